Source: an optimization exercise on an open RTL-to-GDS flow (aim: small area). Production flows keep margins and buffers that such runs may drop.
At most, simulation tests tie the RTL to the original design; equivalence was not proved.
Runs are listed by start time; runs that overlapped did not see each other's results, and the first one shown may already differ from the original design.
Not every run is shown, and edits may drop behaviour that the tests do not exercise.
For runs 1 and 5, only the layout was checked, not whether the RTL still works.
Power and IR drop assume default switching activity.

$ cat flow/run.sh
#!/bin/bash
# synth_recipe.tcl (not shown) runs the flow's synth.tcl, then flattens the netlist and writes it again
# the make line also repeats each setting of config.mk as NAME=value (left out here)
make -C /OpenROAD-flow-scripts/flow DESIGN_CONFIG=/design/flow/config.mk WORK_HOME=/design/flow/orfs CLKGATE_MAP_FILE= SYNTH_SCRIPT=/design/flow/synth_recipe.tcl finish
$ cat flow/config.mk
export PLATFORM = sky130hd
export DESIGN_NAME = SubRenderer
export DESIGN_NICKNAME = SubRenderer
export VERILOG_FILES = /design/flow/design.v
export SDC_FILE = /design/flow/constraint.sdc
export NUM_CORES = 4
export LEC_CHECK = 0
export ABC_AREA = 1
export CAP_MARGIN = 20
export CORE_MARGIN = 2
export CORE_UTILIZATION = 40
export SLEW_MARGIN = 20
$ cat flow/constraint.sdc
create_clock -name core_clock -period 25.0 [get_ports {clk}]
set_input_delay 5.0000 -clock core_clock [delete_from_list [all_inputs] [get_ports {clk}]]
set_output_delay 5.0000 -clock core_clock [all_outputs]
set_load 0.01 [all_outputs]
$ cat flow/design.v
`timescale 1ns / 1ps
module drawWaves(blank, hcount, vcount, waveX, waveY, wave, nextWave);
	input blank;
	input signed[10:0] hcount, vcount;
	input signed[11:0] waveX, waveY;
	output wave;
	output signed[11:0] nextWave;
assign wave = ~blank & ((((hcount-(waveX))*(hcount-(waveX)))+((vcount-waveY)*(vcount-waveY))) <= 1024) |
											(hcount>=0 & hcount <=640 & vcount>=0 & vcount<=36);
assign nextWave = waveX-64;	
endmodule
`timescale 1ns / 1ps
module drawBubble(blank, hcount, vcount, bub1X, bub1Y, bubble);
	input blank;
	input signed [10:0] hcount, vcount;
	input signed [11:0] bub1X, bub1Y;
	output bubble;
	assign bubble = ~blank & ((((hcount-bub1X)*(hcount-bub1X) + (vcount-bub1Y)*(vcount-bub1Y)) <= 49 &
										(((hcount-bub1X)*(hcount-bub1X) + (vcount-bub1Y)*(vcount-bub1Y)) >= 25)));
endmodule
`timescale 1ns / 1ps
module drawRock(blank, hcount, vcount, rockX, rockY, rock);
	input blank;
	input signed [10:0] hcount, vcount;
	input signed [11:0] rockX, rockY;
	output rock;
	assign rock = ~blank & ((hcount>=(rockX-25) & hcount<=rockX) &
										(vcount>=rockY & vcount <= (rockY+25)));
endmodule
`timescale 1ns / 1ps
module drawFish(blank, hcount, vcount, fishX, fishY, fish, fishEyes);
	input blank;
	input signed [11:0] fishX, fishY;
	input signed [10:0] hcount,vcount;
	output fish, fishEyes;
	assign fish = ~blank & 	((hcount>=(fishX-90) & hcount <=(fishX-30) &            
										vcount>=(fishY-30) & vcount<=(fishY+30)) |
									(hcount>=(fishX-30) & hcount <=(fishX-20) &
										vcount>=(fishY-20) & vcount<=(fishY+23)) |
									(hcount>=(fishX-20) & hcount <=(fishX-15) &
										vcount>=(fishY-10) & vcount<=(fishY+15)) |
									(hcount>=(fishX-15) & hcount <=(fishX-10) &
										vcount>=(fishY) & vcount<=(fishY+10))   |
								   (hcount>=(fishX-10) & hcount<=(fishX) &					 
									(vcount>(fishY-15) & vcount<(fishY+27))	&
										((vcount-(fishY-15))>=(-(hcount-fishX)))   &
										((vcount-(fishY+27))<=(hcount-fishX))))
										&
									~((((hcount>=(fishX-79) & hcount<=(fishX-71))|           
										  (hcount>=(fishX-64) & hcount<=(fishX-57))  |
										  (hcount>=(fishX-53) & hcount<=(fishX-49)))  &
										  (vcount<=(fishY+11) & vcount>=(fishY))) |
										  (((hcount>=(fishX-90) & hcount<=(fishX-80))|
										  (hcount>=(fishX-72) & hcount<=(fishX-65))  |
										  (hcount>=(fishX-57) & hcount<=(fishX-49)))  &
										  (vcount<=(fishY+16) & vcount>=(fishY+6))));			
	assign fishEyes = ~blank & (hcount>=(fishX-85) & hcount<=(fishX-75) &			 
											vcount>=(fishY-20) & vcount <=(fishY-12))	|										
										(hcount>=(fishX-72) & hcount<=(fishX-60) &
											vcount>=(fishY-23) & vcount <=(fishY-11));
endmodule
`timescale 1ns / 1ps
module drawOcto(blank, hcount, vcount, octoX, octoY, octopus, octoEyes);
	input blank;
	input signed[11:0] octoX, octoY;
	input signed [10:0] hcount,vcount;
	output octopus, octoEyes;
	assign octopus = ~blank &  (hcount>=(octoX-65) & hcount<=(octoX-20) &			 
											vcount>=(octoY-25) & vcount <=(octoY+20))|										
										(hcount>=(octoX-90) & hcount<=(octoX-65) &			 
											vcount>=(octoY+7) & vcount <=(octoY+20))|										
										(hcount>=(octoX-100) & hcount<=(octoX-80) &
											vcount>=(octoY+20) & vcount <=(octoY+30))|										
										(hcount>=(octoX-65) & hcount<=(octoX-55) &
											vcount>=(octoY+20) & vcount <=(octoY+45))|										
										(hcount>=(octoX-70) & hcount<=(octoX-60) &
											vcount>=(octoY+40) & vcount <=(octoY+55))|										
										(hcount>=(octoX-45) & hcount<=(octoX-35) &
											vcount>=(octoY+20) & vcount <=(octoY+45))|										
										(hcount>=(octoX-35) & hcount<=(octoX-25) &
											vcount>=(octoY+35) & vcount <=(octoY+60))|										
										(hcount>=(octoX-35) & hcount<=(octoX-20) &
											vcount>=(octoY+50) & vcount <=(octoY+60))|										
										(hcount>=(octoX-30) & hcount<=(octoX-5) &
											vcount>=(octoY+20) & vcount <=(octoY+30))|										
										(hcount>=(octoX-15) & hcount<=(octoX-5) &
											vcount>=(octoY+20) & vcount <=(octoY+45))|										
										(hcount>=(octoX-15) & hcount<=(octoX) &
											vcount>=(octoY+35) & vcount <=(octoY+45));	
	assign octoEyes = ~blank &   (hcount>=(octoX-57) & hcount<=(octoX-45) &			 
											vcount>=(octoY-20) & vcount <=(octoY-5))|										
										(hcount>=(octoX-40) & hcount<=(octoX-30) &
											vcount>=(octoY-17) & vcount <=(octoY-5));									
endmodule
`timescale 1ns / 1ps
module drawShark(blank, hcount, vcount, sharkX, sharkY, shark, sharkEyes);
input blank;
input signed[11:0] hcount, vcount;
input signed[11:0] sharkX, sharkY;
output shark, sharkEyes;
assign shark = ~blank & (((hcount>=(sharkX-55) & hcount<=(sharkX-20)) &
((3*(vcount-(sharkY+10))) <= hcount-(sharkX-40)) &
((vcount-(sharkY+10)) <= (-1*(hcount-(sharkX-25)))) &
(vcount>(sharkY-5) & vcount <(sharkY+10))) |
((hcount>(sharkX-35) & hcount<=(sharkX-25)) &
((vcount-(sharkY-5)) >= (-1*(hcount-(sharkX-35)))) &
(vcount>(sharkY-15) & vcount<=(sharkY-5))) |
(((vcount-(sharkY+5)) <= (-1*(hcount-(sharkX-10)))) &
(hcount>=(sharkX-20) & hcount<=(sharkX-5)) &
(vcount>(sharkY-5) & vcount<(sharkY+5))) |
((hcount>=(sharkX-5) & hcount<=(sharkX+2)) &
(vcount>=(sharkY-10) & vcount<=(sharkY+7))));
assign sharkEyes = ~blank & ((hcount>=(sharkX-50) & hcount<=(sharkX-46)) & (vcount>=(sharkY-3) & vcount<=(sharkY)));
endmodule
`timescale 1ns / 1ps
module SubRenderer(clk, rst, hcount, vcount, blank, startscreen, collision,
                   yPos, fish1X, fish1Y, fish2X, fish2Y, octo1X, octo1Y,
                   rock1X, rock1Y, shark1X, shark1Y,
                   bub1Y, bub2Y, bub3Y, bub4Y, bub5Y, waveX,
                   R, G, B);
	input clk;
	input rst;	 
	input [10:0] hcount, vcount;	 
	input blank;	 
	input startscreen, collision;	 
	input signed [11:0] yPos,
		fish1X, fish1Y,
		fish2X, fish2Y,
		octo1X, octo1Y,
		rock1X, rock1Y,
		shark1X, shark1Y,
		bub1Y, bub2Y, bub3Y, bub4Y, bub5Y,
		waveX;
	output reg [2:0] R, G;
	output reg [1:0] B;
	wire signed [11:0] xPos = 100;
	wire signed [11:0] waveY = 30;
	wire signed [11:0] bub1X = 500, bub2X = 400, bub3X = 300, bub4X = 200, bub5X = 100;
	wire submarine, water, bubble1, bubble2, bubble3, bubble4, bubble5;
	wire wave1,wave2,wave3,wave4,wave5,wave6,wave7,wave8,wave9,wave10,wave11,moon,
			fish1, fishEyes1,
			fish2, fishEyes2,
		  octopus1, octoEyes1,
		  rock1,
		  shark1, sharkEyes1;
	assign submarine = ~blank & 																						
				((hcount >= xPos & hcount <= xPos+30 & vcount >= yPos & vcount <= yPos+10) |		 
				(hcount >= xPos+5 & hcount <= xPos+15 & vcount >= yPos-4 & vcount <= yPos) |		 
				(hcount >= xPos+30 & hcount <= xPos+32 & vcount >= yPos+1 & vcount <= yPos+9)|	 
				(hcount >= xPos+30 & hcount <= xPos+32 & vcount >= yPos+1 & vcount <= yPos+9) |
				(hcount >= xPos+32 & hcount <= xPos+34 & vcount >= yPos+2 & vcount <= yPos+8) |
				(hcount >= xPos+34 & hcount <= xPos+36 & vcount >= yPos+3 & vcount <= yPos+7) |		
				(hcount >= xPos-5 & hcount <= xPos & vcount >= yPos+2 & vcount <= yPos+8)) ;		 
	wire signed [11:0]nextWave1, nextWave2, nextWave3, nextWave4, nextWave5, nextWave6, 
						nextWave7 ,nextWave8, nextWave9, nextWave10, nextWave11;
	drawWaves wv1(blank, hcount, vcount, waveX, waveY, wave1, nextWave1);
	drawWaves wv2(blank, hcount, vcount, nextWave1, waveY, wave2, nextWave2);
	drawWaves wv3(blank, hcount, vcount, nextWave2, waveY, wave3, nextWave3);
	drawWaves wv4(blank, hcount, vcount, nextWave3, waveY, wave4, nextWave4);
	drawWaves wv5(blank, hcount, vcount, nextWave4, waveY, wave5, nextWave5);
	drawWaves wv6(blank, hcount, vcount, nextWave5, waveY, wave6, nextWave6);
	drawWaves wv7(blank, hcount, vcount, nextWave6, waveY, wave7, nextWave7);
	drawWaves wv8(blank, hcount, vcount, nextWave7, waveY, wave8, nextWave8);
	drawWaves wv9(blank, hcount, vcount, nextWave8, waveY, wave9, nextWave9);
	drawWaves wv10(blank, hcount, vcount, nextWave9, waveY, wave10, nextWave10);
	drawWaves wv11(blank, hcount, vcount, nextWave10, waveY, wave11, nextWave11);
	assign water = ~blank & (hcount>=0 & hcount<=640 & vcount>=30 & vcount<=480);
	drawBubble bub1(blank, hcount, vcount, bub1X, bub1Y, bubble1);
	drawBubble bub2(blank, hcount, vcount, bub2X, bub2Y, bubble2);
	drawBubble bub3(blank, hcount, vcount, bub3X, bub3Y, bubble3);
	drawBubble bub4(blank, hcount, vcount, bub4X, bub4Y, bubble4);
	drawBubble bub5(blank, hcount, vcount, bub5X, bub5Y, bubble5);
	assign moon = ~blank & (((hcount-400)*(hcount-400) + (vcount-0)*(vcount-0)) <= 1224);
	drawRock rck1(blank, hcount, vcount, rock1X, rock1Y, rock1);
	drawFish fsh1(blank, hcount, vcount, fish1X, fish1Y, fish1, fishEyes1);
	drawFish fsh2(blank, hcount, vcount, fish2X, fish2Y, fish2, fishEyes2);
	drawOcto oct1(blank, hcount, vcount, octo1X, octo1Y, octopus1, octoEyes1);
	drawShark sk1(blank, hcount, vcount, shark1X, shark1Y, shark1, sharkEyes1);
	always @ (posedge clk) begin
	if (rst) begin
		R <= 0;
		G <= 0;
		B <= 0;
	end
	else if (submarine)	begin    
			if (collision) begin
				if (~startscreen) begin
					R <= 3'b111;
					G <= 3'b001;
					B <= 2'b00;	
				end
			end
			else 
				begin
					R <= 3'b111;
					G <= 3'b110;
					B <= 2'b01;
				end
		end
		else if (moon) begin
			R <= 3'b111;
			G <= 3'b111;
			B <= 2'b11;
		end	
		else if (fishEyes1 | fishEyes2 ) begin
			R <= 3'b111;
			G <= 3'b010;
			B <= 2'b00;		
		end
		else if (fish1 | fish2) begin
			R <= 3'b111;
			G <= 3'b010;
			B <= 2'b11;		
		end
		else if (octoEyes1)begin
			R <= 3'b111;
			G <= 3'b000;
			B <= 2'b01;
		end		
		else if (sharkEyes1) begin
				R <= 3'b100;
				G <= 3'b000;
				B <= 2'b01;
		end
		else if (shark1) begin
				R <= 3'b110;
				G <= 3'b110;
				B <= 2'b11;
		end
		else if (octopus1) begin
			R <= 3'b001;
			G <= 3'b111;
			B <= 2'b11;		
		end
		else if (bubble1 | bubble2 | bubble3 | bubble4 | bubble5)begin
			R <= 3'b001;
			G <= 3'b110;
			B <= 2'b11;
		end
		else if (wave1 | wave2 | wave3 | wave4 | wave5 | wave6 |
									wave7 | wave8 | wave9 | wave10 | wave11) begin
			R <= 3'b000;
			G <= 3'b000;
			B <= 2'b00;
		end	
		else if (rock1) begin
				R <= 3'b011;
				G <= 3'b110;
				B <= 2'b01;
		end	
		else if (water) begin
			R <= 3'b000;
			G <= 3'b000;
			B <= 2'b11;
		end
		else begin	 
			R <= 0;
			G <= 0;
			B <= 0;
		end
	end
endmodule
==> flow_metrics.py, run 1 <==
metrics = {
    "synthesis": {
        "synth.distinct_cells": 75,
        "synthTopCellsByArea": "fa_1, ha_1, inv_1",
        "yosysWarnings": 3,
        "ys_top_cells_by_count": "inv_1, fa_1, nand2_1, ha_1, nor2_1",
        "synth_top_area_cell": "fa_1",
        "synth_edf_count": 0,
        "synthArstFlopShare_pct": 0,
        "yosysTopAreaCellShare_pct": 38.6,
        "syn_area_um2": 219000,
        "synth_seq_area_share_pct": 0.0730,
        "yosysMostFrequentCell": "inv_1",
        "syn_area_per_cell_um2": 7.88,
        "synth-seq-cells": 8,
        "synthCells": 27800,
        "ys.flop_type": "dfxtp_1",
    },
    "global_routing": {
        "overflow": 0,
        "track_usage_pct": 25.2,
        "grt_antenna_before_repair": 69,
        "grt_pass1_wl_mm": 1090,
        "grt_pass1_vias": 187000,
        "grt_max_degree": 65,
    },
    "floorplan": {
        "rows": 271,
        "ios": 239,
        "die-area_um2": 554000,
        "die_h_um": 744,
        "initial_utilization_pct": 40.2,
        "coreArea_um2": 545000,
        "die_width_um": 744,
    },
    "timing": {
        "hold_ws_ns": 0.607,
        "fmax_mhz": 47.6,
        "finalSetupViolCount": 0,
        "relSlewSlack_pct": 22.8,
        "slew_violations": 0,
        "worstMarginPinSlew_ns": 1.15,
        "final.setup.tns_ns": 0,
        "fin_skew_ns": 0,
        "min_period_over_period_pct": 84.0,
        "period_needed_ns": 20.99,
        "finalHoldViolations": 0,
        "rsz0062_at_grt": "false",
    },
    "place": {
        "place_congestion": 0.949,
        "dpl_cell_area_um2": 232000,
        "post-dp-hpwl_mm": 582,
        "numPlacedInstances": 35200,
        "port_buffers": 238,
    },
    "drt": {
        "drtPass1Iterations": 8,
        "drt-total-wl_mm": 693,
        "drtIter0Drc": 13300,
        "vias": 182000,
        "via_per_inst": 5.17,
        "wire_per_inst_um": 19.7,
        "drtAntennaViolNets": 0,
        "drc": 0,
    },
    "hold_path": {
        "hold_path_class": "flip-flop to flip-flop",
        "hold_depth": 2,
    },
    "clock_network": {
        "cts_buffers": 3,
        "cts_hold_buffers": 0,
        "clock_latency_ns": 0.23,
        "cts_max_path_buffers": 2,
        "clkTransAtPathRegs_ns": 0.04,
        "ctsResizeCount": 0,
        "cts_tree": "built",
        "root_buffer": "clkbuf_16",
        "cts.sinks": 8,
        "post_cts_buffers": 0,
        "cts_max_level": 1,
    },
    "cells_and_area": {
        "fin_cells": 35200,
        "final_area_um2": 232000,
        "syn_to_final_growth_pct": 5.87,
        "n_fill_cell": 55600,
        "nNetsFinal": 35700,
        "drive_above_1_share_pct": 2.09,
    },
    "setup_path": {
        "cpPeakStageDelay_ns": 0.78,
        "startpoint_type": "primary input",
        "crit_type": "primary input to flip-flop",
        "cp.required_ns": 25.15,
        "worst_path_max_delay_cell": "nor2_1",
        "end_kind": "flip-flop",
        "critPathMaxFanout": 20,
        "cpMostUsedCell": "nand2_1",
        "arrival_ns": 21.14,
        "reg2reg_depth": 2,
    },
    "run_status": {
        "status": "finished clean",
    },
    "run": {
        "drv_cap": 0,
    },
}
## registers in the layout, summed over array words and instances (netlist names)
name / flops
B: 2
G: 3
R: 3
## critical path: cells and delay by family
family | cells | cell delay, ns
AOI/OAI and AO/OA | 6 | 1.40
adders and majority gates | 14 | 6.67
buffers and inverters | 13 | 1.52
and+or+nand+nor | 32 | 6.46
## worst paths after layout
check                  from  slack (ns)    to
setup / recovery  vcount[1]        4.01  G[1]
setup reg to reg       B[1]       24.12  B[1]
hold / removal         G[1]        0.61  G[1]
hold reg to reg        G[1]        0.61  G[1]
## cell usage in the layout, fill, tap and decap left out, types with 52 or more instances in the layout
cell and instances:
a211oi_1 61, a21o_1 116, a21oi_1 1661, a31oi_1 129
buf_4 302, clkdlybuf4s50_1 217, clkinv_1 55, fa_1 4233
ha_1 3339, inv_1 6788, nand2_1 3901, nand3_1 792
nand3b_1 52, nand4_1 292, nor2_1 2722, nor3_1 197
nor4_1 66, o211ai_1 86, o21a_1 61, o21ai_0 727
o21bai_1 96, or2_2 101, xnor2_1 324, xor2_1 1130
## metal layers
metal / part of all wire [%] / track usage (%) / vias to the layer above
met4: 4.4 / 8.92 / 30
met2: 46 / 41.3 / 5530
met3: 6.7 / 2.78 / 1084
li1: - / - / 85800
met1: 43 / 34.4 / 89500
met5: 0.030 / 0 / -
## area by class of cell
type,instances,area (µm²),area share [%]
Inverter,6897,25900,11.2
Sequential cell,8,160,0.0690
Multi-Input combinational cell,20500,192000,82.8
Antenna cell,29,72.6,0.0313
Clock buffer,3,75.1,0.0323
Timing Repair Buffer,541,4750,2.05
Tap cell,7234,9050,3.90
## metrics by stage
step | setup slack (ns) | utilization, %
6_report | 4.01 | 42.6
5_1_grt | 3.05 | 42.6
4_1_cts | 4.12 | 42.6
3_5_place_dp | 3.91 | 42.5
3_3_place_gp | 3.93 | 42.5
2_1_floorplan | 8.57 | -
## cell families (layout without fill, tap and decap cells)
kind of cell | count (synthesis) | count (layout) | share of synthesized area (%)
compound gates | 3213 | 3213 | 8.33
buf+inv | 7318 | 7441 | 12.5
flops | 8 | 8 | 0.0730
fa+ha+maj | 7573 | 7573 | 57.7
mux | 10 | 10 | 0.0502
other cells | 1 | 30 | 0.00171
xor+xnor | 1492 | 1492 | 6.00
simple gates | 8202 | 8202 | 15.3
Power of run 1 is left out: the tool's default activity adds up to more than one toggle a clock period on the data nets, which glitch-free logic cannot reach.
## Run 2: large edit since run 1, in outline
flow/design.v: 262 -> 6987 lines; modules unchanged: 0
  SubRenderer: edited, 147 -> 6986 lines, shown in part
  removed: drawWaves, drawBubble, drawRock, drawFish, drawOcto, drawShark
  code outside the modules changed too, not shown
==> module SubRenderer as of run 2, first 74 of 6986 lines <==
module SubRenderer(clk, rst, hcount, vcount, blank, startscreen, collision,
                   yPos, fish1X, fish1Y, fish2X, fish2Y, octo1X, octo1Y,
                   rock1X, rock1Y, shark1X, shark1Y,
                   bub1Y, bub2Y, bub3Y, bub4Y, bub5Y, waveX,
                   R, G, B);
	input clk;
	input rst;	 
	input [10:0] hcount, vcount;	 
	input blank;	 
	input startscreen, collision;	 
	input signed [11:0] yPos,
		fish1X, fish1Y,
		fish2X, fish2Y,
		octo1X, octo1Y,
		rock1X, rock1Y,
		shark1X, shark1Y,
		bub1Y, bub2Y, bub3Y, bub4Y, bub5Y,
		waveX;
	output reg [2:0] R, G;
	output reg [1:0] B;
	function [12:0] add13(input [12:0] a, input [12:0] b);
		integer i;
		reg c;
		begin
			c = 1'b0;
			for (i = 0; i < 13; i = i + 1) begin
				add13[i] = a[i] ^ b[i] ^ c;
				c = (a[i] & b[i]) | (a[i] & c) | (b[i] & c);
			end
		end
	endfunction
	function le6(input [5:0] a, input [5:0] b);
		integer i;
		reg r;
		begin
			r = 1'b1;
			for (i = 0; i < 6; i = i + 1)
				r = (a[i] == b[i]) ? r : b[i];
			le6 = r;
		end
	endfunction
	function ge(input [12:0] x, input integer k);
		integer i;
		reg [12:0] kk;
		reg r, xb, kb;
		begin
			kk = k;
			r = 1'b1;
			for (i = 0; i < 13; i = i + 1) begin
				xb = (i == 12) ? ~x[i] : x[i];
				kb = (i == 12) ? ~kk[i] : kk[i];
				r = kb ? (xb & r) : (xb | r);
			end
			ge = r;
		end
	endfunction
	function le(input [12:0] x, input integer k);
		integer i;
		reg [12:0] kk;
		reg r, xb, kb;
		begin
			kk = k;
			r = 1'b1;
			for (i = 0; i < 13; i = i + 1) begin
				xb = (i == 12) ? ~x[i] : x[i];
				kb = (i == 12) ? ~kk[i] : kk[i];
				r = kb ? (~xb | r) : (~xb & r);
			end
			le = r;
		end
	endfunction
	function win(input [12:0] x, input integer lo, input integer hi);
		win = ge(x, lo) & le(x, hi);
	endfunction
==> run 2 against run 1 <==
Net effect:
- core utilization grew 9.5 points
- largest cell class unchanged
- sequential cell count is the same
- clock-buffer cell count is the same
- worst hold slack lost 0.13 ns
- maximum frequency grew 50%
- first-iteration DRC count shrank 93%
- wire length shrank 94%
- critical path depth shrank 31
- sequential share of layout area grew 1.2 points
==> flow_metrics.py, run 2 <==
metrics = {
    "run_status": {
        "status": "finished clean",
    },
    "synthesis": {
        "syn_area_per_cell_um2": 6.16,
        "ys_top_cells_by_count": "nand2_1, inv_1, nand3_1, nor2_1, fa_1",
        "ys.flop_type": "dfxtp_1",
        "yosysMostFrequentCell": "nand2_1",
        "synthCells": 1584,
        "synth.distinct_cells": 53,
        "synthTopCellsByArea": "fa_1, nand2_1, inv_1",
        "yosysTopAreaCellShare_pct": 28.5,
        "yosysWarnings": 1,
        "synth-seq-cells": 8,
        "syn_area_um2": 9760,
        "synth_top_area_cell": "fa_1",
        "synth_edf_count": 0,
        "synthArstFlopShare_pct": 0,
        "synth_seq_area_share_pct": 1.64,
    },
    "cells_and_area": {
        "drive_above_1_share_pct": 2.27,
        "mostFrequentLayoutCells": "nand2_1, inv_1, clkdlybuf4s50_1",
        "diodes": 0,
        "n_fill_cell": 2521,
        "reg.largest.list": "G (3), R (3), B (2)",
        "syn_to_final_growth_pct": 28.7,
        "nNetsFinal": 2213,
        "final_common_cell": "nand2_1",
    },
    "setup_path": {
        "cpMostUsedCell": "fa_1",
        "end_kind": "flip-flop",
        "startpoint_type": "primary input",
        "worst_path_max_delay_cell": "clkdlybuf4s50_1",
        "crit_type": "primary input to flip-flop",
        "cpPeakStageDelay_ns": 0.82,
        "arrival_ns": 14.19,
        "cp.required_ns": 25.16,
        "critPathMaxFanout": 15,
        "reg2reg_depth": 2,
    },
    "global_routing": {
        "grt_use_met3_pct": 2.88,
        "use_met2_pct": 53.4,
        "grt_pass1_wl_mm": 60.8,
        "grtUsageMet1_pct": 39.6,
        "grt_max_degree": 17,
        "track_usage_pct": 29.8,
        "grt_antenna_before_repair": 0,
        "top_usage_layer": "met2",
        "grt_pass1_vias": 11500,
        "overflow": 0,
    },
    "clock_network": {
        "ctsResizeCount": 0,
        "cts_hold_buffers": 0,
        "cts_tree": "built",
        "cts_max_path_buffers": 2,
        "cts.sinks": 8,
        "cts_max_level": 1,
        "clock_latency_ns": 0.24,
        "root_buffer": "clkbuf_16",
        "post_cts_buffers": 0,
        "clkTransAtPathRegs_ns": 0.04,
        "cts_buffers": 3,
    },
    "floorplan": {
        "ios": 239,
        "die_width_um": 160,
        "die_h_um": 160,
        "rows": 57,
        "initial_utilization_pct": 40.5,
        "coreArea_um2": 24100,
        "die-area_um2": 25700,
    },
    "timing": {
        "min_period_over_period_pct": 56.2,
        "final.setup.tns_ns": 0,
        "period_needed_ns": 14.04,
        "finalSetupViolCount": 0,
        "finalHoldViolations": 0,
        "fmax_mhz": 71.2,
        "fin_skew_ns": 0,
        "rsz0062_at_grt": "false",
        "slew_violations": 0,
        "relSlewSlack_pct": 45.6,
        "worstMarginPinSlew_ns": 0.815,
    },
    "pwr": {
        "p_leak_nw": 5.73,
        "powerDensity_nw_per_um2": 29.1,
        "switching_share_pct": 56.4,
        "p_comb_share_pct": 88.8,
        "clock_power_share_pct": 7.6,
        "vdd_drop_max_v": 0.0000172,
        "finalPower_uw": 366,
        "internal_power_uw": 159,
        "p_sw_uw": 206,
        "p_seq_share_pct": 3.6,
    },
    "drt": {
        "drtAntennaViolNets": 0,
        "wire_per_inst_um": 18.1,
        "vias": 11700,
        "drtIter0Drc": 956,
        "drtPass1Iterations": 6,
        "drc": 0,
        "drt-total-wl_mm": 38.5,
        "via_per_inst": 5.48,
    },
    "hold_path": {
        "hold_depth": 2,
        "hold_path_class": "flip-flop to flip-flop",
    },
    "run": {
        "drv_cap": 0,
    },
    "place": {
        "port_buffers": 238,
        "post-dp-hpwl_mm": 31.6,
        "place_congestion": 0.954,
    },
}
[run 2: cell families (layout without fill, tap and decap cells)]
logic type,count (synthesis),after routing,synth area share [%]
AND/OR/NAND/NOR,843,843,37.7
flip-flops,8,8,1.64
AO/OA/AOI/OAI,252,252,15.6
buffers and inverters,307,531,12.2
XOR/XNOR,2,2,0.179
adder cells (fa/ha/maj),172,172,32.7
[run 2: power by group through the flow]
stage | Clock [mW] | Combinational [mW] | Sequential [mW]
after floorplan | 0 | 0.209 | 0.0132
after global placement | 0 | 0.320 | 0.0132
after detailed placement | 0 | 0.318 | 0.0132
after CTS | 0.0282 | 0.321 | 0.0130
after global routing | 0.0283 | 0.366 | 0.0130
final | 0.0279 | 0.325 | 0.0130
[run 2: layout make-up]
type,count,area (µm²),area share [%]
multi-input combinational,1269,8410,67.0
clock buffer,3,75.1,0.598
inverter,281,1050,8.40
tap,324,405,3.23
sequential,8,160,1.28
timing repair buffer,247,2450,19.5
[run 2: path summary, 6_finish.rpt]
check | from | endpoint | slack, ns
setup / recovery | hcount[0] | G[2] | 10.96
hold / removal | B[0] | B[0] | 0.47
setup reg to reg | G[0] | G[0] | 24.28
hold reg to reg | B[0] | B[0] | 0.47
[run 2: metrics by stage]
stage	util, %	instances	worst slack [ns]	hold WS, ns	instance area (µm²)
CTS	52.1	2132	11.00	0.471	12600
floorplan	-	1584	13.10	0.482	9760
global route	52.1	2132	10.38	0.511	12600
global placement	51.8	2129	10.97	0.464	12500
detailed placement	51.8	2129	10.79	0.465	12500
finish	52.1	2132	10.96	0.475	12600
[run 2: critical path, delay by kind of cell]
family	cells	cell delay [ns]
adder cells (fa/ha/maj)	13	4.86
AO/OA/AOI/OAI	5	1.09
buffers and inverters	6	1.90
AND/OR/NAND/NOR	10	1.33
[run 2: per-layer routing]
layer,wire length (µm),vias up,share of wire (%)
li1,-,5663,-
met1,16400,5450,43
met2,18800,524,49
met3,2680,44,7.0
met4,680,0,1.8
met5,0,-,0
==> run 3: changes to the inputs <==
==> flow/flow/run.sh (new file) <==
#!/bin/bash
# The standard layout (standard.sh), with the smallest buffer, buf_1, as the buffer
# that placement puts on every input and output port.
set -euo pipefail
export BUFFER_PORTS_ARGS="-buffer_cell sky130_fd_sc_hd__buf_1"
bash standard.sh > standard.log 2>&1
==> flow/standard.sh (new file) <==
#!/bin/bash
# synth_recipe.tcl (not shown) runs the flow's synth.tcl, then flattens the netlist and writes it again
# the make line also repeats each setting of config.mk as NAME=value (left out here)
make -C /OpenROAD-flow-scripts/flow DESIGN_CONFIG=/design/flow/config.mk WORK_HOME=/design/flow/orfs CLKGATE_MAP_FILE= SYNTH_SCRIPT=/design/flow/synth_recipe.tcl "${@:-finish}"
removed: flow/run.sh
==> run 3 against run 2 <==
Net effect:
- clock-buffer cell count stayed put
- cell area fell by 12%
- combinational power decreased by 7.4%
- non-clock buffer count grew 4
- sequential cell count unchanged
- total power down 6.5%
- critical path depth rose by 2
- synthesized cell count is the same
- core utilization decreased by 6.1 points
- synthesized area stayed put
- clock skew stayed put
- wire length decreased by 2.6%
- critical path type unchanged
- highest routed layer unchanged
==> flow_metrics.py, run 3 <==
metrics = {
    "run_status": {
        "status": "finished clean",
    },
    "timing": {
        "worstMarginPinSlew_ns": 0.842,
        "hold_ws_ns": 0.486,
        "finalHoldViolations": 0,
        "finalSetupViolCount": 0,
        "slew_violations": 0,
        "setup_slack_ns": 11.38,
        "min_period_over_period_pct": 54.5,
        "fin_skew_ns": 0,
        "fmax_mhz": 73.4,
        "final.setup.tns_ns": 0,
        "rsz0062_at_grt": "false",
        "period_needed_ns": 13.62,
        "relSlewSlack_pct": 43.9,
    },
    "clock_network": {
        "root_buffer": "clkbuf_16",
        "clock_latency_ns": 0.24,
        "cts.sinks": 8,
        "ctsResizeCount": 0,
        "cts_tree": "built",
        "post_cts_buffers": 0,
        "cts_buffers": 3,
        "cts_max_level": 1,
        "cts_max_path_buffers": 2,
        "cts_hold_buffers": 0,
        "clkTransAtPathRegs_ns": 0.04,
    },
    "setup_path": {
        "arrival_ns": 13.78,
        "end_kind": "flip-flop",
        "cpMostUsedCell": "fa_1",
        "critPathMaxFanout": 15,
        "cp.required_ns": 25.17,
        "startpoint_type": "primary input",
        "cpPeakStageDelay_ns": 0.50,
        "crit_type": "primary input to flip-flop",
        "worst_path_max_delay_cell": "inv_1",
    },
    "cells_and_area": {
        "drive_above_1_share_pct": 2.48,
        "final_common_cell": "nand2_1",
        "diodes": 0,
        "nNetsFinal": 2217,
        "syn_to_final_growth_pct": 13.7,
        "mostFrequentLayoutCells": "nand2_1, inv_1, buf_1",
        "reg.largest.list": "G (3), R (3), B (2)",
        "n_fill_cell": 2702,
    },
    "place": {
        "post-dp-hpwl_mm": 31.0,
        "place_congestion": 0.973,
        "port_buffers": 238,
        "place_ws_ns": 11.19,
    },
    "synthesis": {
        "yosysMostFrequentCell": "nand2_1",
        "ys_top_cells_by_count": "nand2_1, inv_1, nand3_1, nor2_1, fa_1",
        "synthArstFlopShare_pct": 0,
        "ys.flop_type": "dfxtp_1",
        "synth_seq_area_share_pct": 1.64,
        "syn_area_um2": 9760,
        "synth-seq-cells": 8,
        "synth_top_area_cell": "fa_1",
        "synthTopCellsByArea": "fa_1, nand2_1, inv_1",
        "synth_edf_count": 0,
        "synth.distinct_cells": 53,
        "syn_area_per_cell_um2": 6.16,
        "yosysTopAreaCellShare_pct": 28.5,
        "synthCells": 1584,
        "yosysWarnings": 1,
    },
    "global_routing": {
        "track_usage_pct": 29.1,
        "grtUsageMet1_pct": 38.0,
        "grt_pass1_wl_mm": 59.5,
        "overflow": 0,
        "grt_antenna_before_repair": 0,
        "grt_pass1_vias": 11400,
        "top_usage_layer": "met2",
        "grt_max_degree": 17,
        "use_met2_pct": 49.5,
        "grt_use_met3_pct": 3.19,
    },
    "floorplan": {
        "die_width_um": 160,
        "coreArea_um2": 24100,
        "die_h_um": 160,
        "initial_utilization_pct": 40.5,
        "ios": 239,
        "die-area_um2": 25700,
        "rows": 57,
    },
    "pwr": {
        "powerDensity_nw_per_um2": 30.8,
        "vdd_drop_max_v": 0.0000166,
        "p_leak_nw": 5.11,
    },
    "drt": {
        "drt-total-wl_mm": 37.5,
        "wire_per_inst_um": 17.6,
        "drtPass1Iterations": 6,
        "vias": 11700,
        "drtAntennaViolNets": 0,
        "drc": 0,
        "via_per_inst": 5.48,
        "drtIter0Drc": 969,
    },
    "hold_path": {
        "hold_path_class": "flip-flop to flip-flop",
    },
    "run": {
        "drv_cap": 0,
    },
}
==> run 3: cell types whose count changed in the layout (fill, tap and decap cells not counted) <==
cell / change
clkdlybuf4s50_1: -238
buf_1: +238
buf_4: +4
==> run 3: layout make-up <==
type	instances	area, µm²	share of cell area [%]
timing repair buffer	251	991	8.93
clock buffer	3	75.1	0.676
tap	324	405	3.65
sequential	8	160	1.44
multi-input combinational	1269	8410	75.8
inverter	281	1050	9.50
==> run 3: routing by layer <==
layer	vias to the layer above	part of all wire, %
li1	5663	-
met2	530	47
met3	76	7.8
met1	5443	41
met4	0	4.0
met5	-	0
==> run 3: worst max-delay path: cells and delay by family <==
kind | cells | cell delay (ns)
AOI/OAI and AO/OA | 5 | 1.04
adders and majority gates | 13 | 4.90
buffers and inverters | 6 | 1.51
and+or+nand+nor | 12 | 1.32
==> run 3: kinds of logic after synthesis <==
group,count (synthesis),share of synthesized area [%]
and+or+nand+nor,843,37.7
DFF,8,1.64
AOI/OAI and AO/OA,252,15.6
buffers and inverters,307,12.2
adders and majority gates,172,32.7
xor gates and xnor gates,2,0.179
==> run 3: power by group <==
group	internal, mW	total, mW	switching [mW]
Combinational	0.103	0.301	0.199
Sequential	0.0129	0.0130	0.0000861
Clock	0.0207	0.0278	0.00707
Total	0.136	0.342	0.206
==> run 3: per-stage QoR <==
step | instance area (µm²) | std cells | total power, mW | utilization (%)
finish | 11100 | 2136 | 0.342 | 46.1
global route | 11100 | 2136 | 0.384 | 46.1
CTS | 11100 | 2136 | 0.338 | 46.1
detailed placement | 11000 | 2133 | 0.308 | 45.7
global placement | 11000 | 2133 | 0.309 | 45.7
floorplan | 9760 | 1584 | 0.222 | -
==> run 3: final timing paths <==
| kind | start | slack (ns) | endpoint | cells past startpoint |
|---|---|---|---|---|
| min | B[0] | 0.49 | B[0] | 2 |
| max | hcount[0] | 11.38 | B[1] | 36 |
| min reg2reg | B[0] | 0.49 | B[0] | 2 |
| max reg2reg | R[1] | 24.27 | R[1] | 2 |
==> run 4: changes to the inputs <==
==> flow/flow/run.sh (replaced) <==
#!/bin/bash
# The standard layout (standard.sh) with two changes:
#  - synthesis maps the logic with flow/abc_deep.script (ABC's deepsyn, then area
#    mapping) in place of ORFS's abc_area.script; everything else in the synthesis
#    is synth_recipe.tcl unchanged;
#  - placement buffers every input and output port with buf_1, the smallest buffer.
# Each tool's output goes to the ORFS logs under orfs/logs; standard.sh's own output
# goes to standard.log.
set -euo pipefail
HERE=$(pwd)
export MY_ABC_SCRIPT="$HERE/flow/abc_deep.script"
export BUFFER_PORTS_ARGS="-buffer_cell sky130_fd_sc_hd__buf_1"
{
  cat <<'EOT'
proc abc {args} {
  set i [lsearch -exact $args -script]
  if {$i >= 0} {
    set args [lreplace $args [expr {$i + 1}] [expr {$i + 1}] $::env(MY_ABC_SCRIPT)]
  }
  yosys abc {*}$args
}
EOT
  cat synth_recipe.tcl
} > own_synth.tcl
sed "s#SYNTH_SCRIPT=[^ ]*#SYNTH_SCRIPT=$HERE/own_synth.tcl#" standard.sh > own_standard.sh
grep -q "SYNTH_SCRIPT=$HERE/own_synth.tcl" own_standard.sh
bash own_standard.sh > standard.log 2>&1
==> flow/flow/abc_deep.script (new file) <==
strash; &get -n; &deepsyn -T 60; &put; strash; dch -f; amap; topo
==> run 4 against run 3 <==
Net effect:
- global-route usage up 0.44 points
- maximum frequency shrank 11%
- setup slack worse by 1.8 ns
- combinational power shrank 11%
- synthesized area shrank 16%
- first-iteration DRC count fell by 28%
- worst hold slack better by 0.018 ns
- cell area is 13% lower
- cell count shrank 23%
- clock power shrank 4%
- clock-buffer cell count did not move
- register-to-register slack worse by 0.11 ns
- critical path type unchanged
==> flow_metrics.py, run 4 <==
metrics = {
    "place": {
        "dpl_cell_area_um2": 9570,
        "place_congestion": 0.994,
        "place_ws_ns": 9.49,
        "port_buffers": 238,
        "post-dp-hpwl_mm": 27.3,
    },
    "clock_network": {
        "cts_tree": "built",
        "cts_max_level": 1,
        "cts.sinks": 8,
        "cts_max_path_buffers": 2,
        "cts_buffers": 3,
        "post_cts_buffers": 0,
        "root_buffer": "clkbuf_16",
        "clock_latency_ns": 0.23,
        "ctsResizeCount": 0,
        "cts_hold_buffers": 0,
        "clkTransAtPathRegs_ns": 0.04,
    },
    "cells_and_area": {
        "final_area_um2": 9650,
        "syn_to_final_growth_pct": 17.8,
        "final_common_cell": "buf_1",
        "drive_above_1_share_pct": 1.75,
        "diodes": 0,
        "regArea_um2": 160,
        "reg.largest.list": "G (3), R (3), B (2)",
        "multi_input_area_um2": 7200,
        "mostFrequentLayoutCells": "buf_1, clkinv_1, nor2_1",
        "n_fill_cell": 2147,
        "nNetsFinal": 1780,
    },
    "run": {
        "drv_cap": 0,
    },
    "global_routing": {
        "use_met2_pct": 48.0,
        "grt_max_degree": 17,
        "grt_antenna_before_repair": 0,
        "top_usage_layer": "met2",
        "grt_pass1_vias": 9386,
        "grt_use_met3_pct": 4.41,
        "grt_pass1_wl_mm": 50.0,
        "grtUsageMet1_pct": 40.4,
        "overflow": 0,
        "track_usage_pct": 29.5,
    },
    "timing": {
        "fin_skew_ns": 0,
        "rsz0062_at_grt": "false",
        "final.setup.tns_ns": 0,
        "fmax_mhz": 65.0,
        "period_needed_ns": 15.38,
        "worstMarginPinSlew_ns": 0.788,
        "setup_slack_ns": 9.62,
        "slew_violations": 0,
        "min_period_over_period_pct": 61.5,
        "hold_ws_ns": 0.504,
        "finalHoldViolations": 0,
        "relSlewSlack_pct": 46.1,
        "finalSetupViolCount": 0,
    },
    "synthesis": {
        "yosysMostFrequentCell": "clkinv_1",
        "synthCells": 1117,
        "synth-seq-cells": 8,
        "yosysTopAreaCellShare_pct": 34.0,
        "synthArstFlopShare_pct": 0,
        "synthTopCellsByArea": "fa_1, clkinv_1, nor2_1",
        "ys_top_cells_by_count": "clkinv_1, nor2_1, fa_1, nand2_1, o21ai_0",
        "yosysWarnings": 1,
        "synth_seq_area_share_pct": 1.96,
        "synth.distinct_cells": 52,
        "ys.flop_type": "dfxtp_1",
        "synth_edf_count": 0,
        "synth_top_area_cell": "fa_1",
        "syn_area_um2": 8190,
        "syn_area_per_cell_um2": 7.33,
    },
    "run_status": {
        "status": "finished clean",
    },
    "setup_path": {
        "arrival_ns": 15.52,
        "cpMostUsedCell": "fa_1",
        "end_kind": "flip-flop",
        "critPathMaxFanout": 13,
        "startpoint_type": "primary input",
        "cp.required_ns": 25.13,
        "cpPeakStageDelay_ns": 0.70,
        "worst_path_max_delay_cell": "clkinv_1",
        "crit_type": "primary input to flip-flop",
    },
    "floorplan": {
        "coreArea_um2": 20200,
        "die_width_um": 147,
        "initial_utilization_pct": 40.6,
        "rows": 52,
        "die-area_um2": 21600,
        "ios": 239,
        "die_h_um": 147,
    },
    "pwr": {
        "p_seq_share_pct": 4.2,
        "p_leak_nw": 3.14,
        "finalPower_uw": 307,
        "vdd_drop_max_v": 0.0000147,
        "powerDensity_nw_per_um2": 31.8,
        "p_sw_uw": 175,
        "switching_share_pct": 57.0,
        "internal_power_uw": 132,
        "p_comb_share_pct": 87.0,
        "clock_power_share_pct": 8.7,
    },
    "drt": {
        "drtAntennaViolNets": 0,
        "via_per_inst": 5.90,
        "drtIter0Drc": 693,
        "drt-total-wl_mm": 32.4,
        "wire_per_inst_um": 19.7,
        "vias": 9704,
        "drtPass1Iterations": 5,
        "drc": 0,
    },
    "hold_path": {
        "hold_path_class": "flip-flop to flip-flop",
    },
}
[run 4: cell types whose count changed after synthesis, sizes merged, moves of 13 or more]
cell	change
o211ai	-13
clkbuf	-15
a21oi	-29
a221oi	+13
nand2	-318
or4	+20
o21ai	-14
clkinv	+222
inv	-275
nand4	-28
nand3	-145
[run 4: area by class of cell]
class	count	share of cell area [%]
tap	270	3.50
multi-input combinational	881	74.6
inverter	228	8.87
sequential	8	1.66
timing repair buffer	255	10.6
clock buffer	3	0.778
[run 4: final timing paths]
path	depth (start not counted)	slack [ns]	startpoint	to
setup / recovery	36	9.62	hcount[3]	B[1]
hold / removal	2	0.50	B[0]	B[0]
setup reg to reg	3	24.16	G[0]	G[0]
hold reg to reg	2	0.50	B[0]	B[0]
[run 4: critical path, delay by kind of cell]
kind / cells / cell delay (ns)
buffers and inverters: 6 / 1.71
adders and majority gates: 12 / 4.49
AOI/OAI and AO/OA: 8 / 1.90
and+or+nand+nor: 10 / 2.41
[run 4: kinds of logic (layout without fill, tap and decap cells)]
| family | count (synthesis) | in the layout | share of synthesized area (%) |
|---|---|---|---|
| adder cells (fa/ha/maj) | 172 | 172 | 39.0 |
| AND/OR/NAND/NOR | 418 | 418 | 23.9 |
| AO/OA/AOI/OAI | 291 | 291 | 24.7 |
| flip-flops | 8 | 8 | 1.96 |
| buffers and inverters | 228 | 486 | 10.4 |
[run 4: metal layers]
layer / vias up / part of all wire, %
li1: 4508 / -
met1: 4562 / 40
met2: 559 / 46
met3: 75 / 9.8
met4: 0 / 3.8
met5: - / 0
[run 4: through the flow]
stage / cells / utilization (%)
after floorplan: 1117 / -
after global placement: 1642 / 47.5
after detailed placement: 1642 / 47.5
after CTS: 1645 / 47.8
after global routing: 1645 / 47.8
final: 1645 / 47.8
[run 4: power groups by stage]
stage / sequential, mW / clock [mW] / combinational, mW
after global routing: 0.0130 / 0.0276 / 0.298
final: 0.0130 / 0.0268 / 0.267
after floorplan: 0.0132 / 0 / 0.180
after detailed placement: 0.0132 / 0 / 0.260
after CTS: 0.0130 / 0.0267 / 0.262
after global placement: 0.0132 / 0 / 0.261
==> run 5: changes to the inputs <==
==> flow/design.v (replaced) <==
`timescale 1ns / 1ps
module add12(a, b, s);
	input [11:0] a, b;
	output [11:0] s;
	function [11:0] f(input [11:0] a, input [11:0] b);
		integer i;
		reg c;
		begin
			c = 1'b0;
			for (i = 0; i < 12; i = i + 1) begin
				f[i] = a[i] ^ b[i] ^ c;
				c = (a[i] & b[i]) | (a[i] & c) | (b[i] & c);
			end
		end
	endfunction
	assign s = f(a, b);
endmodule
module add13(a, b, s);
	input [12:0] a, b;
	output [12:0] s;
	function [12:0] f(input [12:0] a, input [12:0] b);
		integer i;
		reg c;
		begin
			c = 1'b0;
			for (i = 0; i < 13; i = i + 1) begin
				f[i] = a[i] ^ b[i] ^ c;
				c = (a[i] & b[i]) | (a[i] & c) | (b[i] & c);
			end
		end
	endfunction
	assign s = f(a, b);
endmodule
module SubRenderer(clk, rst, hcount, vcount, blank, startscreen, collision,
                   yPos, fish1X, fish1Y, fish2X, fish2Y, octo1X, octo1Y,
                   rock1X, rock1Y, shark1X, shark1Y,
                   bub1Y, bub2Y, bub3Y, bub4Y, bub5Y, waveX,
                   R, G, B);
	input clk;
	input rst;	 
	input [10:0] hcount, vcount;	 
	input blank;	 
	input startscreen, collision;	 
	input signed [11:0] yPos,
		fish1X, fish1Y,
		fish2X, fish2Y,
		octo1X, octo1Y,
		rock1X, rock1Y,
		shark1X, shark1Y,
		bub1Y, bub2Y, bub3Y, bub4Y, bub5Y,
		waveX;
	output reg [2:0] R, G;
	output reg [1:0] B;
	wire nb = ~blank;
	wire [11:0] nhs = ~{hcount[10], hcount};
	wire [11:0] nvs = ~{vcount[10], vcount};
	wire [12:0] nhu = ~{2'b00, hcount};
	wire [12:0] nvu = ~{2'b00, vcount};
	wire submarine, moon, fish1, fishEyes1, fish2, fishEyes2, octopus1, octoEyes1,
		shark1, sharkEyes1, bubble, wave, rock1;
	wire [12:0] hu = {2'b00, hcount};
	wire [12:0] vu = {2'b00, vcount};
	wire [12:0] sn;
	add13 sa(nvu, {1'b0, yPos}, sn);
	wire [11:0] f1x, f1y, f2x, f2y, ox, oy, rx, ry, bn, wn, bY;
	wire [12:0] kx, ky;
	add12 af1x(nhs, fish1X, f1x);
	add12 af1y(nvs, fish1Y, f1y);
	add12 af2x(nhs, fish2X, f2x);
	add12 af2y(nvs, fish2Y, f2y);
	add12 aox(nhs, octo1X, ox);
	add12 aoy(nvs, octo1Y, oy);
	add13 akx(nhu, {shark1X[11], shark1X}, kx);
	add13 aky(nvu, {shark1Y[11], shark1Y}, ky);
	add12 arx(nhs, rock1X, rx);
	add12 ary(nvs, rock1Y, ry);
	add12 abn(nvs, bY, bn);	 
	add12 awn(nhs, waveX, wn);	 
	function geu(input [12:0] x, input integer k);
		integer i;
		reg r;
		begin
			r = 1'b1;
			for (i = 0; i < 13; i = i + 1) r = k[i] ? (x[i] & r) : (x[i] | r);
			geu = r;
		end
	endfunction
	function leu(input [12:0] x, input integer k);
		integer i;
		reg r;
		begin
			r = 1'b1;
			for (i = 0; i < 13; i = i + 1) r = k[i] ? (~x[i] | r) : (~x[i] & r);
			leu = r;
		end
	endfunction
	function lev6(input [5:0] a, input [5:0] b);
		integer i;
		reg r;
		begin
			r = 1'b1;
			for (i = 0; i < 6; i = i + 1) r = (a[i] == b[i]) ? r : b[i];
			lev6 = r;
		end
	endfunction
	function [5:0] moon_t(input [6:0] i);
		case (i)
		7'd0: moon_t = 6'd31;
		7'd1: moon_t = 6'd31;
		7'd2: moon_t = 6'd32;
		7'd3: moon_t = 6'd32;
		7'd4: moon_t = 6'd32;
		7'd5: moon_t = 6'd33;
		7'd6: moon_t = 6'd33;
		7'd7: moon_t = 6'd33;
		7'd8: moon_t = 6'd34;
		7'd9: moon_t = 6'd34;
		7'd10: moon_t = 6'd34;
		7'd11: moon_t = 6'd34;
		7'd12: moon_t = 6'd34;
		7'd13: moon_t = 6'd34;
		7'd14: moon_t = 6'd34;
		7'd15: moon_t = 6'd34;
		7'd16: moon_t = 6'd34;
		7'd17: moon_t = 6'd34;
		7'd18: moon_t = 6'd34;
		7'd19: moon_t = 6'd34;
		7'd20: moon_t = 6'd34;
		7'd21: moon_t = 6'd34;
		7'd22: moon_t = 6'd34;
		7'd23: moon_t = 6'd34;
		7'd24: moon_t = 6'd34;
		7'd25: moon_t = 6'd33;
		7'd26: moon_t = 6'd33;
		7'd27: moon_t = 6'd33;
		7'd28: moon_t = 6'd32;
		7'd29: moon_t = 6'd32;
		7'd30: moon_t = 6'd32;
		7'd31: moon_t = 6'd31;
		7'd32: moon_t = 6'd31;
		7'd33: moon_t = 6'd30;
		7'd34: moon_t = 6'd30;
		7'd35: moon_t = 6'd29;
		7'd36: moon_t = 6'd28;
		7'd37: moon_t = 6'd27;
		7'd38: moon_t = 6'd27;
		7'd39: moon_t = 6'd26;
		7'd40: moon_t = 6'd25;
		7'd41: moon_t = 6'd24;
		7'd42: moon_t = 6'd23;
		7'd43: moon_t = 6'd22;
		7'd44: moon_t = 6'd20;
		7'd45: moon_t = 6'd19;
		7'd46: moon_t = 6'd18;
		7'd47: moon_t = 6'd16;
		7'd48: moon_t = 6'd14;
		7'd49: moon_t = 6'd11;
		7'd50: moon_t = 6'd8;
		7'd51: moon_t = 6'd0;
		7'd52: moon_t = 6'd0;
		7'd53: moon_t = 6'd0;
		7'd54: moon_t = 6'd0;
		7'd55: moon_t = 6'd0;
		7'd56: moon_t = 6'd0;
		7'd57: moon_t = 6'd0;
		7'd58: moon_t = 6'd0;
		7'd59: moon_t = 6'd0;
		7'd60: moon_t = 6'd0;
		7'd61: moon_t = 6'd0;
		7'd62: moon_t = 6'd0;
		7'd63: moon_t = 6'd0;
		7'd64: moon_t = 6'd0;
		7'd65: moon_t = 6'd0;
		7'd66: moon_t = 6'd0;
		7'd67: moon_t = 6'd0;
		7'd68: moon_t = 6'd0;
		7'd69: moon_t = 6'd0;
		7'd70: moon_t = 6'd0;
		7'd71: moon_t = 6'd0;
		7'd72: moon_t = 6'd0;
		7'd73: moon_t = 6'd0;
		7'd74: moon_t = 6'd0;
		7'd75: moon_t = 6'd0;
		7'd76: moon_t = 6'd0;
		7'd77: moon_t = 6'd0;
		7'd78: moon_t = 6'd0;
		7'd79: moon_t = 6'd0;
		7'd80: moon_t = 6'd0;
		7'd81: moon_t = 6'd0;
		7'd82: moon_t = 6'd0;
		7'd83: moon_t = 6'd0;
		7'd84: moon_t = 6'd0;
		7'd85: moon_t = 6'd0;
		7'd86: moon_t = 6'd0;
		7'd87: moon_t = 6'd0;
		7'd88: moon_t = 6'd0;
		7'd89: moon_t = 6'd0;
		7'd90: moon_t = 6'd0;
		7'd91: moon_t = 6'd0;
		7'd92: moon_t = 6'd0;
		7'd93: moon_t = 6'd0;
		7'd94: moon_t = 6'd0;
		7'd95: moon_t = 6'd0;
		7'd96: moon_t = 6'd0;
		7'd97: moon_t = 6'd0;
		7'd98: moon_t = 6'd0;
		7'd99: moon_t = 6'd0;
		7'd100: moon_t = 6'd0;
		7'd101: moon_t = 6'd0;
		7'd102: moon_t = 6'd0;
		7'd103: moon_t = 6'd0;
		7'd104: moon_t = 6'd0;
		7'd105: moon_t = 6'd0;
		7'd106: moon_t = 6'd0;
		7'd107: moon_t = 6'd0;
		7'd108: moon_t = 6'd0;
		7'd109: moon_t = 6'd0;
		7'd110: moon_t = 6'd8;
		7'd111: moon_t = 6'd11;
		7'd112: moon_t = 6'd14;
		7'd113: moon_t = 6'd16;
		7'd114: moon_t = 6'd18;
		7'd115: moon_t = 6'd19;
		7'd116: moon_t = 6'd20;
		7'd117: moon_t = 6'd22;
		7'd118: moon_t = 6'd23;
		7'd119: moon_t = 6'd24;
		7'd120: moon_t = 6'd25;
		7'd121: moon_t = 6'd26;
		7'd122: moon_t = 6'd27;
		7'd123: moon_t = 6'd27;
		7'd124: moon_t = 6'd28;
		7'd125: moon_t = 6'd29;
		7'd126: moon_t = 6'd30;
		7'd127: moon_t = 6'd30;
		default: moon_t = 6'd0;
		endcase
	endfunction
	function [0:0] ring2(input [9:0] i);
		case (i)
		10'd0: ring2 = 1'd0;
		10'd1: ring2 = 1'd0;
		10'd2: ring2 = 1'd0;
		10'd3: ring2 = 1'd0;
		10'd4: ring2 = 1'd0;
		10'd5: ring2 = 1'd1;
		10'd6: ring2 = 1'd1;
		10'd7: ring2 = 1'd1;
		10'd8: ring2 = 1'd0;
		10'd9: ring2 = 1'd1;
		10'd10: ring2 = 1'd1;
		10'd11: ring2 = 1'd1;
		10'd12: ring2 = 1'd0;
		10'd13: ring2 = 1'd0;
		10'd14: ring2 = 1'd0;
		10'd15: ring2 = 1'd0;
		10'd16: ring2 = 1'd0;
		10'd17: ring2 = 1'd0;
		10'd18: ring2 = 1'd0;
		10'd19: ring2 = 1'd1;
		10'd20: ring2 = 1'd1;
		10'd21: ring2 = 1'd1;
		10'd22: ring2 = 1'd0;
		10'd23: ring2 = 1'd0;
		10'd24: ring2 = 1'd0;
		10'd25: ring2 = 1'd0;
		10'd26: ring2 = 1'd0;
		10'd27: ring2 = 1'd1;
		10'd28: ring2 = 1'd1;
		10'd29: ring2 = 1'd1;
		10'd30: ring2 = 1'd0;
		10'd31: ring2 = 1'd0;
		10'd32: ring2 = 1'd0;
		10'd33: ring2 = 1'd0;
		10'd34: ring2 = 1'd0;
		10'd35: ring2 = 1'd0;
		10'd36: ring2 = 1'd0;
		10'd37: ring2 = 1'd0;
		10'd38: ring2 = 1'd0;
		10'd39: ring2 = 1'd0;
		10'd40: ring2 = 1'd0;
		10'd41: ring2 = 1'd0;
		10'd42: ring2 = 1'd0;
		10'd43: ring2 = 1'd0;
		10'd44: ring2 = 1'd0;
		10'd45: ring2 = 1'd0;
		10'd46: ring2 = 1'd0;
		10'd47: ring2 = 1'd0;
		10'd48: ring2 = 1'd0;
		10'd49: ring2 = 1'd0;
		10'd50: ring2 = 1'd0;
		10'd51: ring2 = 1'd1;
		10'd52: ring2 = 1'd1;
		10'd53: ring2 = 1'd1;
		10'd54: ring2 = 1'd0;
		10'd55: ring2 = 1'd0;
		10'd56: ring2 = 1'd0;
		10'd57: ring2 = 1'd0;
		10'd58: ring2 = 1'd0;
		10'd59: ring2 = 1'd1;
		10'd60: ring2 = 1'd1;
		10'd61: ring2 = 1'd1;
		10'd62: ring2 = 1'd0;
		10'd63: ring2 = 1'd0;
		10'd64: ring2 = 1'd0;
		10'd65: ring2 = 1'd0;
		10'd66: ring2 = 1'd0;
		10'd67: ring2 = 1'd0;
		10'd68: ring2 = 1'd0;
		10'd69: ring2 = 1'd1;
		10'd70: ring2 = 1'd1;
		10'd71: ring2 = 1'd0;
		10'd72: ring2 = 1'd0;
		10'd73: ring2 = 1'd0;
		10'd74: ring2 = 1'd1;
		10'd75: ring2 = 1'd1;
		10'd76: ring2 = 1'd0;
		10'd77: ring2 = 1'd0;
		10'd78: ring2 = 1'd0;
		10'd79: ring2 = 1'd0;
		10'd80: ring2 = 1'd0;
		10'd81: ring2 = 1'd0;
		10'd82: ring2 = 1'd0;
		10'd83: ring2 = 1'd0;
		10'd84: ring2 = 1'd1;
		10'd85: ring2 = 1'd1;
		10'd86: ring2 = 1'd1;
		10'd87: ring2 = 1'd0;
		10'd88: ring2 = 1'd0;
		10'd89: ring2 = 1'd0;
		10'd90: ring2 = 1'd1;
		10'd91: ring2 = 1'd1;
		10'd92: ring2 = 1'd1;
		10'd93: ring2 = 1'd0;
		10'd94: ring2 = 1'd0;
		10'd95: ring2 = 1'd0;
		10'd96: ring2 = 1'd1;
		10'd97: ring2 = 1'd0;
		10'd98: ring2 = 1'd0;
		10'd99: ring2 = 1'd0;
		10'd100: ring2 = 1'd0;
		10'd101: ring2 = 1'd0;
		10'd102: ring2 = 1'd0;
		10'd103: ring2 = 1'd0;
		10'd104: ring2 = 1'd0;
		10'd105: ring2 = 1'd0;
		10'd106: ring2 = 1'd0;
		10'd107: ring2 = 1'd0;
		10'd108: ring2 = 1'd0;
		10'd109: ring2 = 1'd0;
		10'd110: ring2 = 1'd0;
		10'd111: ring2 = 1'd0;
		10'd112: ring2 = 1'd1;
		10'd113: ring2 = 1'd1;
		10'd114: ring2 = 1'd1;
		10'd115: ring2 = 1'd1;
		10'd116: ring2 = 1'd1;
		10'd117: ring2 = 1'd0;
		10'd118: ring2 = 1'd0;
		10'd119: ring2 = 1'd0;
		10'd120: ring2 = 1'd0;
		10'd121: ring2 = 1'd0;
		10'd122: ring2 = 1'd0;
		10'd123: ring2 = 1'd0;
		10'd124: ring2 = 1'd1;
		10'd125: ring2 = 1'd1;
		10'd126: ring2 = 1'd1;
		10'd127: ring2 = 1'd1;
		10'd128: ring2 = 1'd0;
		10'd129: ring2 = 1'd0;
		10'd130: ring2 = 1'd0;
		10'd131: ring2 = 1'd0;
		10'd132: ring2 = 1'd0;
		10'd133: ring2 = 1'd1;
		10'd134: ring2 = 1'd1;
		10'd135: ring2 = 1'd0;
		10'd136: ring2 = 1'd0;
		10'd137: ring2 = 1'd0;
		10'd138: ring2 = 1'd1;
		10'd139: ring2 = 1'd1;
		10'd140: ring2 = 1'd0;
		10'd141: ring2 = 1'd0;
		10'd142: ring2 = 1'd0;
		10'd143: ring2 = 1'd0;
		10'd144: ring2 = 1'd0;
		10'd145: ring2 = 1'd0;
		10'd146: ring2 = 1'd0;
		10'd147: ring2 = 1'd0;
		10'd148: ring2 = 1'd0;
		10'd149: ring2 = 1'd1;
		10'd150: ring2 = 1'd1;
		10'd151: ring2 = 1'd0;
		10'd152: ring2 = 1'd0;
		10'd153: ring2 = 1'd0;
		10'd154: ring2 = 1'd1;
		10'd155: ring2 = 1'd1;
		10'd156: ring2 = 1'd0;
		10'd157: ring2 = 1'd0;
		10'd158: ring2 = 1'd0;
		10'd159: ring2 = 1'd0;
		10'd160: ring2 = 1'd1;
		10'd161: ring2 = 1'd1;
		10'd162: ring2 = 1'd1;
		10'd163: ring2 = 1'd1;
		10'd164: ring2 = 1'd0;
		10'd165: ring2 = 1'd0;
		10'd166: ring2 = 1'd0;
		10'd167: ring2 = 1'd0;
		10'd168: ring2 = 1'd0;
		10'd169: ring2 = 1'd0;
		10'd170: ring2 = 1'd0;
		10'd171: ring2 = 1'd0;
		10'd172: ring2 = 1'd0;
		10'd173: ring2 = 1'd1;
		10'd174: ring2 = 1'd1;
		10'd175: ring2 = 1'd1;
		10'd176: ring2 = 1'd1;
		10'd177: ring2 = 1'd1;
		10'd178: ring2 = 1'd1;
		10'd179: ring2 = 1'd1;
		10'd180: ring2 = 1'd0;
		10'd181: ring2 = 1'd0;
		10'd182: ring2 = 1'd0;
		10'd183: ring2 = 1'd0;
		10'd184: ring2 = 1'd0;
		10'd185: ring2 = 1'd0;
		10'd186: ring2 = 1'd0;
		10'd187: ring2 = 1'd0;
		10'd188: ring2 = 1'd0;
		10'd189: ring2 = 1'd1;
		10'd190: ring2 = 1'd1;
		10'd191: ring2 = 1'd1;
		10'd192: ring2 = 1'd0;
		10'd193: ring2 = 1'd0;
		10'd194: ring2 = 1'd0;
		10'd195: ring2 = 1'd0;
		10'd196: ring2 = 1'd1;
		10'd197: ring2 = 1'd1;
		10'd198: ring2 = 1'd1;
		10'd199: ring2 = 1'd0;
		10'd200: ring2 = 1'd0;
		10'd201: ring2 = 1'd0;
		10'd202: ring2 = 1'd1;
		10'd203: ring2 = 1'd1;
		10'd204: ring2 = 1'd1;
		10'd205: ring2 = 1'd0;
		10'd206: ring2 = 1'd0;
		10'd207: ring2 = 1'd0;
		10'd208: ring2 = 1'd0;
		10'd209: ring2 = 1'd0;
		10'd210: ring2 = 1'd0;
		10'd211: ring2 = 1'd0;
		10'd212: ring2 = 1'd0;
		10'd213: ring2 = 1'd1;
		10'd214: ring2 = 1'd1;
		10'd215: ring2 = 1'd0;
		10'd216: ring2 = 1'd0;
		10'd217: ring2 = 1'd0;
		10'd218: ring2 = 1'd1;
		10'd219: ring2 = 1'd1;
		10'd220: ring2 = 1'd0;
		10'd221: ring2 = 1'd0;
		10'd222: ring2 = 1'd0;
		10'd223: ring2 = 1'd0;
		10'd224: ring2 = 1'd1;
		10'd225: ring2 = 1'd1;
		10'd226: ring2 = 1'd1;
		10'd227: ring2 = 1'd1;
		10'd228: ring2 = 1'd1;
		10'd229: ring2 = 1'd0;
		10'd230: ring2 = 1'd0;
		10'd231: ring2 = 1'd0;
		10'd232: ring2 = 1'd0;
		10'd233: ring2 = 1'd0;
		10'd234: ring2 = 1'd0;
		10'd235: ring2 = 1'd0;
		10'd236: ring2 = 1'd1;
		10'd237: ring2 = 1'd1;
		10'd238: ring2 = 1'd1;
		10'd239: ring2 = 1'd1;
		10'd240: ring2 = 1'd1;
		10'd241: ring2 = 1'd0;
		10'd242: ring2 = 1'd0;
		10'd243: ring2 = 1'd0;
		10'd244: ring2 = 1'd0;
		10'd245: ring2 = 1'd0;
		10'd246: ring2 = 1'd0;
		10'd247: ring2 = 1'd0;
		10'd248: ring2 = 1'd0;
		10'd249: ring2 = 1'd0;
		10'd250: ring2 = 1'd0;
		10'd251: ring2 = 1'd0;
		10'd252: ring2 = 1'd0;
		10'd253: ring2 = 1'd0;
		10'd254: ring2 = 1'd0;
		10'd255: ring2 = 1'd0;
		10'd256: ring2 = 1'd0;
		10'd257: ring2 = 1'd0;
		10'd258: ring2 = 1'd0;
		10'd259: ring2 = 1'd1;
		10'd260: ring2 = 1'd1;
		10'd261: ring2 = 1'd1;
		10'd262: ring2 = 1'd0;
		10'd263: ring2 = 1'd0;
		10'd264: ring2 = 1'd0;
		10'd265: ring2 = 1'd0;
		10'd266: ring2 = 1'd0;
		10'd267: ring2 = 1'd1;
		10'd268: ring2 = 1'd1;
		10'd269: ring2 = 1'd1;
		10'd270: ring2 = 1'd0;
		10'd271: ring2 = 1'd0;
		10'd272: ring2 = 1'd0;
		10'd273: ring2 = 1'd0;
		10'd274: ring2 = 1'd0;
		10'd275: ring2 = 1'd0;
		10'd276: ring2 = 1'd0;
		10'd277: ring2 = 1'd1;
		10'd278: ring2 = 1'd1;
		10'd279: ring2 = 1'd1;
		10'd280: ring2 = 1'd0;
		10'd281: ring2 = 1'd1;
		10'd282: ring2 = 1'd1;
		10'd283: ring2 = 1'd1;
		10'd284: ring2 = 1'd0;
		10'd285: ring2 = 1'd0;
		10'd286: ring2 = 1'd0;
		10'd287: ring2 = 1'd0;
		10'd288: ring2 = 1'd0;
		10'd289: ring2 = 1'd0;
		10'd290: ring2 = 1'd0;
		10'd291: ring2 = 1'd1;
		10'd292: ring2 = 1'd1;
		10'd293: ring2 = 1'd1;
		10'd294: ring2 = 1'd0;
		10'd295: ring2 = 1'd0;
		10'd296: ring2 = 1'd0;
		10'd297: ring2 = 1'd0;
		10'd298: ring2 = 1'd0;
		10'd299: ring2 = 1'd1;
		10'd300: ring2 = 1'd1;
		10'd301: ring2 = 1'd1;
		10'd302: ring2 = 1'd0;
		10'd303: ring2 = 1'd0;
		10'd304: ring2 = 1'd0;
		10'd305: ring2 = 1'd0;
		10'd306: ring2 = 1'd0;
		10'd307: ring2 = 1'd0;
		10'd308: ring2 = 1'd0;
		10'd309: ring2 = 1'd0;
		10'd310: ring2 = 1'd0;
		10'd311: ring2 = 1'd0;
		10'd312: ring2 = 1'd0;
		10'd313: ring2 = 1'd0;
		10'd314: ring2 = 1'd0;
		10'd315: ring2 = 1'd0;
		10'd316: ring2 = 1'd0;
		10'd317: ring2 = 1'd0;
		10'd318: ring2 = 1'd0;
		10'd319: ring2 = 1'd0;
		10'd320: ring2 = 1'd1;
		10'd321: ring2 = 1'd1;
		10'd322: ring2 = 1'd1;
		10'd323: ring2 = 1'd1;
		10'd324: ring2 = 1'd1;
		10'd325: ring2 = 1'd0;
		10'd326: ring2 = 1'd0;
		10'd327: ring2 = 1'd0;
		10'd328: ring2 = 1'd0;
		10'd329: ring2 = 1'd0;
		10'd330: ring2 = 1'd0;
		10'd331: ring2 = 1'd0;
		10'd332: ring2 = 1'd1;
		10'd333: ring2 = 1'd1;
		10'd334: ring2 = 1'd1;
		10'd335: ring2 = 1'd1;
		10'd336: ring2 = 1'd0;
		10'd337: ring2 = 1'd0;
		10'd338: ring2 = 1'd0;
		10'd339: ring2 = 1'd0;
		10'd340: ring2 = 1'd0;
		10'd341: ring2 = 1'd1;
		10'd342: ring2 = 1'd1;
		10'd343: ring2 = 1'd0;
		10'd344: ring2 = 1'd0;
		10'd345: ring2 = 1'd0;
		10'd346: ring2 = 1'd1;
		10'd347: ring2 = 1'd1;
		10'd348: ring2 = 1'd0;
		10'd349: ring2 = 1'd0;
		10'd350: ring2 = 1'd0;
		10'd351: ring2 = 1'd0;
		10'd352: ring2 = 1'd0;
		10'd353: ring2 = 1'd0;
		10'd354: ring2 = 1'd0;
		10'd355: ring2 = 1'd0;
		10'd356: ring2 = 1'd1;
		10'd357: ring2 = 1'd1;
		10'd358: ring2 = 1'd1;
		10'd359: ring2 = 1'd0;
		10'd360: ring2 = 1'd0;
		10'd361: ring2 = 1'd0;
		10'd362: ring2 = 1'd1;
		10'd363: ring2 = 1'd1;
		10'd364: ring2 = 1'd1;
		10'd365: ring2 = 1'd0;
		10'd366: ring2 = 1'd0;
		10'd367: ring2 = 1'd0;
		10'd368: ring2 = 1'd1;
		10'd369: ring2 = 1'd0;
		10'd370: ring2 = 1'd0;
		10'd371: ring2 = 1'd0;
		10'd372: ring2 = 1'd0;
		10'd373: ring2 = 1'd0;
		10'd374: ring2 = 1'd0;
		10'd375: ring2 = 1'd0;
		10'd376: ring2 = 1'd0;
		10'd377: ring2 = 1'd0;
		10'd378: ring2 = 1'd0;
		10'd379: ring2 = 1'd0;
		10'd380: ring2 = 1'd0;
		10'd381: ring2 = 1'd0;
		10'd382: ring2 = 1'd0;
		10'd383: ring2 = 1'd0;
		10'd384: ring2 = 1'd1;
		10'd385: ring2 = 1'd1;
		10'd386: ring2 = 1'd1;
		10'd387: ring2 = 1'd1;
		10'd388: ring2 = 1'd0;
		10'd389: ring2 = 1'd0;
		10'd390: ring2 = 1'd0;
		10'd391: ring2 = 1'd0;
		10'd392: ring2 = 1'd0;
		10'd393: ring2 = 1'd0;
		10'd394: ring2 = 1'd0;
		10'd395: ring2 = 1'd0;
		10'd396: ring2 = 1'd0;
		10'd397: ring2 = 1'd1;
		10'd398: ring2 = 1'd1;
		10'd399: ring2 = 1'd1;
		10'd400: ring2 = 1'd0;
		10'd401: ring2 = 1'd0;
		10'd402: ring2 = 1'd0;
		10'd403: ring2 = 1'd0;
		10'd404: ring2 = 1'd0;
		10'd405: ring2 = 1'd1;
		10'd406: ring2 = 1'd1;
		10'd407: ring2 = 1'd0;
		10'd408: ring2 = 1'd0;
		10'd409: ring2 = 1'd0;
		10'd410: ring2 = 1'd1;
		10'd411: ring2 = 1'd1;
		10'd412: ring2 = 1'd0;
		10'd413: ring2 = 1'd0;
		10'd414: ring2 = 1'd0;
		10'd415: ring2 = 1'd0;
		10'd416: ring2 = 1'd0;
		10'd417: ring2 = 1'd0;
		10'd418: ring2 = 1'd0;
		10'd419: ring2 = 1'd0;
		10'd420: ring2 = 1'd0;
		10'd421: ring2 = 1'd1;
		10'd422: ring2 = 1'd1;
		10'd423: ring2 = 1'd0;
		10'd424: ring2 = 1'd0;
		10'd425: ring2 = 1'd0;
		10'd426: ring2 = 1'd1;
		10'd427: ring2 = 1'd1;
		10'd428: ring2 = 1'd0;
		10'd429: ring2 = 1'd0;
		10'd430: ring2 = 1'd0;
		10'd431: ring2 = 1'd0;
		10'd432: ring2 = 1'd1;
		10'd433: ring2 = 1'd1;
		10'd434: ring2 = 1'd1;
		10'd435: ring2 = 1'd1;
		10'd436: ring2 = 1'd0;
		10'd437: ring2 = 1'd0;
		10'd438: ring2 = 1'd0;
		10'd439: ring2 = 1'd0;
		10'd440: ring2 = 1'd0;
		10'd441: ring2 = 1'd0;
		10'd442: ring2 = 1'd0;
		10'd443: ring2 = 1'd0;
		10'd444: ring2 = 1'd0;
		10'd445: ring2 = 1'd1;
		10'd446: ring2 = 1'd1;
		10'd447: ring2 = 1'd1;
		10'd448: ring2 = 1'd1;
		10'd449: ring2 = 1'd0;
		10'd450: ring2 = 1'd0;
		10'd451: ring2 = 1'd0;
		10'd452: ring2 = 1'd0;
		10'd453: ring2 = 1'd0;
		10'd454: ring2 = 1'd0;
		10'd455: ring2 = 1'd0;
		10'd456: ring2 = 1'd0;
		10'd457: ring2 = 1'd0;
		10'd458: ring2 = 1'd0;
		10'd459: ring2 = 1'd0;
		10'd460: ring2 = 1'd0;
		10'd461: ring2 = 1'd0;
		10'd462: ring2 = 1'd0;
		10'd463: ring2 = 1'd0;
		10'd464: ring2 = 1'd0;
		10'd465: ring2 = 1'd0;
		10'd466: ring2 = 1'd0;
		10'd467: ring2 = 1'd0;
		10'd468: ring2 = 1'd1;
		10'd469: ring2 = 1'd1;
		10'd470: ring2 = 1'd1;
		10'd471: ring2 = 1'd0;
		10'd472: ring2 = 1'd0;
		10'd473: ring2 = 1'd0;
		10'd474: ring2 = 1'd1;
		10'd475: ring2 = 1'd1;
		10'd476: ring2 = 1'd1;
		10'd477: ring2 = 1'd0;
		10'd478: ring2 = 1'd0;
		10'd479: ring2 = 1'd0;
		10'd480: ring2 = 1'd0;
		10'd481: ring2 = 1'd0;
		10'd482: ring2 = 1'd0;
		10'd483: ring2 = 1'd0;
		10'd484: ring2 = 1'd0;
		10'd485: ring2 = 1'd1;
		10'd486: ring2 = 1'd1;
		10'd487: ring2 = 1'd0;
		10'd488: ring2 = 1'd0;
		10'd489: ring2 = 1'd0;
		10'd490: ring2 = 1'd1;
		10'd491: ring2 = 1'd1;
		10'd492: ring2 = 1'd0;
		10'd493: ring2 = 1'd0;
		10'd494: ring2 = 1'd0;
		10'd495: ring2 = 1'd0;
		10'd496: ring2 = 1'd1;
		10'd497: ring2 = 1'd1;
		10'd498: ring2 = 1'd1;
		10'd499: ring2 = 1'd1;
		10'd500: ring2 = 1'd1;
		10'd501: ring2 = 1'd0;
		10'd502: ring2 = 1'd0;
		10'd503: ring2 = 1'd0;
		10'd504: ring2 = 1'd0;
		10'd505: ring2 = 1'd0;
		10'd506: ring2 = 1'd0;
		10'd507: ring2 = 1'd0;
		10'd508: ring2 = 1'd1;
		10'd509: ring2 = 1'd1;
		10'd510: ring2 = 1'd1;
		10'd511: ring2 = 1'd1;
		10'd512: ring2 = 1'd0;
		10'd513: ring2 = 1'd0;
		10'd514: ring2 = 1'd0;
		10'd515: ring2 = 1'd0;
		10'd516: ring2 = 1'd0;
		10'd517: ring2 = 1'd0;
		10'd518: ring2 = 1'd0;
		10'd519: ring2 = 1'd0;
		10'd520: ring2 = 1'd0;
		10'd521: ring2 = 1'd0;
		10'd522: ring2 = 1'd0;
		10'd523: ring2 = 1'd0;
		10'd524: ring2 = 1'd0;
		10'd525: ring2 = 1'd0;
		10'd526: ring2 = 1'd0;
		10'd527: ring2 = 1'd0;
		10'd528: ring2 = 1'd0;
		10'd529: ring2 = 1'd0;
		10'd530: ring2 = 1'd0;
		10'd531: ring2 = 1'd1;
		10'd532: ring2 = 1'd1;
		10'd533: ring2 = 1'd1;
		10'd534: ring2 = 1'd0;
		10'd535: ring2 = 1'd0;
		10'd536: ring2 = 1'd0;
		10'd537: ring2 = 1'd0;
		10'd538: ring2 = 1'd0;
		10'd539: ring2 = 1'd1;
		10'd540: ring2 = 1'd1;
		10'd541: ring2 = 1'd1;
		10'd542: ring2 = 1'd0;
		10'd543: ring2 = 1'd0;
		10'd544: ring2 = 1'd0;
		10'd545: ring2 = 1'd0;
		10'd546: ring2 = 1'd0;
		10'd547: ring2 = 1'd0;
		10'd548: ring2 = 1'd0;
		10'd549: ring2 = 1'd1;
		10'd550: ring2 = 1'd1;
		10'd551: ring2 = 1'd1;
		10'd552: ring2 = 1'd0;
		10'd553: ring2 = 1'd1;
		10'd554: ring2 = 1'd1;
		10'd555: ring2 = 1'd1;
		10'd556: ring2 = 1'd0;
		10'd557: ring2 = 1'd0;
		10'd558: ring2 = 1'd0;
		10'd559: ring2 = 1'd0;
		10'd560: ring2 = 1'd0;
		10'd561: ring2 = 1'd0;
		10'd562: ring2 = 1'd0;
		10'd563: ring2 = 1'd1;
		10'd564: ring2 = 1'd1;
		10'd565: ring2 = 1'd1;
		10'd566: ring2 = 1'd0;
		10'd567: ring2 = 1'd0;
		10'd568: ring2 = 1'd0;
		10'd569: ring2 = 1'd0;
		10'd570: ring2 = 1'd0;
		10'd571: ring2 = 1'd1;
		10'd572: ring2 = 1'd1;
		10'd573: ring2 = 1'd1;
		10'd574: ring2 = 1'd0;
		10'd575: ring2 = 1'd0;
		10'd576: ring2 = 1'd1;
		10'd577: ring2 = 1'd0;
		10'd578: ring2 = 1'd0;
		10'd579: ring2 = 1'd0;
		10'd580: ring2 = 1'd0;
		10'd581: ring2 = 1'd0;
		10'd582: ring2 = 1'd0;
		10'd583: ring2 = 1'd0;
		10'd584: ring2 = 1'd0;
		10'd585: ring2 = 1'd0;
		10'd586: ring2 = 1'd0;
		10'd587: ring2 = 1'd0;
		10'd588: ring2 = 1'd0;
		10'd589: ring2 = 1'd0;
		10'd590: ring2 = 1'd0;
		10'd591: ring2 = 1'd0;
		10'd592: ring2 = 1'd1;
		10'd593: ring2 = 1'd1;
		10'd594: ring2 = 1'd1;
		10'd595: ring2 = 1'd1;
		10'd596: ring2 = 1'd1;
		10'd597: ring2 = 1'd0;
		10'd598: ring2 = 1'd0;
		10'd599: ring2 = 1'd0;
		10'd600: ring2 = 1'd0;
		10'd601: ring2 = 1'd0;
		10'd602: ring2 = 1'd0;
		10'd603: ring2 = 1'd0;
		10'd604: ring2 = 1'd1;
		10'd605: ring2 = 1'd1;
		10'd606: ring2 = 1'd1;
		10'd607: ring2 = 1'd1;
		10'd608: ring2 = 1'd0;
		10'd609: ring2 = 1'd0;
		10'd610: ring2 = 1'd0;
		10'd611: ring2 = 1'd0;
		10'd612: ring2 = 1'd0;
		10'd613: ring2 = 1'd1;
		10'd614: ring2 = 1'd1;
		10'd615: ring2 = 1'd0;
		10'd616: ring2 = 1'd0;
		10'd617: ring2 = 1'd0;
		10'd618: ring2 = 1'd1;
		10'd619: ring2 = 1'd1;
		10'd620: ring2 = 1'd0;
		10'd621: ring2 = 1'd0;
		10'd622: ring2 = 1'd0;
		10'd623: ring2 = 1'd0;
		10'd624: ring2 = 1'd0;
		10'd625: ring2 = 1'd0;
		10'd626: ring2 = 1'd0;
		10'd627: ring2 = 1'd0;
		10'd628: ring2 = 1'd1;
		10'd629: ring2 = 1'd1;
		10'd630: ring2 = 1'd1;
		10'd631: ring2 = 1'd0;
		10'd632: ring2 = 1'd0;
		10'd633: ring2 = 1'd0;
		10'd634: ring2 = 1'd1;
		10'd635: ring2 = 1'd1;
		10'd636: ring2 = 1'd1;
		10'd637: ring2 = 1'd0;
		10'd638: ring2 = 1'd0;
		10'd639: ring2 = 1'd0;
		10'd640: ring2 = 1'd1;
		10'd641: ring2 = 1'd1;
		10'd642: ring2 = 1'd1;
		10'd643: ring2 = 1'd1;
		10'd644: ring2 = 1'd0;
		10'd645: ring2 = 1'd0;
		10'd646: ring2 = 1'd0;
		10'd647: ring2 = 1'd0;
		10'd648: ring2 = 1'd0;
		10'd649: ring2 = 1'd0;
		10'd650: ring2 = 1'd0;
		10'd651: ring2 = 1'd0;
		10'd652: ring2 = 1'd0;
		10'd653: ring2 = 1'd1;
		10'd654: ring2 = 1'd1;
		10'd655: ring2 = 1'd1;
		10'd656: ring2 = 1'd1;
		10'd657: ring2 = 1'd1;
		10'd658: ring2 = 1'd1;
		10'd659: ring2 = 1'd1;
		10'd660: ring2 = 1'd0;
		10'd661: ring2 = 1'd0;
		10'd662: ring2 = 1'd0;
		10'd663: ring2 = 1'd0;
		10'd664: ring2 = 1'd0;
		10'd665: ring2 = 1'd0;
		10'd666: ring2 = 1'd0;
		10'd667: ring2 = 1'd0;
		10'd668: ring2 = 1'd0;
		10'd669: ring2 = 1'd1;
		10'd670: ring2 = 1'd1;
		10'd671: ring2 = 1'd1;
		10'd672: ring2 = 1'd0;
		10'd673: ring2 = 1'd0;
		10'd674: ring2 = 1'd0;
		10'd675: ring2 = 1'd0;
		10'd676: ring2 = 1'd0;
		10'd677: ring2 = 1'd1;
		10'd678: ring2 = 1'd1;
		10'd679: ring2 = 1'd0;
		10'd680: ring2 = 1'd0;
		10'd681: ring2 = 1'd0;
		10'd682: ring2 = 1'd1;
		10'd683: ring2 = 1'd1;
		10'd684: ring2 = 1'd0;
		10'd685: ring2 = 1'd0;
		10'd686: ring2 = 1'd0;
		10'd687: ring2 = 1'd0;
		10'd688: ring2 = 1'd0;
		10'd689: ring2 = 1'd0;
		10'd690: ring2 = 1'd0;
		10'd691: ring2 = 1'd0;
		10'd692: ring2 = 1'd0;
		10'd693: ring2 = 1'd1;
		10'd694: ring2 = 1'd1;
		10'd695: ring2 = 1'd0;
		10'd696: ring2 = 1'd0;
		10'd697: ring2 = 1'd0;
		10'd698: ring2 = 1'd1;
		10'd699: ring2 = 1'd1;
		10'd700: ring2 = 1'd0;
		10'd701: ring2 = 1'd0;
		10'd702: ring2 = 1'd0;
		10'd703: ring2 = 1'd0;
		10'd704: ring2 = 1'd1;
		10'd705: ring2 = 1'd1;
		10'd706: ring2 = 1'd1;
		10'd707: ring2 = 1'd1;
		10'd708: ring2 = 1'd1;
		10'd709: ring2 = 1'd0;
		10'd710: ring2 = 1'd0;
		10'd711: ring2 = 1'd0;
		10'd712: ring2 = 1'd0;
		10'd713: ring2 = 1'd0;
		10'd714: ring2 = 1'd0;
		10'd715: ring2 = 1'd0;
		10'd716: ring2 = 1'd1;
		10'd717: ring2 = 1'd1;
		10'd718: ring2 = 1'd1;
		10'd719: ring2 = 1'd1;
		10'd720: ring2 = 1'd1;
		10'd721: ring2 = 1'd0;
		10'd722: ring2 = 1'd0;
		10'd723: ring2 = 1'd0;
		10'd724: ring2 = 1'd0;
		10'd725: ring2 = 1'd0;
		10'd726: ring2 = 1'd0;
		10'd727: ring2 = 1'd0;
		10'd728: ring2 = 1'd0;
		10'd729: ring2 = 1'd0;
		10'd730: ring2 = 1'd0;
		10'd731: ring2 = 1'd0;
		10'd732: ring2 = 1'd0;
		10'd733: ring2 = 1'd0;
		10'd734: ring2 = 1'd0;
		10'd735: ring2 = 1'd0;
		10'd736: ring2 = 1'd0;
		10'd737: ring2 = 1'd0;
		10'd738: ring2 = 1'd0;
		10'd739: ring2 = 1'd0;
		10'd740: ring2 = 1'd1;
		10'd741: ring2 = 1'd1;
		10'd742: ring2 = 1'd1;
		10'd743: ring2 = 1'd0;
		10'd744: ring2 = 1'd0;
		10'd745: ring2 = 1'd0;
		10'd746: ring2 = 1'd1;
		10'd747: ring2 = 1'd1;
		10'd748: ring2 = 1'd1;
		10'd749: ring2 = 1'd0;
		10'd750: ring2 = 1'd0;
		10'd751: ring2 = 1'd0;
		10'd752: ring2 = 1'd0;
		10'd753: ring2 = 1'd0;
		10'd754: ring2 = 1'd0;
		10'd755: ring2 = 1'd0;
		10'd756: ring2 = 1'd0;
		10'd757: ring2 = 1'd1;
		10'd758: ring2 = 1'd1;
		10'd759: ring2 = 1'd0;
		10'd760: ring2 = 1'd0;
		10'd761: ring2 = 1'd0;
		10'd762: ring2 = 1'd1;
		10'd763: ring2 = 1'd1;
		10'd764: ring2 = 1'd0;
		10'd765: ring2 = 1'd0;
		10'd766: ring2 = 1'd0;
		10'd767: ring2 = 1'd0;
		10'd768: ring2 = 1'd0;
		10'd769: ring2 = 1'd0;
		10'd770: ring2 = 1'd0;
		10'd771: ring2 = 1'd1;
		10'd772: ring2 = 1'd1;
		10'd773: ring2 = 1'd1;
		10'd774: ring2 = 1'd0;
		10'd775: ring2 = 1'd0;
		10'd776: ring2 = 1'd0;
		10'd777: ring2 = 1'd0;
		10'd778: ring2 = 1'd0;
		10'd779: ring2 = 1'd1;
		10'd780: ring2 = 1'd1;
		10'd781: ring2 = 1'd1;
		10'd782: ring2 = 1'd0;
		10'd783: ring2 = 1'd0;
		10'd784: ring2 = 1'd0;
		10'd785: ring2 = 1'd0;
		10'd786: ring2 = 1'd0;
		10'd787: ring2 = 1'd0;
		10'd788: ring2 = 1'd0;
		10'd789: ring2 = 1'd0;
		10'd790: ring2 = 1'd0;
		10'd791: ring2 = 1'd0;
		10'd792: ring2 = 1'd0;
		10'd793: ring2 = 1'd0;
		10'd794: ring2 = 1'd0;
		10'd795: ring2 = 1'd0;
		10'd796: ring2 = 1'd0;
		10'd797: ring2 = 1'd0;
		10'd798: ring2 = 1'd0;
		10'd799: ring2 = 1'd0;
		10'd800: ring2 = 1'd0;
		10'd801: ring2 = 1'd0;
		10'd802: ring2 = 1'd0;
		10'd803: ring2 = 1'd1;
		10'd804: ring2 = 1'd1;
		10'd805: ring2 = 1'd1;
		10'd806: ring2 = 1'd0;
		10'd807: ring2 = 1'd0;
		10'd808: ring2 = 1'd0;
		10'd809: ring2 = 1'd0;
		10'd810: ring2 = 1'd0;
		10'd811: ring2 = 1'd1;
		10'd812: ring2 = 1'd1;
		10'd813: ring2 = 1'd1;
		10'd814: ring2 = 1'd0;
		10'd815: ring2 = 1'd0;
		10'd816: ring2 = 1'd0;
		10'd817: ring2 = 1'd0;
		10'd818: ring2 = 1'd0;
		10'd819: ring2 = 1'd0;
		10'd820: ring2 = 1'd0;
		10'd821: ring2 = 1'd1;
		10'd822: ring2 = 1'd1;
		10'd823: ring2 = 1'd1;
		10'd824: ring2 = 1'd0;
		10'd825: ring2 = 1'd1;
		10'd826: ring2 = 1'd1;
		10'd827: ring2 = 1'd1;
		10'd828: ring2 = 1'd0;
		10'd829: ring2 = 1'd0;
		10'd830: ring2 = 1'd0;
		10'd831: ring2 = 1'd0;
		10'd832: ring2 = 1'd0;
		10'd833: ring2 = 1'd0;
		10'd834: ring2 = 1'd0;
		10'd835: ring2 = 1'd0;
		10'd836: ring2 = 1'd1;
		10'd837: ring2 = 1'd1;
		10'd838: ring2 = 1'd1;
		10'd839: ring2 = 1'd0;
		10'd840: ring2 = 1'd0;
		10'd841: ring2 = 1'd0;
		10'd842: ring2 = 1'd1;
		10'd843: ring2 = 1'd1;
		10'd844: ring2 = 1'd1;
		10'd845: ring2 = 1'd0;
		10'd846: ring2 = 1'd0;
		10'd847: ring2 = 1'd0;
		10'd848: ring2 = 1'd1;
		10'd849: ring2 = 1'd0;
		10'd850: ring2 = 1'd0;
		10'd851: ring2 = 1'd0;
		10'd852: ring2 = 1'd0;
		10'd853: ring2 = 1'd0;
		10'd854: ring2 = 1'd0;
		10'd855: ring2 = 1'd0;
		10'd856: ring2 = 1'd0;
		10'd857: ring2 = 1'd0;
		10'd858: ring2 = 1'd0;
		10'd859: ring2 = 1'd0;
		10'd860: ring2 = 1'd0;
		10'd861: ring2 = 1'd0;
		10'd862: ring2 = 1'd0;
		10'd863: ring2 = 1'd0;
		10'd864: ring2 = 1'd1;
		10'd865: ring2 = 1'd1;
		10'd866: ring2 = 1'd1;
		10'd867: ring2 = 1'd1;
		10'd868: ring2 = 1'd1;
		10'd869: ring2 = 1'd0;
		10'd870: ring2 = 1'd0;
		10'd871: ring2 = 1'd0;
		10'd872: ring2 = 1'd0;
		10'd873: ring2 = 1'd0;
		10'd874: ring2 = 1'd0;
		10'd875: ring2 = 1'd0;
		10'd876: ring2 = 1'd1;
		10'd877: ring2 = 1'd1;
		10'd878: ring2 = 1'd1;
		10'd879: ring2 = 1'd1;
		10'd880: ring2 = 1'd0;
		10'd881: ring2 = 1'd0;
		10'd882: ring2 = 1'd0;
		10'd883: ring2 = 1'd0;
		10'd884: ring2 = 1'd0;
		10'd885: ring2 = 1'd1;
		10'd886: ring2 = 1'd1;
		10'd887: ring2 = 1'd0;
		10'd888: ring2 = 1'd0;
		10'd889: ring2 = 1'd0;
		10'd890: ring2 = 1'd1;
		10'd891: ring2 = 1'd1;
		10'd892: ring2 = 1'd0;
		10'd893: ring2 = 1'd0;
		10'd894: ring2 = 1'd0;
		10'd895: ring2 = 1'd0;
		10'd896: ring2 = 1'd0;
		10'd897: ring2 = 1'd0;
		10'd898: ring2 = 1'd0;
		10'd899: ring2 = 1'd0;
		10'd900: ring2 = 1'd0;
		10'd901: ring2 = 1'd1;
		10'd902: ring2 = 1'd1;
		10'd903: ring2 = 1'd0;
		10'd904: ring2 = 1'd0;
		10'd905: ring2 = 1'd0;
		10'd906: ring2 = 1'd1;
		10'd907: ring2 = 1'd1;
		10'd908: ring2 = 1'd0;
		10'd909: ring2 = 1'd0;
		10'd910: ring2 = 1'd0;
		10'd911: ring2 = 1'd0;
		10'd912: ring2 = 1'd1;
		10'd913: ring2 = 1'd1;
		10'd914: ring2 = 1'd1;
		10'd915: ring2 = 1'd1;
		10'd916: ring2 = 1'd0;
		10'd917: ring2 = 1'd0;
		10'd918: ring2 = 1'd0;
		10'd919: ring2 = 1'd0;
		10'd920: ring2 = 1'd0;
		10'd921: ring2 = 1'd0;
		10'd922: ring2 = 1'd0;
		10'd923: ring2 = 1'd0;
		10'd924: ring2 = 1'd0;
		10'd925: ring2 = 1'd1;
		10'd926: ring2 = 1'd1;
		10'd927: ring2 = 1'd1;
		10'd928: ring2 = 1'd1;
		10'd929: ring2 = 1'd1;
		10'd930: ring2 = 1'd1;
		10'd931: ring2 = 1'd1;
		10'd932: ring2 = 1'd0;
		10'd933: ring2 = 1'd0;
		10'd934: ring2 = 1'd0;
		10'd935: ring2 = 1'd0;
		10'd936: ring2 = 1'd0;
		10'd937: ring2 = 1'd0;
		10'd938: ring2 = 1'd0;
		10'd939: ring2 = 1'd0;
		10'd940: ring2 = 1'd0;
		10'd941: ring2 = 1'd1;
		10'd942: ring2 = 1'd1;
		10'd943: ring2 = 1'd1;
		10'd944: ring2 = 1'd0;
		10'd945: ring2 = 1'd0;
		10'd946: ring2 = 1'd0;
		10'd947: ring2 = 1'd0;
		10'd948: ring2 = 1'd0;
		10'd949: ring2 = 1'd1;
		10'd950: ring2 = 1'd1;
		10'd951: ring2 = 1'd0;
		10'd952: ring2 = 1'd0;
		10'd953: ring2 = 1'd0;
		10'd954: ring2 = 1'd1;
		10'd955: ring2 = 1'd1;
		10'd956: ring2 = 1'd0;
		10'd957: ring2 = 1'd0;
		10'd958: ring2 = 1'd0;
		10'd959: ring2 = 1'd0;
		10'd960: ring2 = 1'd0;
		10'd961: ring2 = 1'd0;
		10'd962: ring2 = 1'd0;
		10'd963: ring2 = 1'd0;
		10'd964: ring2 = 1'd0;
		10'd965: ring2 = 1'd1;
		10'd966: ring2 = 1'd1;
		10'd967: ring2 = 1'd0;
		10'd968: ring2 = 1'd0;
		10'd969: ring2 = 1'd0;
		10'd970: ring2 = 1'd1;
		10'd971: ring2 = 1'd1;
		10'd972: ring2 = 1'd0;
		10'd973: ring2 = 1'd0;
		10'd974: ring2 = 1'd0;
		10'd975: ring2 = 1'd0;
		10'd976: ring2 = 1'd1;
		10'd977: ring2 = 1'd1;
		10'd978: ring2 = 1'd1;
		10'd979: ring2 = 1'd1;
		10'd980: ring2 = 1'd1;
		10'd981: ring2 = 1'd0;
		10'd982: ring2 = 1'd0;
		10'd983: ring2 = 1'd0;
		10'd984: ring2 = 1'd0;
		10'd985: ring2 = 1'd0;
		10'd986: ring2 = 1'd0;
		10'd987: ring2 = 1'd0;
		10'd988: ring2 = 1'd1;
		10'd989: ring2 = 1'd1;
		10'd990: ring2 = 1'd1;
		10'd991: ring2 = 1'd1;
		10'd992: ring2 = 1'd1;
		10'd993: ring2 = 1'd0;
		10'd994: ring2 = 1'd0;
		10'd995: ring2 = 1'd0;
		10'd996: ring2 = 1'd0;
		10'd997: ring2 = 1'd0;
		10'd998: ring2 = 1'd0;
		10'd999: ring2 = 1'd0;
		10'd1000: ring2 = 1'd0;
		10'd1001: ring2 = 1'd0;
		10'd1002: ring2 = 1'd0;
		10'd1003: ring2 = 1'd0;
		10'd1004: ring2 = 1'd0;
		10'd1005: ring2 = 1'd0;
		10'd1006: ring2 = 1'd0;
		10'd1007: ring2 = 1'd0;
		10'd1008: ring2 = 1'd0;
		10'd1009: ring2 = 1'd0;
		10'd1010: ring2 = 1'd0;
		10'd1011: ring2 = 1'd0;
		10'd1012: ring2 = 1'd1;
		10'd1013: ring2 = 1'd1;
		10'd1014: ring2 = 1'd1;
		10'd1015: ring2 = 1'd0;
		10'd1016: ring2 = 1'd0;
		10'd1017: ring2 = 1'd0;
		10'd1018: ring2 = 1'd1;
		10'd1019: ring2 = 1'd1;
		10'd1020: ring2 = 1'd1;
		10'd1021: ring2 = 1'd0;
		10'd1022: ring2 = 1'd0;
		10'd1023: ring2 = 1'd0;
		default: ring2 = 1'd0;
		endcase
	endfunction
	function [5:0] wave_t(input [5:0] i);
		case (i)
		6'd0: wave_t = 6'd32;
		6'd1: wave_t = 6'd31;
		6'd2: wave_t = 6'd31;
		6'd3: wave_t = 6'd31;
		6'd4: wave_t = 6'd31;
		6'd5: wave_t = 6'd31;
		6'd6: wave_t = 6'd31;
		6'd7: wave_t = 6'd31;
		6'd8: wave_t = 6'd30;
		6'd9: wave_t = 6'd30;
		6'd10: wave_t = 6'd30;
		6'd11: wave_t = 6'd30;
		6'd12: wave_t = 6'd29;
		6'd13: wave_t = 6'd29;
		6'd14: wave_t = 6'd28;
		6'd15: wave_t = 6'd28;
		6'd16: wave_t = 6'd27;
		6'd17: wave_t = 6'd27;
		6'd18: wave_t = 6'd26;
		6'd19: wave_t = 6'd25;
		6'd20: wave_t = 6'd24;
		6'd21: wave_t = 6'd24;
		6'd22: wave_t = 6'd23;
		6'd23: wave_t = 6'd22;
		6'd24: wave_t = 6'd21;
		6'd25: wave_t = 6'd19;
		6'd26: wave_t = 6'd18;
		6'd27: wave_t = 6'd17;
		6'd28: wave_t = 6'd15;
		6'd29: wave_t = 6'd13;
		6'd30: wave_t = 6'd11;
		6'd31: wave_t = 6'd7;
		6'd32: wave_t = 6'd0;
		6'd33: wave_t = 6'd7;
		6'd34: wave_t = 6'd11;
		6'd35: wave_t = 6'd13;
		6'd36: wave_t = 6'd15;
		6'd37: wave_t = 6'd17;
		6'd38: wave_t = 6'd18;
		6'd39: wave_t = 6'd19;
		6'd40: wave_t = 6'd21;
		6'd41: wave_t = 6'd22;
		6'd42: wave_t = 6'd23;
		6'd43: wave_t = 6'd24;
		6'd44: wave_t = 6'd24;
		6'd45: wave_t = 6'd25;
		6'd46: wave_t = 6'd26;
		6'd47: wave_t = 6'd27;
		6'd48: wave_t = 6'd27;
		6'd49: wave_t = 6'd28;
		6'd50: wave_t = 6'd28;
		6'd51: wave_t = 6'd29;
		6'd52: wave_t = 6'd29;
		6'd53: wave_t = 6'd30;
		6'd54: wave_t = 6'd30;
		6'd55: wave_t = 6'd30;
		6'd56: wave_t = 6'd30;
		6'd57: wave_t = 6'd31;
		6'd58: wave_t = 6'd31;
		6'd59: wave_t = 6'd31;
		6'd60: wave_t = 6'd31;
		6'd61: wave_t = 6'd31;
		6'd62: wave_t = 6'd31;
		6'd63: wave_t = 6'd31;
		default: wave_t = 6'd0;
		endcase
	endfunction
	function [5:0] wave_b(input [6:0] i);
		case (i)
		7'd0: wave_b = 6'd30;
		7'd1: wave_b = 6'd29;
		7'd2: wave_b = 6'd28;
		7'd3: wave_b = 6'd27;
		7'd4: wave_b = 6'd26;
		7'd5: wave_b = 6'd25;
		7'd6: wave_b = 6'd24;
		7'd7: wave_b = 6'd23;
		7'd8: wave_b = 6'd22;
		7'd9: wave_b = 6'd21;
		7'd10: wave_b = 6'd20;
		7'd11: wave_b = 6'd19;
		7'd12: wave_b = 6'd18;
		7'd13: wave_b = 6'd17;
		7'd14: wave_b = 6'd16;
		7'd15: wave_b = 6'd15;
		7'd16: wave_b = 6'd14;
		7'd17: wave_b = 6'd13;
		7'd18: wave_b = 6'd12;
		7'd19: wave_b = 6'd11;
		7'd20: wave_b = 6'd10;
		7'd21: wave_b = 6'd9;
		7'd22: wave_b = 6'd8;
		7'd23: wave_b = 6'd7;
		7'd24: wave_b = 6'd6;
		7'd25: wave_b = 6'd5;
		7'd26: wave_b = 6'd4;
		7'd27: wave_b = 6'd3;
		7'd28: wave_b = 6'd2;
		7'd29: wave_b = 6'd1;
		7'd30: wave_b = 6'd0;
		7'd31: wave_b = 6'd1;
		7'd32: wave_b = 6'd2;
		7'd33: wave_b = 6'd3;
		7'd34: wave_b = 6'd4;
		7'd35: wave_b = 6'd5;
		7'd36: wave_b = 6'd6;
		7'd37: wave_b = 6'd7;
		7'd38: wave_b = 6'd8;
		7'd39: wave_b = 6'd9;
		7'd40: wave_b = 6'd10;
		7'd41: wave_b = 6'd11;
		7'd42: wave_b = 6'd12;
		7'd43: wave_b = 6'd13;
		7'd44: wave_b = 6'd14;
		7'd45: wave_b = 6'd15;
		7'd46: wave_b = 6'd16;
		7'd47: wave_b = 6'd17;
		7'd48: wave_b = 6'd18;
		7'd49: wave_b = 6'd19;
		7'd50: wave_b = 6'd20;
		7'd51: wave_b = 6'd21;
		7'd52: wave_b = 6'd22;
		7'd53: wave_b = 6'd23;
		7'd54: wave_b = 6'd24;
		7'd55: wave_b = 6'd25;
		7'd56: wave_b = 6'd26;
		7'd57: wave_b = 6'd27;
		7'd58: wave_b = 6'd28;
		7'd59: wave_b = 6'd29;
		7'd60: wave_b = 6'd30;
		7'd61: wave_b = 6'd31;
		7'd62: wave_b = 6'd32;
		7'd63: wave_b = 6'd33;
		7'd64: wave_b = 6'd63;
		7'd65: wave_b = 6'd63;
		7'd66: wave_b = 6'd63;
		7'd67: wave_b = 6'd63;
		7'd68: wave_b = 6'd63;
		7'd69: wave_b = 6'd63;
		7'd70: wave_b = 6'd63;
		7'd71: wave_b = 6'd63;
		7'd72: wave_b = 6'd63;
		7'd73: wave_b = 6'd63;
		7'd74: wave_b = 6'd63;
		7'd75: wave_b = 6'd63;
		7'd76: wave_b = 6'd63;
		7'd77: wave_b = 6'd63;
		7'd78: wave_b = 6'd63;
		7'd79: wave_b = 6'd63;
		7'd80: wave_b = 6'd63;
		7'd81: wave_b = 6'd63;
		7'd82: wave_b = 6'd63;
		7'd83: wave_b = 6'd63;
		7'd84: wave_b = 6'd63;
		7'd85: wave_b = 6'd63;
		7'd86: wave_b = 6'd63;
		7'd87: wave_b = 6'd63;
		7'd88: wave_b = 6'd63;
		7'd89: wave_b = 6'd63;
		7'd90: wave_b = 6'd63;
		7'd91: wave_b = 6'd63;
		7'd92: wave_b = 6'd63;
		7'd93: wave_b = 6'd63;
		7'd94: wave_b = 6'd63;
		7'd95: wave_b = 6'd63;
		7'd96: wave_b = 6'd63;
		7'd97: wave_b = 6'd63;
		7'd98: wave_b = 6'd63;
		7'd99: wave_b = 6'd63;
		7'd100: wave_b = 6'd63;
		7'd101: wave_b = 6'd63;
		7'd102: wave_b = 6'd63;
		7'd103: wave_b = 6'd63;
		7'd104: wave_b = 6'd63;
		7'd105: wave_b = 6'd63;
		7'd106: wave_b = 6'd63;
		7'd107: wave_b = 6'd63;
		7'd108: wave_b = 6'd63;
		7'd109: wave_b = 6'd63;
		7'd110: wave_b = 6'd63;
		7'd111: wave_b = 6'd63;
		7'd112: wave_b = 6'd63;
		7'd113: wave_b = 6'd63;
		7'd114: wave_b = 6'd63;
		7'd115: wave_b = 6'd63;
		7'd116: wave_b = 6'd63;
		7'd117: wave_b = 6'd63;
		7'd118: wave_b = 6'd63;
		7'd119: wave_b = 6'd63;
		7'd120: wave_b = 6'd63;
		7'd121: wave_b = 6'd63;
		7'd122: wave_b = 6'd63;
		7'd123: wave_b = 6'd63;
		7'd124: wave_b = 6'd63;
		7'd125: wave_b = 6'd63;
		7'd126: wave_b = 6'd32;
		7'd127: wave_b = 6'd31;
		default: wave_b = 6'd0;
		endcase
	endfunction
	wire f1_inx = ((f1x[11:7] == 0) | (&f1x[11:7]));
	wire f1_iny = ((f1y[11:5] == 0) | (&f1y[11:5]));
	wire f1_b = f1_inx & f1_iny & (((geu({~f1x[7], f1x[6:0]}, 207) & leu({~f1x[7], f1x[6:0]}, 217)) & ((geu({~f1y[5], f1y[4:0]}, 26) & leu({~f1y[5], f1y[4:0]}, 61)) | (geu({~f1y[5], f1y[4:0]}, 1) & leu({~f1y[5], f1y[4:0]}, 14)))) |
			((geu({~f1x[7], f1x[6:0]}, 200) & leu({~f1x[7], f1x[6:0]}, 206)) & ((geu({~f1y[5], f1y[4:0]}, 32) & leu({~f1y[5], f1y[4:0]}, 61)) | (geu({~f1y[5], f1y[4:0]}, 1) & leu({~f1y[5], f1y[4:0]}, 19)))) |
			((geu({~f1x[7], f1x[6:0]}, 198) & leu({~f1x[7], f1x[6:0]}, 199)) & ((geu({~f1y[5], f1y[4:0]}, 32) & leu({~f1y[5], f1y[4:0]}, 61)) | (geu({~f1y[5], f1y[4:0]}, 1) & leu({~f1y[5], f1y[4:0]}, 14)))) |
			((geu({~f1x[7], f1x[6:0]}, 192) & leu({~f1x[7], f1x[6:0]}, 197)) & ((geu({~f1y[5], f1y[4:0]}, 26) & leu({~f1y[5], f1y[4:0]}, 61)) | (geu({~f1y[5], f1y[4:0]}, 1) & leu({~f1y[5], f1y[4:0]}, 14)))) |
			((geu({~f1x[7], f1x[6:0]}, 185) & leu({~f1x[7], f1x[6:0]}, 191)) & ((geu({~f1y[5], f1y[4:0]}, 32) & leu({~f1y[5], f1y[4:0]}, 61)) | (geu({~f1y[5], f1y[4:0]}, 1) & leu({~f1y[5], f1y[4:0]}, 19)))) |
			((geu({~f1x[7], f1x[6:0]}, 184) & leu({~f1x[7], f1x[6:0]}, 184)) & ((geu({~f1y[5], f1y[4:0]}, 32) & leu({~f1y[5], f1y[4:0]}, 61)) | (geu({~f1y[5], f1y[4:0]}, 1) & leu({~f1y[5], f1y[4:0]}, 14)))) |
			((geu({~f1x[7], f1x[6:0]}, 181) & leu({~f1x[7], f1x[6:0]}, 183)) & ((geu({~f1y[5], f1y[4:0]}, 26) & leu({~f1y[5], f1y[4:0]}, 61)) | (geu({~f1y[5], f1y[4:0]}, 1) & leu({~f1y[5], f1y[4:0]}, 14)))) |
			((geu({~f1x[7], f1x[6:0]}, 176) & leu({~f1x[7], f1x[6:0]}, 180)) & ((geu({~f1y[5], f1y[4:0]}, 32) & leu({~f1y[5], f1y[4:0]}, 61)) | (geu({~f1y[5], f1y[4:0]}, 1) & leu({~f1y[5], f1y[4:0]}, 14)))) |
			((geu({~f1x[7], f1x[6:0]}, 157) & leu({~f1x[7], f1x[6:0]}, 175)) & ((geu({~f1y[5], f1y[4:0]}, 1) & leu({~f1y[5], f1y[4:0]}, 61)))) |
			((geu({~f1x[7], f1x[6:0]}, 147) & leu({~f1x[7], f1x[6:0]}, 156)) & ((geu({~f1y[5], f1y[4:0]}, 8) & leu({~f1y[5], f1y[4:0]}, 51)))) |
			((geu({~f1x[7], f1x[6:0]}, 142) & leu({~f1x[7], f1x[6:0]}, 146)) & ((geu({~f1y[5], f1y[4:0]}, 16) & leu({~f1y[5], f1y[4:0]}, 41)))) |
			((geu({~f1x[7], f1x[6:0]}, 138) & leu({~f1x[7], f1x[6:0]}, 141)) & ((geu({~f1y[5], f1y[4:0]}, 21) & leu({~f1y[5], f1y[4:0]}, 31)))) |
			((geu({~f1x[7], f1x[6:0]}, 137) & leu({~f1x[7], f1x[6:0]}, 137)) & ((geu({~f1y[5], f1y[4:0]}, 14) & leu({~f1y[5], f1y[4:0]}, 36)))) |
			((geu({~f1x[7], f1x[6:0]}, 136) & leu({~f1x[7], f1x[6:0]}, 136)) & ((geu({~f1y[5], f1y[4:0]}, 13) & leu({~f1y[5], f1y[4:0]}, 37)))) |
			((geu({~f1x[7], f1x[6:0]}, 135) & leu({~f1x[7], f1x[6:0]}, 135)) & ((geu({~f1y[5], f1y[4:0]}, 12) & leu({~f1y[5], f1y[4:0]}, 38)))) |
			((geu({~f1x[7], f1x[6:0]}, 134) & leu({~f1x[7], f1x[6:0]}, 134)) & ((geu({~f1y[5], f1y[4:0]}, 11) & leu({~f1y[5], f1y[4:0]}, 39)))) |
			((geu({~f1x[7], f1x[6:0]}, 133) & leu({~f1x[7], f1x[6:0]}, 133)) & ((geu({~f1y[5], f1y[4:0]}, 10) & leu({~f1y[5], f1y[4:0]}, 40)))) |
			((geu({~f1x[7], f1x[6:0]}, 132) & leu({~f1x[7], f1x[6:0]}, 132)) & ((geu({~f1y[5], f1y[4:0]}, 9) & leu({~f1y[5], f1y[4:0]}, 41)))) |
			((geu({~f1x[7], f1x[6:0]}, 131) & leu({~f1x[7], f1x[6:0]}, 131)) & ((geu({~f1y[5], f1y[4:0]}, 8) & leu({~f1y[5], f1y[4:0]}, 42)))) |
			((geu({~f1x[7], f1x[6:0]}, 130) & leu({~f1x[7], f1x[6:0]}, 130)) & ((geu({~f1y[5], f1y[4:0]}, 7) & leu({~f1y[5], f1y[4:0]}, 43)))) |
			((geu({~f1x[7], f1x[6:0]}, 129) & leu({~f1x[7], f1x[6:0]}, 129)) & ((geu({~f1y[5], f1y[4:0]}, 6) & leu({~f1y[5], f1y[4:0]}, 44)))) |
			((geu({~f1x[7], f1x[6:0]}, 127) & leu({~f1x[7], f1x[6:0]}, 128)) & ((geu({~f1y[5], f1y[4:0]}, 5) & leu({~f1y[5], f1y[4:0]}, 45)))));
	wire f1_e1 = f1_inx & f1_iny & (((geu({~f1x[7], f1x[6:0]}, 202) & leu({~f1x[7], f1x[6:0]}, 212)) & ((geu({~f1y[5], f1y[4:0]}, 43) & leu({~f1y[5], f1y[4:0]}, 51)))));
	wire f1_e2 = f1_inx & f1_iny & (((geu({~f1x[7], f1x[6:0]}, 187) & leu({~f1x[7], f1x[6:0]}, 199)) & ((geu({~f1y[5], f1y[4:0]}, 42) & leu({~f1y[5], f1y[4:0]}, 54)))));
	assign fish1 = nb & f1_b;
	assign fishEyes1 = (nb & f1_e1) | f1_e2;
	wire f2_inx = ((f2x[11:7] == 0) | (&f2x[11:7]));
	wire f2_iny = ((f2y[11:5] == 0) | (&f2y[11:5]));
	wire f2_b = f2_inx & f2_iny & (((geu({~f2x[7], f2x[6:0]}, 207) & leu({~f2x[7], f2x[6:0]}, 217)) & ((geu({~f2y[5], f2y[4:0]}, 26) & leu({~f2y[5], f2y[4:0]}, 61)) | (geu({~f2y[5], f2y[4:0]}, 1) & leu({~f2y[5], f2y[4:0]}, 14)))) |
			((geu({~f2x[7], f2x[6:0]}, 200) & leu({~f2x[7], f2x[6:0]}, 206)) & ((geu({~f2y[5], f2y[4:0]}, 32) & leu({~f2y[5], f2y[4:0]}, 61)) | (geu({~f2y[5], f2y[4:0]}, 1) & leu({~f2y[5], f2y[4:0]}, 19)))) |
			((geu({~f2x[7], f2x[6:0]}, 198) & leu({~f2x[7], f2x[6:0]}, 199)) & ((geu({~f2y[5], f2y[4:0]}, 32) & leu({~f2y[5], f2y[4:0]}, 61)) | (geu({~f2y[5], f2y[4:0]}, 1) & leu({~f2y[5], f2y[4:0]}, 14)))) |
			((geu({~f2x[7], f2x[6:0]}, 192) & leu({~f2x[7], f2x[6:0]}, 197)) & ((geu({~f2y[5], f2y[4:0]}, 26) & leu({~f2y[5], f2y[4:0]}, 61)) | (geu({~f2y[5], f2y[4:0]}, 1) & leu({~f2y[5], f2y[4:0]}, 14)))) |
			((geu({~f2x[7], f2x[6:0]}, 185) & leu({~f2x[7], f2x[6:0]}, 191)) & ((geu({~f2y[5], f2y[4:0]}, 32) & leu({~f2y[5], f2y[4:0]}, 61)) | (geu({~f2y[5], f2y[4:0]}, 1) & leu({~f2y[5], f2y[4:0]}, 19)))) |
			((geu({~f2x[7], f2x[6:0]}, 184) & leu({~f2x[7], f2x[6:0]}, 184)) & ((geu({~f2y[5], f2y[4:0]}, 32) & leu({~f2y[5], f2y[4:0]}, 61)) | (geu({~f2y[5], f2y[4:0]}, 1) & leu({~f2y[5], f2y[4:0]}, 14)))) |
			((geu({~f2x[7], f2x[6:0]}, 181) & leu({~f2x[7], f2x[6:0]}, 183)) & ((geu({~f2y[5], f2y[4:0]}, 26) & leu({~f2y[5], f2y[4:0]}, 61)) | (geu({~f2y[5], f2y[4:0]}, 1) & leu({~f2y[5], f2y[4:0]}, 14)))) |
			((geu({~f2x[7], f2x[6:0]}, 176) & leu({~f2x[7], f2x[6:0]}, 180)) & ((geu({~f2y[5], f2y[4:0]}, 32) & leu({~f2y[5], f2y[4:0]}, 61)) | (geu({~f2y[5], f2y[4:0]}, 1) & leu({~f2y[5], f2y[4:0]}, 14)))) |
			((geu({~f2x[7], f2x[6:0]}, 157) & leu({~f2x[7], f2x[6:0]}, 175)) & ((geu({~f2y[5], f2y[4:0]}, 1) & leu({~f2y[5], f2y[4:0]}, 61)))) |
			((geu({~f2x[7], f2x[6:0]}, 147) & leu({~f2x[7], f2x[6:0]}, 156)) & ((geu({~f2y[5], f2y[4:0]}, 8) & leu({~f2y[5], f2y[4:0]}, 51)))) |
			((geu({~f2x[7], f2x[6:0]}, 142) & leu({~f2x[7], f2x[6:0]}, 146)) & ((geu({~f2y[5], f2y[4:0]}, 16) & leu({~f2y[5], f2y[4:0]}, 41)))) |
			((geu({~f2x[7], f2x[6:0]}, 138) & leu({~f2x[7], f2x[6:0]}, 141)) & ((geu({~f2y[5], f2y[4:0]}, 21) & leu({~f2y[5], f2y[4:0]}, 31)))) |
			((geu({~f2x[7], f2x[6:0]}, 137) & leu({~f2x[7], f2x[6:0]}, 137)) & ((geu({~f2y[5], f2y[4:0]}, 14) & leu({~f2y[5], f2y[4:0]}, 36)))) |
			((geu({~f2x[7], f2x[6:0]}, 136) & leu({~f2x[7], f2x[6:0]}, 136)) & ((geu({~f2y[5], f2y[4:0]}, 13) & leu({~f2y[5], f2y[4:0]}, 37)))) |
			((geu({~f2x[7], f2x[6:0]}, 135) & leu({~f2x[7], f2x[6:0]}, 135)) & ((geu({~f2y[5], f2y[4:0]}, 12) & leu({~f2y[5], f2y[4:0]}, 38)))) |
			((geu({~f2x[7], f2x[6:0]}, 134) & leu({~f2x[7], f2x[6:0]}, 134)) & ((geu({~f2y[5], f2y[4:0]}, 11) & leu({~f2y[5], f2y[4:0]}, 39)))) |
			((geu({~f2x[7], f2x[6:0]}, 133) & leu({~f2x[7], f2x[6:0]}, 133)) & ((geu({~f2y[5], f2y[4:0]}, 10) & leu({~f2y[5], f2y[4:0]}, 40)))) |
			((geu({~f2x[7], f2x[6:0]}, 132) & leu({~f2x[7], f2x[6:0]}, 132)) & ((geu({~f2y[5], f2y[4:0]}, 9) & leu({~f2y[5], f2y[4:0]}, 41)))) |
			((geu({~f2x[7], f2x[6:0]}, 131) & leu({~f2x[7], f2x[6:0]}, 131)) & ((geu({~f2y[5], f2y[4:0]}, 8) & leu({~f2y[5], f2y[4:0]}, 42)))) |
			((geu({~f2x[7], f2x[6:0]}, 130) & leu({~f2x[7], f2x[6:0]}, 130)) & ((geu({~f2y[5], f2y[4:0]}, 7) & leu({~f2y[5], f2y[4:0]}, 43)))) |
			((geu({~f2x[7], f2x[6:0]}, 129) & leu({~f2x[7], f2x[6:0]}, 129)) & ((geu({~f2y[5], f2y[4:0]}, 6) & leu({~f2y[5], f2y[4:0]}, 44)))) |
			((geu({~f2x[7], f2x[6:0]}, 127) & leu({~f2x[7], f2x[6:0]}, 128)) & ((geu({~f2y[5], f2y[4:0]}, 5) & leu({~f2y[5], f2y[4:0]}, 45)))));
	wire f2_e1 = f2_inx & f2_iny & (((geu({~f2x[7], f2x[6:0]}, 202) & leu({~f2x[7], f2x[6:0]}, 212)) & ((geu({~f2y[5], f2y[4:0]}, 43) & leu({~f2y[5], f2y[4:0]}, 51)))));
	wire f2_e2 = f2_inx & f2_iny & (((geu({~f2x[7], f2x[6:0]}, 187) & leu({~f2x[7], f2x[6:0]}, 199)) & ((geu({~f2y[5], f2y[4:0]}, 42) & leu({~f2y[5], f2y[4:0]}, 54)))));
	assign fish2 = nb & f2_b;
	assign fishEyes2 = (nb & f2_e1) | f2_e2;
	wire o_inx = ((ox[11:7] == 0) | (&ox[11:7]));
	wire o_iny = ((oy[11:6] == 0) | (&oy[11:6]));
	wire o_b = o_inx & o_iny & (((geu({~ox[7], ox[6:0]}, 147) & leu({~ox[7], ox[6:0]}, 192)) & ((geu({~oy[6], oy[5:0]}, 43) & leu({~oy[6], oy[5:0]}, 88)))));
	wire o_l = o_inx & o_iny & (((geu({~ox[7], ox[6:0]}, 218) & leu({~ox[7], ox[6:0]}, 227)) & ((geu({~oy[6], oy[5:0]}, 33) & leu({~oy[6], oy[5:0]}, 43)))) |
			((geu({~ox[7], ox[6:0]}, 207) & leu({~ox[7], ox[6:0]}, 217)) & ((geu({~oy[6], oy[5:0]}, 33) & leu({~oy[6], oy[5:0]}, 56)))) |
			((geu({~ox[7], ox[6:0]}, 198) & leu({~ox[7], ox[6:0]}, 206)) & ((geu({~oy[6], oy[5:0]}, 43) & leu({~oy[6], oy[5:0]}, 56)))) |
			((geu({~ox[7], ox[6:0]}, 193) & leu({~ox[7], ox[6:0]}, 197)) & ((geu({~oy[6], oy[5:0]}, 43) & leu({~oy[6], oy[5:0]}, 56)) | (geu({~oy[6], oy[5:0]}, 8) & leu({~oy[6], oy[5:0]}, 23)))) |
			((geu({~ox[7], ox[6:0]}, 192) & leu({~ox[7], ox[6:0]}, 192)) & ((geu({~oy[6], oy[5:0]}, 8) & leu({~oy[6], oy[5:0]}, 56)))) |
			((geu({~ox[7], ox[6:0]}, 187) & leu({~ox[7], ox[6:0]}, 191)) & ((geu({~oy[6], oy[5:0]}, 8) & leu({~oy[6], oy[5:0]}, 43)))) |
			((geu({~ox[7], ox[6:0]}, 182) & leu({~ox[7], ox[6:0]}, 186)) & ((geu({~oy[6], oy[5:0]}, 18) & leu({~oy[6], oy[5:0]}, 43)))) |
			((geu({~ox[7], ox[6:0]}, 163) & leu({~ox[7], ox[6:0]}, 172)) & ((geu({~oy[6], oy[5:0]}, 18) & leu({~oy[6], oy[5:0]}, 43)))) |
			((geu({~ox[7], ox[6:0]}, 162) & leu({~ox[7], ox[6:0]}, 162)) & ((geu({~oy[6], oy[5:0]}, 3) & leu({~oy[6], oy[5:0]}, 43)))) |
			((geu({~ox[7], ox[6:0]}, 158) & leu({~ox[7], ox[6:0]}, 161)) & ((geu({~oy[6], oy[5:0]}, 3) & leu({~oy[6], oy[5:0]}, 28)))) |
			((geu({~ox[7], ox[6:0]}, 152) & leu({~ox[7], ox[6:0]}, 157)) & ((geu({~oy[6], oy[5:0]}, 33) & leu({~oy[6], oy[5:0]}, 43)) | (geu({~oy[6], oy[5:0]}, 3) & leu({~oy[6], oy[5:0]}, 28)))) |
			((geu({~ox[7], ox[6:0]}, 147) & leu({~ox[7], ox[6:0]}, 151)) & ((geu({~oy[6], oy[5:0]}, 33) & leu({~oy[6], oy[5:0]}, 43)) | (geu({~oy[6], oy[5:0]}, 3) & leu({~oy[6], oy[5:0]}, 13)))) |
			((geu({~ox[7], ox[6:0]}, 143) & leu({~ox[7], ox[6:0]}, 146)) & ((geu({~oy[6], oy[5:0]}, 33) & leu({~oy[6], oy[5:0]}, 43)))) |
			((geu({~ox[7], ox[6:0]}, 132) & leu({~ox[7], ox[6:0]}, 142)) & ((geu({~oy[6], oy[5:0]}, 18) & leu({~oy[6], oy[5:0]}, 43)))) |
			((geu({~ox[7], ox[6:0]}, 127) & leu({~ox[7], ox[6:0]}, 131)) & ((geu({~oy[6], oy[5:0]}, 18) & leu({~oy[6], oy[5:0]}, 28)))));
	wire o_e1 = o_inx & o_iny & (((geu({~ox[7], ox[6:0]}, 172) & leu({~ox[7], ox[6:0]}, 184)) & ((geu({~oy[6], oy[5:0]}, 68) & leu({~oy[6], oy[5:0]}, 83)))));
	wire o_e2 = o_inx & o_iny & (((geu({~ox[7], ox[6:0]}, 157) & leu({~ox[7], ox[6:0]}, 167)) & ((geu({~oy[6], oy[5:0]}, 68) & leu({~oy[6], oy[5:0]}, 80)))));
	assign octopus1 = (nb & o_b) | o_l;
	assign octoEyes1 = (nb & o_e1) | o_e2;
	wire k_inx = ((kx[12:6] == 0) | (&kx[12:6]));
	wire k_iny = ((ky[12:4] == 0) | (&ky[12:4]));
	wire k_b = k_inx & k_iny & (((geu({~kx[6], kx[5:0]}, 116) & leu({~kx[6], kx[5:0]}, 118)) & ((geu({~ky[4], ky[3:0]}, 10) & leu({~ky[4], ky[3:0]}, 19)))) |
			((geu({~kx[6], kx[5:0]}, 113) & leu({~kx[6], kx[5:0]}, 115)) & ((geu({~ky[4], ky[3:0]}, 9) & leu({~ky[4], ky[3:0]}, 19)))) |
			((geu({~kx[6], kx[5:0]}, 110) & leu({~kx[6], kx[5:0]}, 112)) & ((geu({~ky[4], ky[3:0]}, 8) & leu({~ky[4], ky[3:0]}, 19)))) |
			((geu({~kx[6], kx[5:0]}, 107) & leu({~kx[6], kx[5:0]}, 109)) & ((geu({~ky[4], ky[3:0]}, 7) & leu({~ky[4], ky[3:0]}, 19)))) |
			((geu({~kx[6], kx[5:0]}, 98) & leu({~kx[6], kx[5:0]}, 106)) & ((geu({~ky[4], ky[3:0]}, 6) & leu({~ky[4], ky[3:0]}, 19)))) |
			((geu({~kx[6], kx[5:0]}, 97) & leu({~kx[6], kx[5:0]}, 97)) & ((geu({~ky[4], ky[3:0]}, 6) & leu({~ky[4], ky[3:0]}, 21)))) |
			((geu({~kx[6], kx[5:0]}, 96) & leu({~kx[6], kx[5:0]}, 96)) & ((geu({~ky[4], ky[3:0]}, 6) & leu({~ky[4], ky[3:0]}, 22)))) |
			((geu({~kx[6], kx[5:0]}, 95) & leu({~kx[6], kx[5:0]}, 95)) & ((geu({~ky[4], ky[3:0]}, 6) & leu({~ky[4], ky[3:0]}, 23)))) |
			((geu({~kx[6], kx[5:0]}, 94) & leu({~kx[6], kx[5:0]}, 94)) & ((geu({~ky[4], ky[3:0]}, 6) & leu({~ky[4], ky[3:0]}, 24)))) |
			((geu({~kx[6], kx[5:0]}, 93) & leu({~kx[6], kx[5:0]}, 93)) & ((geu({~ky[4], ky[3:0]}, 6) & leu({~ky[4], ky[3:0]}, 25)))) |
			((geu({~kx[6], kx[5:0]}, 92) & leu({~kx[6], kx[5:0]}, 92)) & ((geu({~ky[4], ky[3:0]}, 6) & leu({~ky[4], ky[3:0]}, 26)))) |
			((geu({~kx[6], kx[5:0]}, 91) & leu({~kx[6], kx[5:0]}, 91)) & ((geu({~ky[4], ky[3:0]}, 6) & leu({~ky[4], ky[3:0]}, 27)))) |
			((geu({~kx[6], kx[5:0]}, 90) & leu({~kx[6], kx[5:0]}, 90)) & ((geu({~ky[4], ky[3:0]}, 6) & leu({~ky[4], ky[3:0]}, 28)))) |
			((geu({~kx[6], kx[5:0]}, 88) & leu({~kx[6], kx[5:0]}, 89)) & ((geu({~ky[4], ky[3:0]}, 6) & leu({~ky[4], ky[3:0]}, 29)))) |
			((geu({~kx[6], kx[5:0]}, 87) & leu({~kx[6], kx[5:0]}, 87)) & ((geu({~ky[4], ky[3:0]}, 6) & leu({~ky[4], ky[3:0]}, 19)))) |
			((geu({~kx[6], kx[5:0]}, 86) & leu({~kx[6], kx[5:0]}, 86)) & ((geu({~ky[4], ky[3:0]}, 7) & leu({~ky[4], ky[3:0]}, 19)))) |
			((geu({~kx[6], kx[5:0]}, 85) & leu({~kx[6], kx[5:0]}, 85)) & ((geu({~ky[4], ky[3:0]}, 8) & leu({~ky[4], ky[3:0]}, 19)))) |
			((geu({~kx[6], kx[5:0]}, 84) & leu({~kx[6], kx[5:0]}, 84)) & ((geu({~ky[4], ky[3:0]}, 9) & leu({~ky[4], ky[3:0]}, 19)))) |
			((geu({~kx[6], kx[5:0]}, 83) & leu({~kx[6], kx[5:0]}, 83)) & ((geu({~ky[4], ky[3:0]}, 10) & leu({~ky[4], ky[3:0]}, 19)))) |
			((geu({~kx[6], kx[5:0]}, 72) & leu({~kx[6], kx[5:0]}, 82)) & ((geu({~ky[4], ky[3:0]}, 11) & leu({~ky[4], ky[3:0]}, 19)))) |
			((geu({~kx[6], kx[5:0]}, 71) & leu({~kx[6], kx[5:0]}, 71)) & ((geu({~ky[4], ky[3:0]}, 12) & leu({~ky[4], ky[3:0]}, 19)))) |
			((geu({~kx[6], kx[5:0]}, 70) & leu({~kx[6], kx[5:0]}, 70)) & ((geu({~ky[4], ky[3:0]}, 13) & leu({~ky[4], ky[3:0]}, 19)))) |
			((geu({~kx[6], kx[5:0]}, 69) & leu({~kx[6], kx[5:0]}, 69)) & ((geu({~ky[4], ky[3:0]}, 14) & leu({~ky[4], ky[3:0]}, 19)))) |
			((geu({~kx[6], kx[5:0]}, 61) & leu({~kx[6], kx[5:0]}, 68)) & ((geu({~ky[4], ky[3:0]}, 8) & leu({~ky[4], ky[3:0]}, 25)))));
	wire k_e = k_inx & k_iny & (((geu({~kx[6], kx[5:0]}, 109) & leu({~kx[6], kx[5:0]}, 113)) & ((geu({~ky[4], ky[3:0]}, 15) & leu({~ky[4], ky[3:0]}, 18)))));
	assign shark1 = nb & k_b;
	assign sharkEyes1 = nb & k_e;
	wire r_inx = ((rx[11:5] == 0) | (&rx[11:5]));
	wire r_iny = ((ry[11:5] == 0) | (&ry[11:5]));
	wire r_b = r_inx & r_iny & (((geu({~rx[5], rx[4:0]}, 31) & leu({~rx[5], rx[4:0]}, 56)) & ((geu({~ry[5], ry[4:0]}, 6) & leu({~ry[5], ry[4:0]}, 31)))));
	assign rock1 = nb & r_b;
	assign submarine = nb & ((sn[12:4] == 0) | (&sn[12:4])) & (((geu(hu, 100) & leu(hu, 130)) & (geu({~sn[4], sn[3:0]}, 5) & leu({~sn[4], sn[3:0]}, 15))) |
		((geu(hu, 130) & leu(hu, 132)) & (geu({~sn[4], sn[3:0]}, 6) & leu({~sn[4], sn[3:0]}, 14))) |
		((geu(hu, 132) & leu(hu, 134)) & (geu({~sn[4], sn[3:0]}, 7) & leu({~sn[4], sn[3:0]}, 13))) |
		((geu(hu, 134) & leu(hu, 136)) & (geu({~sn[4], sn[3:0]}, 8) & leu({~sn[4], sn[3:0]}, 12))) |
		((geu(hu, 95) & leu(hu, 100)) & (geu({~sn[4], sn[3:0]}, 7) & leu({~sn[4], sn[3:0]}, 13))) |
		((geu(hu, 105) & leu(hu, 115)) & (geu({~sn[4], sn[3:0]}, 15) & leu({~sn[4], sn[3:0]}, 19)) & (yPos[11:2] != 0)));
	assign moon = nb & geu(hu, 366) & leu(hu, 434) & (vcount[10:6] == 5'd0) &
		lev6(vcount[5:0], moon_t(hcount[6:0]));
	wire bc1 = geu(hu, 493) & leu(hu, 507);
	wire bc2 = geu(hu, 393) & leu(hu, 407);
	wire bc3 = geu(hu, 293) & leu(hu, 307);
	wire bc4 = geu(hu, 193) & leu(hu, 207);
	wire bc5 = geu(hu, 93) & leu(hu, 107);
	assign bY = ({12{bc1}} & bub1Y) | ({12{bc2}} & bub2Y) | ({12{bc3}} & bub3Y) |
	            ({12{bc4}} & bub4Y) | ({12{bc5}} & bub5Y);
	wire [1:0] bj = {bc3 | bc4, bc1 | bc3 | bc5};
	assign bubble = nb & (bc1 | bc2 | bc3 | bc4 | bc5) & ((bn[11:3] == 0) | (&bn[11:3])) & (leu({~bn[3], bn[2:0]}, 14)) &
		ring2({hcount[3:0], bj, ~bn[3:0]});
	wire wcirc = ((wn[11:10] == 0) | (&wn[11:10])) & (geu({~wn[10], wn[9:0]}, 991) & leu({~wn[10], wn[9:0]}, 1695)) & ((vcount[10:6] == 5'd0) | (&vcount[10:6])) &
		lev6(wave_b({vcount[10], vcount[5:0]}), wave_t(~wn[5:0]));
	assign wave = (nb & wcirc) | (leu(hu, 640) & leu(vu, 36));
	wire water = nb & leu(hu, 640) & geu(vu, 30) & leu(vu, 480);
	always @ (posedge clk) begin
	if (rst) begin
		R <= 0;
		G <= 0;
		B <= 0;
	end
	else if (submarine)	begin    
			if (collision) begin
				if (~startscreen) begin
					R <= 3'b111;
					G <= 3'b001;
					B <= 2'b00;
				end
			end
			else
				begin
					R <= 3'b111;
					G <= 3'b110;
					B <= 2'b01;
				end
		end
		else if (moon) begin
			R <= 3'b111;
			G <= 3'b111;
			B <= 2'b11;
		end
		else if (fishEyes1 | fishEyes2 ) begin
			R <= 3'b111;
			G <= 3'b010;
			B <= 2'b00;
		end
		else if (fish1 | fish2) begin
			R <= 3'b111;
			G <= 3'b010;
			B <= 2'b11;
		end
		else if (octoEyes1)begin
			R <= 3'b111;
			G <= 3'b000;
			B <= 2'b01;
		end
		else if (sharkEyes1) begin
				R <= 3'b100;
				G <= 3'b000;
				B <= 2'b01;
		end
		else if (shark1) begin
				R <= 3'b110;
				G <= 3'b110;
				B <= 2'b11;
		end
		else if (octopus1) begin
			R <= 3'b001;
			G <= 3'b111;
			B <= 2'b11;
		end
		else if (bubble)begin
			R <= 3'b001;
			G <= 3'b110;
			B <= 2'b11;
		end
		else if (wave) begin
			R <= 3'b000;
			G <= 3'b000;
			B <= 2'b00;
		end
		else if (rock1) begin
				R <= 3'b011;
				G <= 3'b110;
				B <= 2'b01;
		end
		else if (water) begin
			R <= 3'b000;
			G <= 3'b000;
			B <= 2'b11;
		end
		else begin	 
			R <= 0;
			G <= 0;
			B <= 0;
		end
	end
endmodule
--- a/flow/config.mk
+++ b/flow/config.mk
@@ -10,3 +10,5 @@
 export CORE_MARGIN = 2
 export CORE_UTILIZATION = 40
 export SLEW_MARGIN = 20
+export SYNTH_HIERARCHICAL = 1
+export SYNTH_MINIMUM_KEEP_SIZE = 0
==> run 5 against run 4 <==
Net effect:
- clock skew unchanged
- clock-buffer cell count unchanged
- worst hold slack got worse by 0.022 ns
- cell count decreased by 3.6%
==> flow_metrics.py, run 5 <==
metrics = {
    "cells_and_area": {
        "syn_to_final_growth_pct": 18.5,
        "reg.largest.list": "G (3), R (3), B (2)",
        "final_area_um2": 9290,
        "multi_input_area_um2": 7250,
        "final_common_cell": "buf_1",
        "n_fill_cell": 1990,
        "drive_above_1_share_pct": 1.44,
        "regArea_um2": 160,
        "nNetsFinal": 1720,
        "mostFrequentLayoutCells": "buf_1, nor2_1, fa_1",
    },
    "setup_path": {
        "cpPeakStageDelay_ns": 0.68,
        "cpMostUsedCell": "fa_1",
        "critPathMaxFanout": 13,
        "cp.required_ns": 25.14,
        "crit_type": "primary input to flip-flop",
        "startpoint_type": "primary input",
        "end_kind": "flip-flop",
        "arrival_ns": 13.95,
        "worst_path_max_delay_cell": "clkinv_1",
    },
    "global_routing": {
        "grt_pass1_vias": 8887,
        "grt_pass1_wl_mm": 48.4,
        "grt_antenna_before_repair": 0,
        "grt_max_degree": 18,
        "overflow": 0,
        "track_usage_pct": 30.7,
    },
    "synthesis": {
        "yosysTopAreaCellShare_pct": 34.0,
        "yosysWarnings": 9,
        "ys_top_cells_by_count": "nor2_1, fa_1, clkinv_1, nand2_1, a21oi_1",
        "synth_top_area_cell": "fa_1",
        "synth_top_family_by_area": "adder cells",
        "synth-seq-cells": 8,
        "synth-simple-area-share_pct": 26.8,
        "yosysMostFrequentCell": "nor2_1",
        "synthTopCellsByArea": "fa_1, nor2_1, clkinv_1",
        "ys.flop_type": "dfxtp_1",
        "syn_area_um2": 7840,
        "synth.distinct_cells": 54,
        "synth-compound-area-share_pct": 25.5,
        "synth_edf_count": 0,
        "syn_area_per_cell_um2": 7.42,
        "synth_fa_ha_area_share_pct": 39.6,
        "synthMuxAreaShare_pct": 0,
        "synthArstFlopShare_pct": 0,
        "synthXorXnorAreaFrac_pct": 0,
        "synth_seq_area_share_pct": 2.04,
        "synthCells": 1056,
    },
    "place": {
        "place_congestion": 0.960,
        "dpl_cell_area_um2": 9210,
        "post-dp-hpwl_mm": 26.3,
        "place_ws_ns": 11.10,
        "port_buffers": 238,
    },
    "run_status": {
        "status": "finished clean",
    },
    "pwr": {
        "powerDensity_nw_per_um2": 34.2,
        "clock_power_share_pct": 8.5,
        "finalPower_uw": 318,
        "p_sw_uw": 179,
        "p_seq_share_pct": 4.1,
        "vdd_drop_max_v": 0.0000194,
        "internal_power_uw": 138,
        "p_comb_share_pct": 87.4,
        "switching_share_pct": 56.4,
        "p_leak_nw": 3.26,
    },
    "clock_network": {
        "cts.sinks": 8,
        "post_cts_buffers": 0,
        "root_buffer": "clkbuf_16",
        "cts_hold_buffers": 0,
        "ctsResizeCount": 0,
        "cts_max_path_buffers": 2,
        "cts_buffers": 3,
        "clock_latency_ns": 0.23,
        "cts_tree": "built",
        "clkTransAtPathRegs_ns": 0.04,
        "cts_max_level": 1,
    },
    "drt": {
        "via_per_inst": 5.89,
        "top_layer": "met4",
        "wire_per_inst_um": 20.3,
        "met3_length_mm": 2.66,
        "wl_met1_mm": 13.2,
        "drc": 0,
        "wl_met2_mm": 14.6,
        "drt-total-wl_mm": 32.1,
        "drtPass1Iterations": 8,
        "drtAntennaViolNets": 0,
        "drtIter0Drc": 832,
        "vias": 9342,
    },
    "timing": {
        "fin_skew_ns": 0,
        "setup_slack_ns": 11.19,
        "period_needed_ns": 13.81,
        "finalHoldViolations": 0,
        "min_period_over_period_pct": 55.2,
        "finalSetupViolCount": 0,
        "rsz0062_at_grt": "false",
        "final.setup.tns_ns": 0,
        "worstMarginPinSlew_ns": 0.914,
        "slew_violations": 0,
        "fmax_mhz": 72.4,
        "relSlewSlack_pct": 38.7,
        "hold_ws_ns": 0.482,
    },
    "floorplan": {
        "die_width_um": 144,
        "rows": 51,
        "ios": 239,
        "initial_utilization_pct": 40.5,
        "die_h_um": 144,
        "coreArea_um2": 19300,
        "die-area_um2": 20700,
    },
    "run": {
        "drv_cap": 0,
    },
    "hold_path": {
        "hold_path_class": "flip-flop to flip-flop",
    },
}
[run 5: layer usage]
| layer | track usage (%) | vias up |
|---|---|---|
| li1 | - | 4379 |
| met2 | 50.5 | 546 |
| met5 | 0 | - |
| met4 | 14.8 | 0 |
| met1 | 39.9 | 4348 |
| met3 | 3.93 | 69 |
[run 5: cell type report]
cell class	count	share of cell area (%)
inverter	126	5.09
antenna	1	0.0269
sequential	8	1.72
multi-input combinational	931	78.1
clock buffer	3	0.808
timing repair buffer	251	10.7
tap	265	3.57
[run 5: power groups by stage]
stage / clock, mW / sequential (mW) / combinational [mW]
floorplan: 0 / 0.0132 / 0.192
global placement: 0 / 0.0132 / 0.273
detailed placement: 0 / 0.0132 / 0.271
CTS: 0.0273 / 0.0130 / 0.272
global route: 0.0283 / 0.0130 / 0.309
finish: 0.0271 / 0.0130 / 0.278
[run 5: modules after synthesis (local to each module, per instance)]
module / flip-flops and latches / cells inside
SubRenderer: 8 / 858
add13: 0 / 16
add12: 0 / 15
[run 5: cells by family after synthesis]
| group | Yosys count |
|---|---|
| simple gates | 463 |
| compound gates | 289 |
| fa+ha+maj | 168 |
| buf+inv | 126 |
| flops | 8 |
| other cells | 2 |
[run 5: critical path, delay by kind of cell]
kind / cells / cell delay (ns)
adders and majority gates: 11 / 4.13
and+or+nand+nor: 12 / 2.09
buffers and inverters: 4 / 1.38
AOI/OAI and AO/OA: 7 / 1.35
[run 5: final timing paths]
kind         startpoint    to  slack, ns  cells after the start
min                B[1]  B[1]       0.48                      2
max reg2reg        G[0]  G[0]      24.17                      3
max           hcount[2]  B[1]      11.19                     34
min reg2reg        B[1]  B[1]       0.48                      2
[run 5: metrics by stage]
step           util [%]  instances
6_report           48.0       1585
5_1_grt            48.0       1584
4_1_cts            48.0       1584
3_5_place_dp       47.6       1581
3_3_place_gp       47.6       1581
2_1_floorplan         -       1065
==> run 6: changes to the inputs <==
==> flow/design.v (replaced) <==
`timescale 1ns / 1ps
module add12(a, b, s);
	input [11:0] a, b;
	output [11:0] s;
	function [11:0] f(input [11:0] a, input [11:0] b);
		integer i;
		reg c;
		begin
			c = 1'b0;
			for (i = 0; i < 12; i = i + 1) begin
				f[i] = a[i] ^ b[i] ^ c;
				c = (a[i] & b[i]) | (a[i] & c) | (b[i] & c);
			end
		end
	endfunction
	assign s = f(a, b);
endmodule
module add13(a, b, s);
	input [12:0] a, b;
	output [12:0] s;
	function [12:0] f(input [12:0] a, input [12:0] b);
		integer i;
		reg c;
		begin
			c = 1'b0;
			for (i = 0; i < 13; i = i + 1) begin
				f[i] = a[i] ^ b[i] ^ c;
				c = (a[i] & b[i]) | (a[i] & c) | (b[i] & c);
			end
		end
	endfunction
	assign s = f(a, b);
endmodule
module SubRenderer(clk, rst, hcount, vcount, blank, startscreen, collision,
                   yPos, fish1X, fish1Y, fish2X, fish2Y, octo1X, octo1Y,
                   rock1X, rock1Y, shark1X, shark1Y,
                   bub1Y, bub2Y, bub3Y, bub4Y, bub5Y, waveX,
                   R, G, B);
	input clk;
	input rst;	 
	input [10:0] hcount, vcount;	 
	input blank;	 
	input startscreen, collision;	 
	input signed [11:0] yPos,
		fish1X, fish1Y,
		fish2X, fish2Y,
		octo1X, octo1Y,
		rock1X, rock1Y,
		shark1X, shark1Y,
		bub1Y, bub2Y, bub3Y, bub4Y, bub5Y,
		waveX;
	output reg [2:0] R, G;
	output reg [1:0] B;
	wire nb = ~blank;
	wire [11:0] nhs = ~{hcount[10], hcount};
	wire [11:0] nvs = ~{vcount[10], vcount};
	wire [12:0] nhu = ~{2'b00, hcount};
	wire [12:0] nvu = ~{2'b00, vcount};
	wire submarine, moon, fish1, fishEyes1, fish2, fishEyes2, octopus1, octoEyes1,
		shark1, sharkEyes1, bubble, wave, rock1;
	wire [12:0] hu = {2'b00, hcount};
	wire [12:0] vu = {2'b00, vcount};
	wire [12:0] sn;
	add13 sa(nvu, {1'b0, yPos}, sn);
	wire [11:0] f1x, f1y, f2x, f2y, ox, oy, rx, ry, bn, wn, bY;
	wire [12:0] kx, ky;
	add12 af1x(nhs, fish1X, f1x);
	add12 af1y(nvs, fish1Y, f1y);
	add12 af2x(nhs, fish2X, f2x);
	add12 af2y(nvs, fish2Y, f2y);
	add12 aox(nhs, octo1X, ox);
	add12 aoy(nvs, octo1Y, oy);
	add13 akx(nhu, {shark1X[11], shark1X}, kx);
	add13 aky(nvu, {shark1Y[11], shark1Y}, ky);
	add12 arx(nhs, rock1X, rx);
	add12 ary(nvs, rock1Y, ry);
	add12 abn(nvs, bY, bn);	 
	add12 awn(nhs, waveX, wn);	 
	function geu(input [12:0] x, input integer k);
		integer i;
		reg r;
		begin
			r = 1'b1;
			for (i = 0; i < 13; i = i + 1) r = k[i] ? (x[i] & r) : (x[i] | r);
			geu = r;
		end
	endfunction
	function leu(input [12:0] x, input integer k);
		integer i;
		reg r;
		begin
			r = 1'b1;
			for (i = 0; i < 13; i = i + 1) r = k[i] ? (~x[i] | r) : (~x[i] & r);
			leu = r;
		end
	endfunction
	function les6(input [5:0] a, input [5:0] b, input s);
		integer i;
		reg r;
		begin
			r = ~s;
			for (i = 0; i < 6; i = i + 1) r = (a[i] == b[i]) ? r : b[i];
			les6 = r;
		end
	endfunction
	function lev6(input [5:0] a, input [5:0] b);
		integer i;
		reg r;
		begin
			r = 1'b1;
			for (i = 0; i < 6; i = i + 1) r = (a[i] == b[i]) ? r : b[i];
			lev6 = r;
		end
	endfunction
	function [5:0] moon_w(input [5:0] i);
		case (i)
		6'd0: moon_w = 6'd34;
		6'd1: moon_w = 6'd34;
		6'd2: moon_w = 6'd34;
		6'd3: moon_w = 6'd34;
		6'd4: moon_w = 6'd34;
		6'd5: moon_w = 6'd34;
		6'd6: moon_w = 6'd34;
		6'd7: moon_w = 6'd34;
		6'd8: moon_w = 6'd34;
		6'd9: moon_w = 6'd33;
		6'd10: moon_w = 6'd33;
		6'd11: moon_w = 6'd33;
		6'd12: moon_w = 6'd32;
		6'd13: moon_w = 6'd32;
		6'd14: moon_w = 6'd32;
		6'd15: moon_w = 6'd31;
		6'd16: moon_w = 6'd31;
		6'd17: moon_w = 6'd30;
		6'd18: moon_w = 6'd30;
		6'd19: moon_w = 6'd29;
		6'd20: moon_w = 6'd28;
		6'd21: moon_w = 6'd27;
		6'd22: moon_w = 6'd27;
		6'd23: moon_w = 6'd26;
		6'd24: moon_w = 6'd25;
		6'd25: moon_w = 6'd24;
		6'd26: moon_w = 6'd23;
		6'd27: moon_w = 6'd22;
		6'd28: moon_w = 6'd20;
		6'd29: moon_w = 6'd19;
		6'd30: moon_w = 6'd18;
		6'd31: moon_w = 6'd16;
		6'd32: moon_w = 6'd14;
		6'd33: moon_w = 6'd11;
		6'd34: moon_w = 6'd8;
		6'd35: moon_w = 6'd0;
		6'd36: moon_w = 6'd0;
		6'd37: moon_w = 6'd0;
		6'd38: moon_w = 6'd0;
		6'd39: moon_w = 6'd0;
		6'd40: moon_w = 6'd0;
		6'd41: moon_w = 6'd0;
		6'd42: moon_w = 6'd0;
		6'd43: moon_w = 6'd0;
		6'd44: moon_w = 6'd0;
		6'd45: moon_w = 6'd0;
		6'd46: moon_w = 6'd0;
		6'd47: moon_w = 6'd0;
		6'd48: moon_w = 6'd0;
		6'd49: moon_w = 6'd0;
		6'd50: moon_w = 6'd0;
		6'd51: moon_w = 6'd0;
		6'd52: moon_w = 6'd0;
		6'd53: moon_w = 6'd0;
		6'd54: moon_w = 6'd0;
		6'd55: moon_w = 6'd0;
		6'd56: moon_w = 6'd0;
		6'd57: moon_w = 6'd0;
		6'd58: moon_w = 6'd0;
		6'd59: moon_w = 6'd0;
		6'd60: moon_w = 6'd0;
		6'd61: moon_w = 6'd0;
		6'd62: moon_w = 6'd0;
		6'd63: moon_w = 6'd0;
		default: moon_w = 6'd0;
		endcase
	endfunction
	function [0:0] ring(input [7:0] i);
		case (i)
		8'd0: ring = 1'd0;
		8'd1: ring = 1'd0;
		8'd2: ring = 1'd0;
		8'd3: ring = 1'd0;
		8'd4: ring = 1'd0;
		8'd5: ring = 1'd1;
		8'd6: ring = 1'd1;
		8'd7: ring = 1'd1;
		8'd8: ring = 1'd0;
		8'd9: ring = 1'd1;
		8'd10: ring = 1'd1;
		8'd11: ring = 1'd1;
		8'd12: ring = 1'd0;
		8'd13: ring = 1'd0;
		8'd14: ring = 1'd0;
		8'd15: ring = 1'd0;
		8'd16: ring = 1'd0;
		8'd17: ring = 1'd0;
		8'd18: ring = 1'd0;
		8'd19: ring = 1'd0;
		8'd20: ring = 1'd0;
		8'd21: ring = 1'd1;
		8'd22: ring = 1'd1;
		8'd23: ring = 1'd0;
		8'd24: ring = 1'd0;
		8'd25: ring = 1'd0;
		8'd26: ring = 1'd1;
		8'd27: ring = 1'd1;
		8'd28: ring = 1'd0;
		8'd29: ring = 1'd0;
		8'd30: ring = 1'd0;
		8'd31: ring = 1'd0;
		8'd32: ring = 1'd0;
		8'd33: ring = 1'd0;
		8'd34: ring = 1'd0;
		8'd35: ring = 1'd0;
		8'd36: ring = 1'd0;
		8'd37: ring = 1'd1;
		8'd38: ring = 1'd1;
		8'd39: ring = 1'd0;
		8'd40: ring = 1'd0;
		8'd41: ring = 1'd0;
		8'd42: ring = 1'd1;
		8'd43: ring = 1'd1;
		8'd44: ring = 1'd0;
		8'd45: ring = 1'd0;
		8'd46: ring = 1'd0;
		8'd47: ring = 1'd0;
		8'd48: ring = 1'd0;
		8'd49: ring = 1'd0;
		8'd50: ring = 1'd0;
		8'd51: ring = 1'd0;
		8'd52: ring = 1'd1;
		8'd53: ring = 1'd1;
		8'd54: ring = 1'd1;
		8'd55: ring = 1'd0;
		8'd56: ring = 1'd0;
		8'd57: ring = 1'd0;
		8'd58: ring = 1'd1;
		8'd59: ring = 1'd1;
		8'd60: ring = 1'd1;
		8'd61: ring = 1'd0;
		8'd62: ring = 1'd0;
		8'd63: ring = 1'd0;
		8'd64: ring = 1'd0;
		8'd65: ring = 1'd0;
		8'd66: ring = 1'd0;
		8'd67: ring = 1'd1;
		8'd68: ring = 1'd1;
		8'd69: ring = 1'd1;
		8'd70: ring = 1'd0;
		8'd71: ring = 1'd0;
		8'd72: ring = 1'd0;
		8'd73: ring = 1'd0;
		8'd74: ring = 1'd0;
		8'd75: ring = 1'd1;
		8'd76: ring = 1'd1;
		8'd77: ring = 1'd1;
		8'd78: ring = 1'd0;
		8'd79: ring = 1'd0;
		8'd80: ring = 1'd1;
		8'd81: ring = 1'd1;
		8'd82: ring = 1'd1;
		8'd83: ring = 1'd1;
		8'd84: ring = 1'd1;
		8'd85: ring = 1'd0;
		8'd86: ring = 1'd0;
		8'd87: ring = 1'd0;
		8'd88: ring = 1'd0;
		8'd89: ring = 1'd0;
		8'd90: ring = 1'd0;
		8'd91: ring = 1'd0;
		8'd92: ring = 1'd1;
		8'd93: ring = 1'd1;
		8'd94: ring = 1'd1;
		8'd95: ring = 1'd1;
		8'd96: ring = 1'd1;
		8'd97: ring = 1'd1;
		8'd98: ring = 1'd1;
		8'd99: ring = 1'd1;
		8'd100: ring = 1'd0;
		8'd101: ring = 1'd0;
		8'd102: ring = 1'd0;
		8'd103: ring = 1'd0;
		8'd104: ring = 1'd0;
		8'd105: ring = 1'd0;
		8'd106: ring = 1'd0;
		8'd107: ring = 1'd0;
		8'd108: ring = 1'd0;
		8'd109: ring = 1'd1;
		8'd110: ring = 1'd1;
		8'd111: ring = 1'd1;
		8'd112: ring = 1'd1;
		8'd113: ring = 1'd0;
		8'd114: ring = 1'd0;
		8'd115: ring = 1'd0;
		8'd116: ring = 1'd0;
		8'd117: ring = 1'd0;
		8'd118: ring = 1'd0;
		8'd119: ring = 1'd0;
		8'd120: ring = 1'd0;
		8'd121: ring = 1'd0;
		8'd122: ring = 1'd0;
		8'd123: ring = 1'd0;
		8'd124: ring = 1'd0;
		8'd125: ring = 1'd0;
		8'd126: ring = 1'd0;
		8'd127: ring = 1'd0;
		8'd128: ring = 1'd0;
		8'd129: ring = 1'd0;
		8'd130: ring = 1'd0;
		8'd131: ring = 1'd0;
		8'd132: ring = 1'd0;
		8'd133: ring = 1'd0;
		8'd134: ring = 1'd0;
		8'd135: ring = 1'd0;
		8'd136: ring = 1'd0;
		8'd137: ring = 1'd0;
		8'd138: ring = 1'd0;
		8'd139: ring = 1'd0;
		8'd140: ring = 1'd0;
		8'd141: ring = 1'd0;
		8'd142: ring = 1'd0;
		8'd143: ring = 1'd0;
		8'd144: ring = 1'd1;
		8'd145: ring = 1'd0;
		8'd146: ring = 1'd0;
		8'd147: ring = 1'd0;
		8'd148: ring = 1'd0;
		8'd149: ring = 1'd0;
		8'd150: ring = 1'd0;
		8'd151: ring = 1'd0;
		8'd152: ring = 1'd0;
		8'd153: ring = 1'd0;
		8'd154: ring = 1'd0;
		8'd155: ring = 1'd0;
		8'd156: ring = 1'd0;
		8'd157: ring = 1'd0;
		8'd158: ring = 1'd0;
		8'd159: ring = 1'd0;
		8'd160: ring = 1'd1;
		8'd161: ring = 1'd1;
		8'd162: ring = 1'd1;
		8'd163: ring = 1'd1;
		8'd164: ring = 1'd0;
		8'd165: ring = 1'd0;
		8'd166: ring = 1'd0;
		8'd167: ring = 1'd0;
		8'd168: ring = 1'd0;
		8'd169: ring = 1'd0;
		8'd170: ring = 1'd0;
		8'd171: ring = 1'd0;
		8'd172: ring = 1'd0;
		8'd173: ring = 1'd1;
		8'd174: ring = 1'd1;
		8'd175: ring = 1'd1;
		8'd176: ring = 1'd1;
		8'd177: ring = 1'd1;
		8'd178: ring = 1'd1;
		8'd179: ring = 1'd1;
		8'd180: ring = 1'd1;
		8'd181: ring = 1'd0;
		8'd182: ring = 1'd0;
		8'd183: ring = 1'd0;
		8'd184: ring = 1'd0;
		8'd185: ring = 1'd0;
		8'd186: ring = 1'd0;
		8'd187: ring = 1'd0;
		8'd188: ring = 1'd1;
		8'd189: ring = 1'd1;
		8'd190: ring = 1'd1;
		8'd191: ring = 1'd1;
		8'd192: ring = 1'd0;
		8'd193: ring = 1'd0;
		8'd194: ring = 1'd0;
		8'd195: ring = 1'd1;
		8'd196: ring = 1'd1;
		8'd197: ring = 1'd1;
		8'd198: ring = 1'd0;
		8'd199: ring = 1'd0;
		8'd200: ring = 1'd0;
		8'd201: ring = 1'd0;
		8'd202: ring = 1'd0;
		8'd203: ring = 1'd1;
		8'd204: ring = 1'd1;
		8'd205: ring = 1'd1;
		8'd206: ring = 1'd0;
		8'd207: ring = 1'd0;
		8'd208: ring = 1'd0;
		8'd209: ring = 1'd0;
		8'd210: ring = 1'd0;
		8'd211: ring = 1'd0;
		8'd212: ring = 1'd1;
		8'd213: ring = 1'd1;
		8'd214: ring = 1'd1;
		8'd215: ring = 1'd0;
		8'd216: ring = 1'd0;
		8'd217: ring = 1'd0;
		8'd218: ring = 1'd1;
		8'd219: ring = 1'd1;
		8'd220: ring = 1'd1;
		8'd221: ring = 1'd0;
		8'd222: ring = 1'd0;
		8'd223: ring = 1'd0;
		8'd224: ring = 1'd0;
		8'd225: ring = 1'd0;
		8'd226: ring = 1'd0;
		8'd227: ring = 1'd0;
		8'd228: ring = 1'd0;
		8'd229: ring = 1'd1;
		8'd230: ring = 1'd1;
		8'd231: ring = 1'd0;
		8'd232: ring = 1'd0;
		8'd233: ring = 1'd0;
		8'd234: ring = 1'd1;
		8'd235: ring = 1'd1;
		8'd236: ring = 1'd0;
		8'd237: ring = 1'd0;
		8'd238: ring = 1'd0;
		8'd239: ring = 1'd0;
		8'd240: ring = 1'd0;
		8'd241: ring = 1'd0;
		8'd242: ring = 1'd0;
		8'd243: ring = 1'd0;
		8'd244: ring = 1'd0;
		8'd245: ring = 1'd1;
		8'd246: ring = 1'd1;
		8'd247: ring = 1'd0;
		8'd248: ring = 1'd0;
		8'd249: ring = 1'd0;
		8'd250: ring = 1'd1;
		8'd251: ring = 1'd1;
		8'd252: ring = 1'd0;
		8'd253: ring = 1'd0;
		8'd254: ring = 1'd0;
		8'd255: ring = 1'd0;
		default: ring = 1'd0;
		endcase
	endfunction
	function [5:0] wave_w(input [6:0] i);
		case (i)
		7'd0: wave_w = 6'd11;
		7'd1: wave_w = 6'd13;
		7'd2: wave_w = 6'd15;
		7'd3: wave_w = 6'd17;
		7'd4: wave_w = 6'd18;
		7'd5: wave_w = 6'd19;
		7'd6: wave_w = 6'd21;
		7'd7: wave_w = 6'd22;
		7'd8: wave_w = 6'd23;
		7'd9: wave_w = 6'd24;
		7'd10: wave_w = 6'd24;
		7'd11: wave_w = 6'd25;
		7'd12: wave_w = 6'd26;
		7'd13: wave_w = 6'd27;
		7'd14: wave_w = 6'd27;
		7'd15: wave_w = 6'd28;
		7'd16: wave_w = 6'd28;
		7'd17: wave_w = 6'd29;
		7'd18: wave_w = 6'd29;
		7'd19: wave_w = 6'd30;
		7'd20: wave_w = 6'd30;
		7'd21: wave_w = 6'd30;
		7'd22: wave_w = 6'd30;
		7'd23: wave_w = 6'd31;
		7'd24: wave_w = 6'd31;
		7'd25: wave_w = 6'd31;
		7'd26: wave_w = 6'd31;
		7'd27: wave_w = 6'd31;
		7'd28: wave_w = 6'd31;
		7'd29: wave_w = 6'd31;
		7'd30: wave_w = 6'd32;
		7'd31: wave_w = 6'd31;
		7'd32: wave_w = 6'd31;
		7'd33: wave_w = 6'd31;
		7'd34: wave_w = 6'd31;
		7'd35: wave_w = 6'd31;
		7'd36: wave_w = 6'd31;
		7'd37: wave_w = 6'd31;
		7'd38: wave_w = 6'd30;
		7'd39: wave_w = 6'd30;
		7'd40: wave_w = 6'd30;
		7'd41: wave_w = 6'd30;
		7'd42: wave_w = 6'd29;
		7'd43: wave_w = 6'd29;
		7'd44: wave_w = 6'd28;
		7'd45: wave_w = 6'd28;
		7'd46: wave_w = 6'd27;
		7'd47: wave_w = 6'd27;
		7'd48: wave_w = 6'd26;
		7'd49: wave_w = 6'd25;
		7'd50: wave_w = 6'd24;
		7'd51: wave_w = 6'd24;
		7'd52: wave_w = 6'd23;
		7'd53: wave_w = 6'd22;
		7'd54: wave_w = 6'd21;
		7'd55: wave_w = 6'd19;
		7'd56: wave_w = 6'd18;
		7'd57: wave_w = 6'd17;
		7'd58: wave_w = 6'd15;
		7'd59: wave_w = 6'd13;
		7'd60: wave_w = 6'd11;
		7'd61: wave_w = 6'd7;
		7'd62: wave_w = 6'd0;
		7'd63: wave_w = 6'd0;
		7'd64: wave_w = 6'd0;
		7'd65: wave_w = 6'd0;
		7'd66: wave_w = 6'd0;
		7'd67: wave_w = 6'd0;
		7'd68: wave_w = 6'd0;
		7'd69: wave_w = 6'd0;
		7'd70: wave_w = 6'd0;
		7'd71: wave_w = 6'd0;
		7'd72: wave_w = 6'd0;
		7'd73: wave_w = 6'd0;
		7'd74: wave_w = 6'd0;
		7'd75: wave_w = 6'd0;
		7'd76: wave_w = 6'd0;
		7'd77: wave_w = 6'd0;
		7'd78: wave_w = 6'd0;
		7'd79: wave_w = 6'd0;
		7'd80: wave_w = 6'd0;
		7'd81: wave_w = 6'd0;
		7'd82: wave_w = 6'd0;
		7'd83: wave_w = 6'd0;
		7'd84: wave_w = 6'd0;
		7'd85: wave_w = 6'd0;
		7'd86: wave_w = 6'd0;
		7'd87: wave_w = 6'd0;
		7'd88: wave_w = 6'd0;
		7'd89: wave_w = 6'd0;
		7'd90: wave_w = 6'd0;
		7'd91: wave_w = 6'd0;
		7'd92: wave_w = 6'd0;
		7'd93: wave_w = 6'd0;
		7'd94: wave_w = 6'd0;
		7'd95: wave_w = 6'd0;
		7'd96: wave_w = 6'd0;
		7'd97: wave_w = 6'd0;
		7'd98: wave_w = 6'd0;
		7'd99: wave_w = 6'd0;
		7'd100: wave_w = 6'd0;
		7'd101: wave_w = 6'd0;
		7'd102: wave_w = 6'd0;
		7'd103: wave_w = 6'd0;
		7'd104: wave_w = 6'd0;
		7'd105: wave_w = 6'd0;
		7'd106: wave_w = 6'd0;
		7'd107: wave_w = 6'd0;
		7'd108: wave_w = 6'd0;
		7'd109: wave_w = 6'd0;
		7'd110: wave_w = 6'd0;
		7'd111: wave_w = 6'd0;
		7'd112: wave_w = 6'd0;
		7'd113: wave_w = 6'd0;
		7'd114: wave_w = 6'd0;
		7'd115: wave_w = 6'd0;
		7'd116: wave_w = 6'd0;
		7'd117: wave_w = 6'd0;
		7'd118: wave_w = 6'd0;
		7'd119: wave_w = 6'd0;
		7'd120: wave_w = 6'd0;
		7'd121: wave_w = 6'd0;
		7'd122: wave_w = 6'd0;
		7'd123: wave_w = 6'd0;
		7'd124: wave_w = 6'd0;
		7'd125: wave_w = 6'd0;
		7'd126: wave_w = 6'd0;
		7'd127: wave_w = 6'd7;
		default: wave_w = 6'd0;
		endcase
	endfunction
	wire f1_inx = ((f1x[11:7] == 0) | (&f1x[11:7]));
	wire f1_iny = ((f1y[11:5] == 0) | (&f1y[11:5]));
	wire f1_b = f1_inx & f1_iny & (((geu({~f1x[7], f1x[6:0]}, 207) & leu({~f1x[7], f1x[6:0]}, 217)) & ((geu({~f1y[5], f1y[4:0]}, 26) & leu({~f1y[5], f1y[4:0]}, 61)) | (geu({~f1y[5], f1y[4:0]}, 1) & leu({~f1y[5], f1y[4:0]}, 14)))) |
			((geu({~f1x[7], f1x[6:0]}, 200) & leu({~f1x[7], f1x[6:0]}, 206)) & ((geu({~f1y[5], f1y[4:0]}, 32) & leu({~f1y[5], f1y[4:0]}, 61)) | (geu({~f1y[5], f1y[4:0]}, 1) & leu({~f1y[5], f1y[4:0]}, 19)))) |
			((geu({~f1x[7], f1x[6:0]}, 198) & leu({~f1x[7], f1x[6:0]}, 199)) & ((geu({~f1y[5], f1y[4:0]}, 32) & leu({~f1y[5], f1y[4:0]}, 61)) | (geu({~f1y[5], f1y[4:0]}, 1) & leu({~f1y[5], f1y[4:0]}, 14)))) |
			((geu({~f1x[7], f1x[6:0]}, 192) & leu({~f1x[7], f1x[6:0]}, 197)) & ((geu({~f1y[5], f1y[4:0]}, 26) & leu({~f1y[5], f1y[4:0]}, 61)) | (geu({~f1y[5], f1y[4:0]}, 1) & leu({~f1y[5], f1y[4:0]}, 14)))) |
			((geu({~f1x[7], f1x[6:0]}, 185) & leu({~f1x[7], f1x[6:0]}, 191)) & ((geu({~f1y[5], f1y[4:0]}, 32) & leu({~f1y[5], f1y[4:0]}, 61)) | (geu({~f1y[5], f1y[4:0]}, 1) & leu({~f1y[5], f1y[4:0]}, 19)))) |
			((geu({~f1x[7], f1x[6:0]}, 184) & leu({~f1x[7], f1x[6:0]}, 184)) & ((geu({~f1y[5], f1y[4:0]}, 32) & leu({~f1y[5], f1y[4:0]}, 61)) | (geu({~f1y[5], f1y[4:0]}, 1) & leu({~f1y[5], f1y[4:0]}, 14)))) |
			((geu({~f1x[7], f1x[6:0]}, 181) & leu({~f1x[7], f1x[6:0]}, 183)) & ((geu({~f1y[5], f1y[4:0]}, 26) & leu({~f1y[5], f1y[4:0]}, 61)) | (geu({~f1y[5], f1y[4:0]}, 1) & leu({~f1y[5], f1y[4:0]}, 14)))) |
			((geu({~f1x[7], f1x[6:0]}, 176) & leu({~f1x[7], f1x[6:0]}, 180)) & ((geu({~f1y[5], f1y[4:0]}, 32) & leu({~f1y[5], f1y[4:0]}, 61)) | (geu({~f1y[5], f1y[4:0]}, 1) & leu({~f1y[5], f1y[4:0]}, 14)))) |
			((geu({~f1x[7], f1x[6:0]}, 157) & leu({~f1x[7], f1x[6:0]}, 175)) & ((geu({~f1y[5], f1y[4:0]}, 1) & leu({~f1y[5], f1y[4:0]}, 61)))) |
			((geu({~f1x[7], f1x[6:0]}, 147) & leu({~f1x[7], f1x[6:0]}, 156)) & ((geu({~f1y[5], f1y[4:0]}, 8) & leu({~f1y[5], f1y[4:0]}, 51)))) |
			((geu({~f1x[7], f1x[6:0]}, 142) & leu({~f1x[7], f1x[6:0]}, 146)) & ((geu({~f1y[5], f1y[4:0]}, 16) & leu({~f1y[5], f1y[4:0]}, 41)))) |
			((geu({~f1x[7], f1x[6:0]}, 138) & leu({~f1x[7], f1x[6:0]}, 141)) & ((geu({~f1y[5], f1y[4:0]}, 21) & leu({~f1y[5], f1y[4:0]}, 31)))) |
			((geu({~f1x[7], f1x[6:0]}, 137) & leu({~f1x[7], f1x[6:0]}, 137)) & ((geu({~f1y[5], f1y[4:0]}, 14) & leu({~f1y[5], f1y[4:0]}, 36)))) |
			((geu({~f1x[7], f1x[6:0]}, 136) & leu({~f1x[7], f1x[6:0]}, 136)) & ((geu({~f1y[5], f1y[4:0]}, 13) & leu({~f1y[5], f1y[4:0]}, 37)))) |
			((geu({~f1x[7], f1x[6:0]}, 135) & leu({~f1x[7], f1x[6:0]}, 135)) & ((geu({~f1y[5], f1y[4:0]}, 12) & leu({~f1y[5], f1y[4:0]}, 38)))) |
			((geu({~f1x[7], f1x[6:0]}, 134) & leu({~f1x[7], f1x[6:0]}, 134)) & ((geu({~f1y[5], f1y[4:0]}, 11) & leu({~f1y[5], f1y[4:0]}, 39)))) |
			((geu({~f1x[7], f1x[6:0]}, 133) & leu({~f1x[7], f1x[6:0]}, 133)) & ((geu({~f1y[5], f1y[4:0]}, 10) & leu({~f1y[5], f1y[4:0]}, 40)))) |
			((geu({~f1x[7], f1x[6:0]}, 132) & leu({~f1x[7], f1x[6:0]}, 132)) & ((geu({~f1y[5], f1y[4:0]}, 9) & leu({~f1y[5], f1y[4:0]}, 41)))) |
			((geu({~f1x[7], f1x[6:0]}, 131) & leu({~f1x[7], f1x[6:0]}, 131)) & ((geu({~f1y[5], f1y[4:0]}, 8) & leu({~f1y[5], f1y[4:0]}, 42)))) |
			((geu({~f1x[7], f1x[6:0]}, 130) & leu({~f1x[7], f1x[6:0]}, 130)) & ((geu({~f1y[5], f1y[4:0]}, 7) & leu({~f1y[5], f1y[4:0]}, 43)))) |
			((geu({~f1x[7], f1x[6:0]}, 129) & leu({~f1x[7], f1x[6:0]}, 129)) & ((geu({~f1y[5], f1y[4:0]}, 6) & leu({~f1y[5], f1y[4:0]}, 44)))) |
			((geu({~f1x[7], f1x[6:0]}, 127) & leu({~f1x[7], f1x[6:0]}, 128)) & ((geu({~f1y[5], f1y[4:0]}, 5) & leu({~f1y[5], f1y[4:0]}, 45)))));
	wire f1_e1 = f1_inx & f1_iny & (((geu({~f1x[7], f1x[6:0]}, 202) & leu({~f1x[7], f1x[6:0]}, 212)) & ((geu({~f1y[5], f1y[4:0]}, 43) & leu({~f1y[5], f1y[4:0]}, 51)))));
	wire f1_e2 = f1_inx & f1_iny & (((geu({~f1x[7], f1x[6:0]}, 187) & leu({~f1x[7], f1x[6:0]}, 199)) & ((geu({~f1y[5], f1y[4:0]}, 42) & leu({~f1y[5], f1y[4:0]}, 54)))));
	assign fish1 = nb & f1_b;
	assign fishEyes1 = (nb & f1_e1) | f1_e2;
	wire f2_inx = ((f2x[11:7] == 0) | (&f2x[11:7]));
	wire f2_iny = ((f2y[11:5] == 0) | (&f2y[11:5]));
	wire f2_b = f2_inx & f2_iny & (((geu({~f2x[7], f2x[6:0]}, 207) & leu({~f2x[7], f2x[6:0]}, 217)) & ((geu({~f2y[5], f2y[4:0]}, 26) & leu({~f2y[5], f2y[4:0]}, 61)) | (geu({~f2y[5], f2y[4:0]}, 1) & leu({~f2y[5], f2y[4:0]}, 14)))) |
			((geu({~f2x[7], f2x[6:0]}, 200) & leu({~f2x[7], f2x[6:0]}, 206)) & ((geu({~f2y[5], f2y[4:0]}, 32) & leu({~f2y[5], f2y[4:0]}, 61)) | (geu({~f2y[5], f2y[4:0]}, 1) & leu({~f2y[5], f2y[4:0]}, 19)))) |
			((geu({~f2x[7], f2x[6:0]}, 198) & leu({~f2x[7], f2x[6:0]}, 199)) & ((geu({~f2y[5], f2y[4:0]}, 32) & leu({~f2y[5], f2y[4:0]}, 61)) | (geu({~f2y[5], f2y[4:0]}, 1) & leu({~f2y[5], f2y[4:0]}, 14)))) |
			((geu({~f2x[7], f2x[6:0]}, 192) & leu({~f2x[7], f2x[6:0]}, 197)) & ((geu({~f2y[5], f2y[4:0]}, 26) & leu({~f2y[5], f2y[4:0]}, 61)) | (geu({~f2y[5], f2y[4:0]}, 1) & leu({~f2y[5], f2y[4:0]}, 14)))) |
			((geu({~f2x[7], f2x[6:0]}, 185) & leu({~f2x[7], f2x[6:0]}, 191)) & ((geu({~f2y[5], f2y[4:0]}, 32) & leu({~f2y[5], f2y[4:0]}, 61)) | (geu({~f2y[5], f2y[4:0]}, 1) & leu({~f2y[5], f2y[4:0]}, 19)))) |
			((geu({~f2x[7], f2x[6:0]}, 184) & leu({~f2x[7], f2x[6:0]}, 184)) & ((geu({~f2y[5], f2y[4:0]}, 32) & leu({~f2y[5], f2y[4:0]}, 61)) | (geu({~f2y[5], f2y[4:0]}, 1) & leu({~f2y[5], f2y[4:0]}, 14)))) |
			((geu({~f2x[7], f2x[6:0]}, 181) & leu({~f2x[7], f2x[6:0]}, 183)) & ((geu({~f2y[5], f2y[4:0]}, 26) & leu({~f2y[5], f2y[4:0]}, 61)) | (geu({~f2y[5], f2y[4:0]}, 1) & leu({~f2y[5], f2y[4:0]}, 14)))) |
			((geu({~f2x[7], f2x[6:0]}, 176) & leu({~f2x[7], f2x[6:0]}, 180)) & ((geu({~f2y[5], f2y[4:0]}, 32) & leu({~f2y[5], f2y[4:0]}, 61)) | (geu({~f2y[5], f2y[4:0]}, 1) & leu({~f2y[5], f2y[4:0]}, 14)))) |
			((geu({~f2x[7], f2x[6:0]}, 157) & leu({~f2x[7], f2x[6:0]}, 175)) & ((geu({~f2y[5], f2y[4:0]}, 1) & leu({~f2y[5], f2y[4:0]}, 61)))) |
			((geu({~f2x[7], f2x[6:0]}, 147) & leu({~f2x[7], f2x[6:0]}, 156)) & ((geu({~f2y[5], f2y[4:0]}, 8) & leu({~f2y[5], f2y[4:0]}, 51)))) |
			((geu({~f2x[7], f2x[6:0]}, 142) & leu({~f2x[7], f2x[6:0]}, 146)) & ((geu({~f2y[5], f2y[4:0]}, 16) & leu({~f2y[5], f2y[4:0]}, 41)))) |
			((geu({~f2x[7], f2x[6:0]}, 138) & leu({~f2x[7], f2x[6:0]}, 141)) & ((geu({~f2y[5], f2y[4:0]}, 21) & leu({~f2y[5], f2y[4:0]}, 31)))) |
			((geu({~f2x[7], f2x[6:0]}, 137) & leu({~f2x[7], f2x[6:0]}, 137)) & ((geu({~f2y[5], f2y[4:0]}, 14) & leu({~f2y[5], f2y[4:0]}, 36)))) |
			((geu({~f2x[7], f2x[6:0]}, 136) & leu({~f2x[7], f2x[6:0]}, 136)) & ((geu({~f2y[5], f2y[4:0]}, 13) & leu({~f2y[5], f2y[4:0]}, 37)))) |
			((geu({~f2x[7], f2x[6:0]}, 135) & leu({~f2x[7], f2x[6:0]}, 135)) & ((geu({~f2y[5], f2y[4:0]}, 12) & leu({~f2y[5], f2y[4:0]}, 38)))) |
			((geu({~f2x[7], f2x[6:0]}, 134) & leu({~f2x[7], f2x[6:0]}, 134)) & ((geu({~f2y[5], f2y[4:0]}, 11) & leu({~f2y[5], f2y[4:0]}, 39)))) |
			((geu({~f2x[7], f2x[6:0]}, 133) & leu({~f2x[7], f2x[6:0]}, 133)) & ((geu({~f2y[5], f2y[4:0]}, 10) & leu({~f2y[5], f2y[4:0]}, 40)))) |
			((geu({~f2x[7], f2x[6:0]}, 132) & leu({~f2x[7], f2x[6:0]}, 132)) & ((geu({~f2y[5], f2y[4:0]}, 9) & leu({~f2y[5], f2y[4:0]}, 41)))) |
			((geu({~f2x[7], f2x[6:0]}, 131) & leu({~f2x[7], f2x[6:0]}, 131)) & ((geu({~f2y[5], f2y[4:0]}, 8) & leu({~f2y[5], f2y[4:0]}, 42)))) |
			((geu({~f2x[7], f2x[6:0]}, 130) & leu({~f2x[7], f2x[6:0]}, 130)) & ((geu({~f2y[5], f2y[4:0]}, 7) & leu({~f2y[5], f2y[4:0]}, 43)))) |
			((geu({~f2x[7], f2x[6:0]}, 129) & leu({~f2x[7], f2x[6:0]}, 129)) & ((geu({~f2y[5], f2y[4:0]}, 6) & leu({~f2y[5], f2y[4:0]}, 44)))) |
			((geu({~f2x[7], f2x[6:0]}, 127) & leu({~f2x[7], f2x[6:0]}, 128)) & ((geu({~f2y[5], f2y[4:0]}, 5) & leu({~f2y[5], f2y[4:0]}, 45)))));
	wire f2_e1 = f2_inx & f2_iny & (((geu({~f2x[7], f2x[6:0]}, 202) & leu({~f2x[7], f2x[6:0]}, 212)) & ((geu({~f2y[5], f2y[4:0]}, 43) & leu({~f2y[5], f2y[4:0]}, 51)))));
	wire f2_e2 = f2_inx & f2_iny & (((geu({~f2x[7], f2x[6:0]}, 187) & leu({~f2x[7], f2x[6:0]}, 199)) & ((geu({~f2y[5], f2y[4:0]}, 42) & leu({~f2y[5], f2y[4:0]}, 54)))));
	assign fish2 = nb & f2_b;
	assign fishEyes2 = (nb & f2_e1) | f2_e2;
	wire o_inx = ((ox[11:7] == 0) | (&ox[11:7]));
	wire o_iny = ((oy[11:6] == 0) | (&oy[11:6]));
	wire o_b = o_inx & o_iny & (((geu({~ox[7], ox[6:0]}, 147) & leu({~ox[7], ox[6:0]}, 192)) & ((geu({~oy[6], oy[5:0]}, 43) & leu({~oy[6], oy[5:0]}, 88)))));
	wire o_l = o_inx & o_iny & (((geu({~ox[7], ox[6:0]}, 218) & leu({~ox[7], ox[6:0]}, 227)) & ((geu({~oy[6], oy[5:0]}, 33) & leu({~oy[6], oy[5:0]}, 43)))) |
			((geu({~ox[7], ox[6:0]}, 207) & leu({~ox[7], ox[6:0]}, 217)) & ((geu({~oy[6], oy[5:0]}, 33) & leu({~oy[6], oy[5:0]}, 56)))) |
			((geu({~ox[7], ox[6:0]}, 198) & leu({~ox[7], ox[6:0]}, 206)) & ((geu({~oy[6], oy[5:0]}, 43) & leu({~oy[6], oy[5:0]}, 56)))) |
			((geu({~ox[7], ox[6:0]}, 193) & leu({~ox[7], ox[6:0]}, 197)) & ((geu({~oy[6], oy[5:0]}, 43) & leu({~oy[6], oy[5:0]}, 56)) | (geu({~oy[6], oy[5:0]}, 8) & leu({~oy[6], oy[5:0]}, 23)))) |
			((geu({~ox[7], ox[6:0]}, 192) & leu({~ox[7], ox[6:0]}, 192)) & ((geu({~oy[6], oy[5:0]}, 8) & leu({~oy[6], oy[5:0]}, 56)))) |
			((geu({~ox[7], ox[6:0]}, 187) & leu({~ox[7], ox[6:0]}, 191)) & ((geu({~oy[6], oy[5:0]}, 8) & leu({~oy[6], oy[5:0]}, 43)))) |
			((geu({~ox[7], ox[6:0]}, 182) & leu({~ox[7], ox[6:0]}, 186)) & ((geu({~oy[6], oy[5:0]}, 18) & leu({~oy[6], oy[5:0]}, 43)))) |
			((geu({~ox[7], ox[6:0]}, 163) & leu({~ox[7], ox[6:0]}, 172)) & ((geu({~oy[6], oy[5:0]}, 18) & leu({~oy[6], oy[5:0]}, 43)))) |
			((geu({~ox[7], ox[6:0]}, 162) & leu({~ox[7], ox[6:0]}, 162)) & ((geu({~oy[6], oy[5:0]}, 3) & leu({~oy[6], oy[5:0]}, 43)))) |
			((geu({~ox[7], ox[6:0]}, 158) & leu({~ox[7], ox[6:0]}, 161)) & ((geu({~oy[6], oy[5:0]}, 3) & leu({~oy[6], oy[5:0]}, 28)))) |
			((geu({~ox[7], ox[6:0]}, 152) & leu({~ox[7], ox[6:0]}, 157)) & ((geu({~oy[6], oy[5:0]}, 33) & leu({~oy[6], oy[5:0]}, 43)) | (geu({~oy[6], oy[5:0]}, 3) & leu({~oy[6], oy[5:0]}, 28)))) |
			((geu({~ox[7], ox[6:0]}, 147) & leu({~ox[7], ox[6:0]}, 151)) & ((geu({~oy[6], oy[5:0]}, 33) & leu({~oy[6], oy[5:0]}, 43)) | (geu({~oy[6], oy[5:0]}, 3) & leu({~oy[6], oy[5:0]}, 13)))) |
			((geu({~ox[7], ox[6:0]}, 143) & leu({~ox[7], ox[6:0]}, 146)) & ((geu({~oy[6], oy[5:0]}, 33) & leu({~oy[6], oy[5:0]}, 43)))) |
			((geu({~ox[7], ox[6:0]}, 132) & leu({~ox[7], ox[6:0]}, 142)) & ((geu({~oy[6], oy[5:0]}, 18) & leu({~oy[6], oy[5:0]}, 43)))) |
			((geu({~ox[7], ox[6:0]}, 127) & leu({~ox[7], ox[6:0]}, 131)) & ((geu({~oy[6], oy[5:0]}, 18) & leu({~oy[6], oy[5:0]}, 28)))));
	wire o_e1 = o_inx & o_iny & (((geu({~ox[7], ox[6:0]}, 172) & leu({~ox[7], ox[6:0]}, 184)) & ((geu({~oy[6], oy[5:0]}, 68) & leu({~oy[6], oy[5:0]}, 83)))));
	wire o_e2 = o_inx & o_iny & (((geu({~ox[7], ox[6:0]}, 157) & leu({~ox[7], ox[6:0]}, 167)) & ((geu({~oy[6], oy[5:0]}, 68) & leu({~oy[6], oy[5:0]}, 80)))));
	assign octopus1 = (nb & o_b) | o_l;
	assign octoEyes1 = (nb & o_e1) | o_e2;
	wire k_inx = ((kx[12:6] == 0) | (&kx[12:6]));
	wire k_iny = ((ky[12:4] == 0) | (&ky[12:4]));
	wire k_b = k_inx & k_iny & (((geu({~kx[6], kx[5:0]}, 116) & leu({~kx[6], kx[5:0]}, 118)) & ((geu({~ky[4], ky[3:0]}, 10) & leu({~ky[4], ky[3:0]}, 19)))) |
			((geu({~kx[6], kx[5:0]}, 113) & leu({~kx[6], kx[5:0]}, 115)) & ((geu({~ky[4], ky[3:0]}, 9) & leu({~ky[4], ky[3:0]}, 19)))) |
			((geu({~kx[6], kx[5:0]}, 110) & leu({~kx[6], kx[5:0]}, 112)) & ((geu({~ky[4], ky[3:0]}, 8) & leu({~ky[4], ky[3:0]}, 19)))) |
			((geu({~kx[6], kx[5:0]}, 107) & leu({~kx[6], kx[5:0]}, 109)) & ((geu({~ky[4], ky[3:0]}, 7) & leu({~ky[4], ky[3:0]}, 19)))) |
			((geu({~kx[6], kx[5:0]}, 98) & leu({~kx[6], kx[5:0]}, 106)) & ((geu({~ky[4], ky[3:0]}, 6) & leu({~ky[4], ky[3:0]}, 19)))) |
			((geu({~kx[6], kx[5:0]}, 97) & leu({~kx[6], kx[5:0]}, 97)) & ((geu({~ky[4], ky[3:0]}, 6) & leu({~ky[4], ky[3:0]}, 21)))) |
			((geu({~kx[6], kx[5:0]}, 96) & leu({~kx[6], kx[5:0]}, 96)) & ((geu({~ky[4], ky[3:0]}, 6) & leu({~ky[4], ky[3:0]}, 22)))) |
			((geu({~kx[6], kx[5:0]}, 95) & leu({~kx[6], kx[5:0]}, 95)) & ((geu({~ky[4], ky[3:0]}, 6) & leu({~ky[4], ky[3:0]}, 23)))) |
			((geu({~kx[6], kx[5:0]}, 94) & leu({~kx[6], kx[5:0]}, 94)) & ((geu({~ky[4], ky[3:0]}, 6) & leu({~ky[4], ky[3:0]}, 24)))) |
			((geu({~kx[6], kx[5:0]}, 93) & leu({~kx[6], kx[5:0]}, 93)) & ((geu({~ky[4], ky[3:0]}, 6) & leu({~ky[4], ky[3:0]}, 25)))) |
			((geu({~kx[6], kx[5:0]}, 92) & leu({~kx[6], kx[5:0]}, 92)) & ((geu({~ky[4], ky[3:0]}, 6) & leu({~ky[4], ky[3:0]}, 26)))) |
			((geu({~kx[6], kx[5:0]}, 91) & leu({~kx[6], kx[5:0]}, 91)) & ((geu({~ky[4], ky[3:0]}, 6) & leu({~ky[4], ky[3:0]}, 27)))) |
			((geu({~kx[6], kx[5:0]}, 90) & leu({~kx[6], kx[5:0]}, 90)) & ((geu({~ky[4], ky[3:0]}, 6) & leu({~ky[4], ky[3:0]}, 28)))) |
			((geu({~kx[6], kx[5:0]}, 88) & leu({~kx[6], kx[5:0]}, 89)) & ((geu({~ky[4], ky[3:0]}, 6) & leu({~ky[4], ky[3:0]}, 29)))) |
			((geu({~kx[6], kx[5:0]}, 87) & leu({~kx[6], kx[5:0]}, 87)) & ((geu({~ky[4], ky[3:0]}, 6) & leu({~ky[4], ky[3:0]}, 19)))) |
			((geu({~kx[6], kx[5:0]}, 86) & leu({~kx[6], kx[5:0]}, 86)) & ((geu({~ky[4], ky[3:0]}, 7) & leu({~ky[4], ky[3:0]}, 19)))) |
			((geu({~kx[6], kx[5:0]}, 85) & leu({~kx[6], kx[5:0]}, 85)) & ((geu({~ky[4], ky[3:0]}, 8) & leu({~ky[4], ky[3:0]}, 19)))) |
			((geu({~kx[6], kx[5:0]}, 84) & leu({~kx[6], kx[5:0]}, 84)) & ((geu({~ky[4], ky[3:0]}, 9) & leu({~ky[4], ky[3:0]}, 19)))) |
			((geu({~kx[6], kx[5:0]}, 83) & leu({~kx[6], kx[5:0]}, 83)) & ((geu({~ky[4], ky[3:0]}, 10) & leu({~ky[4], ky[3:0]}, 19)))) |
			((geu({~kx[6], kx[5:0]}, 72) & leu({~kx[6], kx[5:0]}, 82)) & ((geu({~ky[4], ky[3:0]}, 11) & leu({~ky[4], ky[3:0]}, 19)))) |
			((geu({~kx[6], kx[5:0]}, 71) & leu({~kx[6], kx[5:0]}, 71)) & ((geu({~ky[4], ky[3:0]}, 12) & leu({~ky[4], ky[3:0]}, 19)))) |
			((geu({~kx[6], kx[5:0]}, 70) & leu({~kx[6], kx[5:0]}, 70)) & ((geu({~ky[4], ky[3:0]}, 13) & leu({~ky[4], ky[3:0]}, 19)))) |
			((geu({~kx[6], kx[5:0]}, 69) & leu({~kx[6], kx[5:0]}, 69)) & ((geu({~ky[4], ky[3:0]}, 14) & leu({~ky[4], ky[3:0]}, 19)))) |
			((geu({~kx[6], kx[5:0]}, 61) & leu({~kx[6], kx[5:0]}, 68)) & ((geu({~ky[4], ky[3:0]}, 8) & leu({~ky[4], ky[3:0]}, 25)))));
	wire k_e = k_inx & k_iny & (((geu({~kx[6], kx[5:0]}, 109) & leu({~kx[6], kx[5:0]}, 113)) & ((geu({~ky[4], ky[3:0]}, 15) & leu({~ky[4], ky[3:0]}, 18)))));
	assign shark1 = nb & k_b;
	assign sharkEyes1 = nb & k_e;
	wire r_inx = ((rx[11:5] == 0) | (&rx[11:5]));
	wire r_iny = ((ry[11:5] == 0) | (&ry[11:5]));
	wire r_b = r_inx & r_iny & (((geu({~rx[5], rx[4:0]}, 31) & leu({~rx[5], rx[4:0]}, 56)) & ((geu({~ry[5], ry[4:0]}, 6) & leu({~ry[5], ry[4:0]}, 31)))));
	assign rock1 = nb & r_b;
	assign submarine = nb & ((sn[12:4] == 0) | (&sn[12:4])) & (((geu(hu, 100) & leu(hu, 130)) & (geu({~sn[4], sn[3:0]}, 5) & leu({~sn[4], sn[3:0]}, 15))) |
		((geu(hu, 130) & leu(hu, 132)) & (geu({~sn[4], sn[3:0]}, 6) & leu({~sn[4], sn[3:0]}, 14))) |
		((geu(hu, 132) & leu(hu, 134)) & (geu({~sn[4], sn[3:0]}, 7) & leu({~sn[4], sn[3:0]}, 13))) |
		((geu(hu, 134) & leu(hu, 136)) & (geu({~sn[4], sn[3:0]}, 8) & leu({~sn[4], sn[3:0]}, 12))) |
		((geu(hu, 95) & leu(hu, 100)) & (geu({~sn[4], sn[3:0]}, 7) & leu({~sn[4], sn[3:0]}, 13))) |
		((geu(hu, 105) & leu(hu, 115)) & (geu({~sn[4], sn[3:0]}, 15) & leu({~sn[4], sn[3:0]}, 19)) & (yPos[11:2] != 0)));
	wire [2:0] mh = {hcount[6] ^ ~(hcount[5] | hcount[4]), ~(hcount[5] ^ hcount[4]), ~hcount[4]};
	wire ms = mh[2];
	wire [5:0] mx = {mh[1:0], hcount[3:0]} ^ {6{ms}};
	assign moon = nb & geu(hu, 366) & leu(hu, 434) & (vcount[10:6] == 5'd0) & leu(vu, 34) &
		les6(mx, moon_w(vcount[5:0]), ms);
	wire bc1 = geu(hu, 493) & leu(hu, 507);
	wire bc2 = geu(hu, 393) & leu(hu, 407);
	wire bc3 = geu(hu, 293) & leu(hu, 307);
	wire bc4 = geu(hu, 193) & leu(hu, 207);
	wire bc5 = geu(hu, 93) & leu(hu, 107);
	assign bY = ({12{bc1}} & bub1Y) | ({12{bc2}} & bub2Y) | ({12{bc3}} & bub3Y) |
	            ({12{bc4}} & bub4Y) | ({12{bc5}} & bub5Y);
	wire [1:0] bj = {bc3 | bc4, bc1 | bc3 | bc5};
	wire [3:0] bdx = {hcount[3] ^ bj[1] ^ (~hcount[2] & bj[0]), hcount[2] ^ bj[0], hcount[1:0]};
	assign bubble = nb & (bc1 | bc2 | bc3 | bc4 | bc5) & ((bn[11:3] == 0) | (&bn[11:3])) & (leu({~bn[3], bn[2:0]}, 14)) &
		ring({bdx, ~bn[3:0]});
	wire ws = ~wn[5];
	wire [5:0] wx = {1'b0, wn[4:0] ^ {5{wn[5]}}};
	wire wvy = ((vcount[10:6] == 5'd0) & (vcount[5:0] != 6'd63)) | ((&vcount[10:6]) & (&vcount[5:1]));
	wire wcirc = ((wn[11:10] == 0) | (&wn[11:10])) & (geu({~wn[10], wn[9:0]}, 991) & leu({~wn[10], wn[9:0]}, 1695)) & wvy &
		les6(wx, wave_w({vcount[10], vcount[5:0]}), ws);
	assign wave = (nb & wcirc) | (leu(hu, 640) & leu(vu, 36));
	wire water = nb & leu(hu, 640) & geu(vu, 30) & leu(vu, 480);
	always @ (posedge clk) begin
	if (rst) begin
		R <= 0;
		G <= 0;
		B <= 0;
	end
	else if (submarine)	begin    
			if (collision) begin
				if (~startscreen) begin
					R <= 3'b111;
					G <= 3'b001;
					B <= 2'b00;
				end
			end
			else
				begin
					R <= 3'b111;
					G <= 3'b110;
					B <= 2'b01;
				end
		end
		else if (moon) begin
			R <= 3'b111;
			G <= 3'b111;
			B <= 2'b11;
		end
		else if (fishEyes1 | fishEyes2 ) begin
			R <= 3'b111;
			G <= 3'b010;
			B <= 2'b00;
		end
		else if (fish1 | fish2) begin
			R <= 3'b111;
			G <= 3'b010;
			B <= 2'b11;
		end
		else if (octoEyes1)begin
			R <= 3'b111;
			G <= 3'b000;
			B <= 2'b01;
		end
		else if (sharkEyes1) begin
				R <= 3'b100;
				G <= 3'b000;
				B <= 2'b01;
		end
		else if (shark1) begin
				R <= 3'b110;
				G <= 3'b110;
				B <= 2'b11;
		end
		else if (octopus1) begin
			R <= 3'b001;
			G <= 3'b111;
			B <= 2'b11;
		end
		else if (bubble)begin
			R <= 3'b001;
			G <= 3'b110;
			B <= 2'b11;
		end
		else if (wave) begin
			R <= 3'b000;
			G <= 3'b000;
			B <= 2'b00;
		end
		else if (rock1) begin
				R <= 3'b011;
				G <= 3'b110;
				B <= 2'b01;
		end
		else if (water) begin
			R <= 3'b000;
			G <= 3'b000;
			B <= 2'b11;
		end
		else begin	 
			R <= 0;
			G <= 0;
			B <= 0;
		end
	end
endmodule
==> run 6 against run 5 <==
Net effect:
- still clean
- highest routed layer unchanged
- wire length down 9.4%
- clock power hardly changed
- combinational power fell by 8.6%
- die area down 4.2%
- first-iteration DRC count fell by 2.2%
==> flow_metrics.py, run 6 <==
metrics = {
    "run_status": {
        "status": "finished clean",
    },
    "cells_and_area": {
        "syn_to_final_growth_pct": 18.4,
        "nNetsFinal": 1664,
        "reg.largest.list": "G (3), R (3), B (2)",
        "n_fill_cell": 1964,
        "mostFrequentLayoutCells": "buf_1, nor2_1, fa_1",
        "final_common_cell": "buf_1",
        "drive_above_1_share_pct": 1.18,
    },
    "drt": {
        "drtPass1Iterations": 5,
        "drtIter0Drc": 814,
        "wire_per_inst_um": 19.3,
        "drc": 0,
        "vias": 8891,
        "via_per_inst": 5.90,
        "drt-total-wl_mm": 29.1,
        "drtAntennaViolNets": 0,
    },
    "global_routing": {
        "grt_antenna_before_repair": 0,
        "grt_max_degree": 23,
        "track_usage_pct": 29.5,
        "grt_pass1_vias": 8857,
        "overflow": 0,
        "grt_pass1_wl_mm": 45.5,
    },
    "timing": {
        "slew_violations": 0,
        "finalHoldViolations": 0,
        "worstMarginPinSlew_ns": 0.962,
        "period_needed_ns": 13.02,
        "fmax_mhz": 76.8,
        "final.setup.tns_ns": 0,
        "relSlewSlack_pct": 35.5,
        "min_period_over_period_pct": 52.1,
        "rsz0062_at_grt": "false",
        "finalSetupViolCount": 0,
        "fin_skew_ns": 0,
    },
    "floorplan": {
        "initial_utilization_pct": 40.4,
        "coreArea_um2": 18600,
        "rows": 50,
        "die-area_um2": 19900,
        "ios": 239,
        "die_h_um": 141,
        "die_width_um": 141,
    },
    "synthesis": {
        "synthTopCellsByArea": "fa_1, nor2_1, clkinv_1",
        "synthMuxAreaShare_pct": 0,
        "synth_top_family_by_area": "adder cells",
        "synth_edf_count": 0,
        "synth_seq_area_share_pct": 2.14,
        "ys_top_cells_by_count": "nor2_1, fa_1, clkinv_1, nand2_1, a21oi_1",
        "synth.distinct_cells": 52,
        "yosysWarnings": 9,
        "synth_fa_ha_area_share_pct": 40.0,
        "syn_area_um2": 7500,
        "syn_area_per_cell_um2": 7.40,
        "synth-simple-area-share_pct": 26.1,
        "ys.flop_type": "dfxtp_1",
        "yosysMostFrequentCell": "nor2_1",
        "synth-compound-area-share_pct": 25.8,
        "synth-seq-cells": 8,
        "synthArstFlopShare_pct": 0,
        "synthXorXnorAreaFrac_pct": 0,
        "yosysTopAreaCellShare_pct": 35.5,
        "synth_top_area_cell": "fa_1",
        "synthCells": 1013,
    },
    "clock_network": {
        "cts_max_path_buffers": 2,
        "cts_hold_buffers": 0,
        "cts_max_level": 1,
        "post_cts_buffers": 0,
        "root_buffer": "clkbuf_16",
        "cts_buffers": 3,
        "cts_tree": "built",
        "clkTransAtPathRegs_ns": 0.04,
        "ctsResizeCount": 0,
        "cts.sinks": 8,
        "clock_latency_ns": 0.23,
    },
    "place": {
        "place_congestion": 1.00,
        "port_buffers": 238,
        "post-dp-hpwl_mm": 24.1,
    },
    "setup_path": {
        "reg2reg_from": "G[0]",
        "reg2reg_depth": 3,
        "critPathMaxFanout": 12,
        "cp-endpoint": "G[0]",
        "r2r-end": "G[0]",
        "crit_type": "primary input to flip-flop",
        "critPathLaunch": "vcount[1]",
        "startpoint_type": "primary input",
        "reg2reg_slack_ns": 24.21,
        "arrival_ns": 13.13,
        "end_kind": "flip-flop",
        "cp.required_ns": 25.11,
    },
    "pwr": {
        "p_leak_nw": 3.09,
        "finalPower_uw": 294,
        "vdd_drop_max_v": 0.0000174,
        "powerDensity_nw_per_um2": 33.1,
    },
    "run": {
        "drv_cap": 0,
    },
    "hold_path": {
        "min_from": "B[0]",
        "hold_path_class": "flip-flop to flip-flop",
    },
}
-- run 6: cell count changes after synthesis, moves of 6 or more --
cell      change
nor2_1       -18
clkinv_1      -9
a21oi_1       +8
ha_1          -8
nor4_1        -8
o21ai_0       +7
and3_1        -6
o32a_1        -6
o32ai_1       -6
-- run 6: critical path: stages --
cell and delay [ns]:
buf_1 0.34, clkinv_1 0.79, fa_1 0.70, fa_1 0.39, fa_1 0.38, fa_1 0.39
fa_1 0.39, fa_1 0.39, fa_1 0.39, fa_1 0.39, fa_1 0.40, fa_1 0.40
fa_1 0.39, a21oi_1 0.18, nand3_1 0.10, nor2_1 0.10, nand3_1 0.11, a31oi_1 0.15
o21a_1 0.14, a31oi_1 0.06, nor3_1 0.55, clkinv_1 0.24, o41ai_1 0.19, nand2b_1 0.23
or3_1 0.14, nor2_1 0.04, nor2_1 0.10, nor3_1 0.05
-- run 6: modules after synthesis (local to each module, per instance) --
module | cells inside | cell area [µm²] | flip-flops and latches
SubRenderer | 815 | 4450 | 8
add13 | 16 | 250 | 0
add12 | 15 | 230 | 0
-- run 6: metrics by stage --
step | cells | hold WS (ns) | worst slack [ns] | area [µm²] | util [%]
floorplan | 1022 | 0.480 | 13.17 | 7530 | -
global placement | 1502 | 0.451 | 11.95 | 8800 | 47.4
detailed placement | 1502 | 0.455 | 11.79 | 8800 | 47.4
CTS | 1505 | 0.461 | 11.99 | 8880 | 47.8
global route | 1505 | 0.469 | 11.27 | 8880 | 47.8
finish | 1506 | 0.458 | 11.98 | 8880 | 47.8
-- run 6: kinds of logic after synthesis --
family / count (synthesis)
simple gates: 434
fa+ha+maj: 160
flops: 8
other cells: 2
compound gates: 292
buf+inv: 117
-- run 6: worst min path at each step --
stage | end | cells after the start
4_1_cts | B[0] | 2
2_1_floorplan | G[2] | 2
5_1_grt | G[2] | 2
3_5_place_dp | B[0] | 2
3_3_place_gp | G[2] | 2
6_report | B[0] | 2
-- run 6: layer usage --
metal  vias to the layer above  part of all wire (%)  track usage (%)  wire [µm]
met2                       482                    47             49.6      13600
met5                         -                     0                0          0
met1                      4076                    39             36.0      11200
met3                       119                   9.2             6.15       2680
met4                         0                   5.6             14.9       1630
li1                       4214                     -                -          -
-- run 6: power by group --
part / switching [mW] / internal [mW]
registers: 0.0000558 / 0.0129
clock network: 0.00641 / 0.0206
logic: 0.159 / 0.0957
-- run 6: area by class of cell --
type                       count  area (µm²)  area share [%]
timing repair buffer         246         953            10.7
antenna                        1        2.50          0.0282
clock buffer                   3        75.1           0.845
sequential                     8         160            1.80
inverter                     117         439            4.94
multi-input combinational    897        6960            78.3
tap                          234         293            3.30
==> run 7: changes to the inputs <==
--- a/flow/design.v
+++ b/flow/design.v
@@ -1,7 +1,10 @@
 `timescale 1ns / 1ps
-module add12(a, b, s);
-	input [11:0] a, b;
+module adds(a, b, s);
+	input [10:0] a;
+	input [11:0] b;
 	output [11:0] s;
+	wire [11:0] x = {a[10], a};
+	wire [11:0] y = b;
 	function [11:0] f(input [11:0] a, input [11:0] b);
 		integer i;
 		reg c;
@@ -13,11 +16,14 @@
 			end
 		end
 	endfunction
-	assign s = f(a, b);
+	assign s = f(x, y);
 endmodule
-module add13(a, b, s);
-	input [12:0] a, b;
+module addk(a, b, s);
+	input [10:0] a;
+	input [11:0] b;
 	output [12:0] s;
+	wire [12:0] x = {2'b11, a};
+	wire [12:0] y = {b[11], b};
 	function [12:0] f(input [12:0] a, input [12:0] b);
 		integer i;
 		reg c;
@@ -29,7 +35,26 @@
 			end
 		end
 	endfunction
-	assign s = f(a, b);
+	assign s = f(x, y);
+endmodule
+module addy(a, b, s);
+	input [10:0] a;
+	input [11:0] b;
+	output [12:0] s;
+	wire [12:0] x = {2'b11, a};
+	wire [12:0] y = {1'b0, b};
+	function [12:0] f(input [12:0] a, input [12:0] b);
+		integer i;
+		reg c;
+		begin
+			c = 1'b0;
+			for (i = 0; i < 13; i = i + 1) begin
+				f[i] = a[i] ^ b[i] ^ c;
+				c = (a[i] & b[i]) | (a[i] & c) | (b[i] & c);
+			end
+		end
+	endfunction
+	assign s = f(x, y);
 endmodule
 module SubRenderer(clk, rst, hcount, vcount, blank, startscreen, collision,
                    yPos, fish1X, fish1Y, fish2X, fish2Y, octo1X, octo1Y,
@@ -52,30 +77,27 @@
 	output reg [2:0] R, G;
 	output reg [1:0] B;
 	wire nb = ~blank;
-	wire [11:0] nhs = ~{hcount[10], hcount};
-	wire [11:0] nvs = ~{vcount[10], vcount};
-	wire [12:0] nhu = ~{2'b00, hcount};
-	wire [12:0] nvu = ~{2'b00, vcount};
+	wire [10:0] nh = ~hcount, nv = ~vcount;
 	wire submarine, moon, fish1, fishEyes1, fish2, fishEyes2, octopus1, octoEyes1,
 		shark1, sharkEyes1, bubble, wave, rock1;
 	wire [12:0] hu = {2'b00, hcount};
 	wire [12:0] vu = {2'b00, vcount};
 	wire [12:0] sn;
-	add13 sa(nvu, {1'b0, yPos}, sn);
+	addy sa(nv, yPos, sn);
 	wire [11:0] f1x, f1y, f2x, f2y, ox, oy, rx, ry, bn, wn, bY;
 	wire [12:0] kx, ky;
-	add12 af1x(nhs, fish1X, f1x);
-	add12 af1y(nvs, fish1Y, f1y);
-	add12 af2x(nhs, fish2X, f2x);
-	add12 af2y(nvs, fish2Y, f2y);
-	add12 aox(nhs, octo1X, ox);
-	add12 aoy(nvs, octo1Y, oy);
-	add13 akx(nhu, {shark1X[11], shark1X}, kx);
-	add13 aky(nvu, {shark1Y[11], shark1Y}, ky);
-	add12 arx(nhs, rock1X, rx);
-	add12 ary(nvs, rock1Y, ry);
-	add12 abn(nvs, bY, bn);	 
-	add12 awn(nhs, waveX, wn);	 
+	adds af1x(nh, fish1X, f1x);
+	adds af1y(nv, fish1Y, f1y);
+	adds af2x(nh, fish2X, f2x);
+	adds af2y(nv, fish2Y, f2y);
+	adds aox(nh, octo1X, ox);
+	adds aoy(nv, octo1Y, oy);
+	addk akx(nh, shark1X, kx);
+	addk aky(nv, shark1Y, ky);
+	adds arx(nh, rock1X, rx);
+	adds ary(nv, rock1Y, ry);
+	adds abn(nv, bY, bn);	 
+	adds awn(nh, waveX, wn);	 
 	function geu(input [12:0] x, input integer k);
 		integer i;
 		reg r;
@@ -633,53 +655,41 @@
 	assign fishEyes2 = (nb & f2_e1) | f2_e2;
 	wire o_inx = ((ox[11:7] == 0) | (&ox[11:7]));
 	wire o_iny = ((oy[11:6] == 0) | (&oy[11:6]));
-	wire o_b = o_inx & o_iny & (((geu({~ox[7], ox[6:0]}, 147) & leu({~ox[7], ox[6:0]}, 192)) & ((geu({~oy[6], oy[5:0]}, 43) & leu({~oy[6], oy[5:0]}, 88)))));
-	wire o_l = o_inx & o_iny & (((geu({~ox[7], ox[6:0]}, 218) & leu({~ox[7], ox[6:0]}, 227)) & ((geu({~oy[6], oy[5:0]}, 33) & leu({~oy[6], oy[5:0]}, 43)))) |
-			((geu({~ox[7], ox[6:0]}, 207) & leu({~ox[7], ox[6:0]}, 217)) & ((geu({~oy[6], oy[5:0]}, 33) & leu({~oy[6], oy[5:0]}, 56)))) |
-			((geu({~ox[7], ox[6:0]}, 198) & leu({~ox[7], ox[6:0]}, 206)) & ((geu({~oy[6], oy[5:0]}, 43) & leu({~oy[6], oy[5:0]}, 56)))) |
-			((geu({~ox[7], ox[6:0]}, 193) & leu({~ox[7], ox[6:0]}, 197)) & ((geu({~oy[6], oy[5:0]}, 43) & leu({~oy[6], oy[5:0]}, 56)) | (geu({~oy[6], oy[5:0]}, 8) & leu({~oy[6], oy[5:0]}, 23)))) |
-			((geu({~ox[7], ox[6:0]}, 192) & leu({~ox[7], ox[6:0]}, 192)) & ((geu({~oy[6], oy[5:0]}, 8) & leu({~oy[6], oy[5:0]}, 56)))) |
-			((geu({~ox[7], ox[6:0]}, 187) & leu({~ox[7], ox[6:0]}, 191)) & ((geu({~oy[6], oy[5:0]}, 8) & leu({~oy[6], oy[5:0]}, 43)))) |
-			((geu({~ox[7], ox[6:0]}, 182) & leu({~ox[7], ox[6:0]}, 186)) & ((geu({~oy[6], oy[5:0]}, 18) & leu({~oy[6], oy[5:0]}, 43)))) |
-			((geu({~ox[7], ox[6:0]}, 163) & leu({~ox[7], ox[6:0]}, 172)) & ((geu({~oy[6], oy[5:0]}, 18) & leu({~oy[6], oy[5:0]}, 43)))) |
-			((geu({~ox[7], ox[6:0]}, 162) & leu({~ox[7], ox[6:0]}, 162)) & ((geu({~oy[6], oy[5:0]}, 3) & leu({~oy[6], oy[5:0]}, 43)))) |
-			((geu({~ox[7], ox[6:0]}, 158) & leu({~ox[7], ox[6:0]}, 161)) & ((geu({~oy[6], oy[5:0]}, 3) & leu({~oy[6], oy[5:0]}, 28)))) |
-			((geu({~ox[7], ox[6:0]}, 152) & leu({~ox[7], ox[6:0]}, 157)) & ((geu({~oy[6], oy[5:0]}, 33) & leu({~oy[6], oy[5:0]}, 43)) | (geu({~oy[6], oy[5:0]}, 3) & leu({~oy[6], oy[5:0]}, 28)))) |
-			((geu({~ox[7], ox[6:0]}, 147) & leu({~ox[7], ox[6:0]}, 151)) & ((geu({~oy[6], oy[5:0]}, 33) & leu({~oy[6], oy[5:0]}, 43)) | (geu({~oy[6], oy[5:0]}, 3) & leu({~oy[6], oy[5:0]}, 13)))) |
-			((geu({~ox[7], ox[6:0]}, 143) & leu({~ox[7], ox[6:0]}, 146)) & ((geu({~oy[6], oy[5:0]}, 33) & leu({~oy[6], oy[5:0]}, 43)))) |
-			((geu({~ox[7], ox[6:0]}, 132) & leu({~ox[7], ox[6:0]}, 142)) & ((geu({~oy[6], oy[5:0]}, 18) & leu({~oy[6], oy[5:0]}, 43)))) |
-			((geu({~ox[7], ox[6:0]}, 127) & leu({~ox[7], ox[6:0]}, 131)) & ((geu({~oy[6], oy[5:0]}, 18) & leu({~oy[6], oy[5:0]}, 28)))));
-	wire o_e1 = o_inx & o_iny & (((geu({~ox[7], ox[6:0]}, 172) & leu({~ox[7], ox[6:0]}, 184)) & ((geu({~oy[6], oy[5:0]}, 68) & leu({~oy[6], oy[5:0]}, 83)))));
-	wire o_e2 = o_inx & o_iny & (((geu({~ox[7], ox[6:0]}, 157) & leu({~ox[7], ox[6:0]}, 167)) & ((geu({~oy[6], oy[5:0]}, 68) & leu({~oy[6], oy[5:0]}, 80)))));
+	wire o_b = o_inx & o_iny & (((geu({~oy[6], oy[5:0]}, 43) & leu({~oy[6], oy[5:0]}, 88)) & ((geu({~ox[7], ox[6:0]}, 147) & leu({~ox[7], ox[6:0]}, 192)))));
+	wire o_l = o_inx & o_iny & (((geu({~oy[6], oy[5:0]}, 44) & leu({~oy[6], oy[5:0]}, 56)) & ((geu({~ox[7], ox[6:0]}, 192) & leu({~ox[7], ox[6:0]}, 217)))) |
+			((geu({~oy[6], oy[5:0]}, 43) & leu({~oy[6], oy[5:0]}, 43)) & ((geu({~ox[7], ox[6:0]}, 182) & leu({~ox[7], ox[6:0]}, 227)) | (geu({~ox[7], ox[6:0]}, 162) & leu({~ox[7], ox[6:0]}, 172)) | (geu({~ox[7], ox[6:0]}, 132) & leu({~ox[7], ox[6:0]}, 157)))) |
+			((geu({~oy[6], oy[5:0]}, 33) & leu({~oy[6], oy[5:0]}, 42)) & ((geu({~ox[7], ox[6:0]}, 207) & leu({~ox[7], ox[6:0]}, 227)) | (geu({~ox[7], ox[6:0]}, 182) & leu({~ox[7], ox[6:0]}, 192)) | (geu({~ox[7], ox[6:0]}, 162) & leu({~ox[7], ox[6:0]}, 172)) | (geu({~ox[7], ox[6:0]}, 132) & leu({~ox[7], ox[6:0]}, 157)))) |
+			((geu({~oy[6], oy[5:0]}, 29) & leu({~oy[6], oy[5:0]}, 32)) & ((geu({~ox[7], ox[6:0]}, 182) & leu({~ox[7], ox[6:0]}, 192)) | (geu({~ox[7], ox[6:0]}, 162) & leu({~ox[7], ox[6:0]}, 172)) | (geu({~ox[7], ox[6:0]}, 132) & leu({~ox[7], ox[6:0]}, 142)))) |
+			((geu({~oy[6], oy[5:0]}, 24) & leu({~oy[6], oy[5:0]}, 28)) & ((geu({~ox[7], ox[6:0]}, 182) & leu({~ox[7], ox[6:0]}, 192)) | (geu({~ox[7], ox[6:0]}, 152) & leu({~ox[7], ox[6:0]}, 172)) | (geu({~ox[7], ox[6:0]}, 127) & leu({~ox[7], ox[6:0]}, 142)))) |
+			((geu({~oy[6], oy[5:0]}, 18) & leu({~oy[6], oy[5:0]}, 23)) & ((geu({~ox[7], ox[6:0]}, 182) & leu({~ox[7], ox[6:0]}, 197)) | (geu({~ox[7], ox[6:0]}, 152) & leu({~ox[7], ox[6:0]}, 172)) | (geu({~ox[7], ox[6:0]}, 127) & leu({~ox[7], ox[6:0]}, 142)))) |
+			((geu({~oy[6], oy[5:0]}, 14) & leu({~oy[6], oy[5:0]}, 17)) & ((geu({~ox[7], ox[6:0]}, 187) & leu({~ox[7], ox[6:0]}, 197)) | (geu({~ox[7], ox[6:0]}, 152) & leu({~ox[7], ox[6:0]}, 162)))) |
+			((geu({~oy[6], oy[5:0]}, 8) & leu({~oy[6], oy[5:0]}, 13)) & ((geu({~ox[7], ox[6:0]}, 187) & leu({~ox[7], ox[6:0]}, 197)) | (geu({~ox[7], ox[6:0]}, 147) & leu({~ox[7], ox[6:0]}, 162)))) |
+			((geu({~oy[6], oy[5:0]}, 3) & leu({~oy[6], oy[5:0]}, 7)) & ((geu({~ox[7], ox[6:0]}, 147) & leu({~ox[7], ox[6:0]}, 162)))));
+	wire o_e1 = o_inx & o_iny & (((geu({~oy[6], oy[5:0]}, 68) & leu({~oy[6], oy[5:0]}, 83)) & ((geu({~ox[7], ox[6:0]}, 172) & leu({~ox[7], ox[6:0]}, 184)))));
+	wire o_e2 = o_inx & o_iny & (((geu({~oy[6], oy[5:0]}, 68) & leu({~oy[6], oy[5:0]}, 80)) & ((geu({~ox[7], ox[6:0]}, 157) & leu({~ox[7], ox[6:0]}, 167)))));
 	assign octopus1 = (nb & o_b) | o_l;
 	assign octoEyes1 = (nb & o_e1) | o_e2;
 	wire k_inx = ((kx[12:6] == 0) | (&kx[12:6]));
 	wire k_iny = ((ky[12:4] == 0) | (&ky[12:4]));
-	wire k_b = k_inx & k_iny & (((geu({~kx[6], kx[5:0]}, 116) & leu({~kx[6], kx[5:0]}, 118)) & ((geu({~ky[4], ky[3:0]}, 10) & leu({~ky[4], ky[3:0]}, 19)))) |
-			((geu({~kx[6], kx[5:0]}, 113) & leu({~kx[6], kx[5:0]}, 115)) & ((geu({~ky[4], ky[3:0]}, 9) & leu({~ky[4], ky[3:0]}, 19)))) |
-			((geu({~kx[6], kx[5:0]}, 110) & leu({~kx[6], kx[5:0]}, 112)) & ((geu({~ky[4], ky[3:0]}, 8) & leu({~ky[4], ky[3:0]}, 19)))) |
-			((geu({~kx[6], kx[5:0]}, 107) & leu({~kx[6], kx[5:0]}, 109)) & ((geu({~ky[4], ky[3:0]}, 7) & leu({~ky[4], ky[3:0]}, 19)))) |
-			((geu({~kx[6], kx[5:0]}, 98) & leu({~kx[6], kx[5:0]}, 106)) & ((geu({~ky[4], ky[3:0]}, 6) & leu({~ky[4], ky[3:0]}, 19)))) |
-			((geu({~kx[6], kx[5:0]}, 97) & leu({~kx[6], kx[5:0]}, 97)) & ((geu({~ky[4], ky[3:0]}, 6) & leu({~ky[4], ky[3:0]}, 21)))) |
-			((geu({~kx[6], kx[5:0]}, 96) & leu({~kx[6], kx[5:0]}, 96)) & ((geu({~ky[4], ky[3:0]}, 6) & leu({~ky[4], ky[3:0]}, 22)))) |
-			((geu({~kx[6], kx[5:0]}, 95) & leu({~kx[6], kx[5:0]}, 95)) & ((geu({~ky[4], ky[3:0]}, 6) & leu({~ky[4], ky[3:0]}, 23)))) |
-			((geu({~kx[6], kx[5:0]}, 94) & leu({~kx[6], kx[5:0]}, 94)) & ((geu({~ky[4], ky[3:0]}, 6) & leu({~ky[4], ky[3:0]}, 24)))) |
-			((geu({~kx[6], kx[5:0]}, 93) & leu({~kx[6], kx[5:0]}, 93)) & ((geu({~ky[4], ky[3:0]}, 6) & leu({~ky[4], ky[3:0]}, 25)))) |
-			((geu({~kx[6], kx[5:0]}, 92) & leu({~kx[6], kx[5:0]}, 92)) & ((geu({~ky[4], ky[3:0]}, 6) & leu({~ky[4], ky[3:0]}, 26)))) |
-			((geu({~kx[6], kx[5:0]}, 91) & leu({~kx[6], kx[5:0]}, 91)) & ((geu({~ky[4], ky[3:0]}, 6) & leu({~ky[4], ky[3:0]}, 27)))) |
-			((geu({~kx[6], kx[5:0]}, 90) & leu({~kx[6], kx[5:0]}, 90)) & ((geu({~ky[4], ky[3:0]}, 6) & leu({~ky[4], ky[3:0]}, 28)))) |
-			((geu({~kx[6], kx[5:0]}, 88) & leu({~kx[6], kx[5:0]}, 89)) & ((geu({~ky[4], ky[3:0]}, 6) & leu({~ky[4], ky[3:0]}, 29)))) |
-			((geu({~kx[6], kx[5:0]}, 87) & leu({~kx[6], kx[5:0]}, 87)) & ((geu({~ky[4], ky[3:0]}, 6) & leu({~ky[4], ky[3:0]}, 19)))) |
-			((geu({~kx[6], kx[5:0]}, 86) & leu({~kx[6], kx[5:0]}, 86)) & ((geu({~ky[4], ky[3:0]}, 7) & leu({~ky[4], ky[3:0]}, 19)))) |
-			((geu({~kx[6], kx[5:0]}, 85) & leu({~kx[6], kx[5:0]}, 85)) & ((geu({~ky[4], ky[3:0]}, 8) & leu({~ky[4], ky[3:0]}, 19)))) |
-			((geu({~kx[6], kx[5:0]}, 84) & leu({~kx[6], kx[5:0]}, 84)) & ((geu({~ky[4], ky[3:0]}, 9) & leu({~ky[4], ky[3:0]}, 19)))) |
-			((geu({~kx[6], kx[5:0]}, 83) & leu({~kx[6], kx[5:0]}, 83)) & ((geu({~ky[4], ky[3:0]}, 10) & leu({~ky[4], ky[3:0]}, 19)))) |
-			((geu({~kx[6], kx[5:0]}, 72) & leu({~kx[6], kx[5:0]}, 82)) & ((geu({~ky[4], ky[3:0]}, 11) & leu({~ky[4], ky[3:0]}, 19)))) |
-			((geu({~kx[6], kx[5:0]}, 71) & leu({~kx[6], kx[5:0]}, 71)) & ((geu({~ky[4], ky[3:0]}, 12) & leu({~ky[4], ky[3:0]}, 19)))) |
-			((geu({~kx[6], kx[5:0]}, 70) & leu({~kx[6], kx[5:0]}, 70)) & ((geu({~ky[4], ky[3:0]}, 13) & leu({~ky[4], ky[3:0]}, 19)))) |
-			((geu({~kx[6], kx[5:0]}, 69) & leu({~kx[6], kx[5:0]}, 69)) & ((geu({~ky[4], ky[3:0]}, 14) & leu({~ky[4], ky[3:0]}, 19)))) |
-			((geu({~kx[6], kx[5:0]}, 61) & leu({~kx[6], kx[5:0]}, 68)) & ((geu({~ky[4], ky[3:0]}, 8) & leu({~ky[4], ky[3:0]}, 25)))));
-	wire k_e = k_inx & k_iny & (((geu({~kx[6], kx[5:0]}, 109) & leu({~kx[6], kx[5:0]}, 113)) & ((geu({~ky[4], ky[3:0]}, 15) & leu({~ky[4], ky[3:0]}, 18)))));
+	wire k_b = k_inx & k_iny & (((geu({~ky[4], ky[3:0]}, 29) & leu({~ky[4], ky[3:0]}, 29)) & ((geu({~kx[6], kx[5:0]}, 88) & leu({~kx[6], kx[5:0]}, 89)))) |
+			((geu({~ky[4], ky[3:0]}, 28) & leu({~ky[4], ky[3:0]}, 28)) & ((geu({~kx[6], kx[5:0]}, 88) & leu({~kx[6], kx[5:0]}, 90)))) |
+			((geu({~ky[4], ky[3:0]}, 27) & leu({~ky[4], ky[3:0]}, 27)) & ((geu({~kx[6], kx[5:0]}, 88) & leu({~kx[6], kx[5:0]}, 91)))) |
+			((geu({~ky[4], ky[3:0]}, 26) & leu({~ky[4], ky[3:0]}, 26)) & ((geu({~kx[6], kx[5:0]}, 88) & leu({~kx[6], kx[5:0]}, 92)))) |
+			((geu({~ky[4], ky[3:0]}, 25) & leu({~ky[4], ky[3:0]}, 25)) & ((geu({~kx[6], kx[5:0]}, 88) & leu({~kx[6], kx[5:0]}, 93)) | (geu({~kx[6], kx[5:0]}, 61) & leu({~kx[6], kx[5:0]}, 68)))) |
+			((geu({~ky[4], ky[3:0]}, 24) & leu({~ky[4], ky[3:0]}, 24)) & ((geu({~kx[6], kx[5:0]}, 88) & leu({~kx[6], kx[5:0]}, 94)) | (geu({~kx[6], kx[5:0]}, 61) & leu({~kx[6], kx[5:0]}, 68)))) |
+			((geu({~ky[4], ky[3:0]}, 23) & leu({~ky[4], ky[3:0]}, 23)) & ((geu({~kx[6], kx[5:0]}, 88) & leu({~kx[6], kx[5:0]}, 95)) | (geu({~kx[6], kx[5:0]}, 61) & leu({~kx[6], kx[5:0]}, 68)))) |
+			((geu({~ky[4], ky[3:0]}, 22) & leu({~ky[4], ky[3:0]}, 22)) & ((geu({~kx[6], kx[5:0]}, 88) & leu({~kx[6], kx[5:0]}, 96)) | (geu({~kx[6], kx[5:0]}, 61) & leu({~kx[6], kx[5:0]}, 68)))) |
+			((geu({~ky[4], ky[3:0]}, 20) & leu({~ky[4], ky[3:0]}, 21)) & ((geu({~kx[6], kx[5:0]}, 88) & leu({~kx[6], kx[5:0]}, 97)) | (geu({~kx[6], kx[5:0]}, 61) & leu({~kx[6], kx[5:0]}, 68)))) |
+			((geu({~ky[4], ky[3:0]}, 14) & leu({~ky[4], ky[3:0]}, 19)) & ((geu({~kx[6], kx[5:0]}, 61) & leu({~kx[6], kx[5:0]}, 118)))) |
+			((geu({~ky[4], ky[3:0]}, 13) & leu({~ky[4], ky[3:0]}, 13)) & ((geu({~kx[6], kx[5:0]}, 70) & leu({~kx[6], kx[5:0]}, 118)) | (geu({~kx[6], kx[5:0]}, 61) & leu({~kx[6], kx[5:0]}, 68)))) |
+			((geu({~ky[4], ky[3:0]}, 12) & leu({~ky[4], ky[3:0]}, 12)) & ((geu({~kx[6], kx[5:0]}, 71) & leu({~kx[6], kx[5:0]}, 118)) | (geu({~kx[6], kx[5:0]}, 61) & leu({~kx[6], kx[5:0]}, 68)))) |
+			((geu({~ky[4], ky[3:0]}, 11) & leu({~ky[4], ky[3:0]}, 11)) & ((geu({~kx[6], kx[5:0]}, 72) & leu({~kx[6], kx[5:0]}, 118)) | (geu({~kx[6], kx[5:0]}, 61) & leu({~kx[6], kx[5:0]}, 68)))) |
+			((geu({~ky[4], ky[3:0]}, 10) & leu({~ky[4], ky[3:0]}, 10)) & ((geu({~kx[6], kx[5:0]}, 83) & leu({~kx[6], kx[5:0]}, 118)) | (geu({~kx[6], kx[5:0]}, 61) & leu({~kx[6], kx[5:0]}, 68)))) |
+			((geu({~ky[4], ky[3:0]}, 9) & leu({~ky[4], ky[3:0]}, 9)) & ((geu({~kx[6], kx[5:0]}, 84) & leu({~kx[6], kx[5:0]}, 115)) | (geu({~kx[6], kx[5:0]}, 61) & leu({~kx[6], kx[5:0]}, 68)))) |
+			((geu({~ky[4], ky[3:0]}, 8) & leu({~ky[4], ky[3:0]}, 8)) & ((geu({~kx[6], kx[5:0]}, 85) & leu({~kx[6], kx[5:0]}, 112)) | (geu({~kx[6], kx[5:0]}, 61) & leu({~kx[6], kx[5:0]}, 68)))) |
+			((geu({~ky[4], ky[3:0]}, 7) & leu({~ky[4], ky[3:0]}, 7)) & ((geu({~kx[6], kx[5:0]}, 86) & leu({~kx[6], kx[5:0]}, 109)))) |
+			((geu({~ky[4], ky[3:0]}, 6) & leu({~ky[4], ky[3:0]}, 6)) & ((geu({~kx[6], kx[5:0]}, 87) & leu({~kx[6], kx[5:0]}, 106)))));
+	wire k_e = k_inx & k_iny & (((geu({~ky[4], ky[3:0]}, 15) & leu({~ky[4], ky[3:0]}, 18)) & ((geu({~kx[6], kx[5:0]}, 109) & leu({~kx[6], kx[5:0]}, 113)))));
 	assign shark1 = nb & k_b;
 	assign sharkEyes1 = nb & k_e;
 	wire r_inx = ((rx[11:5] == 0) | (&rx[11:5]));
--- a/flow/flow/run.sh
+++ b/flow/flow/run.sh
@@ -1,6 +1,6 @@
 #!/bin/bash
 # The standard layout (standard.sh) with two changes:
-#  - synthesis maps the logic with flow/abc_deep.script (ABC's deepsyn, then area
+#  - synthesis maps the logic with flow/abc_deep.script (rounds of ABC deepsyn and area
 #    mapping) in place of ORFS's abc_area.script; everything else in the synthesis
 #    is synth_recipe.tcl unchanged;
 #  - placement buffers every input and output port with buf_1, the smallest buffer.
==> flow/flow/abc_deep.script (replaced) <==
strash; &get -n; &deepsyn -T 40; &put; strash; dch -f; amap; &get -n; &deepsyn -T 40; &put; strash; dch -f; amap; &get -n; &deepsyn -T 40; &dch -f; &nf -R 1000 -p -F 8 -A 4; &put; topo
--- a/flow/config.mk
+++ b/flow/config.mk
@@ -9,6 +9,7 @@
 export CAP_MARGIN = 20
 export CORE_MARGIN = 2
 export CORE_UTILIZATION = 40
+export CTS_BUF_LIST = sky130_fd_sc_hd__clkbuf_4
 export SLEW_MARGIN = 20
 export SYNTH_HIERARCHICAL = 1
 export SYNTH_MINIMUM_KEEP_SIZE = 0
==> run 7 against run 6 <==
Net effect:
- non-clock buffer count grew 2
- cell count shrank 8.0%
- synthesized area shrank 3.1%
- worst hold slack gained 0.050 ns
- combinational power shrank 3%
- wire length shrank 3.6%
- sequential cell count is the same
- global-route usage shrank 1.1 points
==> flow_metrics.py, run 7 <==
metrics = {
    "clock_network": {
        "cts_hold_buffers": 0,
        "cts_max_path_buffers": 2,
        "ctsResizeCount": 0,
        "root_buffer": "clkbuf_4",
        "cts_tree": "built",
        "clock_latency_ns": 0.25,
        "cts.sinks": 8,
        "post_cts_buffers": 0,
        "cts_buffers": 3,
        "clkTransAtPathRegs_ns": 0.06,
        "cts_max_level": 1,
    },
    "synthesis": {
        "synthTopCellsByArea": "fa_1, o21ai_0, ha_1",
        "synth_top_area_cell": "fa_1",
        "synth_seq_area_share_pct": 2.20,
        "synthArstFlopShare_pct": 0,
        "ys.flop_type": "dfxtp_1",
        "synthCells": 904,
        "ys_top_cells_by_count": "fa_1, o21ai_0, nand2_1, nor2_1, a21oi_1",
        "yosysWarnings": 10,
        "synth-seq-cells": 8,
        "synth.distinct_cells": 56,
        "syn_area_um2": 7270,
        "syn_area_per_cell_um2": 8.04,
        "yosysMostFrequentCell": "fa_1",
        "yosysTopAreaCellShare_pct": 35.8,
        "synth_edf_count": 0,
    },
    "drt": {
        "drtIter0Drc": 623,
        "drtAntennaViolNets": 0,
        "vias": 8204,
        "via_per_inst": 5.92,
        "wire_per_inst_um": 20.3,
        "drtPass1Iterations": 7,
        "drc": 0,
        "drt-total-wl_mm": 28.1,
    },
    "place": {
        "place_congestion": 0.944,
        "numPlacedInstances": 1381,
        "dpl_cell_area_um2": 8540,
        "port_buffers": 238,
        "post-dp-hpwl_mm": 23.2,
    },
    "timing": {
        "period_needed_ns": 12.85,
        "fmax_mhz": 77.8,
        "finalHoldViolations": 0,
        "rsz0062_at_grt": "false",
        "fin_skew_ns": 0,
        "final.setup.tns_ns": 0,
        "relSlewSlack_pct": 43.2,
        "slew_violations": 0,
        "min_period_over_period_pct": 51.4,
        "hold_ws_ns": 0.508,
        "worstMarginPinSlew_ns": 0.847,
        "finalSetupViolCount": 0,
    },
    "pwr": {
        "p_sw_uw": 153,
        "switching_share_pct": 56.9,
        "clock_power_share_pct": 3.8,
        "powerDensity_nw_per_um2": 31.4,
        "internal_power_uw": 116,
        "p_comb_share_pct": 91.4,
        "vdd_drop_max_v": 0.0000244,
        "p_leak_nw": 2.90,
        "p_seq_share_pct": 4.8,
    },
    "floorplan": {
        "rows": 49,
        "die_width_um": 139,
        "die_h_um": 139,
        "coreArea_um2": 17900,
        "die-area_um2": 19300,
        "ios": 239,
        "initial_utilization_pct": 40.6,
    },
    "cells_and_area": {
        "multi_input_area_um2": 6950,
        "final_area_um2": 8570,
        "regArea_um2": 160,
        "drive_above_1_share_pct": 1.39,
        "fin_cells": 1385,
        "final_common_cell": "buf_1",
        "reg.largest.list": "G (3), R (3), B (2)",
        "mostFrequentLayoutCells": "buf_1, fa_1, o21ai_0",
        "nNetsFinal": 1548,
        "n_fill_cell": 1836,
        "utilization_pct": 47.9,
        "syn_to_final_growth_pct": 17.9,
    },
    "hold_path": {
        "min_from": "G[2]",
        "whs_endpoint": "G[2]",
        "hold_path_class": "flip-flop to flip-flop",
        "hold_depth": 2,
    },
    "setup_path": {
        "cp.required_ns": 25.20,
        "crit_type": "primary input to flip-flop",
        "crit_buf_inv": 4,
        "arrival_ns": 13.06,
        "crit_family": "adder cells",
        "critPathMaxFanout": 13,
        "reg2reg_from": "R[1]",
        "cpPeakStageDelay_ns": 0.50,
        "r2r-end": "R[1]",
        "startpoint_type": "primary input",
        "reg2reg_depth": 4,
        "cpMostUsedCell": "fa_1",
        "worst_path_max_delay_cell": "clkinv_1",
        "end_kind": "flip-flop",
        "reg2reg_slack_ns": 24.25,
    },
    "global_routing": {
        "track_usage_pct": 28.4,
        "grt_pass1_vias": 8187,
        "grt_pass1_wl_mm": 43.4,
        "grt_max_degree": 29,
        "grt_antenna_before_repair": 1,
        "overflow": 0,
    },
    "run_status": {
        "status": "finished clean",
    },
    "run": {
        "drv_cap": 0,
    },
}
==> run 7: changes by cell type after synthesis, moves of 9 or more <==
cell	change
and3_1	+9
xnor2_1	+24
a21oi_1	-18
nor2_1	-113
a222oi_1	-12
a22oi_1	+12
nand3_1	+19
clkinv_1	-70
nand2b_1	+19
o21ai_0	+29
a211oi_1	+13
nor3_1	-13
==> run 7: metrics by stage <==
step	power, mW	setup WS, ns
finish	0.269	12.15
global route	0.300	11.52
CTS	0.266	12.11
detailed placement	0.255	11.88
global placement	0.255	12.09
floorplan	0.184	13.05
==> run 7: logic make-up (layout without fill, tap and decap cells) <==
| logic type | count (synthesis) | in the layout | share of synthesized area [%] |
|---|---|---|---|
| flops | 8 | 8 | 2.20 |
| simple gates | 364 | 364 | 25.0 |
| mux | 1 | 1 | 0.138 |
| xor+xnor | 32 | 32 | 3.85 |
| buf+inv | 47 | 298 | 2.43 |
| other cells | 0 | 1 | 0 |
| compound gates | 292 | 292 | 25.5 |
| fa+ha+maj | 160 | 160 | 41.0 |
==> run 7: area by class of cell <==
class	instances	share of cell area [%]
antenna	1	0.0292
clock buffer	3	0.263
inverter	47	2.06
multi-input combinational	849	81.1
sequential	8	1.87
tap	229	3.34
timing repair buffer	248	11.3
==> run 7: power groups by stage <==
stage	sequential [mW]	combinational (mW)	clock, mW
2_1_floorplan	0.0132	0.171	0
3_3_place_gp	0.0132	0.241	0
3_5_place_dp	0.0132	0.242	0
4_1_cts	0.0130	0.243	0.0101
5_1_grt	0.0130	0.276	0.0111
6_report	0.0130	0.246	0.0101
==> run 7: worst max-delay path by stage <==
stage | from | cells after the start | slack [ns] | endpoint
3_3_place_gp | hcount[4] | 33 | 12.09 | G[2]
4_1_cts | hcount[4] | 33 | 12.11 | G[2]
3_5_place_dp | hcount[4] | 33 | 11.88 | G[2]
5_1_grt | hcount[3] | 33 | 11.52 | G[2]
2_1_floorplan | hcount[4] | 31 | 13.05 | G[2]
6_report | hcount[4] | 33 | 12.15 | G[2]
==> run 7: per-module statistics from Yosys, one instance, submodules excluded <==
| module | flip-flops and latches | cells |
|---|---|---|
| SubRenderer | 8 | 731 |
| addy | 0 | 15 |
| addk | 0 | 14 |
| adds | 0 | 13 |
==> run 7: tightest hold or removal path: stages, from the launching register on <==
cell	delay, ns
dfxtp_1	0.32
nand4b_1	0.09
nand2_1	0.05
==> run 7: per-layer routing <==
layer | vias up | GRT usage (%) | routed length, µm
met5 | - | 0 | 0
met4 | 0 | 10.7 | 1220
met3 | 64 | 5.56 | 2410
met2 | 411 | 48.1 | 13200
met1 | 3813 | 36.1 | 11200
li1 | 3916 | - | -
==> run 8: changes to the inputs <==
--- a/flow/config.mk
+++ b/flow/config.mk
@@ -9,7 +9,7 @@
 export CAP_MARGIN = 20
 export CORE_MARGIN = 2
 export CORE_UTILIZATION = 40
-export CTS_BUF_LIST = sky130_fd_sc_hd__clkbuf_4
+export CTS_BUF_LIST = sky130_fd_sc_hd__clkbuf_2
 export SLEW_MARGIN = 20
 export SYNTH_HIERARCHICAL = 1
 export SYNTH_MINIMUM_KEEP_SIZE = 0
==> run 8 against run 7 <==
Net effect:
- setup slack worse by 0.13 ns
- clock skew did not move
- non-clock buffer count shrank 2
- synthesized cell count decreased by 3.2%
- combinational power increased by 2%
- sequential cell count is the same
- worst hold slack worse by 0.023 ns
- first-iteration DRC count up 36%
- via count is 3.0% higher
- total power rose by 1.3%
- critical path depth is 1 higher
- maximum frequency is 1.0% lower
- critical path type unchanged
- largest cell class unchanged
==> flow_metrics.py, run 8 <==
metrics = {
    "timing": {
        "min_period_over_period_pct": 51.9,
        "final.setup.tns_ns": 0,
        "finalHoldViolations": 0,
        "finalSetupViolCount": 0,
        "hold_ws_ns": 0.485,
        "setup_slack_ns": 12.02,
        "rsz0062_at_grt": "false",
        "relSlewSlack_pct": 35.9,
        "fmax_mhz": 77.0,
        "slew_violations": 0,
        "worstMarginPinSlew_ns": 0.956,
        "period_needed_ns": 12.98,
        "fin_skew_ns": 0,
    },
    "setup_path": {
        "cp.required_ns": 25.18,
        "arrival_ns": 13.16,
        "cp-endpoint": "B[1]",
        "worst_path_max_delay_cell": "clkinv_1",
        "cpPeakStageDelay_ns": 0.54,
        "end_kind": "flip-flop",
        "critPathMaxFanout": 13,
        "critPathLaunch": "hcount[5]",
        "crit_type": "primary input to flip-flop",
        "cpMostUsedCell": "fa_1",
        "reg2reg_from": "G[0]",
        "reg2reg_slack_ns": 24.22,
        "reg2reg_depth": 2,
        "r2r-end": "G[0]",
        "startpoint_type": "primary input",
    },
    "drt": {
        "wire_per_inst_um": 21.4,
        "drtIter0Drc": 846,
        "drtAntennaViolNets": 0,
        "drt-total-wl_mm": 29.0,
        "drtPass1Iterations": 8,
        "via_per_inst": 6.24,
        "drc": 0,
        "vias": 8447,
    },
    "global_routing": {
        "grt_max_degree": 18,
        "track_usage_pct": 29.9,
        "grt_pass1_vias": 8311,
        "overflow": 0,
        "grt_antenna_before_repair": 0,
        "grt_pass1_wl_mm": 45.3,
    },
    "synthesis": {
        "yosysWarnings": 10,
        "synthXorXnorAreaFrac_pct": 3.87,
        "synthMuxAreaShare_pct": 0,
        "ys_top_cells_by_count": "fa_1, nor2_1, nand2_1, o21ai_0, a21oi_1",
        "synthCells": 875,
        "synth_edf_count": 0,
        "syn_area_per_cell_um2": 8.27,
        "synth_fa_ha_area_share_pct": 41.3,
        "yosysTopAreaCellShare_pct": 36.0,
        "synthArstFlopShare_pct": 0,
        "synth-simple-area-share_pct": 23.9,
        "synth_top_area_cell": "fa_1",
        "yosysMostFrequentCell": "fa_1",
        "synth_top_family_by_area": "adder cells",
        "syn_area_um2": 7230,
        "synthTopCellsByArea": "fa_1, ha_1, o21ai_0",
        "synth.distinct_cells": 58,
        "synth-seq-cells": 8,
        "ys.flop_type": "dfxtp_1",
        "synth_seq_area_share_pct": 2.21,
        "synth-compound-area-share_pct": 26.5,
    },
    "pwr": {
        "vdd_drop_max_v": 0.0000168,
        "powerDensity_nw_per_um2": 32.1,
        "p_leak_nw": 2.82,
    },
    "cells_and_area": {
        "n_fill_cell": 1824,
        "syn_to_final_growth_pct": 17.6,
        "final_area_um2": 8510,
        "mostFrequentLayoutCells": "buf_1, fa_1, nor2_1",
        "reg.largest.list": "G (3), R (3), B (2)",
        "drive_above_1_share_pct": 1.25,
        "final_common_cell": "buf_1",
        "nNetsFinal": 1517,
    },
    "floorplan": {
        "die_h_um": 138,
        "rows": 49,
        "ios": 239,
        "initial_utilization_pct": 40.5,
        "die-area_um2": 19200,
        "coreArea_um2": 17800,
        "die_width_um": 138,
    },
    "clock_network": {
        "cts.sinks": 8,
        "clkTransAtPathRegs_ns": 0.08,
        "cts_max_path_buffers": 2,
        "cts_hold_buffers": 0,
        "root_buffer": "clkbuf_2",
        "ctsResizeCount": 0,
        "cts_buffers": 3,
        "clock_latency_ns": 0.24,
        "post_cts_buffers": 0,
        "cts_max_level": 1,
        "cts_tree": "built",
    },
    "place": {
        "place_congestion": 0.971,
        "place_ws_ns": 11.84,
        "dpl_cell_area_um2": 8490,
        "port_buffers": 238,
        "post-dp-hpwl_mm": 24.0,
    },
    "run": {
        "drv_cap": 0,
    },
    "run_status": {
        "status": "finished clean",
    },
    "hold_path": {
        "hold_path_class": "flip-flop to flip-flop",
    },
}
-- run 8: cell types whose count changed after synthesis, moves of 5 or more --
cell / before / now
nor2_1: 78 / 83
nand2b_1: 21 / 12
a21oi_1: 58 / 52
o21a_1: 3 / 10
a22oi_1: 30 / 17
o22ai_1: 12 / 18
o21ai_0: 83 / 63
a222oi_1: 0 / 12
clkinv_1: 47 / 42
nand2_1: 81 / 67
and3_1: 13 / 7
a2111oi_0: 1 / 9
-- run 8: cell type report --
class                      count  area, µm²  share of cell area (%)
multi-input combinational    825       6930                    81.5
timing repair buffer         246        953                    11.2
tap                          229        287                    3.37
sequential                     8        160                    1.88
inverter                      42        158                    1.85
clock buffer                   3       15.0                   0.176
antenna                        1       2.50                  0.0294
-- run 8: worst min-delay path by stage --
stage,from,to,slack (ns),cells past startpoint
floorplan,G[1],G[1],0.50,1
global placement,G[1],G[1],0.46,1
detailed placement,G[1],G[1],0.47,1
CTS,G[1],G[1],0.49,1
global route,G[1],G[1],0.53,1
finish,G[1],G[1],0.48,1
-- run 8: routing by layer --
| layer | GRT usage [%] | routed length, µm | vias up |
|---|---|---|---|
| li1 | - | - | 3879 |
| met1 | 40.5 | 11700 | 4006 |
| met2 | 48.5 | 13500 | 499 |
| met3 | 3.84 | 2360 | 63 |
| met4 | 12.4 | 1440 | 0 |
| met5 | 0 | 0 | - |
-- run 8: Yosys stat by module (local to each module, per instance) --
module	times used	cells	flops+latches	cell area, µm²
addk	2	14	0	233
SubRenderer	1	702	8	4230
addy	1	15	0	236
adds	10	13	0	230
-- run 8: kinds of logic (layout without fill, tap and decap cells) --
kind of cell	Yosys count	after routing
AO/OA/AOI/OAI	285	285
XOR/XNOR	32	32
adder cells (fa/ha/maj)	161	161
buffers and inverters	42	291
flip-flops	8	8
other	0	1
AND/OR/NAND/NOR	347	347
-- run 8: where the power goes --
group / switching (mW) / internal, mW / total (mW) / leakage (nW)
Combinational: 0.153 / 0.0989 / 0.252 / 2.74
Clock: 0.00457 / 0.00327 / 0.00785 / 0.0125
Sequential: 0.0000489 / 0.0128 / 0.0129 / 0.0645
-- run 8: worst max-delay path, delay by kind of cell --
family | cells | cell delay, ns
adders and majority gates | 13 | 4.65
AOI/OAI and AO/OA | 8 | 1.40
buffers and inverters | 4 | 1.10
and+or+nand+nor | 7 | 0.63
xor gates and xnor gates | 2 | 0.37
-- run 8: through the flow --
step | power (mW) | cells | util (%)
after floorplan | 0.188 | 875 | -
after global placement | 0.261 | 1350 | 47.6
after detailed placement | 0.259 | 1350 | 47.6
after CTS | 0.268 | 1353 | 47.7
after global routing | 0.304 | 1353 | 47.7
final | 0.273 | 1354 | 47.7
==> run 9: changes to the inputs <==
==> flow/flow/abc_deep.script (replaced) <==
strash; &get -n; &deepsyn -T 40; &put; strash; dch -f; amap; &get -n; &deepsyn -T 40; &put; strash; dch -f; amap; &get -n; &deepsyn -T 40; &put; strash; dch -f; amap; &get -n; &deepsyn -T 40; &put; strash; dch -f; amap; &get -n; &deepsyn -T 40; &put; strash; dch -f; amap; &get -n; &deepsyn -T 40; &dch -f; &nf -R 1000 -p -F 8 -A 4; &put; topo
--- a/flow/config.mk
+++ b/flow/config.mk
@@ -6,10 +6,10 @@
 export NUM_CORES = 4
 export LEC_CHECK = 0
 export ABC_AREA = 1
-export CAP_MARGIN = 20
+export CAP_MARGIN = 0
 export CORE_MARGIN = 2
 export CORE_UTILIZATION = 40
 export CTS_BUF_LIST = sky130_fd_sc_hd__clkbuf_2
-export SLEW_MARGIN = 20
+export SLEW_MARGIN = 0
 export SYNTH_HIERARCHICAL = 1
 export SYNTH_MINIMUM_KEEP_SIZE = 0
==> run 9 against run 8 <==
Net effect:
- still clean
- clock skew unchanged
- sequential power about the same
- maximum frequency decreased by 0.25%
- clock power about the same
- sequential cell count unchanged
- critical path type unchanged
==> flow_metrics.py, run 9 <==
metrics = {
    "cells_and_area": {
        "utilization_pct": 47.7,
        "syn_to_final_growth_pct": 17.9,
        "final_common_cell": "buf_1",
        "nNetsFinal": 1539,
        "mostFrequentLayoutCells": "buf_1, fa_1, nand2_1",
        "reg.largest.list": "G (3), R (3), B (2)",
        "drive_above_1_share_pct": 1.40,
        "diodes": 0,
        "final_area_um2": 8480,
    },
    "clock_network": {
        "cts_hold_buffers": 0,
        "root_buffer": "clkbuf_2",
        "cts_tree": "built",
        "post_cts_buffers": 0,
        "cts_max_level": 1,
        "cts_buffers": 3,
        "cts.sinks": 8,
        "ctsResizeCount": 0,
        "clock_latency_ns": 0.23,
        "cts_max_path_buffers": 2,
        "clkTransAtPathRegs_ns": 0.08,
    },
    "run": {
        "drv_cap": 0,
    },
    "pwr": {
        "clock_power_share_pct": 2.9,
        "p_seq_share_pct": 4.8,
        "p_leak_nw": 2.85,
        "switching_share_pct": 57.6,
        "internal_power_uw": 114,
        "p_sw_uw": 154,
        "p_comb_share_pct": 92.3,
        "vdd_drop_max_v": 0.0000108,
        "powerDensity_nw_per_um2": 31.6,
    },
    "place": {
        "place_congestion": 0.951,
        "dpl_cell_area_um2": 8460,
        "port_buffers": 238,
        "post-dp-hpwl_mm": 22.4,
    },
    "setup_path": {
        "critPathMaxFanout": 13,
        "cp.required_ns": 25.17,
        "arrival_ns": 13.19,
        "cpMostUsedCell": "fa_1",
        "crit_family": "adder cells",
        "end_kind": "flip-flop",
        "worst_path_max_delay_cell": "clkinv_1",
        "cpPeakStageDelay_ns": 0.63,
        "crit_buf_inv": 4,
        "crit_type": "primary input to flip-flop",
        "startpoint_type": "primary input",
    },
    "synthesis": {
        "ys.flop_type": "dfxtp_1",
        "yosysWarnings": 10,
        "synthCells": 896,
        "synth_seq_area_share_pct": 2.23,
        "synth_edf_count": 0,
        "synthTopCellsByArea": "fa_1, ha_1, nand2_1",
        "synth.distinct_cells": 57,
        "synth_top_area_cell": "fa_1",
        "yosysMostFrequentCell": "fa_1",
        "synthArstFlopShare_pct": 0,
        "syn_area_um2": 7190,
        "yosysTopAreaCellShare_pct": 36.2,
        "ys_top_cells_by_count": "fa_1, nand2_1, nor2_1, a21oi_1, o21ai_0",
        "syn_area_per_cell_um2": 8.03,
        "synth-seq-cells": 8,
    },
    "timing": {
        "final.setup.tns_ns": 0,
        "finalHoldViolations": 0,
        "fmax_mhz": 76.8,
        "slew_violations": 0,
        "finalSetupViolCount": 0,
        "min_period_over_period_pct": 52.1,
        "worstMarginPinSlew_ns": 1.11,
        "fin_skew_ns": 0,
        "relSlewSlack_pct": 25.3,
        "period_needed_ns": 13.02,
        "rsz0062_at_grt": "false",
    },
    "drt": {
        "drtIter0Drc": 705,
        "drt-total-wl_mm": 27.6,
        "drtAntennaViolNets": 0,
        "drc": 0,
        "drtPass1Iterations": 5,
        "via_per_inst": 6.06,
        "wire_per_inst_um": 20.0,
        "vias": 8339,
    },
    "floorplan": {
        "die-area_um2": 19100,
        "coreArea_um2": 17800,
        "ios": 239,
        "initial_utilization_pct": 40.5,
        "rows": 49,
        "die_h_um": 138,
        "die_width_um": 138,
    },
    "global_routing": {
        "grt_pass1_vias": 8040,
        "grt_pass1_wl_mm": 42.9,
        "track_usage_pct": 28.2,
        "grt_max_degree": 16,
        "grt_antenna_before_repair": 0,
        "overflow": 0,
    },
    "hold_path": {
        "hold_path_class": "flip-flop to flip-flop",
    },
    "run_status": {
        "status": "finished clean",
    },
}
==> run 9: routing by layer <==
metal,routed length (µm),share of wire [%],GRT usage [%],vias up
met3,2110,7.6,3.67,78
met4,1160,4.2,11.1,0
met2,13200,48,47.6,479
met5,0,0,0,-
met1,11100,40,37.1,3890
li1,-,-,-,3892
==> run 9: worst paths after layout <==
path	startpoint	endpoint	slack, ns	cells after the start
worst max-delay path	hcount[4]	B[1]	11.99	36
worst min-delay path	G[2]	G[2]	0.46	2
worst max register to register	R[1]	R[1]	24.13	2
worst min register to register	G[2]	G[2]	0.46	2
==> run 9: worst register-to-register path: stages (launching register included) <==
cell and delay [ns]:
dfxtp_1 0.40, nor2_1 0.06, a2111oi_0 0.30
==> run 9: cell families after synthesis <==
kind of cell    Yosys count  share of synthesized area, %
fa+ha+maj               160                          41.4
simple gates            377                          25.4
xor+xnor                 32                          3.90
mux                       1                         0.139
flops                     8                          2.23
buf+inv                  45                          2.35
compound gates          273                          24.6
==> run 9: per-stage QoR <==
stage          std cells  total power, mW  hold slack [ns]  setup slack [ns]
2_1_floorplan        896            0.187            0.467             13.01
3_3_place_gp        1372            0.258            0.445             11.89
3_5_place_dp        1372            0.255            0.449             11.77
4_1_cts             1375            0.264            0.459             12.00
5_1_grt             1375            0.298            0.519             11.35
6_report            1375            0.268            0.459             11.99
==> run 9: cell type report <==
class / count / area (µm²)
clock buffers: 3 / 15.0
fillers: 1835 / 9300
inverters: 45 / 169
multi-input cells: 843 / 6890
flip-flops and latches: 8 / 160
well taps: 229 / 287
repair buffers: 247 / 961
==> run 9: per-module statistics from Yosys, one instance, submodules excluded <==
module,copies in the design,area (µm²)
SubRenderer,1,4190
adds,10,230
addk,2,233
addy,1,236
==> run 9: power by group through the flow <==
stage	clock network, mW	registers, mW	logic, mW
after detailed placement	0	0.0132	0.242
final	0.00787	0.0129	0.247
after floorplan	0	0.0132	0.173
after global routing	0.00897	0.0129	0.277
after global placement	0	0.0132	0.245
after CTS	0.00774	0.0129	0.244
==> run 10: changes to the inputs <==
--- a/flow/design.v
+++ b/flow/design.v
@@ -121,7 +121,7 @@
 		reg r;
 		begin
 			r = ~s;
-			for (i = 0; i < 6; i = i + 1) r = (a[i] == b[i]) ? r : b[i];
+			for (i = 0; i < 6; i = i + 1) r = a[i] ? (b[i] & r) : (b[i] | r);
 			les6 = r;
 		end
 	endfunction
==> flow/flow/run.sh (replaced) <==
#!/bin/bash
# The standard layout (standard.sh) with two changes:
#  - synthesis maps the top module's logic with flow/abc_deep.script (rounds of ABC
#    deepsyn and area mapping) and the adder modules with flow/abc_small.script, in
#    place of ORFS's abc_area.script; everything else in the synthesis is
#    synth_recipe.tcl unchanged;
#  - placement buffers every input and output port with buf_1, the smallest buffer.
# Each tool's output goes to the ORFS logs under orfs/logs; standard.sh's own output
# goes to standard.log.
set -euo pipefail
HERE=$(pwd)
export MY_ABC_DEEP="$HERE/flow/abc_deep.script"
export MY_ABC_SMALL="$HERE/flow/abc_small.script"
export BUFFER_PORTS_ARGS="-buffer_cell sky130_fd_sc_hd__buf_1"
{
  cat <<'EOT'
proc abc {args} {
  set i [lsearch -exact $args -script]
  if {$i < 0} {
    yosys abc {*}$args
    return
  }
  set j [expr {$i + 1}]
  yosys abc {*}[lreplace $args $j $j $::env(MY_ABC_DEEP)] SubRenderer
  yosys abc {*}[lreplace $args $j $j $::env(MY_ABC_SMALL)] add*
}
EOT
  cat synth_recipe.tcl
} > own_synth.tcl
sed "s#SYNTH_SCRIPT=[^ ]*#SYNTH_SCRIPT=$HERE/own_synth.tcl#" standard.sh > own_standard.sh
grep -q "SYNTH_SCRIPT=$HERE/own_synth.tcl" own_standard.sh
bash own_standard.sh > standard.log 2>&1
==> flow/flow/abc_deep.script (replaced) <==
strash; &get -n; &deepsyn -T 40; &put; strash; dch -f; amap; &get -n; &deepsyn -T 40; &put; strash; dch -f; amap; &get -n; &deepsyn -T 40; &put; strash; dch -f; amap; &get -n; &deepsyn -T 40; &put; strash; dch -f; amap; &get -n; &deepsyn -T 40; &put; strash; dch -f; amap; &get -n; &deepsyn -T 40; &put; strash; dch -f; amap; &get -n; &deepsyn -T 40; &put; strash; dch -f; amap; &get -n; &deepsyn -T 40; &dch -f; &nf -R 1000 -p -F 8 -A 4; &put; topo
==> flow/flow/abc_small.script (new file) <==
strash; dch -f; amap; topo
--- a/flow/config.mk
+++ b/flow/config.mk
@@ -6,10 +6,10 @@
 export NUM_CORES = 4
 export LEC_CHECK = 0
 export ABC_AREA = 1
-export CAP_MARGIN = 0
+export CAP_MARGIN = 20
 export CORE_MARGIN = 2
 export CORE_UTILIZATION = 40
 export CTS_BUF_LIST = sky130_fd_sc_hd__clkbuf_2
-export SLEW_MARGIN = 0
+export SLEW_MARGIN = 20
 export SYNTH_HIERARCHICAL = 1
 export SYNTH_MINIMUM_KEEP_SIZE = 0
==> run 10 against run 9 <==
Net effect:
- clock power rose by 6.7%
- register-to-register slack worse by 0.12 ns
- largest power group unchanged
- cell count down 0.58%
- combinational power shrank 3%
- setup slack better by 0.038 ns
- core utilization up 0.61 points
- total power shrank 2.7%
==> flow_metrics.py, run 10 <==
metrics = {
    "run_status": {
        "status": "finished clean",
    },
    "setup_path": {
        "cpMostUsedCell": "fa_1",
        "crit_type": "primary input to flip-flop",
        "startpoint_type": "primary input",
        "critPathMaxFanout": 14,
        "cp.required_ns": 25.20,
        "end_kind": "flip-flop",
        "critPathLaunch": "hcount[3]",
        "worst_path_max_delay_cell": "clkinv_1",
        "arrival_ns": 13.17,
        "reg2reg_from": "R[1]",
        "cpPeakStageDelay_ns": 0.64,
    },
    "synthesis": {
        "synth_seq_area_share_pct": 2.25,
        "syn_area_per_cell_um2": 7.97,
        "ys.flop_type": "dfxtp_1",
        "synth.distinct_cells": 59,
        "yosysMostFrequentCell": "fa_1",
        "synthArstFlopShare_pct": 0,
        "synthTopCellsByArea": "fa_1, a21oi_1, nor2_1",
        "ys_top_cells_by_count": "fa_1, nor2_1, a21oi_1, nand2_1, o21ai_0",
        "synthCells": 894,
        "synth-seq-cells": 8,
        "syn_area_um2": 7120,
        "synth_edf_count": 0,
        "synth_top_area_cell": "fa_1",
        "yosysWarnings": 10,
        "yosysTopAreaCellShare_pct": 36.5,
    },
    "global_routing": {
        "overflow": 0,
        "grt_pass1_wl_mm": 42.0,
        "track_usage_pct": 29.1,
        "grt_max_degree": 23,
        "grt_pass1_vias": 7941,
        "grt_antenna_before_repair": 0,
    },
    "clock_network": {
        "cts_buffers": 3,
        "cts_max_level": 1,
        "cts_max_path_buffers": 2,
        "post_cts_buffers": 0,
        "cts_tree": "built",
        "ctsResizeCount": 0,
        "root_buffer": "clkbuf_2",
        "clkTransAtPathRegs_ns": 0.09,
        "cts_hold_buffers": 0,
        "clock_latency_ns": 0.25,
        "cts.sinks": 8,
    },
    "floorplan": {
        "die-area_um2": 18900,
        "rows": 48,
        "ios": 239,
        "die_width_um": 137,
        "coreArea_um2": 17400,
        "initial_utilization_pct": 41.0,
        "die_h_um": 137,
    },
    "run": {
        "drv_cap": 0,
    },
    "timing": {
        "finalHoldViolations": 0,
        "finalSetupViolCount": 0,
        "period_needed_ns": 12.98,
        "relSlewSlack_pct": 36.2,
        "fmax_mhz": 77.1,
        "fin_skew_ns": 0,
        "worstMarginPinSlew_ns": 0.952,
        "hold_ws_ns": 0.530,
        "final.setup.tns_ns": 0,
        "rsz0062_at_grt": "false",
        "slew_violations": 0,
        "min_period_over_period_pct": 51.9,
        "setup_slack_ns": 12.02,
    },
    "pwr": {
        "p_leak_nw": 2.89,
        "finalPower_uw": 261,
        "vdd_drop_max_v": 0.0000107,
        "powerDensity_nw_per_um2": 31.1,
    },
    "cells_and_area": {
        "diodes": 0,
        "drive_above_1_share_pct": 1.14,
        "mostFrequentLayoutCells": "buf_1, fa_1, nor2_1",
        "fin_cells": 1367,
        "n_fill_cell": 1786,
        "nNetsFinal": 1534,
        "syn_to_final_growth_pct": 17.7,
        "final_common_cell": "buf_1",
        "regArea_um2": 160,
        "reg.largest.list": "G (3), R (3), B (2)",
        "multi_input_area_um2": 6790,
    },
    "place": {
        "place_congestion": 0.949,
        "post-dp-hpwl_mm": 22.2,
        "place_ws_ns": 11.76,
        "port_buffers": 238,
        "numPlacedInstances": 1364,
    },
    "drt": {
        "drt-total-wl_mm": 26.8,
        "drtPass1Iterations": 5,
        "drtAntennaViolNets": 0,
        "drtIter0Drc": 716,
        "via_per_inst": 5.97,
        "vias": 8160,
        "wire_per_inst_um": 19.6,
        "drc": 0,
    },
    "hold_path": {
        "hold_path_class": "flip-flop to flip-flop",
        "min_from": "R[2]",
    },
}
run 10: changes by cell type after synthesis, sizes merged, moves of 12 or more:
cell	delta
a21oi	+22
nand2	-13
nor2	+19
xnor2	-17
a222oi	+12
nand3	-13
a22oi	-19
run 10: per-module statistics from Yosys, one instance, submodules excluded:
module / flops+latches / times used
SubRenderer: 8 / 1
addk: 0 / 2
adds: 0 / 10
addy: 0 / 1
run 10: worst paths after layout:
path / endpoint / slack (ns) / cells after the start
max: B[1] / 12.02 / 32
min: R[2] / 0.53 / 2
max reg2reg: R[1] / 24.01 / 2
min reg2reg: R[2] / 0.53 / 2
run 10: critical path: cells and delay by family:
kind / cells / cell delay [ns]
compound gates: 10 / 2.01
fa+ha+maj: 11 / 4.09
buf+inv: 3 / 1.20
simple gates: 8 / 0.87
run 10: cell type report:
cell class              instances  area share, %
clock buffers                   3          0.179
inverters                      50           2.24
multi-input cells             836           81.0
flip-flops and latches          8           1.91
well taps                     225           3.36
repair buffers                245           11.3
run 10: stage by stage:
| stage | utilization (%) | cell area, µm² |
|---|---|---|
| after global placement | 48.2 | 8370 |
| after global routing | 48.3 | 8380 |
| final | 48.3 | 8380 |
| after detailed placement | 48.2 | 8370 |
| after floorplan | - | 7120 |
| after CTS | 48.3 | 8380 |
run 10: cell families after synthesis:
group | Yosys count | synth area share [%]
fa+ha+maj | 161 | 41.9
flops | 8 | 2.25
simple gates | 362 | 24.3
buf+inv | 50 | 2.63
mux | 2 | 0.281
compound gates | 294 | 26.5
xor+xnor | 17 | 2.09
run 10: per-layer routing:
metal  vias to the layer above  share of wire, %  GRT usage, %
li1                       3889                 -             -
met1                      3835                43          40.2
met2                       388                46          47.4
met3                        48               7.8          4.53
met4                         0               3.0          8.13
met5                         -                 0             0
run 10: power breakdown:
group | internal, mW | switching [mW] | leakage, nW
combinational | 0.0945 | 0.145 | 2.82
sequential | 0.0128 | 0.0000883 | 0.0645
clock | 0.00327 | 0.00513 | 0.0125
total | 0.111 | 0.150 | 2.89
==> run 11: changes to the inputs <==
--- a/flow/design.v
+++ b/flow/design.v
@@ -18,6 +18,25 @@
 	endfunction
 	assign s = f(x, y);
 endmodule
+module adds1(a, b, s);
+	input [10:0] a;
+	input [11:0] b;
+	output [11:0] s;
+	wire [11:0] x = {a[10], a};
+	wire [11:0] y = b;
+	function [11:0] f(input [11:0] a, input [11:0] b);
+		integer i;
+		reg c;
+		begin
+			c = 1'b1;
+			for (i = 0; i < 12; i = i + 1) begin
+				f[i] = a[i] ^ b[i] ^ c;
+				c = (a[i] & b[i]) | (a[i] & c) | (b[i] & c);
+			end
+		end
+	endfunction
+	assign s = f(x, y);
+endmodule
 module addk(a, b, s);
 	input [10:0] a;
 	input [11:0] b;
@@ -86,15 +105,15 @@
 	addy sa(nv, yPos, sn);
 	wire [11:0] f1x, f1y, f2x, f2y, ox, oy, rx, ry, bn, wn, bY;
 	wire [12:0] kx, ky;
-	adds af1x(nh, fish1X, f1x);
+	adds1 af1x(nh, fish1X, f1x);
 	adds af1y(nv, fish1Y, f1y);
-	adds af2x(nh, fish2X, f2x);
+	adds1 af2x(nh, fish2X, f2x);
 	adds af2y(nv, fish2Y, f2y);
-	adds aox(nh, octo1X, ox);
+	adds1 aox(nh, octo1X, ox);
 	adds aoy(nv, octo1Y, oy);
 	addk akx(nh, shark1X, kx);
 	addk aky(nv, shark1Y, ky);
-	adds arx(nh, rock1X, rx);
+	adds1 arx(nh, rock1X, rx);
 	adds ary(nv, rock1Y, ry);
 	adds abn(nv, bY, bn);	 
 	adds awn(nh, waveX, wn);	 
@@ -597,76 +616,76 @@
 		default: wave_w = 6'd0;
 		endcase
 	endfunction
-	wire f1_inx = ((f1x[11:7] == 0) | (&f1x[11:7]));
+	wire f1_inx = (f1x[11:7] == 0);
 	wire f1_iny = ((f1y[11:5] == 0) | (&f1y[11:5]));
-	wire f1_b = f1_inx & f1_iny & (((geu({~f1x[7], f1x[6:0]}, 207) & leu({~f1x[7], f1x[6:0]}, 217)) & ((geu({~f1y[5], f1y[4:0]}, 26) & leu({~f1y[5], f1y[4:0]}, 61)) | (geu({~f1y[5], f1y[4:0]}, 1) & leu({~f1y[5], f1y[4:0]}, 14)))) |
-			((geu({~f1x[7], f1x[6:0]}, 200) & leu({~f1x[7], f1x[6:0]}, 206)) & ((geu({~f1y[5], f1y[4:0]}, 32) & leu({~f1y[5], f1y[4:0]}, 61)) | (geu({~f1y[5], f1y[4:0]}, 1) & leu({~f1y[5], f1y[4:0]}, 19)))) |
-			((geu({~f1x[7], f1x[6:0]}, 198) & leu({~f1x[7], f1x[6:0]}, 199)) & ((geu({~f1y[5], f1y[4:0]}, 32) & leu({~f1y[5], f1y[4:0]}, 61)) | (geu({~f1y[5], f1y[4:0]}, 1) & leu({~f1y[5], f1y[4:0]}, 14)))) |
-			((geu({~f1x[7], f1x[6:0]}, 192) & leu({~f1x[7], f1x[6:0]}, 197)) & ((geu({~f1y[5], f1y[4:0]}, 26) & leu({~f1y[5], f1y[4:0]}, 61)) | (geu({~f1y[5], f1y[4:0]}, 1) & leu({~f1y[5], f1y[4:0]}, 14)))) |
-			((geu({~f1x[7], f1x[6:0]}, 185) & leu({~f1x[7], f1x[6:0]}, 191)) & ((geu({~f1y[5], f1y[4:0]}, 32) & leu({~f1y[5], f1y[4:0]}, 61)) | (geu({~f1y[5], f1y[4:0]}, 1) & leu({~f1y[5], f1y[4:0]}, 19)))) |
-			((geu({~f1x[7], f1x[6:0]}, 184) & leu({~f1x[7], f1x[6:0]}, 184)) & ((geu({~f1y[5], f1y[4:0]}, 32) & leu({~f1y[5], f1y[4:0]}, 61)) | (geu({~f1y[5], f1y[4:0]}, 1) & leu({~f1y[5], f1y[4:0]}, 14)))) |
-			((geu({~f1x[7], f1x[6:0]}, 181) & leu({~f1x[7], f1x[6:0]}, 183)) & ((geu({~f1y[5], f1y[4:0]}, 26) & leu({~f1y[5], f1y[4:0]}, 61)) | (geu({~f1y[5], f1y[4:0]}, 1) & leu({~f1y[5], f1y[4:0]}, 14)))) |
-			((geu({~f1x[7], f1x[6:0]}, 176) & leu({~f1x[7], f1x[6:0]}, 180)) & ((geu({~f1y[5], f1y[4:0]}, 32) & leu({~f1y[5], f1y[4:0]}, 61)) | (geu({~f1y[5], f1y[4:0]}, 1) & leu({~f1y[5], f1y[4:0]}, 14)))) |
-			((geu({~f1x[7], f1x[6:0]}, 157) & leu({~f1x[7], f1x[6:0]}, 175)) & ((geu({~f1y[5], f1y[4:0]}, 1) & leu({~f1y[5], f1y[4:0]}, 61)))) |
-			((geu({~f1x[7], f1x[6:0]}, 147) & leu({~f1x[7], f1x[6:0]}, 156)) & ((geu({~f1y[5], f1y[4:0]}, 8) & leu({~f1y[5], f1y[4:0]}, 51)))) |
-			((geu({~f1x[7], f1x[6:0]}, 142) & leu({~f1x[7], f1x[6:0]}, 146)) & ((geu({~f1y[5], f1y[4:0]}, 16) & leu({~f1y[5], f1y[4:0]}, 41)))) |
-			((geu({~f1x[7], f1x[6:0]}, 138) & leu({~f1x[7], f1x[6:0]}, 141)) & ((geu({~f1y[5], f1y[4:0]}, 21) & leu({~f1y[5], f1y[4:0]}, 31)))) |
-			((geu({~f1x[7], f1x[6:0]}, 137) & leu({~f1x[7], f1x[6:0]}, 137)) & ((geu({~f1y[5], f1y[4:0]}, 14) & leu({~f1y[5], f1y[4:0]}, 36)))) |
-			((geu({~f1x[7], f1x[6:0]}, 136) & leu({~f1x[7], f1x[6:0]}, 136)) & ((geu({~f1y[5], f1y[4:0]}, 13) & leu({~f1y[5], f1y[4:0]}, 37)))) |
-			((geu({~f1x[7], f1x[6:0]}, 135) & leu({~f1x[7], f1x[6:0]}, 135)) & ((geu({~f1y[5], f1y[4:0]}, 12) & leu({~f1y[5], f1y[4:0]}, 38)))) |
-			((geu({~f1x[7], f1x[6:0]}, 134) & leu({~f1x[7], f1x[6:0]}, 134)) & ((geu({~f1y[5], f1y[4:0]}, 11) & leu({~f1y[5], f1y[4:0]}, 39)))) |
-			((geu({~f1x[7], f1x[6:0]}, 133) & leu({~f1x[7], f1x[6:0]}, 133)) & ((geu({~f1y[5], f1y[4:0]}, 10) & leu({~f1y[5], f1y[4:0]}, 40)))) |
-			((geu({~f1x[7], f1x[6:0]}, 132) & leu({~f1x[7], f1x[6:0]}, 132)) & ((geu({~f1y[5], f1y[4:0]}, 9) & leu({~f1y[5], f1y[4:0]}, 41)))) |
-			((geu({~f1x[7], f1x[6:0]}, 131) & leu({~f1x[7], f1x[6:0]}, 131)) & ((geu({~f1y[5], f1y[4:0]}, 8) & leu({~f1y[5], f1y[4:0]}, 42)))) |
-			((geu({~f1x[7], f1x[6:0]}, 130) & leu({~f1x[7], f1x[6:0]}, 130)) & ((geu({~f1y[5], f1y[4:0]}, 7) & leu({~f1y[5], f1y[4:0]}, 43)))) |
-			((geu({~f1x[7], f1x[6:0]}, 129) & leu({~f1x[7], f1x[6:0]}, 129)) & ((geu({~f1y[5], f1y[4:0]}, 6) & leu({~f1y[5], f1y[4:0]}, 44)))) |
-			((geu({~f1x[7], f1x[6:0]}, 127) & leu({~f1x[7], f1x[6:0]}, 128)) & ((geu({~f1y[5], f1y[4:0]}, 5) & leu({~f1y[5], f1y[4:0]}, 45)))));
-	wire f1_e1 = f1_inx & f1_iny & (((geu({~f1x[7], f1x[6:0]}, 202) & leu({~f1x[7], f1x[6:0]}, 212)) & ((geu({~f1y[5], f1y[4:0]}, 43) & leu({~f1y[5], f1y[4:0]}, 51)))));
-	wire f1_e2 = f1_inx & f1_iny & (((geu({~f1x[7], f1x[6:0]}, 187) & leu({~f1x[7], f1x[6:0]}, 199)) & ((geu({~f1y[5], f1y[4:0]}, 42) & leu({~f1y[5], f1y[4:0]}, 54)))));
+	wire f1_b = f1_inx & f1_iny & (((geu(f1x[6:0], 80) & leu(f1x[6:0], 90)) & ((geu({~f1y[5], f1y[4:0]}, 26) & leu({~f1y[5], f1y[4:0]}, 61)) | (geu({~f1y[5], f1y[4:0]}, 1) & leu({~f1y[5], f1y[4:0]}, 14)))) |
+			((geu(f1x[6:0], 73) & leu(f1x[6:0], 79)) & ((geu({~f1y[5], f1y[4:0]}, 32) & leu({~f1y[5], f1y[4:0]}, 61)) | (geu({~f1y[5], f1y[4:0]}, 1) & leu({~f1y[5], f1y[4:0]}, 19)))) |
+			((geu(f1x[6:0], 71) & leu(f1x[6:0], 72)) & ((geu({~f1y[5], f1y[4:0]}, 32) & leu({~f1y[5], f1y[4:0]}, 61)) | (geu({~f1y[5], f1y[4:0]}, 1) & leu({~f1y[5], f1y[4:0]}, 14)))) |
+			((geu(f1x[6:0], 65) & leu(f1x[6:0], 70)) & ((geu({~f1y[5], f1y[4:0]}, 26) & leu({~f1y[5], f1y[4:0]}, 61)) | (geu({~f1y[5], f1y[4:0]}, 1) & leu({~f1y[5], f1y[4:0]}, 14)))) |
+			((geu(f1x[6:0], 58) & leu(f1x[6:0], 64)) & ((geu({~f1y[5], f1y[4:0]}, 32) & leu({~f1y[5], f1y[4:0]}, 61)) | (geu({~f1y[5], f1y[4:0]}, 1) & leu({~f1y[5], f1y[4:0]}, 19)))) |
+			((geu(f1x[6:0], 57) & leu(f1x[6:0], 57)) & ((geu({~f1y[5], f1y[4:0]}, 32) & leu({~f1y[5], f1y[4:0]}, 61)) | (geu({~f1y[5], f1y[4:0]}, 1) & leu({~f1y[5], f1y[4:0]}, 14)))) |
+			((geu(f1x[6:0], 54) & leu(f1x[6:0], 56)) & ((geu({~f1y[5], f1y[4:0]}, 26) & leu({~f1y[5], f1y[4:0]}, 61)) | (geu({~f1y[5], f1y[4:0]}, 1) & leu({~f1y[5], f1y[4:0]}, 14)))) |
+			((geu(f1x[6:0], 49) & leu(f1x[6:0], 53)) & ((geu({~f1y[5], f1y[4:0]}, 32) & leu({~f1y[5], f1y[4:0]}, 61)) | (geu({~f1y[5], f1y[4:0]}, 1) & leu({~f1y[5], f1y[4:0]}, 14)))) |
+			((geu(f1x[6:0], 30) & leu(f1x[6:0], 48)) & ((geu({~f1y[5], f1y[4:0]}, 1) & leu({~f1y[5], f1y[4:0]}, 61)))) |
+			((geu(f1x[6:0], 20) & leu(f1x[6:0], 29)) & ((geu({~f1y[5], f1y[4:0]}, 8) & leu({~f1y[5], f1y[4:0]}, 51)))) |
+			((geu(f1x[6:0], 15) & leu(f1x[6:0], 19)) & ((geu({~f1y[5], f1y[4:0]}, 16) & leu({~f1y[5], f1y[4:0]}, 41)))) |
+			((geu(f1x[6:0], 11) & leu(f1x[6:0], 14)) & ((geu({~f1y[5], f1y[4:0]}, 21) & leu({~f1y[5], f1y[4:0]}, 31)))) |
+			((geu(f1x[6:0], 10) & leu(f1x[6:0], 10)) & ((geu({~f1y[5], f1y[4:0]}, 14) & leu({~f1y[5], f1y[4:0]}, 36)))) |
+			((geu(f1x[6:0], 9) & leu(f1x[6:0], 9)) & ((geu({~f1y[5], f1y[4:0]}, 13) & leu({~f1y[5], f1y[4:0]}, 37)))) |
+			((geu(f1x[6:0], 8) & leu(f1x[6:0], 8)) & ((geu({~f1y[5], f1y[4:0]}, 12) & leu({~f1y[5], f1y[4:0]}, 38)))) |
+			((geu(f1x[6:0], 7) & leu(f1x[6:0], 7)) & ((geu({~f1y[5], f1y[4:0]}, 11) & leu({~f1y[5], f1y[4:0]}, 39)))) |
+			((geu(f1x[6:0], 6) & leu(f1x[6:0], 6)) & ((geu({~f1y[5], f1y[4:0]}, 10) & leu({~f1y[5], f1y[4:0]}, 40)))) |
+			((geu(f1x[6:0], 5) & leu(f1x[6:0], 5)) & ((geu({~f1y[5], f1y[4:0]}, 9) & leu({~f1y[5], f1y[4:0]}, 41)))) |
+			((geu(f1x[6:0], 4) & leu(f1x[6:0], 4)) & ((geu({~f1y[5], f1y[4:0]}, 8) & leu({~f1y[5], f1y[4:0]}, 42)))) |
+			((geu(f1x[6:0], 3) & leu(f1x[6:0], 3)) & ((geu({~f1y[5], f1y[4:0]}, 7) & leu({~f1y[5], f1y[4:0]}, 43)))) |
+			((geu(f1x[6:0], 2) & leu(f1x[6:0], 2)) & ((geu({~f1y[5], f1y[4:0]}, 6) & leu({~f1y[5], f1y[4:0]}, 44)))) |
+			((leu(f1x[6:0], 1)) & ((geu({~f1y[5], f1y[4:0]}, 5) & leu({~f1y[5], f1y[4:0]}, 45)))));
+	wire f1_e1 = f1_inx & f1_iny & (((geu(f1x[6:0], 75) & leu(f1x[6:0], 85)) & ((geu({~f1y[5], f1y[4:0]}, 43) & leu({~f1y[5], f1y[4:0]}, 51)))));
+	wire f1_e2 = f1_inx & f1_iny & (((geu(f1x[6:0], 60) & leu(f1x[6:0], 72)) & ((geu({~f1y[5], f1y[4:0]}, 42) & leu({~f1y[5], f1y[4:0]}, 54)))));
 	assign fish1 = nb & f1_b;
 	assign fishEyes1 = (nb & f1_e1) | f1_e2;
-	wire f2_inx = ((f2x[11:7] == 0) | (&f2x[11:7]));
+	wire f2_inx = (f2x[11:7] == 0);
 	wire f2_iny = ((f2y[11:5] == 0) | (&f2y[11:5]));
-	wire f2_b = f2_inx & f2_iny & (((geu({~f2x[7], f2x[6:0]}, 207) & leu({~f2x[7], f2x[6:0]}, 217)) & ((geu({~f2y[5], f2y[4:0]}, 26) & leu({~f2y[5], f2y[4:0]}, 61)) | (geu({~f2y[5], f2y[4:0]}, 1) & leu({~f2y[5], f2y[4:0]}, 14)))) |
-			((geu({~f2x[7], f2x[6:0]}, 200) & leu({~f2x[7], f2x[6:0]}, 206)) & ((geu({~f2y[5], f2y[4:0]}, 32) & leu({~f2y[5], f2y[4:0]}, 61)) | (geu({~f2y[5], f2y[4:0]}, 1) & leu({~f2y[5], f2y[4:0]}, 19)))) |
-			((geu({~f2x[7], f2x[6:0]}, 198) & leu({~f2x[7], f2x[6:0]}, 199)) & ((geu({~f2y[5], f2y[4:0]}, 32) & leu({~f2y[5], f2y[4:0]}, 61)) | (geu({~f2y[5], f2y[4:0]}, 1) & leu({~f2y[5], f2y[4:0]}, 14)))) |
-			((geu({~f2x[7], f2x[6:0]}, 192) & leu({~f2x[7], f2x[6:0]}, 197)) & ((geu({~f2y[5], f2y[4:0]}, 26) & leu({~f2y[5], f2y[4:0]}, 61)) | (geu({~f2y[5], f2y[4:0]}, 1) & leu({~f2y[5], f2y[4:0]}, 14)))) |
-			((geu({~f2x[7], f2x[6:0]}, 185) & leu({~f2x[7], f2x[6:0]}, 191)) & ((geu({~f2y[5], f2y[4:0]}, 32) & leu({~f2y[5], f2y[4:0]}, 61)) | (geu({~f2y[5], f2y[4:0]}, 1) & leu({~f2y[5], f2y[4:0]}, 19)))) |
-			((geu({~f2x[7], f2x[6:0]}, 184) & leu({~f2x[7], f2x[6:0]}, 184)) & ((geu({~f2y[5], f2y[4:0]}, 32) & leu({~f2y[5], f2y[4:0]}, 61)) | (geu({~f2y[5], f2y[4:0]}, 1) & leu({~f2y[5], f2y[4:0]}, 14)))) |
-			((geu({~f2x[7], f2x[6:0]}, 181) & leu({~f2x[7], f2x[6:0]}, 183)) & ((geu({~f2y[5], f2y[4:0]}, 26) & leu({~f2y[5], f2y[4:0]}, 61)) | (geu({~f2y[5], f2y[4:0]}, 1) & leu({~f2y[5], f2y[4:0]}, 14)))) |
-			((geu({~f2x[7], f2x[6:0]}, 176) & leu({~f2x[7], f2x[6:0]}, 180)) & ((geu({~f2y[5], f2y[4:0]}, 32) & leu({~f2y[5], f2y[4:0]}, 61)) | (geu({~f2y[5], f2y[4:0]}, 1) & leu({~f2y[5], f2y[4:0]}, 14)))) |
-			((geu({~f2x[7], f2x[6:0]}, 157) & leu({~f2x[7], f2x[6:0]}, 175)) & ((geu({~f2y[5], f2y[4:0]}, 1) & leu({~f2y[5], f2y[4:0]}, 61)))) |
-			((geu({~f2x[7], f2x[6:0]}, 147) & leu({~f2x[7], f2x[6:0]}, 156)) & ((geu({~f2y[5], f2y[4:0]}, 8) & leu({~f2y[5], f2y[4:0]}, 51)))) |
-			((geu({~f2x[7], f2x[6:0]}, 142) & leu({~f2x[7], f2x[6:0]}, 146)) & ((geu({~f2y[5], f2y[4:0]}, 16) & leu({~f2y[5], f2y[4:0]}, 41)))) |
-			((geu({~f2x[7], f2x[6:0]}, 138) & leu({~f2x[7], f2x[6:0]}, 141)) & ((geu({~f2y[5], f2y[4:0]}, 21) & leu({~f2y[5], f2y[4:0]}, 31)))) |
-			((geu({~f2x[7], f2x[6:0]}, 137) & leu({~f2x[7], f2x[6:0]}, 137)) & ((geu({~f2y[5], f2y[4:0]}, 14) & leu({~f2y[5], f2y[4:0]}, 36)))) |
-			((geu({~f2x[7], f2x[6:0]}, 136) & leu({~f2x[7], f2x[6:0]}, 136)) & ((geu({~f2y[5], f2y[4:0]}, 13) & leu({~f2y[5], f2y[4:0]}, 37)))) |
-			((geu({~f2x[7], f2x[6:0]}, 135) & leu({~f2x[7], f2x[6:0]}, 135)) & ((geu({~f2y[5], f2y[4:0]}, 12) & leu({~f2y[5], f2y[4:0]}, 38)))) |
-			((geu({~f2x[7], f2x[6:0]}, 134) & leu({~f2x[7], f2x[6:0]}, 134)) & ((geu({~f2y[5], f2y[4:0]}, 11) & leu({~f2y[5], f2y[4:0]}, 39)))) |
-			((geu({~f2x[7], f2x[6:0]}, 133) & leu({~f2x[7], f2x[6:0]}, 133)) & ((geu({~f2y[5], f2y[4:0]}, 10) & leu({~f2y[5], f2y[4:0]}, 40)))) |
-			((geu({~f2x[7], f2x[6:0]}, 132) & leu({~f2x[7], f2x[6:0]}, 132)) & ((geu({~f2y[5], f2y[4:0]}, 9) & leu({~f2y[5], f2y[4:0]}, 41)))) |
-			((geu({~f2x[7], f2x[6:0]}, 131) & leu({~f2x[7], f2x[6:0]}, 131)) & ((geu({~f2y[5], f2y[4:0]}, 8) & leu({~f2y[5], f2y[4:0]}, 42)))) |
-			((geu({~f2x[7], f2x[6:0]}, 130) & leu({~f2x[7], f2x[6:0]}, 130)) & ((geu({~f2y[5], f2y[4:0]}, 7) & leu({~f2y[5], f2y[4:0]}, 43)))) |
-			((geu({~f2x[7], f2x[6:0]}, 129) & leu({~f2x[7], f2x[6:0]}, 129)) & ((geu({~f2y[5], f2y[4:0]}, 6) & leu({~f2y[5], f2y[4:0]}, 44)))) |
-			((geu({~f2x[7], f2x[6:0]}, 127) & leu({~f2x[7], f2x[6:0]}, 128)) & ((geu({~f2y[5], f2y[4:0]}, 5) & leu({~f2y[5], f2y[4:0]}, 45)))));
-	wire f2_e1 = f2_inx & f2_iny & (((geu({~f2x[7], f2x[6:0]}, 202) & leu({~f2x[7], f2x[6:0]}, 212)) & ((geu({~f2y[5], f2y[4:0]}, 43) & leu({~f2y[5], f2y[4:0]}, 51)))));
-	wire f2_e2 = f2_inx & f2_iny & (((geu({~f2x[7], f2x[6:0]}, 187) & leu({~f2x[7], f2x[6:0]}, 199)) & ((geu({~f2y[5], f2y[4:0]}, 42) & leu({~f2y[5], f2y[4:0]}, 54)))));
+	wire f2_b = f2_inx & f2_iny & (((geu(f2x[6:0], 80) & leu(f2x[6:0], 90)) & ((geu({~f2y[5], f2y[4:0]}, 26) & leu({~f2y[5], f2y[4:0]}, 61)) | (geu({~f2y[5], f2y[4:0]}, 1) & leu({~f2y[5], f2y[4:0]}, 14)))) |
+			((geu(f2x[6:0], 73) & leu(f2x[6:0], 79)) & ((geu({~f2y[5], f2y[4:0]}, 32) & leu({~f2y[5], f2y[4:0]}, 61)) | (geu({~f2y[5], f2y[4:0]}, 1) & leu({~f2y[5], f2y[4:0]}, 19)))) |
+			((geu(f2x[6:0], 71) & leu(f2x[6:0], 72)) & ((geu({~f2y[5], f2y[4:0]}, 32) & leu({~f2y[5], f2y[4:0]}, 61)) | (geu({~f2y[5], f2y[4:0]}, 1) & leu({~f2y[5], f2y[4:0]}, 14)))) |
+			((geu(f2x[6:0], 65) & leu(f2x[6:0], 70)) & ((geu({~f2y[5], f2y[4:0]}, 26) & leu({~f2y[5], f2y[4:0]}, 61)) | (geu({~f2y[5], f2y[4:0]}, 1) & leu({~f2y[5], f2y[4:0]}, 14)))) |
+			((geu(f2x[6:0], 58) & leu(f2x[6:0], 64)) & ((geu({~f2y[5], f2y[4:0]}, 32) & leu({~f2y[5], f2y[4:0]}, 61)) | (geu({~f2y[5], f2y[4:0]}, 1) & leu({~f2y[5], f2y[4:0]}, 19)))) |
+			((geu(f2x[6:0], 57) & leu(f2x[6:0], 57)) & ((geu({~f2y[5], f2y[4:0]}, 32) & leu({~f2y[5], f2y[4:0]}, 61)) | (geu({~f2y[5], f2y[4:0]}, 1) & leu({~f2y[5], f2y[4:0]}, 14)))) |
+			((geu(f2x[6:0], 54) & leu(f2x[6:0], 56)) & ((geu({~f2y[5], f2y[4:0]}, 26) & leu({~f2y[5], f2y[4:0]}, 61)) | (geu({~f2y[5], f2y[4:0]}, 1) & leu({~f2y[5], f2y[4:0]}, 14)))) |
+			((geu(f2x[6:0], 49) & leu(f2x[6:0], 53)) & ((geu({~f2y[5], f2y[4:0]}, 32) & leu({~f2y[5], f2y[4:0]}, 61)) | (geu({~f2y[5], f2y[4:0]}, 1) & leu({~f2y[5], f2y[4:0]}, 14)))) |
+			((geu(f2x[6:0], 30) & leu(f2x[6:0], 48)) & ((geu({~f2y[5], f2y[4:0]}, 1) & leu({~f2y[5], f2y[4:0]}, 61)))) |
+			((geu(f2x[6:0], 20) & leu(f2x[6:0], 29)) & ((geu({~f2y[5], f2y[4:0]}, 8) & leu({~f2y[5], f2y[4:0]}, 51)))) |
+			((geu(f2x[6:0], 15) & leu(f2x[6:0], 19)) & ((geu({~f2y[5], f2y[4:0]}, 16) & leu({~f2y[5], f2y[4:0]}, 41)))) |
+			((geu(f2x[6:0], 11) & leu(f2x[6:0], 14)) & ((geu({~f2y[5], f2y[4:0]}, 21) & leu({~f2y[5], f2y[4:0]}, 31)))) |
+			((geu(f2x[6:0], 10) & leu(f2x[6:0], 10)) & ((geu({~f2y[5], f2y[4:0]}, 14) & leu({~f2y[5], f2y[4:0]}, 36)))) |
+			((geu(f2x[6:0], 9) & leu(f2x[6:0], 9)) & ((geu({~f2y[5], f2y[4:0]}, 13) & leu({~f2y[5], f2y[4:0]}, 37)))) |
+			((geu(f2x[6:0], 8) & leu(f2x[6:0], 8)) & ((geu({~f2y[5], f2y[4:0]}, 12) & leu({~f2y[5], f2y[4:0]}, 38)))) |
+			((geu(f2x[6:0], 7) & leu(f2x[6:0], 7)) & ((geu({~f2y[5], f2y[4:0]}, 11) & leu({~f2y[5], f2y[4:0]}, 39)))) |
+			((geu(f2x[6:0], 6) & leu(f2x[6:0], 6)) & ((geu({~f2y[5], f2y[4:0]}, 10) & leu({~f2y[5], f2y[4:0]}, 40)))) |
+			((geu(f2x[6:0], 5) & leu(f2x[6:0], 5)) & ((geu({~f2y[5], f2y[4:0]}, 9) & leu({~f2y[5], f2y[4:0]}, 41)))) |
+			((geu(f2x[6:0], 4) & leu(f2x[6:0], 4)) & ((geu({~f2y[5], f2y[4:0]}, 8) & leu({~f2y[5], f2y[4:0]}, 42)))) |
+			((geu(f2x[6:0], 3) & leu(f2x[6:0], 3)) & ((geu({~f2y[5], f2y[4:0]}, 7) & leu({~f2y[5], f2y[4:0]}, 43)))) |
+			((geu(f2x[6:0], 2) & leu(f2x[6:0], 2)) & ((geu({~f2y[5], f2y[4:0]}, 6) & leu({~f2y[5], f2y[4:0]}, 44)))) |
+			((leu(f2x[6:0], 1)) & ((geu({~f2y[5], f2y[4:0]}, 5) & leu({~f2y[5], f2y[4:0]}, 45)))));
+	wire f2_e1 = f2_inx & f2_iny & (((geu(f2x[6:0], 75) & leu(f2x[6:0], 85)) & ((geu({~f2y[5], f2y[4:0]}, 43) & leu({~f2y[5], f2y[4:0]}, 51)))));
+	wire f2_e2 = f2_inx & f2_iny & (((geu(f2x[6:0], 60) & leu(f2x[6:0], 72)) & ((geu({~f2y[5], f2y[4:0]}, 42) & leu({~f2y[5], f2y[4:0]}, 54)))));
 	assign fish2 = nb & f2_b;
 	assign fishEyes2 = (nb & f2_e1) | f2_e2;
-	wire o_inx = ((ox[11:7] == 0) | (&ox[11:7]));
+	wire o_inx = (ox[11:7] == 0);
 	wire o_iny = ((oy[11:6] == 0) | (&oy[11:6]));
-	wire o_b = o_inx & o_iny & (((geu({~oy[6], oy[5:0]}, 43) & leu({~oy[6], oy[5:0]}, 88)) & ((geu({~ox[7], ox[6:0]}, 147) & leu({~ox[7], ox[6:0]}, 192)))));
-	wire o_l = o_inx & o_iny & (((geu({~oy[6], oy[5:0]}, 44) & leu({~oy[6], oy[5:0]}, 56)) & ((geu({~ox[7], ox[6:0]}, 192) & leu({~ox[7], ox[6:0]}, 217)))) |
-			((geu({~oy[6], oy[5:0]}, 43) & leu({~oy[6], oy[5:0]}, 43)) & ((geu({~ox[7], ox[6:0]}, 182) & leu({~ox[7], ox[6:0]}, 227)) | (geu({~ox[7], ox[6:0]}, 162) & leu({~ox[7], ox[6:0]}, 172)) | (geu({~ox[7], ox[6:0]}, 132) & leu({~ox[7], ox[6:0]}, 157)))) |
-			((geu({~oy[6], oy[5:0]}, 33) & leu({~oy[6], oy[5:0]}, 42)) & ((geu({~ox[7], ox[6:0]}, 207) & leu({~ox[7], ox[6:0]}, 227)) | (geu({~ox[7], ox[6:0]}, 182) & leu({~ox[7], ox[6:0]}, 192)) | (geu({~ox[7], ox[6:0]}, 162) & leu({~ox[7], ox[6:0]}, 172)) | (geu({~ox[7], ox[6:0]}, 132) & leu({~ox[7], ox[6:0]}, 157)))) |
-			((geu({~oy[6], oy[5:0]}, 29) & leu({~oy[6], oy[5:0]}, 32)) & ((geu({~ox[7], ox[6:0]}, 182) & leu({~ox[7], ox[6:0]}, 192)) | (geu({~ox[7], ox[6:0]}, 162) & leu({~ox[7], ox[6:0]}, 172)) | (geu({~ox[7], ox[6:0]}, 132) & leu({~ox[7], ox[6:0]}, 142)))) |
-			((geu({~oy[6], oy[5:0]}, 24) & leu({~oy[6], oy[5:0]}, 28)) & ((geu({~ox[7], ox[6:0]}, 182) & leu({~ox[7], ox[6:0]}, 192)) | (geu({~ox[7], ox[6:0]}, 152) & leu({~ox[7], ox[6:0]}, 172)) | (geu({~ox[7], ox[6:0]}, 127) & leu({~ox[7], ox[6:0]}, 142)))) |
-			((geu({~oy[6], oy[5:0]}, 18) & leu({~oy[6], oy[5:0]}, 23)) & ((geu({~ox[7], ox[6:0]}, 182) & leu({~ox[7], ox[6:0]}, 197)) | (geu({~ox[7], ox[6:0]}, 152) & leu({~ox[7], ox[6:0]}, 172)) | (geu({~ox[7], ox[6:0]}, 127) & leu({~ox[7], ox[6:0]}, 142)))) |
-			((geu({~oy[6], oy[5:0]}, 14) & leu({~oy[6], oy[5:0]}, 17)) & ((geu({~ox[7], ox[6:0]}, 187) & leu({~ox[7], ox[6:0]}, 197)) | (geu({~ox[7], ox[6:0]}, 152) & leu({~ox[7], ox[6:0]}, 162)))) |
-			((geu({~oy[6], oy[5:0]}, 8) & leu({~oy[6], oy[5:0]}, 13)) & ((geu({~ox[7], ox[6:0]}, 187) & leu({~ox[7], ox[6:0]}, 197)) | (geu({~ox[7], ox[6:0]}, 147) & leu({~ox[7], ox[6:0]}, 162)))) |
-			((geu({~oy[6], oy[5:0]}, 3) & leu({~oy[6], oy[5:0]}, 7)) & ((geu({~ox[7], ox[6:0]}, 147) & leu({~ox[7], ox[6:0]}, 162)))));
-	wire o_e1 = o_inx & o_iny & (((geu({~oy[6], oy[5:0]}, 68) & leu({~oy[6], oy[5:0]}, 83)) & ((geu({~ox[7], ox[6:0]}, 172) & leu({~ox[7], ox[6:0]}, 184)))));
-	wire o_e2 = o_inx & o_iny & (((geu({~oy[6], oy[5:0]}, 68) & leu({~oy[6], oy[5:0]}, 80)) & ((geu({~ox[7], ox[6:0]}, 157) & leu({~ox[7], ox[6:0]}, 167)))));
+	wire o_b = o_inx & o_iny & (((geu({~oy[6], oy[5:0]}, 43) & leu({~oy[6], oy[5:0]}, 88)) & ((geu(ox[6:0], 20) & leu(ox[6:0], 65)))));
+	wire o_l = o_inx & o_iny & (((geu({~oy[6], oy[5:0]}, 44) & leu({~oy[6], oy[5:0]}, 56)) & ((geu(ox[6:0], 65) & leu(ox[6:0], 90)))) |
+			((geu({~oy[6], oy[5:0]}, 43) & leu({~oy[6], oy[5:0]}, 43)) & ((geu(ox[6:0], 55) & leu(ox[6:0], 100)) | (geu(ox[6:0], 35) & leu(ox[6:0], 45)) | (geu(ox[6:0], 5) & leu(ox[6:0], 30)))) |
+			((geu({~oy[6], oy[5:0]}, 33) & leu({~oy[6], oy[5:0]}, 42)) & ((geu(ox[6:0], 80) & leu(ox[6:0], 100)) | (geu(ox[6:0], 55) & leu(ox[6:0], 65)) | (geu(ox[6:0], 35) & leu(ox[6:0], 45)) | (geu(ox[6:0], 5) & leu(ox[6:0], 30)))) |
+			((geu({~oy[6], oy[5:0]}, 29) & leu({~oy[6], oy[5:0]}, 32)) & ((geu(ox[6:0], 55) & leu(ox[6:0], 65)) | (geu(ox[6:0], 35) & leu(ox[6:0], 45)) | (geu(ox[6:0], 5) & leu(ox[6:0], 15)))) |
+			((geu({~oy[6], oy[5:0]}, 24) & leu({~oy[6], oy[5:0]}, 28)) & ((geu(ox[6:0], 55) & leu(ox[6:0], 65)) | (geu(ox[6:0], 25) & leu(ox[6:0], 45)) | (leu(ox[6:0], 15)))) |
+			((geu({~oy[6], oy[5:0]}, 18) & leu({~oy[6], oy[5:0]}, 23)) & ((geu(ox[6:0], 55) & leu(ox[6:0], 70)) | (geu(ox[6:0], 25) & leu(ox[6:0], 45)) | (leu(ox[6:0], 15)))) |
+			((geu({~oy[6], oy[5:0]}, 14) & leu({~oy[6], oy[5:0]}, 17)) & ((geu(ox[6:0], 60) & leu(ox[6:0], 70)) | (geu(ox[6:0], 25) & leu(ox[6:0], 35)))) |
+			((geu({~oy[6], oy[5:0]}, 8) & leu({~oy[6], oy[5:0]}, 13)) & ((geu(ox[6:0], 60) & leu(ox[6:0], 70)) | (geu(ox[6:0], 20) & leu(ox[6:0], 35)))) |
+			((geu({~oy[6], oy[5:0]}, 3) & leu({~oy[6], oy[5:0]}, 7)) & ((geu(ox[6:0], 20) & leu(ox[6:0], 35)))));
+	wire o_e1 = o_inx & o_iny & (((geu({~oy[6], oy[5:0]}, 68) & leu({~oy[6], oy[5:0]}, 83)) & ((geu(ox[6:0], 45) & leu(ox[6:0], 57)))));
+	wire o_e2 = o_inx & o_iny & (((geu({~oy[6], oy[5:0]}, 68) & leu({~oy[6], oy[5:0]}, 80)) & ((geu(ox[6:0], 30) & leu(ox[6:0], 40)))));
 	assign octopus1 = (nb & o_b) | o_l;
 	assign octoEyes1 = (nb & o_e1) | o_e2;
 	wire k_inx = ((kx[12:6] == 0) | (&kx[12:6]));
@@ -692,9 +711,9 @@
 	wire k_e = k_inx & k_iny & (((geu({~ky[4], ky[3:0]}, 15) & leu({~ky[4], ky[3:0]}, 18)) & ((geu({~kx[6], kx[5:0]}, 109) & leu({~kx[6], kx[5:0]}, 113)))));
 	assign shark1 = nb & k_b;
 	assign sharkEyes1 = nb & k_e;
-	wire r_inx = ((rx[11:5] == 0) | (&rx[11:5]));
-	wire r_iny = ((ry[11:5] == 0) | (&ry[11:5]));
-	wire r_b = r_inx & r_iny & (((geu({~rx[5], rx[4:0]}, 31) & leu({~rx[5], rx[4:0]}, 56)) & ((geu({~ry[5], ry[4:0]}, 6) & leu({~ry[5], ry[4:0]}, 31)))));
+	wire r_inx = (rx[11:5] == 0);
+	wire r_iny = (&ry[11:5]);
+	wire r_b = r_inx & r_iny & (((leu(rx[4:0], 25)) & ((leu({~ry[4:0]}, 25)))));
 	assign rock1 = nb & r_b;
 	assign submarine = nb & ((sn[12:4] == 0) | (&sn[12:4])) & (((geu(hu, 100) & leu(hu, 130)) & (geu({~sn[4], sn[3:0]}, 5) & leu({~sn[4], sn[3:0]}, 15))) |
 		((geu(hu, 130) & leu(hu, 132)) & (geu({~sn[4], sn[3:0]}, 6) & leu({~sn[4], sn[3:0]}, 14))) |
==> run 11 against run 10 <==
Net effect:
- critical path depth rose by 2
- sequential share of layout area barely moved
- cell count fell by 1.2%
- sequential cell count did not move
- clock-buffer cell count did not move
- clock power fell by 6.7%
- die area fell by 0.75%
- core utilization fell by 0.16 points
- sequential power barely moved
- largest cell class unchanged
- largest power group unchanged
- highest routed layer unchanged
==> flow_metrics.py, run 11 <==
metrics = {
    "timing": {
        "relSlewSlack_pct": 32.6,
        "setup_slack_ns": 11.92,
        "worstMarginPinSlew_ns": 1.00,
        "slew_violations": 0,
        "min_period_over_period_pct": 52.3,
        "finalSetupViolCount": 0,
        "finalHoldViolations": 0,
        "fmax_mhz": 76.5,
        "final.setup.tns_ns": 0,
        "period_needed_ns": 13.08,
        "fin_skew_ns": 0,
        "rsz0062_at_grt": "false",
    },
    "global_routing": {
        "grt_pass1_wl_mm": 42.7,
        "grt_pass1_vias": 7914,
        "track_usage_pct": 29.9,
        "overflow": 0,
        "grt_antenna_before_repair": 0,
        "grt_max_degree": 21,
    },
    "synthesis": {
        "syn_area_per_cell_um2": 8.06,
        "synthCells": 877,
        "yosysWarnings": 11,
        "syn_area_um2": 7070,
    },
    "drt": {
        "drc": 0,
        "vias": 8302,
        "wire_per_inst_um": 20.6,
        "drtPass1Iterations": 7,
        "drt-total-wl_mm": 27.8,
        "via_per_inst": 6.15,
        "drtAntennaViolNets": 0,
        "drtIter0Drc": 657,
    },
    "floorplan": {
        "die_h_um": 137,
        "ios": 239,
        "coreArea_um2": 17300,
        "die-area_um2": 18700,
        "initial_utilization_pct": 40.9,
        "die_width_um": 137,
        "rows": 48,
    },
    "setup_path": {
        "startpoint_type": "primary input",
        "reg2reg_slack_ns": 24.16,
        "crit_type": "primary input to flip-flop",
        "cpMostUsedCell": "fa_1",
        "worst_path_max_delay_cell": "clkinv_1",
        "critPathMaxFanout": 14,
        "end_kind": "flip-flop",
        "cp.required_ns": 25.19,
        "arrival_ns": 13.27,
        "cpPeakStageDelay_ns": 0.59,
    },
    "clock_network": {
        "cts_max_level": 1,
        "post_cts_buffers": 0,
        "cts_tree": "built",
        "ctsResizeCount": 0,
        "clkTransAtPathRegs_ns": 0.08,
        "clock_latency_ns": 0.24,
        "cts_buffers": 3,
        "cts.sinks": 8,
        "cts_max_path_buffers": 2,
        "cts_hold_buffers": 0,
        "root_buffer": "clkbuf_2",
    },
    "cells_and_area": {
        "regArea_um2": 160,
        "drive_above_1_share_pct": 1.16,
        "multi_input_area_um2": 6700,
        "diodes": 0,
        "syn_to_final_growth_pct": 17.8,
        "n_fill_cell": 1801,
        "final_area_um2": 8330,
        "reg.largest.list": "G (3), R (3), B (2)",
        "final_common_cell": "buf_1",
        "mostFrequentLayoutCells": "buf_1, fa_1, nand2_1",
        "nNetsFinal": 1517,
    },
    "pwr": {
        "finalPower_uw": 258,
        "powerDensity_nw_per_um2": 31.0,
        "vdd_drop_max_v": 0.0000110,
        "p_leak_nw": 2.84,
    },
    "place": {
        "port_buffers": 238,
        "place_ws_ns": 11.72,
        "post-dp-hpwl_mm": 22.9,
        "dpl_cell_area_um2": 8310,
        "place_congestion": 1.01,
    },
    "run_status": {
        "status": "finished clean",
    },
    "run": {
        "drv_cap": 0,
    },
    "hold_path": {
        "hold_path_class": "flip-flop to flip-flop",
    },
}
## run 11: where the power goes
| group | switching (mW) | leakage, nW | internal (mW) | total (mW) |
|---|---|---|---|---|
| Combinational | 0.144 | 2.76 | 0.0932 | 0.238 |
| Sequential | 0.0000515 | 0.0645 | 0.0128 | 0.0129 |
| Clock | 0.00457 | 0.0125 | 0.00327 | 0.00784 |
| Total | 0.149 | 2.84 | 0.109 | 0.258 |
## run 11: path summary, 6_finish.rpt
check	startpoint	to	cells past startpoint
hold / removal	B[1]	B[1]	1
hold reg to reg	B[1]	B[1]	1
setup reg to reg	G[0]	G[0]	3
setup / recovery	hcount[4]	B[1]	34
## run 11: critical path, delay by kind of cell
family	cells	cell delay [ns]
simple gates	6	0.75
fa+ha+maj	13	4.69
compound gates	10	1.64
buf+inv	5	1.18
## run 11: cell type report
type                            count  share of cell area, %
Inverter                           59                   2.66
Multi-Input combinational cell    810                   80.5
Sequential cell                     8                   1.92
Tap cell                          225                   3.38
Clock buffer                        3                  0.180
Timing Repair Buffer              245                   11.4
## run 11: through the flow
| step | hold WS, ns | std cells | utilization, % |
|---|---|---|---|
| after floorplan | 0.497 | 877 | - |
| after global placement | 0.471 | 1347 | 48.1 |
| after detailed placement | 0.471 | 1347 | 48.1 |
| after CTS | 0.489 | 1350 | 48.1 |
| after global routing | 0.496 | 1350 | 48.1 |
| final | 0.486 | 1350 | 48.1 |
## run 11: routing by layer
layer | vias up | global-route usage [%] | share of wire (%)
met5 | - | 0 | 0
met4 | 0 | 9.51 | 3.7
met3 | 51 | 4.41 | 9.3
met2 | 491 | 48.6 | 46
met1 | 3931 | 41.0 | 41
li1 | 3829 | - | -
==> run 12: changes to the inputs <==
==> flow/flow/abc_deep.script (replaced) <==
strash; &get -n; &deepsyn -T 40; &put; strash; dch -f; amap; &get -n; &deepsyn -T 40; &put; strash; dch -f; amap; &get -n; &deepsyn -T 40; &put; strash; dch -f; amap; &get -n; &deepsyn -T 40; &put; strash; dch -f; amap; &get -n; &deepsyn -T 40; &put; strash; dch -f; amap; &get -n; &deepsyn -T 40; &put; strash; dch -f; amap; &get -n; &deepsyn -T 40; &put; strash; dch -f; amap; &get -n; &deepsyn -T 40; &put; strash; dch -f; amap; &get -n; &deepsyn -T 40; &put; strash; dch -f; amap; &get -n; &deepsyn -T 40; &put; strash; dch -f; amap; &get -n; &deepsyn -T 40; &put; strash; dch -f; amap; &get -n; &deepsyn -T 40; &put; strash; dch -f; amap; &get -n; &deepsyn -T 40; &put; strash; dch -f; amap; &get -n; &deepsyn -T 40; &put; strash; dch -f; amap; &get -n; &deepsyn -T 40; &put; strash; dch -f; amap; &get -n; &deepsyn -T 40; &dch -f; &nf -R 1000 -p -F 8 -A 4; &put; topo
==> run 12 against run 11 <==
Net effect:
- still clean
- maximum frequency grew 1.3%
- first-iteration DRC count fell by 5.9%
- core utilization barely moved
- sequential power about the same
- wire length down 4.5%
- clock power up 2.8%
- total power down 0.98%
- clock-buffer cell count unchanged
- synthesized cell count grew 0.34%
- sequential share of layout area barely moved
- clock skew unchanged
==> flow_metrics.py, run 12 <==
metrics = {
    "run_status": {
        "status": "finished clean",
    },
    "pwr": {
        "p_seq_share_pct": 5.0,
        "p_leak_nw": 2.83,
        "p_sw_uw": 147,
        "vdd_drop_max_v": 0.0000135,
        "internal_power_uw": 109,
        "powerDensity_nw_per_um2": 30.7,
        "p_comb_share_pct": 91.8,
        "clock_power_share_pct": 3.2,
        "switching_share_pct": 57.5,
    },
    "drt": {
        "via_per_inst": 6.00,
        "drc": 0,
        "drt-total-wl_mm": 26.5,
        "vias": 8136,
        "drtAntennaViolNets": 0,
        "wire_per_inst_um": 19.6,
        "drtPass1Iterations": 8,
        "drtIter0Drc": 618,
    },
    "floorplan": {
        "rows": 48,
        "initial_utilization_pct": 40.8,
        "die_width_um": 137,
        "die-area_um2": 18700,
        "die_h_um": 137,
        "ios": 239,
        "coreArea_um2": 17300,
    },
    "place": {
        "dpl_cell_area_um2": 8320,
        "numPlacedInstances": 1352,
        "port_buffers": 238,
        "post-dp-hpwl_mm": 22.2,
        "place_congestion": 0.982,
    },
    "clock_network": {
        "cts_tree": "built",
        "cts.sinks": 8,
        "root_buffer": "clkbuf_2",
        "cts_max_path_buffers": 2,
        "cts_buffers": 3,
        "clock_latency_ns": 0.25,
        "clkTransAtPathRegs_ns": 0.08,
        "cts_max_level": 1,
        "ctsResizeCount": 0,
        "cts_hold_buffers": 0,
        "post_cts_buffers": 0,
    },
    "synthesis": {
        "yosysWarnings": 11,
        "synthCells": 880,
        "syn_area_um2": 7060,
        "syn_area_per_cell_um2": 8.02,
    },
    "setup_path": {
        "r2r-end": "G[0]",
        "crit_buf_inv": 4,
        "reg2reg_depth": 2,
        "end_kind": "flip-flop",
        "reg2reg_from": "G[0]",
        "crit_family": "adder cells",
        "worst_path_max_delay_cell": "clkinv_1",
        "arrival_ns": 13.08,
        "critPathMaxFanout": 13,
        "crit_type": "primary input to flip-flop",
        "cpMostUsedCell": "fa_1",
        "reg2reg_slack_ns": 24.21,
        "cpPeakStageDelay_ns": 0.62,
        "cp.required_ns": 25.17,
        "startpoint_type": "primary input",
    },
    "timing": {
        "period_needed_ns": 12.91,
        "fmax_mhz": 77.5,
        "final.setup.tns_ns": 0,
        "min_period_over_period_pct": 51.6,
        "hold_ws_ns": 0.522,
        "slew_violations": 0,
        "finalHoldViolations": 0,
        "finalSetupViolCount": 0,
        "worstMarginPinSlew_ns": 0.855,
        "rsz0062_at_grt": "false",
        "relSlewSlack_pct": 42.7,
        "fin_skew_ns": 0,
    },
    "cells_and_area": {
        "diodes": 0,
        "reg.largest.list": "G (3), R (3), B (2)",
        "syn_to_final_growth_pct": 18.1,
        "drive_above_1_share_pct": 1.33,
        "final_common_cell": "buf_1",
        "fin_cells": 1355,
        "final_area_um2": 8330,
        "mostFrequentLayoutCells": "buf_1, fa_1, nor2_1",
        "nNetsFinal": 1522,
    },
    "global_routing": {
        "track_usage_pct": 28.9,
        "grt_pass1_vias": 7850,
        "overflow": 0,
        "grt_antenna_before_repair": 0,
        "grt_pass1_wl_mm": 41.9,
        "grt_max_degree": 20,
    },
    "hold_path": {
        "hold_path_class": "flip-flop to flip-flop",
        "min_from": "R[2]",
        "whs_endpoint": "R[2]",
        "hold_depth": 2,
    },
    "run": {
        "drv_cap": 0,
    },
}
run 12: cell type report:
type                       instances  area (µm²)
fill                            1805        8960
multi-input combinational        815        6700
timing repair buffer             247         961
tap                              225         282
inverter                          57         214
sequential                         8         160
clock buffer                       3        15.0
run 12: per-stage QoR:
step | total power, mW | worst slack [ns] | utilization, %
floorplan | 0.176 | 13.17 | -
global placement | 0.244 | 12.02 | 48.1
detailed placement | 0.243 | 11.87 | 48.1
CTS | 0.252 | 12.13 | 48.2
global route | 0.286 | 11.50 | 48.2
finish | 0.256 | 12.09 | 48.2
run 12: worst reg2reg max path, cell delays in order (launching register included):
cell	delay, ns
dfxtp_1	0.34
o21ai_0	0.10
a221oi_1	0.26
run 12: how the worst max path moves through the flow:
stage	to	startpoint	cells after the start
after floorplan	G[1]	hcount[4]	27
after global placement	G[2]	hcount[4]	31
after detailed placement	G[1]	hcount[4]	31
after CTS	B[1]	hcount[4]	35
after global routing	B[1]	hcount[4]	35
final	G[1]	hcount[4]	31
run 12: power groups by stage:
stage          clock network [mW]  logic, mW  registers, mW
3_3_place_gp                    0      0.231         0.0131
6_report                  0.00806      0.235         0.0128
3_5_place_dp                    0      0.230         0.0131
4_1_cts                   0.00792      0.232         0.0128
2_1_floorplan                   0      0.163         0.0131
5_1_grt                   0.00854      0.265         0.0128
run 12: routing by layer:
layer | GRT usage, % | vias to the layer above | wire length [µm]
met2 | 50.3 | 389 | 12800
met5 | 0 | - | 0
li1 | - | 3838 | -
met3 | 2.52 | 33 | 2010
met1 | 39.9 | 3876 | 11200
met4 | 4.75 | 0 | 458

-- afterwards: timing with drivers on the ports --
The results above use ideal ports. As a check the final layouts listed here were re-extracted and re-timed, cells and wires unchanged.
Step 1: set_driving_cell puts a clkbuf_16 on clk and a buf_2 on each other input, an assumption about the parent block.
Step 2 adds t to the input delays and takes it off the output delays; t is the mean of the earliest and latest rising clock arrival at the registers after step 1. Input paths then give back, and output paths get back, about the clock's delay inside the block.
a / b / c = no drivers / after step 1 / after step 2; a / b = the first two.
run | shift t [ns] | setup WS [ns] | hold WS [ns]
run 1 | 0.285 | 4.012 / 4.037 / 3.752 | 0.607 / 0.607 / 0.607
run 2 | 0.263 | 10.962 / 10.969 / 10.706 | 0.475 / 0.475 / 0.475
run 3 | 0.265 | 11.382 / 11.388 / 11.124 | 0.486 / 0.486 / 0.486
run 4 | 0.269 | 9.615 / 9.626 / 9.358 | 0.504 / 0.504 / 0.504
run 5 | 0.265 | 11.190 / 11.199 / 10.935 | 0.482 / 0.482 / 0.482
run 6 | 0.277 | 11.985 / 12.006 / 11.729 | 0.458 / 0.458 / 0.458
run 7 | 0.274 | 12.148 / 12.118 / 11.845 | 0.508 / 0.508 / 0.508
run 8 | 0.256 | 12.017 / 11.980 / 11.724 | 0.485 / 0.485 / 0.485
run 9 | 0.261 | 11.985 / 11.975 / 11.714 | 0.459 / 0.459 / 0.459
run 10 | 0.285 | 12.023 / 12.012 / 11.727 | 0.530 / 0.530 / 0.530
run 11 | 0.256 | 11.923 / 11.891 / 11.635 | 0.486 / 0.486 / 0.486
run 12 | 0.270 | 12.092 / 12.080 / 11.810 | 0.522 / 0.522 / 0.522
After both steps every run listed still meets setup and hold. The setup slack of run 7, which loses most, moves by -0.030 ns with the drivers and by -0.303 ns with both steps.
